Context: an optimization exercise on an open-source flow, tuned for small area, a short achievable clock period and few clock cycles. The choices shown serve that exercise and are no tape-out recipe. At most, simulation tests tie the RTL to the original design; equivalence was not proved. Order is by start time. A run may have started before the one above it ended, and the first run may already hold edits. Not every run is shown, and edits may drop behaviour that the tests do not exercise. The RTL of runs 2 to 7, 9 to 12, 15, 16, 27, 28 and 33 to 36 was laid out without a check of its function. Power and IR drop assume default switching activity.

**config.mk**
```make
export PLATFORM = sky130hd
export DESIGN_NAME = SequentialMultiplier
export DESIGN_NICKNAME = SequentialMultiplier
export VERILOG_FILES = /design/flow/design.v
export SDC_FILE = /design/flow/constraint.sdc
export NUM_CORES = 4
export LEC_CHECK = 0
export CAP_MARGIN = 20
export CORE_MARGIN = 2
export CORE_UTILIZATION = 40
export SLEW_MARGIN = 20
```
**constraint.sdc**
```tcl
create_clock -name core_clock -period 4.0 [get_ports {clock}]
set_input_delay 0.8000 -clock core_clock [delete_from_list [all_inputs] [get_ports {clock}]]
set_output_delay 0.8000 -clock core_clock [all_outputs]
set_load 0.01 [all_outputs]
```
**design.v**
```verilog
module SequentialMultiplier(clock, reset, multiplicand, multiplier, product, ready, start);
    parameter N = 32;
    input clock;
    input reset;
    input [N-1:0] multiplicand, multiplier;
    output [2*N-1:0] product;
    output ready;
    input start;
    logic add_enable, load, shift, lsb, done, increment, counter_reset;
    DataPath #(N) datapath (clock, reset, start, add_enable, load, shift, increment, counter_reset, multiplicand, multiplier, product, lsb, done);
    FSM #(N) fsm (clock, reset, start, lsb, done, ready, add_enable, load, shift, increment, counter_reset);
endmodule
module DataPath (clock, reset, start, add_enable, load, shift, increment, counter_reset, multiplicand, multiplier, product, lsb, done);
    parameter N = 4;
    input logic clock;
    input logic reset;
    input logic start;
    input logic add_enable;
    input logic load;
    input logic shift;
    input logic increment;
    input logic counter_reset;
    input logic [N-1:0] multiplicand;
    input logic [N-1:0] multiplier;
    output logic [2*N-1:0] product;
    output logic lsb;
    output logic done;
    logic [N-1:0] m_register;
    logic [2*N-1:0] ph_pl_register;
    logic [$clog2(N)-1:0] counter_reg;
    logic adder_carry;
    logic [N-1:0] sum;
    assign done = (counter_reg == N-1);
    assign lsb = ph_pl_register[0];
    assign product = ph_pl_register;
    always_comb begin
        {adder_carry, sum} = add_enable ? (m_register + ph_pl_register[2*N-1:N]) : {1'b0, ph_pl_register[2*N-1:N]};
    end
    always_ff @(posedge clock or posedge reset) begin
        if (reset) begin
            m_register <= '0;
            ph_pl_register <= '0;
        end
        else if (load) begin
            m_register <= multiplicand;
            ph_pl_register <= {{N{1'b0}}, multiplier};
        end
        else if (shift) begin
            ph_pl_register <= {adder_carry, sum, ph_pl_register[N-1:0]} >> 1;
        end
    end
    always_ff @(posedge clock or posedge reset) begin
        if (reset)
            counter_reg <= '0;
        else if (increment)
            counter_reg <= counter_reg + 1'b1;
        else if (counter_reset)
            counter_reg <= '0;
    end
endmodule
module FSM(clock, reset, start, lsb, done, ready, add_enable, load, shift, increment, counter_reset);
    parameter N = 4;
    input logic clock;
    input logic reset;
    input logic start;
    input logic lsb;
    input logic done;
    output logic ready;
    output logic add_enable;
    output logic load;
    output logic shift;
    output logic increment;
    output logic counter_reset;
    typedef enum logic [1:0] {
        INIT = 2'b01,  
        EVAL = 2'b10   
    } state_t;
    state_t current_state, next_state;
    always_ff @(posedge clock or posedge reset) begin
        if (reset)
            current_state <= INIT;
        else
            current_state <= next_state;
    end
    always_comb begin
        next_state = current_state;  
        case (current_state)
            INIT: if (start) next_state = EVAL;
            EVAL: if (done) next_state = INIT;
        endcase
    end
    always_comb begin
        {ready, add_enable, load, shift, increment, counter_reset} = '0;
        case (current_state)
            INIT: { ready, load, counter_reset } = { ~reset, start, start };
            EVAL: { add_enable, shift, increment } = { lsb, '1, '1 };
        endcase
    end
endmodule
```
**run.sh**
```bash
#!/bin/bash
# synth_recipe.tcl (not shown) runs the flow's synth.tcl, then flattens the netlist and writes it again
# the make line also repeats each setting of config.mk as NAME=value (left out here)
make -C /OpenROAD-flow-scripts/flow DESIGN_CONFIG=/design/flow/config.mk WORK_HOME=/design/flow/orfs CLKGATE_MAP_FILE= SYNTH_SCRIPT=/design/flow/synth_recipe.tcl finish
```
==> out/metrics.yaml, run 1 <==
die_h_um: 127.4
whs_ns: 0.4818
grt_pass1_wl_um: 27300
cp-start-kind: "flop"
h-tree-depth: 3
rows: 45
timing.final.crit_share_pct: 74.93
wl_met3_um: 1009
slowest_stage: "fa_1"
syn_area_per_cell_um2: 8.805
gp_congestion: 0.8929
drtIter0Drc: 387
cp.buffers_inverters: 0
cts_tree: "done"
dieWidth_um: 127.4
grt_setup_unrepaired: "false"
slowest_delay_ns: 0.42
setup_tns_ns: 0
cp_cell_sequence: "ha_1, fa_1, a21o_1, a221oi_2, o31a_1, nand3_1, a311o_1, a21oi_2, xor2_1, o21ai_1"
clk_latency_ns: 0.36
viasPerCell: 5.469
clockBufferDepth: 2
ctsHoldBuffers: 0
root_buffer: "clkbuf_16"
finalClockSkew_ns: 0.01172
cts_inserted_buffers: 9
synth-edff-count: 0
peakVddDrop_mv: 0.2804
wl_per_cell_um: 16.52
io_pins: 132
worst_slew_pin_slew_ns: 0.7842
port_buffers: 131
layout_commonest_cell: "nand2_1"
cts_sinks: 103
core_um2: 15030
grt_antenna_before_repair: 0
fin_ws_ns: 1.003
power.density_nw_per_um2: 572.1
drive_above_1_share_pct: 5.074
antenna_left: 0
critPathKind: "reg -> reg"
vias: 5447
yosysSeqAreaShare_pct: 42.32
setup_viol: 0
nNetsFinal: 905
diodes: 0
drt-total-wl_um: 16450
syn2layout_area_growth_pct: 28.40
globalRouteOverflowTotal: 0
top_layer: "met4"
initial_core_util_pct: 40.53
async_reset_ff_share_pct: 100.0
postCtsSetupBuffers: 0
period_minus_slack_ns: 2.997
cp-end-kind: "flop"
critical_path.top_delay_family: "compound AO/OA/AOI/OAI gates"
synthCells: 692
gr-usage-all-layers_pct: 20.96
clkTransAtPathRegs_ns: 0.07
drc: 0
dp_slack_ns: 1.028
drt-met1-wl_um: 7581
worstPathMaxFanout: 4
syn_area_um2: 6093
status: "timing/DRC/antenna clean"
ys_types: 62
die-area_um2: 16240
p_total_w: 0.004476
cts_resized: 0
hold_class: "reg -> reg"
layout_common_cells: "nand2_1 (192), clkdlybuf4s50_1 (131), dfrtp_1 (102), a22oi_1 (48), o21ai_0 (42)"
met2_length_um: 7700
slew_headroom_pct: 47.60
p_leak_nw: 3.576
hpwl_um: 11340
fmax_mhz: 333.6
drv_slew: 0
ff2ff_setup_slack_ns: 1.00
yosys_register_bits: 103
finalHoldViolCount: 0
first_global_vias: 5458
ys_dominant_reg_cell: "dfrtp_1"
max_cap_violations: 0
grt_max_degree: 82
yosysWarnings: 2
largest_reg_flops: 64
first_pass_iters: 4
cp.required_ns: 4.22
arrival_ns: 3.21
==> worst paths after layout <==
path,startpoint,depth (start not counted),endpoint
setup / recovery,datapath.ph_pl_register[32]$_DFFE_PP0P_,10,datapath.ph_pl_register[59]$_DFFE_PP0P_
hold / removal,datapath.m_register[0]$_DFFE_PP0P_,2,datapath.m_register[0]$_DFFE_PP0P_
setup reg to reg,datapath.ph_pl_register[32]$_DFFE_PP0P_,10,datapath.ph_pl_register[59]$_DFFE_PP0P_
hold reg to reg,datapath.m_register[0]$_DFFE_PP0P_,2,datapath.m_register[0]$_DFFE_PP0P_
max in group asynchronous,reset,4,datapath.ph_pl_register[37]$_DFFE_PP0P_
min in group asynchronous,reset,3,datapath.ph_pl_register[2]$_DFFE_PP0P_
==> power breakdown <==
part	internal [W]	total (W)	switching, W
clock	0.000525	0.000941	0.000415
combinational	0.000927	0.00192	0.000991
sequential	0.00133	0.00162	0.000288
total	0.00278	0.00448	0.00169
==> kinds of logic after synthesis <==
| logic type | Yosys count | synth area share [%] |
|---|---|---|
| adders and majority gates | 35 | 7.310 |
| muxes | 14 | 2.320 |
| and+or+nand+nor | 266 | 18.42 |
| xor gates and xnor gates | 27 | 3.881 |
| AOI/OAI and AO/OA | 198 | 21.52 |
| DFF | 103 | 42.32 |
| buffers and inverters | 49 | 4.230 |
==> worst register-to-register path: cells and delay by family, from the launching register on <==
| kind | cells | cell delay (ns) |
|---|---|---|
| AOI/OAI and AO/OA | 6 | 1.48 |
| adders and majority gates | 2 | 0.67 |
| DFF | 1 | 0.41 |
| xor gates and xnor gates | 1 | 0.16 |
| and+or+nand+nor | 1 | 0.13 |
==> layout make-up <==
cell class / count / area, µm²
clock buffer: 11 / 252.7
clock inverter: 5 / 63.81
fill: 1387 / 7209
inverter: 9 / 37.54
multi-input combinational: 540 / 3273
sequential: 103 / 2579
tap: 188 / 235.2
timing repair buffer: 140 / 1383
==> synth_stat cells, types with 2 or more instances <==
master,instances,area share (%)
nand2_1,192,12
dfrtp_1,102,42
a22oi_1,48,5.9
o21ai_0,42,3.4
a21oi_1,38,3.1
ha_1,34,7.0
clkbuf_1,25,1.5
nand3_1,20,1.6
xnor2_1,20,2.9
nor2_1,18,1.1
a21o_1,14,1.7
mux2i_1,13,2.1
o21ai_1,11,0.90
inv_1,9,0.55
a211oi_1,8,0.99
buf_4,7,0.86
nor2b_1,7,0.72
xor2_1,7,1.0
nand4_1,6,0.62
nor3_1,6,0.49
a31oi_1,5,0.51
o21a_1,5,0.62
o21bai_1,5,0.62
buf_1,4,0.25
and3_1,3,0.31
o211ai_1,3,0.37
nand2b_1,2,0.21
nor4_1,2,0.21
o22ai_1,2,0.21
or3_1,2,0.21
==> stage by stage <==
step	utilization, %	cell area [µm²]	instances
4_1_cts	52.02	7820	996
6_report	52.04	7824	996
5_1_grt	52.04	7824	996
3_5_place_dp	49.91	7503	980
3_3_place_gp	49.91	7503	980
2_1_floorplan	-	6097	692
==> per-layer routing <==
layer	GRT usage (%)	vias to the layer above
li1	-	2662
met2	34.13	140
met3	6.156	13
met5	0	-
met4	4.460	0
met1	27.87	2632
Testbench counts, summed over its fixed seeds: cycles 158,408.
==> inputs of run 2 (changes only) <==
==> design.v (replaced) <==
module SequentialMultiplier(clock, reset, multiplicand, multiplier, product, ready, start);
    parameter N = 32;
    localparam K = 8;
    localparam C = N / K;
    input clock;
    input reset;
    input [N-1:0] multiplicand, multiplier;
    output [2*N-1:0] product;
    output ready;
    input start;
    logic busy;
    logic [$clog2(C)-1:0] count;
    logic [N-1:0] m_register;
    logic [2*N-1:0] ph_pl_register;
    wire go = start & ~busy;
    assign ready = ~busy;
    assign product = ph_pl_register;
    wire [N-1:0]   op_a = busy ? m_register : multiplicand;
    wire [K-1:0]   op_b = busy ? ph_pl_register[K-1:0] : multiplier[K-1:0];
    wire [N-1:0]   acc  = busy ? ph_pl_register[2*N-1:N] : '0;
    wire [N-K-1:0] low  = busy ? ph_pl_register[N-1:K] : multiplier[N-1:K];
    wire [N+K-1:0] sum  = acc + op_a * op_b;
    always_ff @(posedge clock) begin
        if (go)
            m_register <= multiplicand;
        if (go | busy)
            ph_pl_register <= {sum, low};
    end
    always_ff @(posedge clock or posedge reset) begin
        if (reset) begin
            busy <= 1'b0;
            count <= '0;
        end else if (go) begin
            busy <= 1'b1;
            count <= '0;
        end else if (busy) begin
            count <= count + 1'b1;
            if (count == C - 2)
                busy <= 1'b0;
        end
    end
endmodule
==> run 2 against run 1 <==
Net effect: now fails the layout checks on setup timing; critical path type is now in -> reg; synthesized cell count is 83% higher; cell count is 110% higher; register-to-register slack worse by 2.8 ns; count of clock-buffer cells in the layout is 2 lower; design area is 140% higher; die area is 100% higher; global-route usage is 2.4 points higher; sequential cell count is 4 lower; critical path depth is 10 higher; fmax is 48% lower; sequential share of layout area is 17 points lower.
==> out/metrics.yaml, run 2 <==
grt_setup_unrepaired: "true"  # was false
stdcell_area_um2: 18450  # was 7824 µm²
yosysWarnings: 1  # was 2
io_pins: 132  # unchanged
cts_inserted_buffers: 9  # unchanged
synthTopCellsByArea: "fa_1 (34%), edfxtp_1 (23%), inv_1 (7.9%)"  # was dfrtp_1 (42%), nand2_1 (12%), ha_1 (7.0%)
hpwl_um: 28790  # was 11340 µm
fin_ws_ns: -1.775  # was 1.003 ns
slowest_stage: "clkdlybuf4s50_1"  # was fa_1
cts_tree: "done"  # unchanged
syn_area_um2: 12530  # was 6093 µm²
vias: 10320  # was 5447
yosysTopAreaCell: "fa_1"  # was dfrtp_1
drive_above_1_share_pct: 32.78  # was 5.074%
timing.final.crit_share_pct: 144.4  # was 74.93%
yosysSeqAreaShare_pct: 23.60  # was 42.32%
core_um2: 30750  # was 15030 µm²
h-tree-depth: 3  # unchanged
yosys_register_bits: 99  # was 103
slew_headroom_pct: 54.01  # was 47.60%
fill_cells: 2495  # was 1387
die_h_um: 181  # was 127.4 µm
cp_common_cell: "fa_1"
ys_dominant_reg_cell: "edfxtp_1"  # was dfrtp_1
cp.required_ns: 4.14  # was 4.22 ns
fmax_mhz: 173.1  # was 333.6 MHz
drc: 0  # unchanged
globalRouteOverflowTotal: 0  # unchanged
synth-edff-count: 96  # was 0
cp-start-kind: "input pin"  # was flop
nNetsFinal: 2020  # was 905
clk_latency_ns: 0.39  # was 0.36 ns
drv_slew: 0  # unchanged
clockBufferDepth: 2  # unchanged
synth_common_cells: "inv_1 (265), fa_1 (212), nor2_1 (183)"  # was nand2_1 (192), dfrtp_1 (102), a22oi_1 (48)
syn2layout_area_growth_pct: 47.24  # was 28.40%
arrival_ns: 5.92  # was 3.21 ns
clkTransAtPathRegs_ns: 0.08  # was 0.07 ns
synthCells: 1267  # was 692
root_buffer: "clkbuf_16"  # unchanged
hold_class: "reg -> reg"  # unchanged
status: "complete, but fails checks"  # was timing/DRC/antenna clean
setup_viol: 36  # was 0
async_reset_ff_share_pct: 3.030  # was 100.0%
first_global_vias: 11250  # was 5458
critPathKind: "in -> reg"  # was reg -> reg
first_pass_iters: 5  # was 4
initial_core_util_pct: 40.76  # was 40.53%
synth_top_area_share_pct: 33.87  # was 41.89%
die-area_um2: 32760  # was 16240 µm²
cp-end-kind: "flop"  # unchanged
layout_common_cells: "buf_4 (256), inv_1 (246), fa_1 (205), nor2_1 (155), clkdlybuf4s50_1 (120)"  # was nand2_1 (192), clkdlybuf4s50_1 (131), dfrtp_1 (102), a22oi_1 (48), o21ai_0 (42)
place_area_um2: 16660  # was 7503 µm²
finalClockSkew_ns: 0.01877  # was 0.01172 ns
worst_slew_pin_slew_ns: 0.6884  # was 0.7842 ns
regMostFlops: "ph_pl_register"
drt-total-wl_um: 36740  # was 16450 µm
gr-usage-all-layers_pct: 23.40  # was 20.96%
largest_reg_flops: 64  # unchanged
cp_cell_sequence: "clkdlybuf4s50_1, mux2i_4, buf_4, nor2_1, fa_1, fa_1, fa_1, inv_1, fa_1, inv_2, ha_4, a21o_1, or3_1, o211ai_1, buf_4, o21ai_4, a41oi_4, o31a_1, o21ai_1, xor2_1"  # was ha_1, fa_1, a21o_1, a221oi_2, o31a_1, nand3_1, a311o_1, a21oi_2, xor2_1, o21ai_1
ctsHoldBuffers: 0  # unchanged
critical_path.top_delay_family: "adder cells"  # was compound AO/OA/AOI/OAI gates
slowest_delay_ns: 0.54  # was 0.42 ns
yosys.cell_count.top_type: "inv_1"  # was nand2_1
dieWidth_um: 181  # was 127.4 µm
grt_max_degree: 46  # was 82
checkFailReasons: "setup timing"
viasPerCell: 4.957  # was 5.469
layout_commonest_cell: "buf_4"  # was nand2_1
max_cap_violations: 0  # unchanged
grt_antenna_before_repair: 1  # was 0
grt_pass1_wl_um: 59420  # was 27300 µm
rows: 64  # was 45
worstPathMaxFanout: 3  # was 4
cts_sinks: 99  # was 103
gp_congestion: 0.8842  # was 0.8929
drtIter0Drc: 498  # was 387
syn_area_per_cell_um2: 9.891  # was 8.805 µm²
ys_types: 51  # was 62
cp.buffers_inverters: 5  # was 0
port_buffers: 131  # unchanged
period_minus_slack_ns: 5.775  # was 2.997 ns
antenna_left: 0  # unchanged
wl_per_cell_um: 17.65  # was 16.52 µm
finalHoldViolCount: 0  # unchanged
==> run 2: changes by cell type in the layout (fill, tap and decap cells not counted), sizes merged, moves of 35 or more <==
| cell | previous run | this run |
|---|---|---|
| inv | 10 | 269 |
| a22oi | 48 | 0 |
| dfrtp | 102 | 3 |
| nor2 | 18 | 183 |
| mux2 | 1 | 39 |
| buf | 9 | 315 |
| nand2 | 192 | 112 |
| o21ai | 53 | 18 |
| edfxtp | 0 | 96 |
| fa | 1 | 212 |
==> run 2: cells by family (layout without fill, tap and decap cells) <==
| family | after synthesis | in the layout | synth area share, % |
|---|---|---|---|
| AND/OR/NAND/NOR | 368 | 368 | 12.37 |
| AO/OA/AOI/OAI | 108 | 108 | 6.011 |
| buffers and inverters | 311 | 728 | 9.375 |
| adder cells (fa/ha/maj) | 273 | 273 | 39.96 |
| other | 0 | 1 | 0 |
| XOR/XNOR | 33 | 33 | 2.306 |
| flip-flops | 99 | 99 | 23.60 |
| multiplexers | 75 | 75 | 6.380 |
==> run 2: per-stage QoR <==
| stage | utilization [%] | worst slack [ns] | std cells | setup TNS (ns) | hold WS [ns] |
|---|---|---|---|---|---|
| 2_1_floorplan | - | -1.633 | 1267 | -38.54 | 0.4510 |
| 3_3_place_gp | 54.17 | -2.229 | 2012 | -63.50 | 0.4613 |
| 3_5_place_dp | 54.17 | -2.291 | 2012 | -64.93 | 0.4707 |
| 4_1_cts | 58.51 | -1.712 | 2068 | -46.55 | 0.4802 |
| 5_1_grt | 60.01 | -1.931 | 2081 | -53.19 | 0.5082 |
| 6_report | 60.01 | -1.775 | 2081 | -48.17 | 0.4776 |
==> run 2: timing repair <==
item,CTS,global route
pin swaps,72,45
buffers inserted,38,15
setup endpoints to repair,36,36
gates resized for setup,135,88
gates cloned,5,0
==> run 2: cell type report <==
| type | instances | area, µm² | share of cell area [%] |
|---|---|---|---|
| antenna | 1 | 2.502 | 0.01356 |
| clock buffer | 9 | 225.2 | 1.221 |
| clock inverter | 6 | 56.30 | 0.3051 |
| inverter | 265 | 1002 | 5.431 |
| multi-input combinational | 857 | 9484 | 51.40 |
| sequential | 99 | 2962 | 16.05 |
| tap | 396 | 495.5 | 2.685 |
| timing repair buffer | 448 | 4225 | 22.90 |
==> run 2: worst paths after layout <==
kind	cells after the start	endpoint	from	slack [ns]
max	20	ph_pl_register[59]$_DFFE_PP_	multiplicand[4]	-1.78
min reg2reg	1	count[0]$_DFFE_PP0P_	count[0]$_DFFE_PP0P_	0.48
max reg2reg	20	ph_pl_register[59]$_DFFE_PP_	busy$_DFF_PP0_	-1.76
max in group asynchronous	2	busy$_DFF_PP0_	reset	3.26
min in group asynchronous	2	count[1]$_DFFE_PP0P_	reset	0.59
min	1	count[0]$_DFFE_PP0P_	count[0]$_DFFE_PP0P_	0.48
==> run 2: layer usage <==
metal,routed length [µm],up-vias,GRT usage (%)
li1,-,4771,-
met1,15620,5221,30.71
met2,18310,262,40.06
met3,1696,62,3.810
met4,1115,0,6.862
met5,0,-,0
Power of run 2 is not shown: default switching activity piles up to over one toggle a cycle in this logic, so the estimate is an artifact.
==> inputs of run 3 (changes only) <==
==> design.v (replaced) <==
module SequentialMultiplier(clock, reset, multiplicand, multiplier, product, ready, start);
    parameter N = 32;
    input clock;
    input reset;
    input [N-1:0] multiplicand, multiplier;
    output [2*N-1:0] product;
    output ready;
    input start;
    logic busy;
    logic [1:0] count;
    logic [N-1:0] m_register;
    logic [33:0] acc_s, acc_c;       
    logic [1:0] acc_ci;                  
    logic [N-1:0] pl_register;           
    logic prev;                          
    wire go = start & ~busy;
    assign ready = ~busy;
    wire [8:0] bb = {pl_register[7:0], prev};
    wire [3:0] one, two, neg;
    genvar j;
    generate
        for (j = 0; j < 4; j = j + 1) begin : enc
            assign one[j] = bb[2*j+1] ^ bb[2*j];
            assign two[j] = (bb[2*j+2] & ~bb[2*j+1] & ~bb[2*j]) | (~bb[2*j+2] & bb[2*j+1] & bb[2*j]);
            assign neg[j] = bb[2*j+2] & ~(bb[2*j+1] & bb[2*j]);
        end
    endgenerate
    wire [N:0] m1 = {1'b0, m_register};
    wire [N:0] m2 = {m_register, 1'b0};
    wire [33:0] row0 = {~neg[0], ({33{one[0]}} & m1 | {33{two[0]}} & m2) ^ {33{neg[0]}}};
    wire [33:0] row1 = {~neg[1], ({33{one[1]}} & m1 | {33{two[1]}} & m2) ^ {33{neg[1]}}};
    wire [33:0] row2 = {~neg[2], ({33{one[2]}} & m1 | {33{two[2]}} & m2) ^ {33{neg[2]}}};
    wire [33:0] row3 = {~neg[3], ({33{one[3]}} & m1 | {33{two[3]}} & m2) ^ {33{neg[3]}}};
    wire hs0 = acc_c[1] ^ acc_ci[1];
    wire hc0 = acc_c[1] & acc_ci[1];
    wire hs1 = acc_c[3] ^ acc_s[3];
    wire hc1 = acc_c[3] & acc_s[3];
    wire hs2 = acc_c[4] ^ acc_s[4];
    wire hc2 = acc_c[4] & acc_s[4];
    wire fs0 = acc_c[5] ^ acc_s[5] ^ neg[2];
    wire fc0 = (acc_c[5] & acc_s[5]) | (acc_c[5] & neg[2]) | (acc_s[5] & neg[2]);
    wire hs3 = row0[4] ^ row1[2];
    wire hc3 = row0[4] & row1[2];
    wire fs1 = acc_c[6] ^ acc_s[6] ^ row0[5];
    wire fc1 = (acc_c[6] & acc_s[6]) | (acc_c[6] & row0[5]) | (acc_s[6] & row0[5]);
    wire hs4 = row1[3] ^ row2[1];
    wire hc4 = row1[3] & row2[1];
    wire fs2 = acc_c[7] ^ acc_s[7] ^ row0[6];
    wire fc2 = (acc_c[7] & acc_s[7]) | (acc_c[7] & row0[6]) | (acc_s[7] & row0[6]);
    wire fs3 = row1[4] ^ row2[2] ^ row3[0];
    wire fc3 = (row1[4] & row2[2]) | (row1[4] & row3[0]) | (row2[2] & row3[0]);
    wire fs4 = acc_c[8] ^ acc_s[8] ^ row0[7];
    wire fc4 = (acc_c[8] & acc_s[8]) | (acc_c[8] & row0[7]) | (acc_s[8] & row0[7]);
    wire fs5 = row1[5] ^ row2[3] ^ row3[1];
    wire fc5 = (row1[5] & row2[3]) | (row1[5] & row3[1]) | (row2[3] & row3[1]);
    wire fs6 = acc_c[9] ^ acc_s[9] ^ row0[8];
    wire fc6 = (acc_c[9] & acc_s[9]) | (acc_c[9] & row0[8]) | (acc_s[9] & row0[8]);
    wire fs7 = row1[6] ^ row2[4] ^ row3[2];
    wire fc7 = (row1[6] & row2[4]) | (row1[6] & row3[2]) | (row2[4] & row3[2]);
    wire fs8 = acc_c[10] ^ acc_s[10] ^ row0[9];
    wire fc8 = (acc_c[10] & acc_s[10]) | (acc_c[10] & row0[9]) | (acc_s[10] & row0[9]);
    wire fs9 = row1[7] ^ row2[5] ^ row3[3];
    wire fc9 = (row1[7] & row2[5]) | (row1[7] & row3[3]) | (row2[5] & row3[3]);
    wire fs10 = acc_c[11] ^ acc_s[11] ^ row0[10];
    wire fc10 = (acc_c[11] & acc_s[11]) | (acc_c[11] & row0[10]) | (acc_s[11] & row0[10]);
    wire fs11 = row1[8] ^ row2[6] ^ row3[4];
    wire fc11 = (row1[8] & row2[6]) | (row1[8] & row3[4]) | (row2[6] & row3[4]);
    wire fs12 = acc_c[12] ^ acc_s[12] ^ row0[11];
    wire fc12 = (acc_c[12] & acc_s[12]) | (acc_c[12] & row0[11]) | (acc_s[12] & row0[11]);
    wire fs13 = row1[9] ^ row2[7] ^ row3[5];
    wire fc13 = (row1[9] & row2[7]) | (row1[9] & row3[5]) | (row2[7] & row3[5]);
    wire fs14 = acc_c[13] ^ acc_s[13] ^ row0[12];
    wire fc14 = (acc_c[13] & acc_s[13]) | (acc_c[13] & row0[12]) | (acc_s[13] & row0[12]);
    wire fs15 = row1[10] ^ row2[8] ^ row3[6];
    wire fc15 = (row1[10] & row2[8]) | (row1[10] & row3[6]) | (row2[8] & row3[6]);
    wire fs16 = acc_c[14] ^ acc_s[14] ^ row0[13];
    wire fc16 = (acc_c[14] & acc_s[14]) | (acc_c[14] & row0[13]) | (acc_s[14] & row0[13]);
    wire fs17 = row1[11] ^ row2[9] ^ row3[7];
    wire fc17 = (row1[11] & row2[9]) | (row1[11] & row3[7]) | (row2[9] & row3[7]);
    wire fs18 = acc_c[15] ^ acc_s[15] ^ row0[14];
    wire fc18 = (acc_c[15] & acc_s[15]) | (acc_c[15] & row0[14]) | (acc_s[15] & row0[14]);
    wire fs19 = row1[12] ^ row2[10] ^ row3[8];
    wire fc19 = (row1[12] & row2[10]) | (row1[12] & row3[8]) | (row2[10] & row3[8]);
    wire fs20 = acc_c[16] ^ acc_s[16] ^ row0[15];
    wire fc20 = (acc_c[16] & acc_s[16]) | (acc_c[16] & row0[15]) | (acc_s[16] & row0[15]);
    wire fs21 = row1[13] ^ row2[11] ^ row3[9];
    wire fc21 = (row1[13] & row2[11]) | (row1[13] & row3[9]) | (row2[11] & row3[9]);
    wire fs22 = acc_c[17] ^ acc_s[17] ^ row0[16];
    wire fc22 = (acc_c[17] & acc_s[17]) | (acc_c[17] & row0[16]) | (acc_s[17] & row0[16]);
    wire fs23 = row1[14] ^ row2[12] ^ row3[10];
    wire fc23 = (row1[14] & row2[12]) | (row1[14] & row3[10]) | (row2[12] & row3[10]);
    wire fs24 = acc_c[18] ^ acc_s[18] ^ row0[17];
    wire fc24 = (acc_c[18] & acc_s[18]) | (acc_c[18] & row0[17]) | (acc_s[18] & row0[17]);
    wire fs25 = row1[15] ^ row2[13] ^ row3[11];
    wire fc25 = (row1[15] & row2[13]) | (row1[15] & row3[11]) | (row2[13] & row3[11]);
    wire fs26 = acc_c[19] ^ acc_s[19] ^ row0[18];
    wire fc26 = (acc_c[19] & acc_s[19]) | (acc_c[19] & row0[18]) | (acc_s[19] & row0[18]);
    wire fs27 = row1[16] ^ row2[14] ^ row3[12];
    wire fc27 = (row1[16] & row2[14]) | (row1[16] & row3[12]) | (row2[14] & row3[12]);
    wire fs28 = acc_c[20] ^ acc_s[20] ^ row0[19];
    wire fc28 = (acc_c[20] & acc_s[20]) | (acc_c[20] & row0[19]) | (acc_s[20] & row0[19]);
    wire fs29 = row1[17] ^ row2[15] ^ row3[13];
    wire fc29 = (row1[17] & row2[15]) | (row1[17] & row3[13]) | (row2[15] & row3[13]);
    wire fs30 = acc_c[21] ^ acc_s[21] ^ row0[20];
    wire fc30 = (acc_c[21] & acc_s[21]) | (acc_c[21] & row0[20]) | (acc_s[21] & row0[20]);
    wire fs31 = row1[18] ^ row2[16] ^ row3[14];
    wire fc31 = (row1[18] & row2[16]) | (row1[18] & row3[14]) | (row2[16] & row3[14]);
    wire fs32 = acc_c[22] ^ acc_s[22] ^ row0[21];
    wire fc32 = (acc_c[22] & acc_s[22]) | (acc_c[22] & row0[21]) | (acc_s[22] & row0[21]);
    wire fs33 = row1[19] ^ row2[17] ^ row3[15];
    wire fc33 = (row1[19] & row2[17]) | (row1[19] & row3[15]) | (row2[17] & row3[15]);
    wire fs34 = acc_c[23] ^ acc_s[23] ^ row0[22];
    wire fc34 = (acc_c[23] & acc_s[23]) | (acc_c[23] & row0[22]) | (acc_s[23] & row0[22]);
    wire fs35 = row1[20] ^ row2[18] ^ row3[16];
    wire fc35 = (row1[20] & row2[18]) | (row1[20] & row3[16]) | (row2[18] & row3[16]);
    wire fs36 = acc_c[24] ^ acc_s[24] ^ row0[23];
    wire fc36 = (acc_c[24] & acc_s[24]) | (acc_c[24] & row0[23]) | (acc_s[24] & row0[23]);
    wire fs37 = row1[21] ^ row2[19] ^ row3[17];
    wire fc37 = (row1[21] & row2[19]) | (row1[21] & row3[17]) | (row2[19] & row3[17]);
    wire fs38 = acc_c[25] ^ acc_s[25] ^ row0[24];
    wire fc38 = (acc_c[25] & acc_s[25]) | (acc_c[25] & row0[24]) | (acc_s[25] & row0[24]);
    wire fs39 = row1[22] ^ row2[20] ^ row3[18];
    wire fc39 = (row1[22] & row2[20]) | (row1[22] & row3[18]) | (row2[20] & row3[18]);
    wire fs40 = acc_c[26] ^ acc_s[26] ^ row0[25];
    wire fc40 = (acc_c[26] & acc_s[26]) | (acc_c[26] & row0[25]) | (acc_s[26] & row0[25]);
    wire fs41 = row1[23] ^ row2[21] ^ row3[19];
    wire fc41 = (row1[23] & row2[21]) | (row1[23] & row3[19]) | (row2[21] & row3[19]);
    wire fs42 = acc_c[27] ^ acc_s[27] ^ row0[26];
    wire fc42 = (acc_c[27] & acc_s[27]) | (acc_c[27] & row0[26]) | (acc_s[27] & row0[26]);
    wire fs43 = row1[24] ^ row2[22] ^ row3[20];
    wire fc43 = (row1[24] & row2[22]) | (row1[24] & row3[20]) | (row2[22] & row3[20]);
    wire fs44 = acc_c[28] ^ acc_s[28] ^ row0[27];
    wire fc44 = (acc_c[28] & acc_s[28]) | (acc_c[28] & row0[27]) | (acc_s[28] & row0[27]);
    wire fs45 = row1[25] ^ row2[23] ^ row3[21];
    wire fc45 = (row1[25] & row2[23]) | (row1[25] & row3[21]) | (row2[23] & row3[21]);
    wire fs46 = acc_c[29] ^ acc_s[29] ^ row0[28];
    wire fc46 = (acc_c[29] & acc_s[29]) | (acc_c[29] & row0[28]) | (acc_s[29] & row0[28]);
    wire fs47 = row1[26] ^ row2[24] ^ row3[22];
    wire fc47 = (row1[26] & row2[24]) | (row1[26] & row3[22]) | (row2[24] & row3[22]);
    wire fs48 = acc_c[30] ^ acc_s[30] ^ row0[29];
    wire fc48 = (acc_c[30] & acc_s[30]) | (acc_c[30] & row0[29]) | (acc_s[30] & row0[29]);
    wire fs49 = row1[27] ^ row2[25] ^ row3[23];
    wire fc49 = (row1[27] & row2[25]) | (row1[27] & row3[23]) | (row2[25] & row3[23]);
    wire fs50 = acc_c[31] ^ acc_s[31] ^ row0[30];
    wire fc50 = (acc_c[31] & acc_s[31]) | (acc_c[31] & row0[30]) | (acc_s[31] & row0[30]);
    wire fs51 = row1[28] ^ row2[26] ^ row3[24];
    wire fc51 = (row1[28] & row2[26]) | (row1[28] & row3[24]) | (row2[26] & row3[24]);
    wire fs52 = acc_c[32] ^ acc_s[32] ^ row0[31];
    wire fc52 = (acc_c[32] & acc_s[32]) | (acc_c[32] & row0[31]) | (acc_s[32] & row0[31]);
    wire fs53 = row1[29] ^ row2[27] ^ row3[25];
    wire fc53 = (row1[29] & row2[27]) | (row1[29] & row3[25]) | (row2[27] & row3[25]);
    wire fs54 = acc_c[33] ^ acc_s[33] ^ row0[32];
    wire fc54 = (acc_c[33] & acc_s[33]) | (acc_c[33] & row0[32]) | (acc_s[33] & row0[32]);
    wire fs55 = row1[30] ^ row2[28] ^ row3[26];
    wire fc55 = (row1[30] & row2[28]) | (row1[30] & row3[26]) | (row2[28] & row3[26]);
    wire fs56 = row0[33] ^ row1[31] ^ row2[29];
    wire fc56 = (row0[33] & row1[31]) | (row0[33] & row2[29]) | (row1[31] & row2[29]);
    wire hs5 = acc_s[1] ^ hs0;
    wire hc5 = acc_s[1] & hs0;
    wire fs57 = acc_c[2] ^ acc_s[2] ^ hc0;
    wire fc57 = (acc_c[2] & acc_s[2]) | (acc_c[2] & hc0) | (acc_s[2] & hc0);
    wire fs58 = hs1 ^ neg[1] ^ row0[2];
    wire fc58 = (hs1 & neg[1]) | (hs1 & row0[2]) | (neg[1] & row0[2]);
    wire fs59 = hc1 ^ hs2 ^ row0[3];
    wire fc59 = (hc1 & hs2) | (hc1 & row0[3]) | (hs2 & row0[3]);
    wire fs60 = hc2 ^ row2[0] ^ fs0;
    wire fc60 = (hc2 & row2[0]) | (hc2 & fs0) | (row2[0] & fs0);
    wire fs61 = fc0 ^ hc3 ^ hs4;
    wire fc61 = (fc0 & hc3) | (fc0 & hs4) | (hc3 & hs4);
    wire fs62 = hc4 ^ fc1 ^ fs2;
    wire fc62 = (hc4 & fc1) | (hc4 & fs2) | (fc1 & fs2);
    wire fs63 = fc2 ^ fc3 ^ fs4;
    wire fc63 = (fc2 & fc3) | (fc2 & fs4) | (fc3 & fs4);
    wire fs64 = fc4 ^ fc5 ^ fs6;
    wire fc64 = (fc4 & fc5) | (fc4 & fs6) | (fc5 & fs6);
    wire fs65 = fc6 ^ fc7 ^ fs8;
    wire fc65 = (fc6 & fc7) | (fc6 & fs8) | (fc7 & fs8);
    wire fs66 = fc8 ^ fc9 ^ fs10;
    wire fc66 = (fc8 & fc9) | (fc8 & fs10) | (fc9 & fs10);
    wire fs67 = fc10 ^ fc11 ^ fs12;
    wire fc67 = (fc10 & fc11) | (fc10 & fs12) | (fc11 & fs12);
    wire fs68 = fc12 ^ fc13 ^ fs14;
    wire fc68 = (fc12 & fc13) | (fc12 & fs14) | (fc13 & fs14);
    wire fs69 = fc14 ^ fc15 ^ fs16;
    wire fc69 = (fc14 & fc15) | (fc14 & fs16) | (fc15 & fs16);
    wire fs70 = fc16 ^ fc17 ^ fs18;
    wire fc70 = (fc16 & fc17) | (fc16 & fs18) | (fc17 & fs18);
    wire fs71 = fc18 ^ fc19 ^ fs20;
    wire fc71 = (fc18 & fc19) | (fc18 & fs20) | (fc19 & fs20);
    wire fs72 = fc20 ^ fc21 ^ fs22;
    wire fc72 = (fc20 & fc21) | (fc20 & fs22) | (fc21 & fs22);
    wire fs73 = fc22 ^ fc23 ^ fs24;
    wire fc73 = (fc22 & fc23) | (fc22 & fs24) | (fc23 & fs24);
    wire fs74 = fc24 ^ fc25 ^ fs26;
    wire fc74 = (fc24 & fc25) | (fc24 & fs26) | (fc25 & fs26);
    wire fs75 = fc26 ^ fc27 ^ fs28;
    wire fc75 = (fc26 & fc27) | (fc26 & fs28) | (fc27 & fs28);
    wire fs76 = fc28 ^ fc29 ^ fs30;
    wire fc76 = (fc28 & fc29) | (fc28 & fs30) | (fc29 & fs30);
    wire fs77 = fc30 ^ fc31 ^ fs32;
    wire fc77 = (fc30 & fc31) | (fc30 & fs32) | (fc31 & fs32);
    wire fs78 = fc32 ^ fc33 ^ fs34;
    wire fc78 = (fc32 & fc33) | (fc32 & fs34) | (fc33 & fs34);
    wire fs79 = fc34 ^ fc35 ^ fs36;
    wire fc79 = (fc34 & fc35) | (fc34 & fs36) | (fc35 & fs36);
    wire fs80 = fc36 ^ fc37 ^ fs38;
    wire fc80 = (fc36 & fc37) | (fc36 & fs38) | (fc37 & fs38);
    wire fs81 = fc38 ^ fc39 ^ fs40;
    wire fc81 = (fc38 & fc39) | (fc38 & fs40) | (fc39 & fs40);
    wire fs82 = fc40 ^ fc41 ^ fs42;
    wire fc82 = (fc40 & fc41) | (fc40 & fs42) | (fc41 & fs42);
    wire fs83 = fc42 ^ fc43 ^ fs44;
    wire fc83 = (fc42 & fc43) | (fc42 & fs44) | (fc43 & fs44);
    wire fs84 = fc44 ^ fc45 ^ fs46;
    wire fc84 = (fc44 & fc45) | (fc44 & fs46) | (fc45 & fs46);
    wire fs85 = fc46 ^ fc47 ^ fs48;
    wire fc85 = (fc46 & fc47) | (fc46 & fs48) | (fc47 & fs48);
    wire fs86 = fc48 ^ fc49 ^ fs50;
    wire fc86 = (fc48 & fc49) | (fc48 & fs50) | (fc49 & fs50);
    wire fs87 = fc50 ^ fc51 ^ fs52;
    wire fc87 = (fc50 & fc51) | (fc50 & fs52) | (fc51 & fs52);
    wire fs88 = fc52 ^ fc53 ^ fs54;
    wire fc88 = (fc52 & fc53) | (fc52 & fs54) | (fc53 & fs54);
    wire fs89 = row3[27] ^ fc54 ^ fc55;
    wire fc89 = (row3[27] & fc54) | (row3[27] & fc55) | (fc54 & fc55);
    wire fs90 = row1[32] ^ row2[30] ^ row3[28];
    wire fc90 = (row1[32] & row2[30]) | (row1[32] & row3[28]) | (row2[30] & row3[28]);
    wire hs6 = row1[33] ^ row2[31];
    wire hc6 = row1[33] & row2[31];
    wire hs7 = neg[0] ^ hs5;
    wire hc7 = neg[0] & hs5;
    wire fs91 = hc5 ^ row0[1] ^ fs57;
    wire fc91 = (hc5 & row0[1]) | (hc5 & fs57) | (row0[1] & fs57);
    wire fs92 = row1[0] ^ fc57 ^ fs58;
    wire fc92 = (row1[0] & fc57) | (row1[0] & fs58) | (fc57 & fs58);
    wire fs93 = row1[1] ^ fc58 ^ fs59;
    wire fc93 = (row1[1] & fc58) | (row1[1] & fs59) | (fc58 & fs59);
    wire fs94 = hs3 ^ fc59 ^ fs60;
    wire fc94 = (hs3 & fc59) | (hs3 & fs60) | (fc59 & fs60);
    wire fs95 = fs1 ^ fc60 ^ fs61;
    wire fc95 = (fs1 & fc60) | (fs1 & fs61) | (fc60 & fs61);
    wire fs96 = fs3 ^ fc61 ^ fs62;
    wire fc96 = (fs3 & fc61) | (fs3 & fs62) | (fc61 & fs62);
    wire fs97 = fs5 ^ fc62 ^ fs63;
    wire fc97 = (fs5 & fc62) | (fs5 & fs63) | (fc62 & fs63);
    wire fs98 = fs7 ^ fc63 ^ fs64;
    wire fc98 = (fs7 & fc63) | (fs7 & fs64) | (fc63 & fs64);
    wire fs99 = fs9 ^ fc64 ^ fs65;
    wire fc99 = (fs9 & fc64) | (fs9 & fs65) | (fc64 & fs65);
    wire fs100 = fs11 ^ fc65 ^ fs66;
    wire fc100 = (fs11 & fc65) | (fs11 & fs66) | (fc65 & fs66);
    wire fs101 = fs13 ^ fc66 ^ fs67;
    wire fc101 = (fs13 & fc66) | (fs13 & fs67) | (fc66 & fs67);
    wire fs102 = fs15 ^ fc67 ^ fs68;
    wire fc102 = (fs15 & fc67) | (fs15 & fs68) | (fc67 & fs68);
    wire fs103 = fs17 ^ fc68 ^ fs69;
    wire fc103 = (fs17 & fc68) | (fs17 & fs69) | (fc68 & fs69);
    wire fs104 = fs19 ^ fc69 ^ fs70;
    wire fc104 = (fs19 & fc69) | (fs19 & fs70) | (fc69 & fs70);
    wire fs105 = fs21 ^ fc70 ^ fs71;
    wire fc105 = (fs21 & fc70) | (fs21 & fs71) | (fc70 & fs71);
    wire fs106 = fs23 ^ fc71 ^ fs72;
    wire fc106 = (fs23 & fc71) | (fs23 & fs72) | (fc71 & fs72);
    wire fs107 = fs25 ^ fc72 ^ fs73;
    wire fc107 = (fs25 & fc72) | (fs25 & fs73) | (fc72 & fs73);
    wire fs108 = fs27 ^ fc73 ^ fs74;
    wire fc108 = (fs27 & fc73) | (fs27 & fs74) | (fc73 & fs74);
    wire fs109 = fs29 ^ fc74 ^ fs75;
    wire fc109 = (fs29 & fc74) | (fs29 & fs75) | (fc74 & fs75);
    wire fs110 = fs31 ^ fc75 ^ fs76;
    wire fc110 = (fs31 & fc75) | (fs31 & fs76) | (fc75 & fs76);
    wire fs111 = fs33 ^ fc76 ^ fs77;
    wire fc111 = (fs33 & fc76) | (fs33 & fs77) | (fc76 & fs77);
    wire fs112 = fs35 ^ fc77 ^ fs78;
    wire fc112 = (fs35 & fc77) | (fs35 & fs78) | (fc77 & fs78);
    wire fs113 = fs37 ^ fc78 ^ fs79;
    wire fc113 = (fs37 & fc78) | (fs37 & fs79) | (fc78 & fs79);
    wire fs114 = fs39 ^ fc79 ^ fs80;
    wire fc114 = (fs39 & fc79) | (fs39 & fs80) | (fc79 & fs80);
    wire fs115 = fs41 ^ fc80 ^ fs81;
    wire fc115 = (fs41 & fc80) | (fs41 & fs81) | (fc80 & fs81);
    wire fs116 = fs43 ^ fc81 ^ fs82;
    wire fc116 = (fs43 & fc81) | (fs43 & fs82) | (fc81 & fs82);
    wire fs117 = fs45 ^ fc82 ^ fs83;
    wire fc117 = (fs45 & fc82) | (fs45 & fs83) | (fc82 & fs83);
    wire fs118 = fs47 ^ fc83 ^ fs84;
    wire fc118 = (fs47 & fc83) | (fs47 & fs84) | (fc83 & fs84);
    wire fs119 = fs49 ^ fc84 ^ fs85;
    wire fc119 = (fs49 & fc84) | (fs49 & fs85) | (fc84 & fs85);
    wire fs120 = fs51 ^ fc85 ^ fs86;
    wire fc120 = (fs51 & fc85) | (fs51 & fs86) | (fc85 & fs86);
    wire fs121 = fs53 ^ fc86 ^ fs87;
    wire fc121 = (fs53 & fc86) | (fs53 & fs87) | (fc86 & fs87);
    wire fs122 = fs55 ^ fc87 ^ fs88;
    wire fc122 = (fs55 & fc87) | (fs55 & fs88) | (fc87 & fs88);
    wire fs123 = fs56 ^ fc88 ^ fs89;
    wire fc123 = (fs56 & fc88) | (fs56 & fs89) | (fc88 & fs89);
    wire fs124 = fc56 ^ fs90 ^ fc89;
    wire fc124 = (fc56 & fs90) | (fc56 & fc89) | (fs90 & fc89);
    wire fs125 = row3[29] ^ hs6 ^ fc90;
    wire fc125 = (row3[29] & hs6) | (row3[29] & fc90) | (hs6 & fc90);
    wire fs126 = row2[32] ^ row3[30] ^ hc6;
    wire fc126 = (row2[32] & row3[30]) | (row2[32] & hc6) | (row3[30] & hc6);
    wire hs8 = row2[33] ^ row3[31];
    wire hc8 = row2[33] & row3[31];
    wire [41:0] tx = {1'b0, row3[33], row3[32], hs8, fs126, fs125, fc123, fc122, fc121, fc120, fc119, fc118, fc117, fc116, fc115, fc114, fc113, fc112, fc111, fc110, fc109, fc108, fc107, fc106, fc105, fc104, fc103, fc102, fc101, fc100, fc99, fc98, fc97, fc96, fc95, fc94, fc93, fc92, fc91, hc7, row0[0], acc_c[0]};
    wire [41:0] ty = {1'b0, 1'b0, hc8, fc126, fc125, fc124, fs124, fs123, fs122, fs121, fs120, fs119, fs118, fs117, fs116, fs115, fs114, fs113, fs112, fs111, fs110, fs109, fs108, fs107, fs106, fs105, fs104, fs103, fs102, fs101, fs100, fs99, fs98, fs97, fs96, fs95, fs94, fs93, fs92, fs91, hs7, acc_s[0]};
    wire [9:0] low = tx[7:0] + ty[7:0] + {neg[3], 7'b0} + acc_ci[0];
    wire [N-1:0] hi = acc_s[N-1:0] + acc_c[N-1:0] + acc_ci + 32'hAAAAAAAC;
    assign product = {hi, pl_register};
    always_ff @(posedge clock) begin
        if (~busy)
            m_register <= multiplicand;
        if (go) begin
            acc_s <= {2'b0, multiplicand & {N{multiplier[0]}}};
            acc_c <= '0;
            acc_ci <= 2'b0;
            pl_register <= {1'b0, multiplier[N-1:1]};
            prev <= 1'b0;
        end else if (busy) begin
            acc_s <= tx[41:8];
            acc_c <= ty[41:8];
            acc_ci <= low[9:8];
            pl_register <= {low[7:0], pl_register[N-1:8]};
            prev <= pl_register[7];
        end
    end
    always_ff @(posedge clock or posedge reset) begin
        if (reset) begin
            busy <= 1'b0;
            count <= '0;
        end else if (go) begin
            busy <= 1'b1;
            count <= '0;
        end else if (busy) begin
            count <= count + 1'b1;
            if (count == 2'd3)
                busy <= 1'b0;
        end
    end
endmodule
==> run 3 against run 2 <==
Net effect: the layout still fails its checks (setup timing); first-iteration DRC count is 61% higher; highest routed layer unchanged; setup slack better by 1.4 ns; count of clock-buffer cells in the layout is 9 higher; design area is 9.3% lower; fmax is 31% higher; worst hold slack worse by 0.0055 ns.
==> out/metrics.yaml, run 3 <==
final_util_pct: 51.43  # was 60.01%
h-tree-depth: 4  # was 3
seq_area_um2: 3670  # was 2962 µm²
drtIter0Drc: 803  # was 498
nNetsFinal: 1815  # was 2020
critPathKind: "reg -> out"  # was in -> reg
drt-total-wl_um: 36400  # was 36740 µm
clkTransAtPathRegs_ns: 0.06  # was 0.08 ns
vias: 10300  # was 10320
drc: 0  # unchanged
slew_headroom_pct: 48.53  # was 54.01%
synth-edff-count: 95  # was 96
cts_tree: "done"  # unchanged
multiInputGateArea_um2: 8817  # was 9484 µm²
ys_types: 59  # was 51
drive_above_1_share_pct: 21.50  # was 32.78%
timing.final.crit_share_pct: 110.1  # was 144.4%
yosys_register_bits: 135  # was 99
grt_antenna_before_repair: 0  # was 1
synth_common_cells: "inv_1 (161), nand2_1 (144), fa_1 (128)"  # was inv_1 (265), fa_1 (212), nor2_1 (183)
syn_area_per_cell_um2: 9.964  # was 9.891 µm²
dieWidth_um: 185.5  # was 181 µm
status: "complete, but fails checks"  # unchanged
finalHoldViolCount: 0  # unchanged
setup_viol: 16  # was 36
ff2ff_setup_slack_ns: -0.16  # was -1.76 ns
first_global_vias: 10600  # was 11250
drv_slew: 0  # unchanged
worstPathMaxFanout: 4  # was 3
dp_slack_ns: -0.6898  # was -2.291 ns
gp_congestion: 0.8638  # was 0.8842
cts_sinks: 135  # was 99
first_pass_iters: 7  # was 5
cts_inserted_buffers: 17  # was 9
clk_latency_ns: 0.44  # was 0.39 ns
hold_class: "reg -> reg"  # unchanged
layout_commonest_cell: "buf_4"  # unchanged
max_cap_violations: 0  # unchanged
grt_pass1_wl_um: 58080  # was 59420 µm
syn_area_um2: 13180  # was 12530 µm²
grt_max_degree: 62  # was 46
initial_core_util_pct: 40.52  # was 40.76%
arrival_ns: 3.61  # was 5.92 ns
globalRouteOverflowTotal: 0  # unchanged
rows: 66  # was 64
ys_dominant_reg_cell: "edfxtp_1"  # unchanged
async_reset_ff_share_pct: 2.222  # was 3.030%
diodes: 0  # was 1
ctsHoldBuffers: 0  # unchanged
wl_per_cell_um: 18.33  # was 17.65 µm
gr-usage-all-layers_pct: 21.96  # was 23.40%
largest_reg_flops: 33  # was 64
worst_slew_pin_slew_ns: 0.7721  # was 0.6884 ns
synthCells: 1323  # was 1267
die_h_um: 185.5  # was 181 µm
cp-end-kind: "output pin"  # was flop
layout_common_cells: "buf_4 (152), inv_1 (150), nand2_1 (143), fa_1 (126), xnor2_1 (121)"  # was buf_4 (256), inv_1 (246), fa_1 (205), nor2_1 (155), clkdlybuf4s50_1 (120)
synthTopCellsByArea: "edfxtp_1 (22%), fa_1 (19%), ha_1 (8.4%)"  # was fa_1 (34%), edfxtp_1 (23%), inv_1 (7.9%)
cp.required_ns: 3.20  # was 4.14 ns
syn2layout_area_growth_pct: 26.94  # was 47.24%
yosysSeqAreaShare_pct: 27.83  # was 23.60%
finalClockSkew_ns: 0.01317  # was 0.01877 ns
checkFailReasons: "setup timing"    # unchanged
die-area_um2: 34430  # was 32760 µm²
regMostFlops: "acc_s"  # was ph_pl_register
fill_cells: 3049  # was 2495
yosys.cell_count.top_type: "inv_1"  # unchanged
grt_setup_unrepaired: "true"  # unchanged
antenna_left: 0  # unchanged
synth_top_area_share_pct: 21.64  # was 33.87%
core_um2: 32540  # was 30750 µm²
fin_ws_ns: -0.4052  # was -1.775 ns
cp-start-kind: "flop"  # was input pin
port_buffers: 131  # unchanged
period_minus_slack_ns: 4.405  # was 5.775 ns
fmax_mhz: 227.0  # was 173.1 MHz
clockBufferDepth: 2  # unchanged
yosysWarnings: 1  # unchanged
viasPerCell: 5.188  # was 4.957
io_pins: 132  # unchanged
yosysTopAreaCell: "edfxtp_1"  # was fa_1
root_buffer: "clkbuf_16"  # unchanged
hpwl_um: 27300  # was 28790 µm
## run 3: final cells by class
| type | instances | area share [%] |
|---|---|---|
| multi-input combinational | 916 | 52.69 |
| sequential | 135 | 21.93 |
| timing repair buffer | 298 | 15.07 |
| inverter | 163 | 3.686 |
| tap | 442 | 3.305 |
| clock buffer | 18 | 2.565 |
| clock inverter | 14 | 0.7552 |
## run 3: worst max-delay path, cell delays in order, from the launching register on
cell      delay [ns]
edfxtp_1        0.41
fa_2            0.57
ha_4            0.14
inv_2           0.04
fa_2            0.37
nor2b_2         0.15
o211ai_1        0.13
a211oi_2        0.23
buf_4           0.16
or3_4           0.14
a21oi_4         0.08
buf_6           0.13
nor3b_4         0.20
nand2b_4        0.16
xor2_1          0.13
buf_2           0.14
## run 3: routing by layer
metal	routed length [µm]	GRT usage [%]	share of wire, %
met3	2245	3.600	6.2
met2	16900	35.09	46
met5	0	0	0
met4	609	5.480	1.7
met1	16650	31.10	46
## run 3: repair_timing
action | CTS | global route
setup buffers | 13 | 10
gates resized for setup | 131 | 51
cloned | 0 | 0
endpoints found under the hold margin | 0 | 0
pin swaps | 25 | 35
setup endpoints to repair | 31 | 30
## run 3: cell families after synthesis
family | share of synthesized area (%)
AO/OA/AOI/OAI | 15.98
buffers and inverters | 8.599
adder cells (fa/ha/maj) | 27.89
AND/OR/NAND/NOR | 6.407
XOR/XNOR | 11.16
flip-flops | 27.83
multiplexers | 2.136
## run 3: path summary, 6_finish.rpt
check                                         start                     end  cells after the start
max in group asynchronous                     reset    count[1]$_DFFE_PP0P_                      2
max reg2reg                pl_register[0]$_DFFE_PP_  acc_ci[0]$_SDFFE_PP0P_                     13
min in group asynchronous                     reset          busy$_DFF_PP0_                      2
min                          acc_s[32]$_SDFFE_PP0P_  acc_s[32]$_SDFFE_PP0P_                      2
min reg2reg                  acc_s[32]$_SDFFE_PP0P_  acc_s[32]$_SDFFE_PP0P_                      2
max                              acc_s[1]$_DFFE_PP_             product[59]                     15
## run 3: metrics by stage
stage / hold WS [ns] / cell area (µm²) / setup TNS (ns) / std cells
2_1_floorplan: 0.4315 / 13260 / -0.03586 / 1323
3_3_place_gp: 0.4508 / 15700 / -6.418 / 1934
3_5_place_dp: 0.4600 / 15700 / -7.087 / 1934
4_1_cts: 0.4749 / 16460 / -3.884 / 1977
5_1_grt: 0.5187 / 16730 / -6.265 / 1986
6_report: 0.4721 / 16730 / -3.421 / 1986
Power of run 3 is left out for the same reason.
==> inputs of run 4 (changes only) <==
==> design.v (replaced) <==
module SequentialMultiplier(clock, reset, multiplicand, multiplier, product, ready, start);
    parameter N = 32;
    input clock;
    input reset;
    input [N-1:0] multiplicand, multiplier;
    output [2*N-1:0] product;
    output ready;
    input start;
    logic busy;
    logic [1:0] count;
    logic [N-1:0] m_register;
    logic [33:0] acc_s, acc_c;       
    logic [1:0] acc_ci;                  
    logic [N-1:0] pl_register;           
    logic prev;                          
    wire go = start & ~busy;
    assign ready = ~busy;
    wire [8:0] bb = {pl_register[7:0], prev};
    wire [3:0] one, two, neg;
    genvar j;
    generate
        for (j = 0; j < 4; j = j + 1) begin : enc
            assign one[j] = bb[2*j+1] ^ bb[2*j];
            assign two[j] = (bb[2*j+2] & ~bb[2*j+1] & ~bb[2*j]) | (~bb[2*j+2] & bb[2*j+1] & bb[2*j]);
            assign neg[j] = bb[2*j+2] & ~(bb[2*j+1] & bb[2*j]);
        end
    endgenerate
    wire [N:0] m1 = {1'b0, m_register};
    wire [N:0] m2 = {m_register, 1'b0};
    wire [33:0] row0 = {~neg[0], ({33{one[0]}} & m1 | {33{two[0]}} & m2) ^ {33{neg[0]}}};
    wire [33:0] row1 = {~neg[1], ({33{one[1]}} & m1 | {33{two[1]}} & m2) ^ {33{neg[1]}}};
    wire [33:0] row2 = {~neg[2], ({33{one[2]}} & m1 | {33{two[2]}} & m2) ^ {33{neg[2]}}};
    wire [33:0] row3 = {~neg[3], ({33{one[3]}} & m1 | {33{two[3]}} & m2) ^ {33{neg[3]}}};
    wire hs0, hc0;
    HalfAdder ha0 (acc_c[1], acc_ci[1], hs0, hc0);
    wire hs1, hc1;
    HalfAdder ha1 (acc_c[3], acc_s[3], hs1, hc1);
    wire hs2, hc2;
    HalfAdder ha2 (acc_c[4], acc_s[4], hs2, hc2);
    wire fs0, fc0;
    FullAdder fa0 (acc_c[5], acc_s[5], neg[2], fs0, fc0);
    wire hs3, hc3;
    HalfAdder ha3 (row0[4], row1[2], hs3, hc3);
    wire fs1, fc1;
    FullAdder fa1 (acc_c[6], acc_s[6], row0[5], fs1, fc1);
    wire hs4, hc4;
    HalfAdder ha4 (row1[3], row2[1], hs4, hc4);
    wire fs2, fc2;
    FullAdder fa2 (acc_c[7], acc_s[7], row0[6], fs2, fc2);
    wire fs3, fc3;
    FullAdder fa3 (row1[4], row2[2], row3[0], fs3, fc3);
    wire fs4, fc4;
    FullAdder fa4 (acc_c[8], acc_s[8], row0[7], fs4, fc4);
    wire fs5, fc5;
    FullAdder fa5 (row1[5], row2[3], row3[1], fs5, fc5);
    wire fs6, fc6;
    FullAdder fa6 (acc_c[9], acc_s[9], row0[8], fs6, fc6);
    wire fs7, fc7;
    FullAdder fa7 (row1[6], row2[4], row3[2], fs7, fc7);
    wire fs8, fc8;
    FullAdder fa8 (acc_c[10], acc_s[10], row0[9], fs8, fc8);
    wire fs9, fc9;
    FullAdder fa9 (row1[7], row2[5], row3[3], fs9, fc9);
    wire fs10, fc10;
    FullAdder fa10 (acc_c[11], acc_s[11], row0[10], fs10, fc10);
    wire fs11, fc11;
    FullAdder fa11 (row1[8], row2[6], row3[4], fs11, fc11);
    wire fs12, fc12;
    FullAdder fa12 (acc_c[12], acc_s[12], row0[11], fs12, fc12);
    wire fs13, fc13;
    FullAdder fa13 (row1[9], row2[7], row3[5], fs13, fc13);
    wire fs14, fc14;
    FullAdder fa14 (acc_c[13], acc_s[13], row0[12], fs14, fc14);
    wire fs15, fc15;
    FullAdder fa15 (row1[10], row2[8], row3[6], fs15, fc15);
    wire fs16, fc16;
    FullAdder fa16 (acc_c[14], acc_s[14], row0[13], fs16, fc16);
    wire fs17, fc17;
    FullAdder fa17 (row1[11], row2[9], row3[7], fs17, fc17);
    wire fs18, fc18;
    FullAdder fa18 (acc_c[15], acc_s[15], row0[14], fs18, fc18);
    wire fs19, fc19;
    FullAdder fa19 (row1[12], row2[10], row3[8], fs19, fc19);
    wire fs20, fc20;
    FullAdder fa20 (acc_c[16], acc_s[16], row0[15], fs20, fc20);
    wire fs21, fc21;
    FullAdder fa21 (row1[13], row2[11], row3[9], fs21, fc21);
    wire fs22, fc22;
    FullAdder fa22 (acc_c[17], acc_s[17], row0[16], fs22, fc22);
    wire fs23, fc23;
    FullAdder fa23 (row1[14], row2[12], row3[10], fs23, fc23);
    wire fs24, fc24;
    FullAdder fa24 (acc_c[18], acc_s[18], row0[17], fs24, fc24);
    wire fs25, fc25;
    FullAdder fa25 (row1[15], row2[13], row3[11], fs25, fc25);
    wire fs26, fc26;
    FullAdder fa26 (acc_c[19], acc_s[19], row0[18], fs26, fc26);
    wire fs27, fc27;
    FullAdder fa27 (row1[16], row2[14], row3[12], fs27, fc27);
    wire fs28, fc28;
    FullAdder fa28 (acc_c[20], acc_s[20], row0[19], fs28, fc28);
    wire fs29, fc29;
    FullAdder fa29 (row1[17], row2[15], row3[13], fs29, fc29);
    wire fs30, fc30;
    FullAdder fa30 (acc_c[21], acc_s[21], row0[20], fs30, fc30);
    wire fs31, fc31;
    FullAdder fa31 (row1[18], row2[16], row3[14], fs31, fc31);
    wire fs32, fc32;
    FullAdder fa32 (acc_c[22], acc_s[22], row0[21], fs32, fc32);
    wire fs33, fc33;
    FullAdder fa33 (row1[19], row2[17], row3[15], fs33, fc33);
    wire fs34, fc34;
    FullAdder fa34 (acc_c[23], acc_s[23], row0[22], fs34, fc34);
    wire fs35, fc35;
    FullAdder fa35 (row1[20], row2[18], row3[16], fs35, fc35);
    wire fs36, fc36;
    FullAdder fa36 (acc_c[24], acc_s[24], row0[23], fs36, fc36);
    wire fs37, fc37;
    FullAdder fa37 (row1[21], row2[19], row3[17], fs37, fc37);
    wire fs38, fc38;
    FullAdder fa38 (acc_c[25], acc_s[25], row0[24], fs38, fc38);
    wire fs39, fc39;
    FullAdder fa39 (row1[22], row2[20], row3[18], fs39, fc39);
    wire fs40, fc40;
    FullAdder fa40 (acc_c[26], acc_s[26], row0[25], fs40, fc40);
    wire fs41, fc41;
    FullAdder fa41 (row1[23], row2[21], row3[19], fs41, fc41);
    wire fs42, fc42;
    FullAdder fa42 (acc_c[27], acc_s[27], row0[26], fs42, fc42);
    wire fs43, fc43;
    FullAdder fa43 (row1[24], row2[22], row3[20], fs43, fc43);
    wire fs44, fc44;
    FullAdder fa44 (acc_c[28], acc_s[28], row0[27], fs44, fc44);
    wire fs45, fc45;
    FullAdder fa45 (row1[25], row2[23], row3[21], fs45, fc45);
    wire fs46, fc46;
    FullAdder fa46 (acc_c[29], acc_s[29], row0[28], fs46, fc46);
    wire fs47, fc47;
    FullAdder fa47 (row1[26], row2[24], row3[22], fs47, fc47);
    wire fs48, fc48;
    FullAdder fa48 (acc_c[30], acc_s[30], row0[29], fs48, fc48);
    wire fs49, fc49;
    FullAdder fa49 (row1[27], row2[25], row3[23], fs49, fc49);
    wire fs50, fc50;
    FullAdder fa50 (acc_c[31], acc_s[31], row0[30], fs50, fc50);
    wire fs51, fc51;
    FullAdder fa51 (row1[28], row2[26], row3[24], fs51, fc51);
    wire fs52, fc52;
    FullAdder fa52 (acc_c[32], acc_s[32], row0[31], fs52, fc52);
    wire fs53, fc53;
    FullAdder fa53 (row1[29], row2[27], row3[25], fs53, fc53);
    wire fs54, fc54;
    FullAdder fa54 (acc_c[33], acc_s[33], row0[32], fs54, fc54);
    wire fs55, fc55;
    FullAdder fa55 (row1[30], row2[28], row3[26], fs55, fc55);
    wire fs56, fc56;
    FullAdder fa56 (row0[33], row1[31], row2[29], fs56, fc56);
    wire hs5, hc5;
    HalfAdder ha5 (acc_s[1], hs0, hs5, hc5);
    wire fs57, fc57;
    FullAdder fa57 (acc_c[2], acc_s[2], hc0, fs57, fc57);
    wire fs58, fc58;
    FullAdder fa58 (hs1, neg[1], row0[2], fs58, fc58);
    wire fs59, fc59;
    FullAdder fa59 (hc1, hs2, row0[3], fs59, fc59);
    wire fs60, fc60;
    FullAdder fa60 (hc2, row2[0], fs0, fs60, fc60);
    wire fs61, fc61;
    FullAdder fa61 (fc0, hc3, hs4, fs61, fc61);
    wire fs62, fc62;
    FullAdder fa62 (hc4, fc1, fs2, fs62, fc62);
    wire fs63, fc63;
    FullAdder fa63 (fc2, fc3, fs4, fs63, fc63);
    wire fs64, fc64;
    FullAdder fa64 (fc4, fc5, fs6, fs64, fc64);
    wire fs65, fc65;
    FullAdder fa65 (fc6, fc7, fs8, fs65, fc65);
    wire fs66, fc66;
    FullAdder fa66 (fc8, fc9, fs10, fs66, fc66);
    wire fs67, fc67;
    FullAdder fa67 (fc10, fc11, fs12, fs67, fc67);
    wire fs68, fc68;
    FullAdder fa68 (fc12, fc13, fs14, fs68, fc68);
    wire fs69, fc69;
    FullAdder fa69 (fc14, fc15, fs16, fs69, fc69);
    wire fs70, fc70;
    FullAdder fa70 (fc16, fc17, fs18, fs70, fc70);
    wire fs71, fc71;
    FullAdder fa71 (fc18, fc19, fs20, fs71, fc71);
    wire fs72, fc72;
    FullAdder fa72 (fc20, fc21, fs22, fs72, fc72);
    wire fs73, fc73;
    FullAdder fa73 (fc22, fc23, fs24, fs73, fc73);
    wire fs74, fc74;
    FullAdder fa74 (fc24, fc25, fs26, fs74, fc74);
    wire fs75, fc75;
    FullAdder fa75 (fc26, fc27, fs28, fs75, fc75);
    wire fs76, fc76;
    FullAdder fa76 (fc28, fc29, fs30, fs76, fc76);
    wire fs77, fc77;
    FullAdder fa77 (fc30, fc31, fs32, fs77, fc77);
    wire fs78, fc78;
    FullAdder fa78 (fc32, fc33, fs34, fs78, fc78);
    wire fs79, fc79;
    FullAdder fa79 (fc34, fc35, fs36, fs79, fc79);
    wire fs80, fc80;
    FullAdder fa80 (fc36, fc37, fs38, fs80, fc80);
    wire fs81, fc81;
    FullAdder fa81 (fc38, fc39, fs40, fs81, fc81);
    wire fs82, fc82;
    FullAdder fa82 (fc40, fc41, fs42, fs82, fc82);
    wire fs83, fc83;
    FullAdder fa83 (fc42, fc43, fs44, fs83, fc83);
    wire fs84, fc84;
    FullAdder fa84 (fc44, fc45, fs46, fs84, fc84);
    wire fs85, fc85;
    FullAdder fa85 (fc46, fc47, fs48, fs85, fc85);
    wire fs86, fc86;
    FullAdder fa86 (fc48, fc49, fs50, fs86, fc86);
    wire fs87, fc87;
    FullAdder fa87 (fc50, fc51, fs52, fs87, fc87);
    wire fs88, fc88;
    FullAdder fa88 (fc52, fc53, fs54, fs88, fc88);
    wire fs89, fc89;
    FullAdder fa89 (row3[27], fc54, fc55, fs89, fc89);
    wire fs90, fc90;
    FullAdder fa90 (row1[32], row2[30], row3[28], fs90, fc90);
    wire hs6, hc6;
    HalfAdder ha6 (row1[33], row2[31], hs6, hc6);
    wire hs7, hc7;
    HalfAdder ha7 (neg[0], hs5, hs7, hc7);
    wire fs91, fc91;
    FullAdder fa91 (hc5, row0[1], fs57, fs91, fc91);
    wire fs92, fc92;
    FullAdder fa92 (row1[0], fc57, fs58, fs92, fc92);
    wire fs93, fc93;
    FullAdder fa93 (row1[1], fc58, fs59, fs93, fc93);
    wire fs94, fc94;
    FullAdder fa94 (hs3, fc59, fs60, fs94, fc94);
    wire fs95, fc95;
    FullAdder fa95 (fs1, fc60, fs61, fs95, fc95);
    wire fs96, fc96;
    FullAdder fa96 (fs3, fc61, fs62, fs96, fc96);
    wire fs97, fc97;
    FullAdder fa97 (fs5, fc62, fs63, fs97, fc97);
    wire fs98, fc98;
    FullAdder fa98 (fs7, fc63, fs64, fs98, fc98);
    wire fs99, fc99;
    FullAdder fa99 (fs9, fc64, fs65, fs99, fc99);
    wire fs100, fc100;
    FullAdder fa100 (fs11, fc65, fs66, fs100, fc100);
    wire fs101, fc101;
    FullAdder fa101 (fs13, fc66, fs67, fs101, fc101);
    wire fs102, fc102;
    FullAdder fa102 (fs15, fc67, fs68, fs102, fc102);
    wire fs103, fc103;
    FullAdder fa103 (fs17, fc68, fs69, fs103, fc103);
    wire fs104, fc104;
    FullAdder fa104 (fs19, fc69, fs70, fs104, fc104);
    wire fs105, fc105;
    FullAdder fa105 (fs21, fc70, fs71, fs105, fc105);
    wire fs106, fc106;
    FullAdder fa106 (fs23, fc71, fs72, fs106, fc106);
    wire fs107, fc107;
    FullAdder fa107 (fs25, fc72, fs73, fs107, fc107);
    wire fs108, fc108;
    FullAdder fa108 (fs27, fc73, fs74, fs108, fc108);
    wire fs109, fc109;
    FullAdder fa109 (fs29, fc74, fs75, fs109, fc109);
    wire fs110, fc110;
    FullAdder fa110 (fs31, fc75, fs76, fs110, fc110);
    wire fs111, fc111;
    FullAdder fa111 (fs33, fc76, fs77, fs111, fc111);
    wire fs112, fc112;
    FullAdder fa112 (fs35, fc77, fs78, fs112, fc112);
    wire fs113, fc113;
    FullAdder fa113 (fs37, fc78, fs79, fs113, fc113);
    wire fs114, fc114;
    FullAdder fa114 (fs39, fc79, fs80, fs114, fc114);
    wire fs115, fc115;
    FullAdder fa115 (fs41, fc80, fs81, fs115, fc115);
    wire fs116, fc116;
    FullAdder fa116 (fs43, fc81, fs82, fs116, fc116);
    wire fs117, fc117;
    FullAdder fa117 (fs45, fc82, fs83, fs117, fc117);
    wire fs118, fc118;
    FullAdder fa118 (fs47, fc83, fs84, fs118, fc118);
    wire fs119, fc119;
    FullAdder fa119 (fs49, fc84, fs85, fs119, fc119);
    wire fs120, fc120;
    FullAdder fa120 (fs51, fc85, fs86, fs120, fc120);
    wire fs121, fc121;
    FullAdder fa121 (fs53, fc86, fs87, fs121, fc121);
    wire fs122, fc122;
    FullAdder fa122 (fs55, fc87, fs88, fs122, fc122);
    wire fs123, fc123;
    FullAdder fa123 (fs56, fc88, fs89, fs123, fc123);
    wire fs124, fc124;
    FullAdder fa124 (fc56, fs90, fc89, fs124, fc124);
    wire fs125, fc125;
    FullAdder fa125 (row3[29], hs6, fc90, fs125, fc125);
    wire fs126, fc126;
    FullAdder fa126 (row2[32], row3[30], hc6, fs126, fc126);
    wire hs8, hc8;
    HalfAdder ha8 (row2[33], row3[31], hs8, hc8);
    wire [41:0] tx = {1'b0, row3[33], row3[32], hs8, fs126, fs125, fc123, fc122, fc121, fc120, fc119, fc118, fc117, fc116, fc115, fc114, fc113, fc112, fc111, fc110, fc109, fc108, fc107, fc106, fc105, fc104, fc103, fc102, fc101, fc100, fc99, fc98, fc97, fc96, fc95, fc94, fc93, fc92, fc91, hc7, row0[0], acc_c[0]};
    wire [41:0] ty = {1'b0, 1'b0, hc8, fc126, fc125, fc124, fs124, fs123, fs122, fs121, fs120, fs119, fs118, fs117, fs116, fs115, fs114, fs113, fs112, fs111, fs110, fs109, fs108, fs107, fs106, fs105, fs104, fs103, fs102, fs101, fs100, fs99, fs98, fs97, fs96, fs95, fs94, fs93, fs92, fs91, hs7, acc_s[0]};
    wire [9:0] low = tx[7:0] + ty[7:0] + {neg[3], 7'b0} + acc_ci[0];
    wire [N-1:0] hi = acc_s[N-1:0] + acc_c[N-1:0] + acc_ci + 32'hAAAAAAAC;
    assign product = {hi, pl_register};
    always_ff @(posedge clock) begin
        if (~busy)
            m_register <= multiplicand;
        if (go) begin
            acc_s <= {2'b0, multiplicand & {N{multiplier[0]}}};
            acc_c <= '0;
            acc_ci <= 2'b0;
            pl_register <= {1'b0, multiplier[N-1:1]};
            prev <= 1'b0;
        end else if (busy) begin
            acc_s <= tx[41:8];
            acc_c <= ty[41:8];
            acc_ci <= low[9:8];
            pl_register <= {low[7:0], pl_register[N-1:8]};
            prev <= pl_register[7];
        end
    end
    always_ff @(posedge clock or posedge reset) begin
        if (reset) begin
            busy <= 1'b0;
            count <= '0;
        end else if (go) begin
            busy <= 1'b1;
            count <= '0;
        end else if (busy) begin
            count <= count + 1'b1;
            if (count == 2'd3)
                busy <= 1'b0;
        end
    end
endmodule
module FullAdder(input a, input b, input c, output s, output co);
    assign s = a ^ b ^ c;
    assign co = (a & b) | (a & c) | (b & c);
endmodule
module HalfAdder(input a, input b, output s, output co);
    assign s = a ^ b;
    assign co = a & b;
endmodule
--- a/config.mk
+++ b/config.mk
@@ -11 +11,2 @@
 export SLEW_MARGIN = 20
+export SYNTH_HIERARCHICAL = 1
==> run 4 against run 3 <==
Net effect: worst hold slack improved by 0.020 ns; count of clock-buffer cells in the layout fell by 1; fmax rose by 1.9%; via count fell by 0.48%; register-to-register slack improved by 0.15 ns; the layout still fails its checks (setup timing); design area fell by 2.5%; synthesized cell count fell by 2.9%; critical path depth fell by 5; wire length rose by 2.5%; cell count fell by 3.9%.
==> out/metrics.yaml, run 4 <==
status: "complete, but fails checks"  # unchanged
checkFailReasons: "setup timing"    # unchanged
cts_tree: "done"  # unchanged
cts_inserted_buffers: 17  # unchanged
period_minus_slack_ns: 4.323  # was 4.405 ns
finalClockSkew_ns: 0.01409  # was 0.01317 ns
largest_reg_flops: 33  # unchanged
synth_top_area_share_pct: 21.94  # was 21.64%
final_util_pct: 50.54  # was 51.43%
dieWidth_um: 184.3  # was 185.5 µm
fmax_mhz: 231.3  # was 227.0 MHz
worst_slew_pin_slew_ns: 0.8338  # was 0.7721 ns
first_global_vias: 10800  # was 10600
gp_congestion: 0.8685  # was 0.8638
yosys.cell_count.top_type: "nand2_1"  # was inv_1
wl_per_cell_um: 19.54  # was 18.33 µm
io_pins: 132  # unchanged
grt_antenna_before_repair: 1  # was 0
yosysSeqAreaShare_pct: 28.22  # was 27.83%
stdcell_area_um2: 16320  # was 16730 µm²
core_um2: 32290  # was 32540 µm²
drc: 0  # unchanged
die_h_um: 184.3  # was 185.5 µm
port_buffers: 131  # unchanged
syn_area_per_cell_um2: 10.13  # was 9.964 µm²
worstPathMaxFanout: 4  # unchanged
grt_setup_unrepaired: "true"  # unchanged
synth_common_cells: "nand2_1 (157), fa_1 (132), a22oi_1 (124)"  # was inv_1 (161), nand2_1 (144), fa_1 (128)
initial_core_util_pct: 40.27  # was 40.52%
clk_latency_ns: 0.43  # was 0.44 ns
grt_max_degree: 54  # was 62
setup_tns_ns: -1.828  # was -3.421 ns
fin_ws_ns: -0.3228  # was -0.4052 ns
root_buffer: "clkbuf_16"  # unchanged
synthTopCellsByArea: "edfxtp_1 (22%), fa_1 (20%), ha_1 (8.3%)"  # was edfxtp_1 (22%), fa_1 (19%), ha_1 (8.4%)
clockBufferDepth: 2  # unchanged
nNetsFinal: 1739  # was 1815
vias: 10260  # was 10300
synthCells: 1284  # was 1323
first_pass_iters: 5  # was 7
grt_pass1_wl_um: 60700  # was 58080 µm
max_cap_violations: 0  # unchanged
timing.final.crit_share_pct: 108.1  # was 110.1%
async_reset_ff_share_pct: 2.222  # unchanged
gr-usage-all-layers_pct: 23.11  # was 21.96%
syn_area_um2: 13000  # was 13180 µm²
hpwl_um: 27800  # was 27300 µm
clkTransAtPathRegs_ns: 0.07  # was 0.06 ns
cp-start-kind: "flop"  # unchanged
hold_class: "reg -> reg"  # unchanged
synth-edff-count: 95  # unchanged
antenna_left: 0  # unchanged
viasPerCell: 5.372  # was 5.188
die-area_um2: 33960  # was 34430 µm²
cts_sinks: 135  # unchanged
ctsHoldBuffers: 0  # unchanged
slew_headroom_pct: 44.41  # was 48.53%
drive_above_1_share_pct: 18.47  # was 21.50%
drt-total-wl_um: 37310  # was 36400 µm
cp-end-kind: "output pin"  # unchanged
place_area_um2: 15330  # was 15700 µm²
critPathKind: "reg -> out"  # unchanged
diodes: 0  # unchanged
drtIter0Drc: 734  # was 803
layout_commonest_cell: "nand2_1"  # was buf_4
layout_common_cells: "nand2_1 (153), fa_1 (130), a22oi_1 (123), buf_4 (115), xnor2_1 (112)"  # was buf_4 (152), inv_1 (150), nand2_1 (143), fa_1 (126), xnor2_1 (121)
regMostFlops: "acc_s"  # unchanged
arrival_ns: 3.52  # was 3.61 ns
h-tree-depth: 4  # unchanged
ys_types: 57  # was 59
yosys_register_bits: 135  # unchanged
ys_dominant_reg_cell: "edfxtp_1"  # unchanged
syn2layout_area_growth_pct: 25.52  # was 26.94%
finalHoldViolCount: 0  # unchanged
globalRouteOverflowTotal: 0  # unchanged
rows: 66  # unchanged
yosysTopAreaCell: "edfxtp_1"  # unchanged
cp.required_ns: 3.20  # about the same
setup_viol: 15  # was 16
drv_slew: 0  # unchanged
yosysWarnings: 7  # was 1
==> run 4: changes by cell type in the layout (fill, tap and decap cells not counted), moves of 8 or more <==
cell | previous run | this run
inv_1 | 150 | 79
a21oi_1 | 34 | 43
buf_4 | 152 | 115
a22oi_1 | 115 | 123
xnor2_1 | 121 | 112
nor2_1 | 16 | 27
nand2_1 | 143 | 153
a22oi_2 | 9 | 1
==> run 4: logic make-up (layout without fill, tap and decap cells) <==
kind of cell / after synthesis / after routing / share of synthesized area [%]
XOR/XNOR: 163 / 163 / 10.98
adder cells (fa/ha/maj): 218 / 218 / 28.60
multiplexers: 26 / 26 / 2.242
AO/OA/AOI/OAI: 319 / 319 / 16.75
flip-flops: 135 / 135 / 28.22
buffers and inverters: 197 / 378 / 5.909
AND/OR/NAND/NOR: 225 / 225 / 7.276
other: 1 / 3 / 0.02884
==> run 4: final timing paths <==
check                                             start                      endpoint  slack, ns  depth (start not counted)
setup reg to reg               pl_register[0]$_DFFE_PP_        acc_ci[0]$_SDFFE_PP0P_      -0.01                         13
setup / recovery                     acc_s[1]$_DFFE_PP_                   product[60]      -0.32                         10
max in group asynchronous                         reset          count[0]$_DFFE_PP0P_       3.32                          2
hold / removal             pl_register[31]$_SDFFE_PP0P_  pl_register[31]$_SDFFE_PP0P_       0.49                          2
min in group asynchronous                         reset          count[1]$_DFFE_PP0P_       0.54                          2
hold reg to reg            pl_register[31]$_SDFFE_PP0P_  pl_register[31]$_SDFFE_PP0P_       0.49                          2
==> run 4: cell type report <==
class / count / area (µm²)
multi-input cells: 954 / 8932
clock inverters: 15 / 181.4
flip-flops and latches: 135 / 3670
inverters: 90 / 340.3
repair buffers: 256 / 2217
fillers: 2981 / 15970
well taps: 442 / 553.0
clock buffers: 17 / 425.4
==> run 4: per-layer routing <==
metal | vias to the layer above | track usage (%) | part of all wire [%]
met4 | 2 | 4.224 | 1.1
li1 | 4781 | - | -
met1 | 5111 | 32.31 | 45
met5 | - | 0 | 0.035
met3 | 31 | 4.466 | 6.5
met2 | 330 | 37.69 | 47
==> run 4: through the flow <==
step           hold slack (ns)  std cells  worst slack [ns]
6_report                0.4925       1909           -0.3228
5_1_grt                 0.5201       1909           -0.4486
4_1_cts                 0.4942       1900           -0.3368
3_5_place_dp            0.4855       1859           -0.5725
3_3_place_gp            0.4710       1859           -0.5531
2_1_floorplan           0.4536       1286          0.004257
==> run 4: modules after synthesis, one instance, submodules excluded <==
| module | cell area (µm²) | times used | flip-flops and latches |
|---|---|---|---|
| FullAdder | 20.02 | 127 | 0 |
| HalfAdder | 12.51 | 9 | 0 |
| SequentialMultiplier | 10350 | 1 | 135 |
==> run 4: worst max-delay path, stage by stage, from the launching register on <==
cell and delay, ns:
edfxtp_1 0.42, fa_2 0.58, ha_4 0.16, a21oi_4 0.06
or3b_4 0.42, a211o_4 0.39, a2111oi_4 0.37, o21ai_2 0.14
and3_4 0.17, a311oi_2 0.21, buf_2 0.18
==> run 4: repair_timing <==
action,4_1_cts,5_1_grt
gates cloned,0,0
gates resized for setup,119,31
endpoints found under the setup margin,29,25
setup buffers,10,13
pin swaps,32,23
Power of run 4 is left out for the same reason.
==> run 5: too many edits to list; what changed since run 4 <==
design.v: 349 -> 357 lines; modules unchanged: 0
  SequentialMultiplier: edited, 341 -> 357 lines, shown in part
  removed: FullAdder, HalfAdder
==> module SequentialMultiplier, changes in run 5, first 24 of 628 lines <==
@@ -9,12 +9,16 @@
     logic busy;
-    logic [1:0] count;
+    logic [2:0] count;                   
     logic [N-1:0] m_register;
     logic [33:0] acc_s, acc_c;       
-    logic [1:0] acc_ci;                  
     logic [N-1:0] pl_register;           
-    logic prev;                          
+    logic [3:0] one, two, neg;      
+    logic [7:0] pend_s, pend_c;          
+    logic pend_n;                        
+    logic [1:0] pend_ci;                 
     wire go = start & ~busy;
+    wire accumulate = busy & ~count[2];
+    wire resolve = busy & count[2];
     assign ready = ~busy;
-    wire [8:0] bb = {pl_register[7:0], prev};
-    wire [3:0] one, two, neg;
+    wire [8:0] bb = go ? {multiplier[8:1], 1'b0} : pl_register[15:7];
+    wire [3:0] one_d, two_d, neg_d;
     genvar j;
@@ -22,5 +26,5 @@
         for (j = 0; j < 4; j = j + 1) begin : enc
--- a/config.mk
+++ b/config.mk
@@ -11,2 +11 @@
 export SLEW_MARGIN = 20
-export SYNTH_HIERARCHICAL = 1
==> run 5 against run 4 <==
Net effect: still fails the layout checks on setup timing; register-to-register slack worse by 0.66 ns; synthesized cell count is 11% higher; sequential cell count grew 29; fmax shrank 7.5%; die area grew 8.0%; cell count grew 3.1%; count of clock-buffer cells in the layout increased by 3; synthesized area increased by 8.2%; via count increased by 7.2%; design area rose by 2.3%; non-clock buffer count is 56 lower.
==> out/metrics.yaml, run 5 <==
status: "complete, but fails checks"  # unchanged
finalClockSkew_ns: 0.01390  # was 0.01409 ns
synth-edff-count: 95  # unchanged
yosys.cell_count.top_type: "nand2_1"  # unchanged
die-area_um2: 36690  # was 33960 µm²
worst-path-stages: 23  # was 10
grt_antenna_before_repair: 0  # was 1
grt_max_degree: 56  # was 54
hpwl_um: 31910  # was 27800 µm
worstPathMaxFanout: 4  # unchanged
yosysWarnings: 1  # was 7
gp_congestion: 0.9019  # was 0.8685
cp-start-kind: "flop"  # unchanged
h-tree-depth: 4  # unchanged
setup_viol: 29  # was 15
yosys_register_bits: 164  # was 135
globalRouteOverflowTotal: 0  # unchanged
die_h_um: 191.6  # was 184.3 µm
cp.required_ns: 4.21  # was 3.20 ns
drive_above_1_share_pct: 11.04  # was 18.47%
root_buffer: "clkbuf_16"  # unchanged
rows: 68  # was 66
cp-end-kind: "flop"  # was output pin
port_buffers: 131  # unchanged
yosysTopAreaCell: "edfxtp_1"  # unchanged
period_minus_slack_ns: 4.673  # was 4.323 ns
slew_headroom_pct: 26.32  # was 44.41%
core_um2: 34630  # was 32290 µm²
max_cap_violations: 0  # unchanged
synthTopCellsByArea: "edfxtp_1 (20%), fa_1 (18%), dfxtp_1 (9.2%)"  # was edfxtp_1 (22%), fa_1 (20%), ha_1 (8.3%)
drtIter0Drc: 1104  # was 734
cts_inserted_buffers: 17  # unchanged
fmax_mhz: 214.0  # was 231.3 MHz
slowest_stage: "fa_1"  # was fa_2
drt-total-wl_um: 42690  # was 37310 µm
antenna_left: 0  # unchanged
wl_per_cell_um: 21.69  # was 19.54 µm
ctsHoldBuffers: 0  # unchanged
gr-usage-all-layers_pct: 23.89  # was 23.11%
min_to: "acc_c[4]$_SDFFE_PP0P_"  # was pl_register[31]$_SDFFE_PP0P_
fin_ws_ns: -0.6730  # was -0.3228 ns
hold_path_depth: 2  # unchanged
ff2ff_setup_slack_ns: -0.67  # was -0.01 ns
worstRegToRegCells: 23  # was 13
ys_types: 67  # was 57
drv_slew: 0  # unchanged
first_pass_iters: 5  # unchanged
drc: 0  # unchanged
reg2reg_to: "product[45]$_DFFE_PP_"  # was acc_ci[0]$_SDFFE_PP0P_
syn2layout_area_growth_pct: 18.61  # was 25.52%
io_pins: 132  # unchanged
synth_common_cells: "nand2_1 (183), xnor2_1 (146), a22oi_1 (141)"  # was nand2_1 (157), fa_1 (132), a22oi_1 (124)
grt_setup_unrepaired: "true"  # unchanged
layout_common_cells: "nand2_1 (181), a22oi_1 (141), xnor2_1 (139), clkdlybuf4s50_1 (131), fa_1 (128)"  # was nand2_1 (153), fa_1 (130), a22oi_1 (123), buf_4 (115), xnor2_1 (112)
viasPerCell: 5.585  # was 5.372
cp_cell_sequence: "fa_1, ha_2, fa_2, a21oi_2, nor2_1, nor2_1, o21bai_1, a21o_1, a21oi_2, nor2_1, fa_1, ha_2, inv_2, fa_2, nand2b_4, a21oi_4, o21ai_4, buf_4, buf_6, nand2_1, xnor2_1, a21oi_1, a22o_1"  # was fa_2, ha_4, a21oi_4, or3b_4, a211o_4, a2111oi_4, o21ai_2, and3_4, a311oi_2, buf_2
first_global_vias: 11130  # was 10800
r2r-start: "pend_s[1]$_SDFF_PP0_"  # was pl_register[0]$_DFFE_PP_
synthCells: 1424  # was 1284
hold_class: "reg -> reg"  # unchanged
nNetsFinal: 1785  # was 1739
min_from: "acc_c[4]$_SDFFE_PP0P_"  # was pl_register[31]$_SDFFE_PP0P_
arrival_ns: 4.88  # was 3.52 ns
async_reset_ff_share_pct: 2.439  # was 2.222%
yosysSeqAreaShare_pct: 30.23  # was 28.22%
initial_core_util_pct: 40.63  # was 40.27%
cp.buffers_inverters: 3  # was 1
cts_tree: "done"  # unchanged
critical_path.top_delay_family: "adder cells"  # was compound AO/OA/AOI/OAI gates
dieWidth_um: 191.6  # was 184.3 µm
cp_common_cell: "nor2_1"
ys_dominant_reg_cell: "edfxtp_1"  # unchanged
clk_latency_ns: 0.45  # was 0.43 ns
syn_area_per_cell_um2: 9.881  # was 10.13 µm²
crit_start: "pend_s[1]$_SDFF_PP0_"  # was acc_s[1]$_DFFE_PP_
diodes: 0  # unchanged
grt_pass1_wl_um: 65790  # was 60700 µm
critPathKind: "reg -> reg"  # was reg -> out
syn_area_um2: 14070  # was 13000 µm²
worst_slew_pin_slew_ns: 1.105  # was 0.8338 ns
timing.final.crit_share_pct: 116.8  # was 108.1%
layout_commonest_cell: "nand2_1"  # unchanged
setup_tns_ns: -13.06  # was -1.828 ns
synth_top_area_share_pct: 20.27  # was 21.94%
cts_sinks: 164  # was 135
clockBufferDepth: 2  # unchanged
checkFailReasons: "setup timing"    # unchanged
clkTransAtPathRegs_ns: 0.07  # about the same
vias: 10990  # was 10260
finalHoldViolCount: 0  # unchanged
slowest_delay_ns: 0.49  # was 0.58 ns
[run 5: how the worst max path moves through the flow]
| stage | slack, ns | end |
|---|---|---|
| after global routing | -0.85 | product[55]$_DFFE_PP_ |
| final | -0.67 | product[45]$_DFFE_PP_ |
| after floorplan | -0.49 | product[61]$_DFFE_PP_ |
| after detailed placement | -0.69 | product[61]$_DFFE_PP_ |
| after global placement | -0.62 | product[61]$_DFFE_PP_ |
| after CTS | -0.66 | product[61]$_DFFE_PP_ |
[run 5: cell type report]
cell class / count / area (µm²)
Fill cell: 3226 / 17940
Multi-Input combinational cell: 1016 / 9021
Sequential cell: 164 / 4260
Timing Repair Buffer: 200 / 1876
Tap cell: 455 / 569.3
Clock buffer: 20 / 479.2
Inverter: 101 / 379.1
Clock inverter: 12 / 105.1
[run 5: cell families (layout without fill, tap and decap cells)]
kind of cell               Yosys count  count (layout)  share of synthesized area (%)
DFF                                164             164                          30.23
xor gates and xnor gates           160             160                          9.959
muxes                                6               6                         0.4357
adders and majority gates          218             218                          26.32
AOI/OAI and AO/OA                  343             343                          16.63
buffers and inverters              244             333                          7.692
and+or+nand+nor                    289             289                          8.732
[run 5: per-layer routing]
metal | vias to the layer above | wire [µm] | GRT usage, %
li1 | 4998 | - | -
met5 | - | 0 | 0
met3 | 64 | 2732 | 3.965
met4 | 0 | 1068 | 7.722
met1 | 5500 | 18230 | 32.14
met2 | 429 | 20660 | 39.17
[run 5: through the flow]
step                instance area (µm²)  hold WS (ns)  util [%]  setup slack [ns]  instances
finish                            16690        0.4785     48.20           -0.6730       1968
global route                      16690        0.5044     48.20           -0.8463       1968
CTS                               16570        0.4744     47.86           -0.6600       1966
global placement                  15740        0.4484     45.47           -0.6174       1921
floorplan                         14120        0.4400         -           -0.4920       1424
detailed placement                15740        0.4647     45.47           -0.6892       1921
[run 5: what timing repair did]
action                     CTS  global route
setup buffers               13             3
resized for setup           41            19
hold endpoints to repair     0             0
pin swaps                   36            26
setup endpoints to repair   29            29
[run 5: worst reg2reg max path, delay by kind of cell (launching register included)]
| family | cells | cell delay, ns |
|---|---|---|
| fa+ha+maj | 6 | 2.06 |
| compound gates | 8 | 1.11 |
| simple gates | 5 | 0.49 |
| flops | 1 | 0.33 |
| buf+inv | 3 | 0.32 |
| xor+xnor | 1 | 0.12 |
Power of run 5 is left out for the same reason.
## Run 6: large edit since run 5, in outline
design.v: 357 -> 365 lines; modules unchanged: 0
  SequentialMultiplier: edited, 357 -> 357 lines, shown in part
  FullAdder: new, 4 lines
  HalfAdder: new, 4 lines
==> module SequentialMultiplier as of run 6, first 17 of 357 lines <==
module SequentialMultiplier(clock, reset, multiplicand, multiplier, product, ready, start);
    parameter N = 32;
    input clock;
    input reset;
    input [N-1:0] multiplicand, multiplier;
    output [2*N-1:0] product;
    output ready;
    input start;
    logic busy;
    logic [2:0] count;                   
    logic [N-1:0] m_register;
    logic [33:0] acc_s, acc_c;       
    logic [N-1:0] pl_register;           
    logic [3:0] one, two, neg;      
    logic [7:0] pend_s, pend_c;          
    logic pend_n;                        
    logic [1:0] pend_ci;                 
==> module FullAdder as of run 6 <==
module FullAdder(input a, input b, input c, output s, output co);
    assign s = a ^ b ^ c;
    assign co = (a & b) | (a & c) | (b & c);
endmodule
==> module HalfAdder as of run 6 <==
module HalfAdder(input a, input b, output s, output co);
    assign s = a ^ b;
    assign co = a & b;
endmodule
--- a/config.mk
+++ b/config.mk
@@ -11 +11,2 @@
 export SLEW_MARGIN = 20
+export SYNTH_HIERARCHICAL = 1
==> run 6 against run 5 <==
Net effect: still fails the layout checks on setup timing; sequential cell count stayed put; non-clock buffer count is 6 higher; worst hold slack better by 0.0082 ns; design area is 1.3% higher; via count is 2.4% higher; cell count is 2.1% higher; fmax is 2.4% higher; highest routed layer unchanged.
==> out/metrics.yaml, run 6 <==
clockBufferDepth: 2  # unchanged
cp_cell_sequence: "fa_1, ha_2, inv_2, fa_2, nor2b_2, o21ai_2, a21oi_2, o21ai_2, a21boi_2, o21a_1, fa_1, ha_2, inv_2, fa_2, nand2b_4, a21oi_4, o21a_4, o21ai_4, buf_4, a21oi_2, mux2i_1, nand2_1"  # was fa_1, ha_2, fa_2, a21oi_2, nor2_1, nor2_1, o21bai_1, a21o_1, a21oi_2, nor2_1, fa_1, ha_2, inv_2, fa_2, nand2b_4, a21oi_4, o21ai_4, buf_4, buf_6, nand2_1, xnor2_1, a21oi_1, a22o_1
io_pins: 132  # unchanged
min_from: "acc_c[3]$_SDFFE_PP0P_"  # was acc_c[4]$_SDFFE_PP0P_
slowest_delay_ns: 0.53  # was 0.49 ns
period_minus_slack_ns: 4.565  # was 4.673 ns
ys_dominant_reg_cell: "edfxtp_1"  # unchanged
diodes: 0  # unchanged
core_um2: 35400  # was 34630 µm²
cp.required_ns: 4.20  # was 4.21 ns
die_h_um: 193.2  # was 191.6 µm
timing.final.crit_share_pct: 114.1  # was 116.8%
layout_common_cells: "nand2_1 (189), xnor2_1 (150), a22oi_1 (141), clkdlybuf4s50_1 (131), fa_1 (130)"  # was nand2_1 (181), a22oi_1 (141), xnor2_1 (139), clkdlybuf4s50_1 (131), fa_1 (128)
synthTopCellsByArea: "edfxtp_1 (20%), fa_1 (19%), xnor2_1 (9.2%)"  # was edfxtp_1 (20%), fa_1 (18%), dfxtp_1 (9.2%)
dpl.cell_count: 1947  # was 1921
cp-end-kind: "flop"  # unchanged
fill_cells: 3324  # was 3226
final_cells: 2009  # was 1968
synth_top_area_share_pct: 19.93  # was 20.27%
grt_setup_unrepaired: "true"  # unchanged
syn_area_per_cell_um2: 9.839  # was 9.881 µm²
first_global_vias: 11570  # was 11130
yosysWarnings: 7  # was 1
worstPathMaxFanout: 5  # was 4
h-tree-depth: 4  # unchanged
yosys.cell_count.top_type: "nand2_1"  # unchanged
stdcell_area_um2: 16900  # was 16690 µm²
gr-usage-all-layers_pct: 24.49  # was 23.89%
crit_start: "pend_ci[1]$_SDFF_PP0_"  # was pend_s[1]$_SDFF_PP0_
synthCells: 1455  # was 1424
checkFailReasons: "setup timing"    # unchanged
syn_area_um2: 14320  # was 14070 µm²
vias: 11260  # was 10990
clkTransAtPathRegs_ns: 0.07  # about the same
first_pass_iters: 6  # was 5
cts_tree: "done"  # unchanged
layout_commonest_cell: "nand2_1"  # unchanged
dieWidth_um: 193.2  # was 191.6 µm
min_to: "acc_c[3]$_SDFFE_PP0P_"  # was acc_c[4]$_SDFFE_PP0P_
hpwl_um: 32890  # was 31910 µm
drc: 0  # unchanged
globalRouteOverflowTotal: 0  # unchanged
worst_slew_pin_slew_ns: 0.7973  # was 1.105 ns
finalClockSkew_ns: 0.01464  # was 0.01390 ns
cts_sinks: 164  # unchanged
ff2ff_setup_slack_ns: -0.57  # was -0.67 ns
slew_headroom_pct: 46.77  # was 26.32%
synth-edff-count: 95  # unchanged
grt_max_degree: 66  # was 56
viasPerCell: 5.603  # was 5.585
max_cap_violations: 0  # unchanged
multiInputGateArea_um2: 9181  # was 9021 µm²
seq_area_um2: 4263  # was 4260 µm²
finalHoldViolCount: 0  # unchanged
syn2layout_area_growth_pct: 18.04  # was 18.61%
grt_antenna_before_repair: 0  # unchanged
fmax_mhz: 219.0  # was 214.0 MHz
worstRegToRegCells: 22  # was 23
die-area_um2: 37320  # was 36690 µm²
place_area_um2: 15900  # was 15740 µm²
fin_ws_ns: -0.5655  # was -0.6730 ns
nNetsFinal: 1821  # was 1785
drtIter0Drc: 993  # was 1104
grt_pass1_wl_um: 68410  # was 65790 µm
drive_above_1_share_pct: 11.43  # was 11.04%
cts_inserted_buffers: 17  # unchanged
synth_common_cells: "nand2_1 (192), xnor2_1 (150), a22oi_1 (141)"  # was nand2_1 (183), xnor2_1 (146), a22oi_1 (141)
slowest_stage: "fa_1"  # unchanged
dp_slack_ns: -0.6459  # was -0.6892 ns
critPathKind: "reg -> reg"  # unchanged
status: "complete, but fails checks"  # unchanged
drv_slew: 0  # unchanged
gp_congestion: 0.9411  # was 0.9019
root_buffer: "clkbuf_16"  # unchanged
async_reset_ff_share_pct: 2.439  # unchanged
whs_ns: 0.4867  # was 0.4785 ns
hold_class: "reg -> reg"  # unchanged
antenna_left: 0  # unchanged
yosysTopAreaCell: "edfxtp_1"  # unchanged
wl_per_cell_um: 21.87  # was 21.69 µm
initial_core_util_pct: 40.45  # was 40.63%
drt-total-wl_um: 43940  # was 42690 µm
clk_latency_ns: 0.46  # was 0.45 ns
ys_types: 73  # was 67
setup_viol: 29  # unchanged
arrival_ns: 4.77  # was 4.88 ns
cp-start-kind: "flop"  # unchanged
yosysSeqAreaShare_pct: 29.72  # was 30.23%
port_buffers: 131  # unchanged
rows: 69  # was 68
r2r-start: "pend_ci[1]$_SDFF_PP0_"  # was pend_s[1]$_SDFF_PP0_
yosys_register_bits: 164  # unchanged
reg2reg_to: "product[49]$_DFFE_PP_"  # was product[45]$_DFFE_PP_
hold_path_depth: 2  # unchanged
## run 6: cell count changes after synthesis, sizes merged, moves of 4 or more
cell    change
buf        +14
inv         -5
o21a        +6
nor2       -11
a21o        +4
and3        +8
clkbuf     -10
o31ai       +6
xor2        -6
xnor2       +4
a21oi       +4
nor3        +5
nand2      +10
## run 6: through the flow
stage | util, % | setup TNS (ns)
global placement | 44.91 | -10.47
CTS | 47.48 | -10.95
global route | 47.74 | -18.12
floorplan | - | -2.179
finish | 47.74 | -11.26
detailed placement | 44.91 | -12.87
## run 6: timing repair
item | in CTS | in global routing
gates resized for setup | 36 | 25
cloned | 0 | 0
setup buffers | 29 | 4
endpoints found under the setup margin | 29 | 31
pin swaps | 22 | 24
hold buffers | 0 | 0
## run 6: how the worst max path moves through the flow
stage / slack (ns) / end
after CTS: -0.55 / product[49]$_DFFE_PP_
after global routing: -0.78 / product[53]$_DFFE_PP_
after detailed placement: -0.65 / product[60]$_DFFE_PP_
after global placement: -0.55 / product[47]$_DFFE_PP_
final: -0.57 / product[49]$_DFFE_PP_
after floorplan: -0.24 / product[63]$_DFFE_PP_
## run 6: cells by family after synthesis
group | synth area share (%)
flops | 29.72
fa+ha+maj | 26.11
xor+xnor | 9.666
other cells | 0.02619
compound gates | 16.77
simple gates | 9.422
buf+inv | 7.717
mux | 0.5681
## run 6: critical path, delay by kind of cell (launching register included)
kind            cells  cell delay (ns)
compound gates      9             1.27
fa+ha+maj           6             1.95
buf+inv             3             0.26
flops               1             0.33
mux                 1             0.16
simple gates        3             0.34
## run 6: layout make-up
type	instances	share of cell area, %
Multi-Input combinational cell	1049	54.33
Timing Repair Buffer	206	11.48
Tap cell	461	3.413
Clock inverter	14	0.7922
Inverter	97	2.155
Sequential cell	164	25.23
Clock buffer	18	2.599
## run 6: Yosys stat by module, one instance, submodules excluded
module / cells inside / flip-flops and latches
FullAdder: 1 / 0
SequentialMultiplier: 1320 / 164
HalfAdder: 1 / 0
## run 6: routing by layer
| metal | GRT usage (%) | up-vias | part of all wire [%] |
|---|---|---|---|
| met5 | 0 | - | 0 |
| met4 | 9.441 | 0 | 3.6 |
| met3 | 4.036 | 81 | 6.3 |
| met2 | 39.96 | 417 | 47 |
| met1 | 32.65 | 5608 | 43 |
| li1 | - | 5151 | - |
Power of run 6 is left out for the same reason.
--- run 7: outline of the changes from run 6 ---
design.v: 365 -> 366 lines; modules unchanged: 0
  SequentialMultiplier: edited, 357 -> 366 lines, shown in part
  removed: FullAdder, HalfAdder
==> module SequentialMultiplier as of run 7, first 26 of 366 lines <==
module SequentialMultiplier(clock, reset, multiplicand, multiplier, product, ready, start);
    parameter N = 32;
    input clock;
    input reset;
    input [N-1:0] multiplicand, multiplier;
    output [2*N-1:0] product;
    output ready;
    input start;
    logic busy;
    logic [2:0] count;                   
    logic [N-1:0] m_register;
    logic [33:0] acc_s, acc_c;       
    logic [N-1:0] pl_register;           
    logic [3:0] one, two, neg;      
    logic [7:0] pend_s, pend_c;          
    logic pend_n;                        
    logic [1:0] pend_ci;                 
    wire go = start & ~busy;
    wire accumulate = busy & ~count[2];
    wire resolve = busy & count[2];
    assign ready = ~busy;
    wire [8:0] bb = go ? {multiplier[8:1], 1'b0} : pl_register[15:7];
    wire [3:0] one_d, two_d, neg_d;
    genvar j;
    generate
        for (j = 0; j < 4; j = j + 1) begin : enc
--- a/config.mk
+++ b/config.mk
@@ -11,2 +11 @@
 export SLEW_MARGIN = 20
-export SYNTH_HIERARCHICAL = 1
==> run 7 against run 6 <==
Net effect: the run now finishes clean; global-route usage is 0.75 points lower; critical path depth fell by 11; sequential cell count unchanged; count of clock-buffer cells in the layout up 2; cell count up 1.1%; clock skew is 0.0012 ns lower; core utilization fell by 1.7 points; die area up 2.1%; highest routed layer unchanged.
==> out/metrics.yaml, run 7 <==
gp_congestion: 0.8814  # was 0.9411
status: "timing/DRC/antenna clean"  # was complete, but fails checks
drtIter0Drc: 855  # was 993
setup_viol: 0  # was 29
initial_core_util_pct: 40.32  # was 40.45%
setup_tns_ns: 0  # was -11.26 ns
worstPathMaxFanout: 4  # was 5
cts_sinks: 164  # unchanged
synth-edff-count: 95  # unchanged
drive_above_1_share_pct: 5.754  # was 11.43%
ys_types: 71  # was 73
worst_slew_pin_slew_ns: 0.7431  # was 0.7973 ns
gr-usage-all-layers_pct: 23.74  # was 24.49%
dieWidth_um: 195.2  # was 193.2 µm
synth_top_area_share_pct: 19.51  # was 19.93%
globalRouteOverflowTotal: 0  # unchanged
nNetsFinal: 1835  # was 1821
drv_slew: 0  # unchanged
finalClockSkew_ns: 0.01347  # was 0.01464 ns
slew_headroom_pct: 50.28  # was 46.77%
grt_setup_unrepaired: "false"  # was true
timing.final.crit_share_pct: 92.75  # was 114.1%
h-tree-depth: 4  # unchanged
yosysWarnings: 1  # was 7
first_global_vias: 11840  # was 11570
synth_common_cells: "nand2_1 (185), a22oi_1 (141), inv_1 (139)"  # was nand2_1 (192), xnor2_1 (150), a22oi_1 (141)
whs_ns: 0.4866  # was 0.4867 ns
die_h_um: 195.2  # was 193.2 µm
syn_area_per_cell_um2: 9.600  # was 9.839 µm²
async_reset_ff_share_pct: 2.439  # unchanged
syn_area_um2: 14620  # was 14320 µm²
postCtsSetupBuffers: 0  # was 29
cp-start-kind: "flop"  # unchanged
critPathKind: "reg -> reg"  # unchanged
max_cap_violations: 0  # unchanged
syn2layout_area_growth_pct: 14.21  # was 18.04%
core_um2: 36260  # was 35400 µm²
yosys.cell_count.top_type: "nand2_1"  # unchanged
clk_latency_ns: 0.45  # was 0.46 ns
cts_inserted_buffers: 17  # unchanged
clkTransAtPathRegs_ns: 0.07  # about the same
grt_pass1_wl_um: 69340  # was 68410 µm
cp-end-kind: "flop"  # unchanged
port_buffers: 131  # unchanged
grt_antenna_before_repair: 0  # unchanged
cp.required_ns: 4.18  # was 4.20 ns
grt_max_degree: 44  # was 66
synthCells: 1523  # was 1455
period_minus_slack_ns: 3.710  # was 4.565 ns
drc: 0  # unchanged
ys_dominant_reg_cell: "edfxtp_1"  # unchanged
root_buffer: "clkbuf_16"  # unchanged
cts_resized: 0  # was 36
met2_usage_pct: 39.18  # was 39.96%
ctsHoldBuffers: 0  # unchanged
yosys_register_bits: 164  # unchanged
hpwl_um: 32460  # was 32890 µm
clockBufferDepth: 2  # unchanged
cts_tree: "done"  # unchanged
layout_common_cells: "nand2_1 (184), a22oi_1 (141), inv_1 (139), clkdlybuf4s50_1 (131), fa_1 (127)"  # was nand2_1 (189), xnor2_1 (150), a22oi_1 (141), clkdlybuf4s50_1 (131), fa_1 (130)
first_pass_iters: 5  # was 6
hold_class: "reg -> reg"  # unchanged
drt-total-wl_um: 44000  # was 43940 µm
rows: 70  # was 69
antenna_left: 0  # unchanged
use_met3_pct: 3.921  # was 4.036%
wl_per_cell_um: 21.65  # was 21.87 µm
fmax_mhz: 269.5  # was 219.0 MHz
vias: 11380  # was 11260
synthTopCellsByArea: "edfxtp_1 (20%), fa_1 (17%), dfxtp_1 (8.9%)"  # was edfxtp_1 (20%), fa_1 (19%), xnor2_1 (9.2%)
yosysTopAreaCell: "edfxtp_1"  # unchanged
use_met1_pct: 31.88  # was 32.65%
arrival_ns: 3.89  # was 4.77 ns
io_pins: 132  # unchanged
finalHoldViolCount: 0  # unchanged
fill_cells: 3463  # was 3324
viasPerCell: 5.598  # was 5.603
layout_commonest_cell: "nand2_1"  # unchanged
diodes: 0  # unchanged
die-area_um2: 38100  # was 37320 µm²
top_usage_layer: "met2"  # unchanged
yosysSeqAreaShare_pct: 29.10  # was 29.72%
[run 7: final cells by class]
type | count | area (µm²) | area share, %
Clock inverter | 12 | 160.2 | 0.9591
Tap cell | 468 | 585.6 | 3.507
Timing Repair Buffer | 162 | 1594 | 9.546
Clock buffer | 20 | 457.9 | 2.742
Inverter | 140 | 525.5 | 3.147
Sequential cell | 164 | 4257 | 25.49
Multi-Input combinational cell | 1066 | 9119 | 54.61
[run 7: path summary, 6_finish.rpt]
kind                                          to                 start  cells past startpoint  slack [ns]
setup / recovery           product[59]$_DFFE_PP_  pend_s[1]$_SDFF_PP0_                     11        0.29
hold / removal              count[0]$_DFFE_PP0P_  count[0]$_DFFE_PP0P_                      1        0.49
setup reg to reg           product[59]$_DFFE_PP_  pend_s[1]$_SDFF_PP0_                     11        0.29
hold reg to reg             count[0]$_DFFE_PP0P_  count[0]$_DFFE_PP0P_                      1        0.49
max in group asynchronous   count[1]$_DFFE_PP0P_                 reset                      2        3.32
min in group asynchronous   count[0]$_DFFE_PP0P_                 reset                      2        0.53
[run 7: critical path: stages (launching register included)]
cell,delay [ns]
dfxtp_1,0.32
fa_1,0.47
ha_1,0.26
fa_1,0.50
a211oi_2,0.31
o21bai_1,0.12
a21oi_1,0.36
o32a_1,0.38
o21ai_1,0.17
and3_1,0.21
a2111oi_2,0.24
o21ai_1,0.10
[run 7: per-stage QoR]
step | setup WS (ns) | instance area (µm²) | utilization, % | instances
4_1_cts | 0.3153 | 16700 | 46.05 | 2032
3_5_place_dp | 0.3560 | 16080 | 44.35 | 2000
2_1_floorplan | 0.5240 | 14620 | - | 1523
5_1_grt | 0.1933 | 16700 | 46.05 | 2032
6_report | 0.2901 | 16700 | 46.05 | 2032
3_3_place_gp | 0.4364 | 16080 | 44.35 | 2000
[run 7: kinds of logic after synthesis]
group / count (synthesis) / synth area share [%]
buf+inv: 293 / 8.669
flops: 164 / 29.10
mux: 8 / 0.5563
fa+ha+maj: 218 / 25.16
xor+xnor: 164 / 9.876
compound gates: 369 / 17.42
simple gates: 307 / 9.217
[run 7: routing by layer]
metal,vias up,wire [µm]
met5,-,0
met4,0,962
met3,70,2564
met2,420,21140
met1,5681,19330
li1,5204,-
Power of run 7 is left out for the same reason.
## Run 8: large edit since run 7, in outline
design.v: 366 -> 374 lines; modules unchanged: 0
  SequentialMultiplier: edited, 366 -> 366 lines, shown in part
  FullAdder: new, 4 lines
  HalfAdder: new, 4 lines
==> module SequentialMultiplier as of run 8, first 17 of 366 lines <==
module SequentialMultiplier(clock, reset, multiplicand, multiplier, product, ready, start);
    parameter N = 32;
    input clock;
    input reset;
    input [N-1:0] multiplicand, multiplier;
    output [2*N-1:0] product;
    output ready;
    input start;
    logic busy;
    logic [2:0] count;                   
    logic [N-1:0] m_register;
    logic [33:0] acc_s, acc_c;       
    logic [N-1:0] pl_register;           
    logic [3:0] one, two, neg;      
    logic [7:0] pend_s, pend_c;          
    logic pend_n;                        
    logic [1:0] pend_ci;                 
==> module FullAdder as of run 8 <==
module FullAdder(input a, input b, input c, output s, output co);
    assign s = a ^ b ^ c;
    assign co = (a & b) | (a & c) | (b & c);
endmodule
==> module HalfAdder as of run 8 <==
module HalfAdder(input a, input b, output s, output co);
    assign s = a ^ b;
    assign co = a & b;
endmodule
--- a/config.mk
+++ b/config.mk
@@ -11 +11,2 @@
 export SLEW_MARGIN = 20
+export SYNTH_HIERARCHICAL = 1
==> run 8 against run 7 <==
Net effect: still clean; synthesized area fell by 2.9%; fmax rose by 0.51%; clock skew barely moved; sequential share of layout area rose by 0.75 points; register-to-register slack improved by 0.02 ns; count of clock-buffer cells in the layout fell by 3; largest cell class unchanged.
==> out/metrics.yaml, run 8 <==
status: "timing/DRC/antenna clean"  # unchanged
muxShareOfSynthArea_pct: 0.4317  # was 0.5563%
yosysWarnings: 7  # was 1
syn_area_per_cell_um2: 9.849  # was 9.600 µm²
cts_sinks: 164  # unchanged
nNetsFinal: 1767  # was 1835
ys_types: 64  # was 71
synth_common_cells: "nand2_1 (186), xnor2_1 (154), a22oi_1 (141)"  # was nand2_1 (185), a22oi_1 (141), inv_1 (139)
worst_slew_pin_slew_ns: 0.9434  # was 0.7431 ns
syn_area_um2: 14200  # was 14620 µm²
dieWidth_um: 192.4  # was 195.2 µm
synth_compound_area_share_pct: 16.62  # was 17.42%
hpwl_um: 32500  # was 32460 µm
clk_latency_ns: 0.45  # about the same
grt_antenna_before_repair: 0  # unchanged
arrival_ns: 3.88  # was 3.89 ns
port_buffers: 131  # unchanged
clockBufferDepth: 2  # unchanged
drv_slew: 0  # unchanged
yosys_register_bits: 164  # unchanged
drc: 0  # unchanged
yosysSeqAreaShare_pct: 29.95  # was 29.10%
synth-adder-area-share_pct: 26.08  # was 25.16%
yosysTopAreaCell: "edfxtp_1"  # unchanged
layout_common_cells: "nand2_1 (186), xnor2_1 (154), a22oi_1 (141), clkdlybuf4s50_1 (131), fa_1 (130)"  # was nand2_1 (184), a22oi_1 (141), inv_1 (139), clkdlybuf4s50_1 (131), fa_1 (127)
cp.required_ns: 4.19  # was 4.18 ns
max_cap_violations: 0  # unchanged
drive_above_1_share_pct: 5.819  # was 5.754%
initial_core_util_pct: 40.32  # about the same
grt_pass1_wl_um: 66610  # was 69340 µm
seq_area_um2: 4259  # was 4257 µm²
synthTopCellsByArea: "edfxtp_1 (20%), fa_1 (18%), xnor2_1 (9.5%)"  # was edfxtp_1 (20%), fa_1 (17%), dfxtp_1 (8.9%)
critPathKind: "reg -> reg"  # unchanged
clkTransAtPathRegs_ns: 0.08  # was 0.07 ns
grt_setup_unrepaired: "false"  # unchanged
setup_tns_ns: 0  # unchanged
cp-end-kind: "flop"  # unchanged
cts_inserted_buffers: 17  # unchanged
finalHoldViolCount: 0  # unchanged
grt_max_degree: 60  # was 44
io_pins: 132  # unchanged
fill_cells: 3403  # was 3463
root_buffer: "clkbuf_16"  # unchanged
postCtsSetupBuffers: 0  # unchanged
multiInputGateArea_um2: 8919  # was 9119 µm²
r2r-start: "pend_s[1]$_SDFF_PP0_"  # unchanged
cp-start-kind: "flop"  # unchanged
fmax_mhz: 270.9  # was 269.5 MHz
antenna_left: 0  # unchanged
synthSimpleGateAreaFrac_pct: 8.695  # was 9.217%
vias: 10980  # was 11380
synth-edff-count: 95  # unchanged
synth_top_area_share_pct: 20.09  # was 19.51%
ys_dominant_reg_cell: "edfxtp_1"  # unchanged
globalRouteOverflowTotal: 0  # unchanged
die-area_um2: 37030  # was 38100 µm²
wl_per_cell_um: 22.14  # was 21.65 µm
cts_tree: "done"  # unchanged
first_global_vias: 11180  # was 11840
period_minus_slack_ns: 3.691  # was 3.710 ns
syn2layout_area_growth_pct: 14.26  # was 14.21%
core_um2: 35220  # was 36260 µm²
gp_congestion: 0.9057  # was 0.8814
gr-usage-all-layers_pct: 24.08  # was 23.74%
viasPerCell: 5.614  # was 5.598
rows: 69  # was 70
drtIter0Drc: 784  # was 855
h-tree-depth: 4  # unchanged
async_reset_ff_share_pct: 2.439  # unchanged
die_h_um: 192.4  # was 195.2 µm
layout_commonest_cell: "nand2_1"  # unchanged
worstPathMaxFanout: 3  # was 4
hold_class: "reg -> reg"  # unchanged
yosys.cell_count.top_type: "nand2_1"  # unchanged
timing.final.crit_share_pct: 92.27  # was 92.75%
first_pass_iters: 5  # unchanged
finalClockSkew_ns: 0.01374  # was 0.01347 ns
min_from: "acc_c[2]$_SDFFE_PP0P_"  # was count[0]$_DFFE_PP0P_
crit_start: "pend_s[1]$_SDFF_PP0_"  # unchanged
setup_viol: 0  # unchanged
synth_top_family_by_area: "adder cells"  # unchanged
diodes: 0  # unchanged
drt-total-wl_um: 43310  # was 44000 µm
synth_xor_area_share_pct: 10.72  # was 9.876%
slew_headroom_pct: 37.04  # was 50.28%
synthCells: 1442  # was 1523
==> run 8: routing by layer <==
| layer | vias up | part of all wire [%] | global-route usage, % |
|---|---|---|---|
| li1 | 4990 | - | - |
| met1 | 5469 | 43 | 32.43 |
| met2 | 437 | 48 | 39.85 |
| met3 | 85 | 5.8 | 3.492 |
| met4 | 0 | 2.8 | 7.898 |
| met5 | - | 0 | 0 |
==> run 8: cells by family after synthesis <==
group           count (synthesis)
other cells                     1
compound gates                364
xor+xnor                      173
fa+ha+maj                     218
buf+inv                       229
mux                             6
flops                         164
simple gates                  287
==> run 8: per-module statistics from Yosys (local to each module, per instance) <==
module,cells,area (µm²)
SequentialMultiplier,1307,11570
FullAdder,1,20.02
HalfAdder,1,12.51
==> run 8: final timing paths <==
kind / slack, ns / cells past startpoint / endpoint
min: 0.49 / 2 / acc_c[2]$_SDFFE_PP0P_
min in group asynchronous: 0.56 / 2 / count[1]$_DFFE_PP0P_
max reg2reg: 0.31 / 14 / product[63]$_DFFE_PP_
min reg2reg: 0.49 / 2 / acc_c[2]$_SDFFE_PP0P_
max: 0.31 / 14 / product[63]$_DFFE_PP_
max in group asynchronous: 3.27 / 2 / count[2]$_DFFE_PP0P_
==> run 8: timing repair <==
action                     4_1_cts  5_1_grt
gates resized for setup          0        2
hold buffers                     0        0
setup endpoints to repair        0        4
==> run 8: metrics by stage <==
step	worst slack (ns)	std cells	util [%]	hold WS, ns	cell area [µm²]
after floorplan	0.6352	1444	-	0.4536	14210
after global placement	0.3090	1924	44.44	0.4733	15650
after detailed placement	0.1397	1924	44.44	0.4768	15650
after CTS	0.1308	1956	46.05	0.4962	16220
after global routing	0.07169	1956	46.07	0.5219	16230
final	0.3090	1956	46.07	0.4947	16230
==> run 8: area by class of cell <==
class                   count  share of cell area, %
clock buffers              17                  2.621
clock inverters            15                 0.8867
inverters                  86                  1.989
multi-input cells        1051                  54.96
flip-flops and latches    164                  26.25
well taps                 461                  3.554
repair buffers            162                  9.746
==> run 8: worst max-delay path: stages, from the launching register on <==
cell and delay, ns:
dfxtp_1 0.32, fa_1 0.54, ha_1 0.16, inv_1 0.06, fa_1 0.44, and2b_2 0.24
o2111ai_1 0.14, a211o_1 0.39, a2111oi_2 0.35, buf_4 0.19, o21ai_0 0.09, nand2_1 0.18
a211oi_1 0.11, xnor2_1 0.13, o21ai_0 0.08
Testbench counts for the RTL of run 8, summed over its fixed seeds: cycles 28,808.
Power of run 8 is left out for the same reason.
==> inputs of run 9 (changes only) <==
--- a/design.v
+++ b/design.v
@@ -315,5 +315,170 @@
     wire [40:0] fv = {(fx & fy) | ((fx | fy) & (fk | fz)), 1'b0};
-    wire [39:0] fsum = fu + fv[39:0];
+    wire [39:0] fa_p = fu ^ fv[39:0];
+    wire [39:0] fa_g = fu & fv[39:0];
+    wire fa_G0 = fa_g[1] | (fa_p[1] & fa_g[0]);
+    wire fa_G1 = fa_g[3] | (fa_p[3] & fa_g[2]);
+    wire fa_P1 = fa_p[3] & fa_p[2];
+    wire fa_G2 = fa_g[5] | (fa_p[5] & fa_g[4]);
+    wire fa_P2 = fa_p[5] & fa_p[4];
+    wire fa_G3 = fa_g[7] | (fa_p[7] & fa_g[6]);
+    wire fa_P3 = fa_p[7] & fa_p[6];
+    wire fa_G4 = fa_g[9] | (fa_p[9] & fa_g[8]);
+    wire fa_P4 = fa_p[9] & fa_p[8];
+    wire fa_G5 = fa_g[11] | (fa_p[11] & fa_g[10]);
+    wire fa_P5 = fa_p[11] & fa_p[10];
+    wire fa_G6 = fa_g[13] | (fa_p[13] & fa_g[12]);
+    wire fa_P6 = fa_p[13] & fa_p[12];
+    wire fa_G7 = fa_g[15] | (fa_p[15] & fa_g[14]);
+    wire fa_P7 = fa_p[15] & fa_p[14];
+    wire fa_G8 = fa_g[17] | (fa_p[17] & fa_g[16]);
+    wire fa_P8 = fa_p[17] & fa_p[16];
+    wire fa_G9 = fa_g[19] | (fa_p[19] & fa_g[18]);
+    wire fa_P9 = fa_p[19] & fa_p[18];
+    wire fa_G10 = fa_g[21] | (fa_p[21] & fa_g[20]);
+    wire fa_P10 = fa_p[21] & fa_p[20];
+    wire fa_G11 = fa_g[23] | (fa_p[23] & fa_g[22]);
+    wire fa_P11 = fa_p[23] & fa_p[22];
+    wire fa_G12 = fa_g[25] | (fa_p[25] & fa_g[24]);
+    wire fa_P12 = fa_p[25] & fa_p[24];
+    wire fa_G13 = fa_g[27] | (fa_p[27] & fa_g[26]);
+    wire fa_P13 = fa_p[27] & fa_p[26];
+    wire fa_G14 = fa_g[29] | (fa_p[29] & fa_g[28]);
+    wire fa_P14 = fa_p[29] & fa_p[28];
+    wire fa_G15 = fa_g[31] | (fa_p[31] & fa_g[30]);
+    wire fa_P15 = fa_p[31] & fa_p[30];
+    wire fa_G16 = fa_g[33] | (fa_p[33] & fa_g[32]);
+    wire fa_P16 = fa_p[33] & fa_p[32];
+    wire fa_G17 = fa_g[35] | (fa_p[35] & fa_g[34]);
+    wire fa_P17 = fa_p[35] & fa_p[34];
+    wire fa_G18 = fa_g[37] | (fa_p[37] & fa_g[36]);
+    wire fa_P18 = fa_p[37] & fa_p[36];
+    wire fa_G19 = fa_g[39] | (fa_p[39] & fa_g[38]);
+    wire fa_P19 = fa_p[39] & fa_p[38];
+    wire fa_G20 = fa_g[2] | (fa_p[2] & fa_G0);
+    wire fa_G21 = fa_G1 | (fa_P1 & fa_G0);
+    wire fa_G22 = fa_g[6] | (fa_p[6] & fa_G2);
+    wire fa_P22 = fa_p[6] & fa_P2;
+    wire fa_G23 = fa_G3 | (fa_P3 & fa_G2);
+    wire fa_P23 = fa_P3 & fa_P2;
+    wire fa_G24 = fa_g[10] | (fa_p[10] & fa_G4);
+    wire fa_P24 = fa_p[10] & fa_P4;
+    wire fa_G25 = fa_G5 | (fa_P5 & fa_G4);
+    wire fa_P25 = fa_P5 & fa_P4;
+    wire fa_G26 = fa_g[14] | (fa_p[14] & fa_G6);
+    wire fa_P26 = fa_p[14] & fa_P6;
+    wire fa_G27 = fa_G7 | (fa_P7 & fa_G6);
+    wire fa_P27 = fa_P7 & fa_P6;
+    wire fa_G28 = fa_g[18] | (fa_p[18] & fa_G8);
+    wire fa_P28 = fa_p[18] & fa_P8;
+    wire fa_G29 = fa_G9 | (fa_P9 & fa_G8);
+    wire fa_P29 = fa_P9 & fa_P8;
+    wire fa_G30 = fa_g[22] | (fa_p[22] & fa_G10);
+    wire fa_P30 = fa_p[22] & fa_P10;
+    wire fa_G31 = fa_G11 | (fa_P11 & fa_G10);
+    wire fa_P31 = fa_P11 & fa_P10;
+    wire fa_G32 = fa_g[26] | (fa_p[26] & fa_G12);
+    wire fa_P32 = fa_p[26] & fa_P12;
+    wire fa_G33 = fa_G13 | (fa_P13 & fa_G12);
+    wire fa_P33 = fa_P13 & fa_P12;
+    wire fa_G34 = fa_g[30] | (fa_p[30] & fa_G14);
+    wire fa_P34 = fa_p[30] & fa_P14;
+    wire fa_G35 = fa_G15 | (fa_P15 & fa_G14);
+    wire fa_P35 = fa_P15 & fa_P14;
+    wire fa_G36 = fa_g[34] | (fa_p[34] & fa_G16);
+    wire fa_P36 = fa_p[34] & fa_P16;
+    wire fa_G37 = fa_G17 | (fa_P17 & fa_G16);
+    wire fa_P37 = fa_P17 & fa_P16;
+    wire fa_G38 = fa_g[38] | (fa_p[38] & fa_G18);
+    wire fa_P38 = fa_p[38] & fa_P18;
+    wire fa_G39 = fa_G19 | (fa_P19 & fa_G18);
+    wire fa_P39 = fa_P19 & fa_P18;
+    wire fa_G40 = fa_g[4] | (fa_p[4] & fa_G21);
+    wire fa_G41 = fa_G2 | (fa_P2 & fa_G21);
+    wire fa_G42 = fa_G22 | (fa_P22 & fa_G21);
+    wire fa_G43 = fa_G23 | (fa_P23 & fa_G21);
+    wire fa_G44 = fa_g[12] | (fa_p[12] & fa_G25);
+    wire fa_P44 = fa_p[12] & fa_P25;
+    wire fa_G45 = fa_G6 | (fa_P6 & fa_G25);
+    wire fa_P45 = fa_P6 & fa_P25;
+    wire fa_G46 = fa_G26 | (fa_P26 & fa_G25);
+    wire fa_P46 = fa_P26 & fa_P25;
+    wire fa_G47 = fa_G27 | (fa_P27 & fa_G25);
+    wire fa_P47 = fa_P27 & fa_P25;
+    wire fa_G48 = fa_g[20] | (fa_p[20] & fa_G29);
+    wire fa_P48 = fa_p[20] & fa_P29;
+    wire fa_G49 = fa_G10 | (fa_P10 & fa_G29);
+    wire fa_P49 = fa_P10 & fa_P29;
+    wire fa_G50 = fa_G30 | (fa_P30 & fa_G29);
+    wire fa_P50 = fa_P30 & fa_P29;
+    wire fa_G51 = fa_G31 | (fa_P31 & fa_G29);
+    wire fa_P51 = fa_P31 & fa_P29;
+    wire fa_G52 = fa_g[28] | (fa_p[28] & fa_G33);
+    wire fa_P52 = fa_p[28] & fa_P33;
+    wire fa_G53 = fa_G14 | (fa_P14 & fa_G33);
+    wire fa_P53 = fa_P14 & fa_P33;
+    wire fa_G54 = fa_G34 | (fa_P34 & fa_G33);
+    wire fa_P54 = fa_P34 & fa_P33;
+    wire fa_G55 = fa_G35 | (fa_P35 & fa_G33);
+    wire fa_P55 = fa_P35 & fa_P33;
+    wire fa_G56 = fa_g[36] | (fa_p[36] & fa_G37);
+    wire fa_P56 = fa_p[36] & fa_P37;
+    wire fa_G57 = fa_G18 | (fa_P18 & fa_G37);
+    wire fa_P57 = fa_P18 & fa_P37;
+    wire fa_G58 = fa_G38 | (fa_P38 & fa_G37);
+    wire fa_P58 = fa_P38 & fa_P37;
+    wire fa_G59 = fa_G39 | (fa_P39 & fa_G37);
+    wire fa_P59 = fa_P39 & fa_P37;
+    wire fa_G60 = fa_g[8] | (fa_p[8] & fa_G43);
+    wire fa_G61 = fa_G4 | (fa_P4 & fa_G43);
+    wire fa_G62 = fa_G24 | (fa_P24 & fa_G43);
+    wire fa_G63 = fa_G25 | (fa_P25 & fa_G43);
+    wire fa_G64 = fa_G44 | (fa_P44 & fa_G43);
+    wire fa_G65 = fa_G45 | (fa_P45 & fa_G43);
+    wire fa_G66 = fa_G46 | (fa_P46 & fa_G43);
+    wire fa_G67 = fa_G47 | (fa_P47 & fa_G43);
+    wire fa_G68 = fa_g[24] | (fa_p[24] & fa_G51);
+    wire fa_P68 = fa_p[24] & fa_P51;
+    wire fa_G69 = fa_G12 | (fa_P12 & fa_G51);
+    wire fa_P69 = fa_P12 & fa_P51;
+    wire fa_G70 = fa_G32 | (fa_P32 & fa_G51);
+    wire fa_P70 = fa_P32 & fa_P51;
+    wire fa_G71 = fa_G33 | (fa_P33 & fa_G51);
+    wire fa_P71 = fa_P33 & fa_P51;
+    wire fa_G72 = fa_G52 | (fa_P52 & fa_G51);
+    wire fa_P72 = fa_P52 & fa_P51;
+    wire fa_G73 = fa_G53 | (fa_P53 & fa_G51);
+    wire fa_P73 = fa_P53 & fa_P51;
+    wire fa_G74 = fa_G54 | (fa_P54 & fa_G51);
+    wire fa_P74 = fa_P54 & fa_P51;
+    wire fa_G75 = fa_G55 | (fa_P55 & fa_G51);
+    wire fa_P75 = fa_P55 & fa_P51;
+    wire fa_G76 = fa_g[16] | (fa_p[16] & fa_G67);
+    wire fa_G77 = fa_G8 | (fa_P8 & fa_G67);
+    wire fa_G78 = fa_G28 | (fa_P28 & fa_G67);
+    wire fa_G79 = fa_G29 | (fa_P29 & fa_G67);
+    wire fa_G80 = fa_G48 | (fa_P48 & fa_G67);
+    wire fa_G81 = fa_G49 | (fa_P49 & fa_G67);
+    wire fa_G82 = fa_G50 | (fa_P50 & fa_G67);
+    wire fa_G83 = fa_G51 | (fa_P51 & fa_G67);
+    wire fa_G84 = fa_G68 | (fa_P68 & fa_G67);
+    wire fa_G85 = fa_G69 | (fa_P69 & fa_G67);
+    wire fa_G86 = fa_G70 | (fa_P70 & fa_G67);
+    wire fa_G87 = fa_G71 | (fa_P71 & fa_G67);
+    wire fa_G88 = fa_G72 | (fa_P72 & fa_G67);
+    wire fa_G89 = fa_G73 | (fa_P73 & fa_G67);
+    wire fa_G90 = fa_G74 | (fa_P74 & fa_G67);
+    wire fa_G91 = fa_G75 | (fa_P75 & fa_G67);
+    wire fa_G92 = fa_g[32] | (fa_p[32] & fa_G91);
+    wire fa_G93 = fa_G16 | (fa_P16 & fa_G91);
+    wire fa_G94 = fa_G36 | (fa_P36 & fa_G91);
+    wire fa_G95 = fa_G37 | (fa_P37 & fa_G91);
+    wire fa_G96 = fa_G56 | (fa_P56 & fa_G91);
+    wire fa_G97 = fa_G57 | (fa_P57 & fa_G91);
+    wire fa_G98 = fa_G58 | (fa_P58 & fa_G91);
+    wire fa_G99 = fa_G59 | (fa_P59 & fa_G91);
+    wire [39:0] fa_c = {fa_G98, fa_G97, fa_G96, fa_G95, fa_G94, fa_G93, fa_G92, fa_G91, fa_G90, fa_G89, fa_G88, fa_G87, fa_G86, fa_G85, fa_G84, fa_G83, fa_G82, fa_G81, fa_G80, fa_G79, fa_G78, fa_G77, fa_G76, fa_G67, fa_G66, fa_G65, fa_G64, fa_G63, fa_G62, fa_G61, fa_G60, fa_G43, fa_G42, fa_G41, fa_G40, fa_G21, fa_G20, fa_G0, fa_g[0], 1'b0};
+    wire [39:0] fa_sum = fa_p ^ fa_c;
+    wire [39:0] fsum = fa_sum;
     wire [7:0] low = fsum[7:0];
-    wire c8 = fsum[8] ^ fu[8] ^ fv[8];                  
+    wire c8 = fa_c[8];   
     wire [1:0] low_ci = {1'b0, c8} + {1'b0, fv[8]};   
==> run 9 against run 8 <==
Net effect: wire length decreased by 11%; clock skew increased by 0.0016 ns; sequential cell count unchanged; fmax increased by 3.1%; synthesized cell count decreased by 7.3%; worst hold slack got worse by 0.0051 ns; die area decreased by 3.9%; non-clock buffer count decreased by 5.
==> out/metrics.yaml, run 9 <==
port_buffers: 131  # unchanged
drive_above_1_share_pct: 5.312  # was 5.819%
ff2ff_setup_slack_ns: 0.42  # was 0.31 ns
synth_top_area_share_pct: 20.91  # was 20.09%
syn_area_per_cell_um2: 10.20  # was 9.849 µm²
setup_tns_ns: 0  # unchanged
drt-total-wl_um: 38630  # was 43310 µm
clk_latency_ns: 0.45  # about the same
synthSimpleGateAreaFrac_pct: 7.841  # was 8.695%
status: "timing/DRC/antenna clean"  # unchanged
drc: 0  # unchanged
synth_top_family_by_area: "adder cells"  # unchanged
root_buffer: "clkbuf_16"  # unchanged
postCtsSetupBuffers: 0  # unchanged
h-tree-depth: 4  # unchanged
synth_common_cells: "nand2_1 (168), a22oi_1 (143), xnor2_1 (140)"  # was nand2_1 (186), xnor2_1 (154), a22oi_1 (141)
r2r-start: "pend_s[1]$_SDFF_PP0_"  # unchanged
grt_pass1_wl_um: 61200  # was 66610 µm
drv_slew: 0  # unchanged
synth-adder-area-share_pct: 27.77  # was 26.08%
cts_tree: "done"  # unchanged
crit_start: "pend_s[1]$_SDFF_PP0_"  # unchanged
ys_dominant_reg_cell: "edfxtp_1"  # unchanged
die_h_um: 188.7  # was 192.4 µm
setup_viol: 0  # unchanged
gr-usage-all-layers_pct: 22.54  # was 24.08%
critPathKind: "reg -> reg"  # unchanged
first_pass_iters: 5  # unchanged
synth_compound_area_share_pct: 15.32  # was 16.62%
grt_antenna_before_repair: 3  # was 0
gp_congestion: 0.8722  # was 0.9057
cts_resized: 0  # unchanged
syn_area_um2: 13640  # was 14200 µm²
yosys_register_bits: 164  # unchanged
cp.required_ns: 4.21  # was 4.19 ns
nNetsFinal: 1670  # was 1767
first_global_vias: 10400  # was 11180
clkTransAtPathRegs_ns: 0.08  # about the same
finalHoldViolCount: 0  # unchanged
dieWidth_um: 188.7  # was 192.4 µm
wl_per_cell_um: 20.97  # was 22.14 µm
fmax_mhz: 279.4  # was 270.9 MHz
ys_types: 48  # was 64
synth_xor_area_share_pct: 9.950  # was 10.72%
antenna_left: 0  # unchanged
yosysSeqAreaShare_pct: 31.18  # was 29.95%
vias: 9994  # was 10980
synthTopCellsByArea: "edfxtp_1 (21%), fa_1 (20%), dfxtp_1 (9.5%)"  # was edfxtp_1 (20%), fa_1 (18%), xnor2_1 (9.5%)
worstRegToRegCells: 11  # was 14
cts_inserted_buffers: 17  # unchanged
max_cap_violations: 0  # unchanged
async_reset_ff_share_pct: 2.439  # unchanged
grt_setup_unrepaired: "false"  # unchanged
globalRouteOverflowTotal: 0  # unchanged
crit_end: "product[63]$_DFFE_PP_"  # unchanged
cp-start-kind: "flop"  # unchanged
min_from: "acc_c[0]$_SDFFE_PP0P_"  # was acc_c[2]$_SDFFE_PP0P_
finalClockSkew_ns: 0.01537  # was 0.01374 ns
worst_slew_pin_slew_ns: 1.075  # was 0.9434 ns
initial_core_util_pct: 40.69  # was 40.32%
viasPerCell: 5.426  # was 5.614
layout_commonest_cell: "nand2_1"  # unchanged
worstPathMaxFanout: 4  # was 3
yosys.cell_count.top_type: "nand2_1"  # unchanged
arrival_ns: 3.78  # was 3.88 ns
layout_common_cells: "nand2_1 (168), a22oi_1 (143), xnor2_1 (140), fa_1 (133), clkdlybuf4s50_1 (131)"  # was nand2_1 (186), xnor2_1 (154), a22oi_1 (141), clkdlybuf4s50_1 (131), fa_1 (130)
hold_class: "reg -> reg"  # unchanged
io_pins: 132  # unchanged
timing.final.crit_share_pct: 89.47  # was 92.27%
slew_headroom_pct: 28.19  # was 37.04%
rows: 67  # was 69
hpwl_um: 28400  # was 32500 µm
die-area_um2: 35600  # was 37030 µm²
clockBufferDepth: 2  # unchanged
syn2layout_area_growth_pct: 15.00  # was 14.26%
period_minus_slack_ns: 3.579  # was 3.691 ns
synth-edff-count: 95  # unchanged
cts_sinks: 164  # unchanged
muxShareOfSynthArea_pct: 0.4494  # was 0.4317%
ctsHoldBuffers: 0  # unchanged
synthCells: 1337  # was 1442
reg2reg_to: "product[63]$_DFFE_PP_"  # unchanged
drtIter0Drc: 852  # was 784
core_um2: 33530  # was 35220 µm²
cp-end-kind: "flop"  # unchanged
yosysWarnings: 7  # unchanged
yosysTopAreaCell: "edfxtp_1"  # unchanged
grt_max_degree: 52  # was 60
-- run 9: changes by cell type after synthesis, sizes merged, moves of 10 or more --
| cell | delta |
|---|---|
| a21o | -10 |
| a21oi | -22 |
| nand2 | -18 |
| nor2 | -15 |
| o21ai | -25 |
| xnor2 | -14 |
-- run 9: logic make-up (layout without fill, tap and decap cells) --
group / after synthesis / in the layout
fa+ha+maj: 223 / 223
simple gates: 247 / 247
other cells: 1 / 4
xor+xnor: 155 / 155
buf+inv: 230 / 284
flops: 164 / 164
compound gates: 311 / 311
mux: 6 / 6
-- run 9: critical path: stages, from the launching register on --
cell and delay (ns):
dfxtp_1 0.32, fa_1 0.46, ha_1 0.33, a211oi_1 0.31, o211ai_1 0.19, nand4_1 0.41, a211oi_2 0.17, nor3_4 0.28
o221ai_2 0.24, a211oi_2 0.33, mux2i_1 0.23, a21oi_1 0.08
-- run 9: through the flow --
stage | cell area, µm² | hold slack [ns] | util, % | setup slack, ns | instances
after floorplan | 13650 | 0.4536 | - | 0.8696 | 1339
after global placement | 15120 | 0.4742 | 45.08 | 0.5001 | 1809
after detailed placement | 15120 | 0.4731 | 45.08 | 0.4196 | 1809
after CTS | 15690 | 0.4916 | 46.78 | 0.4079 | 1841
after global routing | 15690 | 0.5159 | 46.79 | 0.1875 | 1842
final | 15690 | 0.4896 | 46.79 | 0.4213 | 1842
-- run 9: routing by layer --
metal | share of wire, % | global-route usage [%] | wire (µm) | vias up
met3 | 5.9 | 3.017 | 2283 | 35
li1 | - | - | - | 4617
met1 | 44 | 31.48 | 17110 | 4983
met2 | 48 | 36.82 | 18560 | 359
met5 | 0 | 0 | 0 | -
met4 | 1.7 | 6.130 | 673 | 0
-- run 9: how the worst min path moves through the flow --
stage / cells after the start / to
after floorplan: 2 / acc_c[2]$_SDFFE_PP0P_
after global placement: 2 / acc_c[3]$_SDFFE_PP0P_
after detailed placement: 1 / pend_s[0]$_SDFF_PP0_
after CTS: 2 / acc_c[4]$_SDFFE_PP0P_
after global routing: 1 / pend_s[0]$_SDFF_PP0_
final: 1 / pend_s[0]$_SDFF_PP0_
-- run 9: per-module statistics from Yosys, one instance, submodules excluded --
module / copies in the design / cells
SequentialMultiplier: 1 / 1202
FullAdder: 126 / 1
HalfAdder: 9 / 1
-- run 9: cell type report --
type | count | area, µm²
multi-input cells | 945 | 8396
flip-flops and latches | 164 | 4259
clock inverters | 13 | 138.9
fillers | 3156 | 17840
well taps | 448 | 560.5
inverters | 95 | 356.6
repair buffers | 157 | 1544
clock buffers | 19 | 432.9
diodes | 1 | 2.502
Power of run 9 is left out for the same reason.
==> inputs of run 10 (changes only) <==
--- a/design.v
+++ b/design.v
@@ -12,2 +12,3 @@
     logic [33:0] acc_s, acc_c;       
+    logic b0;                            
     logic [N-1:0] pl_register;           
@@ -19,2 +20,3 @@
     wire accumulate = busy & ~count[2];
+    logic first;                         
     wire resolve = busy & count[2];
@@ -31,2 +33,4 @@
     endgenerate
+    wire [33:0] sum_in = first ? {2'b0, m_register & {N{b0}}} : acc_s;
+    wire [33:0] carry_in = first ? '0 : acc_c;
     wire [N:0] m1 = {1'b0, m_register};
@@ -38,7 +42,7 @@
     wire hs0, hc0;
-    HalfAdder ha0 (acc_c[3], acc_s[3], hs0, hc0);
+    HalfAdder ha0 (carry_in[3], sum_in[3], hs0, hc0);
     wire hs1, hc1;
-    HalfAdder ha1 (acc_c[4], acc_s[4], hs1, hc1);
+    HalfAdder ha1 (carry_in[4], sum_in[4], hs1, hc1);
     wire fs0, fc0;
-    FullAdder fa0 (acc_c[5], acc_s[5], neg[2], fs0, fc0);
+    FullAdder fa0 (carry_in[5], sum_in[5], neg[2], fs0, fc0);
     wire hs2, hc2;
@@ -46,3 +50,3 @@
     wire fs1, fc1;
-    FullAdder fa1 (acc_c[6], acc_s[6], row0[5], fs1, fc1);
+    FullAdder fa1 (carry_in[6], sum_in[6], row0[5], fs1, fc1);
     wire hs3, hc3;
@@ -50,3 +54,3 @@
     wire fs2, fc2;
-    FullAdder fa2 (acc_c[7], acc_s[7], row0[6], fs2, fc2);
+    FullAdder fa2 (carry_in[7], sum_in[7], row0[6], fs2, fc2);
     wire fs3, fc3;
@@ -54,3 +58,3 @@
     wire fs4, fc4;
-    FullAdder fa4 (acc_c[8], acc_s[8], row0[7], fs4, fc4);
+    FullAdder fa4 (carry_in[8], sum_in[8], row0[7], fs4, fc4);
     wire fs5, fc5;
@@ -58,3 +62,3 @@
     wire fs6, fc6;
-    FullAdder fa6 (acc_c[9], acc_s[9], row0[8], fs6, fc6);
+    FullAdder fa6 (carry_in[9], sum_in[9], row0[8], fs6, fc6);
     wire fs7, fc7;
@@ -62,3 +66,3 @@
     wire fs8, fc8;
-    FullAdder fa8 (acc_c[10], acc_s[10], row0[9], fs8, fc8);
+    FullAdder fa8 (carry_in[10], sum_in[10], row0[9], fs8, fc8);
     wire fs9, fc9;
@@ -66,3 +70,3 @@
     wire fs10, fc10;
-    FullAdder fa10 (acc_c[11], acc_s[11], row0[10], fs10, fc10);
+    FullAdder fa10 (carry_in[11], sum_in[11], row0[10], fs10, fc10);
     wire fs11, fc11;
@@ -70,3 +74,3 @@
     wire fs12, fc12;
-    FullAdder fa12 (acc_c[12], acc_s[12], row0[11], fs12, fc12);
+    FullAdder fa12 (carry_in[12], sum_in[12], row0[11], fs12, fc12);
     wire fs13, fc13;
@@ -74,3 +78,3 @@
     wire fs14, fc14;
-    FullAdder fa14 (acc_c[13], acc_s[13], row0[12], fs14, fc14);
+    FullAdder fa14 (carry_in[13], sum_in[13], row0[12], fs14, fc14);
     wire fs15, fc15;
@@ -78,3 +82,3 @@
     wire fs16, fc16;
-    FullAdder fa16 (acc_c[14], acc_s[14], row0[13], fs16, fc16);
+    FullAdder fa16 (carry_in[14], sum_in[14], row0[13], fs16, fc16);
     wire fs17, fc17;
@@ -82,3 +86,3 @@
     wire fs18, fc18;
-    FullAdder fa18 (acc_c[15], acc_s[15], row0[14], fs18, fc18);
+    FullAdder fa18 (carry_in[15], sum_in[15], row0[14], fs18, fc18);
     wire fs19, fc19;
@@ -86,3 +90,3 @@
     wire fs20, fc20;
-    FullAdder fa20 (acc_c[16], acc_s[16], row0[15], fs20, fc20);
+    FullAdder fa20 (carry_in[16], sum_in[16], row0[15], fs20, fc20);
     wire fs21, fc21;
@@ -90,3 +94,3 @@
     wire fs22, fc22;
-    FullAdder fa22 (acc_c[17], acc_s[17], row0[16], fs22, fc22);
+    FullAdder fa22 (carry_in[17], sum_in[17], row0[16], fs22, fc22);
     wire fs23, fc23;
@@ -94,3 +98,3 @@
     wire fs24, fc24;
-    FullAdder fa24 (acc_c[18], acc_s[18], row0[17], fs24, fc24);
+    FullAdder fa24 (carry_in[18], sum_in[18], row0[17], fs24, fc24);
     wire fs25, fc25;
@@ -98,3 +102,3 @@
     wire fs26, fc26;
-    FullAdder fa26 (acc_c[19], acc_s[19], row0[18], fs26, fc26);
+    FullAdder fa26 (carry_in[19], sum_in[19], row0[18], fs26, fc26);
     wire fs27, fc27;
@@ -102,3 +106,3 @@
     wire fs28, fc28;
-    FullAdder fa28 (acc_c[20], acc_s[20], row0[19], fs28, fc28);
+    FullAdder fa28 (carry_in[20], sum_in[20], row0[19], fs28, fc28);
     wire fs29, fc29;
@@ -106,3 +110,3 @@
     wire fs30, fc30;
-    FullAdder fa30 (acc_c[21], acc_s[21], row0[20], fs30, fc30);
+    FullAdder fa30 (carry_in[21], sum_in[21], row0[20], fs30, fc30);
     wire fs31, fc31;
@@ -110,3 +114,3 @@
     wire fs32, fc32;
-    FullAdder fa32 (acc_c[22], acc_s[22], row0[21], fs32, fc32);
+    FullAdder fa32 (carry_in[22], sum_in[22], row0[21], fs32, fc32);
     wire fs33, fc33;
@@ -114,3 +118,3 @@
     wire fs34, fc34;
-    FullAdder fa34 (acc_c[23], acc_s[23], row0[22], fs34, fc34);
+    FullAdder fa34 (carry_in[23], sum_in[23], row0[22], fs34, fc34);
     wire fs35, fc35;
@@ -118,3 +122,3 @@
     wire fs36, fc36;
-    FullAdder fa36 (acc_c[24], acc_s[24], row0[23], fs36, fc36);
+    FullAdder fa36 (carry_in[24], sum_in[24], row0[23], fs36, fc36);
     wire fs37, fc37;
@@ -122,3 +126,3 @@
     wire fs38, fc38;
-    FullAdder fa38 (acc_c[25], acc_s[25], row0[24], fs38, fc38);
+    FullAdder fa38 (carry_in[25], sum_in[25], row0[24], fs38, fc38);
     wire fs39, fc39;
@@ -126,3 +130,3 @@
     wire fs40, fc40;
-    FullAdder fa40 (acc_c[26], acc_s[26], row0[25], fs40, fc40);
+    FullAdder fa40 (carry_in[26], sum_in[26], row0[25], fs40, fc40);
     wire fs41, fc41;
@@ -130,3 +134,3 @@
     wire fs42, fc42;
-    FullAdder fa42 (acc_c[27], acc_s[27], row0[26], fs42, fc42);
+    FullAdder fa42 (carry_in[27], sum_in[27], row0[26], fs42, fc42);
     wire fs43, fc43;
@@ -134,3 +138,3 @@
     wire fs44, fc44;
-    FullAdder fa44 (acc_c[28], acc_s[28], row0[27], fs44, fc44);
+    FullAdder fa44 (carry_in[28], sum_in[28], row0[27], fs44, fc44);
     wire fs45, fc45;
@@ -138,3 +142,3 @@
     wire fs46, fc46;
-    FullAdder fa46 (acc_c[29], acc_s[29], row0[28], fs46, fc46);
+    FullAdder fa46 (carry_in[29], sum_in[29], row0[28], fs46, fc46);
     wire fs47, fc47;
@@ -142,3 +146,3 @@
     wire fs48, fc48;
-    FullAdder fa48 (acc_c[30], acc_s[30], row0[29], fs48, fc48);
+    FullAdder fa48 (carry_in[30], sum_in[30], row0[29], fs48, fc48);
     wire fs49, fc49;
@@ -146,3 +150,3 @@
     wire fs50, fc50;
-    FullAdder fa50 (acc_c[31], acc_s[31], row0[30], fs50, fc50);
+    FullAdder fa50 (carry_in[31], sum_in[31], row0[30], fs50, fc50);
     wire fs51, fc51;
@@ -150,3 +154,3 @@
     wire fs52, fc52;
-    FullAdder fa52 (acc_c[32], acc_s[32], row0[31], fs52, fc52);
+    FullAdder fa52 (carry_in[32], sum_in[32], row0[31], fs52, fc52);
     wire fs53, fc53;
@@ -154,3 +158,3 @@
     wire fs54, fc54;
-    FullAdder fa54 (acc_c[33], acc_s[33], row0[32], fs54, fc54);
+    FullAdder fa54 (carry_in[33], sum_in[33], row0[32], fs54, fc54);
     wire fs55, fc55;
@@ -160,5 +164,5 @@
     wire hs4, hc4;
-    HalfAdder ha4 (acc_c[1], acc_s[1], hs4, hc4);
+    HalfAdder ha4 (carry_in[1], sum_in[1], hs4, hc4);
     wire hs5, hc5;
-    HalfAdder ha5 (acc_c[2], acc_s[2], hs5, hc5);
+    HalfAdder ha5 (carry_in[2], sum_in[2], hs5, hc5);
     wire fs57, fc57;
@@ -307,4 +311,4 @@
     HalfAdder ha8 (row2[33], row3[31], hs8, hc8);
-    wire [41:0] tx = {1'b0, row3[33], row3[32], hs8, fs125, fs124, fc122, fc121, fc120, fc119, fc118, fc117, fc116, fc115, fc114, fc113, fc112, fc111, fc110, fc109, fc108, fc107, fc106, fc105, fc104, fc103, fc102, fc101, fc100, fc99, fc98, fc97, fc96, fc95, fc94, fc93, fc92, fc91, fc90, hc7, hs7, acc_c[0]};
-    wire [41:0] ty = {1'b0, 1'b0, hc8, fc125, fc124, fc123, fs123, fs122, fs121, fs120, fs119, fs118, fs117, fs116, fs115, fs114, fs113, fs112, fs111, fs110, fs109, fs108, fs107, fs106, fs105, fs104, fs103, fs102, fs101, fs100, fs99, fs98, fs97, fs96, fs95, fs94, fs93, fs92, fs91, fs90, row0[0], acc_s[0]};
+    wire [41:0] tx = {1'b0, row3[33], row3[32], hs8, fs125, fs124, fc122, fc121, fc120, fc119, fc118, fc117, fc116, fc115, fc114, fc113, fc112, fc111, fc110, fc109, fc108, fc107, fc106, fc105, fc104, fc103, fc102, fc101, fc100, fc99, fc98, fc97, fc96, fc95, fc94, fc93, fc92, fc91, fc90, hc7, hs7, carry_in[0]};
+    wire [41:0] ty = {1'b0, 1'b0, hc8, fc125, fc124, fc123, fs123, fs122, fs121, fs120, fs119, fs118, fs117, fs116, fs115, fs114, fs113, fs112, fs111, fs110, fs109, fs108, fs107, fs106, fs105, fs104, fs103, fs102, fs101, fs100, fs99, fs98, fs97, fs96, fs95, fs94, fs93, fs92, fs91, fs90, row0[0], sum_in[0]};
     wire [39:0] fx = {acc_s[N-1:0], pend_s};
@@ -489,2 +493,4 @@
             m_register <= multiplicand;
+        if (go)
+            b0 <= multiplier[0];
         one <= one_d;
@@ -492,22 +498,11 @@
         neg <= neg_d;
-        if (go) begin
-            pend_s <= '0;
-            pend_c <= '0;
-            pend_n <= 1'b0;
-            pend_ci <= '0;
-        end else begin
-            pend_s <= tx[7:0];
-            pend_c <= ty[7:0];
-            pend_n <= neg[3];
-            pend_ci <= low_ci;
-        end
-        if (go) begin
-            acc_s <= {2'b0, multiplicand & {N{multiplier[0]}}};
-            acc_c <= '0;
-        end else if (accumulate) begin
+        pend_s <= tx[7:0];
+        pend_c <= ty[7:0];
+        pend_n <= neg[3];
+        pend_ci <= first ? 2'b0 : low_ci;
+        acc_c <= ty[41:8];
+        if (accumulate)
             acc_s <= tx[41:8];
-            acc_c <= ty[41:8];
-        end else if (resolve) begin
+        else if (resolve)
             acc_s[N-1:0] <= hi;
-        end
         if (go)
@@ -517,2 +512,8 @@
     end
+    always_ff @(posedge clock or posedge reset) begin
+        if (reset)
+            first <= 1'b0;
+        else
+            first <= go;
+    end
     always_ff @(posedge clock or posedge reset) begin
==> run 10 against run 9 <==
Net effect: die area is 0.80% lower; fmax is 1.2% higher; clock skew is 0.00078 ns lower; worst hold slack worse by 0.017 ns; setup slack better by 0.044 ns; global-route usage is 2.2 points lower; via count is 6.9% lower; core utilization is 0.070 points lower.
==> out/metrics.yaml, run 10 <==
synth_common_cells: "xnor2_1 (146), fa_1 (134), a22oi_1 (124)"  # was nand2_1 (168), a22oi_1 (143), xnor2_1 (140)
period_minus_slack_ns: 3.535  # was 3.579 ns
drv_slew: 0  # unchanged
cp.required_ns: 4.18  # was 4.21 ns
clockBufferDepth: 2  # unchanged
syn_area_um2: 13530  # was 13640 µm²
viasPerCell: 5.262  # was 5.426
rows: 67  # unchanged
clkTransAtPathRegs_ns: 0.07  # was 0.08 ns
critPathKind: "reg -> reg"  # unchanged
antenna_left: 0  # unchanged
timing.final.crit_share_pct: 88.37  # was 89.47%
cp-end-kind: "flop"  # unchanged
yosysSeqAreaShare_pct: 31.92  # was 31.18%
drive_above_1_share_pct: 7.040  # was 5.312%
setup_tns_ns: 0  # unchanged
gp_congestion: 0.8344  # was 0.8722
io_pins: 132  # unchanged
globalRouteOverflowTotal: 0  # unchanged
crit_end: "product[62]$_DFFE_PP_"  # was product[63]$_DFFE_PP_
synthTopCellsByArea: "edfxtp_1 (22%), fa_1 (20%), dfxtp_1 (9.5%)"  # was edfxtp_1 (21%), fa_1 (20%), dfxtp_1 (9.5%)
gr-usage-all-layers_pct: 20.32  # was 22.54%
grt_antenna_before_repair: 0  # was 3
clk_latency_ns: 0.43  # was 0.45 ns
cp-start-kind: "flop"  # unchanged
worstPathMaxFanout: 4  # unchanged
cts_inserted_buffers: 17  # unchanged
die_h_um: 187.9  # was 188.7 µm
grt_setup_unrepaired: "false"  # unchanged
max_cap_violations: 0  # unchanged
drc: 0  # unchanged
synth_top_area_share_pct: 21.53  # was 20.91%
drtIter0Drc: 591  # was 852
root_buffer: "clkbuf_16"  # unchanged
yosysWarnings: 7  # unchanged
dieWidth_um: 187.9  # was 188.7 µm
drt-total-wl_um: 34830  # was 38630 µm
h-tree-depth: 4  # unchanged
finalHoldViolCount: 0  # unchanged
reg2reg_to: "product[62]$_DFFE_PP_"  # was product[63]$_DFFE_PP_
ys_types: 50  # was 48
arrival_ns: 3.71  # was 3.78 ns
cts_tree: "done"  # unchanged
r2r-start: "pend_s[1]$_DFF_P_"  # was pend_s[1]$_SDFF_PP0_
slowest_delay_ns: 0.44  # was 0.46 ns
wl_per_cell_um: 19.69  # was 20.97 µm
grt_pass1_wl_um: 55500  # was 61200 µm
crit_start: "pend_s[1]$_DFF_P_"  # was pend_s[1]$_SDFF_PP0_
syn2layout_area_growth_pct: 15.50  # was 15.00%
initial_core_util_pct: 40.45  # was 40.69%
hold_class: "reg -> reg"  # unchanged
cts_sinks: 166  # was 164
slowest_stage: "fa_1"  # unchanged
first_pass_iters: 7  # was 5
syn_area_per_cell_um2: 10.70  # was 10.20 µm²
layout_commonest_cell: "xnor2_1"  # was nand2_1
layout_common_cells: "xnor2_1 (146), fa_1 (134), clkdlybuf4s50_1 (131), a22oi_1 (124), inv_1 (111)"  # was nand2_1 (168), a22oi_1 (143), xnor2_1 (140), fa_1 (133), clkdlybuf4s50_1 (131)
core_um2: 33450  # was 33530 µm²
status: "timing/DRC/antenna clean"  # unchanged
setup_viol: 0  # unchanged
cp_cell_sequence: "fa_1, ha_1, a211oi_1, o211a_1, or3_1, a21boi_2, a21bo_4, a32oi_4, a31oi_4, a21o_4, a2111oi_4, nor3_1"  # was fa_1, ha_1, a211oi_1, o211ai_1, nand4_1, a211oi_2, nor3_4, o221ai_2, a211oi_2, mux2i_1, a21oi_1
async_reset_ff_share_pct: 3.012  # was 2.439%
cts_resized: 0  # unchanged
grt_max_degree: 100  # was 52
slew_headroom_pct: 26.84  # was 28.19%
worstRegToRegCells: 12  # was 11
ctsHoldBuffers: 0  # unchanged
vias: 9308  # was 9994
synth-edff-count: 97  # was 95
yosysTopAreaCell: "edfxtp_1"  # unchanged
die-area_um2: 35310  # was 35600 µm²
yosys_register_bits: 166  # was 164
synthCells: 1265  # was 1337
diodes: 0  # was 1
yosys.cell_count.top_type: "xnor2_1"  # was nand2_1
nNetsFinal: 1599  # was 1670
ys_dominant_reg_cell: "edfxtp_1"  # unchanged
fmax_mhz: 282.9  # was 279.4 MHz
finalClockSkew_ns: 0.01459  # was 0.01537 ns
hpwl_um: 25960  # was 28400 µm
port_buffers: 131  # unchanged
worst_slew_pin_slew_ns: 1.096  # was 1.075 ns
first_global_vias: 9758  # was 10400
ff2ff_setup_slack_ns: 0.47  # was 0.42 ns
postCtsSetupBuffers: 0  # unchanged
==> run 10: changes by cell type after synthesis, moves of 11 or more <==
cell      change
nand2_1     -122
o21ai_1      -11
clkbuf_2     -28
a21oi_1      -33
nand3_1      +33
a22oi_1      -19
nor2_1       +29
mux2_2       +21
o21ai_0      +29
inv_1        +16
clkbuf_1     +28
==> run 10: modules after synthesis (local to each module, per instance) <==
module / cells / times used / area [µm²] / flip-flops and latches
SequentialMultiplier: 1130 / 1 / 10900 / 166
FullAdder: 1 / 126 / 20.02 / 0
HalfAdder: 1 / 9 / 12.51 / 0
==> run 10: worst min path at each step <==
stage                    startpoint                    to  cells past startpoint
3_3_place_gp   count[2]$_DFFE_PP0P_        busy$_DFF_PP0_                      1
2_1_floorplan        neg[3]$_DFF_P_        pend_n$_DFF_P_                      0
3_5_place_dp       acc_c[0]$_DFF_P_  pend_s[0]$_SDFF_PP0_                      1
5_1_grt            acc_c[0]$_DFF_P_  pend_s[0]$_SDFF_PP0_                      1
6_report           acc_c[0]$_DFF_P_  pend_s[0]$_SDFF_PP0_                      1
4_1_cts            acc_c[0]$_DFF_P_  pend_s[0]$_SDFF_PP0_                      1
==> run 10: routing by layer <==
layer	part of all wire (%)	global-route usage (%)	up-vias
met5	0	0	-
met4	1.2	4.634	0
met3	4.6	3.462	26
met2	50	34.46	255
met1	44	27.21	4669
li1	-	-	4358
==> run 10: kinds of logic after synthesis <==
logic type,count (synthesis),synth area share [%]
AOI/OAI and AO/OA,261,13.37
xor gates and xnor gates,164,10.62
DFF,166,31.92
buffers and inverters,242,7.601
adders and majority gates,224,28.15
and+or+nand+nor,182,6.260
other,1,0.02772
muxes,25,2.053
==> run 10: area by class of cell <==
class                           count  area, µm²
Timing Repair Buffer              153       1551
Sequential cell                   166       4327
Multi-Input combinational cell    859       8200
Inverter                          111      416.7
Fill cell                        3038      17820
Tap cell                          448      560.5
Clock buffer                       20      457.9
Clock inverter                     12      113.9
==> run 10: metrics by stage <==
| step | hold WS, ns | area (µm²) | setup WS [ns] | instances | util (%) |
|---|---|---|---|---|---|
| after floorplan | 0.3290 | 13540 | 0.8508 | 1267 | - |
| after global placement | 0.4713 | 15060 | 0.5057 | 1737 | 45.01 |
| after detailed placement | 0.4698 | 15060 | 0.4334 | 1737 | 45.01 |
| final | 0.4724 | 15630 | 0.4651 | 1769 | 46.72 |
| after global routing | 0.4856 | 15630 | 0.2950 | 1769 | 46.72 |
| after CTS | 0.4802 | 15630 | 0.4304 | 1769 | 46.72 |
==> run 10: critical path: cells and delay by family (launching register included) <==
kind / cells / cell delay (ns)
AOI/OAI and AO/OA: 8 / 1.92
adders and majority gates: 2 / 0.76
DFF: 1 / 0.32
and+or+nand+nor: 2 / 0.27
Power of run 10 is left out for the same reason.
==> inputs of run 11 (changes only) <==
--- a/config.mk
+++ b/config.mk
@@ -10,2 +10,3 @@
 export CORE_UTILIZATION = 40
+export SETUP_SLACK_MARGIN = 1.0
 export SLEW_MARGIN = 20
==> run 11 against run 10 <==
Net effect: fmax up 9.4%; design area up 5.4%; clock skew up 0.0046 ns; synthesized area unchanged; sequential cell count unchanged; highest routed layer unchanged; count of clock-buffer cells in the layout up 1; critical endpoint is now product[47]$_DFFE_PP_; non-clock buffer count up 50.
==> out/metrics.yaml, run 11 <==
status: "timing/DRC/antenna clean"  # unchanged
clkTransAtPathRegs_ns: 0.07  # about the same
nNetsFinal: 1649  # was 1599
cp-start-kind: "flop"  # unchanged
timing.final.crit_share_pct: 80.76  # was 88.37%
clk_latency_ns: 0.45  # was 0.43 ns
io_pins: 132  # unchanged
max_cap_violations: 0  # unchanged
synthCells: 1265  # unchanged
clockBufferDepth: 2  # unchanged
slew_headroom_pct: 49.16  # was 26.84%
synth_common_cells: "xnor2_1 (146), fa_1 (134), a22oi_1 (124)"  # unchanged
rows: 67  # unchanged
setup_viol: 0  # unchanged
cp-end-kind: "flop"  # unchanged
period_minus_slack_ns: 3.230  # was 3.535 ns
die_h_um: 187.9  # unchanged
layout_common_cells: "xnor2_1 (144), fa_1 (132), clkdlybuf4s50_1 (131), a22oi_1 (124), edfxtp_1 (97)"  # was xnor2_1 (146), fa_1 (134), clkdlybuf4s50_1 (131), a22oi_1 (124), inv_1 (111)
yosysWarnings: 7  # unchanged
arrival_ns: 3.41  # was 3.71 ns
dp_slack_ns: 0.6238  # was 0.4334 ns
layout_commonest_cell: "xnor2_1"  # unchanged
yosys_register_bits: 166  # unchanged
ff2ff_setup_slack_ns: 0.77  # was 0.47 ns
worst_slew_pin_slew_ns: 0.7618  # was 1.096 ns
cp.required_ns: 4.18  # about the same
cts_tree: "done"  # unchanged
dieWidth_um: 187.9  # unchanged
met2_length_um: 17820  # was 17340 µm
initial_core_util_pct: 40.45  # unchanged
dpl.cell_count: 1739  # was 1737
grt_antenna_before_repair: 1  # was 0
setup_tns_ns: 0  # unchanged
cts_inserted_buffers: 17  # unchanged
drt-total-wl_um: 36850  # was 34830 µm
synthTopCellsByArea: "edfxtp_1 (22%), fa_1 (20%), dfxtp_1 (9.5%)"  # unchanged
yosysSeqAreaShare_pct: 31.92  # unchanged
finalHoldViolCount: 0  # unchanged
grt_setup_unrepaired: "true"  # was false
first_pass_iters: 6  # was 7
final_cells: 1820  # was 1769
yosys.cell_count.top_type: "xnor2_1"  # unchanged
fin_ws_ns: 0.7695  # was 0.4651 ns
globalRouteOverflowTotal: 0  # unchanged
h-tree-depth: 4  # unchanged
async_reset_ff_share_pct: 3.012  # unchanged
fill_cells: 2984  # was 3038
grt_pass1_wl_um: 57450  # was 55500 µm
synth_top_area_share_pct: 21.53  # unchanged
wl_met3_um: 1926  # was 1589 µm
synth-edff-count: 97  # unchanged
vias: 9645  # was 9308
syn_area_per_cell_um2: 10.70  # unchanged
finalClockSkew_ns: 0.01918  # was 0.01459 ns
drive_above_1_share_pct: 15.24  # was 7.040%
root_buffer: "clkbuf_16"  # unchanged
drv_slew: 0  # unchanged
antenna_left: 0  # unchanged
viasPerCell: 5.299  # was 5.262
die-area_um2: 35310  # unchanged
drtIter0Drc: 823  # was 591
ctsHoldBuffers: 0  # unchanged
gp_congestion: 0.8434  # was 0.8344
critPathKind: "reg -> reg"  # unchanged
hpwl_um: 26420  # was 25960 µm
top_layer: "met4"  # unchanged
drt-met1-wl_um: 16340  # was 15470 µm
syn_area_um2: 13530  # unchanged
worstPathMaxFanout: 3  # was 4
hold_class: "reg -> reg"  # unchanged
grt_max_degree: 54  # was 100
syn2layout_area_growth_pct: 21.70  # was 15.50%
drc: 0  # unchanged
wl_per_cell_um: 20.25  # was 19.69 µm
cts_sinks: 166  # unchanged
fmax_mhz: 309.6  # was 282.9 MHz
yosysTopAreaCell: "edfxtp_1"  # unchanged
ys_dominant_reg_cell: "edfxtp_1"  # unchanged
port_buffers: 131  # unchanged
core_um2: 33450  # unchanged
first_global_vias: 10130  # was 9758
gr-usage-all-layers_pct: 21.15  # was 20.32%
ys_types: 50  # unchanged
==> run 11: final timing paths <==
path,startpoint,end,depth (start not counted)
setup / recovery,product[35]$_DFFE_PP_,product[47]$_DFFE_PP_,14
hold / removal,acc_c[0]$_DFF_P_,pend_s[0]$_SDFF_PP0_,1
setup reg to reg,product[35]$_DFFE_PP_,product[47]$_DFFE_PP_,14
hold reg to reg,acc_c[0]$_DFF_P_,pend_s[0]$_SDFF_PP0_,1
max in group asynchronous,reset,busy$_DFF_PP0_,2
min in group asynchronous,reset,count[2]$_DFFE_PP0P_,2
==> run 11: modules after synthesis, one instance, submodules excluded <==
module / times used / cell area, µm²
HalfAdder: 9 / 12.51
SequentialMultiplier: 1 / 10900
FullAdder: 126 / 20.02
==> run 11: cell type report <==
| type | count | area [µm²] | share of cell area, % |
|---|---|---|---|
| sequential | 166 | 4335 | 26.33 |
| tap | 448 | 560.5 | 3.404 |
| inverter | 111 | 419.2 | 2.545 |
| multi-input combinational | 859 | 8616 | 52.32 |
| timing repair buffer | 203 | 1976 | 12.00 |
| clock buffer | 21 | 471.7 | 2.865 |
| clock inverter | 11 | 86.33 | 0.5243 |
| antenna | 1 | 2.502 | 0.01520 |
==> run 11: timing repair <==
action,in CTS,in global routing
cloned,0,1
setup buffers,24,23
resized for setup,46,35
setup endpoints to repair,23,31
pin swaps,47,22
==> run 11: routing by layer <==
metal	global-route usage (%)	up-vias
met3	3.462	41
met5	0	-
met1	28.99	4861
li1	-	4451
met4	6.632	0
met2	34.36	292
==> run 11: logic make-up after synthesis <==
group	share of synthesized area, %
and+or+nand+nor	6.260
DFF	31.92
buffers and inverters	7.601
AOI/OAI and AO/OA	13.37
adders and majority gates	28.15
xor gates and xnor gates	10.62
other	0.02772
muxes	2.053
==> run 11: critical path, cell delays in order (launching register included) <==
cell and delay [ns]:
edfxtp_1 0.37, inv_2 0.06, ha_4 0.27, inv_4 0.03, ha_4 0.25, a21oi_4 0.16, o21ai_2 0.09, a221oi_4 0.33
a21boi_4 0.10, o21a_1 0.21, o41a_1 0.42, a41o_1 0.22, nor2_2 0.14, xor2_2 0.20, o21ai_1 0.10
==> run 11: metrics by stage <==
step	hold WS [ns]	instance area, µm²	utilization (%)
floorplan	0.3290	13650	-
global placement	0.4644	15170	45.36
detailed placement	0.4779	15170	45.36
CTS	0.4964	16130	48.23
global route	0.5038	16470	49.23
finish	0.4847	16470	49.23
Power of run 11 is left out for the same reason.
--- run 12: outline of the changes from run 11 ---
design.v: 540 -> 561 lines; modules unchanged: 2
  SequentialMultiplier: edited, 532 -> 370 lines, shown in part
  FinalAdder: new, 174 lines, not shown
  AndOr: new, 3 lines
  And2: new, 3 lines
  Xor2: new, 3 lines
==> module SequentialMultiplier, changes in run 12, first 17 of 461 lines <==
@@ -9,6 +9,8 @@
     logic busy;
+    logic first;                         
     logic [2:0] count;                   
     logic [N-1:0] m_register;
-    logic [33:0] acc_s, acc_c;       
     logic b0;                            
+    logic [34:0] acc_s, acc_c;       
+    logic [N-1:0] ph_register;           
     logic [N-1:0] pl_register;           
@@ -20,3 +22,2 @@
     wire accumulate = busy & ~count[2];
-    logic first;                         
     wire resolve = busy & count[2];
@@ -33,4 +34,5 @@
     endgenerate
-    wire [33:0] sum_in = first ? {2'b0, m_register & {N{b0}}} : acc_s;
==> module AndOr as of run 12 <==
module AndOr(input a, input b, input c, output y);
    assign y = (a & b) | c;
endmodule
==> module And2 as of run 12 <==
module And2(input a, input b, output y);
    assign y = a & b;
endmodule
==> module Xor2 as of run 12 <==
module Xor2(input a, input b, output y);
    assign y = a ^ b;
endmodule
==> run 12 against run 11 <==
Net effect: still clean; global-route usage shrank 1.4 points; synthesized cell count grew 0.40%; non-clock buffer count shrank 35; sequential cell count grew 34; fmax grew 5.8%; core utilization shrank 0.84 points; sequential share of layout area grew 3.6 points; critical path type unchanged.
==> out/metrics.yaml, run 12 <==
core_um2: 34540  # was 33450 µm²
drc: 0  # unchanged
slew_headroom_pct: 33.09  # was 49.16%
yosysWarnings: 7  # unchanged
yosys_register_bits: 200  # was 166
grt_antenna_before_repair: 2  # was 1
worstPathMaxFanout: 4  # was 3
gr-usage-all-layers_pct: 19.77  # was 21.15%
min_from: "pl_register[31]$_SDFFE_PN0P_"  # was acc_c[0]$_DFF_P_
min_to: "pl_register[31]$_SDFFE_PN0P_"  # was pend_s[0]$_SDFF_PP0_
hpwl_um: 24670  # was 26420 µm
syn_area_um2: 14010  # was 13530 µm²
dieWidth_um: 191.1  # was 187.9 µm
grt_max_degree: 53  # was 54
clk_latency_ns: 0.46  # was 0.45 ns
finalHoldViolCount: 0  # unchanged
setup_viol: 0  # unchanged
port_buffers: 131  # unchanged
finalClockSkew_ns: 0.01777  # was 0.01918 ns
syn_area_per_cell_um2: 11.03  # was 10.70 µm²
cp-start-kind: "flop"  # unchanged
period_minus_slack_ns: 3.054  # was 3.230 ns
critPathKind: "reg -> reg"  # unchanged
timing.final.crit_share_pct: 76.35  # was 80.76%
clockBufferDepth: 2  # unchanged
regMostFlops: "acc_s"
synthCells: 1270  # was 1265
setup_tns_ns: 0  # unchanged
crit_start: "acc_s[13]$_DFF_P_"  # was product[35]$_DFFE_PP_
yosysSeqAreaShare_pct: 35.62  # was 31.92%
vias: 9716  # was 9645
synth_top_area_share_pct: 20.58  # was 21.53%
drt-total-wl_um: 34760  # was 36850 µm
grt_pass1_wl_um: 55400  # was 57450 µm
largest_reg_flops: 34
io_pins: 132  # unchanged
synth_common_cells: "xnor2_1 (160), fa_1 (137), a22oi_1 (125)"  # was xnor2_1 (146), fa_1 (134), a22oi_1 (124)
clkTransAtPathRegs_ns: 0.08  # was 0.07 ns
die_h_um: 191.1  # was 187.9 µm
globalRouteOverflowTotal: 0  # unchanged
grt_setup_unrepaired: "true"  # unchanged
synthTopCellsByArea: "edfxtp_1 (21%), fa_1 (20%), dfxtp_1 (14%)"  # was edfxtp_1 (22%), fa_1 (20%), dfxtp_1 (9.5%)
drive_above_1_share_pct: 10.48  # was 15.24%
reg2reg_to: "ph_register[24]$_DFFE_PP_"  # was product[47]$_DFFE_PP_
initial_core_util_pct: 40.55  # was 40.45%
ys_types: 60  # was 50
max_cap_violations: 0  # unchanged
gp_congestion: 0.8268  # was 0.8434
first_global_vias: 10070  # was 10130
async_reset_ff_share_pct: 2.500  # was 3.012%
fmax_mhz: 327.4  # was 309.6 MHz
ff2ff_setup_slack_ns: 0.95  # was 0.77 ns
root_buffer: "clkbuf_16"  # unchanged
hold_class: "reg -> reg"  # unchanged
cts_tree: "done"  # unchanged
yosys.cell_count.top_type: "xnor2_1"  # unchanged
layout_commonest_cell: "xnor2_1"  # unchanged
cts_inserted_buffers: 17  # unchanged
drv_slew: 0  # unchanged
first_pass_iters: 5  # was 6
arrival_ns: 3.28  # was 3.41 ns
viasPerCell: 5.309  # was 5.299
rows: 68  # was 67
yosysTopAreaCell: "edfxtp_1"  # unchanged
drtIter0Drc: 672  # was 823
die-area_um2: 36530  # was 35310 µm²
nNetsFinal: 1651  # was 1649
ys_dominant_reg_cell: "dfxtp_1"  # was edfxtp_1
synth-edff-count: 96  # was 97
antenna_left: 0  # unchanged
worstRegToRegCells: 13  # was 14
cp-end-kind: "flop"  # unchanged
syn2layout_area_growth_pct: 19.33  # was 21.70%
cp.required_ns: 4.22  # was 4.18 ns
layout_common_cells: "xnor2_1 (160), fa_1 (134), clkdlybuf4s50_1 (131), a22oi_1 (124), nand2_1 (115)"  # was xnor2_1 (144), fa_1 (132), clkdlybuf4s50_1 (131), a22oi_1 (124), edfxtp_1 (97)
h-tree-depth: 4  # unchanged
status: "timing/DRC/antenna clean"  # unchanged
worst_slew_pin_slew_ns: 1.004  # was 0.7618 ns
r2r-start: "acc_s[13]$_DFF_P_"  # was product[35]$_DFFE_PP_
hold_path_depth: 2  # was 1
cts_sinks: 200  # was 166
wl_per_cell_um: 18.99  # was 20.25 µm
==> run 12: changes by cell type after synthesis, sizes merged, moves of 19 or more <==
cell,before,now
nand2,46,116
clkbuf,87,42
dfxtp,64,99
inv,111,79
nor2,53,23
mux2,22,1
nor2b,25,44
==> run 12: how the worst max path moves through the flow <==
stage	endpoint	slack (ns)
after floorplan	ph_register[25]$_DFFE_PP_	1.10
after global placement	ph_register[24]$_DFFE_PP_	0.57
after CTS	ph_register[25]$_DFFE_PP_	1.00
after global routing	ph_register[24]$_DFFE_PP_	0.85
after detailed placement	ph_register[25]$_DFFE_PP_	0.53
final	ph_register[24]$_DFFE_PP_	0.95
==> run 12: final cells by class <==
type                    instances  area (µm²)
inverters                      79       296.5
flip-flops and latches        200        5009
well taps                     455       569.3
diodes                          1       2.502
fillers                      3207       17830
clock inverters                15       181.4
repair buffers                168        1650
clock buffers                  17       425.4
multi-input cells             895        8581
==> run 12: critical path, stage by stage (launching register included) <==
cell	delay, ns
dfxtp_2	0.34
ha_4	0.25
ha_4	0.28
nand4_1	0.14
buf_6	0.17
nor4_4	0.33
buf_4	0.18
nand3_4	0.12
a21oi_4	0.18
o211ai_1	0.12
nand2_1	0.12
inv_2	0.04
fa_2	0.52
inv_2	0.03
==> run 12: what timing repair did <==
item                                    4_1_cts  5_1_grt
endpoints found under the setup margin       16       19
pin swaps                                    11       21
hold buffers                                  0        0
setup buffers                                10        9
gates resized for setup                      28       38
==> run 12: per-layer routing <==
metal / GRT usage [%] / vias to the layer above / part of all wire, %
met5: 0 / - / 0.037
met3: 4.755 / 40 / 7.3
met2: 30.53 / 335 / 46
met1: 27.09 / 4821 / 44
met4: 7.041 / 2 / 2.3
li1: - / 4518 / -
==> run 12: per-module statistics from Yosys (local to each module, per instance) <==
module	area (µm²)	times used
HalfAdder	12.51	7
FinalAdder	2238	1
SequentialMultiplier	9099	1
FullAdder	20.02	129
==> run 12: logic make-up (layout without fill, tap and decap cells) <==
logic type               Yosys count  in the layout  share of synthesized area (%)
AND/OR/NAND/NOR                  255            255                          8.736
AO/OA/AOI/OAI                    247            247                          12.38
flip-flops                       200            200                          35.62
multiplexers                       1              1                        0.08039
XOR/XNOR                         167            167                          10.44
other                              1              3                        0.02677
buffers and inverters            176            279                          5.449
adder cells (fa/ha/maj)          223            223                          27.26
==> run 12: through the flow <==
step                      cell area, µm²  hold WS [ns]  std cells  setup WS (ns)  util [%]
after floorplan                    14010        0.3258       1271          1.103         -
after global placement             15620        0.4740       1778         0.5696     45.21
after detailed placement           15620        0.4745       1778         0.5306     45.21
after CTS                          16480        0.4922       1820          1.002     47.71
after global routing               16710        0.5311       1829         0.8513     48.38
final                              16710        0.4893       1830         0.9459     48.39
Power of run 12 is left out for the same reason.
==> run 13: too many edits to list; what changed since run 12 <==
design.v: 561 -> 838 lines; modules unchanged: 6
  FinalAdder: edited, 174 -> 451 lines, shown in part
==> module FinalAdder as of run 13, first 31 of 451 lines <==
module FinalAdder(input [39:0] x, input [39:0] y, input n, input [1:0] ci,
                  output [39:0] sum, output [1:0] low_ci);
    wire [39:0] z = {32'b0, n, 5'b0, ci};
    wire [39:0] u = x ^ y ^ z;
    wire [40:0] v = {(x & y) | ((x | y) & z), 1'b0};
    wire c8;
    wire p0, g0;
    HalfAdder pg0 (u[0], v[0], p0, g0);
    wire p1, g1;
    HalfAdder pg1 (u[1], v[1], p1, g1);
    wire p2, g2;
    HalfAdder pg2 (u[2], v[2], p2, g2);
    wire p3, g3;
    HalfAdder pg3 (u[3], v[3], p3, g3);
    wire p4, g4;
    HalfAdder pg4 (u[4], v[4], p4, g4);
    wire p5, g5;
    HalfAdder pg5 (u[5], v[5], p5, g5);
    wire p6, g6;
    HalfAdder pg6 (u[6], v[6], p6, g6);
    wire p7, g7;
    HalfAdder pg7 (u[7], v[7], p7, g7);
    wire p8, g8;
    HalfAdder pg8 (u[8], v[8], p8, g8);
    wire p9, g9;
    HalfAdder pg9 (u[9], v[9], p9, g9);
    wire p10, g10;
    HalfAdder pg10 (u[10], v[10], p10, g10);
    wire p11, g11;
    HalfAdder pg11 (u[11], v[11], p11, g11);
    wire p12, g12;
==> run 13 against run 12 <==
Net effect: still clean on timing, DRC and antenna; synthesized cell count is 0.55% higher; non-clock buffer count is 16 lower; fmax is 6.8% higher; cell count is 0.27% lower; clock skew is 0.0061 ns lower; wire length is 0.76% higher; sequential share of layout area is 0.44 points higher; critical path type unchanged; largest cell class unchanged.
==> out/metrics.yaml, run 13 <==
drtIter0Drc: 556  # was 672
cts_inserted_buffers: 17  # unchanged
ctsHoldBuffers: 0  # unchanged
max_cap_violations: 0  # unchanged
dieWidth_um: 192.7  # was 191.1 µm
regMostFlops: "acc_s"  # unchanged
timing.final.crit_share_pct: 71.52  # was 76.35%
first_pass_iters: 5  # unchanged
fmax_mhz: 349.6  # was 327.4 MHz
layout_commonest_cell: "xnor2_1"  # unchanged
antenna_left: 0  # unchanged
gr-usage-all-layers_pct: 19.75  # was 19.77%
slowest_delay_ns: 0.48  # was 0.52 ns
globalRouteOverflowTotal: 0  # unchanged
cp-end-kind: "flop"  # unchanged
die-area_um2: 37120  # was 36530 µm²
drt-total-wl_um: 35020  # was 34760 µm
ys_dominant_reg_cell: "dfxtp_1"  # unchanged
finalHoldViolCount: 0  # unchanged
slew_headroom_pct: 32.68  # was 33.09%
status: "timing/DRC/antenna clean"  # unchanged
wl_per_cell_um: 19.19  # was 18.99 µm
drc: 0  # unchanged
viasPerCell: 5.294  # was 5.309
synthTopCellsByArea: "edfxtp_1 (20%), fa_1 (19%), dfxtp_1 (14%)"  # was edfxtp_1 (21%), fa_1 (20%), dfxtp_1 (14%)
layout_common_cells: "xnor2_1 (136), fa_1 (132), clkdlybuf4s50_1 (131), a22oi_1 (124), nand2_1 (108)"  # was xnor2_1 (160), fa_1 (134), clkdlybuf4s50_1 (131), a22oi_1 (124), nand2_1 (115)
setup_tns_ns: 0  # unchanged
yosysWarnings: 7  # unchanged
clockBufferDepth: 2  # unchanged
grt_antenna_before_repair: 0  # was 2
nNetsFinal: 1638  # was 1651
drive_above_1_share_pct: 5.132  # was 10.48%
initial_core_util_pct: 40.32  # was 40.55%
synth_top_area_share_pct: 20.25  # was 20.58%
cts_tree: "done"  # unchanged
cp_common_cell: "a21o_4"
largest_reg_flops: 34  # unchanged
grt_pass1_wl_um: 55780  # was 55400 µm
whs_ns: 0.4812  # was 0.4893 ns
clk_latency_ns: 0.46  # about the same
syn_area_per_cell_um2: 11.15  # was 11.03 µm²
vias: 9661  # was 9716
period_minus_slack_ns: 2.861  # was 3.054 ns
finalClockSkew_ns: 0.01166  # was 0.01777 ns
arrival_ns: 3.08  # was 3.28 ns
worstPathMaxFanout: 10  # was 4
port_buffers: 131  # unchanged
drv_slew: 0  # unchanged
setup_viol: 0  # unchanged
cts_sinks: 200  # unchanged
critPathKind: "reg -> reg"  # unchanged
yosysTopAreaCell: "edfxtp_1"  # unchanged
rows: 69  # was 68
yosys_register_bits: 200  # unchanged
yosysSeqAreaShare_pct: 35.05  # was 35.62%
hpwl_um: 24710  # was 24670 µm
core_um2: 35310  # was 34540 µm²
ys_types: 34  # was 60
root_buffer: "clkbuf_16"  # unchanged
async_reset_ff_share_pct: 2.500  # unchanged
syn2layout_area_growth_pct: 15.55  # was 19.33%
hold_class: "reg -> reg"  # unchanged
cp.required_ns: 4.22  # about the same
yosys.cell_count.top_type: "xnor2_1"  # unchanged
synth_common_cells: "xnor2_1 (136), fa_1 (132), a22oi_1 (124)"  # was xnor2_1 (160), fa_1 (137), a22oi_1 (125)
syn_area_um2: 14240  # was 14010 µm²
diodes: 0  # was 1
synthCells: 1277  # was 1270
io_pins: 132  # unchanged
die_h_um: 192.7  # was 191.1 µm
h-tree-depth: 4  # unchanged
first_global_vias: 10080  # was 10070
cp-start-kind: "flop"  # unchanged
slowest_stage: "fa_1"  # was fa_2
clkTransAtPathRegs_ns: 0.08  # about the same
cp_cell_sequence: "fa_1, ha_1, and2_1, and2_1, a21o_4, a21o_4, a21o_4, a21o_1, xor2_1"  # was ha_4, ha_4, nand4_1, buf_6, nor4_4, buf_4, nand3_4, a21oi_4, o211ai_1, nand2_1, inv_2, fa_2, inv_2
worst_slew_pin_slew_ns: 1.010  # was 1.004 ns
synth-edff-count: 96  # unchanged
grt_max_degree: 60  # was 53
gp_congestion: 0.8091  # was 0.8268
grt_setup_unrepaired: "false"  # was true
-- run 13: changes by cell type in the layout (fill, tap and decap cells not counted), sizes merged, moves of 8 or more --
cell	delta
a21oi	-19
xnor2	-24
nor2	-21
o21ai	-9
nor3	-8
nand2	-8
buf	-16
and2	+57
a21o	+92
inv	-30
xor2	+36
-- run 13: area by class of cell --
type | count | area (µm²)
fill | 3285 | 18860
multi-input combinational | 932 | 8621
sequential | 200 | 5001
timing repair buffer | 152 | 1506
tap | 461 | 576.8
clock buffer | 17 | 425.4
inverter | 48 | 180.2
clock inverter | 15 | 140.1
-- run 13: per-layer routing --
metal | routed length, µm | GRT usage [%] | share of wire, % | vias up
met4 | 626 | 6.019 | 1.8 | 0
li1 | - | - | - | 4496
met2 | 16790 | 32.05 | 48 | 298
met1 | 15590 | 26.33 | 45 | 4824
met3 | 2016 | 4.401 | 5.8 | 43
met5 | 0 | 0 | 0 | -
-- run 13: final timing paths --
| check | startpoint | to | slack [ns] | cells after the start |
|---|---|---|---|---|
| max in group asynchronous | reset | first$_DFF_PP0_ | 3.24 | 2 |
| worst min-delay path | acc_s[0]$_DFF_P_ | pend_c[0]$_DFF_P_ | 0.48 | 2 |
| worst max register to register | pend_c[7]$_DFF_P_ | ph_register[29]$_DFFE_PP_ | 1.14 | 9 |
| worst max-delay path | pend_c[7]$_DFF_P_ | ph_register[29]$_DFFE_PP_ | 1.14 | 9 |
| worst min register to register | acc_s[0]$_DFF_P_ | pend_c[0]$_DFF_P_ | 0.48 | 2 |
| min in group asynchronous | reset | count[1]$_DFFE_PP0P_ | 0.55 | 2 |
-- run 13: Yosys stat by module (local to each module, per instance) --
module | flops+latches | cells | copies in the design | cell area [µm²]
HalfAdder | 0 | 1 | 47 | 12.51
AndOr | 0 | 1 | 96 | 7.507
And2 | 0 | 1 | 58 | 6.256
FullAdder | 0 | 1 | 129 | 20.02
Xor2 | 0 | 1 | 39 | 8.758
FinalAdder | 0 | 43 | 1 | 543.0
SequentialMultiplier | 200 | 865 | 1 | 9099
-- run 13: kinds of logic after synthesis --
family	Yosys count	synth area share [%]
muxes	1	0.07909
buffers and inverters	146	4.596
other	2	0.05275
adders and majority gates	220	26.29
AOI/OAI and AO/OA	283	14.21
xor gates and xnor gates	179	11.01
and+or+nand+nor	246	8.709
DFF	200	35.05
-- run 13: critical path: cells and delay by family (launching register included) --
family	cells	cell delay, ns
simple gates	2	0.34
flops	1	0.32
compound gates	4	0.96
fa+ha+maj	2	0.83
xor+xnor	1	0.15
-- run 13: through the flow --
| step | cell area [µm²] | util, % | instances | setup slack (ns) |
|---|---|---|---|---|
| 6_report | 16450 | 46.59 | 1825 | 1.139 |
| 5_1_grt | 16450 | 46.59 | 1825 | 1.033 |
| 4_1_cts | 16420 | 46.52 | 1824 | 1.020 |
| 3_5_place_dp | 15850 | 44.89 | 1792 | 0.9111 |
| 3_3_place_gp | 15850 | 44.89 | 1792 | 0.9235 |
| 2_1_floorplan | 14240 | - | 1278 | 1.160 |
-- run 13: what timing repair did --
action                     4_1_cts  5_1_grt
buffers inserted                 0        1
setup endpoints to repair       19       25
gates cloned                     0        0
resized for setup                3        5
Testbench counts for the RTL of run 13, summed over its fixed seeds: cycles 28,808.
Power of run 13 is left out for the same reason.
==> inputs of run 14 (changes only) <==
--- a/config.mk
+++ b/config.mk
@@ -10,3 +10,3 @@
 export CORE_UTILIZATION = 40
-export SETUP_SLACK_MARGIN = 1.0
+export SETUP_SLACK_MARGIN = 1.5
 export SLEW_MARGIN = 20
==> run 14 against run 13 <==
Net effect: via count rose by 5.2%; count of clock-buffer cells in the layout increased by 5; sequential share of layout area decreased by 2.9 points; global-route usage up 1.0 points; first-iteration DRC count up 5.9%; wire length rose by 11%; largest cell class unchanged.
==> out/metrics.yaml, run 14 <==
status: "timing/DRC/antenna clean"  # unchanged
yosysTopAreaCell: "edfxtp_1"  # unchanged
gr-usage-all-layers_pct: 20.80  # was 19.75%
io_pins: 132  # unchanged
clockBufferDepth: 2  # unchanged
drv_slew: 0  # unchanged
synth_top_area_share_pct: 20.25  # unchanged
h-tree-depth: 4  # unchanged
dieWidth_um: 192.7  # unchanged
syn_area_per_cell_um2: 11.15  # unchanged
first_global_vias: 10410  # was 10080
clk_latency_ns: 0.46  # about the same
async_reset_ff_share_pct: 2.500  # unchanged
largest_reg_flops: 34  # unchanged
seq_area_um2: 5024  # was 5001 µm²
critPathKind: "reg -> reg"  # unchanged
max_cap_violations: 0  # unchanged
root_buffer: "clkbuf_16"  # unchanged
timing.final.crit_share_pct: 68.72  # was 71.52%
ctsHoldBuffers: 0  # unchanged
port_buffers: 131  # unchanged
grt_antenna_before_repair: 2  # was 0
grt_max_degree: 49  # was 60
drc: 0  # unchanged
yosysSeqAreaShare_pct: 35.05  # unchanged
cp_common_cell: "a21o_4"  # unchanged
slew_headroom_pct: 31.49  # was 32.68%
drtIter0Drc: 589  # was 556
die_h_um: 192.7  # unchanged
hpwl_um: 25250  # was 24710 µm
dpl.cell_count: 1792  # unchanged
fmax_mhz: 363.8  # was 349.6 MHz
slowest_stage: "fa_2"  # was fa_1
arrival_ns: 2.96  # was 3.08 ns
worstPathMaxFanout: 8  # was 10
antenna_left: 0  # unchanged
period_minus_slack_ns: 2.749  # was 2.861 ns
r2r-start: "pend_c[7]$_DFF_P_"  # unchanged
setup_viol: 0  # unchanged
gp_congestion: 0.8301  # was 0.8091
ys_dominant_reg_cell: "dfxtp_1"  # unchanged
grt_setup_unrepaired: "true"  # was false
vias: 10160  # was 9661
drt-total-wl_um: 39000  # was 35020 µm
worst_slew_pin_slew_ns: 1.028  # was 1.010 ns
layout_commonest_cell: "clkdlybuf4s50_1"  # was xnor2_1
yosysWarnings: 7  # unchanged
cp_cell_sequence: "fa_2, ha_4, and2_4, a21o_1, a21o_4, a21o_4, a21o_4, a21o_1, xor2_1"  # was fa_1, ha_1, and2_1, and2_1, a21o_4, a21o_4, a21o_4, a21o_1, xor2_1
yosys.cell_count.top_type: "xnor2_1"  # unchanged
finalClockSkew_ns: 0.01337  # was 0.01166 ns
synth_common_cells: "xnor2_1 (136), fa_1 (132), a22oi_1 (124)"  # unchanged
multiInputGateArea_um2: 9251  # was 8621 µm²
cp-end-kind: "flop"  # unchanged
syn2layout_area_growth_pct: 28.09  # was 15.55%
fill_cells: 3058  # was 3285
first_pass_iters: 5  # unchanged
initial_core_util_pct: 40.32  # unchanged
min_from: "acc_s[0]$_DFF_P_"  # unchanged
syn_area_um2: 14240  # unchanged
die-area_um2: 37120  # unchanged
cts_tree: "done"  # unchanged
viasPerCell: 5.310  # was 5.294
synthCells: 1277  # unchanged
wl_per_cell_um: 20.37  # was 19.19 µm
globalRouteOverflowTotal: 0  # unchanged
drive_above_1_share_pct: 21.23  # was 5.132%
rows: 69  # unchanged
hold_class: "reg -> reg"  # unchanged
crit_start: "pend_c[7]$_DFF_P_"  # unchanged
ys_types: 34  # unchanged
regMostFlops: "acc_s"  # unchanged
clkTransAtPathRegs_ns: 0.08  # about the same
cp-start-kind: "flop"  # unchanged
setup_tns_ns: 0  # unchanged
whs_ns: 0.4705  # was 0.4812 ns
final_cells: 1914  # was 1825
cts_inserted_buffers: 17  # unchanged
finalHoldViolCount: 0  # unchanged
synth-edff-count: 96  # unchanged
slowest_delay_ns: 0.60  # was 0.48 ns
layout_common_cells: "clkdlybuf4s50_1 (131), xnor2_1 (129), nand2_1 (108), a22oi_1 (99)"  # was xnor2_1 (136), fa_1 (132), clkdlybuf4s50_1 (131), a22oi_1 (124), nand2_1 (108)
cp.required_ns: 4.21  # was 4.22 ns
cts_sinks: 200  # unchanged
nNetsFinal: 1725  # was 1638
grt_pass1_wl_um: 58330  # was 55780 µm
synthTopCellsByArea: "edfxtp_1 (20%), fa_1 (19%), dfxtp_1 (14%)"  # unchanged
yosys_register_bits: 200  # unchanged
core_um2: 35310  # unchanged
==> run 14: cell counts after synthesis <==
Identical to the previous run, type by type.
==> run 14: per-module statistics from Yosys (local to each module, per instance) <==
module / flops+latches / times used
Xor2: 0 / 39
FinalAdder: 0 / 1
And2: 0 / 58
AndOr: 0 / 96
HalfAdder: 0 / 47
FullAdder: 0 / 129
SequentialMultiplier: 200 / 1
==> run 14: repair_timing <==
item,4_1_cts,5_1_grt
pin swaps,23,39
gates resized for setup,89,156
setup endpoints to repair,92,86
buffers inserted,48,29
cloned,1,10
==> run 14: final cells by class <==
type                       instances  share of cell area, %
clock buffer                      22                  2.834
tap                              461                  3.163
antenna                            2                0.02744
multi-input combinational        932                  50.73
clock inverter                    10                 0.5283
timing repair buffer             239                  14.18
inverter                          48                 0.9880
sequential                       200                  27.55
==> run 14: stage by stage <==
step                worst slack, ns  util (%)  instance area (µm²)
floorplan                     1.309         -                14290
global placement             0.8716     45.00                15890
detailed placement           0.7484     45.00                15890
CTS                           1.230     48.63                17170
global route                  1.178     51.63                18230
finish                        1.251     51.65                18240
==> run 14: worst paths after layout <==
path,to,slack [ns],cells past startpoint
max reg2reg,ph_register[30]$_DFFE_PP_,1.25,9
max in group asynchronous,first$_DFF_PP0_,3.24,2
min reg2reg,pend_c[0]$_DFF_P_,0.47,2
max,ph_register[30]$_DFFE_PP_,1.25,9
min,pend_c[0]$_DFF_P_,0.47,2
min in group asynchronous,count[1]$_DFFE_PP0P_,0.54,2
==> run 14: logic make-up (layout without fill, tap and decap cells) <==
group / Yosys count / in the layout / synth area share (%)
adders and majority gates: 220 / 220 / 26.29
AOI/OAI and AO/OA: 283 / 283 / 14.21
and+or+nand+nor: 246 / 246 / 8.709
DFF: 200 / 200 / 35.05
buffers and inverters: 146 / 319 / 4.596
other: 2 / 5 / 0.05275
muxes: 1 / 1 / 0.07909
xor gates and xnor gates: 179 / 179 / 11.01
==> run 14: worst max-delay path: cells and delay by family, from the launching register on <==
| kind | cells | cell delay [ns] |
|---|---|---|
| XOR/XNOR | 1 | 0.13 |
| AO/OA/AOI/OAI | 5 | 1.06 |
| AND/OR/NAND/NOR | 1 | 0.16 |
| adder cells (fa/ha/maj) | 2 | 0.82 |
| flip-flops | 1 | 0.33 |
==> run 14: routing by layer <==
metal	wire length [µm]	share of wire (%)	global-route usage [%]	vias to the layer above
li1	-	-	-	4689
met1	17020	44	28.27	5058
met2	18260	47	32.92	347
met3	2577	6.6	4.637	68
met4	1114	2.9	6.753	2
met5	19	0.049	0	-
Power of run 14 is left out for the same reason.
==> inputs of run 15 (changes only) <==
--- a/design.v
+++ b/design.v
@@ -9,3 +9,3 @@
     logic busy;
-    logic first;                         
+    logic first, first_n;                
     logic [2:0] count;                   
@@ -17,2 +17,3 @@
     logic [3:0] one, two, neg;      
+    logic [3:0] one_n1, two_n1, neg_n1;    
     logic [7:0] pend_s, pend_c;          
@@ -35,3 +36,3 @@
     wire [34:0] sum_in = first ? {3'b0, m_register & {N{b0}}} : acc_s;
-    wire [34:0] carry_in = first ? {1'b1, 34'b0} : acc_c;
+    wire [34:0] carry_in = ~first_n ? {1'b1, 34'b0} : acc_c;
     wire inj41 = ~(count[1] & count[0]);
@@ -39,6 +40,142 @@
     wire [N:0] m2 = {m_register, 1'b0};
-    wire [33:0] row0 = {~neg[0], ({33{one[0]}} & m1 | {33{two[0]}} & m2) ^ {33{neg[0]}}};
-    wire [33:0] row1 = {~neg[1], ({33{one[1]}} & m1 | {33{two[1]}} & m2) ^ {33{neg[1]}}};
-    wire [33:0] row2 = {~neg[2], ({33{one[2]}} & m1 | {33{two[2]}} & m2) ^ {33{neg[2]}}};
-    wire [33:0] row3 = {~neg[3], ({33{one[3]}} & m1 | {33{two[3]}} & m2) ^ {33{neg[3]}}};
+    wire [33:0] row0;
+    assign row0[0] = ((one[0] & m1[0]) | (two[0] & m2[0])) ^ neg[0];
+    assign row0[1] = ((one[0] & m1[1]) | (two[0] & m2[1])) ^ neg[0];
+    assign row0[2] = ((one[0] & m1[2]) | (two[0] & m2[2])) ^ neg[0];
+    assign row0[3] = ((one[0] & m1[3]) | (two[0] & m2[3])) ^ neg[0];
+    assign row0[4] = ((one[0] & m1[4]) | (two[0] & m2[4])) ^ neg[0];
+    assign row0[5] = ((one[0] & m1[5]) | (two[0] & m2[5])) ^ neg[0];
+    assign row0[6] = ((one[0] & m1[6]) | (two[0] & m2[6])) ^ neg[0];
+    assign row0[7] = ((one[0] & m1[7]) | (two[0] & m2[7])) ^ neg[0];
+    assign row0[8] = ((one[0] & m1[8]) | (two[0] & m2[8])) ^ neg[0];
+    assign row0[9] = ((one[0] & m1[9]) | (two[0] & m2[9])) ^ neg[0];
+    assign row0[10] = ((one[0] & m1[10]) | (two[0] & m2[10])) ^ neg[0];
+    assign row0[11] = ((one[0] & m1[11]) | (two[0] & m2[11])) ^ neg[0];
+    assign row0[12] = ((one[0] & m1[12]) | (two[0] & m2[12])) ^ neg[0];
+    assign row0[13] = ((one[0] & m1[13]) | (two[0] & m2[13])) ^ neg[0];
+    assign row0[14] = ((one[0] & m1[14]) | (two[0] & m2[14])) ^ neg[0];
+    assign row0[15] = ((one[0] & m1[15]) | (two[0] & m2[15])) ^ neg[0];
+    assign row0[16] = ((one[0] & m1[16]) | (two[0] & m2[16])) ^ neg[0];
+    assign row0[17] = ((~one_n1[0] & m1[17]) | (~two_n1[0] & m2[17])) ^ ~neg_n1[0];
+    assign row0[18] = ((~one_n1[0] & m1[18]) | (~two_n1[0] & m2[18])) ^ ~neg_n1[0];
+    assign row0[19] = ((~one_n1[0] & m1[19]) | (~two_n1[0] & m2[19])) ^ ~neg_n1[0];
+    assign row0[20] = ((~one_n1[0] & m1[20]) | (~two_n1[0] & m2[20])) ^ ~neg_n1[0];
+    assign row0[21] = ((~one_n1[0] & m1[21]) | (~two_n1[0] & m2[21])) ^ ~neg_n1[0];
+    assign row0[22] = ((~one_n1[0] & m1[22]) | (~two_n1[0] & m2[22])) ^ ~neg_n1[0];
+    assign row0[23] = ((~one_n1[0] & m1[23]) | (~two_n1[0] & m2[23])) ^ ~neg_n1[0];
+    assign row0[24] = ((~one_n1[0] & m1[24]) | (~two_n1[0] & m2[24])) ^ ~neg_n1[0];
+    assign row0[25] = ((~one_n1[0] & m1[25]) | (~two_n1[0] & m2[25])) ^ ~neg_n1[0];
+    assign row0[26] = ((~one_n1[0] & m1[26]) | (~two_n1[0] & m2[26])) ^ ~neg_n1[0];
+    assign row0[27] = ((~one_n1[0] & m1[27]) | (~two_n1[0] & m2[27])) ^ ~neg_n1[0];
+    assign row0[28] = ((~one_n1[0] & m1[28]) | (~two_n1[0] & m2[28])) ^ ~neg_n1[0];
+    assign row0[29] = ((~one_n1[0] & m1[29]) | (~two_n1[0] & m2[29])) ^ ~neg_n1[0];
+    assign row0[30] = ((~one_n1[0] & m1[30]) | (~two_n1[0] & m2[30])) ^ ~neg_n1[0];
+    assign row0[31] = ((~one_n1[0] & m1[31]) | (~two_n1[0] & m2[31])) ^ ~neg_n1[0];
+    assign row0[32] = ((~one_n1[0] & m1[32]) | (~two_n1[0] & m2[32])) ^ ~neg_n1[0];
+    assign row0[33] = neg_n1[0];
+    wire [33:0] row1;
+    assign row1[0] = ((one[1] & m1[0]) | (two[1] & m2[0])) ^ neg[1];
+    assign row1[1] = ((one[1] & m1[1]) | (two[1] & m2[1])) ^ neg[1];
+    assign row1[2] = ((one[1] & m1[2]) | (two[1] & m2[2])) ^ neg[1];
+    assign row1[3] = ((one[1] & m1[3]) | (two[1] & m2[3])) ^ neg[1];
+    assign row1[4] = ((one[1] & m1[4]) | (two[1] & m2[4])) ^ neg[1];
+    assign row1[5] = ((one[1] & m1[5]) | (two[1] & m2[5])) ^ neg[1];
+    assign row1[6] = ((one[1] & m1[6]) | (two[1] & m2[6])) ^ neg[1];
+    assign row1[7] = ((one[1] & m1[7]) | (two[1] & m2[7])) ^ neg[1];
+    assign row1[8] = ((one[1] & m1[8]) | (two[1] & m2[8])) ^ neg[1];
+    assign row1[9] = ((one[1] & m1[9]) | (two[1] & m2[9])) ^ neg[1];
+    assign row1[10] = ((one[1] & m1[10]) | (two[1] & m2[10])) ^ neg[1];
+    assign row1[11] = ((one[1] & m1[11]) | (two[1] & m2[11])) ^ neg[1];
+    assign row1[12] = ((one[1] & m1[12]) | (two[1] & m2[12])) ^ neg[1];
+    assign row1[13] = ((one[1] & m1[13]) | (two[1] & m2[13])) ^ neg[1];
+    assign row1[14] = ((one[1] & m1[14]) | (two[1] & m2[14])) ^ neg[1];
+    assign row1[15] = ((one[1] & m1[15]) | (two[1] & m2[15])) ^ neg[1];
+    assign row1[16] = ((one[1] & m1[16]) | (two[1] & m2[16])) ^ neg[1];
+    assign row1[17] = ((~one_n1[1] & m1[17]) | (~two_n1[1] & m2[17])) ^ ~neg_n1[1];
+    assign row1[18] = ((~one_n1[1] & m1[18]) | (~two_n1[1] & m2[18])) ^ ~neg_n1[1];
+    assign row1[19] = ((~one_n1[1] & m1[19]) | (~two_n1[1] & m2[19])) ^ ~neg_n1[1];
+    assign row1[20] = ((~one_n1[1] & m1[20]) | (~two_n1[1] & m2[20])) ^ ~neg_n1[1];
+    assign row1[21] = ((~one_n1[1] & m1[21]) | (~two_n1[1] & m2[21])) ^ ~neg_n1[1];
+    assign row1[22] = ((~one_n1[1] & m1[22]) | (~two_n1[1] & m2[22])) ^ ~neg_n1[1];
+    assign row1[23] = ((~one_n1[1] & m1[23]) | (~two_n1[1] & m2[23])) ^ ~neg_n1[1];
+    assign row1[24] = ((~one_n1[1] & m1[24]) | (~two_n1[1] & m2[24])) ^ ~neg_n1[1];
+    assign row1[25] = ((~one_n1[1] & m1[25]) | (~two_n1[1] & m2[25])) ^ ~neg_n1[1];
+    assign row1[26] = ((~one_n1[1] & m1[26]) | (~two_n1[1] & m2[26])) ^ ~neg_n1[1];
+    assign row1[27] = ((~one_n1[1] & m1[27]) | (~two_n1[1] & m2[27])) ^ ~neg_n1[1];
+    assign row1[28] = ((~one_n1[1] & m1[28]) | (~two_n1[1] & m2[28])) ^ ~neg_n1[1];
+    assign row1[29] = ((~one_n1[1] & m1[29]) | (~two_n1[1] & m2[29])) ^ ~neg_n1[1];
+    assign row1[30] = ((~one_n1[1] & m1[30]) | (~two_n1[1] & m2[30])) ^ ~neg_n1[1];
+    assign row1[31] = ((~one_n1[1] & m1[31]) | (~two_n1[1] & m2[31])) ^ ~neg_n1[1];
+    assign row1[32] = ((~one_n1[1] & m1[32]) | (~two_n1[1] & m2[32])) ^ ~neg_n1[1];
+    assign row1[33] = neg_n1[1];
+    wire [33:0] row2;
+    assign row2[0] = ((one[2] & m1[0]) | (two[2] & m2[0])) ^ neg[2];
+    assign row2[1] = ((one[2] & m1[1]) | (two[2] & m2[1])) ^ neg[2];
+    assign row2[2] = ((one[2] & m1[2]) | (two[2] & m2[2])) ^ neg[2];
+    assign row2[3] = ((one[2] & m1[3]) | (two[2] & m2[3])) ^ neg[2];
+    assign row2[4] = ((one[2] & m1[4]) | (two[2] & m2[4])) ^ neg[2];
+    assign row2[5] = ((one[2] & m1[5]) | (two[2] & m2[5])) ^ neg[2];
+    assign row2[6] = ((one[2] & m1[6]) | (two[2] & m2[6])) ^ neg[2];
+    assign row2[7] = ((one[2] & m1[7]) | (two[2] & m2[7])) ^ neg[2];
+    assign row2[8] = ((one[2] & m1[8]) | (two[2] & m2[8])) ^ neg[2];
+    assign row2[9] = ((one[2] & m1[9]) | (two[2] & m2[9])) ^ neg[2];
+    assign row2[10] = ((one[2] & m1[10]) | (two[2] & m2[10])) ^ neg[2];
+    assign row2[11] = ((one[2] & m1[11]) | (two[2] & m2[11])) ^ neg[2];
+    assign row2[12] = ((one[2] & m1[12]) | (two[2] & m2[12])) ^ neg[2];
+    assign row2[13] = ((one[2] & m1[13]) | (two[2] & m2[13])) ^ neg[2];
+    assign row2[14] = ((one[2] & m1[14]) | (two[2] & m2[14])) ^ neg[2];
+    assign row2[15] = ((one[2] & m1[15]) | (two[2] & m2[15])) ^ neg[2];
+    assign row2[16] = ((one[2] & m1[16]) | (two[2] & m2[16])) ^ neg[2];
+    assign row2[17] = ((~one_n1[2] & m1[17]) | (~two_n1[2] & m2[17])) ^ ~neg_n1[2];
+    assign row2[18] = ((~one_n1[2] & m1[18]) | (~two_n1[2] & m2[18])) ^ ~neg_n1[2];
+    assign row2[19] = ((~one_n1[2] & m1[19]) | (~two_n1[2] & m2[19])) ^ ~neg_n1[2];
+    assign row2[20] = ((~one_n1[2] & m1[20]) | (~two_n1[2] & m2[20])) ^ ~neg_n1[2];
+    assign row2[21] = ((~one_n1[2] & m1[21]) | (~two_n1[2] & m2[21])) ^ ~neg_n1[2];
+    assign row2[22] = ((~one_n1[2] & m1[22]) | (~two_n1[2] & m2[22])) ^ ~neg_n1[2];
+    assign row2[23] = ((~one_n1[2] & m1[23]) | (~two_n1[2] & m2[23])) ^ ~neg_n1[2];
+    assign row2[24] = ((~one_n1[2] & m1[24]) | (~two_n1[2] & m2[24])) ^ ~neg_n1[2];
+    assign row2[25] = ((~one_n1[2] & m1[25]) | (~two_n1[2] & m2[25])) ^ ~neg_n1[2];
+    assign row2[26] = ((~one_n1[2] & m1[26]) | (~two_n1[2] & m2[26])) ^ ~neg_n1[2];
+    assign row2[27] = ((~one_n1[2] & m1[27]) | (~two_n1[2] & m2[27])) ^ ~neg_n1[2];
+    assign row2[28] = ((~one_n1[2] & m1[28]) | (~two_n1[2] & m2[28])) ^ ~neg_n1[2];
+    assign row2[29] = ((~one_n1[2] & m1[29]) | (~two_n1[2] & m2[29])) ^ ~neg_n1[2];
+    assign row2[30] = ((~one_n1[2] & m1[30]) | (~two_n1[2] & m2[30])) ^ ~neg_n1[2];
+    assign row2[31] = ((~one_n1[2] & m1[31]) | (~two_n1[2] & m2[31])) ^ ~neg_n1[2];
+    assign row2[32] = ((~one_n1[2] & m1[32]) | (~two_n1[2] & m2[32])) ^ ~neg_n1[2];
+    assign row2[33] = neg_n1[2];
+    wire [33:0] row3;
+    assign row3[0] = ((one[3] & m1[0]) | (two[3] & m2[0])) ^ neg[3];
+    assign row3[1] = ((one[3] & m1[1]) | (two[3] & m2[1])) ^ neg[3];
+    assign row3[2] = ((one[3] & m1[2]) | (two[3] & m2[2])) ^ neg[3];
+    assign row3[3] = ((one[3] & m1[3]) | (two[3] & m2[3])) ^ neg[3];
+    assign row3[4] = ((one[3] & m1[4]) | (two[3] & m2[4])) ^ neg[3];
+    assign row3[5] = ((one[3] & m1[5]) | (two[3] & m2[5])) ^ neg[3];
+    assign row3[6] = ((one[3] & m1[6]) | (two[3] & m2[6])) ^ neg[3];
+    assign row3[7] = ((one[3] & m1[7]) | (two[3] & m2[7])) ^ neg[3];
+    assign row3[8] = ((one[3] & m1[8]) | (two[3] & m2[8])) ^ neg[3];
+    assign row3[9] = ((one[3] & m1[9]) | (two[3] & m2[9])) ^ neg[3];
+    assign row3[10] = ((one[3] & m1[10]) | (two[3] & m2[10])) ^ neg[3];
+    assign row3[11] = ((one[3] & m1[11]) | (two[3] & m2[11])) ^ neg[3];
+    assign row3[12] = ((one[3] & m1[12]) | (two[3] & m2[12])) ^ neg[3];
+    assign row3[13] = ((one[3] & m1[13]) | (two[3] & m2[13])) ^ neg[3];
+    assign row3[14] = ((one[3] & m1[14]) | (two[3] & m2[14])) ^ neg[3];
+    assign row3[15] = ((one[3] & m1[15]) | (two[3] & m2[15])) ^ neg[3];
+    assign row3[16] = ((one[3] & m1[16]) | (two[3] & m2[16])) ^ neg[3];
+    assign row3[17] = ((~one_n1[3] & m1[17]) | (~two_n1[3] & m2[17])) ^ ~neg_n1[3];
+    assign row3[18] = ((~one_n1[3] & m1[18]) | (~two_n1[3] & m2[18])) ^ ~neg_n1[3];
+    assign row3[19] = ((~one_n1[3] & m1[19]) | (~two_n1[3] & m2[19])) ^ ~neg_n1[3];
+    assign row3[20] = ((~one_n1[3] & m1[20]) | (~two_n1[3] & m2[20])) ^ ~neg_n1[3];
+    assign row3[21] = ((~one_n1[3] & m1[21]) | (~two_n1[3] & m2[21])) ^ ~neg_n1[3];
+    assign row3[22] = ((~one_n1[3] & m1[22]) | (~two_n1[3] & m2[22])) ^ ~neg_n1[3];
+    assign row3[23] = ((~one_n1[3] & m1[23]) | (~two_n1[3] & m2[23])) ^ ~neg_n1[3];
+    assign row3[24] = ((~one_n1[3] & m1[24]) | (~two_n1[3] & m2[24])) ^ ~neg_n1[3];
+    assign row3[25] = ((~one_n1[3] & m1[25]) | (~two_n1[3] & m2[25])) ^ ~neg_n1[3];
+    assign row3[26] = ((~one_n1[3] & m1[26]) | (~two_n1[3] & m2[26])) ^ ~neg_n1[3];
+    assign row3[27] = ((~one_n1[3] & m1[27]) | (~two_n1[3] & m2[27])) ^ ~neg_n1[3];
+    assign row3[28] = ((~one_n1[3] & m1[28]) | (~two_n1[3] & m2[28])) ^ ~neg_n1[3];
+    assign row3[29] = ((~one_n1[3] & m1[29]) | (~two_n1[3] & m2[29])) ^ ~neg_n1[3];
+    assign row3[30] = ((~one_n1[3] & m1[30]) | (~two_n1[3] & m2[30])) ^ ~neg_n1[3];
+    assign row3[31] = ((~one_n1[3] & m1[31]) | (~two_n1[3] & m2[31])) ^ ~neg_n1[3];
+    assign row3[32] = ((~one_n1[3] & m1[32]) | (~two_n1[3] & m2[32])) ^ ~neg_n1[3];
+    assign row3[33] = neg_n1[3];
     wire hs0, hc0;
@@ -337,2 +474,5 @@
         neg <= neg_d;
+        one_n1 <= ~one_d;
+        two_n1 <= ~two_d;
+        neg_n1 <= ~neg_d;
         pend_s <= tx[7:0];
@@ -351,6 +491,9 @@
     always_ff @(posedge clock or posedge reset) begin
-        if (reset)
+        if (reset) begin
             first <= 1'b0;
-        else
+            first_n <= 1'b1;
+        end else begin
             first <= go;
+            first_n <= ~go;
+        end
     end
--- a/config.mk
+++ b/config.mk
@@ -10,3 +10,3 @@
 export CORE_UTILIZATION = 40
-export SETUP_SLACK_MARGIN = 1.5
+export SETUP_SLACK_MARGIN = 1.0
 export SLEW_MARGIN = 20
==> run 15 against run 14 <==
Net effect: synthesized cell count is 1.5% higher; count of clock-buffer cells in the layout increased by 12; via count decreased by 5.0%; clock skew hardly changed; setup slack worse by 0.14 ns; sequential cell count rose by 13; wire length down 11%.
==> out/metrics.yaml, run 15 <==
first_global_vias: 10000  # was 10410
synthCells: 1296  # was 1277
hpwl_um: 25840  # was 25250 µm
antenna_left: 0  # unchanged
port_buffers: 131  # unchanged
worstPathMaxFanout: 10  # was 8
syn_area_um2: 14460  # was 14240 µm²
io_pins: 132  # unchanged
synthTopCellsByArea: "edfxtp_1 (20%), fa_1 (18%), dfxtp_1 (15%)"  # was edfxtp_1 (20%), fa_1 (19%), dfxtp_1 (14%)
largest_reg_flops: 34  # unchanged
multiInputGateArea_um2: 8608  # was 9251 µm²
cts_sinks: 213  # was 200
fmax_mhz: 346.3  # was 363.8 MHz
slew_headroom_pct: 33.62  # was 31.49%
syn_area_per_cell_um2: 11.16  # was 11.15 µm²
cts_tree: "done"  # unchanged
status: "timing/DRC/antenna clean"  # unchanged
cp.required_ns: 4.28  # was 4.21 ns
clkTransAtPathRegs_ns: 0.07  # was 0.08 ns
cts_inserted_buffers: 25  # was 17
finalClockSkew_ns: 0.01343  # was 0.01337 ns
met2_length_um: 15900  # was 18260 µm
syn2layout_area_growth_pct: 17.45  # was 28.09%
grt_pass1_wl_um: 55690  # was 58330 µm
vias: 9654  # was 10160
nNetsFinal: 1680  # was 1725
initial_core_util_pct: 40.65  # was 40.32%
first_pass_iters: 6  # was 5
cp.buffers_inverters: 0  # unchanged
top_layer: "met4"  # was met5
regMostFlops: "acc_s"  # unchanged
max_cap_violations: 0  # unchanged
grt_max_degree: 47  # was 49
synth-edff-count: 96  # unchanged
drive_above_1_share_pct: 5.106  # was 21.23%
synth_top_area_share_pct: 19.94  # was 20.25%
setup_viol: 0  # unchanged
yosys_register_bits: 213  # was 200
dp_slack_ns: 0.9273  # was 0.7484 ns
cp-end-kind: "flop"  # unchanged
yosysTopAreaCell: "edfxtp_1"  # unchanged
timing.final.crit_share_pct: 72.19  # was 68.72%
drc: 0  # unchanged
ys_types: 42  # was 34
cp_cell_sequence: "fa_1, ha_1, and2_1, and2_1, a21o_4, a21o_4, a21o_4, a21o_1, xor2_1"  # was fa_2, ha_4, and2_4, a21o_1, a21o_4, a21o_4, a21o_4, a21o_1, xor2_1
critical_path.top_delay_family: "compound AO/OA/AOI/OAI gates"  # unchanged
worst_slew_pin_slew_ns: 0.9957  # was 1.028 ns
cp-start-kind: "flop"  # unchanged
finalHoldViolCount: 0  # unchanged
clk_latency_ns: 0.53  # was 0.46 ns
gr-usage-all-layers_pct: 18.45  # was 20.80%
drtIter0Drc: 573  # was 589
hold_class: "reg -> reg"  # unchanged
root_buffer: "clkbuf_16"  # unchanged
drt-total-wl_um: 34680  # was 39000 µm
drv_slew: 0  # unchanged
die-area_um2: 37680  # was 37120 µm²
drt-met1-wl_um: 16260  # was 17020 µm
viasPerCell: 5.160  # was 5.310
yosysWarnings: 7  # unchanged
wl_met3_um: 1876  # was 2577 µm
ctsHoldBuffers: 0  # unchanged
place_area_um2: 16080  # was 15890 µm²
yosysSeqAreaShare_pct: 36.35  # was 35.05%
period_minus_slack_ns: 2.888  # was 2.749 ns
die_h_um: 194.1  # was 192.7 µm
critPathKind: "reg -> reg"  # unchanged
stdcell_area_um2: 16980  # was 18240 µm²
ys_dominant_reg_cell: "dfxtp_1"  # unchanged
dieWidth_um: 194.1  # was 192.7 µm
synth_common_cells: "nand2_1 (133), xnor2_1 (133), fa_1 (132)"  # was xnor2_1 (136), fa_1 (132), a22oi_1 (124)
slowest_stage: "fa_1"  # was fa_2
cp_common_cell: "a21o_4"  # unchanged
grt_antenna_before_repair: 0  # was 2
layout_common_cells: "nand2_1 (133), xnor2_1 (133), fa_1 (132), clkdlybuf4s50_1 (131), dfxtp_1 (111)"  # was clkdlybuf4s50_1 (131), xnor2_1 (129), nand2_1 (108), a22oi_1 (99)
async_reset_ff_share_pct: 2.817  # was 2.500%
fill_cells: 3323  # was 3058
rows: 69  # unchanged
gp_congestion: 0.8184  # was 0.8301
final_util_pct: 47.75  # was 51.65%
wl_per_cell_um: 18.54  # was 20.37 µm
core_um2: 35570  # was 35310 µm²
arrival_ns: 3.17  # was 2.96 ns
globalRouteOverflowTotal: 0  # unchanged
seq_area_um2: 5256  # was 5024 µm²
grt_setup_unrepaired: "false"  # was true
diodes: 0  # was 2
clockBufferDepth: 3  # was 2
slowest_delay_ns: 0.49  # was 0.60 ns
fin_ws_ns: 1.112  # was 1.251 ns
h-tree-depth: 1  # was 4
setup_tns_ns: 0  # unchanged
run 15: cell types whose count changed after synthesis, sizes merged, moves of 7 or more:
cell / change
buf: -7
nand3: -30
dfxtp: +12
and2: +34
nand2: +25
o22ai: +62
a22oi: -60
inv: +17
clkbuf: -13
nor2b: -30
a21oi: -8
nand2b: +8
run 15: what timing repair did:
action / CTS / global route
buffers inserted: 0 / 0
setup endpoints to repair: 7 / 7
gates resized for setup: 3 / 3
endpoints found under the hold margin: 0 / 0
pin swaps: 0 / 0
run 15: Yosys stat by module, one instance, submodules excluded, excerpt:
module	area [µm²]	times used	cells
And2	6.256	58	1
HalfAdder	12.51	47	1
SequentialMultiplier	9320	1	884
FinalAdder	543.0	1	43
AndOr	7.507	96	1
Xor2	8.758	39	1
run 15: layout make-up:
cell class / count / area share (%)
Inverter: 65 / 1.466
Timing Repair Buffer: 145 / 8.340
Clock inverter: 12 / 0.6041
Clock buffer: 34 / 4.553
Tap cell: 461 / 3.396
Sequential cell: 213 / 30.95
Multi-Input combinational cell: 941 / 50.69
run 15: stage by stage:
stage	cells	hold slack, ns
6_report	1871	0.4797
4_1_cts	1871	0.4764
5_1_grt	1871	0.5156
3_3_place_gp	1825	0.4612
2_1_floorplan	1297	0.3258
3_5_place_dp	1825	0.4675
run 15: cell families (layout without fill, tap and decap cells):
logic type | count (synthesis) | after routing | synth area share [%]
mux | 7 | 7 | 0.5798
xor+xnor | 179 | 179 | 10.84
flops | 213 | 213 | 36.35
buf+inv | 143 | 256 | 4.301
compound gates | 274 | 274 | 13.04
other cells | 2 | 3 | 0.05194
simple gates | 256 | 256 | 8.766
fa+ha+maj | 222 | 222 | 26.06
run 15: per-layer routing:
metal	global-route usage, %	vias up
met3	2.818	46
met2	29.27	279
li1	-	4596
met5	0	-
met4	4.405	0
met1	26.55	4733
run 15: path summary, 6_finish.rpt:
kind	start	to	slack, ns	depth (start not counted)
setup / recovery	pend_c[7]$_DFF_P_	ph_register[30]$_DFFE_PP_	1.11	9
hold / removal	count[2]$_DFFE_PP0P_	count[2]$_DFFE_PP0P_	0.48	1
setup reg to reg	pend_c[7]$_DFF_P_	ph_register[30]$_DFFE_PP_	1.11	9
hold reg to reg	count[2]$_DFFE_PP0P_	count[2]$_DFFE_PP0P_	0.48	1
max in group asynchronous	reset	first_n$_DFF_PP1_	3.16	2
min in group asynchronous	reset	first$_DFF_PP0_	0.58	2
Power of run 15 is left out for the same reason.
==> inputs of run 16 (changes only) <==
--- a/config.mk
+++ b/config.mk
@@ -10,3 +10,3 @@
 export CORE_UTILIZATION = 40
-export SETUP_SLACK_MARGIN = 1.0
+export SETUP_SLACK_MARGIN = 0.5
 export SLEW_MARGIN = 20
==> run 16 against run 15 <==
Net effect: register-to-register slack worse by 0.22 ns; core utilization down 0.063 points; still clean; sequential cell count unchanged; non-clock buffer count did not move; critical path depth unchanged; first-iteration DRC count increased by 7.3%; setup slack worse by 0.22 ns.
==> out/metrics.yaml, run 16 <==
crit_end: "ph_register[30]$_DFFE_PP_"  # unchanged
cp.required_ns: 4.28  # about the same
setup_tns_ns: 0  # unchanged
synth_top_area_share_pct: 19.94  # unchanged
clockBufferDepth: 3  # unchanged
synthCells: 1296  # unchanged
fill_cells: 3322  # was 3323
stdcell_area_um2: 16960  # was 16980 µm²
hpwl_um: 25840  # unchanged
drtIter0Drc: 615  # was 573
ctsHoldBuffers: 0  # unchanged
drv_slew: 0  # unchanged
gr-usage-all-layers_pct: 18.45  # unchanged
dieWidth_um: 194.1  # unchanged
crit_start: "pend_c[7]$_DFF_P_"  # unchanged
cts_tree: "done"  # unchanged
slew_headroom_pct: 33.81  # was 33.62%
io_pins: 132  # unchanged
rows: 69  # unchanged
finalClockSkew_ns: 0.01397  # was 0.01343 ns
initial_core_util_pct: 40.65  # unchanged
cp-start-kind: "flop"  # unchanged
yosys_register_bits: 213  # unchanged
ys_types: 42  # unchanged
globalRouteOverflowTotal: 0  # unchanged
final_cells: 1871  # unchanged
yosysWarnings: 7  # unchanged
diodes: 0  # unchanged
cts_inserted_buffers: 25  # unchanged
antenna_left: 0  # unchanged
first_pass_iters: 6  # unchanged
die_h_um: 194.1  # unchanged
reg2reg_to: "ph_register[30]$_DFFE_PP_"  # unchanged
drive_above_1_share_pct: 4.894  # was 5.106%
critPathKind: "reg -> reg"  # unchanged
grt_pass1_wl_um: 55690  # unchanged
layout_common_cells: "nand2_1 (133), xnor2_1 (133), fa_1 (132), clkdlybuf4s50_1 (131), dfxtp_1 (111)"  # unchanged
hold_class: "reg -> reg"  # unchanged
yosysTopAreaCell: "edfxtp_1"  # unchanged
timing.final.crit_share_pct: 77.81  # was 72.19%
viasPerCell: 5.147  # was 5.160
fmax_mhz: 321.3  # was 346.3 MHz
dpl.cell_count: 1825  # unchanged
worst_slew_pin_slew_ns: 0.9929  # was 0.9957 ns
status: "timing/DRC/antenna clean"  # unchanged
port_buffers: 131  # unchanged
grt_setup_unrepaired: "false"  # unchanged
die-area_um2: 37680  # unchanged
grt_max_degree: 47  # unchanged
r2r-start: "pend_c[7]$_DFF_P_"  # unchanged
worstPathMaxFanout: 10  # unchanged
regMostFlops: "acc_s"  # unchanged
cts_resized: 0  # was 3
arrival_ns: 3.39  # was 3.17 ns
clk_latency_ns: 0.54  # was 0.53 ns
first_global_vias: 10000  # unchanged
drc: 0  # unchanged
ys_dominant_reg_cell: "dfxtp_1"  # unchanged
period_minus_slack_ns: 3.113  # was 2.888 ns
vias: 9630  # was 9654
root_buffer: "clkbuf_16"  # unchanged
finalHoldViolCount: 0  # unchanged
setup_viol: 0  # unchanged
grt_antenna_before_repair: 0  # unchanged
gp_congestion: 0.8184  # unchanged
ff2ff_setup_slack_ns: 0.89  # was 1.11 ns
syn2layout_area_growth_pct: 17.30  # was 17.45%
synth-edff-count: 96  # unchanged
cts_sinks: 213  # unchanged
synthTopCellsByArea: "edfxtp_1 (20%), fa_1 (18%), dfxtp_1 (15%)"  # unchanged
h-tree-depth: 1  # unchanged
drt-total-wl_um: 34640  # was 34680 µm
worstRegToRegCells: 9  # unchanged
async_reset_ff_share_pct: 2.817  # unchanged
nNetsFinal: 1680  # unchanged
postCtsSetupBuffers: 0  # unchanged
max_cap_violations: 0  # unchanged
cp-end-kind: "flop"  # unchanged
syn_area_um2: 14460  # unchanged
largest_reg_flops: 34  # unchanged
wl_per_cell_um: 18.51  # was 18.54 µm
syn_area_per_cell_um2: 11.16  # unchanged
core_um2: 35570  # unchanged
clkTransAtPathRegs_ns: 0.07  # about the same
place_area_um2: 16080  # unchanged
synth_common_cells: "nand2_1 (133), xnor2_1 (133), fa_1 (132)"  # unchanged
yosysSeqAreaShare_pct: 36.35  # unchanged
final_util_pct: 47.68  # was 47.75%
[run 16: worst min path at each step]
stage                                    start                    to  cells past startpoint
after floorplan              neg_n1[3]$_DFF_P_     acc_s[32]$_DFF_P_                      0
after global placement    count[2]$_DFFE_PP0P_  count[2]$_DFFE_PP0P_                      1
after detailed placement  count[2]$_DFFE_PP0P_  count[2]$_DFFE_PP0P_                      1
after CTS                 count[2]$_DFFE_PP0P_  count[2]$_DFFE_PP0P_                      1
after global routing      count[2]$_DFFE_PP0P_  count[2]$_DFFE_PP0P_                      1
final                     count[2]$_DFFE_PP0P_  count[2]$_DFFE_PP0P_                      1
[run 16: kinds of logic after synthesis]
kind of cell               after synthesis  share of synthesized area, %
buffers and inverters                  143                         4.301
DFF                                    213                         36.35
AOI/OAI and AO/OA                      274                         13.04
other                                    2                       0.05194
adders and majority gates              222                         26.06
and+or+nand+nor                        256                         8.766
muxes                                    7                        0.5798
xor gates and xnor gates               179                         10.84
[run 16: cell type report]
cell class / count / area (µm²) / share of cell area (%)
multi-input cells: 941 / 8586 / 50.62
clock buffers: 34 / 773.2 / 4.559
well taps: 461 / 576.8 / 3.401
clock inverters: 12 / 102.6 / 0.6049
repair buffers: 145 / 1416 / 8.351
flip-flops and latches: 213 / 5256 / 30.99
inverters: 65 / 249.0 / 1.468
[run 16: per-layer routing]
layer  part of all wire (%)  vias up  track usage (%)
met3                    5.1       45            2.818
met5                      0        -                0
li1                       -     4597                -
met1                     47     4740            26.55
met2                     46      248            29.27
met4                    1.8        0            4.405
[run 16: worst max-delay path, cell delays in order, from the launching register on]
cell and delay (ns):
dfxtp_1 0.32, fa_1 0.49, ha_1 0.35, and2_1 0.18
and2_1 0.15, a21o_1 0.32, a21o_1 0.33, a21o_1 0.32
a21o_1 0.22, xor2_1 0.15
[run 16: through the flow]
stage | hold WS [ns] | setup slack (ns)
2_1_floorplan | 0.3258 | 1.160
3_3_place_gp | 0.4612 | 0.9613
3_5_place_dp | 0.4675 | 0.9273
4_1_cts | 0.4764 | 0.8855
5_1_grt | 0.5156 | 0.7625
6_report | 0.4797 | 0.8874
[run 16: modules after synthesis, one instance, submodules excluded]
module / times used / cell area (µm²)
FinalAdder: 1 / 543.0
And2: 58 / 6.256
SequentialMultiplier: 1 / 9320
AndOr: 96 / 7.507
HalfAdder: 47 / 12.51
Xor2: 39 / 8.758
FullAdder: 129 / 20.02
Power of run 16 is left out for the same reason.
==> inputs of run 17 (changes only) <==
==> design.v: back to that of run 13 <==
==> flow/run.sh (new file) <==
#!/bin/bash
# Standard layout (standard.sh, unchanged synthesis and steps), with
# the port buffers made from sky130_fd_sc_hd__buf_1 instead of the flow's
# default pick. Every tool's output goes to standard.log here.
set -euo pipefail
cp standard.sh standard.sh.txt 2>/dev/null || true
export BUFFER_PORTS_ARGS="-buffer_cell sky130_fd_sc_hd__buf_1"
bash standard.sh > standard.log 2>&1
==> standard.sh (new file) <==
#!/bin/bash
# synth_recipe.tcl (not shown) runs the flow's synth.tcl, then flattens the netlist and writes it again
# the make line also repeats each setting of config.mk as NAME=value (left out here)
make -C /OpenROAD-flow-scripts/flow DESIGN_CONFIG=/design/flow/config.mk WORK_HOME=/design/flow/orfs CLKGATE_MAP_FILE= SYNTH_SCRIPT=/design/flow/synth_recipe.tcl "${@:-finish}"
--- a/config.mk
+++ b/config.mk
@@ -10,3 +10,3 @@
 export CORE_UTILIZATION = 40
-export SETUP_SLACK_MARGIN = 0.5
+export SETUP_SLACK_MARGIN = 1.0
 export SLEW_MARGIN = 20
removed: run.sh
==> run 17 against run 16 <==
Net effect: still clean on timing, DRC and antenna; non-clock buffer count increased by 8; fmax increased by 8.0%; critical path depth unchanged; setup slack improved by 0.23 ns; synthesized area decreased by 1.5%; synthesized cell count decreased by 1.5%.
==> out/metrics.yaml, run 17 <==
status: "timing/DRC/antenna clean"  # unchanged
hold_class: "in -> async"  # was reg -> reg
finalClockSkew_ns: 0.01452  # was 0.01397 ns
fmax_mhz: 347.1  # was 321.3 MHz
globalRouteOverflowTotal: 0  # unchanged
drt-total-wl_um: 33430  # was 34640 µm
syn_area_per_cell_um2: 11.15  # was 11.16 µm²
cp.required_ns: 4.21  # was 4.28 ns
slew_headroom_pct: 32.17  # was 33.81%
ctsHoldBuffers: 0  # unchanged
initial_core_util_pct: 40.32  # was 40.65%
root_buffer: "clkbuf_16"  # unchanged
clockBufferDepth: 2  # was 3
stdcell_area_um2: 15680  # was 16960 µm²
io_pins: 132  # unchanged
wl_per_cell_um: 18.31  # was 18.51 µm
viasPerCell: 5.211  # was 5.147
synth-edff-count: 96  # unchanged
ys_types: 34  # was 42
fill_cells: 3321  # was 3322
setup_tns_ns: 0  # unchanged
regMostFlops: "acc_s"  # unchanged
worst_slew_pin_slew_ns: 1.017  # was 0.9929 ns
layout_common_cells: "xnor2_1 (136), fa_1 (132), buf_1 (131), a22oi_1 (124), nand2_1 (108)"  # was nand2_1 (133), xnor2_1 (133), fa_1 (132), clkdlybuf4s50_1 (131), dfxtp_1 (111)
syn2layout_area_growth_pct: 10.15  # was 17.30%
yosysWarnings: 7  # unchanged
grt_setup_unrepaired: "false"  # unchanged
drc: 0  # unchanged
drive_above_1_share_pct: 5.275  # was 4.894%
arrival_ns: 3.09  # was 3.39 ns
layout_commonest_cell: "xnor2_1"
max_cap_violations: 0  # unchanged
cts_inserted_buffers: 17  # was 25
synthCells: 1277  # was 1296
synthTopCellsByArea: "edfxtp_1 (20%), fa_1 (19%), dfxtp_1 (14%)"  # was edfxtp_1 (20%), fa_1 (18%), dfxtp_1 (15%)
gp_congestion: 0.8318  # was 0.8184
timing.final.crit_share_pct: 72.04  # was 77.81%
period_minus_slack_ns: 2.881  # was 3.113 ns
vias: 9516  # was 9630
drv_slew: 0  # unchanged
nNetsFinal: 1639  # was 1680
yosys.cell_count.top_type: "xnor2_1"
antenna_left: 0  # unchanged
critPathKind: "reg -> reg"  # unchanged
grt_pass1_wl_um: 53760  # was 55690 µm
place_area_um2: 15030  # was 16080 µm²
first_pass_iters: 6  # unchanged
hpwl_um: 24430  # was 25840 µm
cts_sinks: 200  # was 213
die-area_um2: 37120  # was 37680 µm²
h-tree-depth: 4  # was 1
grt_max_degree: 49  # was 47
worstPathMaxFanout: 10  # unchanged
ys_dominant_reg_cell: "dfxtp_1"  # unchanged
first_global_vias: 9777  # was 10000
clkTransAtPathRegs_ns: 0.08  # was 0.07 ns
cp-end-kind: "flop"  # unchanged
clk_latency_ns: 0.46  # was 0.54 ns
final_util_pct: 44.41  # was 47.68%
diodes: 0  # unchanged
synth_top_area_share_pct: 20.25  # was 19.94%
async_reset_ff_share_pct: 2.500  # was 2.817%
setup_viol: 0  # unchanged
grt_antenna_before_repair: 1  # was 0
cp-start-kind: "flop"  # unchanged
cts_tree: "done"  # unchanged
port_buffers: 131  # unchanged
yosysTopAreaCell: "edfxtp_1"  # unchanged
core_um2: 35310  # was 35570 µm²
syn_area_um2: 14240  # was 14460 µm²
drtIter0Drc: 734  # was 615
rows: 69  # unchanged
finalHoldViolCount: 0  # unchanged
dieWidth_um: 192.7  # was 194.1 µm
yosys_register_bits: 200  # was 213
synth_common_cells: "xnor2_1 (136), fa_1 (132), a22oi_1 (124)"  # was nand2_1 (133), xnor2_1 (133), fa_1 (132)
gr-usage-all-layers_pct: 18.95  # was 18.45%
yosysSeqAreaShare_pct: 35.05  # was 36.35%
die_h_um: 192.7  # was 194.1 µm
largest_reg_flops: 34  # unchanged
-- run 17: changes by cell type in the layout (fill, tap and decap cells not counted), moves of 31 or more --
cell | before | now
clkdlybuf4s50_1 | 131 | 0
o22ai_1 | 62 | 0
and2_1 | 93 | 59
nor2b_1 | 7 | 38
a22oi_1 | 64 | 124
buf_1 | 0 | 131
-- run 17: metal layers --
metal | routed length [µm] | track usage (%) | part of all wire (%)
met5 | 15 | 0 | 0.045
met4 | 665 | 6.342 | 2.0
met3 | 1813 | 3.910 | 5.4
met2 | 15650 | 29.75 | 47
met1 | 15290 | 26.08 | 46
-- run 17: logic make-up (layout without fill, tap and decap cells) --
kind of cell               Yosys count  in the layout  synth area share (%)
AOI/OAI and AO/OA                  283            283                 14.21
and+or+nand+nor                    246            246                 8.709
adders and majority gates          220            220                 26.29
DFF                                200            200                 35.05
xor gates and xnor gates           179            179                 11.01
buffers and inverters              146            233                 4.596
other                                2              3               0.05275
muxes                                1              1               0.07909
-- run 17: what timing repair did --
action,CTS,global route
buffers inserted,0,1
endpoints found under the setup margin,7,43
resized for setup,1,4
-- run 17: final timing paths --
| check | slack (ns) | from | to | cells past startpoint |
|---|---|---|---|---|
| min in group core_clock | 0.49 | acc_s[0]$_DFF_P_ | pend_c[0]$_DFF_P_ | 2 |
| max in group asynchronous | 3.58 | reset | first$_DFF_PP0_ | 2 |
| worst max-delay path | 1.12 | pend_c[7]$_DFF_P_ | ph_register[25]$_DFFE_PP_ | 9 |
| worst min-delay path | 0.20 | reset | first$_DFF_PP0_ | 2 |
| worst min register to register | 0.49 | acc_s[0]$_DFF_P_ | pend_c[0]$_DFF_P_ | 2 |
| worst max register to register | 1.12 | pend_c[7]$_DFF_P_ | ph_register[25]$_DFFE_PP_ | 9 |
-- run 17: final cells by class --
type | instances | area, µm² | share of cell area, %
inverter | 48 | 180.2 | 1.149
clock buffer | 18 | 450.4 | 2.872
clock inverter | 14 | 180.2 | 1.149
multi-input combinational | 932 | 8615 | 54.93
tap | 461 | 576.8 | 3.678
sequential | 200 | 4999 | 31.87
timing repair buffer | 153 | 681.9 | 4.348
-- run 17: per-module statistics from Yosys (local to each module, per instance) --
module	cells	area, µm²	flops+latches
SequentialMultiplier	865	9099	200
FinalAdder	43	543.0	0
FullAdder	1	20.02	0
HalfAdder	1	12.51	0
Xor2	1	8.758	0
AndOr	1	7.507	0
And2	1	6.256	0
-- run 17: per-stage QoR --
stage / hold slack, ns / instances / worst slack [ns]
after floorplan: 0.3258 / 1278 / 1.160
after detailed placement: 0.4737 / 1793 / 1.010
after CTS: 0.1844 / 1825 / 1.010
after global routing: 0.2139 / 1826 / 1.005
after global placement: 0.4671 / 1793 / 1.055
final: 0.2030 / 1826 / 1.119
-- run 17: critical path, stage by stage (launching register included) --
cell and delay [ns]:
dfxtp_1 0.32, fa_1 0.48, ha_1 0.35, and2_1 0.18
and2_1 0.15, a21o_2 0.30, a21o_4 0.26, a21o_4 0.25
a21o_1 0.17, xor2_1 0.15
Testbench counts for the RTL of run 17, summed over its fixed seeds: cycles 28,808.
Power of run 17 is left out for the same reason.
==> inputs of run 18 (changes only) <==
--- a/flow/run.sh
+++ b/flow/run.sh
@@ -5,3 +5,2 @@
 set -euo pipefail
-cp standard.sh standard.sh.txt 2>/dev/null || true
 export BUFFER_PORTS_ARGS="-buffer_cell sky130_fd_sc_hd__buf_1"
--- a/config.mk
+++ b/config.mk
@@ -9,3 +9,3 @@
 export CORE_MARGIN = 2
-export CORE_UTILIZATION = 40
+export CORE_UTILIZATION = 60
 export SETUP_SLACK_MARGIN = 1.0
==> run 18 against run 17 <==
Net effect: cell count is 7.7% lower; synthesized area stayed put; design area is 1.1% lower; via count is 1.3% higher; non-clock buffer count is 1 higher; clock skew is 0.0051 ns higher; fmax is 1.8% lower; sequential cell count stayed put; register-to-register slack worse by 0.05 ns; wire length is 1.0% lower; global-route usage is 8.9 points higher; critical path type unchanged; largest cell class unchanged.
==> out/metrics.yaml, run 18 <==
cp-start-kind: "flop"  # unchanged
worstRegToRegCells: 9  # unchanged
drv_slew: 0  # unchanged
nNetsFinal: 1640  # was 1639
wl_per_cell_um: 19.62  # was 18.31 µm
clockBufferDepth: 2  # unchanged
globalRouteOverflowTotal: 0  # unchanged
r2r-start: "pend_c[7]$_DFF_P_"  # unchanged
h-tree-depth: 4  # unchanged
ff2ff_setup_slack_ns: 1.06  # was 1.12 ns
setup_viol: 0  # unchanged
yosysSeqAreaShare_pct: 35.05  # unchanged
first_global_vias: 9517  # was 9777
first_pass_iters: 6  # unchanged
cts_sinks: 200  # unchanged
clk_latency_ns: 0.45  # was 0.46 ns
synth-edff-count: 96  # unchanged
setup_tns_ns: 0  # unchanged
gp_congestion: 0.8315  # was 0.8318
drc: 0  # unchanged
core_um2: 23400  # was 35310 µm²
drtIter0Drc: 809  # was 734
timing.final.crit_share_pct: 73.38  # was 72.04%
ys_dominant_reg_cell: "dfxtp_1"  # unchanged
drt-total-wl_um: 33080  # was 33430 µm
synthTopCellsByArea: "edfxtp_1 (20%), fa_1 (19%), dfxtp_1 (14%)"  # unchanged
syn2layout_area_growth_pct: 8.946  # was 10.15%
vias: 9643  # was 9516
yosysTopAreaCell: "edfxtp_1"  # unchanged
gr-usage-all-layers_pct: 27.83  # was 18.95%
rows: 56  # was 69
fmax_mhz: 340.7  # was 347.1 MHz
yosysWarnings: 7  # unchanged
worst_slew_pin_slew_ns: 1.009  # was 1.017 ns
ctsHoldBuffers: 0  # unchanged
syn_area_per_cell_um2: 11.15  # unchanged
arrival_ns: 3.14  # was 3.09 ns
cp-end-kind: "flop"  # unchanged
period_minus_slack_ns: 2.935  # was 2.881 ns
cts_inserted_buffers: 17  # unchanged
dieWidth_um: 158.0  # was 192.7 µm
regMostFlops: "acc_s"  # unchanged
grt_max_degree: 51  # was 49
drive_above_1_share_pct: 5.344  # was 5.275%
io_pins: 132  # unchanged
slew_headroom_pct: 32.71  # was 32.17%
initial_core_util_pct: 60.84  # was 40.32%
synth_common_cells: "xnor2_1 (136), fa_1 (132), a22oi_1 (124)"  # unchanged
yosys.cell_count.top_type: "xnor2_1"  # unchanged
finalClockSkew_ns: 0.01963  # was 0.01452 ns
worstPathMaxFanout: 10  # unchanged
syn_area_um2: 14240  # unchanged
hold_class: "in -> async"  # unchanged
grt_setup_unrepaired: "false"  # unchanged
layout_common_cells: "xnor2_1 (136), fa_1 (132), buf_1 (131), a22oi_1 (124), nand2_1 (108)"  # unchanged
grt_antenna_before_repair: 2  # was 1
port_buffers: 131  # unchanged
die_h_um: 158.0  # was 192.7 µm
ys_types: 34  # unchanged
die-area_um2: 24980  # was 37120 µm²
layout_commonest_cell: "xnor2_1"  # unchanged
synth_top_area_share_pct: 20.25  # unchanged
postCtsSetupBuffers: 0  # unchanged
synthCells: 1277  # unchanged
clkTransAtPathRegs_ns: 0.09  # was 0.08 ns
reg2reg_to: "ph_register[26]$_DFFE_PP_"  # was ph_register[25]$_DFFE_PP_
viasPerCell: 5.719  # was 5.211
cts_tree: "done"  # unchanged
grt_pass1_wl_um: 52650  # was 53760 µm
final_util_pct: 66.28  # was 44.41%
cp.required_ns: 4.20  # was 4.21 ns
largest_reg_flops: 34  # unchanged
yosys_register_bits: 200  # unchanged
async_reset_ff_share_pct: 2.500  # unchanged
root_buffer: "clkbuf_16"  # unchanged
status: "timing/DRC/antenna clean"  # unchanged
finalHoldViolCount: 0  # unchanged
critPathKind: "reg -> reg"  # unchanged
antenna_left: 0  # unchanged
max_cap_violations: 0  # unchanged
hpwl_um: 24040  # was 24430 µm
==> run 18: cell counts after synthesis <==
Identical to the previous run, type by type.
==> run 18: cell families (layout without fill, tap and decap cells) <==
group                    count (synthesis)  count (layout)  share of synthesized area, %
AO/OA/AOI/OAI                          283             283                         14.21
AND/OR/NAND/NOR                        246             246                         8.709
adder cells (fa/ha/maj)                220             220                         26.29
flip-flops                             200             200                         35.05
XOR/XNOR                               179             179                         11.01
buffers and inverters                  146             234                         4.596
other                                    2               4                       0.05275
multiplexers                             1               1                       0.07909
==> run 18: worst max-delay path by stage <==
stage                     slack, ns                        end         startpoint  cells after the start
after floorplan                1.16  ph_register[28]$_DFFE_PP_  pend_c[7]$_DFF_P_                      9
after global placement         1.02  ph_register[28]$_DFFE_PP_  pend_c[7]$_DFF_P_                      9
after detailed placement       0.97  ph_register[26]$_DFFE_PP_  pend_c[7]$_DFF_P_                      9
after CTS                      1.06  ph_register[26]$_DFFE_PP_  pend_c[7]$_DFF_P_                      9
after global routing           1.00  ph_register[26]$_DFFE_PP_  pend_c[7]$_DFF_P_                      9
final                          1.06  ph_register[26]$_DFFE_PP_  pend_c[7]$_DFF_P_                      9
==> run 18: layout make-up <==
| class | count | area [µm²] |
|---|---|---|
| Tap cell | 319 | 399.1 |
| Clock inverter | 15 | 206.4 |
| Timing Repair Buffer | 154 | 693.2 |
| Clock buffer | 17 | 425.4 |
| Multi-Input combinational cell | 932 | 8608 |
| Fill cell | 1919 | 7891 |
| Sequential cell | 200 | 4996 |
| Inverter | 48 | 180.2 |
| Antenna cell | 1 | 2.502 |
==> run 18: what timing repair did <==
| item | 4_1_cts | 5_1_grt |
|---|---|---|
| cloned | 0 | 0 |
| endpoints found under the setup margin | 7 | 8 |
| resized for setup | 2 | 2 |
==> run 18: critical path, stage by stage, from the launching register on <==
cell and delay, ns:
dfxtp_1 0.32, fa_1 0.49, ha_1 0.35, and2_1 0.18
a21o_1 0.17, a21o_2 0.29, a21o_4 0.27, a21o_2 0.26
a21o_1 0.19, xor2_1 0.16
==> run 18: routing by layer <==
layer,part of all wire [%],track usage [%]
met1,45,39.26
met2,46,43.71
met3,6.7,6.214
met4,1.8,7.550
met5,0.036,0
==> run 18: per-module statistics from Yosys (local to each module, per instance) <==
module | copies in the design | cells
FullAdder | 129 | 1
AndOr | 96 | 1
SequentialMultiplier | 1 | 865
And2 | 58 | 1
HalfAdder | 47 | 1
Xor2 | 39 | 1
FinalAdder | 1 | 43
==> run 18: per-stage QoR <==
| stage | hold slack [ns] | cell area, µm² | setup WS (ns) | std cells |
|---|---|---|---|---|
| after floorplan | 0.3258 | 14240 | 1.160 | 1278 |
| after global placement | 0.4715 | 14860 | 1.017 | 1653 |
| after detailed placement | 0.4761 | 14860 | 0.9678 | 1653 |
| after CTS | 0.1991 | 15500 | 1.056 | 1685 |
| after global routing | 0.2018 | 15510 | 1.004 | 1685 |
| final | 0.2120 | 15510 | 1.065 | 1686 |
Power of run 18 is left out for the same reason.
==> inputs of run 19 (changes only) <==
--- a/config.mk
+++ b/config.mk
@@ -9,3 +9,4 @@
 export CORE_MARGIN = 2
-export CORE_UTILIZATION = 60
+export CORE_UTILIZATION = 40
+export CTS_BUF_LIST = sky130_fd_sc_hd__clkbuf_8
 export SETUP_SLACK_MARGIN = 1.0
==> run 19 against run 18 <==
Net effect: count of clock-buffer cells in the layout unchanged; critical path type unchanged; critical endpoint is now acc_c[3]$_DFF_P_; highest routed layer unchanged; clock skew up 0.0031 ns; largest cell class unchanged; synthesized area unchanged; still clean on timing, DRC and antenna; sequential share of layout area hardly changed; die area grew 49%.
==> out/metrics.yaml, run 19 <==
max_cap_violations: 0  # unchanged
syn_area_per_cell_um2: 11.15  # unchanged
top_usage_layer: "met2"  # unchanged
drive_above_1_share_pct: 5.275  # was 5.344%
first_pass_iters: 5  # was 6
root_buffer: "clkbuf_8"  # was clkbuf_16
synthTopCellsByArea: "edfxtp_1 (20%), fa_1 (19%), dfxtp_1 (14%)"  # unchanged
worst_slew_pin_slew_ns: 1.026  # was 1.009 ns
yosysSeqAreaShare_pct: 35.05  # unchanged
regMostFlops: "acc_s"  # unchanged
synth-adder-area-share_pct: 26.29  # unchanged
slowest_stage: "dfxtp_2"  # was fa_1
cts_sinks: 200  # unchanged
synth_top_family_by_area: "adder cells"  # unchanged
grt_max_degree: 49  # was 51
slowest_delay_ns: 1.00  # was 0.49 ns
ys_types: 34  # unchanged
ys_dominant_reg_cell: "dfxtp_1"  # unchanged
largest_reg_flops: 34  # unchanged
clockBufferDepth: 2  # unchanged
hpwl_um: 24430  # was 24040 µm
port_buffers: 131  # unchanged
yosys.cell_count.top_type: "xnor2_1"  # unchanged
synth-edff-count: 96  # unchanged
slew_headroom_pct: 31.61  # was 32.71%
cts_inserted_buffers: 17  # unchanged
synth_top_area_share_pct: 20.25  # unchanged
reg2reg_to: "acc_c[3]$_DFF_P_"  # was ph_register[26]$_DFFE_PP_
arrival_ns: 3.28  # was 3.14 ns
timing.final.crit_share_pct: 72.22  # was 73.38%
io_pins: 132  # unchanged
ctsHoldBuffers: 0  # unchanged
cts_tree: "done"  # unchanged
cp-start-kind: "flop"  # unchanged
rows: 69  # was 56
drt-total-wl_um: 33420  # was 33080 µm
r2r-start: "neg[3]$_DFF_P_"  # was pend_c[7]$_DFF_P_
syn2layout_area_growth_pct: 8.841  # was 8.946%
critPathKind: "reg -> reg"  # unchanged
vias: 9537  # was 9643
yosysWarnings: 7  # unchanged
use_met1_pct: 25.86  # was 39.26%
syn_area_um2: 14240  # unchanged
setup_tns_ns: 0  # unchanged
cp_cell_sequence: "xnor2_1, fa_1, fa_1, fa_1"  # was fa_1, ha_1, and2_1, a21o_1, a21o_2, a21o_4, a21o_2, a21o_1, xor2_1
finalClockSkew_ns: 0.02274  # was 0.01963 ns
muxShareOfSynthArea_pct: 0.07909  # unchanged
grt_pass1_wl_um: 53530  # was 52650 µm
layout_common_cells: "xnor2_1 (136), fa_1 (132), buf_1 (131), a22oi_1 (124), nand2_1 (108)"  # unchanged
core_um2: 35310  # was 23400 µm²
antenna_left: 0  # unchanged
initial_core_util_pct: 40.32  # was 60.84%
first_global_vias: 9780  # was 9517
synthCells: 1277  # unchanged
synth_xor_area_share_pct: 11.01  # unchanged
worstPathMaxFanout: 31  # was 10
clkTransAtPathRegs_ns: 0.12  # was 0.09 ns
use_met3_pct: 3.892  # was 6.214%
layout_commonest_cell: "xnor2_1"  # unchanged
diodes: 0  # was 1
die_h_um: 192.7  # was 158.0 µm
drtIter0Drc: 683  # was 809
gp_congestion: 0.8318  # was 0.8315
synthSimpleGateAreaFrac_pct: 8.709  # unchanged
clk_latency_ns: 0.51  # was 0.45 ns
dieWidth_um: 192.7  # was 158.0 µm
h-tree-depth: 4  # unchanged
hold_class: "in -> async"  # unchanged
gr-usage-all-layers_pct: 18.88  # was 27.83%
synth_common_cells: "xnor2_1 (136), fa_1 (132), a22oi_1 (124)"  # unchanged
grt_setup_unrepaired: "false"  # unchanged
worstRegToRegCells: 4  # was 9
period_minus_slack_ns: 2.889  # was 2.935 ns
wl_per_cell_um: 18.30  # was 19.62 µm
drv_slew: 0  # unchanged
status: "timing/DRC/antenna clean"  # unchanged
cp_common_cell: "fa_1"
grt_antenna_before_repair: 1  # was 2
drc: 0  # unchanged
ff2ff_setup_slack_ns: 1.11  # was 1.06 ns
async_reset_ff_share_pct: 2.500  # unchanged
cp-end-kind: "flop"  # unchanged
nNetsFinal: 1639  # was 1640
yosysTopAreaCell: "edfxtp_1"  # unchanged
yosys_register_bits: 200  # unchanged
met2_usage_pct: 29.83  # was 43.71%
setup_viol: 0  # unchanged
fmax_mhz: 346.2  # was 340.7 MHz
finalHoldViolCount: 0  # unchanged
viasPerCell: 5.223  # was 5.719
cp.required_ns: 4.39  # was 4.20 ns
synth_compound_area_share_pct: 14.21  # unchanged
globalRouteOverflowTotal: 0  # unchanged
die-area_um2: 37120  # was 24980 µm²
[run 19: Yosys stat by module (local to each module, per instance)]
module                copies in the design  area [µm²]
SequentialMultiplier                     1        9099
And2                                    58       6.256
FullAdder                              129       20.02
FinalAdder                               1       543.0
HalfAdder                               47       12.51
Xor2                                    39       8.758
AndOr                                   96       7.507
[run 19: logic make-up after synthesis]
logic type | after synthesis
AO/OA/AOI/OAI | 283
AND/OR/NAND/NOR | 246
adder cells (fa/ha/maj) | 220
flip-flops | 200
XOR/XNOR | 179
buffers and inverters | 146
other | 2
multiplexers | 1
[run 19: area by class of cell]
type / instances / area, µm²
clock inverters: 15 / 210.2
flip-flops and latches: 200 / 4999
multi-input cells: 932 / 8615
repair buffers: 153 / 681.9
well taps: 461 / 576.8
clock buffers: 17 / 234.0
inverters: 48 / 180.2
fillers: 3345 / 19810
[run 19: worst max path at each step]
stage | startpoint | end | slack (ns) | cells past startpoint
floorplan | pend_c[7]$_DFF_P_ | ph_register[28]$_DFFE_PP_ | 1.16 | 9
global placement | pend_c[7]$_DFF_P_ | ph_register[28]$_DFFE_PP_ | 1.05 | 9
detailed placement | pend_c[7]$_DFF_P_ | ph_register[31]$_DFFE_PP_ | 1.01 | 9
CTS | pend_c[7]$_DFF_P_ | ph_register[25]$_DFFE_PP_ | 1.0 | 9
global route | pend_c[7]$_DFF_P_ | ph_register[28]$_DFFE_PP_ | 1.01 | 9
finish | neg[3]$_DFF_P_ | acc_c[3]$_DFF_P_ | 1.11 | 4
[run 19: per-layer routing]
layer  share of wire, %  wire (µm)
met4                1.9        642
met1                 45      15080
met2                 47      15680
met3                6.0       2004
met5              0.036         12
[run 19: repair_timing]
action | CTS | global route
buffers inserted | 1 | 0
hold endpoints to repair | 0 | 0
setup endpoints to repair | 8 | 37
resized for setup | 1 | 4
[run 19: through the flow]
step                hold slack, ns  std cells  setup slack [ns]  util [%]  cell area [µm²]
floorplan                   0.3258       1278             1.160         -            14240
global placement            0.4671       1793             1.055     42.55            15030
detailed placement          0.4737       1793             1.010     42.55            15030
CTS                         0.1001       1826            0.9969     43.84            15480
global route                0.1240       1826             1.006     43.89            15500
finish                      0.1464       1826             1.111     43.89            15500
[run 19: critical path, delay by kind of cell (launching register included)]
kind | cells | cell delay (ns)
xor+xnor | 1 | 0.25
fa+ha+maj | 3 | 1.49
flops | 1 | 1.00
Power of run 19 is left out for the same reason.
==> inputs of run 20 (changes only) <==
--- a/flow/run.sh
+++ b/flow/run.sh
@@ -6,2 +6,3 @@
 export BUFFER_PORTS_ARGS="-buffer_cell sky130_fd_sc_hd__buf_1"
+export RECOVER_POWER=100
 bash standard.sh > standard.log 2>&1
--- a/config.mk
+++ b/config.mk
@@ -10,3 +10,2 @@
 export CORE_UTILIZATION = 40
-export CTS_BUF_LIST = sky130_fd_sc_hd__clkbuf_8
 export SETUP_SLACK_MARGIN = 1.0
==> run 20 against run 19 <==
Net effect: sequential cell count unchanged; largest cell class unchanged; the layout now fails its checks (capacitance limit, slew limit); wire length grew 0.54%; cell count unchanged; via count rose by 0.13%; clock skew decreased by 0.0075 ns; non-clock buffer count unchanged; design area increased by 0.91%.
==> out/metrics.yaml, run 20 <==
grt_max_degree: 49  # unchanged
globalRouteOverflowTotal: 0  # unchanged
arrival_ns: 3.63  # was 3.28 ns
checkFailReasons: "capacitance limit, slew limit"
max_cap_violations: 3  # was 0
core_um2: 35310  # unchanged
finalClockSkew_ns: 0.01525  # was 0.02274 ns
drt-total-wl_um: 33600  # was 33420 µm
setup_tns_ns: 0  # unchanged
synth_compound_area_share_pct: 14.21  # unchanged
h-tree-depth: 4  # unchanged
finalHoldViolCount: 0  # unchanged
syn_area_per_cell_um2: 11.15  # unchanged
ys_types: 34  # unchanged
ff2ff_setup_slack_ns: 0.72  # was 1.11 ns
antenna_left: 0  # unchanged
synth-adder-area-share_pct: 26.29  # unchanged
fill_cells: 3328  # was 3345
cts_tree: "done"  # unchanged
synth-edff-count: 96  # unchanged
final_cells: 1826  # unchanged
layout_commonest_cell: "xnor2_1"  # unchanged
yosysTopAreaCell: "edfxtp_1"  # unchanged
cp_cell_sequence: "buf_4, clkbuf_1, xnor2_1, ha_1, fa_1, fa_1"  # was xnor2_1, fa_1, fa_1, fa_1
critPathKind: "reg -> reg"  # unchanged
root_buffer: "clkbuf_16"  # was clkbuf_8
muxShareOfSynthArea_pct: 0.07909  # unchanged
nNetsFinal: 1639  # unchanged
grt_pass1_wl_um: 53760  # was 53530 µm
final_util_pct: 44.29  # was 43.89%
use_met3_pct: 3.910  # was 3.892%
top_usage_layer: "met2"  # unchanged
diodes: 0  # unchanged
slew_headroom_pct: -86.77  # was 31.61%
cp-end-kind: "flop"  # unchanged
yosysSeqAreaShare_pct: 35.05  # unchanged
drtIter0Drc: 712  # was 683
met2_usage_pct: 29.75  # was 29.83%
drive_above_1_share_pct: 4.322  # was 5.275%
synth_top_family_by_area: "adder cells"  # unchanged
rows: 69  # unchanged
drc: 0  # unchanged
cts_inserted_buffers: 17  # unchanged
timing.final.crit_share_pct: 82.08  # was 72.22%
dieWidth_um: 192.7  # unchanged
worst_slew_pin_slew_ns: 2.800  # was 1.026 ns
initial_core_util_pct: 40.32  # unchanged
slowest_delay_ns: 1.02  # was 1.00 ns
ys_dominant_reg_cell: "dfxtp_1"  # unchanged
cp_common_cell: "fa_1"  # unchanged
layout_common_cells: "xnor2_1 (136), fa_1 (132), buf_1 (130), a22oi_1 (124), nand2_1 (108)"  # was xnor2_1 (136), fa_1 (132), buf_1 (131), a22oi_1 (124), nand2_1 (108)
synthTopCellsByArea: "edfxtp_1 (20%), fa_1 (19%), dfxtp_1 (14%)"  # unchanged
synthCells: 1277  # unchanged
period_minus_slack_ns: 3.283  # was 2.889 ns
clk_latency_ns: 0.46  # was 0.51 ns
multiInputGateArea_um2: 8593  # was 8615 µm²
cts_sinks: 200  # unchanged
viasPerCell: 5.229  # was 5.223
clockBufferDepth: 2  # unchanged
first_pass_iters: 5  # unchanged
grt_antenna_before_repair: 1  # unchanged
syn_area_um2: 14240  # unchanged
fmax_mhz: 304.6  # was 346.2 MHz
die-area_um2: 37120  # unchanged
syn2layout_area_growth_pct: 9.834  # was 8.841%
synth_top_area_share_pct: 20.25  # unchanged
gp_congestion: 0.8318  # unchanged
async_reset_ff_share_pct: 2.500  # unchanged
port_buffers: 131  # unchanged
cp-start-kind: "flop"  # unchanged
seq_area_um2: 4994  # was 4999 µm²
drv_slew: 102  # was 0
cp.buffers_inverters: 2  # was 0
synth_xor_area_share_pct: 11.01  # unchanged
worstPathMaxFanout: 17  # was 31
status: "complete, but fails checks"  # was timing/DRC/antenna clean
hold_class: "in -> async"  # unchanged
yosysWarnings: 7  # unchanged
largest_reg_flops: 34  # unchanged
regMostFlops: "acc_s"  # unchanged
yosys.cell_count.top_type: "xnor2_1"  # unchanged
gr-usage-all-layers_pct: 18.95  # was 18.88%
clkTransAtPathRegs_ns: 0.09  # was 0.12 ns
setup_viol: 0  # unchanged
critical_path.top_delay_family: "adder cells"  # unchanged
first_global_vias: 9777  # was 9780
io_pins: 132  # unchanged
dpl.cell_count: 1793  # unchanged
use_met1_pct: 26.08  # was 25.86%
synth_common_cells: "xnor2_1 (136), fa_1 (132), a22oi_1 (124)"  # unchanged
synthSimpleGateAreaFrac_pct: 8.709  # unchanged
die_h_um: 192.7  # unchanged
wl_per_cell_um: 18.40  # was 18.30 µm
yosys_register_bits: 200  # unchanged
slowest_stage: "dfxtp_1"  # was dfxtp_2
hpwl_um: 24430  # unchanged
cp.required_ns: 4.34  # was 4.39 ns
grt_setup_unrepaired: "false"  # unchanged
vias: 9549  # was 9537
[run 20: what timing repair did]
| action | in CTS | in global routing |
|---|---|---|
| setup endpoints to repair | 7 | 43 |
| gates resized for setup | 1 | 4 |
| setup buffers | 0 | 1 |
| hold buffers | 0 | 0 |
[run 20: logic make-up (layout without fill, tap and decap cells)]
family | Yosys count | after routing
AOI/OAI and AO/OA | 283 | 283
and+or+nand+nor | 246 | 246
adders and majority gates | 220 | 220
DFF | 200 | 200
xor gates and xnor gates | 179 | 179
buffers and inverters | 146 | 233
other | 2 | 3
muxes | 1 | 1
[run 20: final timing paths]
path | from | end | cells after the start
min in group core_clock | acc_s[0]$_DFF_P_ | pend_c[0]$_DFF_P_ | 2
max reg2reg | neg[0]$_DFF_P_ | pend_c[6]$_DFF_P_ | 6
min reg2reg | acc_s[0]$_DFF_P_ | pend_c[0]$_DFF_P_ | 2
min | reset | first$_DFF_PP0_ | 2
max | neg[0]$_DFF_P_ | pend_c[6]$_DFF_P_ | 6
max in group asynchronous | reset | count[0]$_DFFE_PP0P_ | 2
[run 20: cell type report]
cell class | count | area share, %
Clock buffer | 18 | 2.880
Multi-Input combinational cell | 932 | 54.95
Sequential cell | 200 | 31.93
Tap cell | 461 | 3.689
Inverter | 48 | 1.152
Timing Repair Buffer | 153 | 4.241
Clock inverter | 14 | 1.152
[run 20: metal layers]
| metal | part of all wire (%) | routed length (µm) |
|---|---|---|
| met5 | 0.045 | 15 |
| met4 | 2.0 | 665 |
| met3 | 5.7 | 1907 |
| met2 | 47 | 15740 |
| met1 | 45 | 15270 |
[run 20: stage by stage]
step,setup WS [ns],hold WS (ns),cell area (µm²)
finish,0.7170,0.2031,15640
detailed placement,1.010,0.4737,15030
global placement,1.055,0.4671,15030
global route,0.5585,0.2140,15640
CTS,1.010,0.1844,15660
floorplan,1.160,0.3258,14240
[run 20: Yosys stat by module (local to each module, per instance), a selection]
module / cells / cell area [µm²] / flops+latches
SequentialMultiplier: 865 / 9099 / 200
FullAdder: 1 / 20.02 / 0
AndOr: 1 / 7.507 / 0
HalfAdder: 1 / 12.51 / 0
And2: 1 / 6.256 / 0
FinalAdder: 43 / 543.0 / 0
Power of run 20 is left out for the same reason.
==> inputs of run 21 (changes only) <==
--- a/flow/run.sh
+++ b/flow/run.sh
@@ -6,3 +6,2 @@
 export BUFFER_PORTS_ARGS="-buffer_cell sky130_fd_sc_hd__buf_1"
-export RECOVER_POWER=100
 bash standard.sh > standard.log 2>&1
--- a/config.mk
+++ b/config.mk
@@ -10,3 +10,3 @@
 export CORE_UTILIZATION = 40
-export SETUP_SLACK_MARGIN = 1.0
+export SETUP_SLACK_MARGIN = 1.4
 export SLEW_MARGIN = 20
==> run 21 against run 20 <==
Net effect: the run now finishes clean; core utilization grew 2.7 points; global-route usage grew 0.51 points; clock skew down 0.0041 ns; fmax is 21% higher.
==> out/metrics.yaml, run 21 <==
arrival_ns: 2.93  # was 3.63 ns
drc: 0  # unchanged
fmax_mhz: 368.8  # was 304.6 MHz
grt_setup_unrepaired: "true"  # was false
largest_reg_flops: 34  # unchanged
muxShareOfSynthArea_pct: 0.07909  # unchanged
drive_above_1_share_pct: 13.60  # was 4.322%
setup_tns_ns: 0  # unchanged
finalClockSkew_ns: 0.01114  # was 0.01525 ns
synth_xor_area_share_pct: 11.01  # unchanged
dieWidth_um: 192.7  # unchanged
max_cap_violations: 0  # was 3
vias: 9933  # was 9549
first_pass_iters: 9  # was 5
cp.required_ns: 4.22  # was 4.34 ns
critPathKind: "reg -> reg"  # unchanged
gp_congestion: 0.8358  # was 0.8318
ys_types: 34  # unchanged
antenna_left: 0  # unchanged
syn2layout_area_growth_pct: 16.61  # was 9.834%
clk_latency_ns: 0.46  # about the same
yosys.cell_count.top_type: "xnor2_1"  # unchanged
drt-total-wl_um: 36450  # was 33600 µm
die_h_um: 192.7  # unchanged
finalHoldViolCount: 0  # unchanged
synthSimpleGateAreaFrac_pct: 8.709  # unchanged
status: "timing/DRC/antenna clean"  # was complete, but fails checks
cp-start-kind: "flop"  # unchanged
syn_area_um2: 14240  # unchanged
cts_sinks: 200  # unchanged
grt_antenna_before_repair: 0  # was 1
yosys_register_bits: 200  # unchanged
synth_top_area_share_pct: 20.25  # unchanged
viasPerCell: 5.264  # was 5.229
regMostFlops: "acc_s"  # unchanged
globalRouteOverflowTotal: 0  # unchanged
ff2ff_setup_slack_ns: 1.29  # was 0.72 ns
cts_tree: "done"  # unchanged
synthTopCellsByArea: "edfxtp_1 (20%), fa_1 (19%), dfxtp_1 (14%)"  # unchanged
first_global_vias: 9852  # was 9777
io_pins: 132  # unchanged
h-tree-depth: 4  # unchanged
core_um2: 35310  # unchanged
rows: 69  # unchanged
yosysTopAreaCell: "edfxtp_1"  # unchanged
wl_per_cell_um: 19.32  # was 18.40 µm
period_minus_slack_ns: 2.711  # was 3.283 ns
synthCells: 1277  # unchanged
drtIter0Drc: 809  # was 712
worstPathMaxFanout: 8  # was 17
ys_dominant_reg_cell: "dfxtp_1"  # unchanged
worst_slew_pin_slew_ns: 0.9531  # was 2.800 ns
port_buffers: 131  # unchanged
diodes: 0  # unchanged
gr-usage-all-layers_pct: 19.46  # was 18.95%
async_reset_ff_share_pct: 2.500  # unchanged
hpwl_um: 24610  # was 24430 µm
initial_core_util_pct: 40.32  # unchanged
syn_area_per_cell_um2: 11.15  # unchanged
root_buffer: "clkbuf_16"  # unchanged
fill_cells: 3225  # was 3328
hold_class: "in -> async"  # unchanged
synth_common_cells: "xnor2_1 (136), fa_1 (132), a22oi_1 (124)"  # unchanged
clkTransAtPathRegs_ns: 0.08  # was 0.09 ns
setup_viol: 0  # unchanged
synth-edff-count: 96  # unchanged
die-area_um2: 37120  # unchanged
layout_commonest_cell: "xnor2_1"  # unchanged
nNetsFinal: 1700  # was 1639
fin_ws_ns: 1.289  # was 0.7170 ns
cp-end-kind: "flop"  # unchanged
cts_inserted_buffers: 17  # unchanged
dp_slack_ns: 1.023  # was 1.010 ns
yosysWarnings: 7  # unchanged
clockBufferDepth: 2  # unchanged
grt_pass1_wl_um: 54990  # was 53760 µm
drv_slew: 0  # was 102
layout_common_cells: "xnor2_1 (135), buf_1 (131), a22oi_1 (119), fa_1 (119), nand2_1 (108)"  # was xnor2_1 (136), fa_1 (132), buf_1 (130), a22oi_1 (124), nand2_1 (108)
synth_top_family_by_area: "adder cells"  # unchanged
grt_max_degree: 49  # unchanged
timing.final.crit_share_pct: 67.78  # was 82.08%
yosysSeqAreaShare_pct: 35.05  # unchanged
synth-adder-area-share_pct: 26.29  # unchanged
synth_compound_area_share_pct: 14.21  # unchanged
slew_headroom_pct: 36.46  # was -86.77%
## run 21: timing repair
action                     CTS  global route
setup buffers               11            49
pin swaps                    8            19
hold endpoints to repair     0             0
resized for setup           26            94
hold buffers                 0             0
setup endpoints to repair   91            62
gates cloned                 1             4
## run 21: worst max-delay path, stage by stage (launching register included)
cell	delay (ns)
dfxtp_2	0.33
fa_1	0.57
ha_4	0.21
a21o_1	0.17
a21o_1	0.16
a21o_4	0.20
a21o_4	0.25
a21o_4	0.25
a21o_1	0.19
xor2_1	0.14
## run 21: cells by family (layout without fill, tap and decap cells)
kind of cell / after synthesis / after routing
AO/OA/AOI/OAI: 283 / 283
AND/OR/NAND/NOR: 246 / 246
multiplexers: 1 / 1
buffers and inverters: 146 / 294
XOR/XNOR: 179 / 179
other: 2 / 3
adder cells (fa/ha/maj): 220 / 220
flip-flops: 200 / 200
## run 21: final cells by class
cell class | instances | area, µm² | share of cell area [%]
multi-input cells | 932 | 8861 | 53.37
flip-flops and latches | 200 | 5010 | 30.18
repair buffers | 214 | 1341 | 8.079
well taps | 461 | 576.8 | 3.474
clock buffers | 17 | 425.4 | 2.562
clock inverters | 15 | 207.7 | 1.251
inverters | 48 | 180.2 | 1.085
## run 21: worst paths after layout
check / from / end / cells past startpoint
min in group core_clock: pl_register[31]$_SDFFE_PN0P_ / pl_register[31]$_SDFFE_PN0P_ / 2
hold / removal: reset / count[0]$_DFFE_PP0P_ / 2
max in group asynchronous: reset / first$_DFF_PP0_ / 2
setup / recovery: pend_c[7]$_DFF_P_ / ph_register[28]$_DFFE_PP_ / 9
hold reg to reg: pl_register[31]$_SDFFE_PN0P_ / pl_register[31]$_SDFFE_PN0P_ / 2
setup reg to reg: pend_c[7]$_DFF_P_ / ph_register[28]$_DFFE_PP_ / 9
## run 21: per-stage QoR
step | cell area (µm²) | util [%] | hold WS, ns | instances
finish | 16600 | 47.02 | 0.2145 | 1887
global route | 16600 | 47.02 | 0.2145 | 1887
CTS | 15860 | 44.92 | 0.2011 | 1834
detailed placement | 15050 | 42.63 | 0.4694 | 1790
global placement | 15050 | 42.63 | 0.4697 | 1790
floorplan | 14290 | - | 0.3258 | 1278
## run 21: Yosys stat by module, one instance, submodules excluded
module	cells	flip-flops and latches
And2	1	0
AndOr	1	0
FinalAdder	43	0
FullAdder	1	0
HalfAdder	1	0
SequentialMultiplier	865	200
Xor2	1	0
## run 21: layer usage
metal / share of wire (%) / global-route usage (%)
met3: 6.4 / 4.073
met5: 0 / 0
met4: 1.4 / 4.815
met1: 45 / 26.96
met2: 47 / 31.07
Power of run 21 is left out for the same reason.
==> inputs of run 22 (changes only) <==
--- a/config.mk
+++ b/config.mk
@@ -10,3 +10,3 @@
 export CORE_UTILIZATION = 40
-export SETUP_SLACK_MARGIN = 1.4
+export SETUP_SLACK_MARGIN = 1.6
 export SLEW_MARGIN = 20
==> run 22 against run 21 <==
Net effect: still clean; non-clock buffer count up 38; setup slack worse by 0.0093 ns; via count up 3.5%; worst hold slack better by 0.0081 ns; synthesized area unchanged; wire length rose by 9.0%; core utilization grew 4.1 points; critical path type unchanged; critical endpoint is now ph_register[27]$_DFFE_PP_; largest cell class unchanged.
==> out/metrics.yaml, run 22 <==
grt_pass1_wl_um: 61370  # was 54990 µm
fill_cells: 3028  # was 3225
top_usage_layer: "met2"  # unchanged
fmax_mhz: 367.6  # was 368.8 MHz
dieWidth_um: 192.7  # unchanged
met2_usage_pct: 36.45  # was 31.07%
grt_antenna_before_repair: 0  # unchanged
whs_ns: 0.2226  # was 0.2145 ns
critical_path.top_delay_family: "compound AO/OA/AOI/OAI gates"  # unchanged
regMostFlops: "acc_s"  # unchanged
cp_common_cell: "a21o_4"
drt-total-wl_um: 39720  # was 36450 µm
yosys_register_bits: 200  # unchanged
port_buffers: 131  # unchanged
cts_sinks: 200  # unchanged
cp-start-kind: "flop"  # unchanged
yosysWarnings: 7  # unchanged
hold_class: "in -> async"  # unchanged
period_minus_slack_ns: 2.721  # was 2.711 ns
syn_area_um2: 14240  # unchanged
arrival_ns: 2.93  # about the same
synthCells: 1277  # unchanged
die-area_um2: 37120  # unchanged
yosysSeqAreaShare_pct: 35.05  # unchanged
ys_types: 34  # unchanged
cts_inserted_buffers: 17  # unchanged
clk_latency_ns: 0.46  # about the same
nNetsFinal: 1738  # was 1700
viasPerCell: 5.338  # was 5.264
slew_headroom_pct: 37.86  # was 36.46%
synth-edff-count: 96  # unchanged
cp-end-kind: "flop"  # unchanged
wl_per_cell_um: 20.63  # was 19.32 µm
clkTransAtPathRegs_ns: 0.08  # about the same
first_global_vias: 10740  # was 9852
timing.final.crit_share_pct: 68.02  # was 67.78%
setup_tns_ns: 0  # unchanged
finalClockSkew_ns: 0.01400  # was 0.01114 ns
synthTopCellsByArea: "edfxtp_1 (20%), fa_1 (19%), dfxtp_1 (14%)"  # unchanged
ctsHoldBuffers: 0  # unchanged
vias: 10280  # was 9933
drc: 0  # unchanged
critPathKind: "reg -> reg"  # unchanged
async_reset_ff_share_pct: 2.500  # unchanged
root_buffer: "clkbuf_16"  # unchanged
rows: 69  # unchanged
slowest_stage: "fa_1"  # unchanged
status: "timing/DRC/antenna clean"  # unchanged
synth_common_cells: "xnor2_1 (136), fa_1 (132), a22oi_1 (124)"  # unchanged
yosys.cell_count.top_type: "xnor2_1"  # unchanged
use_met3_pct: 4.819  # was 4.073%
drive_above_1_share_pct: 25.75  # was 13.60%
layout_commonest_cell: "buf_1"  # was xnor2_1
max_cap_violations: 0  # unchanged
crit_start: "pend_c[7]$_DFF_P_"  # unchanged
die_h_um: 192.7  # unchanged
globalRouteOverflowTotal: 0  # unchanged
place_area_um2: 15080  # was 15050 µm²
gr-usage-all-layers_pct: 22.12  # was 19.46%
yosysTopAreaCell: "edfxtp_1"  # unchanged
clockBufferDepth: 2  # unchanged
stdcell_area_um2: 18060  # was 16600 µm²
ys_dominant_reg_cell: "dfxtp_1"  # unchanged
use_met1_pct: 27.85  # was 26.96%
worstPathMaxFanout: 8  # unchanged
worst_slew_pin_slew_ns: 0.9321  # was 0.9531 ns
slowest_delay_ns: 0.58  # was 0.57 ns
layout_common_cells: "buf_1 (131), xnor2_1 (125), nand2_1 (107), edfxtp_1 (96), a21o_1 (95)"  # was xnor2_1 (135), buf_1 (131), a22oi_1 (119), fa_1 (119), nand2_1 (108)
hpwl_um: 25230  # was 24610 µm
finalHoldViolCount: 0  # unchanged
first_pass_iters: 7  # was 9
syn2layout_area_growth_pct: 26.86  # was 16.61%
h-tree-depth: 4  # unchanged
cp.required_ns: 4.21  # was 4.22 ns
io_pins: 132  # unchanged
grt_setup_unrepaired: "true"  # unchanged
antenna_left: 0  # unchanged
cp.buffers_inverters: 0  # unchanged
diodes: 0  # unchanged
drv_slew: 0  # unchanged
synth_top_area_share_pct: 20.25  # unchanged
cts_tree: "done"  # unchanged
grt_max_degree: 49  # unchanged
setup_viol: 0  # unchanged
r2r-start: "pend_c[7]$_DFF_P_"  # unchanged
syn_area_per_cell_um2: 11.15  # unchanged
initial_core_util_pct: 40.32  # unchanged
drtIter0Drc: 753  # was 809
gp_congestion: 0.8312  # was 0.8358
core_um2: 35310  # unchanged
largest_reg_flops: 34  # unchanged
cp_cell_sequence: "fa_1, ha_4, and2_4, a21o_1, a21o_4, a21o_4, a21o_4, a21o_1, xor2_1"  # was fa_1, ha_4, a21o_1, a21o_1, a21o_4, a21o_4, a21o_4, a21o_1, xor2_1
==> run 22: cell counts after synthesis <==
Identical to the previous run, type by type.
==> run 22: what timing repair did <==
action	4_1_cts	5_1_grt
buffers inserted	81	6
endpoints found under the setup margin	93	97
resized for setup	255	68
cloned	13	0
pin swaps	59	41
==> run 22: through the flow <==
stage	utilization, %	setup WS, ns	instances
2_1_floorplan	-	1.311	1278
3_3_place_gp	42.71	1.112	1793
3_5_place_dp	42.71	1.087	1793
4_1_cts	49.94	1.263	1919
5_1_grt	51.15	1.196	1925
6_report	51.15	1.279	1925
==> run 22: cells by family (layout without fill, tap and decap cells) <==
family / after synthesis / after routing / share of synthesized area [%]
fa+ha+maj: 220 / 220 / 26.29
compound gates: 283 / 283 / 14.21
simple gates: 246 / 246 / 8.709
xor+xnor: 179 / 179 / 11.01
mux: 1 / 1 / 0.07909
flops: 200 / 200 / 35.05
buf+inv: 146 / 332 / 4.596
other cells: 2 / 3 / 0.05275
==> run 22: worst paths after layout <==
| kind | end | slack, ns | cells after the start |
|---|---|---|---|
| max in group asynchronous | first$_DFF_PP0_ | 3.54 | 2 |
| worst min-delay path | count[0]$_DFFE_PP0P_ | 0.22 | 2 |
| min in group core_clock | pend_c[0]$_DFF_P_ | 0.47 | 2 |
| worst min register to register | pend_c[0]$_DFF_P_ | 0.47 | 2 |
| worst max register to register | ph_register[27]$_DFFE_PP_ | 1.28 | 9 |
| worst max-delay path | ph_register[27]$_DFFE_PP_ | 1.28 | 9 |
==> run 22: per-module statistics from Yosys (local to each module, per instance) <==
| module | cell area, µm² | cells inside | flip-flops and latches |
|---|---|---|---|
| And2 | 6.256 | 1 | 0 |
| AndOr | 7.507 | 1 | 0 |
| FinalAdder | 543.0 | 43 | 0 |
| FullAdder | 20.02 | 1 | 0 |
| HalfAdder | 12.51 | 1 | 0 |
| SequentialMultiplier | 9099 | 865 | 200 |
| Xor2 | 8.758 | 1 | 0 |
==> run 22: routing by layer <==
metal / part of all wire, % / vias up
met1: 41 / 5094
li1: - / 4716
met5: 0 / -
met2: 48 / 374
met4: 3.7 / 0
met3: 6.8 / 92
==> run 22: worst reg2reg max path: cells and delay by family, from the launching register on <==
family / cells / cell delay [ns]
flops: 1 / 0.32
simple gates: 1 / 0.16
xor+xnor: 1 / 0.14
compound gates: 5 / 1.07
fa+ha+maj: 2 / 0.80
==> run 22: cell type report <==
| cell class | instances | area, µm² | share of cell area [%] |
|---|---|---|---|
| multi-input combinational | 932 | 9716 | 53.79 |
| timing repair buffer | 252 | 1972 | 10.92 |
| clock buffer | 20 | 467.9 | 2.591 |
| clock inverter | 12 | 125.1 | 0.6928 |
| inverter | 48 | 183.9 | 1.018 |
| tap | 461 | 576.8 | 3.194 |
| sequential | 200 | 5020 | 27.79 |
Power of run 22 is left out for the same reason.
==> inputs of run 23 (changes only) <==
--- a/config.mk
+++ b/config.mk
@@ -10,3 +10,3 @@
 export CORE_UTILIZATION = 40
-export SETUP_SLACK_MARGIN = 1.6
+export SETUP_SLACK_MARGIN = 1.2
 export SLEW_MARGIN = 20
==> run 23 against run 22 <==
Net effect: count of clock-buffer cells in the layout is 3 lower; die area stayed put; global-route usage is 2.9 points lower; still clean; critical path type unchanged; critical path depth stayed put; highest routed layer is now met5; fmax is 0.67% lower; setup slack worse by 0.018 ns.
==> out/metrics.yaml, run 23 <==
critPathKind: "reg -> reg"  # unchanged
grt_setup_unrepaired: "true"  # unchanged
core_um2: 35310  # unchanged
drt-total-wl_um: 33970  # was 39720 µm
cts_tree: "done"  # unchanged
syn2layout_area_growth_pct: 10.48  # was 26.86%
async_reset_ff_share_pct: 2.500  # unchanged
fill_cells: 3353  # was 3028
initial_core_util_pct: 40.32  # unchanged
clk_latency_ns: 0.46  # about the same
finalClockSkew_ns: 0.01410  # was 0.01400 ns
synthCells: 1277  # unchanged
stdcell_area_um2: 15730  # was 18060 µm²
yosysWarnings: 7  # unchanged
port_buffers: 131  # unchanged
worst_slew_pin_slew_ns: 1.019  # was 0.9321 ns
grt_pass1_wl_um: 54640  # was 61370 µm
gp_congestion: 0.8134  # was 0.8312
cts_inserted_buffers: 17  # unchanged
ys_types: 34  # unchanged
cp-end-kind: "flop"  # unchanged
cp-start-kind: "flop"  # unchanged
dieWidth_um: 192.7  # unchanged
yosysTopAreaCell: "edfxtp_1"  # unchanged
crit_start: "pend_c[7]$_DFF_P_"  # unchanged
nNetsFinal: 1648  # was 1738
h-tree-depth: 4  # unchanged
drtIter0Drc: 672  # was 753
wl_per_cell_um: 18.51  # was 20.63 µm
hold_class: "in -> async"  # unchanged
final_cells: 1835  # was 1925
vias: 9630  # was 10280
synth-edff-count: 96  # unchanged
globalRouteOverflowTotal: 0  # unchanged
diodes: 0  # unchanged
drv_slew: 0  # unchanged
syn_area_per_cell_um2: 11.15  # unchanged
timing.final.crit_share_pct: 68.47  # was 68.02%
layout_common_cells: "xnor2_1 (136), fa_1 (132), buf_1 (131), a22oi_1 (124), nand2_1 (108)"  # was buf_1 (131), xnor2_1 (125), nand2_1 (107), edfxtp_1 (96), a21o_1 (95)
drc: 0  # unchanged
yosys_register_bits: 200  # unchanged
slew_headroom_pct: 32.08  # was 37.86%
grt_max_degree: 49  # unchanged
ctsHoldBuffers: 0  # unchanged
synth_common_cells: "xnor2_1 (136), fa_1 (132), a22oi_1 (124)"  # unchanged
regMostFlops: "acc_s"  # unchanged
cts_sinks: 200  # unchanged
synth_top_area_share_pct: 20.25  # unchanged
viasPerCell: 5.248  # was 5.338
status: "timing/DRC/antenna clean"  # unchanged
top_usage_layer: "met2"  # unchanged
clkTransAtPathRegs_ns: 0.08  # about the same
syn_area_um2: 14240  # unchanged
ys_dominant_reg_cell: "dfxtp_1"  # unchanged
fmax_mhz: 365.1  # was 367.6 MHz
use_met1_pct: 26.84  # was 27.85%
root_buffer: "clkbuf_16"  # unchanged
rows: 69  # unchanged
cp.required_ns: 4.22  # was 4.21 ns
antenna_left: 0  # unchanged
grt_antenna_before_repair: 1  # was 0
die_h_um: 192.7  # unchanged
first_global_vias: 9800  # was 10740
final_util_pct: 44.54  # was 51.15%
largest_reg_flops: 34  # unchanged
synthTopCellsByArea: "edfxtp_1 (20%), fa_1 (19%), dfxtp_1 (14%)"  # unchanged
max_cap_violations: 0  # unchanged
finalHoldViolCount: 0  # unchanged
hpwl_um: 24460  # was 25230 µm
drive_above_1_share_pct: 6.259  # was 25.75%
worstPathMaxFanout: 8  # unchanged
arrival_ns: 2.95  # was 2.93 ns
die-area_um2: 37120  # unchanged
dpl.cell_count: 1794  # was 1793
place_area_um2: 15030  # was 15080 µm²
period_minus_slack_ns: 2.739  # was 2.721 ns
r2r-start: "pend_c[7]$_DFF_P_"  # unchanged
layout_commonest_cell: "xnor2_1"  # was buf_1
setup_tns_ns: 0  # unchanged
io_pins: 132  # unchanged
setup_viol: 0  # unchanged
yosys.cell_count.top_type: "xnor2_1"  # unchanged
use_met3_pct: 3.510  # was 4.819%
first_pass_iters: 5  # was 7
met2_usage_pct: 30.84  # was 36.45%
clockBufferDepth: 2  # unchanged
gr-usage-all-layers_pct: 19.22  # was 22.12%
yosysSeqAreaShare_pct: 35.05  # unchanged
==> run 23: final cells by class <==
| cell class | instances | area, µm² | area share (%) |
|---|---|---|---|
| inverter | 48 | 180.2 | 1.145 |
| timing repair buffer | 162 | 757.0 | 4.813 |
| tap | 461 | 576.8 | 3.667 |
| clock inverter | 15 | 116.4 | 0.7398 |
| sequential | 200 | 5009 | 31.84 |
| multi-input combinational | 932 | 8665 | 55.09 |
| clock buffer | 17 | 425.4 | 2.705 |
==> run 23: path summary, 6_finish.rpt <==
| path | cells past startpoint | to | slack (ns) |
|---|---|---|---|
| worst max-delay path | 9 | ph_register[30]$_DFFE_PP_ | 1.26 |
| worst min-delay path | 2 | count[1]$_DFFE_PP0P_ | 0.23 |
| worst max register to register | 9 | ph_register[30]$_DFFE_PP_ | 1.26 |
| worst min register to register | 1 | pend_s[0]$_SDFF_PP0_ | 0.50 |
| max in group asynchronous | 2 | first$_DFF_PP0_ | 3.56 |
| min in group core_clock | 1 | pend_s[0]$_SDFF_PP0_ | 0.50 |
==> run 23: routing by layer <==
metal	vias up	wire (µm)
li1	4518	-
met1	4790	15440
met2	296	16170
met3	24	1935
met4	2	404
met5	-	15
==> run 23: stage by stage <==
stage / hold slack [ns] / setup slack [ns]
after floorplan: 0.3258 / 1.201
after global placement: 0.4781 / 0.9143
after detailed placement: 0.4783 / 0.8810
after CTS: 0.2074 / 1.203
after global routing: 0.2250 / 1.179
final: 0.2281 / 1.261
==> run 23: Yosys stat by module (local to each module, per instance) <==
module,cell area (µm²),times used,cells inside,flip-flops and latches
And2,6.256,58,1,0
AndOr,7.507,96,1,0
FinalAdder,543.0,1,43,0
FullAdder,20.02,129,1,0
HalfAdder,12.51,47,1,0
SequentialMultiplier,9099,1,865,200
Xor2,8.758,39,1,0
==> run 23: cell families (layout without fill, tap and decap cells) <==
group	count (synthesis)	in the layout	share of synthesized area (%)
compound gates	283	283	14.21
simple gates	246	246	8.709
fa+ha+maj	220	220	26.29
flops	200	200	35.05
xor+xnor	179	179	11.01
buf+inv	146	242	4.596
other cells	2	3	0.05275
mux	1	1	0.07909
==> run 23: worst max-delay path, stage by stage (launching register included) <==
cell and delay [ns]:
dfxtp_2 0.32, fa_1 0.57, ha_4 0.21, and2_4 0.15, a21o_1 0.17, a21o_4 0.20, a21o_4 0.25, a21o_4 0.27
a21o_1 0.19, xor2_1 0.15
==> run 23: what timing repair did <==
action / 4_1_cts / 5_1_grt
gates resized for setup: 6 / 13
endpoints found under the setup margin: 28 / 41
pin swaps: 4 / 4
setup buffers: 4 / 5
Power of run 23 is left out for the same reason.
==> inputs of run 24 (changes only) <==
--- a/config.mk
+++ b/config.mk
@@ -10,3 +10,3 @@
 export CORE_UTILIZATION = 40
-export SETUP_SLACK_MARGIN = 1.2
+export SETUP_SLACK_MARGIN = 1.3
 export SLEW_MARGIN = 20
==> run 24 against run 23 <==
Net effect: core utilization rose by 0.23 points; design area rose by 0.53%; worst hold slack got worse by 0.0041 ns; via count fell by 1.1%; cell count fell by 0.11%; setup slack improved by 0.00065 ns; register-to-register slack barely moved; non-clock buffer count fell by 2; first-iteration DRC count rose by 2.1%; critical path depth did not move.
==> out/metrics.yaml, run 24 <==
core_um2: 35310  # unchanged
hpwl_um: 24670  # was 24460 µm
synth-adder-area-share_pct: 26.29  # unchanged
grt_setup_unrepaired: "true"  # unchanged
worstPathMaxFanout: 8  # unchanged
cts_tree: "done"  # unchanged
rows: 69  # unchanged
grt_antenna_before_repair: 0  # was 1
layout_common_cells: "xnor2_1 (136), fa_1 (132), buf_1 (131), a22oi_1 (124), nand2_1 (108)"  # unchanged
nNetsFinal: 1646  # was 1648
drive_above_1_share_pct: 6.122  # was 6.259%
critPathKind: "reg -> reg"  # unchanged
clockBufferDepth: 2  # unchanged
synth-edff-count: 96  # unchanged
fill_cells: 3306  # was 3353
syn_area_um2: 14240  # unchanged
clk_latency_ns: 0.46  # about the same
timing.final.crit_share_pct: 68.46  # was 68.47%
first_global_vias: 9895  # was 9800
drtIter0Drc: 686  # was 672
antenna_left: 0  # unchanged
dieWidth_um: 192.7  # unchanged
syn2layout_area_growth_pct: 11.06  # was 10.48%
hold_class: "in -> async"  # unchanged
finalHoldViolCount: 0  # unchanged
layout_commonest_cell: "xnor2_1"  # unchanged
diodes: 0  # unchanged
grt_max_degree: 50  # was 49
yosysTopAreaCell: "edfxtp_1"  # unchanged
ys_dominant_reg_cell: "dfxtp_1"  # unchanged
synthCells: 1277  # unchanged
gp_congestion: 0.8230  # was 0.8134
fin_ws_ns: 1.262  # was 1.261 ns
synth_top_family_by_area: "adder cells"  # unchanged
worst_slew_pin_slew_ns: 0.9898  # was 1.019 ns
synthTopCellsByArea: "edfxtp_1 (20%), fa_1 (19%), dfxtp_1 (14%)"  # unchanged
synthSimpleGateAreaFrac_pct: 8.709  # unchanged
yosysWarnings: 7  # unchanged
synth_compound_area_share_pct: 14.21  # unchanged
drc: 0  # unchanged
io_pins: 132  # unchanged
dp_slack_ns: 1.119  # was 0.8810 ns
wl_per_cell_um: 18.76  # was 18.51 µm
syn_area_per_cell_um2: 11.15  # unchanged
drv_slew: 0  # unchanged
yosysSeqAreaShare_pct: 35.05  # unchanged
ctsHoldBuffers: 0  # unchanged
cp.required_ns: 4.21  # was 4.22 ns
vias: 9526  # was 9630
period_minus_slack_ns: 2.738  # was 2.739 ns
globalRouteOverflowTotal: 0  # unchanged
muxShareOfSynthArea_pct: 0.07909  # unchanged
ys_types: 34  # unchanged
grt_pass1_wl_um: 55320  # was 54640 µm
regMostFlops: "acc_s"  # unchanged
slew_headroom_pct: 34.01  # was 32.08%
cts_sinks: 200  # unchanged
drt-total-wl_um: 34390  # was 33970 µm
multiInputGateArea_um2: 8652  # was 8665 µm²
cp-end-kind: "flop"  # unchanged
clkTransAtPathRegs_ns: 0.08  # about the same
status: "timing/DRC/antenna clean"  # unchanged
root_buffer: "clkbuf_16"  # unchanged
synth_xor_area_share_pct: 11.01  # unchanged
h-tree-depth: 4  # unchanged
seq_area_um2: 5007  # was 5009 µm²
setup_viol: 0  # unchanged
fmax_mhz: 365.2  # was 365.1 MHz
yosys.cell_count.top_type: "xnor2_1"  # unchanged
max_cap_violations: 0  # unchanged
initial_core_util_pct: 40.32  # unchanged
viasPerCell: 5.197  # was 5.248
largest_reg_flops: 34  # unchanged
synth_common_cells: "xnor2_1 (136), fa_1 (132), a22oi_1 (124)"  # unchanged
port_buffers: 131  # unchanged
die-area_um2: 37120  # unchanged
setup_tns_ns: 0  # unchanged
worstRegToRegCells: 9  # unchanged
async_reset_ff_share_pct: 2.500  # unchanged
first_pass_iters: 5  # unchanged
die_h_um: 192.7  # unchanged
gr-usage-all-layers_pct: 19.47  # was 19.22%
cts_inserted_buffers: 17  # unchanged
cp-start-kind: "flop"  # unchanged
arrival_ns: 2.94  # was 2.95 ns
yosys_register_bits: 200  # unchanged
synth_top_area_share_pct: 20.25  # unchanged
finalClockSkew_ns: 0.01310  # was 0.01410 ns
## run 24: cell count changes in the layout (fill, tap and decap cells not counted), sizes merged
cell,delta
clkinvlp,+1
inv,-2
buf,-2
clkinv,-3
clkbuf,+2
bufinv,+2
## run 24: cell families after synthesis
kind of cell / count (synthesis)
AOI/OAI and AO/OA: 283
xor gates and xnor gates: 179
adders and majority gates: 220
buffers and inverters: 146
DFF: 200
muxes: 1
other: 2
and+or+nand+nor: 246
## run 24: per-layer routing
layer / vias up / part of all wire, % / track usage [%]
li1: 4512 / - / -
met5: - / 0 / 0
met2: 267 / 47 / 31.22
met3: 27 / 5.7 / 4.110
met1: 4720 / 46 / 26.95
met4: 0 / 1.3 / 4.551
## run 24: what timing repair did
item | 4_1_cts | 5_1_grt
pin swaps | 5 | 0
resized for setup | 7 | 15
setup endpoints to repair | 70 | 55
buffers inserted | 8 | 2
## run 24: worst paths after layout
check | endpoint | from | slack, ns
worst max register to register | ph_register[30]$_DFFE_PP_ | pend_c[7]$_DFF_P_ | 1.26
min in group core_clock | pend_s[0]$_SDFF_PP0_ | acc_c[0]$_DFF_P_ | 0.50
worst min register to register | pend_s[0]$_SDFF_PP0_ | acc_c[0]$_DFF_P_ | 0.50
max in group asynchronous | first$_DFF_PP0_ | reset | 3.56
worst min-delay path | busy$_DFF_PP0_ | reset | 0.22
worst max-delay path | ph_register[30]$_DFFE_PP_ | pend_c[7]$_DFF_P_ | 1.26
## run 24: Yosys stat by module (local to each module, per instance)
module	flops+latches	cells	cell area [µm²]	copies in the design
FinalAdder	0	43	543.0	1
AndOr	0	1	7.507	96
SequentialMultiplier	200	865	9099	1
Xor2	0	1	8.758	39
FullAdder	0	1	20.02	129
HalfAdder	0	1	12.51	47
And2	0	1	6.256	58
## run 24: worst max-delay path: stages (launching register included)
cell	delay (ns)
dfxtp_2	0.33
fa_1	0.58
ha_4	0.21
and2_4	0.15
a21o_1	0.18
a21o_4	0.20
a21o_4	0.25
a21o_4	0.25
a21o_1	0.17
xor2_1	0.15
## run 24: final cells by class
class                      count  share of cell area (%)
clock buffer                  19                   2.801
clock inverter                13                   1.163
tap                          461                   3.648
timing repair buffer         160                   4.859
inverter                      48                   1.140
sequential                   200                   31.67
multi-input combinational    932                   54.72
## run 24: per-stage QoR
step | area [µm²] | hold WS [ns] | std cells | util (%)
2_1_floorplan | 14280 | 0.3258 | 1278 | -
3_5_place_dp | 15050 | 0.4914 | 1791 | 42.61
6_report | 15810 | 0.2241 | 1833 | 44.78
3_3_place_gp | 15050 | 0.4994 | 1791 | 42.61
5_1_grt | 15810 | 0.2258 | 1833 | 44.78
4_1_cts | 15750 | 0.2077 | 1831 | 44.61
Power of run 24 is left out for the same reason.
==> inputs of run 25 (changes only) <==
--- a/config.mk
+++ b/config.mk
@@ -10,3 +10,4 @@
 export CORE_UTILIZATION = 40
-export SETUP_SLACK_MARGIN = 1.3
+export PLACE_DENSITY = 0.8
+export SETUP_SLACK_MARGIN = 1.2
 export SLEW_MARGIN = 20
==> run 25 against run 24 <==
Net effect: first-iteration DRC count rose by 43%; non-clock buffer count rose by 1; critical path depth did not move; sequential share of layout area barely moved; largest cell class unchanged.
==> out/metrics.yaml, run 25 <==
h-tree-depth: 4  # unchanged
initial_core_util_pct: 40.32  # unchanged
ctsHoldBuffers: 0  # unchanged
hold_class: "in -> async"  # unchanged
cp-end-kind: "flop"  # unchanged
worst_slew_pin_slew_ns: 0.8621  # was 0.9898 ns
vias: 9999  # was 9526
worstPathMaxFanout: 8  # unchanged
first_pass_iters: 5  # unchanged
slew_headroom_pct: 42.52  # was 34.01%
regMostFlops: "acc_s"  # unchanged
yosys_register_bits: 200  # unchanged
clockBufferDepth: 2  # unchanged
grt_pass1_wl_um: 54870  # was 55320 µm
synth_top_area_share_pct: 20.25  # unchanged
rows: 69  # unchanged
finalHoldViolCount: 0  # unchanged
viasPerCell: 5.452  # was 5.197
period_minus_slack_ns: 2.763  # was 2.738 ns
antenna_left: 0  # unchanged
syn_area_per_cell_um2: 11.15  # unchanged
synthTopCellsByArea: "edfxtp_1 (20%), fa_1 (19%), dfxtp_1 (14%)"  # unchanged
cp.required_ns: 4.20  # was 4.21 ns
diodes: 0  # unchanged
drtIter0Drc: 982  # was 686
first_global_vias: 10220  # was 9895
clkTransAtPathRegs_ns: 0.08  # about the same
synth_common_cells: "xnor2_1 (136), fa_1 (132), a22oi_1 (124)"  # unchanged
yosysTopAreaCell: "edfxtp_1"  # unchanged
ys_dominant_reg_cell: "dfxtp_1"  # unchanged
worstRegToRegCells: 9  # unchanged
core_um2: 35310  # unchanged
root_buffer: "clkbuf_16"  # unchanged
gp_congestion: 0.9064  # was 0.8230
gr-usage-all-layers_pct: 19.16  # was 19.47%
status: "timing/DRC/antenna clean"  # unchanged
yosys.cell_count.top_type: "xnor2_1"  # unchanged
crit_start: "pend_n$_DFF_P_"  # was pend_c[7]$_DFF_P_
setup_tns_ns: 0  # unchanged
die-area_um2: 37120  # unchanged
synth-edff-count: 96  # unchanged
critPathKind: "reg -> reg"  # unchanged
yosysWarnings: 7  # unchanged
yosysSeqAreaShare_pct: 35.05  # unchanged
cts_tree: "done"  # unchanged
arrival_ns: 2.96  # was 2.94 ns
grt_antenna_before_repair: 0  # unchanged
clk_latency_ns: 0.46  # about the same
synthCells: 1277  # unchanged
nNetsFinal: 1647  # was 1646
finalClockSkew_ns: 0.01448  # was 0.01310 ns
fmax_mhz: 362.0  # was 365.2 MHz
grt_max_degree: 61  # was 50
r2r-start: "pend_n$_DFF_P_"  # was pend_c[7]$_DFF_P_
setup_viol: 0  # unchanged
drt-total-wl_um: 34760  # was 34390 µm
final_cells: 1834  # was 1833
dpl.cell_count: 1791  # unchanged
ff2ff_setup_slack_ns: 1.24  # was 1.26 ns
layout_common_cells: "xnor2_1 (136), fa_1 (132), buf_1 (131), a22oi_1 (124), nand2_1 (108)"  # unchanged
largest_reg_flops: 34  # unchanged
port_buffers: 131  # unchanged
io_pins: 132  # unchanged
drc: 0  # unchanged
max_cap_violations: 0  # unchanged
drv_slew: 0  # unchanged
globalRouteOverflowTotal: 0  # unchanged
syn2layout_area_growth_pct: 10.93  # was 11.06%
grt_setup_unrepaired: "true"  # unchanged
syn_area_um2: 14240  # unchanged
dieWidth_um: 192.7  # unchanged
drive_above_1_share_pct: 6.336  # was 6.122%
timing.final.crit_share_pct: 69.07  # was 68.46%
layout_commonest_cell: "xnor2_1"  # unchanged
cts_sinks: 200  # unchanged
async_reset_ff_share_pct: 2.500  # unchanged
wl_per_cell_um: 18.95  # was 18.76 µm
cp-start-kind: "flop"  # unchanged
ys_types: 34  # unchanged
cts_inserted_buffers: 17  # unchanged
die_h_um: 192.7  # unchanged
hpwl_um: 24730  # was 24670 µm
reg2reg_to: "ph_register[31]$_DFFE_PP_"  # was ph_register[30]$_DFFE_PP_
-- run 25: cell count changes in the layout (fill, tap and decap cells not counted), sizes merged --
cell / previous run / this run
clkinvlp: 2 / 1
buf: 160 / 161
inv: 53 / 58
clkinv: 4 / 2
clkbuf: 19 / 17
-- run 25: kinds of logic (layout without fill, tap and decap cells) --
group | count (synthesis) | in the layout | synth area share (%)
compound gates | 283 | 283 | 14.21
simple gates | 246 | 246 | 8.709
fa+ha+maj | 220 | 220 | 26.29
flops | 200 | 200 | 35.05
xor+xnor | 179 | 179 | 11.01
buf+inv | 146 | 241 | 4.596
other cells | 2 | 3 | 0.05275
mux | 1 | 1 | 0.07909
-- run 25: Yosys stat by module, one instance, submodules excluded --
module / copies in the design / cells / flip-flops and latches
And2: 58 / 1 / 0
FullAdder: 129 / 1 / 0
SequentialMultiplier: 1 / 865 / 200
Xor2: 39 / 1 / 0
HalfAdder: 47 / 1 / 0
AndOr: 96 / 1 / 0
FinalAdder: 1 / 43 / 0
-- run 25: worst max path at each step --
stage / to / slack, ns / cells after the start
floorplan: ph_register[28]$_DFFE_PP_ / 1.20 / 9
global route: ph_register[31]$_DFFE_PP_ / 1.16 / 9
finish: ph_register[31]$_DFFE_PP_ / 1.24 / 9
CTS: acc_c[20]$_DFF_P_ / 1.20 / 4
global placement: ph_register[31]$_DFFE_PP_ / 0.98 / 9
detailed placement: ph_register[29]$_DFFE_PP_ / 0.91 / 9
-- run 25: cell type report --
type	instances	area (µm²)
repair buffers	161	762.0
fillers	3161	19520
well taps	461	576.8
clock inverters	15	177.7
flip-flops and latches	200	5006
inverters	48	180.2
multi-input cells	932	8666
clock buffers	17	425.4
-- run 25: critical path, stage by stage, from the launching register on --
cell and delay (ns):
dfxtp_2 0.32, fa_1 0.58, ha_4 0.22, and2_4 0.16, and2_4 0.15, a21o_4 0.22
a21o_4 0.24, a21o_4 0.26, a21o_1 0.19, xor2_1 0.16
-- run 25: through the flow --
stage	worst slack, ns	instance area, µm²	utilization (%)	hold slack (ns)
after floorplan	1.201	14240	-	0.3258
after global placement	0.9780	15010	42.51	0.4649
after detailed placement	0.9129	15010	42.51	0.4716
after CTS	1.203	15720	44.53	0.2148
after global routing	1.159	15790	44.73	0.2268
final	1.237	15790	44.73	0.2241
-- run 25: timing repair --
action | CTS | global route
endpoints found under the hold margin | 0 | 0
pin swaps | 4 | 14
gates resized for setup | 8 | 9
endpoints found under the setup margin | 68 | 60
setup buffers | 7 | 4
-- run 25: metal layers --
layer	track usage (%)	wire length (µm)
met5	0	0
met4	7.223	1073
met3	3.837	3019
met2	30.70	16310
met1	25.62	14360
Power of run 25 is left out for the same reason.
==> inputs of run 26 (changes only) <==
==> run.sh (new file) <==
#!/bin/bash
# synth_recipe.tcl (not shown) runs the flow's synth.tcl, then flattens the netlist and writes it again
# the make line also repeats each setting of config.mk as NAME=value (left out here)
make -C /OpenROAD-flow-scripts/flow DESIGN_CONFIG=/design/flow/config.mk WORK_HOME=/design/flow/orfs CLKGATE_MAP_FILE= SYNTH_SCRIPT=/design/flow/synth_recipe.tcl finish
--- a/config.mk
+++ b/config.mk
@@ -10,3 +10,2 @@
 export CORE_UTILIZATION = 40
-export PLACE_DENSITY = 0.8
 export SETUP_SLACK_MARGIN = 1.2
removed: flow/run.sh
removed: standard.sh
==> run 26 against run 25 <==
Net effect: clock skew shrank 0.0018 ns; fmax grew 0.36%; critical endpoint is now ph_register[25]$_DFFE_PP_; worst hold slack gained 0.25 ns; wire length shrank 1.2%; still clean; die area is the same; count of clock-buffer cells in the layout is the same; first-iteration DRC count shrank 31%; synthesized area is the same; setup slack gained 0.010 ns; core utilization grew 2.2 points; non-clock buffer count shrank 4.
==> out/metrics.yaml, run 26 <==
layout_commonest_cell: "xnor2_1"  # unchanged
gp_congestion: 0.8017  # was 0.9064
drv_slew: 0  # unchanged
drive_above_1_share_pct: 5.990  # was 6.336%
met2_length_um: 16140  # was 16310 µm
drc: 0  # unchanged
finalHoldViolCount: 0  # unchanged
syn_area_per_cell_um2: 11.15  # unchanged
cts_sinks: 200  # unchanged
worstPathMaxFanout: 8  # unchanged
max_cap_violations: 0  # unchanged
die-area_um2: 37120  # unchanged
drt-met1-wl_um: 15630  # was 14360 µm
first_global_vias: 9954  # was 10220
globalRouteOverflowTotal: 0  # unchanged
yosys_register_bits: 200  # unchanged
grt_max_degree: 53  # was 61
clk_latency_ns: 0.45  # was 0.46 ns
status: "timing/DRC/antenna clean"  # unchanged
h-tree-depth: 4  # unchanged
die_h_um: 192.7  # unchanged
timing.final.crit_share_pct: 68.82  # was 69.07%
regMostFlops: "acc_s"  # unchanged
clockBufferDepth: 2  # unchanged
wl_per_cell_um: 18.76  # was 18.95 µm
io_pins: 132  # unchanged
grt_pass1_wl_um: 54790  # was 54870 µm
synth-edff-count: 96  # unchanged
async_reset_ff_share_pct: 2.500  # unchanged
viasPerCell: 5.188  # was 5.452
cts_tree: "done"  # unchanged
setup_viol: 0  # unchanged
largest_reg_flops: 34  # unchanged
root_buffer: "clkbuf_16"  # unchanged
finalClockSkew_ns: 0.01266  # was 0.01448 ns
fmax_mhz: 363.3  # was 362.0 MHz
final_util_pct: 46.95  # was 44.73%
antenna_left: 0  # unchanged
yosysTopAreaCell: "edfxtp_1"  # unchanged
cp-start-kind: "flop"  # unchanged
slew_headroom_pct: 36.61  # was 42.52%
dieWidth_um: 192.7  # unchanged
synth_top_area_share_pct: 20.25  # unchanged
cp-end-kind: "flop"  # unchanged
clkTransAtPathRegs_ns: 0.08  # about the same
rows: 69  # unchanged
vias: 9494  # was 9999
ys_types: 34  # unchanged
drt-total-wl_um: 34330  # was 34760 µm
layout_common_cells: "xnor2_1 (136), fa_1 (132), clkdlybuf4s50_1 (131), a22oi_1 (124), nand2_1 (108)"  # was xnor2_1 (136), fa_1 (132), buf_1 (131), a22oi_1 (124), nand2_1 (108)
hold_class: "reg -> reg"  # was in -> async
diodes: 0  # unchanged
period_minus_slack_ns: 2.753  # was 2.763 ns
cp.required_ns: 4.20  # about the same
drtIter0Drc: 673  # was 982
critPathKind: "reg -> reg"  # unchanged
core_um2: 35310  # unchanged
synth_common_cells: "xnor2_1 (136), fa_1 (132), a22oi_1 (124)"  # unchanged
first_pass_iters: 5  # unchanged
synthTopCellsByArea: "edfxtp_1 (20%), fa_1 (19%), dfxtp_1 (14%)"  # unchanged
grt_antenna_before_repair: 1  # was 0
arrival_ns: 2.96  # about the same
yosys.cell_count.top_type: "xnor2_1"  # unchanged
syn2layout_area_growth_pct: 16.45  # was 10.93%
grt_setup_unrepaired: "true"  # unchanged
setup_tns_ns: 0  # unchanged
synthCells: 1277  # unchanged
cts_inserted_buffers: 17  # unchanged
wl_met3_um: 1860  # was 3019 µm
initial_core_util_pct: 40.32  # unchanged
ys_dominant_reg_cell: "dfxtp_1"  # unchanged
hpwl_um: 24490  # was 24730 µm
top_layer: "met5"  # was met4
yosysWarnings: 7  # unchanged
nNetsFinal: 1643  # was 1647
syn_area_um2: 14240  # unchanged
gr-usage-all-layers_pct: 19.35  # was 19.16%
yosysSeqAreaShare_pct: 35.05  # unchanged
port_buffers: 131  # unchanged
worst_slew_pin_slew_ns: 0.9509  # was 0.8621 ns
[run 26: logic make-up (layout without fill, tap and decap cells)]
logic type	after synthesis	after routing	synth area share, %
flops	200	200	35.05
other cells	2	3	0.05275
buf+inv	146	237	4.596
compound gates	283	283	14.21
fa+ha+maj	220	220	26.29
simple gates	246	246	8.709
xor+xnor	179	179	11.01
mux	1	1	0.07909
[run 26: timing repair]
item,in CTS,in global routing
setup buffers,4,3
setup endpoints to repair,56,22
gates cloned,0,0
pin swaps,4,10
hold buffers,0,0
resized for setup,12,8
[run 26: final timing paths]
path	slack, ns	endpoint	cells after the start	from
max	1.25	ph_register[25]$_DFFE_PP_	9	pend_s[7]$_DFF_P_
max reg2reg	1.25	ph_register[25]$_DFFE_PP_	9	pend_s[7]$_DFF_P_
min reg2reg	0.47	pend_c[0]$_DFF_P_	2	acc_s[0]$_DFF_P_
min	0.47	pend_c[0]$_DFF_P_	2	acc_s[0]$_DFF_P_
min in group asynchronous	0.57	count[1]$_DFFE_PP0P_	2	reset
max in group asynchronous	3.21	first$_DFF_PP0_	2	reset
[run 26: through the flow]
| stage | setup WS [ns] | std cells | cell area (µm²) | hold slack, ns |
|---|---|---|---|---|
| 2_1_floorplan | 1.201 | 1278 | 14240 | 0.3258 |
| 3_3_place_gp | 0.9177 | 1791 | 15830 | 0.4731 |
| 3_5_place_dp | 0.8922 | 1791 | 15830 | 0.4807 |
| 4_1_cts | 1.208 | 1827 | 16520 | 0.4927 |
| 5_1_grt | 1.164 | 1830 | 16580 | 0.5169 |
| 6_report | 1.247 | 1830 | 16580 | 0.4746 |
[run 26: layer usage]
| metal | track usage (%) | up-vias |
|---|---|---|
| li1 | - | 4509 |
| met1 | 26.15 | 4703 |
| met2 | 30.98 | 245 |
| met3 | 4.310 | 35 |
| met4 | 5.960 | 2 |
| met5 | 0 | - |
[run 26: layout make-up]
cell class / count / area [µm²]
Clock buffer: 17 / 425.4
Clock inverter: 15 / 186.4
Fill cell: 3231 / 18730
Inverter: 48 / 180.2
Multi-Input combinational cell: 932 / 8665
Sequential cell: 200 / 5007
Tap cell: 461 / 576.8
Timing Repair Buffer: 157 / 1539
[run 26: worst max-delay path, stage by stage, from the launching register on]
cell	delay, ns
dfxtp_2	0.33
fa_1	0.58
ha_4	0.22
and2_4	0.15
and2_4	0.15
a21o_4	0.21
a21o_4	0.25
a21o_4	0.27
a21o_1	0.20
xor2_1	0.15
[run 26: Yosys stat by module (local to each module, per instance)]
module / cells inside / area, µm²
SequentialMultiplier: 865 / 9099
FinalAdder: 43 / 543.0
FullAdder: 1 / 20.02
HalfAdder: 1 / 12.51
Xor2: 1 / 8.758
AndOr: 1 / 7.507
And2: 1 / 6.256
Power of run 26 is left out for the same reason.
==> inputs of run 27 (changes only) <==
==> design.v: back to that of run 15 <==
==> flow/run.sh (new file) <==
#!/bin/bash
# Standard layout (standard.sh, unchanged synthesis and steps), with
# the port buffers made from sky130_fd_sc_hd__buf_1 instead of the flow's
# default pick. Every tool's output goes to standard.log here.
set -euo pipefail
export BUFFER_PORTS_ARGS="-buffer_cell sky130_fd_sc_hd__buf_1"
bash standard.sh > standard.log 2>&1
==> standard.sh (new file) <==
#!/bin/bash
# synth_recipe.tcl (not shown) runs the flow's synth.tcl, then flattens the netlist and writes it again
# the make line also repeats each setting of config.mk as NAME=value (left out here)
make -C /OpenROAD-flow-scripts/flow DESIGN_CONFIG=/design/flow/config.mk WORK_HOME=/design/flow/orfs CLKGATE_MAP_FILE= SYNTH_SCRIPT=/design/flow/synth_recipe.tcl "${@:-finish}"
removed: run.sh
==> run 27 against run 26 <==
Net effect: wire length increased by 1.7%; sequential share of layout area increased by 2.2 points; die area increased by 1.5%; register-to-register slack about the same; cell count increased by 2.5%; first-iteration DRC count increased by 0.30%; synthesized area increased by 1.6%; setup slack got worse by 0.014 ns.
==> out/metrics.yaml, run 27 <==
yosysTopAreaCell: "edfxtp_1"  # unchanged
drtIter0Drc: 675  # was 673
yosysWarnings: 7  # unchanged
ff2ff_setup_slack_ns: 1.23  # was 1.25 ns
grt_setup_unrepaired: "true"  # unchanged
grt_antenna_before_repair: 0  # was 1
vias: 9676  # was 9494
worst_slew_pin_slew_ns: 0.9605  # was 0.9509 ns
io_pins: 132  # unchanged
synth_xor_area_share_pct: 10.84  # was 11.01%
syn_area_per_cell_um2: 11.16  # was 11.15 µm²
fmax_mhz: 361.4  # was 363.3 MHz
synth_top_family_by_area: "adder cells"  # unchanged
largest_reg_flops: 34  # unchanged
cts_sinks: 213  # was 200
cts_inserted_buffers: 25  # was 17
worstPathMaxFanout: 8  # unchanged
drt-total-wl_um: 34910  # was 34330 µm
clk_latency_ns: 0.55  # was 0.45 ns
drv_slew: 0  # unchanged
regMostFlops: "acc_s"  # unchanged
clkTransAtPathRegs_ns: 0.06  # was 0.08 ns
finalHoldViolCount: 0  # unchanged
h-tree-depth: 1  # was 4
setup_tns_ns: 0  # unchanged
finalClockSkew_ns: 0.03075  # was 0.01266 ns
slowest_delay_ns: 0.58  # about the same
status: "timing/DRC/antenna clean"  # unchanged
gr-usage-all-layers_pct: 18.57  # was 19.35%
cts_tree: "done"  # unchanged
async_reset_ff_share_pct: 2.817  # was 2.500%
muxShareOfSynthArea_pct: 0.5798  # was 0.07909%
cp.buffers_inverters: 0  # unchanged
root_buffer: "clkbuf_16"  # unchanged
ctsHoldBuffers: 0  # unchanged
syn_area_um2: 14460  # was 14240 µm²
synthCells: 1296  # was 1277
rows: 69  # unchanged
gp_congestion: 0.8208  # was 0.8017
core_um2: 35570  # was 35310 µm²
initial_core_util_pct: 40.65  # was 40.32%
grt_pass1_wl_um: 55970  # was 54790 µm
synthSimpleGateAreaFrac_pct: 8.766  # was 8.709%
slowest_stage: "fa_1"  # unchanged
viasPerCell: 5.161  # was 5.188
hpwl_um: 25850  # was 24490 µm
dieWidth_um: 194.1  # was 192.7 µm
yosys_register_bits: 213  # was 200
port_buffers: 131  # unchanged
synth-edff-count: 96  # unchanged
die_h_um: 194.1  # was 192.7 µm
antenna_left: 0  # unchanged
timing.final.crit_share_pct: 69.18  # was 68.82%
cp-end-kind: "flop"  # unchanged
synthTopCellsByArea: "edfxtp_1 (20%), fa_1 (18%), dfxtp_1 (15%)"  # was edfxtp_1 (20%), fa_1 (19%), dfxtp_1 (14%)
drive_above_1_share_pct: 6.789  # was 5.990%
max_cap_violations: 0  # unchanged
slew_headroom_pct: 35.96  # was 36.61%
cp.required_ns: 4.28  # was 4.20 ns
period_minus_slack_ns: 2.767  # was 2.753 ns
setup_viol: 0  # unchanged
synth-adder-area-share_pct: 26.06  # was 26.29%
yosysSeqAreaShare_pct: 36.35  # was 35.05%
cp-start-kind: "flop"  # unchanged
critical_path.top_delay_family: "compound AO/OA/AOI/OAI gates"  # unchanged
ys_dominant_reg_cell: "dfxtp_1"  # unchanged
first_global_vias: 10010  # was 9954
diodes: 0  # unchanged
globalRouteOverflowTotal: 0  # unchanged
critPathKind: "reg -> reg"  # unchanged
clockBufferDepth: 3  # was 2
synth_common_cells: "nand2_1 (133), xnor2_1 (133), fa_1 (132)"  # was xnor2_1 (136), fa_1 (132), a22oi_1 (124)
drc: 0  # unchanged
wl_per_cell_um: 18.62  # was 18.76 µm
hold_class: "in -> async"  # was reg -> reg
layout_common_cells: "nand2_1 (133), xnor2_1 (133), fa_1 (132), buf_1 (131), edfxtp_1 (96)"  # was xnor2_1 (136), fa_1 (132), clkdlybuf4s50_1 (131), a22oi_1 (124), nand2_1 (108)
grt_max_degree: 47  # was 53
die-area_um2: 37680  # was 37120 µm²
synth_compound_area_share_pct: 13.04  # was 14.21%
synth_top_area_share_pct: 19.94  # was 20.25%
first_pass_iters: 5  # unchanged
syn2layout_area_growth_pct: 12.77  # was 16.45%
cp_cell_sequence: "fa_1, ha_4, a21o_1, a21o_1, a21o_4, a21o_4, a21o_4, a21o_1, xor2_1"  # was fa_1, ha_4, and2_4, and2_4, a21o_4, a21o_4, a21o_4, a21o_1, xor2_1
arrival_ns: 3.05  # was 2.96 ns
ys_types: 42  # was 34
nNetsFinal: 1685  # was 1643
-- run 27: logic make-up after synthesis --
family                   Yosys count
buffers and inverters            143
XOR/XNOR                         179
other                              2
multiplexers                       7
flip-flops                       213
adder cells (fa/ha/maj)          222
AO/OA/AOI/OAI                    274
AND/OR/NAND/NOR                  256
-- run 27: layout make-up --
| class | instances | area, µm² |
|---|---|---|
| timing repair buffer | 150 | 645.6 |
| clock buffer | 35 | 768.2 |
| clock inverter | 10 | 131.4 |
| tap | 461 | 576.8 |
| fill | 3342 | 19260 |
| inverter | 65 | 249.0 |
| multi-input combinational | 941 | 8655 |
| sequential | 213 | 5280 |
-- run 27: path summary, 6_finish.rpt --
| path | from | end | cells past startpoint |
|---|---|---|---|
| setup / recovery | pend_c[7]$_DFF_P_ | ph_register[30]$_DFFE_PP_ | 9 |
| hold / removal | reset | busy$_DFF_PP0_ | 2 |
| setup reg to reg | pend_c[7]$_DFF_P_ | ph_register[30]$_DFFE_PP_ | 9 |
| hold reg to reg | count[2]$_DFFE_PP0P_ | count[2]$_DFFE_PP0P_ | 1 |
| max in group asynchronous | reset | first_n$_DFF_PP1_ | 2 |
| min in group core_clock | multiplicand[3] | m_register[3]$_DFFE_PN_ | 1 |
-- run 27: metal layers --
metal / track usage [%] / wire length [µm] / share of wire, % / vias up
met3: 2.766 / 2110 / 6.0 / 48
met4: 4.882 / 845 / 2.4 / 0
li1: - / - / - / 4605
met1: 26.45 / 15920 / 46 / 4715
met5: 0 / 0 / 0 / -
met2: 29.62 / 16040 / 46 / 308
-- run 27: worst register-to-register path, cell delays in order, from the launching register on --
cell and delay, ns:
dfxtp_2 0.32, fa_1 0.58, ha_4 0.22, a21o_1 0.17, a21o_1 0.16, a21o_4 0.20
a21o_4 0.24, a21o_4 0.25, a21o_1 0.20, xor2_1 0.15
-- run 27: modules after synthesis, one instance, submodules excluded, a selection --
module                area (µm²)  flip-flops and latches  cells  times used
FinalAdder                 543.0                       0     43           1
HalfAdder                  12.51                       0      1          47
FullAdder                  20.02                       0      1         129
And2                       6.256                       0      1          58
SequentialMultiplier        9320                     213    884           1
Xor2                       8.758                       0      1          39
-- run 27: what timing repair did --
item                                    4_1_cts  5_1_grt
setup buffers                                 4        1
pin swaps                                    10        9
endpoints found under the setup margin       26       40
resized for setup                            16       17
-- run 27: through the flow --
step	area (µm²)	utilization (%)	std cells	setup slack, ns	hold slack, ns
global route	16310	45.84	1875	1.166	0.1928
floorplan	14460	-	1297	1.201	0.3258
global placement	15270	42.92	1825	1.011	0.4596
detailed placement	15270	42.92	1825	0.9734	0.4711
CTS	16260	45.72	1874	1.200	0.1790
finish	16310	45.84	1875	1.233	0.1906
Power of run 27 is left out for the same reason.
==> inputs of run 28 (changes only) <==
--- a/config.mk
+++ b/config.mk
@@ -10,3 +10,3 @@
 export CORE_UTILIZATION = 40
-export SETUP_SLACK_MARGIN = 1.2
+export SETUP_SLACK_MARGIN = 1.3
 export SLEW_MARGIN = 20
==> run 28 against run 27 <==
Net effect: still clean on timing, DRC and antenna; wire length is 3.2% higher; critical path depth is the same; count of clock-buffer cells in the layout is 8 lower; synthesized cell count unchanged; critical endpoint is now ph_register[29]$_DFFE_PP_.
==> out/metrics.yaml, run 28 <==
cts_tree: "done"  # unchanged
finalHoldViolCount: 0  # unchanged
dieWidth_um: 194.1  # unchanged
grt_pass1_wl_um: 56090  # was 55970 µm
first_pass_iters: 5  # unchanged
nNetsFinal: 1698  # was 1685
ff2ff_setup_slack_ns: 1.24  # was 1.23 ns
yosysSeqAreaShare_pct: 36.35  # unchanged
clk_latency_ns: 0.54  # was 0.55 ns
hpwl_um: 26420  # was 25850 µm
drtIter0Drc: 829  # was 675
synthTopCellsByArea: "edfxtp_1 (20%), fa_1 (18%), dfxtp_1 (15%)"  # unchanged
initial_core_util_pct: 40.65  # unchanged
slowest_delay_ns: 0.59  # was 0.58 ns
grt_setup_unrepaired: "true"  # unchanged
period_minus_slack_ns: 2.761  # was 2.767 ns
die-area_um2: 37680  # unchanged
rows: 69  # unchanged
clkTransAtPathRegs_ns: 0.07  # was 0.06 ns
viasPerCell: 5.194  # was 5.161
syn_area_per_cell_um2: 11.16  # unchanged
ys_dominant_reg_cell: "dfxtp_1"  # unchanged
yosysTopAreaCell: "edfxtp_1"  # unchanged
globalRouteOverflowTotal: 0  # unchanged
fmax_mhz: 362.2  # was 361.4 MHz
hold_class: "in -> async"  # unchanged
yosys_register_bits: 213  # unchanged
syn_area_um2: 14460  # unchanged
layout_commonest_cell: "xnor2_1"
status: "timing/DRC/antenna clean"  # unchanged
worstRegToRegCells: 9  # unchanged
die_h_um: 194.1  # unchanged
cts_sinks: 213  # unchanged
drt-total-wl_um: 36020  # was 34910 µm
critical_path.top_delay_family: "compound AO/OA/AOI/OAI gates"  # unchanged
ctsHoldBuffers: 0  # unchanged
dp_slack_ns: 1.086  # was 0.9734 ns
critPathKind: "reg -> reg"  # unchanged
slowest_stage: "fa_2"  # was fa_1
drv_slew: 0  # unchanged
r2r-start: "pend_s[7]$_DFF_P_"  # was pend_c[7]$_DFF_P_
cp.buffers_inverters: 0  # unchanged
yosysWarnings: 7  # unchanged
wl_per_cell_um: 19.07  # was 18.62 µm
setup_tns_ns: 0  # unchanged
vias: 9811  # was 9676
core_um2: 35570  # unchanged
io_pins: 132  # unchanged
max_cap_violations: 0  # unchanged
arrival_ns: 3.04  # was 3.05 ns
fill_cells: 3327  # was 3342
worst_slew_pin_slew_ns: 0.9593  # was 0.9605 ns
cp_cell_sequence: "fa_2, ha_4, a21o_1, a21o_1, a21o_4, a21o_4, a21o_4, a21o_1, xor2_1"  # was fa_1, ha_4, a21o_1, a21o_1, a21o_4, a21o_4, a21o_4, a21o_1, xor2_1
worstPathMaxFanout: 8  # unchanged
async_reset_ff_share_pct: 2.817  # unchanged
cp-end-kind: "flop"  # unchanged
drc: 0  # unchanged
largest_reg_flops: 34  # unchanged
finalClockSkew_ns: 0.01794  # was 0.03075 ns
diodes: 0  # unchanged
synth-edff-count: 96  # unchanged
cp-start-kind: "flop"  # unchanged
synthCells: 1296  # unchanged
grt_antenna_before_repair: 0  # unchanged
gp_congestion: 0.9093  # was 0.8208
timing.final.crit_share_pct: 69.02  # was 69.18%
setup_viol: 0  # unchanged
fin_ws_ns: 1.239  # was 1.233 ns
grt_max_degree: 47  # unchanged
clockBufferDepth: 3  # unchanged
layout_common_cells: "xnor2_1 (133), nand2_1 (132), buf_1 (131), fa_1 (120), edfxtp_1 (96)"  # was nand2_1 (133), xnor2_1 (133), fa_1 (132), buf_1 (131), edfxtp_1 (96)
slew_headroom_pct: 36.05  # was 35.96%
cts_inserted_buffers: 25  # unchanged
cp.required_ns: 4.28  # about the same
drive_above_1_share_pct: 9.524  # was 6.789%
first_global_vias: 9953  # was 10010
ys_types: 42  # unchanged
antenna_left: 0  # unchanged
gr-usage-all-layers_pct: 18.57  # about the same
h-tree-depth: 1  # unchanged
regMostFlops: "acc_s"  # unchanged
synth_common_cells: "nand2_1 (133), xnor2_1 (133), fa_1 (132)"  # unchanged
syn2layout_area_growth_pct: 13.42  # was 12.77%
port_buffers: 131  # unchanged
reg2reg_to: "ph_register[29]$_DFFE_PP_"  # was ph_register[30]$_DFFE_PP_
synth_top_area_share_pct: 19.94  # unchanged
root_buffer: "clkbuf_16"  # unchanged
run 28: cell counts after synthesis:
Identical to the previous run, type by type.
run 28: layout make-up:
class	instances	area [µm²]	area share, %
timing repair buffer	163	829.5	5.058
multi-input combinational	941	8677	52.91
inverter	65	249.0	1.518
tap	461	576.8	3.517
clock buffer	27	633.1	3.861
clock inverter	19	143.9	0.8774
sequential	213	5290	32.26
run 28: stage by stage:
step | cell area, µm² | utilization (%) | hold WS (ns) | std cells
6_report | 16400 | 46.11 | 0.1998 | 1889
5_1_grt | 16400 | 46.11 | 0.1976 | 1889
4_1_cts | 16180 | 45.48 | 0.1861 | 1879
3_5_place_dp | 15300 | 43.01 | 0.4754 | 1825
3_3_place_gp | 15300 | 43.01 | 0.4594 | 1825
2_1_floorplan | 14500 | - | 0.3258 | 1297
run 28: Yosys stat by module, one instance, submodules excluded:
module	area [µm²]	cells inside	times used
Xor2	8.758	1	39
FullAdder	20.02	1	129
FinalAdder	543.0	43	1
And2	6.256	1	58
AndOr	7.507	1	96
HalfAdder	12.51	1	47
SequentialMultiplier	9320	884	1
run 28: logic make-up after synthesis:
logic type | after synthesis | synth area share [%]
AO/OA/AOI/OAI | 274 | 13.04
XOR/XNOR | 179 | 10.84
adder cells (fa/ha/maj) | 222 | 26.06
buffers and inverters | 143 | 4.301
flip-flops | 213 | 36.35
multiplexers | 7 | 0.5798
other | 2 | 0.05194
AND/OR/NAND/NOR | 256 | 8.766
run 28: metal layers:
| layer | GRT usage [%] | wire (µm) |
|---|---|---|
| met3 | 2.940 | 2215 |
| met5 | 0 | 0 |
| met1 | 26.09 | 16320 |
| met4 | 4.742 | 823 |
| met2 | 29.97 | 16660 |
run 28: worst max-delay path by stage:
| stage | slack (ns) | cells past startpoint | endpoint | start |
|---|---|---|---|---|
| 5_1_grt | 1.17 | 9 | ph_register[31]$_DFFE_PP_ | pend_s[7]$_DFF_P_ |
| 2_1_floorplan | 1.30 | 9 | ph_register[28]$_DFFE_PP_ | pend_c[7]$_DFF_P_ |
| 3_5_place_dp | 1.09 | 9 | ph_register[29]$_DFFE_PP_ | pend_c[1]$_DFF_P_ |
| 4_1_cts | 1.24 | 9 | ph_register[31]$_DFFE_PP_ | pend_s[7]$_DFF_P_ |
| 3_3_place_gp | 1.11 | 9 | ph_register[31]$_DFFE_PP_ | pend_c[7]$_DFF_P_ |
| 6_report | 1.24 | 9 | ph_register[29]$_DFFE_PP_ | pend_s[7]$_DFF_P_ |
run 28: what timing repair did:
action,4_1_cts,5_1_grt
gates cloned,0,3
pin swaps,6,11
setup endpoints to repair,68,72
setup buffers,8,7
resized for setup,16,48
Power of run 28 is left out for the same reason.
## Run 29: large edit since run 28, in outline
design.v: 981 -> 980 lines; modules unchanged: 5
  SequentialMultiplier: edited, 513 -> 511 lines, shown in part
  FinalAdder: edited, 451 -> 452 lines, not shown
==> module SequentialMultiplier as of run 29, first 22 of 511 lines <==
module SequentialMultiplier(clock, reset, multiplicand, multiplier, product, ready, start);
    parameter N = 32;
    input clock;
    input reset;
    input [N-1:0] multiplicand, multiplier;
    output [2*N-1:0] product;
    output ready;
    input start;
    logic busy;
    logic first, first_n;                
    logic [2:0] count;                   
    logic [N-1:0] m_register;
    logic b0;                            
    logic [34:0] acc_s, acc_c;       
    logic [N-1:0] ph_register;           
    logic [N-1:0] pl_register;           
    logic [3:0] one, two, neg;      
    logic [7:0] pend_s, pend_c;          
    logic pend_ci;                       
    logic pend_x;                        
    wire go = start & ~busy;
    wire accumulate = busy & ~count[2];
--- a/config.mk
+++ b/config.mk
@@ -10,3 +10,3 @@
 export CORE_UTILIZATION = 40
-export SETUP_SLACK_MARGIN = 1.3
+export SETUP_SLACK_MARGIN = 1.2
 export SLEW_MARGIN = 20
==> run 29 against run 28 <==
Net effect: highest routed layer unchanged; design area is 7.8% lower; sequential share of layout area grew 0.90 points; global-route usage is 0.90 points higher; synthesized area decreased by 5.0%; still clean; count of clock-buffer cells in the layout fell by 10; via count decreased by 6.6%; critical path depth shrank 2; setup slack improved by 0.049 ns.
==> out/metrics.yaml, run 29 <==
status: "timing/DRC/antenna clean"  # unchanged
cp-end-kind: "flop"  # unchanged
drt-total-wl_um: 33230  # was 36020 µm
clkTransAtPathRegs_ns: 0.08  # was 0.07 ns
cp_common_cell: "fa_1"
dpl.cell_count: 1749  # was 1825
max_cap_violations: 0  # unchanged
timing.final.crit_share_pct: 67.80  # was 69.02%
synth_common_cells: "nand2_1 (137), xnor2_1 (135), fa_1 (130)"  # was nand2_1 (133), xnor2_1 (133), fa_1 (132)
final_util_pct: 44.88  # was 46.11%
critPathKind: "reg -> reg"  # unchanged
largest_reg_flops: 34  # unchanged
layout_commonest_cell: "nand2_1"  # was xnor2_1
first_global_vias: 9559  # was 9953
final_cells: 1781  # was 1889
synth_top_area_share_pct: 20.98  # was 19.94%
first_pass_iters: 6  # was 5
finalHoldViolCount: 0  # unchanged
whs_ns: 0.2326  # was 0.1998 ns
gr-usage-all-layers_pct: 19.47  # was 18.57%
synth_compound_area_share_pct: 14.80  # was 13.04%
synth_top_family_by_area: "adder cells"  # unchanged
fmax_mhz: 368.7  # was 362.2 MHz
vias: 9166  # was 9811
worstPathMaxFanout: 20  # was 8
initial_core_util_pct: 40.77  # was 40.65%
cp.required_ns: 4.34  # was 4.28 ns
worst_slew_pin_slew_ns: 0.8868  # was 0.9593 ns
diodes: 0  # unchanged
slowest_stage: "fa_1"  # was fa_2
dieWidth_um: 189.3  # was 194.1 µm
slew_headroom_pct: 40.88  # was 36.05%
ys_types: 37  # was 42
synth-edff-count: 96  # unchanged
drive_above_1_share_pct: 5.176  # was 9.524%
hpwl_um: 24420  # was 26420 µm
h-tree-depth: 4  # was 1
synthTopCellsByArea: "edfxtp_1 (21%), fa_1 (19%), dfxtp_1 (14%)"  # was edfxtp_1 (20%), fa_1 (18%), dfxtp_1 (15%)
grt_max_degree: 49  # was 47
die_h_um: 189.3  # was 194.1 µm
postCtsSetupBuffers: 0  # was 8
yosysTopAreaCell: "edfxtp_1"  # unchanged
regMostFlops: "acc_s"  # unchanged
cp-start-kind: "flop"  # unchanged
grt_setup_unrepaired: "false"  # was true
clk_latency_ns: 0.47  # was 0.54 ns
port_buffers: 131  # unchanged
cts_sinks: 200  # was 213
muxShareOfSynthArea_pct: 0.1093  # was 0.5798%
grt_antenna_before_repair: 0  # unchanged
die-area_um2: 35850  # was 37680 µm²
cts_tree: "done"  # unchanged
hold_class: "in -> async"  # unchanged
clockBufferDepth: 2  # was 3
slowest_delay_ns: 0.54  # was 0.59 ns
root_buffer: "clkbuf_16"  # unchanged
drtIter0Drc: 779  # was 829
globalRouteOverflowTotal: 0  # unchanged
async_reset_ff_share_pct: 3.000  # was 2.817%
arrival_ns: 3.05  # was 3.04 ns
syn_area_um2: 13740  # was 14460 µm²
core_um2: 33700  # was 35570 µm²
synth-adder-area-share_pct: 23.59  # was 26.06%
rows: 67  # was 69
nNetsFinal: 1568  # was 1698
grt_pass1_wl_um: 54010  # was 56090 µm
gp_congestion: 0.8381  # was 0.9093
io_pins: 132  # unchanged
synthSimpleGateAreaFrac_pct: 9.006  # was 8.766%
layout_common_cells: "nand2_1 (137), xnor2_1 (135), buf_1 (131), fa_1 (130), a22oi_1 (124)"  # was xnor2_1 (133), nand2_1 (132), buf_1 (131), fa_1 (120), edfxtp_1 (96)
viasPerCell: 5.147  # was 5.194
syn_area_per_cell_um2: 11.06  # was 11.16 µm²
synth_xor_area_share_pct: 11.35  # was 10.84%
antenna_left: 0  # unchanged
yosys.cell_count.top_type: "nand2_1"
setup_tns_ns: 0  # unchanged
yosysSeqAreaShare_pct: 36.36  # was 36.35%
cts_inserted_buffers: 17  # was 25
cp_cell_sequence: "and2_1, buf_4, nand2_1, o21ai_0, fa_1, fa_1, fa_1"  # was fa_2, ha_4, a21o_1, a21o_1, a21o_4, a21o_4, a21o_4, a21o_1, xor2_1
period_minus_slack_ns: 2.712  # was 2.761 ns
synthCells: 1242  # was 1296
setup_viol: 0  # unchanged
finalClockSkew_ns: 0.02012  # was 0.01794 ns
yosysWarnings: 7  # unchanged
yosys_register_bits: 200  # was 213
syn2layout_area_growth_pct: 10.09  # was 13.42%
ys_dominant_reg_cell: "dfxtp_1"  # unchanged
wl_per_cell_um: 18.66  # was 19.07 µm
drc: 0  # unchanged
drv_slew: 0  # unchanged
==> run 29: per-module statistics from Yosys (local to each module, per instance), a selection <==
module / flip-flops and latches / cells inside
Xor2: 0 / 1
AndOr: 0 / 1
HalfAdder: 0 / 1
And2: 0 / 1
FullAdder: 0 / 1
SequentialMultiplier: 200 / 864
==> run 29: final cells by class <==
cell class                      count  area, µm²
Clock buffer                       17      425.4
Clock inverter                     15      173.9
Fill cell                        3192      18570
Inverter                           49      183.9
Multi-Input combinational cell    899       8097
Sequential cell                   200       5016
Tap cell                          448      560.5
Timing Repair Buffer              153      669.4
==> run 29: path summary, 6_finish.rpt <==
| kind | from | end | slack, ns | depth (start not counted) |
|---|---|---|---|---|
| worst max-delay path | b0$_DFFE_PP_ | acc_c[3]$_DFF_P_ | 1.29 | 7 |
| worst min-delay path | reset | count[1]$_DFFE_PP0P_ | 0.23 | 2 |
| worst max register to register | b0$_DFFE_PP_ | acc_c[3]$_DFF_P_ | 1.29 | 7 |
| worst min register to register | pend_x$_DFF_P_ | pend_c[0]$_DFF_P_ | 0.49 | 1 |
| max in group asynchronous | reset | first_n$_DFF_PP1_ | 3.49 | 2 |
| min in group core_clock | pend_x$_DFF_P_ | pend_c[0]$_DFF_P_ | 0.49 | 1 |
==> run 29: cell families after synthesis <==
group / Yosys count
other cells: 1
fa+ha+maj: 181
compound gates: 287
mux: 1
simple gates: 250
xor+xnor: 178
buf+inv: 144
flops: 200
==> run 29: metrics by stage <==
step,cell area [µm²],setup slack (ns)
3_5_place_dp,14510,1.122
3_3_place_gp,14510,1.194
6_report,15130,1.288
4_1_cts,15110,1.201
2_1_floorplan,13740,1.447
5_1_grt,15130,1.203
==> run 29: critical path, delay by kind of cell, from the launching register on <==
| kind | cells | cell delay (ns) |
|---|---|---|
| AND/OR/NAND/NOR | 2 | 0.29 |
| flip-flops | 1 | 0.42 |
| adder cells (fa/ha/maj) | 3 | 1.48 |
| AO/OA/AOI/OAI | 1 | 0.18 |
| buffers and inverters | 1 | 0.21 |
==> run 29: timing repair <==
action | 4_1_cts | 5_1_grt
pin swaps | 0 | 0
setup endpoints to repair | 21 | 33
hold endpoints to repair | 0 | 0
gates resized for setup | 2 | 6
hold buffers | 0 | 0
==> run 29: layer usage <==
layer | share of wire (%) | track usage, %
met4 | 1.4 | 5.009
met2 | 46 | 30.94
met1 | 46 | 26.86
met5 | 0 | 0
met3 | 6.1 | 4.523
Testbench counts for the RTL of run 29, summed over its fixed seeds: cycles 28,808.
Power of run 29 is left out for the same reason.
==> inputs of run 30 (changes only) <==
--- a/config.mk
+++ b/config.mk
@@ -10,3 +10,3 @@
 export CORE_UTILIZATION = 40
-export SETUP_SLACK_MARGIN = 1.2
+export SETUP_SLACK_MARGIN = 1.4
 export SLEW_MARGIN = 20
==> run 30 against run 29 <==
Net effect: still clean on timing, DRC and antenna; first-iteration DRC count decreased by 7.4%; clock skew down 0.0015 ns; via count rose by 3.5%; core utilization rose by 1.8 points; design area increased by 4.1%; register-to-register slack improved by 0.11 ns; critical path type unchanged; critical endpoint is now acc_c[22]$_DFF_P_; largest cell class unchanged.
==> out/metrics.yaml, run 30 <==
drt-total-wl_um: 35110  # was 33230 µm
initial_core_util_pct: 40.77  # unchanged
synth_top_area_share_pct: 20.98  # unchanged
yosys_register_bits: 200  # unchanged
finalClockSkew_ns: 0.01860  # was 0.02012 ns
critPathKind: "reg -> reg"  # unchanged
period_minus_slack_ns: 2.602  # was 2.712 ns
drv_slew: 0  # unchanged
fill_cells: 3155  # was 3192
clockBufferDepth: 2  # unchanged
fmax_mhz: 384.4  # was 368.7 MHz
rows: 67  # unchanged
antenna_left: 0  # unchanged
gp_congestion: 0.8381  # unchanged
ys_dominant_reg_cell: "dfxtp_1"  # unchanged
port_buffers: 131  # unchanged
r2r-start: "m_register[28]$_DFFE_PN_"  # was b0$_DFFE_PP_
first_global_vias: 9579  # was 9559
timing.final.crit_share_pct: 65.04  # was 67.80%
finalHoldViolCount: 0  # unchanged
syn2layout_area_growth_pct: 14.60  # was 10.09%
grt_setup_unrepaired: "true"  # was false
slowest_delay_ns: 0.60  # was 0.54 ns
hpwl_um: 24420  # unchanged
cts_inserted_buffers: 17  # unchanged
gr-usage-all-layers_pct: 19.54  # was 19.47%
arrival_ns: 2.93  # was 3.05 ns
async_reset_ff_share_pct: 3.000  # unchanged
clk_latency_ns: 0.46  # was 0.47 ns
setup_viol: 0  # unchanged
slowest_stage: "fa_1"  # unchanged
globalRouteOverflowTotal: 0  # unchanged
hold_class: "in -> async"  # unchanged
grt_antenna_before_repair: 0  # unchanged
vias: 9486  # was 9166
cp_common_cell: "fa_1"  # unchanged
setup_tns_ns: 0  # unchanged
worstPathMaxFanout: 8  # was 20
layout_common_cells: "nand2_1 (136), xnor2_1 (135), buf_1 (131), a22oi_1 (122), fa_1 (116)"  # was nand2_1 (137), xnor2_1 (135), buf_1 (131), fa_1 (130), a22oi_1 (124)
nNetsFinal: 1617  # was 1568
die_h_um: 189.3  # unchanged
worstRegToRegCells: 5  # was 7
reg2reg_to: "acc_c[22]$_DFF_P_"  # was acc_c[3]$_DFF_P_
core_um2: 33700  # unchanged
layout_commonest_cell: "nand2_1"  # unchanged
wl_per_cell_um: 19.19  # was 18.66 µm
grt_pass1_wl_um: 54150  # was 54010 µm
diodes: 0  # unchanged
ys_types: 37  # unchanged
yosys.cell_count.top_type: "nand2_1"  # unchanged
grt_max_degree: 49  # unchanged
cp_cell_sequence: "a22oi_2, xnor2_1, fa_1, fa_1, fa_1"  # was and2_1, buf_4, nand2_1, o21ai_0, fa_1, fa_1, fa_1
status: "timing/DRC/antenna clean"  # unchanged
drtIter0Drc: 721  # was 779
drc: 0  # unchanged
cp-end-kind: "flop"  # unchanged
io_pins: 132  # unchanged
max_cap_violations: 0  # unchanged
yosysTopAreaCell: "edfxtp_1"  # unchanged
synth_common_cells: "nand2_1 (137), xnor2_1 (135), fa_1 (130)"  # unchanged
cts_tree: "done"  # unchanged
regMostFlops: "acc_s"  # unchanged
cp.required_ns: 4.33  # was 4.34 ns
viasPerCell: 5.184  # was 5.147
die-area_um2: 35850  # unchanged
largest_reg_flops: 34  # unchanged
slew_headroom_pct: 40.00  # was 40.88%
dp_slack_ns: 1.122  # unchanged
root_buffer: "clkbuf_16"  # unchanged
cp-start-kind: "flop"  # unchanged
dieWidth_um: 189.3  # unchanged
h-tree-depth: 4  # unchanged
yosysWarnings: 7  # unchanged
worst_slew_pin_slew_ns: 0.9001  # was 0.8868 ns
yosysSeqAreaShare_pct: 36.36  # unchanged
fin_ws_ns: 1.398  # was 1.288 ns
cts_sinks: 200  # unchanged
first_pass_iters: 6  # unchanged
drive_above_1_share_pct: 10.71  # was 5.176%
clkTransAtPathRegs_ns: 0.09  # was 0.08 ns
ctsHoldBuffers: 0  # unchanged
synth-edff-count: 96  # unchanged
synthTopCellsByArea: "edfxtp_1 (21%), fa_1 (19%), dfxtp_1 (14%)"  # unchanged
syn_area_per_cell_um2: 11.06  # unchanged
ff2ff_setup_slack_ns: 1.40  # was 1.29 ns
synthCells: 1242  # unchanged
syn_area_um2: 13740  # unchanged
run 30: cell types whose count changed in the layout (fill, tap and decap cells not counted), moves of 3 or more:
cell,change
buf_2,+3
o21ai_2,+9
fa_1,-14
clkbuf_2,+3
fa_2,+14
buf_4,+26
buf_6,+6
a21o_4,+4
o21ai_1,+4
buf_8,+5
o21ai_0,-13
buf_12,+3
run 30: stage by stage:
stage          instances  instance area (µm²)  util [%]  hold WS (ns)
6_report            1830                15750     46.72        0.2304
3_3_place_gp        1749                14510     43.05        0.4768
2_1_floorplan       1243                13740         -        0.4200
4_1_cts             1782                15170     45.03        0.2271
3_5_place_dp        1749                14510     43.05        0.4790
5_1_grt             1830                15750     46.72        0.2442
run 30: cell families after synthesis:
| logic type | count (synthesis) | share of synthesized area [%] |
|---|---|---|
| buffers and inverters | 144 | 4.763 |
| AND/OR/NAND/NOR | 250 | 9.007 |
| other | 1 | 0.02729 |
| multiplexers | 1 | 0.1092 |
| flip-flops | 200 | 36.36 |
| XOR/XNOR | 178 | 11.35 |
| adder cells (fa/ha/maj) | 181 | 23.59 |
| AO/OA/AOI/OAI | 287 | 14.80 |
run 30: timing repair:
action                     4_1_cts  5_1_grt
pin swaps                        1       14
gates cloned                     0        3
resized for setup               24       50
buffers inserted                 1       45
setup endpoints to repair       71       58
run 30: Yosys stat by module, one instance, submodules excluded, a selection:
module,cell area (µm²),flops+latches,cells,copies in the design
AndOr,7.507,0,1,100
FullAdder,20.02,0,1,130
HalfAdder,12.51,0,1,47
Xor2,8.758,0,1,40
And2,6.256,0,1,61
SequentialMultiplier,9066,200,864,1
run 30: layout make-up:
class / instances / area, µm² / area share (%)
Clock buffer: 17 / 425.4 / 2.702
Sequential cell: 200 / 5019 / 31.87
Timing Repair Buffer: 201 / 1147 / 7.287
Multi-Input combinational cell: 900 / 8235 / 52.30
Inverter: 49 / 183.9 / 1.168
Clock inverter: 15 / 173.9 / 1.105
Tap cell: 448 / 560.5 / 3.560
run 30: worst max-delay path by stage:
stage | to | start | slack (ns)
after detailed placement | acc_c[3]$_DFF_P_ | two[0]$_DFF_P_ | 1.12
after CTS | acc_c[1]$_DFF_P_ | b0$_DFFE_PP_ | 1.39
after global placement | acc_c[1]$_DFF_P_ | two[0]$_DFF_P_ | 1.19
after global routing | acc_c[22]$_DFF_P_ | m_register[28]$_DFFE_PN_ | 1.31
after floorplan | acc_c[2]$_DFF_P_ | first$_DFF_PP0_ | 1.45
final | acc_c[22]$_DFF_P_ | m_register[28]$_DFFE_PN_ | 1.40
run 30: worst max-delay path, delay by kind of cell, from the launching register on:
family	cells	cell delay, ns
adders and majority gates	3	1.52
DFF	1	0.55
AOI/OAI and AO/OA	1	0.23
xor gates and xnor gates	1	0.17
run 30: metal layers:
layer / wire length [µm] / vias up / GRT usage, %
li1: - / 4448 / -
met1: 16120 / 4676 / 26.96
met2: 16160 / 332 / 31.07
met3: 2311 / 30 / 4.523
met4: 513 / 0 / 5.009
met5: 0 / - / 0
Power of run 30 is left out for the same reason.
==> inputs of run 31 (changes only) <==
--- a/config.mk
+++ b/config.mk
@@ -10,3 +10,3 @@
 export CORE_UTILIZATION = 40
-export SETUP_SLACK_MARGIN = 1.4
+export SETUP_SLACK_MARGIN = 1.5
 export SLEW_MARGIN = 20
==> run 31 against run 30 <==
Net effect: synthesized area unchanged; die area unchanged; fmax down 0.46%; wire length up 6.6%; sequential share of layout area down 0.97 points; design area up 3.0%; critical endpoint is now acc_c[13]$_DFF_P_; synthesized cell count unchanged; highest routed layer unchanged; setup slack worse by 0.012 ns; non-clock buffer count up 8; sequential cell count unchanged.
==> out/metrics.yaml, run 31 <==
status: "timing/DRC/antenna clean"  # unchanged
viasPerCell: 5.324  # was 5.184
cp_common_cell: "fa_2"  # was fa_1
drv_slew: 0  # unchanged
yosys_register_bits: 200  # unchanged
root_buffer: "clkbuf_16"  # unchanged
slew_headroom_pct: 39.23  # was 40.00%
ff2ff_setup_slack_ns: 1.39  # was 1.40 ns
synth_top_area_share_pct: 20.98  # unchanged
globalRouteOverflowTotal: 0  # unchanged
syn2layout_area_growth_pct: 18.03  # was 14.60%
setup_viol: 0  # unchanged
async_reset_ff_share_pct: 3.000  # unchanged
first_global_vias: 9985  # was 9579
stdcell_area_um2: 16220  # was 15750 µm²
cp-end-kind: "flop"  # unchanged
diodes: 0  # unchanged
r2r-start: "first_n$_DFF_PP1_"  # was m_register[28]$_DFFE_PN_
fill_cells: 3136  # was 3155
drtIter0Drc: 756  # was 721
seq_area_um2: 5011  # was 5019 µm²
syn_area_um2: 13740  # unchanged
dieWidth_um: 189.3  # unchanged
fmax_mhz: 382.6  # was 384.4 MHz
rows: 67  # unchanged
synth-edff-count: 96  # unchanged
period_minus_slack_ns: 2.614  # was 2.602 ns
ys_types: 37  # unchanged
drive_above_1_share_pct: 15.87  # was 10.71%
clkTransAtPathRegs_ns: 0.09  # about the same
largest_reg_flops: 34  # unchanged
timing.final.crit_share_pct: 65.34  # was 65.04%
gp_congestion: 0.7964  # was 0.8381
h-tree-depth: 4  # unchanged
vias: 9802  # was 9486
synth_common_cells: "nand2_1 (137), xnor2_1 (135), fa_1 (130)"  # unchanged
arrival_ns: 2.95  # was 2.93 ns
initial_core_util_pct: 40.77  # unchanged
syn_area_per_cell_um2: 11.06  # unchanged
max_cap_violations: 0  # unchanged
wl_per_cell_um: 20.33  # was 19.19 µm
layout_commonest_cell: "xnor2_1"  # was nand2_1
die_h_um: 189.3  # unchanged
drc: 0  # unchanged
drt-total-wl_um: 37430  # was 35110 µm
yosysWarnings: 7  # unchanged
grt_max_degree: 49  # unchanged
cp-start-kind: "flop"  # unchanged
layout_common_cells: "xnor2_1 (135), nand2_1 (132), buf_1 (131), a22oi_1 (120), a21o_1 (99)"  # was nand2_1 (136), xnor2_1 (135), buf_1 (131), a22oi_1 (122), fa_1 (116)
nNetsFinal: 1628  # was 1617
worstRegToRegCells: 5  # unchanged
clk_latency_ns: 0.46  # about the same
synthCells: 1242  # unchanged
cp.buffers_inverters: 1  # was 0
cp_cell_sequence: "buf_12, and2_1, fa_2, fa_2, fa_2"  # was a22oi_2, xnor2_1, fa_1, fa_1, fa_1
setup_tns_ns: 0  # unchanged
synthTopCellsByArea: "edfxtp_1 (21%), fa_1 (19%), dfxtp_1 (14%)"  # unchanged
die-area_um2: 35850  # unchanged
critPathKind: "reg -> reg"  # unchanged
cts_inserted_buffers: 17  # unchanged
gr-usage-all-layers_pct: 20.78  # was 19.54%
yosys.cell_count.top_type: "nand2_1"  # unchanged
grt_antenna_before_repair: 0  # unchanged
worst_slew_pin_slew_ns: 0.9116  # was 0.9001 ns
io_pins: 132  # unchanged
cts_sinks: 200  # unchanged
finalClockSkew_ns: 0.01677  # was 0.01860 ns
worstPathMaxFanout: 12  # was 8
yosysSeqAreaShare_pct: 36.36  # unchanged
critical_path.top_delay_family: "adder cells"  # unchanged
slowest_delay_ns: 0.72  # was 0.60 ns
yosysTopAreaCell: "edfxtp_1"  # unchanged
multiInputGateArea_um2: 8476  # was 8235 µm²
ctsHoldBuffers: 0  # unchanged
cts_tree: "done"  # unchanged
grt_setup_unrepaired: "true"  # unchanged
first_pass_iters: 7  # was 6
port_buffers: 131  # unchanged
slowest_stage: "dfstp_4"  # was fa_1
hpwl_um: 24450  # was 24420 µm
hold_class: "in -> async"  # unchanged
crit_start: "first_n$_DFF_PP1_"  # was m_register[28]$_DFFE_PN_
cp.required_ns: 4.33  # about the same
antenna_left: 0  # unchanged
regMostFlops: "acc_s"  # unchanged
finalHoldViolCount: 0  # unchanged
grt_pass1_wl_um: 57270  # was 54150 µm
clockBufferDepth: 2  # unchanged
core_um2: 33700  # unchanged
ys_dominant_reg_cell: "dfxtp_1"  # unchanged
reg2reg_to: "acc_c[13]$_DFF_P_"  # was acc_c[22]$_DFF_P_
place_area_um2: 14560  # was 14510 µm²
-- run 31: cell counts after synthesis --
No cell type changed its count.
-- run 31: metal layers --
metal / vias up / track usage, % / wire length [µm]
li1: 4480 / - / -
met1: 4866 / 29.02 / 16660
met2: 410 / 33.11 / 17380
met3: 46 / 4.245 / 2678
met4: 0 / 5.247 / 711
met5: - / 0 / 0
-- run 31: area by class of cell --
| class | count | share of cell area (%) |
|---|---|---|
| repair buffers | 209 | 8.286 |
| clock inverters | 14 | 1.165 |
| multi-input cells | 903 | 52.26 |
| inverters | 49 | 1.150 |
| well taps | 448 | 3.457 |
| clock buffers | 18 | 2.778 |
| flip-flops and latches | 200 | 30.90 |
-- run 31: worst max path at each step --
| stage | cells past startpoint | end |
|---|---|---|
| after floorplan | 9 | acc_c[10]$_DFF_P_ |
| after global placement | 4 | acc_c[23]$_DFF_P_ |
| after detailed placement | 4 | acc_c[23]$_DFF_P_ |
| after CTS | 7 | pend_c[3]$_DFF_P_ |
| after global routing | 5 | acc_c[13]$_DFF_P_ |
| final | 5 | acc_c[13]$_DFF_P_ |
-- run 31: Yosys stat by module, one instance, submodules excluded, a selection --
module	cells inside	copies in the design
And2	1	61
AndOr	1	100
FullAdder	1	130
HalfAdder	1	47
SequentialMultiplier	864	1
Xor2	1	40
-- run 31: cells by family after synthesis --
logic type / Yosys count / synth area share [%]
DFF: 200 / 36.36
muxes: 1 / 0.1092
buffers and inverters: 144 / 4.763
and+or+nand+nor: 250 / 9.007
other: 1 / 0.02729
adders and majority gates: 181 / 23.59
xor gates and xnor gates: 178 / 11.35
AOI/OAI and AO/OA: 287 / 14.80
-- run 31: stage by stage --
stage / utilization, % / setup WS [ns] / cells / hold WS [ns]
2_1_floorplan: - / 1.486 / 1243 / 0.4200
3_3_place_gp: 43.19 / 1.234 / 1745 / 0.4822
3_5_place_dp: 43.19 / 1.222 / 1745 / 0.4920
4_1_cts: 46.25 / 1.401 / 1805 / 0.2010
5_1_grt: 48.12 / 1.326 / 1841 / 0.2172
6_report: 48.12 / 1.386 / 1841 / 0.2080
-- run 31: timing repair --
item	in CTS	in global routing
gates resized for setup	43	71
pin swaps	13	16
setup buffers	24	31
setup endpoints to repair	77	73
cloned	4	5
hold endpoints to repair	0	0
Power of run 31 is left out for the same reason.
==> inputs of run 32 (changes only) <==
--- a/config.mk
+++ b/config.mk
@@ -10,3 +10,3 @@
 export CORE_UTILIZATION = 40
-export SETUP_SLACK_MARGIN = 1.5
+export SETUP_SLACK_MARGIN = 1.3
 export SLEW_MARGIN = 20
==> run 32 against run 31 <==
Net effect: synthesized area unchanged; worst hold slack improved by 0.025 ns; critical path type unchanged; still clean; cell count decreased by 3.1%; critical endpoint is now acc_c[1]$_DFF_P_; first-iteration DRC count decreased by 0.40%; highest routed layer unchanged.
==> out/metrics.yaml, run 32 <==
layout_commonest_cell: "nand2_1"  # was xnor2_1
clkTransAtPathRegs_ns: 0.09  # about the same
yosysWarnings: 7  # unchanged
drv_slew: 0  # unchanged
ctsHoldBuffers: 0  # unchanged
gp_congestion: 0.8381  # was 0.7964
async_reset_ff_share_pct: 3.000  # unchanged
layout_common_cells: "nand2_1 (137), xnor2_1 (135), buf_1 (131), fa_1 (128), a22oi_1 (124)"  # was xnor2_1 (135), nand2_1 (132), buf_1 (131), a22oi_1 (120), a21o_1 (99)
first_global_vias: 9571  # was 9985
core_um2: 33700  # unchanged
root_buffer: "clkbuf_16"  # unchanged
nNetsFinal: 1571  # was 1628
drc: 0  # unchanged
max_cap_violations: 0  # unchanged
first_pass_iters: 6  # was 7
setup_viol: 0  # unchanged
worst_slew_pin_slew_ns: 0.8925  # was 0.9116 ns
antenna_left: 0  # unchanged
timing.final.crit_share_pct: 65.44  # was 65.34%
period_minus_slack_ns: 2.618  # was 2.614 ns
gr-usage-all-layers_pct: 19.49  # was 20.78%
yosysTopAreaCell: "edfxtp_1"  # unchanged
yosysSeqAreaShare_pct: 36.36  # unchanged
cts_sinks: 200  # unchanged
status: "timing/DRC/antenna clean"  # unchanged
cp-start-kind: "flop"  # unchanged
port_buffers: 131  # unchanged
cts_tree: "done"  # unchanged
drtIter0Drc: 753  # was 756
finalHoldViolCount: 0  # unchanged
cp.required_ns: 4.33  # about the same
synthCells: 1242  # unchanged
arrival_ns: 2.95  # about the same
grt_max_degree: 49  # unchanged
synthTopCellsByArea: "edfxtp_1 (21%), fa_1 (19%), dfxtp_1 (14%)"  # unchanged
grt_setup_unrepaired: "true"  # unchanged
dieWidth_um: 189.3  # unchanged
globalRouteOverflowTotal: 0  # unchanged
viasPerCell: 5.138  # was 5.324
hpwl_um: 24420  # was 24450 µm
h-tree-depth: 4  # unchanged
die_h_um: 189.3  # unchanged
grt_antenna_before_repair: 0  # unchanged
drive_above_1_share_pct: 5.689  # was 15.87%
ys_dominant_reg_cell: "dfxtp_1"  # unchanged
synth-edff-count: 96  # unchanged
synth_top_area_share_pct: 20.98  # unchanged
vias: 9167  # was 9802
rows: 67  # unchanged
wl_per_cell_um: 18.68  # was 20.33 µm
slew_headroom_pct: 40.50  # was 39.23%
io_pins: 132  # unchanged
clk_latency_ns: 0.46  # about the same
hold_class: "in -> async"  # unchanged
diodes: 0  # unchanged
clockBufferDepth: 2  # unchanged
largest_reg_flops: 34  # unchanged
initial_core_util_pct: 40.77  # unchanged
syn_area_um2: 13740  # unchanged
yosys.cell_count.top_type: "nand2_1"  # unchanged
fmax_mhz: 382.0  # was 382.6 MHz
syn_area_per_cell_um2: 11.06  # unchanged
die-area_um2: 35850  # unchanged
cts_inserted_buffers: 17  # unchanged
regMostFlops: "acc_s"  # unchanged
finalClockSkew_ns: 0.01807  # was 0.01677 ns
critPathKind: "reg -> reg"  # unchanged
grt_pass1_wl_um: 54060  # was 57270 µm
drt-total-wl_um: 33330  # was 37430 µm
setup_tns_ns: 0  # unchanged
worstPathMaxFanout: 11  # was 12
cp-end-kind: "flop"  # unchanged
yosys_register_bits: 200  # unchanged
synth_common_cells: "nand2_1 (137), xnor2_1 (135), fa_1 (130)"  # unchanged
ys_types: 37  # unchanged
syn2layout_area_growth_pct: 10.65  # was 18.03%
==> run 32: cell types whose count changed in the layout (fill, tap and decap cells not counted), sizes merged <==
| cell | delta |
|---|---|
| clkinv | +1 |
| buf | -46 |
| inv | +1 |
| and2 | -3 |
| clkbuf | -8 |
| bufinv | -1 |
| a21o | -1 |
==> run 32: worst max-delay path, cell delays in order (launching register included) <==
cell and delay (ns):
edfxtp_1 0.41, and2_1 0.21, buf_4 0.19, nand2_1 0.07, o21ai_1 0.11, fa_1 0.61, fa_1 0.44, fa_1 0.44
==> run 32: cell type report <==
class	instances	area (µm²)
Clock buffer	17	425.4
Sequential cell	200	5019
Tap cell	448	560.5
Clock inverter	15	173.9
Inverter	49	183.9
Multi-Input combinational cell	899	8125
Timing Repair Buffer	156	714.4
Fill cell	3189	18500
==> run 32: worst paths after layout <==
path                           startpoint  cells past startpoint  slack (ns)              endpoint
setup / recovery             b0$_DFFE_PP_                      7        1.38      acc_c[1]$_DFF_P_
hold / removal                      reset                      2        0.23  count[1]$_DFFE_PP0P_
setup reg to reg             b0$_DFFE_PP_                      7        1.38      acc_c[1]$_DFF_P_
hold reg to reg            pend_x$_DFF_P_                      1        0.49     pend_c[0]$_DFF_P_
max in group asynchronous           reset                      2        3.49     first_n$_DFF_PP1_
min in group core_clock    pend_x$_DFF_P_                      1        0.49     pend_c[0]$_DFF_P_
==> run 32: routing by layer <==
| layer | GRT usage [%] | wire length, µm | vias to the layer above |
|---|---|---|---|
| li1 | - | - | 4350 |
| met1 | 26.86 | 15490 | 4524 |
| met2 | 31.01 | 15470 | 269 |
| met3 | 4.523 | 1962 | 24 |
| met4 | 5.009 | 398 | 0 |
| met5 | 0 | 0 | - |
==> run 32: modules after synthesis, one instance, submodules excluded, excerpt <==
module	cell area [µm²]	cells	times used
AndOr	7.507	1	100
And2	6.256	1	61
Xor2	8.758	1	40
SequentialMultiplier	9066	864	1
FullAdder	20.02	1	130
HalfAdder	12.51	1	47
==> run 32: cell families (layout without fill, tap and decap cells) <==
kind of cell | count (synthesis) | after routing | share of synthesized area (%)
AOI/OAI and AO/OA | 287 | 287 | 14.80
xor gates and xnor gates | 178 | 178 | 11.35
adders and majority gates | 181 | 181 | 23.59
buffers and inverters | 144 | 237 | 4.763
DFF | 200 | 200 | 36.36
muxes | 1 | 1 | 0.1092
other | 1 | 2 | 0.02729
and+or+nand+nor | 250 | 250 | 9.007
==> run 32: repair_timing <==
item | CTS | global route
buffers inserted | 0 | 3
endpoints found under the setup margin | 63 | 37
gates resized for setup | 9 | 19
cloned | 0 | 0
pin swaps | 0 | 1
==> run 32: metrics by stage <==
stage	cell area (µm²)	cells	setup WS, ns	util (%)	hold slack, ns
floorplan	13740	1243	1.447	-	0.4200
global placement	14510	1749	1.194	43.05	0.4768
detailed placement	14510	1749	1.122	43.05	0.4790
CTS	15130	1781	1.302	44.89	0.2271
global route	15200	1784	1.287	45.11	0.2444
finish	15200	1784	1.382	45.11	0.2327
Power of run 32 is left out for the same reason.
==> inputs of run 33 (changes only) <==
--- a/design.v
+++ b/design.v
@@ -17,2 +17,3 @@
     logic [3:0] one, two, neg;      
+    logic [3:0] one_n1, two_n1, neg_n1;    
     logic [7:0] pend_s, pend_c;          
@@ -57,19 +58,19 @@
     assign row0[16] = ((one[0] & m1[16]) | (two[0] & m2[16])) ^ neg[0];
-    assign row0[17] = ((one[0] & m1[17]) | (two[0] & m2[17])) ^ neg[0];
-    assign row0[18] = ((one[0] & m1[18]) | (two[0] & m2[18])) ^ neg[0];
-    assign row0[19] = ((one[0] & m1[19]) | (two[0] & m2[19])) ^ neg[0];
-    assign row0[20] = ((one[0] & m1[20]) | (two[0] & m2[20])) ^ neg[0];
-    assign row0[21] = ((one[0] & m1[21]) | (two[0] & m2[21])) ^ neg[0];
-    assign row0[22] = ((one[0] & m1[22]) | (two[0] & m2[22])) ^ neg[0];
-    assign row0[23] = ((one[0] & m1[23]) | (two[0] & m2[23])) ^ neg[0];
-    assign row0[24] = ((one[0] & m1[24]) | (two[0] & m2[24])) ^ neg[0];
-    assign row0[25] = ((one[0] & m1[25]) | (two[0] & m2[25])) ^ neg[0];
-    assign row0[26] = ((one[0] & m1[26]) | (two[0] & m2[26])) ^ neg[0];
-    assign row0[27] = ((one[0] & m1[27]) | (two[0] & m2[27])) ^ neg[0];
-    assign row0[28] = ((one[0] & m1[28]) | (two[0] & m2[28])) ^ neg[0];
-    assign row0[29] = ((one[0] & m1[29]) | (two[0] & m2[29])) ^ neg[0];
-    assign row0[30] = ((one[0] & m1[30]) | (two[0] & m2[30])) ^ neg[0];
-    assign row0[31] = ((one[0] & m1[31]) | (two[0] & m2[31])) ^ neg[0];
-    assign row0[32] = ((one[0] & m1[32]) | (two[0] & m2[32])) ^ neg[0];
-    assign row0[33] = ~neg[0];
+    assign row0[17] = ((~one_n1[0] & m1[17]) | (~two_n1[0] & m2[17])) ^ ~neg_n1[0];
+    assign row0[18] = ((~one_n1[0] & m1[18]) | (~two_n1[0] & m2[18])) ^ ~neg_n1[0];
+    assign row0[19] = ((~one_n1[0] & m1[19]) | (~two_n1[0] & m2[19])) ^ ~neg_n1[0];
+    assign row0[20] = ((~one_n1[0] & m1[20]) | (~two_n1[0] & m2[20])) ^ ~neg_n1[0];
+    assign row0[21] = ((~one_n1[0] & m1[21]) | (~two_n1[0] & m2[21])) ^ ~neg_n1[0];
+    assign row0[22] = ((~one_n1[0] & m1[22]) | (~two_n1[0] & m2[22])) ^ ~neg_n1[0];
+    assign row0[23] = ((~one_n1[0] & m1[23]) | (~two_n1[0] & m2[23])) ^ ~neg_n1[0];
+    assign row0[24] = ((~one_n1[0] & m1[24]) | (~two_n1[0] & m2[24])) ^ ~neg_n1[0];
+    assign row0[25] = ((~one_n1[0] & m1[25]) | (~two_n1[0] & m2[25])) ^ ~neg_n1[0];
+    assign row0[26] = ((~one_n1[0] & m1[26]) | (~two_n1[0] & m2[26])) ^ ~neg_n1[0];
+    assign row0[27] = ((~one_n1[0] & m1[27]) | (~two_n1[0] & m2[27])) ^ ~neg_n1[0];
+    assign row0[28] = ((~one_n1[0] & m1[28]) | (~two_n1[0] & m2[28])) ^ ~neg_n1[0];
+    assign row0[29] = ((~one_n1[0] & m1[29]) | (~two_n1[0] & m2[29])) ^ ~neg_n1[0];
+    assign row0[30] = ((~one_n1[0] & m1[30]) | (~two_n1[0] & m2[30])) ^ ~neg_n1[0];
+    assign row0[31] = ((~one_n1[0] & m1[31]) | (~two_n1[0] & m2[31])) ^ ~neg_n1[0];
+    assign row0[32] = ((~one_n1[0] & m1[32]) | (~two_n1[0] & m2[32])) ^ ~neg_n1[0];
+    assign row0[33] = neg_n1[0];
     wire [33:0] row1;
@@ -92,19 +93,19 @@
     assign row1[16] = ((one[1] & m1[16]) | (two[1] & m2[16])) ^ neg[1];
-    assign row1[17] = ((one[1] & m1[17]) | (two[1] & m2[17])) ^ neg[1];
-    assign row1[18] = ((one[1] & m1[18]) | (two[1] & m2[18])) ^ neg[1];
-    assign row1[19] = ((one[1] & m1[19]) | (two[1] & m2[19])) ^ neg[1];
-    assign row1[20] = ((one[1] & m1[20]) | (two[1] & m2[20])) ^ neg[1];
-    assign row1[21] = ((one[1] & m1[21]) | (two[1] & m2[21])) ^ neg[1];
-    assign row1[22] = ((one[1] & m1[22]) | (two[1] & m2[22])) ^ neg[1];
-    assign row1[23] = ((one[1] & m1[23]) | (two[1] & m2[23])) ^ neg[1];
-    assign row1[24] = ((one[1] & m1[24]) | (two[1] & m2[24])) ^ neg[1];
-    assign row1[25] = ((one[1] & m1[25]) | (two[1] & m2[25])) ^ neg[1];
-    assign row1[26] = ((one[1] & m1[26]) | (two[1] & m2[26])) ^ neg[1];
-    assign row1[27] = ((one[1] & m1[27]) | (two[1] & m2[27])) ^ neg[1];
-    assign row1[28] = ((one[1] & m1[28]) | (two[1] & m2[28])) ^ neg[1];
-    assign row1[29] = ((one[1] & m1[29]) | (two[1] & m2[29])) ^ neg[1];
-    assign row1[30] = ((one[1] & m1[30]) | (two[1] & m2[30])) ^ neg[1];
-    assign row1[31] = ((one[1] & m1[31]) | (two[1] & m2[31])) ^ neg[1];
-    assign row1[32] = ((one[1] & m1[32]) | (two[1] & m2[32])) ^ neg[1];
-    assign row1[33] = ~neg[1];
+    assign row1[17] = ((~one_n1[1] & m1[17]) | (~two_n1[1] & m2[17])) ^ ~neg_n1[1];
+    assign row1[18] = ((~one_n1[1] & m1[18]) | (~two_n1[1] & m2[18])) ^ ~neg_n1[1];
+    assign row1[19] = ((~one_n1[1] & m1[19]) | (~two_n1[1] & m2[19])) ^ ~neg_n1[1];
+    assign row1[20] = ((~one_n1[1] & m1[20]) | (~two_n1[1] & m2[20])) ^ ~neg_n1[1];
+    assign row1[21] = ((~one_n1[1] & m1[21]) | (~two_n1[1] & m2[21])) ^ ~neg_n1[1];
+    assign row1[22] = ((~one_n1[1] & m1[22]) | (~two_n1[1] & m2[22])) ^ ~neg_n1[1];
+    assign row1[23] = ((~one_n1[1] & m1[23]) | (~two_n1[1] & m2[23])) ^ ~neg_n1[1];
+    assign row1[24] = ((~one_n1[1] & m1[24]) | (~two_n1[1] & m2[24])) ^ ~neg_n1[1];
+    assign row1[25] = ((~one_n1[1] & m1[25]) | (~two_n1[1] & m2[25])) ^ ~neg_n1[1];
+    assign row1[26] = ((~one_n1[1] & m1[26]) | (~two_n1[1] & m2[26])) ^ ~neg_n1[1];
+    assign row1[27] = ((~one_n1[1] & m1[27]) | (~two_n1[1] & m2[27])) ^ ~neg_n1[1];
+    assign row1[28] = ((~one_n1[1] & m1[28]) | (~two_n1[1] & m2[28])) ^ ~neg_n1[1];
+    assign row1[29] = ((~one_n1[1] & m1[29]) | (~two_n1[1] & m2[29])) ^ ~neg_n1[1];
+    assign row1[30] = ((~one_n1[1] & m1[30]) | (~two_n1[1] & m2[30])) ^ ~neg_n1[1];
+    assign row1[31] = ((~one_n1[1] & m1[31]) | (~two_n1[1] & m2[31])) ^ ~neg_n1[1];
+    assign row1[32] = ((~one_n1[1] & m1[32]) | (~two_n1[1] & m2[32])) ^ ~neg_n1[1];
+    assign row1[33] = neg_n1[1];
     wire [33:0] row2;
@@ -127,19 +128,19 @@
     assign row2[16] = ((one[2] & m1[16]) | (two[2] & m2[16])) ^ neg[2];
-    assign row2[17] = ((one[2] & m1[17]) | (two[2] & m2[17])) ^ neg[2];
-    assign row2[18] = ((one[2] & m1[18]) | (two[2] & m2[18])) ^ neg[2];
-    assign row2[19] = ((one[2] & m1[19]) | (two[2] & m2[19])) ^ neg[2];
-    assign row2[20] = ((one[2] & m1[20]) | (two[2] & m2[20])) ^ neg[2];
-    assign row2[21] = ((one[2] & m1[21]) | (two[2] & m2[21])) ^ neg[2];
-    assign row2[22] = ((one[2] & m1[22]) | (two[2] & m2[22])) ^ neg[2];
-    assign row2[23] = ((one[2] & m1[23]) | (two[2] & m2[23])) ^ neg[2];
-    assign row2[24] = ((one[2] & m1[24]) | (two[2] & m2[24])) ^ neg[2];
-    assign row2[25] = ((one[2] & m1[25]) | (two[2] & m2[25])) ^ neg[2];
-    assign row2[26] = ((one[2] & m1[26]) | (two[2] & m2[26])) ^ neg[2];
-    assign row2[27] = ((one[2] & m1[27]) | (two[2] & m2[27])) ^ neg[2];
-    assign row2[28] = ((one[2] & m1[28]) | (two[2] & m2[28])) ^ neg[2];
-    assign row2[29] = ((one[2] & m1[29]) | (two[2] & m2[29])) ^ neg[2];
-    assign row2[30] = ((one[2] & m1[30]) | (two[2] & m2[30])) ^ neg[2];
-    assign row2[31] = ((one[2] & m1[31]) | (two[2] & m2[31])) ^ neg[2];
-    assign row2[32] = ((one[2] & m1[32]) | (two[2] & m2[32])) ^ neg[2];
-    assign row2[33] = ~neg[2];
+    assign row2[17] = ((~one_n1[2] & m1[17]) | (~two_n1[2] & m2[17])) ^ ~neg_n1[2];
+    assign row2[18] = ((~one_n1[2] & m1[18]) | (~two_n1[2] & m2[18])) ^ ~neg_n1[2];
+    assign row2[19] = ((~one_n1[2] & m1[19]) | (~two_n1[2] & m2[19])) ^ ~neg_n1[2];
+    assign row2[20] = ((~one_n1[2] & m1[20]) | (~two_n1[2] & m2[20])) ^ ~neg_n1[2];
+    assign row2[21] = ((~one_n1[2] & m1[21]) | (~two_n1[2] & m2[21])) ^ ~neg_n1[2];
+    assign row2[22] = ((~one_n1[2] & m1[22]) | (~two_n1[2] & m2[22])) ^ ~neg_n1[2];
+    assign row2[23] = ((~one_n1[2] & m1[23]) | (~two_n1[2] & m2[23])) ^ ~neg_n1[2];
+    assign row2[24] = ((~one_n1[2] & m1[24]) | (~two_n1[2] & m2[24])) ^ ~neg_n1[2];
+    assign row2[25] = ((~one_n1[2] & m1[25]) | (~two_n1[2] & m2[25])) ^ ~neg_n1[2];
+    assign row2[26] = ((~one_n1[2] & m1[26]) | (~two_n1[2] & m2[26])) ^ ~neg_n1[2];
+    assign row2[27] = ((~one_n1[2] & m1[27]) | (~two_n1[2] & m2[27])) ^ ~neg_n1[2];
+    assign row2[28] = ((~one_n1[2] & m1[28]) | (~two_n1[2] & m2[28])) ^ ~neg_n1[2];
+    assign row2[29] = ((~one_n1[2] & m1[29]) | (~two_n1[2] & m2[29])) ^ ~neg_n1[2];
+    assign row2[30] = ((~one_n1[2] & m1[30]) | (~two_n1[2] & m2[30])) ^ ~neg_n1[2];
+    assign row2[31] = ((~one_n1[2] & m1[31]) | (~two_n1[2] & m2[31])) ^ ~neg_n1[2];
+    assign row2[32] = ((~one_n1[2] & m1[32]) | (~two_n1[2] & m2[32])) ^ ~neg_n1[2];
+    assign row2[33] = neg_n1[2];
     wire [33:0] row3;
@@ -162,19 +163,19 @@
     assign row3[16] = ((one[3] & m1[16]) | (two[3] & m2[16])) ^ neg[3];
-    assign row3[17] = ((one[3] & m1[17]) | (two[3] & m2[17])) ^ neg[3];
-    assign row3[18] = ((one[3] & m1[18]) | (two[3] & m2[18])) ^ neg[3];
-    assign row3[19] = ((one[3] & m1[19]) | (two[3] & m2[19])) ^ neg[3];
-    assign row3[20] = ((one[3] & m1[20]) | (two[3] & m2[20])) ^ neg[3];
-    assign row3[21] = ((one[3] & m1[21]) | (two[3] & m2[21])) ^ neg[3];
-    assign row3[22] = ((one[3] & m1[22]) | (two[3] & m2[22])) ^ neg[3];
-    assign row3[23] = ((one[3] & m1[23]) | (two[3] & m2[23])) ^ neg[3];
-    assign row3[24] = ((one[3] & m1[24]) | (two[3] & m2[24])) ^ neg[3];
-    assign row3[25] = ((one[3] & m1[25]) | (two[3] & m2[25])) ^ neg[3];
-    assign row3[26] = ((one[3] & m1[26]) | (two[3] & m2[26])) ^ neg[3];
-    assign row3[27] = ((one[3] & m1[27]) | (two[3] & m2[27])) ^ neg[3];
-    assign row3[28] = ((one[3] & m1[28]) | (two[3] & m2[28])) ^ neg[3];
-    assign row3[29] = ((one[3] & m1[29]) | (two[3] & m2[29])) ^ neg[3];
-    assign row3[30] = ((one[3] & m1[30]) | (two[3] & m2[30])) ^ neg[3];
-    assign row3[31] = ((one[3] & m1[31]) | (two[3] & m2[31])) ^ neg[3];
-    assign row3[32] = ((one[3] & m1[32]) | (two[3] & m2[32])) ^ neg[3];
-    assign row3[33] = ~neg[3];
+    assign row3[17] = ((~one_n1[3] & m1[17]) | (~two_n1[3] & m2[17])) ^ ~neg_n1[3];
+    assign row3[18] = ((~one_n1[3] & m1[18]) | (~two_n1[3] & m2[18])) ^ ~neg_n1[3];
+    assign row3[19] = ((~one_n1[3] & m1[19]) | (~two_n1[3] & m2[19])) ^ ~neg_n1[3];
+    assign row3[20] = ((~one_n1[3] & m1[20]) | (~two_n1[3] & m2[20])) ^ ~neg_n1[3];
+    assign row3[21] = ((~one_n1[3] & m1[21]) | (~two_n1[3] & m2[21])) ^ ~neg_n1[3];
+    assign row3[22] = ((~one_n1[3] & m1[22]) | (~two_n1[3] & m2[22])) ^ ~neg_n1[3];
+    assign row3[23] = ((~one_n1[3] & m1[23]) | (~two_n1[3] & m2[23])) ^ ~neg_n1[3];
+    assign row3[24] = ((~one_n1[3] & m1[24]) | (~two_n1[3] & m2[24])) ^ ~neg_n1[3];
+    assign row3[25] = ((~one_n1[3] & m1[25]) | (~two_n1[3] & m2[25])) ^ ~neg_n1[3];
+    assign row3[26] = ((~one_n1[3] & m1[26]) | (~two_n1[3] & m2[26])) ^ ~neg_n1[3];
+    assign row3[27] = ((~one_n1[3] & m1[27]) | (~two_n1[3] & m2[27])) ^ ~neg_n1[3];
+    assign row3[28] = ((~one_n1[3] & m1[28]) | (~two_n1[3] & m2[28])) ^ ~neg_n1[3];
+    assign row3[29] = ((~one_n1[3] & m1[29]) | (~two_n1[3] & m2[29])) ^ ~neg_n1[3];
+    assign row3[30] = ((~one_n1[3] & m1[30]) | (~two_n1[3] & m2[30])) ^ ~neg_n1[3];
+    assign row3[31] = ((~one_n1[3] & m1[31]) | (~two_n1[3] & m2[31])) ^ ~neg_n1[3];
+    assign row3[32] = ((~one_n1[3] & m1[32]) | (~two_n1[3] & m2[32])) ^ ~neg_n1[3];
+    assign row3[33] = neg_n1[3];
     wire hs0, hc0;
@@ -475,2 +476,5 @@
         neg <= neg_d;
+        one_n1 <= ~one_d;
+        two_n1 <= ~two_d;
+        neg_n1 <= ~neg_d;
         pend_s <= tx[7:0];
==> run 33 against run 32 <==
Net effect: count of clock-buffer cells in the layout is 17 higher; register-to-register slack worse by 0.02 ns; worst hold slack lost 0.038 ns; first-iteration DRC count fell by 17%; synthesized area is 1.6% higher; setup slack got worse by 0.024 ns; die area rose by 1.5%; design area grew 3.0%; core utilization increased by 0.33 points; non-clock buffer count down 11; critical endpoint is now acc_c[20]$_DFF_P_.
==> out/metrics.yaml, run 33 <==
status: "timing/DRC/antenna clean"  # unchanged
hpwl_um: 25850  # was 24420 µm
period_minus_slack_ns: 2.642  # was 2.618 ns
die-area_um2: 36400  # was 35850 µm²
diodes: 0  # unchanged
die_h_um: 190.8  # was 189.3 µm
clkTransAtPathRegs_ns: 0.06  # was 0.09 ns
clk_latency_ns: 0.54  # was 0.46 ns
drtIter0Drc: 623  # was 753
fmax_mhz: 378.5  # was 382.0 MHz
ff2ff_setup_slack_ns: 1.36  # was 1.38 ns
yosysWarnings: 7  # unchanged
antenna_left: 0  # unchanged
seq_area_um2: 5266  # was 5019 µm²
first_pass_iters: 5  # was 6
globalRouteOverflowTotal: 0  # unchanged
hold_class: "in -> async"  # unchanged
whs_ns: 0.1950  # was 0.2327 ns
worst_slew_pin_slew_ns: 0.9936  # was 0.8925 ns
worstPathMaxFanout: 8  # was 11
clockBufferDepth: 3  # was 2
syn_area_um2: 13960  # was 13740 µm²
largest_reg_flops: 34  # unchanged
root_buffer: "clkbuf_16"  # unchanged
io_pins: 132  # unchanged
grt_antenna_before_repair: 0  # unchanged
first_global_vias: 10060  # was 9571
dieWidth_um: 190.8  # was 189.3 µm
synthCells: 1260  # was 1242
h-tree-depth: 1  # was 4
arrival_ns: 3.03  # was 2.95 ns
grt_pass1_wl_um: 55390  # was 54060 µm
drt-total-wl_um: 34780  # was 33330 µm
initial_core_util_pct: 40.50  # was 40.77%
slew_headroom_pct: 33.76  # was 40.50%
grt_max_degree: 47  # was 49
timing.final.crit_share_pct: 66.05  # was 65.44%
cts_inserted_buffers: 24  # was 17
cp.required_ns: 4.39  # was 4.33 ns
drive_above_1_share_pct: 6.409  # was 5.689%
yosysTopAreaCell: "edfxtp_1"  # unchanged
layout_common_cells: "nand2_1 (133), xnor2_1 (133), buf_1 (131), fa_1 (130)"  # was nand2_1 (137), xnor2_1 (135), buf_1 (131), fa_1 (128), a22oi_1 (124)
setup_tns_ns: 0  # unchanged
synth_top_area_share_pct: 20.66  # was 20.98%
regMostFlops: "acc_s"  # unchanged
synth-edff-count: 96  # unchanged
place_area_um2: 14760  # was 14510 µm²
setup_viol: 0  # unchanged
yosysSeqAreaShare_pct: 37.52  # was 36.36%
wl_per_cell_um: 19.03  # was 18.68 µm
viasPerCell: 5.181  # was 5.138
synthTopCellsByArea: "edfxtp_1 (21%), fa_1 (19%), dfxtp_1 (16%)"  # was edfxtp_1 (21%), fa_1 (19%), dfxtp_1 (14%)
drv_slew: 0  # unchanged
rows: 68  # was 67
syn2layout_area_growth_pct: 12.18  # was 10.65%
ys_types: 43  # was 37
cp-start-kind: "flop"  # unchanged
cp-end-kind: "flop"  # unchanged
drc: 0  # unchanged
ys_dominant_reg_cell: "dfxtp_1"  # unchanged
port_buffers: 131  # unchanged
finalClockSkew_ns: 0.03202  # was 0.01807 ns
yosys_register_bits: 212  # was 200
core_um2: 34460  # was 33700 µm²
async_reset_ff_share_pct: 2.830  # was 3.000%
synth_common_cells: "nand2_1 (133), xnor2_1 (133), fa_1 (130)"  # was nand2_1 (137), xnor2_1 (135), fa_1 (130)
fill_cells: 3265  # was 3189
nNetsFinal: 1605  # was 1571
max_cap_violations: 0  # unchanged
ctsHoldBuffers: 0  # unchanged
multiInputGateArea_um2: 8125  # unchanged
gr-usage-all-layers_pct: 19.43  # was 19.49%
gp_congestion: 0.8315  # was 0.8381
stdcell_area_um2: 15660  # was 15200 µm²
cts_sinks: 212  # was 200
grt_setup_unrepaired: "true"  # unchanged
finalHoldViolCount: 0  # unchanged
syn_area_per_cell_um2: 11.08  # was 11.06 µm²
vias: 9471  # was 9167
cts_tree: "done"  # unchanged
critPathKind: "reg -> reg"  # unchanged
[run 33: cell types whose count changed in the layout (fill, tap and decap cells not counted), moves of 5 or more]
| cell | change |
|---|---|
| dfxtp_2 | +21 |
| a21oi_1 | -7 |
| dfxtp_4 | -5 |
| nand2b_1 | +9 |
| buf_4 | -7 |
| a22oi_1 | -60 |
| inv_1 | +14 |
| clkbuf_16 | +11 |
| clkinvlp_4 | +5 |
| o22ai_1 | +62 |
| o21ai_0 | -6 |
[run 33: logic make-up (layout without fill, tap and decap cells)]
family          after synthesis  in the layout  share of synthesized area, %
fa+ha+maj                   183            183                         23.40
buf+inv                     142            254                         4.321
simple gates                259            259                         9.225
compound gates              277            277                         13.67
mux                           7              7                        0.6007
other cells                   1              2                       0.02687
xor+xnor                    179            179                         11.23
flops                       212            212                         37.52
[run 33: repair_timing]
action	CTS	global route
setup buffers	0	1
gates resized for setup	10	21
hold endpoints to repair	0	0
endpoints found under the setup margin	48	62
cloned	0	0
[run 33: critical path, stage by stage (launching register included)]
cell	delay, ns
edfxtp_1	0.47
inv_1	0.29
o22ai_1	0.16
xnor2_1	0.21
fa_1	0.46
fa_1	0.51
fa_1	0.41
[run 33: worst paths after layout]
kind,startpoint,endpoint,depth (start not counted)
max in group asynchronous,reset,first_n$_DFF_PP1_,2
worst max-delay path,m_register[27]$_DFFE_PN_,acc_c[20]$_DFF_P_,6
worst max register to register,m_register[27]$_DFFE_PN_,acc_c[20]$_DFF_P_,6
worst min register to register,pend_x$_DFF_P_,pend_c[0]$_DFF_P_,1
min in group core_clock,multiplicand[1],m_register[1]$_DFFE_PN_,1
worst min-delay path,reset,busy$_DFF_PP0_,2
[run 33: final cells by class]
type / count / area share, %
Inverter: 65 / 1.574
Timing Repair Buffer: 145 / 3.884
Sequential cell: 212 / 33.64
Clock buffer: 34 / 4.811
Tap cell: 455 / 3.636
Clock inverter: 10 / 0.5594
Multi-Input combinational cell: 907 / 51.90
[run 33: metal layers]
metal,up-vias,wire length [µm],global-route usage (%)
met5,-,0,0
met4,0,1027,6.410
met3,62,2393,3.202
met2,337,16000,30.92
met1,4621,15360,26.98
li1,4451,-,-
[run 33: metrics by stage]
step / cells / setup slack [ns] / util (%)
after floorplan: 1261 / 1.439 / -
after global placement: 1783 / 1.256 / 42.84
after detailed placement: 1783 / 1.223 / 42.84
after CTS: 1827 / 1.310 / 45.33
after global routing: 1828 / 1.280 / 45.44
final: 1828 / 1.358 / 45.44
[run 33: Yosys stat by module (local to each module, per instance), a selection]
module                copies in the design  cells inside  flops+latches  area [µm²]
And2                                    61             1              0       6.256
AndOr                                  100             1              0       7.507
FullAdder                              130             1              0       20.02
HalfAdder                               47             1              0       12.51
SequentialMultiplier                     1           882            212        9283
Xor2                                    40             1              0       8.758
Power of run 33 is left out for the same reason.
==> inputs of run 34 (changes only) <==
--- a/design.v
+++ b/design.v
@@ -11,3 +11,2 @@
     logic [2:0] count;                   
-    logic [N-1:0] m_register;
     logic b0;                            
@@ -17,3 +16,2 @@
     logic [3:0] one, two, neg;      
-    logic [3:0] one_n1, two_n1, neg_n1;    
     logic [7:0] pend_s, pend_c;          
@@ -35,2 +33,3 @@
     endgenerate
+    wire [N-1:0] m_register = ph_register;
     wire [34:0] sum_in = first ? {3'b0, m_register & {N{b0}}} : acc_s;
@@ -58,19 +57,19 @@
     assign row0[16] = ((one[0] & m1[16]) | (two[0] & m2[16])) ^ neg[0];
-    assign row0[17] = ((~one_n1[0] & m1[17]) | (~two_n1[0] & m2[17])) ^ ~neg_n1[0];
-    assign row0[18] = ((~one_n1[0] & m1[18]) | (~two_n1[0] & m2[18])) ^ ~neg_n1[0];
-    assign row0[19] = ((~one_n1[0] & m1[19]) | (~two_n1[0] & m2[19])) ^ ~neg_n1[0];
-    assign row0[20] = ((~one_n1[0] & m1[20]) | (~two_n1[0] & m2[20])) ^ ~neg_n1[0];
-    assign row0[21] = ((~one_n1[0] & m1[21]) | (~two_n1[0] & m2[21])) ^ ~neg_n1[0];
-    assign row0[22] = ((~one_n1[0] & m1[22]) | (~two_n1[0] & m2[22])) ^ ~neg_n1[0];
-    assign row0[23] = ((~one_n1[0] & m1[23]) | (~two_n1[0] & m2[23])) ^ ~neg_n1[0];
-    assign row0[24] = ((~one_n1[0] & m1[24]) | (~two_n1[0] & m2[24])) ^ ~neg_n1[0];
-    assign row0[25] = ((~one_n1[0] & m1[25]) | (~two_n1[0] & m2[25])) ^ ~neg_n1[0];
-    assign row0[26] = ((~one_n1[0] & m1[26]) | (~two_n1[0] & m2[26])) ^ ~neg_n1[0];
-    assign row0[27] = ((~one_n1[0] & m1[27]) | (~two_n1[0] & m2[27])) ^ ~neg_n1[0];
-    assign row0[28] = ((~one_n1[0] & m1[28]) | (~two_n1[0] & m2[28])) ^ ~neg_n1[0];
-    assign row0[29] = ((~one_n1[0] & m1[29]) | (~two_n1[0] & m2[29])) ^ ~neg_n1[0];
-    assign row0[30] = ((~one_n1[0] & m1[30]) | (~two_n1[0] & m2[30])) ^ ~neg_n1[0];
-    assign row0[31] = ((~one_n1[0] & m1[31]) | (~two_n1[0] & m2[31])) ^ ~neg_n1[0];
-    assign row0[32] = ((~one_n1[0] & m1[32]) | (~two_n1[0] & m2[32])) ^ ~neg_n1[0];
-    assign row0[33] = neg_n1[0];
+    assign row0[17] = ((one[0] & m1[17]) | (two[0] & m2[17])) ^ neg[0];
+    assign row0[18] = ((one[0] & m1[18]) | (two[0] & m2[18])) ^ neg[0];
+    assign row0[19] = ((one[0] & m1[19]) | (two[0] & m2[19])) ^ neg[0];
+    assign row0[20] = ((one[0] & m1[20]) | (two[0] & m2[20])) ^ neg[0];
+    assign row0[21] = ((one[0] & m1[21]) | (two[0] & m2[21])) ^ neg[0];
+    assign row0[22] = ((one[0] & m1[22]) | (two[0] & m2[22])) ^ neg[0];
+    assign row0[23] = ((one[0] & m1[23]) | (two[0] & m2[23])) ^ neg[0];
+    assign row0[24] = ((one[0] & m1[24]) | (two[0] & m2[24])) ^ neg[0];
+    assign row0[25] = ((one[0] & m1[25]) | (two[0] & m2[25])) ^ neg[0];
+    assign row0[26] = ((one[0] & m1[26]) | (two[0] & m2[26])) ^ neg[0];
+    assign row0[27] = ((one[0] & m1[27]) | (two[0] & m2[27])) ^ neg[0];
+    assign row0[28] = ((one[0] & m1[28]) | (two[0] & m2[28])) ^ neg[0];
+    assign row0[29] = ((one[0] & m1[29]) | (two[0] & m2[29])) ^ neg[0];
+    assign row0[30] = ((one[0] & m1[30]) | (two[0] & m2[30])) ^ neg[0];
+    assign row0[31] = ((one[0] & m1[31]) | (two[0] & m2[31])) ^ neg[0];
+    assign row0[32] = ((one[0] & m1[32]) | (two[0] & m2[32])) ^ neg[0];
+    assign row0[33] = ~neg[0];
     wire [33:0] row1;
@@ -93,19 +92,19 @@
     assign row1[16] = ((one[1] & m1[16]) | (two[1] & m2[16])) ^ neg[1];
-    assign row1[17] = ((~one_n1[1] & m1[17]) | (~two_n1[1] & m2[17])) ^ ~neg_n1[1];
-    assign row1[18] = ((~one_n1[1] & m1[18]) | (~two_n1[1] & m2[18])) ^ ~neg_n1[1];
-    assign row1[19] = ((~one_n1[1] & m1[19]) | (~two_n1[1] & m2[19])) ^ ~neg_n1[1];
-    assign row1[20] = ((~one_n1[1] & m1[20]) | (~two_n1[1] & m2[20])) ^ ~neg_n1[1];
-    assign row1[21] = ((~one_n1[1] & m1[21]) | (~two_n1[1] & m2[21])) ^ ~neg_n1[1];
-    assign row1[22] = ((~one_n1[1] & m1[22]) | (~two_n1[1] & m2[22])) ^ ~neg_n1[1];
-    assign row1[23] = ((~one_n1[1] & m1[23]) | (~two_n1[1] & m2[23])) ^ ~neg_n1[1];
-    assign row1[24] = ((~one_n1[1] & m1[24]) | (~two_n1[1] & m2[24])) ^ ~neg_n1[1];
-    assign row1[25] = ((~one_n1[1] & m1[25]) | (~two_n1[1] & m2[25])) ^ ~neg_n1[1];
-    assign row1[26] = ((~one_n1[1] & m1[26]) | (~two_n1[1] & m2[26])) ^ ~neg_n1[1];
-    assign row1[27] = ((~one_n1[1] & m1[27]) | (~two_n1[1] & m2[27])) ^ ~neg_n1[1];
-    assign row1[28] = ((~one_n1[1] & m1[28]) | (~two_n1[1] & m2[28])) ^ ~neg_n1[1];
-    assign row1[29] = ((~one_n1[1] & m1[29]) | (~two_n1[1] & m2[29])) ^ ~neg_n1[1];
-    assign row1[30] = ((~one_n1[1] & m1[30]) | (~two_n1[1] & m2[30])) ^ ~neg_n1[1];
-    assign row1[31] = ((~one_n1[1] & m1[31]) | (~two_n1[1] & m2[31])) ^ ~neg_n1[1];
-    assign row1[32] = ((~one_n1[1] & m1[32]) | (~two_n1[1] & m2[32])) ^ ~neg_n1[1];
-    assign row1[33] = neg_n1[1];
+    assign row1[17] = ((one[1] & m1[17]) | (two[1] & m2[17])) ^ neg[1];
+    assign row1[18] = ((one[1] & m1[18]) | (two[1] & m2[18])) ^ neg[1];
+    assign row1[19] = ((one[1] & m1[19]) | (two[1] & m2[19])) ^ neg[1];
+    assign row1[20] = ((one[1] & m1[20]) | (two[1] & m2[20])) ^ neg[1];
+    assign row1[21] = ((one[1] & m1[21]) | (two[1] & m2[21])) ^ neg[1];
+    assign row1[22] = ((one[1] & m1[22]) | (two[1] & m2[22])) ^ neg[1];
+    assign row1[23] = ((one[1] & m1[23]) | (two[1] & m2[23])) ^ neg[1];
+    assign row1[24] = ((one[1] & m1[24]) | (two[1] & m2[24])) ^ neg[1];
+    assign row1[25] = ((one[1] & m1[25]) | (two[1] & m2[25])) ^ neg[1];
+    assign row1[26] = ((one[1] & m1[26]) | (two[1] & m2[26])) ^ neg[1];
+    assign row1[27] = ((one[1] & m1[27]) | (two[1] & m2[27])) ^ neg[1];
+    assign row1[28] = ((one[1] & m1[28]) | (two[1] & m2[28])) ^ neg[1];
+    assign row1[29] = ((one[1] & m1[29]) | (two[1] & m2[29])) ^ neg[1];
+    assign row1[30] = ((one[1] & m1[30]) | (two[1] & m2[30])) ^ neg[1];
+    assign row1[31] = ((one[1] & m1[31]) | (two[1] & m2[31])) ^ neg[1];
+    assign row1[32] = ((one[1] & m1[32]) | (two[1] & m2[32])) ^ neg[1];
+    assign row1[33] = ~neg[1];
     wire [33:0] row2;
@@ -128,19 +127,19 @@
     assign row2[16] = ((one[2] & m1[16]) | (two[2] & m2[16])) ^ neg[2];
-    assign row2[17] = ((~one_n1[2] & m1[17]) | (~two_n1[2] & m2[17])) ^ ~neg_n1[2];
-    assign row2[18] = ((~one_n1[2] & m1[18]) | (~two_n1[2] & m2[18])) ^ ~neg_n1[2];
-    assign row2[19] = ((~one_n1[2] & m1[19]) | (~two_n1[2] & m2[19])) ^ ~neg_n1[2];
-    assign row2[20] = ((~one_n1[2] & m1[20]) | (~two_n1[2] & m2[20])) ^ ~neg_n1[2];
-    assign row2[21] = ((~one_n1[2] & m1[21]) | (~two_n1[2] & m2[21])) ^ ~neg_n1[2];
-    assign row2[22] = ((~one_n1[2] & m1[22]) | (~two_n1[2] & m2[22])) ^ ~neg_n1[2];
-    assign row2[23] = ((~one_n1[2] & m1[23]) | (~two_n1[2] & m2[23])) ^ ~neg_n1[2];
-    assign row2[24] = ((~one_n1[2] & m1[24]) | (~two_n1[2] & m2[24])) ^ ~neg_n1[2];
-    assign row2[25] = ((~one_n1[2] & m1[25]) | (~two_n1[2] & m2[25])) ^ ~neg_n1[2];
-    assign row2[26] = ((~one_n1[2] & m1[26]) | (~two_n1[2] & m2[26])) ^ ~neg_n1[2];
-    assign row2[27] = ((~one_n1[2] & m1[27]) | (~two_n1[2] & m2[27])) ^ ~neg_n1[2];
-    assign row2[28] = ((~one_n1[2] & m1[28]) | (~two_n1[2] & m2[28])) ^ ~neg_n1[2];
-    assign row2[29] = ((~one_n1[2] & m1[29]) | (~two_n1[2] & m2[29])) ^ ~neg_n1[2];
-    assign row2[30] = ((~one_n1[2] & m1[30]) | (~two_n1[2] & m2[30])) ^ ~neg_n1[2];
-    assign row2[31] = ((~one_n1[2] & m1[31]) | (~two_n1[2] & m2[31])) ^ ~neg_n1[2];
-    assign row2[32] = ((~one_n1[2] & m1[32]) | (~two_n1[2] & m2[32])) ^ ~neg_n1[2];
-    assign row2[33] = neg_n1[2];
+    assign row2[17] = ((one[2] & m1[17]) | (two[2] & m2[17])) ^ neg[2];
+    assign row2[18] = ((one[2] & m1[18]) | (two[2] & m2[18])) ^ neg[2];
+    assign row2[19] = ((one[2] & m1[19]) | (two[2] & m2[19])) ^ neg[2];
+    assign row2[20] = ((one[2] & m1[20]) | (two[2] & m2[20])) ^ neg[2];
+    assign row2[21] = ((one[2] & m1[21]) | (two[2] & m2[21])) ^ neg[2];
+    assign row2[22] = ((one[2] & m1[22]) | (two[2] & m2[22])) ^ neg[2];
+    assign row2[23] = ((one[2] & m1[23]) | (two[2] & m2[23])) ^ neg[2];
+    assign row2[24] = ((one[2] & m1[24]) | (two[2] & m2[24])) ^ neg[2];
+    assign row2[25] = ((one[2] & m1[25]) | (two[2] & m2[25])) ^ neg[2];
+    assign row2[26] = ((one[2] & m1[26]) | (two[2] & m2[26])) ^ neg[2];
+    assign row2[27] = ((one[2] & m1[27]) | (two[2] & m2[27])) ^ neg[2];
+    assign row2[28] = ((one[2] & m1[28]) | (two[2] & m2[28])) ^ neg[2];
+    assign row2[29] = ((one[2] & m1[29]) | (two[2] & m2[29])) ^ neg[2];
+    assign row2[30] = ((one[2] & m1[30]) | (two[2] & m2[30])) ^ neg[2];
+    assign row2[31] = ((one[2] & m1[31]) | (two[2] & m2[31])) ^ neg[2];
+    assign row2[32] = ((one[2] & m1[32]) | (two[2] & m2[32])) ^ neg[2];
+    assign row2[33] = ~neg[2];
     wire [33:0] row3;
@@ -163,19 +162,19 @@
     assign row3[16] = ((one[3] & m1[16]) | (two[3] & m2[16])) ^ neg[3];
-    assign row3[17] = ((~one_n1[3] & m1[17]) | (~two_n1[3] & m2[17])) ^ ~neg_n1[3];
-    assign row3[18] = ((~one_n1[3] & m1[18]) | (~two_n1[3] & m2[18])) ^ ~neg_n1[3];
-    assign row3[19] = ((~one_n1[3] & m1[19]) | (~two_n1[3] & m2[19])) ^ ~neg_n1[3];
-    assign row3[20] = ((~one_n1[3] & m1[20]) | (~two_n1[3] & m2[20])) ^ ~neg_n1[3];
-    assign row3[21] = ((~one_n1[3] & m1[21]) | (~two_n1[3] & m2[21])) ^ ~neg_n1[3];
-    assign row3[22] = ((~one_n1[3] & m1[22]) | (~two_n1[3] & m2[22])) ^ ~neg_n1[3];
-    assign row3[23] = ((~one_n1[3] & m1[23]) | (~two_n1[3] & m2[23])) ^ ~neg_n1[3];
-    assign row3[24] = ((~one_n1[3] & m1[24]) | (~two_n1[3] & m2[24])) ^ ~neg_n1[3];
-    assign row3[25] = ((~one_n1[3] & m1[25]) | (~two_n1[3] & m2[25])) ^ ~neg_n1[3];
-    assign row3[26] = ((~one_n1[3] & m1[26]) | (~two_n1[3] & m2[26])) ^ ~neg_n1[3];
-    assign row3[27] = ((~one_n1[3] & m1[27]) | (~two_n1[3] & m2[27])) ^ ~neg_n1[3];
-    assign row3[28] = ((~one_n1[3] & m1[28]) | (~two_n1[3] & m2[28])) ^ ~neg_n1[3];
-    assign row3[29] = ((~one_n1[3] & m1[29]) | (~two_n1[3] & m2[29])) ^ ~neg_n1[3];
-    assign row3[30] = ((~one_n1[3] & m1[30]) | (~two_n1[3] & m2[30])) ^ ~neg_n1[3];
-    assign row3[31] = ((~one_n1[3] & m1[31]) | (~two_n1[3] & m2[31])) ^ ~neg_n1[3];
-    assign row3[32] = ((~one_n1[3] & m1[32]) | (~two_n1[3] & m2[32])) ^ ~neg_n1[3];
-    assign row3[33] = neg_n1[3];
+    assign row3[17] = ((one[3] & m1[17]) | (two[3] & m2[17])) ^ neg[3];
+    assign row3[18] = ((one[3] & m1[18]) | (two[3] & m2[18])) ^ neg[3];
+    assign row3[19] = ((one[3] & m1[19]) | (two[3] & m2[19])) ^ neg[3];
+    assign row3[20] = ((one[3] & m1[20]) | (two[3] & m2[20])) ^ neg[3];
+    assign row3[21] = ((one[3] & m1[21]) | (two[3] & m2[21])) ^ neg[3];
+    assign row3[22] = ((one[3] & m1[22]) | (two[3] & m2[22])) ^ neg[3];
+    assign row3[23] = ((one[3] & m1[23]) | (two[3] & m2[23])) ^ neg[3];
+    assign row3[24] = ((one[3] & m1[24]) | (two[3] & m2[24])) ^ neg[3];
+    assign row3[25] = ((one[3] & m1[25]) | (two[3] & m2[25])) ^ neg[3];
+    assign row3[26] = ((one[3] & m1[26]) | (two[3] & m2[26])) ^ neg[3];
+    assign row3[27] = ((one[3] & m1[27]) | (two[3] & m2[27])) ^ neg[3];
+    assign row3[28] = ((one[3] & m1[28]) | (two[3] & m2[28])) ^ neg[3];
+    assign row3[29] = ((one[3] & m1[29]) | (two[3] & m2[29])) ^ neg[3];
+    assign row3[30] = ((one[3] & m1[30]) | (two[3] & m2[30])) ^ neg[3];
+    assign row3[31] = ((one[3] & m1[31]) | (two[3] & m2[31])) ^ neg[3];
+    assign row3[32] = ((one[3] & m1[32]) | (two[3] & m2[32])) ^ neg[3];
+    assign row3[33] = ~neg[3];
     wire hs0, hc0;
@@ -469,4 +468,2 @@
     always_ff @(posedge clock) begin
-        if (~busy)
-            m_register <= multiplicand;
         if (go)
@@ -476,5 +473,2 @@
         neg <= neg_d;
-        one_n1 <= ~one_d;
-        two_n1 <= ~two_d;
-        neg_n1 <= ~neg_d;
         pend_s <= tx[7:0];
@@ -485,4 +479,4 @@
         acc_c <= ty[42:8];
-        if (resolve)
-            ph_register <= hi;
+        if (go | resolve)
+            ph_register <= resolve ? hi : multiplicand;
         if (go)
==> run 34 against run 33 <==
Net effect: design area down 4.5%; synthesized cell count decreased by 1.0%; count of clock-buffer cells in the layout decreased by 17; fmax fell by 1.5%; global-route usage is 1.2 points higher; die area is 5.6% lower; cell count is 1.8% lower; setup slack worse by 0.039 ns; non-clock buffer count rose by 27.
==> out/metrics.yaml, run 34 <==
status: "timing/DRC/antenna clean"  # unchanged
rows: 66  # was 68
synthTopCellsByArea: "fa_1 (20%), dfxtp_1 (15%), edfxtp_1 (15%)"  # was edfxtp_1 (21%), fa_1 (19%), dfxtp_1 (16%)
diodes: 0  # unchanged
async_reset_ff_share_pct: 3.571  # was 2.830%
die-area_um2: 34380  # was 36400 µm²
first_pass_iters: 7  # was 5
drtIter0Drc: 665  # was 623
vias: 9490  # was 9471
globalRouteOverflowTotal: 0  # unchanged
arrival_ns: 2.88  # was 3.03 ns
clk_latency_ns: 0.45  # was 0.54 ns
finalClockSkew_ns: 0.01588  # was 0.03202 ns
worstRegToRegCells: 10  # was 6
clockBufferDepth: 2  # was 3
timing.final.crit_share_pct: 67.02  # was 66.05%
drive_above_1_share_pct: 10.35  # was 6.409%
slew_headroom_pct: 63.02  # was 33.76%
die_h_um: 185.4  # was 190.8 µm
wl_per_cell_um: 19.55  # was 19.03 µm
grt_pass1_wl_um: 54360  # was 55390 µm
ys_dominant_reg_cell: "dfxtp_1"  # unchanged
critPathKind: "reg -> reg"  # unchanged
r2r-start: "pend_c[0]$_DFF_P_"  # was m_register[27]$_DFFE_PN_
fill_cells: 3046  # was 3265
largest_reg_flops: 34  # unchanged
gr-usage-all-layers_pct: 20.60  # was 19.43%
gp_congestion: 0.8291  # was 0.8315
grt_max_degree: 40  # was 47
cts_sinks: 168  # was 212
fmax_mhz: 373.0  # was 378.5 MHz
ctsHoldBuffers: 0  # unchanged
setup_tns_ns: 0  # unchanged
regMostFlops: "acc_s"  # unchanged
hpwl_um: 24590  # was 25850 µm
finalHoldViolCount: 0  # unchanged
first_global_vias: 9605  # was 10060
yosysTopAreaCell: "fa_1"  # was edfxtp_1
drt-total-wl_um: 35080  # was 34780 µm
yosysSeqAreaShare_pct: 30.65  # was 37.52%
reg2reg_to: "ph_register[28]$_DFFE_PP_"  # was acc_c[20]$_DFF_P_
layout_commonest_cell: "nand2_1"
core_um2: 32450  # was 34460 µm²
nNetsFinal: 1588  # was 1605
max_cap_violations: 0  # unchanged
initial_core_util_pct: 40.56  # was 40.50%
yosys_register_bits: 168  # was 212
setup_viol: 0  # unchanged
layout_common_cells: "nand2_1 (137), xnor2_1 (134), buf_1 (131), fa_1 (130), a22oi_1 (124)"  # was nand2_1 (133), xnor2_1 (133), buf_1 (131), fa_1 (130)
dieWidth_um: 185.4  # was 190.8 µm
cp-start-kind: "flop"  # unchanged
period_minus_slack_ns: 2.681  # was 2.642 ns
drc: 0  # unchanged
clkTransAtPathRegs_ns: 0.08  # was 0.06 ns
ff2ff_setup_slack_ns: 1.32  # was 1.36 ns
h-tree-depth: 4  # was 1
syn_area_per_cell_um2: 10.56  # was 11.08 µm²
antenna_left: 0  # unchanged
whs_ns: 0.2474  # was 0.1950 ns
viasPerCell: 5.287  # was 5.181
grt_setup_unrepaired: "true"  # unchanged
yosysWarnings: 7  # unchanged
synth_common_cells: "nand2_1 (137), xnor2_1 (134), fa_1 (130)"  # was nand2_1 (133), xnor2_1 (133), fa_1 (130)
root_buffer: "clkbuf_16"  # unchanged
grt_antenna_before_repair: 0  # unchanged
synth-edff-count: 64  # was 96
cp.required_ns: 4.20  # was 4.39 ns
synthCells: 1247  # was 1260
worst_slew_pin_slew_ns: 0.5547  # was 0.9936 ns
io_pins: 132  # unchanged
port_buffers: 131  # unchanged
syn_area_um2: 13160  # was 13960 µm²
cp-end-kind: "flop"  # unchanged
syn2layout_area_growth_pct: 13.53  # was 12.18%
drv_slew: 0  # unchanged
yosys.cell_count.top_type: "nand2_1"
synth_top_area_share_pct: 19.77  # was 20.66%
cts_inserted_buffers: 17  # was 24
worstPathMaxFanout: 6  # was 8
cts_tree: "done"  # unchanged
hold_class: "in -> async"  # unchanged
ys_types: 40  # was 43
-- run 34: cell types whose count changed after synthesis, moves of 10 or more --
cell	delta
dfxtp_1	-12
o21ai_1	-10
o21ai_0	+14
a22oi_1	+60
edfxtp_1	-32
inv_1	-16
o22ai_1	-62
mux2_2	+30
-- run 34: logic make-up (layout without fill, tap and decap cells) --
logic type / after synthesis / after routing / synth area share [%]
buffers and inverters: 148 / 253 / 5.161
muxes: 33 / 33 / 2.851
adders and majority gates: 181 / 181 / 24.62
AOI/OAI and AO/OA: 288 / 288 / 15.48
and+or+nand+nor: 251 / 251 / 9.429
other: 1 / 2 / 0.02849
xor gates and xnor gates: 177 / 177 / 11.78
DFF: 168 / 168 / 30.65
-- run 34: worst max path at each step --
stage                            startpoint                         to  slack, ns
after floorplan           pend_s[0]$_DFF_P_  ph_register[29]$_DFFE_PP_       1.33
final                     pend_c[0]$_DFF_P_  ph_register[28]$_DFFE_PP_       1.32
after global routing      pend_c[0]$_DFF_P_  ph_register[30]$_DFFE_PP_       1.25
after detailed placement  pend_s[0]$_DFF_P_  ph_register[31]$_DFFE_PP_       0.99
after CTS                   first$_DFF_PP0_           acc_c[1]$_DFF_P_       1.31
after global placement    pend_s[0]$_DFF_P_  ph_register[27]$_DFFE_PP_       1.04
-- run 34: final cells by class --
type                            count  area [µm²]  share of cell area [%]
Tap cell                          442       553.0                   3.700
Multi-Input combinational cell    932        8633                   57.76
Sequential cell                   168        4060                   27.17
Inverter                           49       183.9                   1.231
Clock buffer                       17       425.4                   2.846
Timing Repair Buffer              172       895.9                   5.994
Clock inverter                     15       193.9                   1.298
-- run 34: metal layers --
metal | wire, µm | vias up | track usage [%]
li1 | - | 4396 | -
met1 | 15850 | 4715 | 28.64
met2 | 16510 | 342 | 32.76
met3 | 2206 | 37 | 4.109
met4 | 508 | 0 | 5.429
met5 | 0 | - | 0
-- run 34: timing repair --
action	4_1_cts	5_1_grt
gates cloned	0	1
gates resized for setup	12	36
buffers inserted	2	16
endpoints found under the setup margin	72	46
pin swaps	2	11
-- run 34: worst max-delay path, stage by stage, from the launching register on --
cell     delay [ns]
dfxtp_1        0.31
ha_1           0.30
a21o_1         0.19
a21o_1         0.19
a21o_4         0.25
a21o_4         0.25
a21o_4         0.23
buf_6          0.13
a21o_1         0.16
xor2_1         0.15
mux2_2         0.26
-- run 34: per-module statistics from Yosys (local to each module, per instance), excerpt --
module,times used,area (µm²)
SequentialMultiplier,1,8491
HalfAdder,47,12.51
And2,61,6.256
FullAdder,130,20.02
AndOr,100,7.507
Xor2,40,8.758
-- run 34: through the flow --
step                setup WS, ns  cell area, µm²  instances  utilization (%)
CTS                        1.313           14600       1778            44.98
global route               1.253           14950       1795            46.05
floorplan                  1.330           13170       1248                -
finish                     1.319           14950       1795            46.05
global placement           1.041           13920       1744            42.91
detailed placement        0.9945           13920       1744            42.91
Power of run 34 is left out for the same reason.
==> inputs of run 35 (changes only) <==
--- a/config.mk
+++ b/config.mk
@@ -10,3 +10,3 @@
 export CORE_UTILIZATION = 40
-export SETUP_SLACK_MARGIN = 1.3
+export SETUP_SLACK_MARGIN = 1.2
 export SLEW_MARGIN = 20
==> run 35 against run 34 <==
Net effect: still clean; fmax is 3.2% lower; sequential share of layout area is 0.21 points higher; setup slack worse by 0.088 ns; global-route usage down 0.057 points; first-iteration DRC count down 4.1%; critical path depth unchanged; core utilization decreased by 0.42 points; synthesized cell count unchanged; die area did not move; count of clock-buffer cells in the layout is the same; via count fell by 1.0%; register-to-register slack got worse by 0.09 ns; critical endpoint unchanged.
==> out/metrics.yaml, run 35 <==
setup_viol: 0  # unchanged
wl_per_cell_um: 19.40  # was 19.55 µm
yosysWarnings: 7  # unchanged
setup_tns_ns: 0  # unchanged
first_global_vias: 9603  # was 9605
io_pins: 132  # unchanged
synthCells: 1247  # unchanged
ys_types: 40  # unchanged
syn2layout_area_growth_pct: 12.51  # was 13.53%
synth_top_area_share_pct: 19.77  # unchanged
viasPerCell: 5.232  # was 5.287
gp_congestion: 0.8291  # unchanged
max_cap_violations: 0  # unchanged
yosys_register_bits: 168  # unchanged
grt_max_degree: 40  # unchanged
fmax_mhz: 361.2  # was 373.0 MHz
initial_core_util_pct: 40.56  # unchanged
period_minus_slack_ns: 2.769  # was 2.681 ns
drive_above_1_share_pct: 9.756  # was 10.35%
yosysSeqAreaShare_pct: 30.65  # unchanged
grt_setup_unrepaired: "true"  # unchanged
root_buffer: "clkbuf_16"  # unchanged
layout_commonest_cell: "nand2_1"  # unchanged
yosysTopAreaCell: "fa_1"  # unchanged
rows: 66  # unchanged
globalRouteOverflowTotal: 0  # unchanged
finalClockSkew_ns: 0.01623  # was 0.01588 ns
fill_cells: 3062  # was 3046
dieWidth_um: 185.4  # unchanged
antenna_left: 0  # unchanged
vias: 9392  # was 9490
die-area_um2: 34380  # unchanged
cts_tree: "done"  # unchanged
drtIter0Drc: 638  # was 665
slew_headroom_pct: 62.12  # was 63.02%
async_reset_ff_share_pct: 3.571  # unchanged
die_h_um: 185.4  # unchanged
final_util_pct: 45.64  # was 46.05%
worstRegToRegCells: 10  # unchanged
grt_pass1_wl_um: 54220  # was 54360 µm
largest_reg_flops: 34  # unchanged
reg2reg_to: "ph_register[28]$_DFFE_PP_"  # unchanged
drv_slew: 0  # unchanged
cp-start-kind: "flop"  # unchanged
r2r-start: "pend_c[0]$_DFF_P_"  # unchanged
nNetsFinal: 1588  # unchanged
hold_class: "in -> async"  # unchanged
clk_latency_ns: 0.45  # about the same
first_pass_iters: 5  # was 7
cts_sinks: 168  # unchanged
gr-usage-all-layers_pct: 20.54  # was 20.60%
hpwl_um: 24590  # unchanged
cp-end-kind: "flop"  # unchanged
clkTransAtPathRegs_ns: 0.08  # about the same
port_buffers: 131  # unchanged
layout_common_cells: "nand2_1 (137), xnor2_1 (134), buf_1 (131), fa_1 (130), a22oi_1 (124)"  # unchanged
cts_inserted_buffers: 17  # unchanged
worst_slew_pin_slew_ns: 0.5683  # was 0.5547 ns
synth-edff-count: 64  # unchanged
ys_dominant_reg_cell: "dfxtp_1"  # unchanged
synthTopCellsByArea: "fa_1 (20%), dfxtp_1 (15%), edfxtp_1 (15%)"  # unchanged
ff2ff_setup_slack_ns: 1.23  # was 1.32 ns
synth_common_cells: "nand2_1 (137), xnor2_1 (134), fa_1 (130)"  # unchanged
h-tree-depth: 4  # unchanged
status: "timing/DRC/antenna clean"  # unchanged
syn_area_per_cell_um2: 10.56  # unchanged
cp.required_ns: 4.20  # about the same
critPathKind: "reg -> reg"  # unchanged
arrival_ns: 2.97  # was 2.88 ns
regMostFlops: "acc_s"  # unchanged
grt_antenna_before_repair: 0  # unchanged
drc: 0  # unchanged
yosys.cell_count.top_type: "nand2_1"  # unchanged
finalHoldViolCount: 0  # unchanged
ctsHoldBuffers: 0  # unchanged
clockBufferDepth: 2  # unchanged
syn_area_um2: 13160  # unchanged
core_um2: 32450  # unchanged
worstPathMaxFanout: 6  # unchanged
timing.final.crit_share_pct: 69.22  # was 67.02%
diodes: 0  # unchanged
drt-total-wl_um: 34830  # was 35080 µm
## run 35: cell count changes in the layout (fill, tap and decap cells not counted), moves of 3 or more
cell / previous run / this run
ha_4: 11 / 5
buf_6: 5 / 0
buf_4: 29 / 35
ha_1: 40 / 46
o21ai_1: 6 / 3
o21ai_0: 36 / 39
## run 35: modules after synthesis, one instance, submodules excluded, excerpt
| module | area (µm²) | copies in the design | cells |
|---|---|---|---|
| And2 | 6.256 | 61 | 1 |
| FullAdder | 20.02 | 130 | 1 |
| Xor2 | 8.758 | 40 | 1 |
| HalfAdder | 12.51 | 47 | 1 |
| AndOr | 7.507 | 100 | 1 |
| SequentialMultiplier | 8491 | 1 | 869 |
## run 35: layer usage
layer / part of all wire [%] / GRT usage [%] / vias up
met5: 0 / 0 / -
met4: 2.2 / 5.492 / 0
met3: 6.4 / 4.109 / 42
met2: 47 / 32.70 / 342
met1: 45 / 28.49 / 4614
li1: - / - / 4394
## run 35: worst max-delay path by stage
stage | from | cells after the start | slack [ns] | endpoint
after floorplan | pend_s[0]$_DFF_P_ | 9 | 1.33 | ph_register[29]$_DFFE_PP_
after global placement | pend_s[0]$_DFF_P_ | 9 | 1.04 | ph_register[27]$_DFFE_PP_
after detailed placement | pend_s[0]$_DFF_P_ | 9 | 0.99 | ph_register[31]$_DFFE_PP_
after CTS | one[3]$_DFF_P_ | 6 | 1.21 | acc_c[20]$_DFF_P_
after global routing | pend_c[0]$_DFF_P_ | 10 | 1.17 | ph_register[30]$_DFFE_PP_
final | pend_c[0]$_DFF_P_ | 10 | 1.23 | ph_register[28]$_DFFE_PP_
## run 35: kinds of logic after synthesis
family                   count (synthesis)  synth area share, %
other                                    1              0.02849
XOR/XNOR                               177                11.78
adder cells (fa/ha/maj)                181                24.62
AND/OR/NAND/NOR                        251                9.429
multiplexers                            33                2.851
AO/OA/AOI/OAI                          288                15.48
flip-flops                             168                30.65
buffers and inverters                  148                5.161
## run 35: cell type report
cell class / count / area, µm² / share of cell area, %
clock buffers: 17 / 425.4 / 2.872
clock inverters: 15 / 193.9 / 1.309
inverters: 49 / 183.9 / 1.242
multi-input cells: 933 / 8564 / 57.83
flip-flops and latches: 168 / 4055 / 27.38
well taps: 442 / 553.0 / 3.734
repair buffers: 171 / 834.6 / 5.635
## run 35: repair_timing
| action | 4_1_cts | 5_1_grt |
|---|---|---|
| endpoints found under the setup margin | 38 | 48 |
| resized for setup | 6 | 22 |
| pin swaps | 0 | 9 |
| setup buffers | 0 | 18 |
| gates cloned | 0 | 1 |
## run 35: metrics by stage
stage	hold WS, ns	cells	area, µm²	setup slack, ns
floorplan	0.4200	1248	13170	1.330
global placement	0.4786	1744	13920	1.041
detailed placement	0.4820	1744	13920	0.9945
CTS	0.2401	1776	14560	1.214
global route	0.2551	1795	14810	1.168
finish	0.2488	1795	14810	1.231
## run 35: critical path, cell delays in order (launching register included)
cell	delay, ns
dfxtp_1	0.31
ha_1	0.30
a21o_1	0.19
a21o_1	0.24
a21o_4	0.27
a21o_4	0.26
a21o_4	0.22
buf_4	0.16
a21o_1	0.17
xor2_1	0.15
mux2_2	0.26
Power of run 35 is left out for the same reason.
==> inputs of run 36 (changes only) <==
--- a/config.mk
+++ b/config.mk
@@ -10,3 +10,3 @@
 export CORE_UTILIZATION = 40
-export SETUP_SLACK_MARGIN = 1.2
+export SETUP_SLACK_MARGIN = 1.4
 export SLEW_MARGIN = 20
==> run 36 against run 35 <==
Net effect: core utilization rose by 2.5 points; critical path depth fell by 3; sequential cell count did not move; synthesized area did not move; first-iteration DRC count rose by 7.5%; count of clock-buffer cells in the layout rose by 1; highest routed layer unchanged; wire length rose by 5.8%; register-to-register slack improved by 0.17 ns; fmax rose by 6.5%; sequential share of layout area fell by 1.2 points; design area rose by 5.4%; cell count rose by 2.8%; critical endpoint is now pend_c[5]$_DFF_P_; still clean.
==> out/metrics.yaml, run 36 <==
dieWidth_um: 185.4  # unchanged
vias: 9777  # was 9392
top_usage_layer: "met2"  # unchanged
yosysWarnings: 7  # unchanged
drtIter0Drc: 686  # was 638
cts_tree: "done"  # unchanged
slew_headroom_pct: 45.03  # was 62.12%
fmax_mhz: 384.5  # was 361.2 MHz
max_cap_violations: 0  # unchanged
grt_pass1_wl_um: 55300  # was 54220 µm
status: "timing/DRC/antenna clean"  # unchanged
largest_reg_flops: 34  # unchanged
port_buffers: 131  # unchanged
slowest_stage: "fa_2"  # was dfxtp_1
finalHoldViolCount: 0  # unchanged
drv_slew: 0  # unchanged
arrival_ns: 2.94  # was 2.97 ns
layout_common_cells: "nand2_1 (135), xnor2_1 (134), buf_1 (131), a22oi_1 (124), fa_1 (120)"  # was nand2_1 (137), xnor2_1 (134), buf_1 (131), fa_1 (130), a22oi_1 (124)
hpwl_um: 24210  # was 24590 µm
first_global_vias: 9865  # was 9603
dp_slack_ns: 1.090  # was 0.9945 ns
setup_tns_ns: 0  # unchanged
rows: 66  # unchanged
ctsHoldBuffers: 0  # unchanged
cp.required_ns: 4.34  # was 4.20 ns
clk_latency_ns: 0.46  # was 0.45 ns
synth-edff-count: 64  # unchanged
antenna_left: 0  # unchanged
ys_dominant_reg_cell: "dfxtp_1"  # unchanged
ff2ff_setup_slack_ns: 1.40  # was 1.23 ns
synthCells: 1247  # unchanged
slowest_delay_ns: 0.59  # was 0.31 ns
async_reset_ff_share_pct: 3.571  # unchanged
worst_slew_pin_slew_ns: 0.8233  # was 0.5683 ns
die-area_um2: 34380  # unchanged
layout_commonest_cell: "nand2_1"  # unchanged
nNetsFinal: 1639  # was 1588
die_h_um: 185.4  # unchanged
grt_max_degree: 50  # was 40
initial_core_util_pct: 40.56  # unchanged
ys_types: 40  # unchanged
synthTopCellsByArea: "fa_1 (20%), dfxtp_1 (15%), edfxtp_1 (15%)"  # unchanged
synth_common_cells: "nand2_1 (137), xnor2_1 (134), fa_1 (130)"  # unchanged
fin_ws_ns: 1.399  # was 1.231 ns
yosys.cell_count.top_type: "nand2_1"  # unchanged
gp_congestion: 0.8112  # was 0.8291
fill_cells: 3053  # was 3062
syn_area_um2: 13160  # unchanged
cp-start-kind: "flop"  # unchanged
yosys_register_bits: 168  # unchanged
io_pins: 132  # unchanged
timing.final.crit_share_pct: 65.02  # was 69.22%
cts_sinks: 168  # unchanged
gr-usage-all-layers_pct: 21.20  # was 20.54%
globalRouteOverflowTotal: 0  # unchanged
finalClockSkew_ns: 0.02089  # was 0.01623 ns
cp_common_cell: "fa_1"
period_minus_slack_ns: 2.601  # was 2.769 ns
first_pass_iters: 5  # unchanged
yosysTopAreaCell: "fa_1"  # unchanged
syn2layout_area_growth_pct: 18.59  # was 12.51%
clockBufferDepth: 2  # unchanged
cp_cell_sequence: "and2_4, clkbuf_16, nand2_1, o21ai_0, fa_2, fa_1, fa_1"  # was ha_1, a21o_1, a21o_1, a21o_4, a21o_4, a21o_4, buf_4, a21o_1, xor2_1, mux2_2
regMostFlops: "acc_s"  # unchanged
clkTransAtPathRegs_ns: 0.08  # about the same
drive_above_1_share_pct: 17.38  # was 9.756%
use_met3_pct: 4.050  # was 4.109%
core_um2: 32450  # unchanged
worstPathMaxFanout: 15  # was 6
critPathKind: "reg -> reg"  # unchanged
hold_class: "in -> async"  # unchanged
wl_per_cell_um: 19.96  # was 19.40 µm
cp-end-kind: "flop"  # unchanged
drt-total-wl_um: 36840  # was 34830 µm
grt_antenna_before_repair: 0  # unchanged
use_met1_pct: 28.67  # was 28.49%
yosysSeqAreaShare_pct: 30.65  # unchanged
diodes: 0  # unchanged
viasPerCell: 5.296  # was 5.232
root_buffer: "clkbuf_16"  # unchanged
h-tree-depth: 4  # unchanged
synth_top_area_share_pct: 19.77  # unchanged
syn_area_per_cell_um2: 10.56  # unchanged
cts_inserted_buffers: 17  # unchanged
drc: 0  # unchanged
met2_usage_pct: 33.99  # was 32.70%
setup_viol: 0  # unchanged
grt_setup_unrepaired: "true"  # unchanged
[run 36: kinds of logic (layout without fill, tap and decap cells)]
group | count (synthesis) | after routing | share of synthesized area (%)
adders and majority gates | 181 | 181 | 24.62
other | 1 | 2 | 0.02849
and+or+nand+nor | 251 | 251 | 9.429
muxes | 33 | 33 | 2.851
DFF | 168 | 168 | 30.65
AOI/OAI and AO/OA | 288 | 290 | 15.48
xor gates and xnor gates | 177 | 177 | 11.78
buffers and inverters | 148 | 302 | 5.161
[run 36: final cells by class]
cell class	count	area, µm²	share of cell area, %
clock buffer	18	429.2	2.749
clock inverter	14	130.1	0.8335
inverter	49	183.9	1.178
multi-input combinational	934	8894	56.97
sequential	168	4086	26.18
tap	442	553.0	3.543
timing repair buffer	221	1335	8.552
[run 36: repair_timing]
item	4_1_cts	5_1_grt
pin swaps	17	28
endpoints found under the setup margin	72	68
gates cloned	2	2
gates resized for setup	31	89
buffers inserted	19	49
[run 36: worst max-delay path: cells and delay by family (launching register included)]
| family | cells | cell delay [ns] |
|---|---|---|
| flip-flops | 1 | 0.40 |
| AND/OR/NAND/NOR | 2 | 0.28 |
| buffers and inverters | 1 | 0.20 |
| adder cells (fa/ha/maj) | 3 | 1.50 |
| AO/OA/AOI/OAI | 1 | 0.12 |
[run 36: stage by stage]
step                utilization, %  cell area [µm²]  hold WS [ns]  std cells
floorplan                        -            13180        0.4200       1248
global placement             42.84            13900        0.4893       1742
detailed placement           42.84            13900        0.4748       1742
CTS                          45.57            14790        0.2242       1795
global route                 48.10            15610        0.2391       1846
finish                       48.10            15610        0.2336       1846
[run 36: worst paths after layout]
check	from	endpoint	cells past startpoint
max	b0$_DFFE_PP_	pend_c[5]$_DFF_P_	7
min	reset	count[1]$_DFFE_PP0P_	2
max reg2reg	b0$_DFFE_PP_	pend_c[5]$_DFF_P_	7
min reg2reg	count[0]$_DFFE_PP0P_	count[0]$_DFFE_PP0P_	1
max in group asynchronous	reset	first_n$_DFF_PP1_	2
min in group core_clock	count[0]$_DFFE_PP0P_	count[0]$_DFFE_PP0P_	1
[run 36: per-layer routing]
layer  wire (µm)  share of wire [%]
met1       16470                 45
met2       17190                 47
met3        2171                5.9
met4        1003                2.7
met5           0                  0
[run 36: Yosys stat by module (local to each module, per instance), excerpt]
| module | copies in the design | area (µm²) |
|---|---|---|
| And2 | 61 | 6.256 |
| AndOr | 100 | 7.507 |
| FullAdder | 130 | 20.02 |
| HalfAdder | 47 | 12.51 |
| SequentialMultiplier | 1 | 8491 |
| Xor2 | 40 | 8.758 |
Power of run 36 is left out for the same reason.
--- run 37: outline of the changes from run 36 ---
design.v: 978 -> 1006 lines; modules unchanged: 6
  FinalAdder: edited, 452 -> 480 lines, shown in part
==> module FinalAdder, changes in run 37, first 38 of 493 lines <==
@@ -161,292 +161,320 @@
     wire G20;
-    AndOr go20 (p1, G0, g1, G20);
+    AndOr go20 (P1, G0, G1, G20);
     wire G21;
-    AndOr go21 (P1, G0, G1, G21);
+    AndOr go21 (P2, G1, G2, G21);
+    wire P21;
+    And2 po21 (P2, P1, P21);
     wire G22;
-    AndOr go22 (p5, G2, g5, G22);
+    AndOr go22 (P3, G2, G3, G22);
     wire P22;
-    And2 po22 (p5, P2, P22);
+    And2 po22 (P3, P2, P22);
     wire G23;
-    AndOr go23 (P3, G2, G3, G23);
+    AndOr go23 (P4, G3, G4, G23);
     wire P23;
-    And2 po23 (P3, P2, P23);
+    And2 po23 (P4, P3, P23);
     wire G24;
-    AndOr go24 (p9, G4, g9, G24);
+    AndOr go24 (P5, G4, G5, G24);
     wire P24;
-    And2 po24 (p9, P4, P24);
+    And2 po24 (P5, P4, P24);
     wire G25;
-    AndOr go25 (P5, G4, G5, G25);
+    AndOr go25 (P6, G5, G6, G25);
     wire P25;
-    And2 po25 (P5, P4, P25);
+    And2 po25 (P6, P5, P25);
     wire G26;
-    AndOr go26 (p13, G6, g13, G26);
+    AndOr go26 (P7, G6, G7, G26);
     wire P26;
-    And2 po26 (p13, P6, P26);
==> run 37 against run 36 <==
Net effect: register-to-register slack improved by 0.03 ns; cell count is 0.65% higher; worst hold slack better by 0.00052 ns; still clean on timing, DRC and antenna; wire length is 5.5% higher; first-iteration DRC count up 23%; global-route usage is 1.6 points higher; non-clock buffer count is 2 lower; critical path type unchanged; synthesized cell count rose by 1.3%.
==> out/metrics.yaml, run 37 <==
setup_viol: 0  # unchanged
root_buffer: "clkbuf_16"  # unchanged
drv_slew: 0  # unchanged
setup_tns_ns: 0  # unchanged
max_cap_violations: 0  # unchanged
grt_antenna_before_repair: 1  # was 0
core_um2: 32620  # was 32450 µm²
hpwl_um: 26660  # was 24210 µm
port_buffers: 131  # unchanged
cp-start-kind: "flop"  # unchanged
regMostFlops: "acc_s"  # unchanged
globalRouteOverflowTotal: 0  # unchanged
cp_common_cell: "a21o_1"  # was fa_1
slowest_stage: "dfxtp_2"  # was fa_2
slowest_delay_ns: 0.35  # was 0.59 ns
synth_top_area_share_pct: 19.61  # was 19.77%
h-tree-depth: 4  # unchanged
yosysTopAreaCell: "fa_1"  # unchanged
syn2layout_area_growth_pct: 19.70  # was 18.59%
layout_commonest_cell: "nand2_1"  # unchanged
vias: 10080  # was 9777
period_minus_slack_ns: 2.568  # was 2.601 ns
timing.final.crit_share_pct: 64.19  # was 65.02%
cts_sinks: 168  # unchanged
grt_pass1_wl_um: 59120  # was 55300 µm
synth-edff-count: 64  # unchanged
nNetsFinal: 1651  # was 1639
dieWidth_um: 186.2  # was 185.4 µm
clk_latency_ns: 0.45  # was 0.46 ns
layout_common_cells: "nand2_1 (137), xnor2_1 (134), buf_1 (131), fa_1 (126), a22oi_1 (123)"  # was nand2_1 (135), xnor2_1 (134), buf_1 (131), a22oi_1 (124), fa_1 (120)
drt-total-wl_um: 38870  # was 36840 µm
fill_cells: 3005  # was 3053
arrival_ns: 2.77  # was 2.94 ns
drive_above_1_share_pct: 18.50  # was 17.38%
cts_tree: "done"  # unchanged
cp-end-kind: "flop"  # unchanged
diodes: 0  # unchanged
wl_per_cell_um: 20.92  # was 19.96 µm
drc: 0  # unchanged
clockBufferDepth: 2  # unchanged
syn_area_um2: 13270  # was 13160 µm²
synth_common_cells: "nand2_1 (137), xnor2_1 (134), fa_1 (130)"  # unchanged
use_met1_pct: 30.82  # was 28.67%
cp_cell_sequence: "ha_4, a21o_1, a21o_1, a21o_1, a21o_1, a21o_1, a21o_1, a21o_1, xor2_1, mux2_2"  # was and2_4, clkbuf_16, nand2_1, o21ai_0, fa_2, fa_1, fa_1
rows: 66  # unchanged
critical_path.top_delay_family: "compound AO/OA/AOI/OAI gates"  # was adder cells
seq_area_um2: 4119  # was 4086 µm²
async_reset_ff_share_pct: 3.571  # unchanged
io_pins: 132  # unchanged
yosysWarnings: 7  # unchanged
antenna_left: 0  # unchanged
cts_inserted_buffers: 17  # unchanged
die_h_um: 186.2  # was 185.4 µm
first_pass_iters: 5  # unchanged
grt_setup_unrepaired: "true"  # unchanged
cp.buffers_inverters: 0  # was 1
first_global_vias: 10330  # was 9865
met2_usage_pct: 36.58  # was 33.99%
yosys_register_bits: 168  # unchanged
die-area_um2: 34660  # was 34380 µm²
ys_dominant_reg_cell: "dfxtp_1"  # unchanged
clkTransAtPathRegs_ns: 0.08  # about the same
synthTopCellsByArea: "fa_1 (20%), dfxtp_1 (15%), edfxtp_1 (14%)"  # was fa_1 (20%), dfxtp_1 (15%), edfxtp_1 (15%)
grt_max_degree: 49  # was 50
status: "timing/DRC/antenna clean"  # unchanged
yosys.cell_count.top_type: "nand2_1"  # unchanged
gr-usage-all-layers_pct: 22.82  # was 21.20%
initial_core_util_pct: 40.69  # was 40.56%
synthCells: 1263  # was 1247
finalHoldViolCount: 0  # unchanged
yosysSeqAreaShare_pct: 30.40  # was 30.65%
dp_slack_ns: 1.015  # was 1.090 ns
use_met3_pct: 4.887  # was 4.050%
hold_class: "in -> async"  # unchanged
gp_congestion: 0.8273  # was 0.8112
cp.required_ns: 4.20  # was 4.34 ns
largest_reg_flops: 34  # unchanged
fin_ws_ns: 1.432  # was 1.399 ns
viasPerCell: 5.427  # was 5.296
syn_area_per_cell_um2: 10.51  # was 10.56 µm²
ys_types: 40  # unchanged
fmax_mhz: 389.5  # was 384.5 MHz
drtIter0Drc: 841  # was 686
top_usage_layer: "met2"  # unchanged
critPathKind: "reg -> reg"  # unchanged
worstPathMaxFanout: 3  # was 15
multiInputGateArea_um2: 9091  # was 8894 µm²
worst_slew_pin_slew_ns: 0.5540  # was 0.8233 ns
finalClockSkew_ns: 0.01434  # was 0.02089 ns
slew_headroom_pct: 63.04  # was 45.03%
run 37: changes by cell type after synthesis:
| cell | previous run | this run |
|---|---|---|
| a21o_1 | 103 | 111 |
| and2_1 | 97 | 105 |
run 37: per-module statistics from Yosys (local to each module, per instance), excerpt:
module | cell area [µm²] | cells inside | times used | flip-flops and latches
FullAdder | 20.02 | 1 | 130 | 0
SequentialMultiplier | 8491 | 869 | 1 | 168
AndOr | 7.507 | 1 | 108 | 0
HalfAdder | 12.51 | 1 | 47 | 0
And2 | 6.256 | 1 | 69 | 0
Xor2 | 8.758 | 1 | 40 | 0
run 37: what timing repair did:
action                     CTS  global route
setup endpoints to repair   74            49
hold buffers                 0             0
cloned                       0             0
pin swaps                   25            15
resized for setup           72            72
setup buffers               10            59
run 37: logic make-up after synthesis:
family / share of synthesized area (%)
buffers and inverters: 5.118
other: 0.02825
muxes: 2.828
adders and majority gates: 24.41
AOI/OAI and AO/OA: 15.81
xor gates and xnor gates: 11.68
and+or+nand+nor: 9.728
DFF: 30.40
run 37: path summary, 6_finish.rpt:
kind / startpoint / endpoint / slack (ns) / cells past startpoint
setup / recovery: acc_s[6]$_DFF_P_ / ph_register[26]$_DFFE_PP_ / 1.43 / 10
hold / removal: reset / count[1]$_DFFE_PP0P_ / 0.23 / 2
setup reg to reg: acc_s[6]$_DFF_P_ / ph_register[26]$_DFFE_PP_ / 1.43 / 10
hold reg to reg: pend_x$_DFF_P_ / pend_c[0]$_DFF_P_ / 0.45 / 1
max in group asynchronous: reset / first_n$_DFF_PP1_ / 3.49 / 2
min in group core_clock: pend_x$_DFF_P_ / pend_c[0]$_DFF_P_ / 0.45 / 1
run 37: final cells by class:
class | instances | area share, %
Clock buffer | 19 | 2.795
Timing Repair Buffer | 219 | 8.449
Tap cell | 442 | 3.481
Sequential cell | 168 | 25.92
Multi-Input combinational cell | 948 | 57.22
Clock inverter | 13 | 0.9765
Inverter | 49 | 1.158
run 37: stage by stage:
step / util, % / cell area (µm²) / std cells / hold WS (ns)
5_1_grt: 48.71 / 15890 / 1858 / 0.2276
6_report: 48.71 / 15890 / 1858 / 0.2341
3_3_place_gp: 43.00 / 14020 / 1757 / 0.4283
2_1_floorplan: - / 13280 / 1264 / 0.4200
4_1_cts: 46.12 / 15040 / 1799 / 0.2207
3_5_place_dp: 43.00 / 14020 / 1757 / 0.4345
run 37: routing by layer:
layer,up-vias,wire (µm),share of wire (%)
met2,408,18330,47
met3,53,2481,6.4
met4,0,907,2.3
met1,5080,17160,44
met5,-,0,0
li1,4543,-,-
Testbench counts for the RTL of run 37, summed over its fixed seeds: cycles 28,808.
Power of run 37 is left out for the same reason.
==> inputs of run 38 (changes only) <==
--- a/config.mk
+++ b/config.mk
@@ -10,3 +10,3 @@
 export CORE_UTILIZATION = 40
-export SETUP_SLACK_MARGIN = 1.4
+export SETUP_SLACK_MARGIN = 1.3
 export SLEW_MARGIN = 20
==> run 38 against run 37 <==
Net effect: clock skew increased by 0.00052 ns; critical path type unchanged; largest cell class unchanged; sequential share of layout area increased by 1.3 points; design area decreased by 6.1%; still clean; synthesized cell count unchanged.
==> out/metrics.yaml, run 38 <==
status: "timing/DRC/antenna clean"  # unchanged
layout_commonest_cell: "nand2_1"  # unchanged
syn2layout_area_growth_pct: 12.40  # was 19.70%
drtIter0Drc: 911  # was 841
viasPerCell: 5.421  # was 5.427
muxShareOfSynthArea_pct: 2.828  # unchanged
synth_top_area_share_pct: 19.61  # unchanged
max_cap_violations: 0  # unchanged
worst_slew_pin_slew_ns: 0.5538  # was 0.5540 ns
timing.final.crit_share_pct: 65.95  # was 64.19%
hpwl_um: 26660  # unchanged
slowest_stage: "dfxtp_2"  # unchanged
diodes: 0  # unchanged
clk_latency_ns: 0.45  # about the same
globalRouteOverflowTotal: 0  # unchanged
yosysWarnings: 7  # unchanged
root_buffer: "clkbuf_16"  # unchanged
drc: 0  # unchanged
cp.required_ns: 4.20  # about the same
slew_headroom_pct: 63.05  # was 63.04%
critPathKind: "reg -> reg"  # unchanged
synthSimpleGateAreaFrac_pct: 9.728  # unchanged
seq_area_um2: 4068  # was 4119 µm²
syn_area_per_cell_um2: 10.51  # unchanged
first_global_vias: 10190  # was 10330
largest_reg_flops: 34  # unchanged
final_cells: 1793  # was 1858
synth_compound_area_share_pct: 15.81  # unchanged
syn_area_um2: 13270  # unchanged
setup_viol: 0  # unchanged
io_pins: 132  # unchanged
clkTransAtPathRegs_ns: 0.08  # about the same
initial_core_util_pct: 40.69  # unchanged
dieWidth_um: 186.2  # unchanged
core_um2: 32620  # unchanged
grt_max_degree: 49  # unchanged
whs_ns: 0.2305  # was 0.2341 ns
cts_tree: "done"  # unchanged
yosys_register_bits: 168  # unchanged
drive_above_1_share_pct: 9.993  # was 18.50%
setup_tns_ns: 0  # unchanged
synth_xor_area_share_pct: 11.68  # unchanged
cp-start-kind: "flop"  # unchanged
synth_top_family_by_area: "adder cells"  # unchanged
dpl.cell_count: 1757  # unchanged
multiInputGateArea_um2: 8760  # was 9091 µm²
vias: 9720  # was 10080
antenna_left: 0  # unchanged
finalHoldViolCount: 0  # unchanged
synthTopCellsByArea: "fa_1 (20%), dfxtp_1 (15%), edfxtp_1 (14%)"  # unchanged
regMostFlops: "acc_s"  # unchanged
die-area_um2: 34660  # unchanged
layout_common_cells: "nand2_1 (137), xnor2_1 (134), buf_1 (131), fa_1 (128), a22oi_1 (124)"  # was nand2_1 (137), xnor2_1 (134), buf_1 (131), fa_1 (126), a22oi_1 (123)
finalClockSkew_ns: 0.01486  # was 0.01434 ns
ys_dominant_reg_cell: "dfxtp_1"  # unchanged
async_reset_ff_share_pct: 3.571  # unchanged
rows: 66  # unchanged
yosysSeqAreaShare_pct: 30.40  # unchanged
clockBufferDepth: 2  # unchanged
slowest_delay_ns: 0.35  # about the same
period_minus_slack_ns: 2.638  # was 2.568 ns
port_buffers: 131  # unchanged
ys_types: 40  # unchanged
h-tree-depth: 4  # unchanged
synth-adder-area-share_pct: 24.41  # unchanged
place_area_um2: 14020  # unchanged
gp_congestion: 0.8273  # unchanged
arrival_ns: 2.84  # was 2.77 ns
first_pass_iters: 6  # was 5
cts_sinks: 168  # unchanged
worstPathMaxFanout: 3  # unchanged
wl_per_cell_um: 20.58  # was 20.92 µm
stdcell_area_um2: 14920  # was 15890 µm²
grt_antenna_before_repair: 1  # unchanged
synth_common_cells: "nand2_1 (137), xnor2_1 (134), fa_1 (130)"  # unchanged
die_h_um: 186.2  # unchanged
gr-usage-all-layers_pct: 22.52  # was 22.82%
hold_class: "in -> async"  # unchanged
grt_setup_unrepaired: "true"  # unchanged
grt_pass1_wl_um: 58260  # was 59120 µm
synth-edff-count: 64  # unchanged
cts_inserted_buffers: 17  # unchanged
cp-end-kind: "flop"  # unchanged
drv_slew: 0  # unchanged
fmax_mhz: 379.1  # was 389.5 MHz
nNetsFinal: 1586  # was 1651
yosysTopAreaCell: "fa_1"  # unchanged
yosys.cell_count.top_type: "nand2_1"  # unchanged
ctsHoldBuffers: 0  # unchanged
drt-total-wl_um: 36900  # was 38870 µm
fill_cells: 3094  # was 3005
synthCells: 1263  # unchanged
cp_cell_sequence: "ha_1, and2_1, and2_1, and2_1, a21o_1, a21o_1, a21o_4, a21o_1, xor2_1, mux2_2"  # was ha_4, a21o_1, a21o_1, a21o_1, a21o_1, a21o_1, a21o_1, a21o_1, xor2_1, mux2_2
run 38: cell counts after synthesis:
Identical to the previous run, type by type.
run 38: stage by stage:
stage | setup WS, ns | utilization (%)
after detailed placement | 1.015 | 43.00
after floorplan | 1.443 | -
after global placement | 1.121 | 43.00
after global routing | 1.267 | 45.74
after CTS | 1.307 | 44.93
final | 1.362 | 45.74
run 38: critical path, delay by kind of cell, from the launching register on:
family                   cells  cell delay (ns)
XOR/XNOR                     1             0.16
adder cells (fa/ha/maj)      1             0.33
multiplexers                 1             0.26
AND/OR/NAND/NOR              3             0.56
AO/OA/AOI/OAI                4             0.75
flip-flops                   1             0.35
run 38: final cells by class:
| cell class | count | share of cell area, % |
|---|---|---|
| clock inverter | 13 | 1.040 |
| inverter | 49 | 1.233 |
| sequential | 168 | 27.26 |
| clock buffer | 19 | 2.977 |
| timing repair buffer | 154 | 5.073 |
| multi-input combinational | 948 | 58.71 |
| tap | 442 | 3.706 |
run 38: Yosys stat by module, one instance, submodules excluded, excerpt:
module / flip-flops and latches / cell area, µm² / cells / times used
AndOr: 0 / 7.507 / 1 / 108
FullAdder: 0 / 20.02 / 1 / 130
Xor2: 0 / 8.758 / 1 / 40
SequentialMultiplier: 168 / 8491 / 869 / 1
And2: 0 / 6.256 / 1 / 69
HalfAdder: 0 / 12.51 / 1 / 47
run 38: per-layer routing:
metal  global-route usage, %  wire length, µm  up-vias
met1                   30.52            16020     4820
met2                   35.67            17250      414
met5                       0               11        -
met4                   7.717             1005        2
met3                   5.101             2620       65
li1                        -                -     4419
run 38: cell families after synthesis:
kind of cell	count (synthesis)
xor gates and xnor gates	177
muxes	33
adders and majority gates	181
buffers and inverters	148
AOI/OAI and AO/OA	296
DFF	168
and+or+nand+nor	259
other	1
run 38: timing repair:
action	CTS	global route
pin swaps	0	6
endpoints found under the setup margin	61	33
setup buffers	0	4
resized for setup	11	50
run 38: worst paths after layout:
path	cells past startpoint	slack, ns	endpoint	start
worst max-delay path	10	1.36	ph_register[28]$_DFFE_PP_	acc_c[10]$_DFF_P_
worst min-delay path	2	0.23	first$_DFF_PP0_	reset
worst max register to register	10	1.36	ph_register[28]$_DFFE_PP_	acc_c[10]$_DFF_P_
worst min register to register	1	0.45	pend_c[0]$_DFF_P_	pend_x$_DFF_P_
max in group asynchronous	2	3.50	first_n$_DFF_PP1_	reset
min in group core_clock	1	0.45	pend_c[0]$_DFF_P_	pend_x$_DFF_P_
Power of run 38 is left out for the same reason.
==> inputs of run 39 (changes only) <==
--- a/config.mk
+++ b/config.mk
@@ -10,2 +10,3 @@
 export CORE_UTILIZATION = 40
+export CTS_BUF_LIST = sky130_fd_sc_hd__clkbuf_8 sky130_fd_sc_hd__clkbuf_16
 export SETUP_SLACK_MARGIN = 1.3
==> run 39 against run 38 <==
Net effect: sequential share of layout area about the same; register-to-register slack about the same; critical path type unchanged; cell count unchanged; via count about the same; wire length about the same; still clean; critical endpoint unchanged.
==> out/metrics.yaml, run 39 <==
synthTopCellsByArea: "fa_1 (20%), dfxtp_1 (15%), edfxtp_1 (14%)"  # unchanged
largest_reg_flops: 34  # unchanged
synth-adder-area-share_pct: 24.41  # unchanged
multiInputGateArea_um2: 8760  # unchanged
worstPathMaxFanout: 3  # unchanged
synth_top_area_share_pct: 19.61  # unchanged
drt-met1-wl_um: 16010  # was 16020 µm
drv_slew: 0  # unchanged
slowest_stage: "dfxtp_2"  # unchanged
crit_start: "acc_c[10]$_DFF_P_"  # unchanged
arrival_ns: 2.84  # about the same
grt_setup_unrepaired: "true"  # unchanged
muxShareOfSynthArea_pct: 2.828  # unchanged
antenna_left: 0  # unchanged
yosys_register_bits: 168  # unchanged
critPathKind: "reg -> reg"  # unchanged
synthCells: 1263  # unchanged
layout_commonest_cell: "nand2_1"  # unchanged
synth_compound_area_share_pct: 15.81  # unchanged
reg2reg_to: "ph_register[28]$_DFFE_PP_"  # unchanged
crit_end: "ph_register[28]$_DFFE_PP_"  # unchanged
globalRouteOverflowTotal: 0  # unchanged
seq_area_um2: 4068  # unchanged
synth_xor_area_share_pct: 11.68  # unchanged
met2_length_um: 17270  # was 17250 µm
gp_congestion: 0.8273  # unchanged
clk_latency_ns: 0.45  # about the same
nNetsFinal: 1586  # unchanged
layout_common_cells: "nand2_1 (137), xnor2_1 (134), buf_1 (131), fa_1 (128), a22oi_1 (124)"  # unchanged
stdcell_area_um2: 14920  # about the same
worstRegToRegCells: 10  # unchanged
die-area_um2: 34660  # unchanged
port_buffers: 131  # unchanged
fill_cells: 3095  # was 3094
yosysWarnings: 7  # unchanged
cp-start-kind: "flop"  # unchanged
dieWidth_um: 186.2  # unchanged
rows: 66  # unchanged
wl_met3_um: 2611  # was 2620 µm
drive_above_1_share_pct: 9.919  # was 9.993%
clockBufferDepth: 2  # unchanged
slew_headroom_pct: 63.06  # was 63.05%
initial_core_util_pct: 40.69  # unchanged
slowest_delay_ns: 0.35  # about the same
cp.required_ns: 4.20  # about the same
max_cap_violations: 0  # unchanged
cp-end-kind: "flop"  # unchanged
ys_types: 40  # unchanged
first_global_vias: 10190  # unchanged
grt_max_degree: 49  # unchanged
r2r-start: "acc_c[10]$_DFF_P_"  # unchanged
gr-usage-all-layers_pct: 22.52  # unchanged
setup_tns_ns: 0  # unchanged
drtIter0Drc: 911  # unchanged
ff2ff_setup_slack_ns: 1.36  # about the same
syn_area_per_cell_um2: 10.51  # unchanged
drc: 0  # unchanged
wl_per_cell_um: 20.58  # about the same
status: "timing/DRC/antenna clean"  # unchanged
ys_dominant_reg_cell: "dfxtp_1"  # unchanged
synth_top_family_by_area: "adder cells"  # unchanged
async_reset_ff_share_pct: 3.571  # unchanged
setup_viol: 0  # unchanged
dpl.cell_count: 1757  # unchanged
top_layer: "met5"  # unchanged
period_minus_slack_ns: 2.638  # about the same
hold_class: "in -> async"  # unchanged
yosysTopAreaCell: "fa_1"  # unchanged
clkTransAtPathRegs_ns: 0.08  # about the same
yosysSeqAreaShare_pct: 30.40  # unchanged
final_cells: 1793  # unchanged
regMostFlops: "acc_s"  # unchanged
cts_tree: "done"  # unchanged
final_util_pct: 45.74  # about the same
yosys.cell_count.top_type: "nand2_1"  # unchanged
worst-path-stages: 10  # unchanged
synth_common_cells: "nand2_1 (137), xnor2_1 (134), fa_1 (130)"  # unchanged
cp_cell_sequence: "ha_1, and2_1, and2_1, and2_1, a21o_1, a21o_1, a21o_4, a21o_1, xor2_1, mux2_2"  # unchanged
place_area_um2: 14020  # unchanged
critical_path.top_delay_family: "compound AO/OA/AOI/OAI gates"  # unchanged
core_um2: 32620  # unchanged
root_buffer: "clkbuf_16"  # unchanged
hpwl_um: 26660  # unchanged
synthSimpleGateAreaFrac_pct: 9.728  # unchanged
viasPerCell: 5.419  # was 5.421
drt-total-wl_um: 36900  # about the same
finalHoldViolCount: 0  # unchanged
io_pins: 132  # unchanged
syn_area_um2: 13270  # unchanged
cts_inserted_buffers: 17  # unchanged
first_pass_iters: 5  # was 6
cp.buffers_inverters: 0  # unchanged
syn2layout_area_growth_pct: 12.40  # about the same
grt_antenna_before_repair: 1  # unchanged
vias: 9717  # was 9720
ctsHoldBuffers: 0  # unchanged
h-tree-depth: 4  # unchanged
cts_sinks: 168  # unchanged
grt_pass1_wl_um: 58260  # unchanged
fmax_mhz: 379.1  # about the same
timing.final.crit_share_pct: 65.95  # about the same
diodes: 0  # unchanged
synth-edff-count: 64  # unchanged
die_h_um: 186.2  # unchanged
finalClockSkew_ns: 0.01486  # about the same
worst_slew_pin_slew_ns: 0.5536  # was 0.5538 ns
[run 39: cell counts after synthesis]
No cell type changed its count.
[run 39: metal layers]
layer / global-route usage (%) / vias to the layer above
met2: 35.67 / 409
li1: - / 4419
met3: 5.101 / 62
met4: 7.717 / 2
met1: 30.52 / 4825
met5: 0 / -
[run 39: through the flow]
stage	hold slack (ns)	worst slack, ns
after floorplan	0.4200	1.443
after global placement	0.4283	1.121
after detailed placement	0.4345	1.015
after CTS	0.2207	1.307
after global routing	0.2276	1.267
final	0.2305	1.362
[run 39: worst min path at each step]
stage	from	end	slack [ns]	cells after the start
3_5_place_dp	pend_x$_DFF_P_	pend_c[0]$_DFF_P_	0.43	1
4_1_cts	reset	count[0]$_DFFE_PP0P_	0.22	2
6_report	reset	first$_DFF_PP0_	0.23	2
3_3_place_gp	pend_x$_DFF_P_	pend_c[0]$_DFF_P_	0.43	1
2_1_floorplan	pend_x$_DFF_P_	pend_c[0]$_DFF_P_	0.42	1
5_1_grt	reset	count[1]$_DFFE_PP0P_	0.23	2
[run 39: what timing repair did]
action,CTS,global route
pin swaps,0,6
cloned,0,0
endpoints found under the setup margin,61,33
buffers inserted,0,4
resized for setup,11,50
[run 39: final cells by class]
type / count / share of cell area [%]
inverters: 49 / 1.233
well taps: 442 / 3.707
repair buffers: 154 / 5.074
clock inverters: 14 / 1.065
clock buffers: 18 / 2.944
multi-input cells: 948 / 58.71
flip-flops and latches: 168 / 27.26
[run 39: Yosys stat by module (local to each module, per instance), excerpt]
module,cell area (µm²),flops+latches,cells inside
Xor2,8.758,0,1
SequentialMultiplier,8491,168,869
And2,6.256,0,1
FullAdder,20.02,0,1
HalfAdder,12.51,0,1
AndOr,7.507,0,1
[run 39: logic make-up (layout without fill, tap and decap cells)]
family | after synthesis | count (layout)
AO/OA/AOI/OAI | 296 | 296
XOR/XNOR | 177 | 177
adder cells (fa/ha/maj) | 181 | 181
buffers and inverters | 148 | 235
flip-flops | 168 | 168
multiplexers | 33 | 33
other | 1 | 2
AND/OR/NAND/NOR | 259 | 259
Power of run 39 is left out for the same reason.
==> inputs of run 40 (changes only) <==
--- a/config.mk
+++ b/config.mk
@@ -10,4 +10,3 @@
 export CORE_UTILIZATION = 40
-export CTS_BUF_LIST = sky130_fd_sc_hd__clkbuf_8 sky130_fd_sc_hd__clkbuf_16
-export SETUP_SLACK_MARGIN = 1.3
+export SETUP_SLACK_MARGIN = 1.25
 export SLEW_MARGIN = 20
==> run 40 against run 39 <==
Net effect: still clean on timing, DRC and antenna; count of clock-buffer cells in the layout up 1; clock skew up 0.0016 ns; synthesized area unchanged; wire length up 0.17%; fmax down 1.3%; global-route usage about the same; via count up 0.23%; synthesized cell count unchanged; cell count down 0.22%; die area unchanged; critical path depth down 5.
==> out/metrics.yaml, run 40 <==
status: "timing/DRC/antenna clean"  # unchanged
gr-usage-all-layers_pct: 22.51  # was 22.52%
gp_congestion: 0.8273  # unchanged
antenna_left: 0  # unchanged
layout_common_cells: "nand2_1 (137), xnor2_1 (134), buf_1 (131), fa_1 (130), a22oi_1 (124)"  # was nand2_1 (137), xnor2_1 (134), buf_1 (131), fa_1 (128), a22oi_1 (124)
clockBufferDepth: 2  # unchanged
synthCells: 1263  # unchanged
drtIter0Drc: 983  # was 911
io_pins: 132  # unchanged
vias: 9739  # was 9717
finalHoldViolCount: 0  # unchanged
dieWidth_um: 186.2  # unchanged
drc: 0  # unchanged
nNetsFinal: 1582  # was 1586
first_global_vias: 10190  # about the same
syn2layout_area_growth_pct: 11.03  # was 12.40%
hold_class: "in -> async"  # unchanged
viasPerCell: 5.444  # was 5.419
cp_common_cell: "fa_1"
cp.required_ns: 4.31  # was 4.20 ns
layout_commonest_cell: "nand2_1"  # unchanged
arrival_ns: 2.99  # was 2.84 ns
cts_sinks: 168  # unchanged
cp-end-kind: "flop"  # unchanged
slowest_stage: "dfxtp_2"  # unchanged
port_buffers: 131  # unchanged
setup_viol: 0  # unchanged
synth_top_area_share_pct: 19.61  # unchanged
drv_slew: 0  # unchanged
yosysWarnings: 7  # unchanged
finalClockSkew_ns: 0.01647  # was 0.01486 ns
clkTransAtPathRegs_ns: 0.08  # about the same
yosys_register_bits: 168  # unchanged
setup_tns_ns: 0  # unchanged
cp-start-kind: "flop"  # unchanged
globalRouteOverflowTotal: 0  # unchanged
slew_headroom_pct: 53.11  # was 63.06%
period_minus_slack_ns: 2.673  # was 2.638 ns
fmax_mhz: 374.1  # was 379.1 MHz
first_pass_iters: 6  # was 5
worstPathMaxFanout: 23  # was 3
cts_tree: "done"  # unchanged
yosysSeqAreaShare_pct: 30.40  # unchanged
syn_area_um2: 13270  # unchanged
core_um2: 32620  # unchanged
initial_core_util_pct: 40.69  # unchanged
die-area_um2: 34660  # unchanged
postCtsSetupBuffers: 0  # unchanged
hpwl_um: 26660  # unchanged
ctsHoldBuffers: 0  # unchanged
grt_pass1_wl_um: 58250  # was 58260 µm
h-tree-depth: 4  # unchanged
worstRegToRegCells: 5  # was 10
largest_reg_flops: 34  # unchanged
synth_common_cells: "nand2_1 (137), xnor2_1 (134), fa_1 (130)"  # unchanged
grt_max_degree: 49  # unchanged
syn_area_per_cell_um2: 10.51  # unchanged
max_cap_violations: 0  # unchanged
worst_slew_pin_slew_ns: 0.7034  # was 0.5536 ns
critPathKind: "reg -> reg"  # unchanged
yosys.cell_count.top_type: "nand2_1"  # unchanged
timing.final.crit_share_pct: 66.82  # was 65.95%
synthTopCellsByArea: "fa_1 (20%), dfxtp_1 (15%), edfxtp_1 (14%)"  # unchanged
ys_dominant_reg_cell: "dfxtp_1"  # unchanged
diodes: 0  # unchanged
die_h_um: 186.2  # unchanged
grt_setup_unrepaired: "true"  # unchanged
rows: 66  # unchanged
root_buffer: "clkbuf_16"  # unchanged
drt-total-wl_um: 36960  # was 36900 µm
ys_types: 40  # unchanged
synth-edff-count: 64  # unchanged
cts_inserted_buffers: 17  # unchanged
regMostFlops: "acc_s"  # unchanged
async_reset_ff_share_pct: 3.571  # unchanged
cp_cell_sequence: "buf_12, xnor2_1, fa_1, fa_1, fa_1"  # was ha_1, and2_1, and2_1, and2_1, a21o_1, a21o_1, a21o_4, a21o_1, xor2_1, mux2_2
wl_per_cell_um: 20.66  # was 20.58 µm
grt_antenna_before_repair: 2  # was 1
yosysTopAreaCell: "fa_1"  # unchanged
slowest_delay_ns: 0.63  # was 0.35 ns
clk_latency_ns: 0.45  # about the same
drive_above_1_share_pct: 8.315  # was 9.919%
==> run 40: cell counts after synthesis <==
Identical to the previous run, type by type.
==> run 40: cell type report <==
type | instances | area, µm²
clock buffer | 19 | 444.2
sequential | 168 | 4059
clock inverter | 13 | 155.1
fill | 3117 | 17880
timing repair buffer | 150 | 706.9
multi-input combinational | 948 | 8636
tap | 442 | 553.0
inverter | 49 | 183.9
==> run 40: worst max-delay path: cells and delay by family, from the launching register on <==
family / cells / cell delay, ns
fa+ha+maj: 3 / 1.43
flops: 1 / 0.63
buf+inv: 1 / 0.29
xor+xnor: 1 / 0.16
==> run 40: repair_timing <==
item,CTS,global route
setup endpoints to repair,58,41
gates resized for setup,6,25
pin swaps,0,2
==> run 40: final timing paths <==
path                            slack, ns      startpoint                    to
worst max-delay path                 1.33  neg[0]$_DFF_P_     pend_c[7]$_DFF_P_
worst min-delay path                 0.23           reset  count[0]$_DFFE_PP0P_
worst max register to register       1.33  neg[0]$_DFF_P_     pend_c[7]$_DFF_P_
worst min register to register       0.45  pend_x$_DFF_P_     pend_c[0]$_DFF_P_
max in group asynchronous            3.50           reset     first_n$_DFF_PP1_
min in group core_clock              0.45  pend_x$_DFF_P_     pend_c[0]$_DFF_P_
==> run 40: routing by layer <==
metal  global-route usage, %  vias to the layer above  wire [µm]
met5                       0                        -          9
met3                   5.101                       66       2600
met4                   7.717                        2       1049
met1                   30.53                     4880      16320
li1                        -                     4414          -
met2                   35.63                      377      16980
==> run 40: kinds of logic after synthesis <==
| family | share of synthesized area (%) |
|---|---|
| adders and majority gates | 24.41 |
| muxes | 2.828 |
| and+or+nand+nor | 9.728 |
| other | 0.02825 |
| xor gates and xnor gates | 11.68 |
| DFF | 30.40 |
| buffers and inverters | 5.118 |
| AOI/OAI and AO/OA | 15.81 |
==> run 40: Yosys stat by module, one instance, submodules excluded, excerpt <==
| module | flops+latches | cell area, µm² | cells inside | copies in the design |
|---|---|---|---|---|
| AndOr | 0 | 7.507 | 1 | 108 |
| FullAdder | 0 | 20.02 | 1 | 130 |
| And2 | 0 | 6.256 | 1 | 69 |
| Xor2 | 0 | 8.758 | 1 | 40 |
| HalfAdder | 0 | 12.51 | 1 | 47 |
| SequentialMultiplier | 168 | 8491 | 869 | 1 |
==> run 40: through the flow <==
stage                     area (µm²)  setup slack [ns]  util (%)  cells  hold WS [ns]
final                          14740             1.327     45.18   1789        0.2274
after floorplan                13280             1.443         -   1264        0.4200
after detailed placement       14020             1.015     43.00   1757        0.4345
after global routing           14740             1.236     45.18   1789        0.2276
after global placement         14020             1.121     43.00   1757        0.4283
after CTS                      14640             1.252     44.88   1789        0.2207
Power of run 40 is left out for the same reason.
==> inputs of run 41 (changes only) <==
--- a/config.mk
+++ b/config.mk
@@ -10,3 +10,6 @@
 export CORE_UTILIZATION = 40
-export SETUP_SLACK_MARGIN = 1.25
+export CTS_BUF_LIST = sky130_fd_sc_hd__clkbuf_8
+export CTS_CLUSTER_DIAMETER = 40
+export CTS_CLUSTER_SIZE = 10
+export SETUP_SLACK_MARGIN = 1.3
 export SLEW_MARGIN = 20
==> run 41 against run 40 <==
Net effect: still clean on timing, DRC and antenna; register-to-register slack about the same; die area unchanged; core utilization increased by 0.23 points; clock skew increased by 0.0064 ns; sequential share of layout area decreased by 0.070 points; first-iteration DRC count decreased by 2.3%; sequential cell count unchanged; setup slack improved by 0.015 ns; synthesized area unchanged.
==> out/metrics.yaml, run 41 <==
slew_headroom_pct: 62.76  # was 53.11%
hold_class: "in -> async"  # unchanged
use_met3_pct: 4.147  # was 5.101%
yosysSeqAreaShare_pct: 30.40  # unchanged
arrival_ns: 2.91  # was 2.99 ns
top_usage_layer: "met2"  # unchanged
grt_setup_unrepaired: "true"  # unchanged
syn_area_per_cell_um2: 10.51  # unchanged
viasPerCell: 5.423  # was 5.444
status: "timing/DRC/antenna clean"  # unchanged
syn2layout_area_growth_pct: 11.58  # was 11.03%
clk_latency_ns: 0.50  # was 0.45 ns
grt_max_degree: 49  # unchanged
setup_viol: 0  # unchanged
cp.required_ns: 4.25  # was 4.31 ns
die_h_um: 186.2  # unchanged
worstRegToRegCells: 10  # was 5
setup_tns_ns: 0  # unchanged
regMostFlops: "acc_s"  # unchanged
timing.final.crit_share_pct: 66.46  # was 66.82%
worst_slew_pin_slew_ns: 0.5581  # was 0.7034 ns
met2_usage_pct: 36.03  # was 35.63%
gp_congestion: 0.8273  # unchanged
fmax_mhz: 376.2  # was 374.1 MHz
rows: 66  # unchanged
first_pass_iters: 5  # was 6
cp_cell_sequence: "ha_1, a21o_1, a21o_1, a21o_1, a21o_1, a21o_1, a21o_1, a21o_1, xor2_1, mux2_2"  # was buf_12, xnor2_1, fa_1, fa_1, fa_1
cp-end-kind: "flop"  # unchanged
drc: 0  # unchanged
vias: 9723  # was 9739
cts_tree: "done"  # unchanged
h-tree-depth: 4  # unchanged
slowest_delay_ns: 0.34  # was 0.63 ns
worstPathMaxFanout: 3  # was 23
io_pins: 132  # unchanged
synth-edff-count: 64  # unchanged
max_cap_violations: 0  # unchanged
cp_common_cell: "a21o_1"  # was fa_1
yosysTopAreaCell: "fa_1"  # unchanged
cts_sinks: 168  # unchanged
root_buffer: "clkbuf_8"  # was clkbuf_16
drive_above_1_share_pct: 10.36  # was 8.315%
cts_inserted_buffers: 17  # unchanged
largest_reg_flops: 34  # unchanged
ctsHoldBuffers: 0  # unchanged
synth_common_cells: "nand2_1 (137), xnor2_1 (134), fa_1 (130)"  # unchanged
slowest_stage: "ha_1"  # was dfxtp_2
synthCells: 1263  # unchanged
yosys.cell_count.top_type: "nand2_1"  # unchanged
drv_slew: 0  # unchanged
synth_top_area_share_pct: 19.61  # unchanged
hpwl_um: 26660  # unchanged
nNetsFinal: 1586  # was 1582
antenna_left: 0  # unchanged
layout_commonest_cell: "nand2_1"  # unchanged
core_um2: 32620  # unchanged
dieWidth_um: 186.2  # unchanged
syn_area_um2: 13270  # unchanged
ys_dominant_reg_cell: "dfxtp_1"  # unchanged
use_met1_pct: 31.05  # was 30.53%
clockBufferDepth: 2  # unchanged
grt_pass1_wl_um: 58300  # was 58250 µm
finalClockSkew_ns: 0.02290  # was 0.01647 ns
port_buffers: 131  # unchanged
critPathKind: "reg -> reg"  # unchanged
fill_cells: 3106  # was 3117
async_reset_ff_share_pct: 3.571  # unchanged
globalRouteOverflowTotal: 0  # unchanged
clkTransAtPathRegs_ns: 0.11  # was 0.08 ns
final_util_pct: 45.41  # was 45.18%
period_minus_slack_ns: 2.658  # was 2.673 ns
layout_common_cells: "nand2_1 (137), xnor2_1 (134), buf_1 (131), fa_1 (129), a22oi_1 (124)"  # was nand2_1 (137), xnor2_1 (134), buf_1 (131), fa_1 (130), a22oi_1 (124)
diodes: 0  # unchanged
drtIter0Drc: 960  # was 983
finalHoldViolCount: 0  # unchanged
ys_types: 40  # unchanged
grt_antenna_before_repair: 0  # was 2
yosysWarnings: 7  # unchanged
cp-start-kind: "flop"  # unchanged
wl_per_cell_um: 20.68  # was 20.66 µm
first_global_vias: 10190  # about the same
yosys_register_bits: 168  # unchanged
gr-usage-all-layers_pct: 22.43  # was 22.51%
initial_core_util_pct: 40.69  # unchanged
drt-total-wl_um: 37080  # was 36960 µm
die-area_um2: 34660  # unchanged
synthTopCellsByArea: "fa_1 (20%), dfxtp_1 (15%), edfxtp_1 (14%)"  # unchanged
==> run 41: cell count changes in the layout (fill, tap and decap cells not counted), sizes merged <==
cell	previous run	this run
inv	57	58
buf	150	154
clkbuf	19	18
==> run 41: critical path: cells and delay by family, from the launching register on <==
kind / cells / cell delay, ns
mux: 1 / 0.26
fa+ha+maj: 1 / 0.34
xor+xnor: 1 / 0.16
flops: 1 / 0.31
compound gates: 7 / 1.35
==> run 41: cell families (layout without fill, tap and decap cells) <==
| logic type | after synthesis | in the layout | synth area share, % |
|---|---|---|---|
| XOR/XNOR | 177 | 177 | 11.68 |
| AO/OA/AOI/OAI | 296 | 296 | 15.81 |
| multiplexers | 33 | 33 | 2.828 |
| other | 1 | 2 | 0.02825 |
| flip-flops | 168 | 168 | 30.40 |
| adder cells (fa/ha/maj) | 181 | 181 | 24.41 |
| AND/OR/NAND/NOR | 259 | 259 | 9.728 |
| buffers and inverters | 148 | 235 | 5.118 |
==> run 41: metrics by stage <==
stage	area, µm²	instances	setup slack, ns	hold slack, ns
after floorplan	13280	1264	1.443	0.4200
after global placement	14020	1757	1.121	0.4283
after detailed placement	14020	1757	1.015	0.4345
after CTS	14460	1789	1.301	0.1456
after global routing	14810	1793	1.261	0.1538
final	14810	1793	1.342	0.1667
==> run 41: path summary, 6_finish.rpt <==
path | from | to | slack, ns
max | pend_s[6]$_DFF_P_ | ph_register[28]$_DFFE_PP_ | 1.34
min | reset | count[1]$_DFFE_PP0P_ | 0.17
max reg2reg | pend_s[6]$_DFF_P_ | ph_register[28]$_DFFE_PP_ | 1.34
min reg2reg | pend_x$_DFF_P_ | pend_c[0]$_DFF_P_ | 0.46
max in group asynchronous | reset | first_n$_DFF_PP1_ | 3.55
min in group core_clock | pend_x$_DFF_P_ | pend_c[0]$_DFF_P_ | 0.46
==> run 41: layout make-up <==
type | instances | area, µm² | share of cell area [%]
well taps | 442 | 553.0 | 3.734
multi-input cells | 948 | 8842 | 59.70
clock buffers | 18 | 247.7 | 1.673
flip-flops and latches | 168 | 4069 | 27.47
inverters | 49 | 183.9 | 1.242
repair buffers | 154 | 757.0 | 5.111
clock inverters | 14 | 158.9 | 1.073
==> run 41: metal layers <==
layer / wire length [µm] / up-vias
li1: - / 4419
met1: 16280 / 4851
met2: 17650 / 413
met3: 2539 / 40
met4: 609 / 0
met5: 0 / -
==> run 41: repair_timing <==
item,CTS,global route
setup endpoints to repair,62,35
resized for setup,11,55
pin swaps,0,6
setup buffers,0,4
==> run 41: per-module statistics from Yosys (local to each module, per instance), a selection <==
module,cells,flops+latches,area [µm²]
HalfAdder,1,0,12.51
Xor2,1,0,8.758
AndOr,1,0,7.507
SequentialMultiplier,869,168,8491
And2,1,0,6.256
FullAdder,1,0,20.02
Power of run 41 is left out for the same reason.
==> inputs of run 42 (changes only) <==
--- a/config.mk
+++ b/config.mk
@@ -10,6 +10,3 @@
 export CORE_UTILIZATION = 40
-export CTS_BUF_LIST = sky130_fd_sc_hd__clkbuf_8
-export CTS_CLUSTER_DIAMETER = 40
-export CTS_CLUSTER_SIZE = 10
-export SETUP_SLACK_MARGIN = 1.3
+export SETUP_SLACK_MARGIN = 1.35
 export SLEW_MARGIN = 20
==> run 42 against run 41 <==
Net effect: count of clock-buffer cells in the layout is 1 higher; fmax grew 1.9%; non-clock buffer count is 11 higher; core utilization up 1.6 points; wire length rose by 1.8%; still clean; sequential share of layout area is 0.80 points lower; global-route usage is 0.14 points higher; via count is 0.60% higher; worst hold slack better by 0.062 ns; critical endpoint is now acc_c[0]$_DFF_P_.
==> out/metrics.yaml, run 42 <==
status: "timing/DRC/antenna clean"  # unchanged
nNetsFinal: 1597  # was 1586
cp.buffers_inverters: 1  # was 0
largest_reg_flops: 34  # unchanged
first_pass_iters: 5  # unchanged
io_pins: 132  # unchanged
finalHoldViolCount: 0  # unchanged
cp-end-kind: "flop"  # unchanged
cts_sinks: 168  # unchanged
wl_per_cell_um: 20.92  # was 20.68 µm
ys_dominant_reg_cell: "dfxtp_1"  # unchanged
timing.final.crit_share_pct: 65.20  # was 66.46%
drive_above_1_share_pct: 13.14  # was 10.36%
period_minus_slack_ns: 2.608  # was 2.658 ns
slowest_stage: "fa_1"  # was ha_1
grt_max_degree: 49  # unchanged
yosysTopAreaCell: "fa_1"  # unchanged
synth-edff-count: 64  # unchanged
layout_common_cells: "nand2_1 (137), xnor2_1 (134), buf_1 (131), fa_1 (129), a22oi_1 (124)"  # unchanged
fin_ws_ns: 1.392  # was 1.342 ns
cp-start-kind: "flop"  # unchanged
core_um2: 32620  # unchanged
hpwl_um: 26660  # unchanged
first_global_vias: 10200  # was 10190
rows: 66  # unchanged
clkTransAtPathRegs_ns: 0.08  # was 0.11 ns
setup_tns_ns: 0  # unchanged
worstPathMaxFanout: 32  # was 3
fmax_mhz: 383.4  # was 376.2 MHz
slew_headroom_pct: 62.88  # was 62.76%
die_h_um: 186.2  # unchanged
fill_cells: 3046  # was 3106
ys_types: 40  # unchanged
setup_viol: 0  # unchanged
critPathKind: "reg -> reg"  # unchanged
yosys.cell_count.top_type: "nand2_1"  # unchanged
synthTopCellsByArea: "fa_1 (20%), dfxtp_1 (15%), edfxtp_1 (14%)"  # unchanged
dieWidth_um: 186.2  # unchanged
layout_commonest_cell: "nand2_1"  # unchanged
globalRouteOverflowTotal: 0  # unchanged
drv_slew: 0  # unchanged
gr-usage-all-layers_pct: 22.57  # was 22.43%
viasPerCell: 5.422  # was 5.423
yosysWarnings: 7  # unchanged
syn2layout_area_growth_pct: 15.53  # was 11.58%
clk_latency_ns: 0.45  # was 0.50 ns
critical_path.top_delay_family: "adder cells"  # was compound AO/OA/AOI/OAI gates
diodes: 0  # unchanged
initial_core_util_pct: 40.69  # unchanged
antenna_left: 0  # unchanged
grt_antenna_before_repair: 1  # was 0
die-area_um2: 34660  # unchanged
slowest_delay_ns: 0.52  # was 0.34 ns
whs_ns: 0.2285  # was 0.1667 ns
drt-total-wl_um: 37740  # was 37080 µm
max_cap_violations: 0  # unchanged
final_util_pct: 47.02  # was 45.41%
cts_inserted_buffers: 17  # unchanged
worst_slew_pin_slew_ns: 0.5563  # was 0.5581 ns
vias: 9781  # was 9723
grt_pass1_wl_um: 58370  # was 58300 µm
drtIter0Drc: 864  # was 960
syn_area_um2: 13270  # unchanged
yosys_register_bits: 168  # unchanged
syn_area_per_cell_um2: 10.51  # unchanged
port_buffers: 131  # unchanged
grt_setup_unrepaired: "true"  # unchanged
regMostFlops: "acc_s"  # unchanged
cts_tree: "done"  # unchanged
synthCells: 1263  # unchanged
dp_slack_ns: 1.015  # unchanged
async_reset_ff_share_pct: 3.571  # unchanged
root_buffer: "clkbuf_16"  # was clkbuf_8
clockBufferDepth: 2  # unchanged
finalClockSkew_ns: 0.01643  # was 0.02290 ns
synth_common_cells: "nand2_1 (137), xnor2_1 (134), fa_1 (130)"  # unchanged
gp_congestion: 0.8273  # unchanged
cp_cell_sequence: "buf_6, a22oi_1, xnor2_1, fa_1, fa_1, fa_1"  # was ha_1, a21o_1, a21o_1, a21o_1, a21o_1, a21o_1, a21o_1, a21o_1, xor2_1, mux2_2
arrival_ns: 2.92  # was 2.91 ns
h-tree-depth: 4  # unchanged
hold_class: "in -> async"  # unchanged
synth_top_area_share_pct: 19.61  # unchanged
cp.required_ns: 4.31  # was 4.25 ns
yosysSeqAreaShare_pct: 30.40  # unchanged
cp_common_cell: "fa_1"  # was a21o_1
drc: 0  # unchanged
==> run 42: changes by cell type in the layout (fill, tap and decap cells not counted), sizes merged <==
cell	change
buf	+8
inv	-1
clkbuf	+4
==> run 42: worst paths after layout <==
check / start / end / cells past startpoint / slack, ns
max in group asynchronous: reset / first_n$_DFF_PP1_ / 2 / 3.49
worst min register to register: pend_x$_DFF_P_ / pend_c[0]$_DFF_P_ / 1 / 0.45
worst min-delay path: reset / count[0]$_DFFE_PP0P_ / 2 / 0.23
worst max register to register: two[0]$_DFF_P_ / acc_c[0]$_DFF_P_ / 6 / 1.39
min in group core_clock: pend_x$_DFF_P_ / pend_c[0]$_DFF_P_ / 1 / 0.45
worst max-delay path: two[0]$_DFF_P_ / acc_c[0]$_DFF_P_ / 6 / 1.39
==> run 42: logic make-up (layout without fill, tap and decap cells) <==
family / count (synthesis) / count (layout) / synth area share, %
xor+xnor: 177 / 177 / 11.68
flops: 168 / 168 / 30.40
simple gates: 259 / 259 / 9.728
buf+inv: 148 / 246 / 5.118
mux: 33 / 33 / 2.828
other cells: 1 / 2 / 0.02825
compound gates: 296 / 296 / 15.81
fa+ha+maj: 181 / 181 / 24.41
==> run 42: metal layers <==
metal,GRT usage (%),routed length [µm],up-vias
met3,5.218,2540,60
met5,0,11,-
li1,-,-,4438
met1,30.53,16450,4880
met2,35.87,17840,401
met4,7.465,903,2
==> run 42: layout make-up <==
type / instances / area (µm²) / share of cell area [%]
clock buffer: 19 / 444.2 / 2.896
clock inverter: 13 / 155.1 / 1.012
inverter: 49 / 183.9 / 1.199
multi-input combinational: 948 / 9019 / 58.81
sequential: 168 / 4090 / 26.67
tap: 442 / 553.0 / 3.606
timing repair buffer: 165 / 890.9 / 5.809
==> run 42: per-module statistics from Yosys, one instance, submodules excluded, excerpt <==
module                cell area, µm²  cells inside  flip-flops and latches  copies in the design
SequentialMultiplier            8491           869                     168                     1
FullAdder                      20.02             1                       0                   130
HalfAdder                      12.51             1                       0                    47
Xor2                           8.758             1                       0                    40
AndOr                          7.507             1                       0                   108
And2                           6.256             1                       0                    69
==> run 42: repair_timing <==
action                                  4_1_cts  5_1_grt
setup buffers                                 0       15
endpoints found under the setup margin       70       43
gates cloned                                  0        0
pin swaps                                     5        5
resized for setup                            33       65
hold buffers                                  0        0
==> run 42: per-stage QoR <==
step	area, µm²	cells
6_report	15340	1804
5_1_grt	15340	1804
4_1_cts	14760	1789
3_5_place_dp	14020	1757
3_3_place_gp	14020	1757
2_1_floorplan	13280	1264
Power of run 42 is left out for the same reason.
==> inputs of run 43 (changes only) <==
--- a/config.mk
+++ b/config.mk
@@ -7,2 +7,3 @@
 export LEC_CHECK = 0
+export ABC_AREA = 1
 export CAP_MARGIN = 20
@@ -10,3 +11,3 @@
 export CORE_UTILIZATION = 40
-export SETUP_SLACK_MARGIN = 1.35
+export SETUP_SLACK_MARGIN = 1.3
 export SLEW_MARGIN = 20
==> run 43 against run 42 <==
Net effect: first-iteration DRC count rose by 32%; sequential share of layout area fell by 1.7 points; synthesized area rose by 7.8%; cell count rose by 41%; design area rose by 6.1%; via count rose by 24%; die area rose by 7.7%; clock skew rose by 0.0042 ns; wire length rose by 8.6%; critical path depth rose by 1; sequential cell count did not move; critical path type unchanged.
==> out/metrics.yaml, run 43 <==
finalClockSkew_ns: 0.02067  # was 0.01643 ns
ys_dominant_reg_cell: "dfxtp_1"  # unchanged
whs_ns: 0.2558  # was 0.2285 ns
cp-end-kind: "flop"  # unchanged
regMostFlops: "acc_s"  # unchanged
worstRegToRegCells: 7  # was 6
worst_slew_pin_slew_ns: 0.7943  # was 0.5563 ns
clk_latency_ns: 0.46  # was 0.45 ns
grt_pass1_wl_um: 63890  # was 58370 µm
diodes: 0  # unchanged
max_cap_violations: 0  # unchanged
cp.required_ns: 4.32  # was 4.31 ns
setup_tns_ns: 0  # unchanged
cp-start-kind: "flop"  # unchanged
syn_area_per_cell_um2: 7.420  # was 10.51 µm²
yosysWarnings: 7  # unchanged
worstPathMaxFanout: 15  # was 32
antenna_left: 0  # unchanged
timing.final.crit_share_pct: 65.51  # was 65.20%
core_um2: 35400  # was 32620 µm²
dieWidth_um: 193.2  # was 186.2 µm
slew_headroom_pct: 46.97  # was 62.88%
grt_setup_unrepaired: "true"  # unchanged
ys_types: 29  # was 40
yosys.cell_count.top_type: "nand2_1"  # unchanged
hold_class: "in -> async"  # unchanged
vias: 12150  # was 9781
ff2ff_setup_slack_ns: 1.38  # was 1.39 ns
drc: 0  # unchanged
grt_max_degree: 41  # was 49
gp_congestion: 0.8832  # was 0.8273
grt_antenna_before_repair: 0  # was 1
yosys_register_bits: 168  # unchanged
reg2reg_to: "acc_c[19]$_DFF_P_"  # was acc_c[0]$_DFF_P_
h-tree-depth: 4  # unchanged
yosysTopAreaCell: "nand2_1"  # was fa_1
setup_viol: 0  # unchanged
layout_common_cells: "nand2_1 (768), inv_1 (392), xor2_1 (131), buf_1 (131), fa_1 (128)"  # was nand2_1 (137), xnor2_1 (134), buf_1 (131), fa_1 (129), a22oi_1 (124)
cts_tree: "done"  # unchanged
first_global_vias: 11740  # was 10200
die-area_um2: 37310  # was 34660 µm²
synth_common_cells: "nand2_1 (773), inv_1 (395), xor2_1 (131)"  # was nand2_1 (137), xnor2_1 (134), fa_1 (130)
period_minus_slack_ns: 2.621  # was 2.608 ns
r2r-start: "one[3]$_DFF_P_"  # was two[0]$_DFF_P_
status: "timing/DRC/antenna clean"  # unchanged
synth-edff-count: 64  # unchanged
clkTransAtPathRegs_ns: 0.08  # about the same
port_buffers: 131  # unchanged
crit_start: "one[3]$_DFF_P_"  # was two[0]$_DFF_P_
root_buffer: "clkbuf_16"  # unchanged
arrival_ns: 2.95  # was 2.92 ns
die_h_um: 193.2  # was 186.2 µm
first_pass_iters: 6  # was 5
globalRouteOverflowTotal: 0  # unchanged
crit_end: "acc_c[19]$_DFF_P_"  # was acc_c[0]$_DFF_P_
drtIter0Drc: 1143  # was 864
drv_slew: 0  # unchanged
finalHoldViolCount: 0  # unchanged
yosysSeqAreaShare_pct: 28.19  # was 30.40%
synthTopCellsByArea: "nand2_1 (20%), fa_1 (18%), dfxtp_1 (14%)"  # was fa_1 (20%), dfxtp_1 (15%), edfxtp_1 (14%)
fmax_mhz: 381.6  # was 383.4 MHz
critPathKind: "reg -> reg"  # unchanged
layout_commonest_cell: "nand2_1"  # unchanged
synthCells: 1929  # was 1263
cts_inserted_buffers: 17  # unchanged
drt-total-wl_um: 41000  # was 37740 µm
largest_reg_flops: 34  # unchanged
nNetsFinal: 2324  # was 1597
initial_core_util_pct: 40.43  # was 40.69%
gr-usage-all-layers_pct: 22.73  # was 22.57%
synth_top_area_share_pct: 20.27  # was 19.61%
async_reset_ff_share_pct: 3.571  # unchanged
cts_sinks: 168  # unchanged
clockBufferDepth: 2  # unchanged
rows: 69  # was 66
drive_above_1_share_pct: 6.079  # was 13.14%
viasPerCell: 4.764  # was 5.422
fill_cells: 3624  # was 3046
wl_per_cell_um: 16.08  # was 20.92 µm
io_pins: 132  # unchanged
syn_area_um2: 14310  # was 13270 µm²
hpwl_um: 30390  # was 26660 µm
syn2layout_area_growth_pct: 13.69  # was 15.53%
==> run 43: changes by cell type after synthesis, moves of 105 or more <==
cell     change
nand2_1    +636
a21o_1     -111
a22oi_1    -124
and2_1     -105
xnor2_1    -134
inv_1      +347
==> run 43: worst min-delay path by stage <==
stage / start / endpoint / slack (ns) / cells past startpoint
2_1_floorplan: pend_x$_DFF_P_ / pend_c[0]$_DFF_P_ / 0.42 / 1
4_1_cts: reset / count[2]$_DFFE_PP0P_ / 0.23 / 2
6_report: reset / count[1]$_DFFE_PP0P_ / 0.26 / 2
3_5_place_dp: pend_x$_DFF_P_ / pend_c[0]$_DFF_P_ / 0.45 / 1
5_1_grt: reset / count[1]$_DFFE_PP0P_ / 0.26 / 2
3_3_place_gp: pend_x$_DFF_P_ / pend_c[0]$_DFF_P_ / 0.45 / 1
==> run 43: routing by layer <==
metal  vias up  routed length (µm)  GRT usage [%]
met1      5680               18510          31.01
li1       5981                   -              -
met3        64                2821          4.633
met5         -                   0              0
met2       422               18430          36.13
met4         0                1236          7.488
==> run 43: area by class of cell <==
cell class | count | area [µm²] | share of cell area, %
multi-input cells | 1296 | 8411 | 51.69
flip-flops and latches | 168 | 4058 | 24.94
inverters | 398 | 1508 | 9.266
repair buffers | 195 | 1116 | 6.859
well taps | 461 | 576.8 | 3.545
clock buffers | 17 | 425.4 | 2.614
clock inverters | 15 | 177.7 | 1.092
==> run 43: logic make-up (layout without fill, tap and decap cells) <==
family / count (synthesis) / count (layout) / synth area share, %
and+or+nand+nor: 819 / 819 / 21.94
xor gates and xnor gates: 131 / 131 / 8.016
adders and majority gates: 181 / 181 / 22.64
buffers and inverters: 466 / 625 / 13.19
AOI/OAI and AO/OA: 163 / 163 / 5.988
DFF: 168 / 168 / 28.19
other: 1 / 2 / 0.02620
==> run 43: worst max-delay path, stage by stage, from the launching register on <==
cell and delay [ns]:
dfxtp_2 0.37, clkinvlp_4 0.19, buf_12 0.21, o21ai_0 0.19
xor2_1 0.14, fa_1 0.44, fa_1 0.54, fa_1 0.42
==> run 43: per-module statistics from Yosys (local to each module, per instance), a selection <==
module,flip-flops and latches,cell area [µm²]
AndOr,0,11.26
SequentialMultiplier,168,8637
FullAdder,0,20.02
And2,0,7.507
HalfAdder,0,12.51
Xor2,0,18.77
==> run 43: repair_timing <==
item                       4_1_cts  5_1_grt
gates resized for setup         17       44
setup buffers                    3       38
cloned                           0        0
setup endpoints to repair       65       46
pin swaps                        0        1
hold buffers                     0        0
==> run 43: through the flow <==
stage	cells	utilization (%)	worst slack (ns)	cell area, µm²
global placement	2477	42.93	1.136	15200
global route	2550	45.97	1.295	16270
finish	2550	45.97	1.379	16270
detailed placement	2477	42.93	1.053	15200
floorplan	1930	-	1.475	14320
CTS	2512	44.93	1.273	15900
Power of run 43 is left out for the same reason.

-- port drivers added, routing unchanged --
In the flow no input, the clock included, has a driving cell. The finished layouts below were timed again as built, in two steps. Step 1: set_driving_cell puts a clkbuf_16 on clock and a buf_2 on each other input, an assumption about the parent block. Step 2 also shifts input and output timing later by t, the mid clock arrival at the registers, as if the neighbouring blocks saw the same clock. Three values: ideal ports, drivers, drivers and shift; two values: the first two.
run	shift t [ns]	setup WS [ns]	cell pins on the clock port's net
run 1	0.394	1.003 / 1.003 / 1.003	1
run 2	0.427	-1.775 / -1.794 / -2.222	1
run 3	0.478	-0.405 / -0.454 / -0.159	1
run 4	0.475	-0.323 / -0.372 / -0.008	1
run 5	0.494	-0.673 / -0.673 / -0.673	1
run 6	0.498	-0.565 / -0.565 / -0.565	1
run 7	0.496	0.290 / 0.290 / 0.290	1
run 8	0.497	0.309 / 0.309 / 0.309	1
run 9	0.491	0.421 / 0.421 / 0.421	1
run 10	0.478	0.465 / 0.465 / 0.465	1
run 11	0.493	0.770 / 0.770 / 0.770	1
run 12	0.504	0.946 / 0.946 / 0.946	1
run 13	0.506	1.139 / 1.139 / 1.139	1
run 14	0.504	1.251 / 1.251 / 1.195	1
run 15	0.575	1.112 / 1.112 / 1.112	1
run 16	0.577	0.887 / 0.887 / 0.887	1
run 17	0.506	1.119 / 1.119 / 1.119	1
run 18	0.494	1.065 / 1.065 / 1.065	1
run 19	0.549	1.111 / 1.111 / 1.111	1
run 20	0.506	0.717 / 0.717 / 0.717	1
run 21	0.502	1.289 / 1.289 / 1.289	1
run 22	0.497	1.279 / 1.279 / 1.279	1
run 23	0.500	1.261 / 1.261 / 1.261	1
run 24	0.500	1.262 / 1.262 / 1.262	1
run 25	0.499	1.237 / 1.237 / 1.237	1
run 26	0.494	1.247 / 1.247 / 1.247	1
run 27	0.587	1.233 / 1.233 / 1.233	1
run 28	0.585	1.239 / 1.239 / 1.239	1
run 29	0.505	1.288 / 1.288 / 1.288	1
run 30	0.504	1.398 / 1.398 / 1.398	1
run 31	0.504	1.386 / 1.386 / 1.386	1
run 32	0.504	1.382 / 1.382 / 1.382	1
run 33	0.571	1.358 / 1.358 / 1.358	1
run 34	0.491	1.319 / 1.319 / 1.212	1
run 35	0.491	1.231 / 1.231 / 1.217	1
run 36	0.502	1.399 / 1.399 / 1.105	1
run 37	0.492	1.432 / 1.432 / 1.432	1
run 38	0.493	1.362 / 1.362 / 1.362	1
run 39	0.493	1.362 / 1.362 / 1.362	1
run 40	0.495	1.327 / 1.327 / 1.327	1
run 41	0.540	1.342 / 1.342 / 1.342	1
run 42	0.493	1.392 / 1.392 / 1.392	1
run 43	0.498	1.379 / 1.379 / 1.379	1
For run 2, which loses most, drivers alone change the setup slack by -0.019 ns; drivers and shift together by -0.447 ns.
